This is an optimization exercise on Yosys and OpenROAD, whose aim is small area and a short achievable clock period, not a production implementation.
Where RTL was checked, it was by simulation tests only, not by an equivalence proof against the original.
Order is by start time. A run may have started before the one above it ended, and the first run may already hold edits.
Not every run is shown, and edits may drop behaviour that the tests do not exercise.
Function not checked in runs 2 to 8, 15, 17, 18, 22, 23, 25, 27 and 31 to 33: the RTL went through the layout flow alone.
Power and IR drop assume default switching activity.

`flow/run.sh`:
```
#!/bin/bash
# synth_recipe.tcl (not shown) runs the flow's synth.tcl, then flattens the netlist and writes it again
# the make line also repeats each setting of config.mk as NAME=value (left out here)
make -C /OpenROAD-flow-scripts/flow DESIGN_CONFIG=/design/flow/config.mk WORK_HOME=/design/flow/orfs CLKGATE_MAP_FILE= SYNTH_SCRIPT=/design/flow/synth_recipe.tcl finish
```
`flow/design.v`:
```
`timescale 1ns/1ps
module line_buffer #(
    parameter IMG_WIDTH = 8
)(
    input  wire        clk,
    input  wire        rst,
    input  wire        pixel_valid,
    input  wire [7:0]  pixel_in,
    output reg         window_valid,
    output reg [71:0]  window_out    
);
    reg [7:0] line0[0:IMG_WIDTH-1];
    reg [7:0] line1[0:IMG_WIDTH-1];
    reg [7:0] prev_pixel1;  
    reg [7:0] prev_pixel2;  
    reg [7:0] top_pixel1, top_pixel2;
    reg [7:0] mid_pixel1, mid_pixel2;
    integer col;
    integer row;
    always @(posedge clk or posedge rst) begin
        if (rst) begin
            col <= 0;
            row <= 0;
            window_valid <= 0;
            prev_pixel1 <= 0;
            prev_pixel2 <= 0;
            top_pixel1 <= 0;
            top_pixel2 <= 0;
            mid_pixel1 <= 0;
            mid_pixel2 <= 0;
            window_out <= 72'd0;
        end else if (pixel_valid) begin
            prev_pixel2 <= prev_pixel1;
            prev_pixel1 <= pixel_in;
            top_pixel2  <= top_pixel1;
            top_pixel1  <= line0[col];
            mid_pixel2  <= mid_pixel1;
            mid_pixel1  <= line1[col];
            line0[col] <= line1[col];
            line1[col] <= pixel_in;
            if (col == IMG_WIDTH - 1) begin
                col <= 0;
                row <= row + 1;
            end else begin
                col <= col + 1;
            end
            if (row >= 2 && col >= 2) begin
                window_valid <= 1;
                window_out <= {
                    top_pixel2,   top_pixel1,   line0[col],
                    mid_pixel2,   mid_pixel1,   line1[col],
                    prev_pixel2,  prev_pixel1,  pixel_in
                };
            end else begin
                window_valid <= 0;
            end
        end else begin
            window_valid <= 0;
        end
    end
endmodule
`timescale 1ns/1ps
module conv_core(
    input  wire        clk,
    input  wire        rst,
    input  wire        window_valid,
    input  wire [71:0] window_in,    
    input  wire [71:0] kernel_in,    
    output reg signed [15:0] conv_out,    
    output reg         conv_valid
);
    integer i;
    reg signed [15:0] sum;
    reg signed [7:0]  pix;
    reg signed [7:0]  wgt;
    always @(posedge clk or posedge rst) begin
        if (rst) begin
            conv_out   <= 0;
            conv_valid <= 0;
        end else if (window_valid) begin
            sum = 0;
            for (i = 0; i < 9; i = i + 1) begin
                pix = $signed(window_in[(71-8*i) -: 8]);
                wgt = $signed(kernel_in[(71-8*i) -: 8]);
                sum = sum + $signed(pix) * $signed(wgt);
            end
            conv_out   <= sum;
            conv_valid <= 1;
        end else begin
            conv_valid <= 0;
        end
    end
endmodule
`timescale 1ns/1ps
module conv_top (
    input  wire        clk,
    input  wire        rst,
    input  wire        pixel_valid,
    input  wire [7:0]  pixel_in,
    input  wire [71:0] kernel_in,      
    output wire signed [15:0] conv_out,
    output wire        conv_valid
);
    wire [71:0] window_out;
    wire        window_valid;
    line_buffer u_line_buffer (
        .clk(clk),
        .rst(rst),
        .pixel_valid(pixel_valid),
        .pixel_in(pixel_in),
        .window_out(window_out),
        .window_valid(window_valid)
    );
    conv_core u_core (
        .clk(clk),
        .rst(rst),
        .window_valid(window_valid),
        .window_in(window_out),    
        .kernel_in(kernel_in),     
        .conv_out(conv_out),
        .conv_valid(conv_valid)
    );
endmodule
```
`flow/config.mk`:
```
export PLATFORM = sky130hd
export DESIGN_NAME = conv_top
export DESIGN_NICKNAME = conv_top
export VERILOG_FILES = /design/flow/design.v
export SDC_FILE = /design/flow/constraint.sdc
export NUM_CORES = 4
export LEC_CHECK = 0
export CAP_MARGIN = 20
export CORE_MARGIN = 2
export CORE_UTILIZATION = 40
export SLEW_MARGIN = 20
```
`flow/constraint.sdc`:
```
create_clock -name core_clock -period 11.0 [get_ports {clk}]
set_input_delay 2.2000 -clock core_clock [delete_from_list [all_inputs] [get_ports {clk}]]
set_output_delay 2.2000 -clock core_clock [all_outputs]
set_load 0.01 [all_outputs]
```
==> flow_summary.json, run 1 <==
{
  "status": "complete, no violations",
  "crit_required_ns": 11.39,
  "drtIter0Drc": 1431,
  "grt_usage_pct": 20.54,
  "drc": 0,
  "rows": 109,
  "routedWlPerCell_um": 20.33,
  "min_to": "u_line_buffer.window_out[13]",
  "first_pass_iters": 6,
  "min_period_ns": 9.929,
  "final_cell_mix": "inv_1, fa_1, and2_1",
  "dp.final_hpwl_um": 76110,
  "io-pin-count": 100,
  "grt_max_degree": 79,
  "rsz0062_at_grt": "no",
  "portBuffers": 99,
  "hold_class": "register to register",
  "ff2ff_path_depth": 23,
  "timing_hold_violations_final": 0,
  "die_area_um2": 92290,
  "initial_core_util_pct": 40.49,
  "postCtsSetupRepairBufs": 0,
  "seq_area_um2": 8899,
  "dpl-instance-area_um2": 38280,
  "min_period_over_period_pct": 90.27,
  "synth_warnings": 4,
  "core_area_um2": 88780,
  "tightest_slew_ns": 1.091,
  "fin_cells": 4492,
  "overflow": 0,
  "h-tree-depth": 2,
  "multi_input_area_um2": 23980,
  "finalClockSkew_ns": 0.06341,
  "ys.flop_type": "dfrtp_1",
  "antennaDiodeCount": 0,
  "cts_tree": "yes",
  "vias_per_cell": 4.856,
  "clk_pin_slew_ns": 0.08,
  "clock_tree.buffer_depth": 3,
  "finalSetupViolations": 0,
  "async_flop_share_pct": 61.21,
  "reg2reg_slack_ns": 2.77,
  "wl_um": 91310,
  "seq_area_frac_synth_pct": 24.75,
  "slew_violations": 0,
  "wl_met3_um": 4966,
  "cts_buffers": 38,
  "cts_resized": 0,
  "area_growth_pct": 9.978,
  "whs_path_depth": 1,
  "top_layer": "met5",
  "end_kind": "register",
  "cp.arrival_ns": 10.32,
  "fmax_mhz": 100.7,
  "wl_met1_um": 39100,
  "place.gp.congestion": 0.8909,
  "timing.rr.start": "u_line_buffer.window_out[55]",
  "cts-root-buf": "clkbuf_16",
  "worstSetupStartpointType": "input pin",
  "hold_buffers": 0,
  "yosysUniqueCellTypes": 53,
  "crit_fanout": 8,
  "syn-cell-area_um2": 35950,
  "clock-sinks": 330,
  "die_h_um": 303.8,
  "synth_nets": 4160,
  "grt_pass1_wl_um": 143700,
  "synth-edff-count": 128,
  "syn_inst": 3196,
  "met2WireLength_um": 44800,
  "num-fill-cells": 8303,
  "hold-worst-slack_ns": 0.4637,
  "nets": 4262,
  "finalInstanceArea_um2": 39540,
  "antenna_found_initial": 11,
  "syn_area_per_cell_um2": 11.25,
  "worst-setup-path-type": "input pin to register",
  "maxCapViolations": 0,
  "placedCellCount": 4423,
  "clk_latency_ns": 0.60,
  "drive_gt1_share_pct": 5.621,
  "dieWidth_um": 303.8,
  "slew_headroom_pct": 26.30,
  "hp-start": "u_line_buffer.prev_pixel1[5]",
  "r2r-end": "u_core.conv_out[15]",
  "grt_pass1_vias": 24000,
  "tns_ns": 0,
  "vias": 21810,
  "final_common_cell": "inv_1",
  "ant_nets": 0,
  "ys_ff_latch": 330
}
[area by class of cell]
class	count	area share, %
Clock inverter	17	0.5158
Clock buffer	52	2.614
Sequential cell	330	22.51
Inverter	776	7.386
Timing Repair Buffer	107	2.646
Multi-Input combinational cell	2045	60.65
Tap cell	1165	3.687
[flip-flops by register name, summed over array words and instances (netlist names)]
register / cells
u_line_buffer.window_out: 72
u_line_buffer.line0: 64
u_line_buffer.line1: 64
u_line_buffer.col: 32
u_line_buffer.row: 32
u_core.conv_out: 16
u_line_buffer.mid_pixel1: 8
u_line_buffer.mid_pixel2: 8
u_line_buffer.prev_pixel1: 8
u_line_buffer.prev_pixel2: 8
u_line_buffer.top_pixel1: 8
u_line_buffer.top_pixel2: 8
u_core.conv_valid: 1
u_line_buffer.window_valid: 1
[worst max-delay path, cell delays in order]
cell and delay (ns):
clkdlybuf4s50_1 0.67, nand2_1 0.22, fa_1 0.77, inv_1 0.15, fa_1 0.62, inv_1 0.07, fa_1 0.46, fa_1 0.55
inv_1 0.05, fa_1 0.50, inv_1 0.06, fa_1 0.52, fa_1 0.45, fa_1 0.51, fa_1 0.42, fa_1 0.39
xor2_1 0.17, xnor2_1 0.19, xnor2_1 0.16, xnor2_1 0.11, xnor2_1 0.23, xnor3_1 0.47, xnor2_1 0.24, a21oi_1 0.09
[per-stage QoR]
step	worst slack [ns]	util [%]
finish	1.071	44.53
global placement	0.6177	43.12
floorplan	1.788	-
detailed placement	0.5634	43.12
CTS	1.105	44.51
global route	0.7651	44.53
[worst max-delay path by stage]
stage | start | endpoint | slack, ns | depth (start not counted)
floorplan | kernel_in[10] | u_core.conv_out[15] | 1.79 | 25
global placement | kernel_in[49] | u_core.conv_out[15] | 0.62 | 24
detailed placement | kernel_in[49] | u_core.conv_out[15] | 0.56 | 24
CTS | kernel_in[49] | u_core.conv_out[15] | 1.11 | 24
global route | kernel_in[49] | u_core.conv_out[15] | 0.77 | 24
finish | kernel_in[49] | u_core.conv_out[15] | 1.07 | 24
[synthesized netlist by cell type (9+ instances only)]
master    count  area [um^2]
a21oi_1      13        65.06
a222oi_1     16        160.2
a41oi_1      11        96.34
and2_1      303         1896
and3_1       15        93.84
buf_2         9        45.04
clkbuf_1     31        116.4
dfrtp_1     202         5055
edfxtp_1    128         3844
fa_1        689        13790
ha_1        192         2402
inv_1       776         2913
mux2_1       48        540.5
mux2_2      104         1171
nand2_1     264        991.0
nand2b_1     40        250.2
nand3_1      21        105.1
nand4_1      15        93.84
nor2_1       59        221.5
nor2b_1      27        168.9
nor4_1       12        75.07
o21ai_0      15        75.07
xnor2_1     119         1042
xor2_1       24        210.2
[per-layer routing]
layer	up-vias	global-route usage, %
met3	120	4.060
met5	-	0
met1	11410	27.30
met2	452	34.67
li1	9822	-
met4	14	4.964
[cells by family after synthesis]
kind of cell	share of synthesized area, %
adder cells (fa/ha/maj)	45.05
buffers and inverters	8.624
AND/OR/NAND/NOR	11.44
flip-flops	24.75
multiplexers	4.817
XOR/XNOR	3.546
AO/OA/AOI/OAI	1.775
Power of run 1 is left out: the tool's default activity adds up to more than one toggle a clock period on the data nets, which glitch-free logic cannot reach.
==> run 2: too many edits to list; what changed since run 1 <==
flow/design.v: 123 -> 3064 lines; modules unchanged: 0
  line_buffer: edited, 60 -> 30 lines, not shown
  conv_core: edited, 31 -> 2990 lines, shown in part
  csa_fa: new, 4 lines
  conv_top: edited, 29 -> 37 lines, not shown
==> module conv_core, changes in run 2, first 61 of 3005 lines <==
@@ -4,26 +4,2985 @@
     input  wire        window_valid,
-    input  wire [71:0] window_in,    
-    input  wire [71:0] kernel_in,    
-    output reg signed [15:0] conv_out,    
+    input  wire [71:0] px,
+    input  wire [71:0] wt,
+    output reg  [15:0] conv_out,
     output reg         conv_valid
 );
-    integer i;
-    reg signed [15:0] sum;
-    reg signed [7:0]  pix;
-    reg signed [7:0]  wgt;
+    wire pp1;
+    wire pp2;
+    wire pp3;
+    wire pp4;
+    wire pp5;
+    wire pp6;
+    wire pp7;
+    wire pp8;
+    wire pp9;
+    wire pp10;
+    wire pp11;
+    wire pp12;
+    wire pp13;
+    wire pp14;
+    wire pp15;
+    wire pp16;
+    wire pp17;
+    wire pp18;
+    wire pp19;
+    wire pp20;
+    wire pp21;
+    wire pp22;
+    wire pp23;
+    wire pp24;
+    wire pp25;
+    wire pp26;
+    wire pp27;
+    wire pp28;
+    wire pp29;
+    wire pp30;
+    wire pp31;
+    wire pp32;
+    wire pp33;
+    wire pp34;
+    wire pp35;
+    wire pp36;
+    wire pp37;
+    wire pp38;
+    wire pp39;
+    wire pp40;
+    wire pp41;
+    wire pp42;
+    wire pp43;
+    wire pp44;
+    wire pp45;
+    wire pp46;
+    wire pp47;
==> module csa_fa as of run 2 <==
module csa_fa(input wire a, input wire b, input wire c, output wire s, output wire co);
    assign s  = a ^ b ^ c;
    assign co = (a & b) | (a & c) | (b & c);
endmodule
--- a/flow/config.mk
+++ b/flow/config.mk
@@ -11 +11,2 @@
 export SLEW_MARGIN = 20
+export SYNTH_HIERARCHICAL = 1
==> run 2 against run 1 <==
Effect of this change: critical path type is now register to register; setup slack gained 6.2 ns; die area shrank 34%; via count decreased by 44%; global-route usage increased by 1.4 points; largest cell class unchanged; sequential share of layout area rose by 8.1 points; utilization increased by 0.92 points; fmax rose to 2.7 times the previous value; critical path depth fell by 17.
==> flow_summary.json, run 2 <==
{
  "seq_area_frac_synth_pct": 34.34,
  "cts_tree": "yes",
  "timing.rr.start": "u_line_buffer.sr[123]",
  "grt_usage_pct": 21.94,
  "place.gp.congestion": 0.8776,
  "syn_inst": 1613,
  "vias": 12200,
  "top_register": "u_line_buffer.sr",
  "wl_um": 62030,
  "core_area_um2": 57920,
  "crit_fanout": 9,
  "rsz0062_at_grt": "no",
  "nets": 2309,
  "yosysUniqueCellTypes": 40,
  "min_period_over_period_pct": 33.92,
  "overflow": 0,
  "slew_headroom_pct": 31.67,
  "drc": 0,
  "met2WireLength_um": 31790,
  "worstSetupStartpointType": "register",
  "portBuffers": 99,
  "hold_buffers": 0,
  "clk_pin_slew_ns": 0.06,
  "status": "complete, no violations",
  "vias_per_cell": 4.928,
  "routedWlPerCell_um": 25.06,
  "num-fill-cells": 5239,
  "first_pass_iters": 5,
  "fmax_mhz": 268.0,
  "dieWidth_um": 246.3,
  "postCtsSetupRepairBufs": 0,
  "reg_top3": "u_line_buffer.sr x144, kq x72, u_core.conv_out x16",
  "timing_hold_violations_final": 0,
  "yosysTopAreaCell": "fa_1",
  "clk_latency_ns": 0.59,
  "die_area_um2": 60650,
  "hp-start": "u_core.r1562",
  "ys.flop_type": "dfxtp_1",
  "drive_gt1_share_pct": 5.088,
  "min_period_ns": 3.731,
  "initial_core_util_pct": 40.54,
  "synth-edff-count": 144,
  "wl_met1_um": 25920,
  "cts_resized": 0,
  "largest_register_ffs": 144,
  "top_layer": "met4",
  "drtIter0Drc": 920,
  "end_kind": "register",
  "final_cell_mix": "fa_1, and2_1, dfxtp_1",
  "rows": 88,
  "yosysMostFrequentCell": "fa_1",
  "grt_pass1_vias": 14360,
  "synth_warnings": 9,
  "grt_max_degree": 71,
  "synth_area_leaders": "fa_1, edfxtp_1, dfxtp_1, and2_1, buf_4",
  "hold_class": "register to register",
  "clock-sinks": 329,
  "slew_violations": 0,
  "area_growth_pct": 12.11,
  "wl_met3_um": 2382,
  "synth_nets": 2246,
  "async_flop_share_pct": 2.128,
  "synth_top_area_share_pct": 45.79,
  "cp.arrival_ns": 4.19,
  "antenna_found_initial": 0,
  "worst-setup-path-type": "register to register",
  "synth_commonest_cells": "fa_1, and2_1, dfxtp_1",
  "tightest_slew_ns": 1.025,
  "tns_ns": 0,
  "ys_ff_latch": 329,
  "grt_pass1_wl_um": 95050,
  "startpoint": "u_line_buffer.sr[123]",
  "clock_tree.buffer_depth": 3,
  "die_h_um": 246.3,
  "antennaDiodeCount": 0,
  "finalClockSkew_ns": 0.02315,
  "h-tree-depth": 2,
  "finalSetupViolations": 0,
  "final_common_cell": "fa_1",
  "ant_nets": 0,
  "syn-cell-area_um2": 23480,
  "io-pin-count": 100,
  "cts-root-buf": "clkbuf_16",
  "crit_required_ns": 11.45,
  "dp.final_hpwl_um": 52030,
  "syn_area_per_cell_um2": 14.56,
  "maxCapViolations": 0,
  "cts_buffers": 42
}
-- run 2: cell type report --
type	instances	area (um^2)	share of cell area, %
Timing Repair Buffer	101	1006	3.822
Clock buffer	58	1266	4.811
Sequential cell	329	8066	30.65
Multi-Input combinational cell	1195	14800	56.23
Tap cell	765	957.2	3.636
Inverter	7	26.28	0.09982
Clock inverter	20	197.7	0.7511
-- run 2: worst paths after layout --
kind	end	slack, ns	depth (start not counted)
hold / removal	u_core.conv_out[0]	0.33	0
max in group asynchronous	u_line_buffer.col[2]	8.98	2
setup / recovery	u_core.r1605	7.27	7
setup reg to reg	u_core.r1605	7.27	7
hold reg to reg	u_core.conv_out[0]	0.33	0
min in group asynchronous	u_core.vpipe	1.81	2
-- run 2: Yosys stat by module (local to each module, per instance) --
| module | cells inside | copies in the design | flops+latches |
|---|---|---|---|
| conv_core | 763 | 1 | 99 |
| line_buffer | 232 | 1 | 149 |
| conv_top | 81 | 1 | 81 |
| csa_fa | 1 | 537 | 0 |
-- run 2: metal layers --
metal,track usage [%],vias to the layer above
met4,7.034,0
met5,0,-
met2,37.88,311
li1,-,5152
met3,2.135,89
met1,29.24,6646
-- run 2: worst max-delay path, stage by stage, from the launching register on --
cell      delay (ns)
edfxtp_1        0.59
and2_1          0.28
fa_1            0.44
fa_1            0.41
fa_1            0.48
fa_1            0.45
fa_1            0.53
fa_1            0.42
-- run 2: metrics by stage --
stage | utilization, % | cell area [um^2] | std cells | hold WS, ns | setup WS, ns
detailed placement | 42.92 | 24860 | 2397 | 0.3211 | 7.269
finish | 45.45 | 26320 | 2475 | 0.3313 | 7.269
floorplan | - | 23480 | 1613 | 0.3096 | 6.768
CTS | 45.45 | 26320 | 2475 | 0.3339 | 7.272
global route | 45.45 | 26320 | 2475 | 0.3351 | 7.077
global placement | 42.92 | 24860 | 2397 | 0.3165 | 7.278
-- run 2: cell families after synthesis --
group	after synthesis	share of synthesized area, %
buf+inv	89	2.611
flops	329	34.34
fa+ha+maj	550	46.48
compound gates	17	0.7781
xor+xnor	28	1.045
simple gates	598	14.61
mux	2	0.1279
Power of run 2 is not shown: the default activity estimate is doubtful for this run.
--- run 3: outline of the changes from run 2 ---
flow/design.v: 3064 -> 3112 lines; modules unchanged: 3
  conv_core: edited, 2990 -> 3038 lines, shown in part
==> module conv_core, changes in run 3, first 48 of 3006 lines <==
@@ -4,4 +4,4 @@
     input  wire        window_valid,
-    input  wire [71:0] px,
-    input  wire [71:0] wt,
+    input  wire [71:0] px,           
+    input  wire [71:0] wt,           
     output reg  [15:0] conv_out,
@@ -1045,16 +1045,16 @@
     wire c1036;
-    wire s1037;
-    wire c1038;
-    wire s1039;
-    wire c1040;
-    wire s1041;
-    wire c1042;
-    wire s1043;
-    wire c1044;
-    wire s1045;
-    wire c1046;
-    wire s1047;
-    wire c1048;
-    wire s1049;
-    wire c1050;
+    wire i1037;
+    wire s1038;
+    wire c1039;
+    wire s1040;
+    wire c1041;
+    wire s1042;
+    wire c1043;
+    wire s1044;
+    wire c1045;
+    wire s1046;
+    wire c1047;
+    wire s1048;
+    wire c1049;
+    wire i1050;
     wire s1051;
@@ -1257,94 +1257,94 @@
     wire c1248;
-    wire s1249;
-    wire c1250;
-    wire s1251;
-    wire c1252;
-    wire s1253;
-    wire c1254;
-    wire s1255;
-    wire c1256;
removed: flow/run.sh
==> flow/flow/run.sh (new file) <==
#!/bin/bash
bash standard.sh BUFFER_PORTS_ARGS="-buffer_cell sky130_fd_sc_hd__buf_2" finish > standard.log 2>&1
==> flow/standard.sh (new file) <==
#!/bin/bash
# synth_recipe.tcl (not shown) runs the flow's synth.tcl, then flattens the netlist and writes it again
# the make line also repeats each setting of config.mk as NAME=value (left out here)
make -C /OpenROAD-flow-scripts/flow DESIGN_CONFIG=/design/flow/config.mk WORK_HOME=/design/flow/orfs CLKGATE_MAP_FILE= SYNTH_SCRIPT=/design/flow/synth_recipe.tcl "${@:-finish}"
--- a/flow/config.mk
+++ b/flow/config.mk
@@ -7,2 +7,3 @@
 export LEC_CHECK = 0
+export ABC_CLOCK_PERIOD_IN_PS = 3000
 export CAP_MARGIN = 20
==> run 3 against run 2 <==
Effect of this change: die area fell by 2.4%; first-iteration DRC count is 26% higher; wire length increased by 2.9%; highest routed layer unchanged.
==> flow_summary.json, run 3 <==
{
  "finalClockSkew_ns": 0.03925,
  "die_area_um2": 59200,
  "dieWidth_um": 243.3,
  "clk_latency_ns": 0.58,
  "grt_max_degree": 75,
  "drc": 0,
  "timing_hold_violations_final": 0,
  "syn_inst": 1782,
  "cts_buffers": 39,
  "clock_tree.buffer_depth": 3,
  "finalSetupViolations": 0,
  "wl_um": 63810,
  "vias": 12840,
  "worstSetupStartpointType": "register",
  "utilization_pct": 43.60,
  "slew_violations": 0,
  "worst-setup-path-type": "register to register",
  "place.gp.congestion": 1.036,
  "clock-sinks": 329,
  "drive_gt1_share_pct": 10.16,
  "end_kind": "register",
  "synth-edff-count": 144,
  "fmax_mhz": 236.4,
  "ys_ff_latch": 329,
  "grt_pass1_wl_um": 95890,
  "crit_required_ns": 11.50,
  "yosysTopAreaCell": "fa_1",
  "routedWlPerCell_um": 25.55,
  "cts_tree": "yes",
  "io-pin-count": 100,
  "antennaDiodeCount": 0,
  "rows": 87,
  "syn-cell-area_um2": 22910,
  "synth_commonest_cells": "nand2_1, fa_1, dfxtp_1",
  "hold_buffers": 0,
  "grt_pass1_vias": 14640,
  "synth_area_leaders": "fa_1, edfxtp_1, dfxtp_1, nand2_1, buf_4",
  "maxCapViolations": 0,
  "dp.final_hpwl_um": 53700,
  "cp.arrival_ns": 4.73,
  "first_pass_iters": 5,
  "initial_core_util_pct": 40.55,
  "status": "complete, no violations",
  "placedCellCount": 2426,
  "postCtsSetupRepairBufs": 0,
  "tightest_slew_ns": 1.070,
  "core_area_um2": 56500,
  "portBuffers": 99,
  "clk_pin_slew_ns": 0.06,
  "num-fill-cells": 5167,
  "die_h_um": 243.3,
  "antenna_found_initial": 0,
  "final_common_cell": "nand2_1",
  "path_cells": "fa_1, fa_1, fa_1, fa_1, inv_1, ha_1, or2b_2, nor4_1, o21ai_0, a21oi_1, xnor2_1",
  "cp_slowest_cell": "nor4_1",
  "async_flop_share_pct": 2.128,
  "ff2ff_path_depth": 11,
  "synth_nets": 2415,
  "slew_headroom_pct": 28.66,
  "grt_usage_pct": 22.56,
  "area_growth_pct": 7.532,
  "seq_area_frac_synth_pct": 35.20,
  "ys.flop_type": "dfxtp_1",
  "min_period_over_period_pct": 38.45,
  "synth_top_area_share_pct": 46.93,
  "crit_fanout": 4,
  "reg_top3": "u_line_buffer.sr x144, kq x72, u_core.conv_out x16",
  "whs_path_depth": 0,
  "drtIter0Drc": 1162,
  "yosysUniqueCellTypes": 32,
  "synth_warnings": 9,
  "min_period_ns": 4.230,
  "largest_register_ffs": 144,
  "ant_nets": 0,
  "final_cell_mix": "nand2_1, fa_1, dfxtp_1",
  "cts_resized": 0,
  "crit_path_frequent_cell": "fa_1",
  "max_stage_delay_ns": 0.72,
  "tns_ns": 0,
  "yosysMostFrequentCell": "nand2_1",
  "syn_area_per_cell_um2": 12.85,
  "overflow": 0,
  "top_register": "u_line_buffer.sr",
  "rsz0062_at_grt": "no",
  "nets": 2344,
  "vias_per_cell": 5.141,
  "fin_cells": 2498,
  "cts-root-buf": "clkbuf_16",
  "h-tree-depth": 2,
  "hold_class": "register to register"
}
run 3: final cells by class:
cell class	instances	area, um^2	share of cell area (%)
multi-input combinational	1190	13580	55.13
sequential	329	8066	32.75
clock buffer	52	1180	4.790
tap	756	945.9	3.840
timing repair buffer	101	510.5	2.072
inverter	50	187.7	0.7619
clock inverter	20	162.7	0.6603
run 3: final timing paths:
path                              startpoint  slack (ns)                    to
max in group asynchronous                rst        9.31  u_line_buffer.col[1]
worst max register to register  u_core.r1586        6.77   u_core.conv_out[15]
worst min register to register  u_core.vpipe        0.35     u_core.conv_valid
worst max-delay path            u_core.r1586        6.77   u_core.conv_out[15]
min in group asynchronous                rst        1.48     u_core.conv_valid
worst min-delay path            u_core.vpipe        0.35     u_core.conv_valid
run 3: metrics by stage:
stage / worst slack (ns) / cell area, um^2 / hold WS [ns]
3_3_place_gp: 6.639 / 23290 / 0.3336
6_report: 6.770 / 24630 / 0.3489
3_5_place_dp: 6.628 / 23290 / 0.3418
5_1_grt: 6.466 / 24630 / 0.3731
4_1_cts: 6.625 / 24630 / 0.3558
2_1_floorplan: 6.768 / 22910 / 0.3312
run 3: critical path: cells and delay by family, from the launching register on:
family | cells | cell delay (ns)
compound gates | 2 | 0.51
xor+xnor | 1 | 0.14
fa+ha+maj | 5 | 2.11
buf+inv | 1 | 0.04
flops | 1 | 0.32
simple gates | 2 | 1.06
run 3: kinds of logic after synthesis:
family	after synthesis	share of synthesized area [%]
XOR/XNOR	30	1.147
flip-flops	329	35.20
buffers and inverters	263	5.522
multiplexers	2	0.1311
adder cells (fa/ha/maj)	550	47.64
AO/OA/AOI/OAI	15	0.4370
AND/OR/NAND/NOR	593	9.925
run 3: Yosys stat by module (local to each module, per instance):
module	cell area [um^2]	flops+latches
conv_core	5431	99
line_buffer	5104	149
conv_top	1622	81
csa_fa	20.02	0
run 3: per-layer routing:
| layer | global-route usage, % | vias to the layer above | share of wire (%) |
|---|---|---|---|
| met1 | 29.59 | 6901 | 39 |
| met2 | 37.04 | 620 | 49 |
| li1 | - | 5178 | - |
| met4 | 11.28 | 0 | 5.6 |
| met3 | 3.040 | 143 | 6.6 |
| met5 | 0 | - | 0 |
Power of run 3 is not shown: the default activity estimate is doubtful for this run.
==> inputs of run 4 (changes only) <==
==> flow/run.sh (new file) <==
#!/bin/bash
# synth_recipe.tcl (not shown) runs the flow's synth.tcl, then flattens the netlist and writes it again
# the make line also repeats each setting of config.mk as NAME=value (left out here)
make -C /OpenROAD-flow-scripts/flow DESIGN_CONFIG=/design/flow/config.mk WORK_HOME=/design/flow/orfs CLKGATE_MAP_FILE= SYNTH_SCRIPT=/design/flow/synth_recipe.tcl finish
removed: flow/flow/run.sh
removed: flow/standard.sh
==> run 4 against run 3 <==
Effect of this change: clock-buffer cell count fell by 4; sequential share of layout area fell by 0.74 points; via count rose by 1.5%; hold slack got worse by 0.0075 ns; final cell count barely moved; synthesized cell count did not move; global-route usage rose by 0.29 points; area after synthesis did not move; non-clock buffer count did not move; fmax fell by 2.3%; utilization rose by 1.0 points; die area did not move; largest cell class unchanged; highest routed layer is now met5.
==> flow_summary.json, run 4 <==
{
  "cts_tree": "yes",
  "crit_required_ns": 11.49,
  "synth_nets": 2415,
  "synth_warnings": 9,
  "cts-root-buf": "clkbuf_16",
  "timing_hold_violations_final": 0,
  "ys_ff_latch": 329,
  "clk_latency_ns": 0.57,
  "synth_top_area_share_pct": 46.93,
  "synth_commonest_cells": "nand2_1, fa_1, dfxtp_1",
  "seq_area_um2": 8066,
  "antenna_found_initial": 1,
  "final_cell_mix": "nand2_1, fa_1, dfxtp_1",
  "finalClockSkew_ns": 0.02659,
  "ant_nets": 0,
  "worstSetupStartpointType": "register",
  "fmax_mhz": 231.1,
  "top_register": "u_line_buffer.sr",
  "core_area_um2": 56500,
  "io-pin-count": 100,
  "clock_tree.buffer_depth": 3,
  "synth-edff-count": 144,
  "h-tree-depth": 2,
  "die_h_um": 243.3,
  "vias": 13040,
  "num-fill-cells": 5117,
  "final_common_cell": "nand2_1",
  "cp.arrival_ns": 4.82,
  "wl_um": 64180,
  "initial_core_util_pct": 40.55,
  "end_kind": "register",
  "cts_buffers": 40,
  "reg_top3": "u_line_buffer.sr x144, kq x72, u_core.conv_out x16",
  "maxCapViolations": 0,
  "nets": 2345,
  "hold_buffers": 0,
  "dp.final_hpwl_um": 52850,
  "hold_class": "register to register",
  "cts_resized": 0,
  "dieWidth_um": 243.3,
  "tightest_slew_ns": 1.005,
  "async_flop_share_pct": 2.128,
  "ys.flop_type": "dfxtp_1",
  "clk_pin_slew_ns": 0.06,
  "yosysTopAreaCell": "fa_1",
  "largest_register_ffs": 144,
  "grt_pass1_vias": 15100,
  "grt_max_degree": 72,
  "grt_pass1_wl_um": 97170,
  "drive_gt1_share_pct": 4.590,
  "slew_headroom_pct": 32.97,
  "status": "complete, no violations",
  "synth_area_leaders": "fa_1, edfxtp_1, dfxtp_1, nand2_1, buf_4",
  "grt_usage_pct": 22.86,
  "routedWlPerCell_um": 25.68,
  "antennaDiodeCount": 0,
  "rsz0062_at_grt": "no",
  "finalSetupViolations": 0,
  "syn_area_per_cell_um2": 12.85,
  "clock-sinks": 329,
  "tns_ns": 0,
  "syn_inst": 1782,
  "worst-setup-path-type": "register to register",
  "place.gp.congestion": 0.9834,
  "vias_per_cell": 5.216,
  "crit_fanout": 4,
  "yosysMostFrequentCell": "nand2_1",
  "multi_input_area_um2": 13580,
  "portBuffers": 99,
  "overflow": 0,
  "seq_area_frac_synth_pct": 35.20,
  "first_pass_iters": 5,
  "postCtsSetupRepairBufs": 0,
  "syn-cell-area_um2": 22910,
  "slew_violations": 0,
  "die_area_um2": 59200,
  "yosysUniqueCellTypes": 32,
  "rows": 87,
  "area_growth_pct": 10.01,
  "drtIter0Drc": 1220,
  "min_period_ns": 4.328,
  "min_period_over_period_pct": 39.34,
  "drc": 0
}
[run 4: cell counts after synthesis]
No cell type changed its count.
[run 4: per-stage QoR]
step	utilization, %	hold slack [ns]	setup slack [ns]	area, um^2	cells
floorplan	-	0.3312	6.768	22910	1782
global placement	42.10	0.3336	6.715	23790	2426
detailed placement	42.10	0.3379	6.669	23790	2426
CTS	44.61	0.3432	6.656	25200	2499
global route	44.61	0.3436	6.379	25200	2499
finish	44.61	0.3415	6.672	25200	2499
[run 4: final timing paths]
| path | start | to | slack [ns] | depth (start not counted) |
|---|---|---|---|---|
| min in group asynchronous | rst | u_core.conv_valid | 1.83 | 2 |
| hold / removal | u_core.vpipe | u_core.conv_valid | 0.34 | 0 |
| setup reg to reg | u_core.r1586 | u_core.conv_out[15] | 6.67 | 11 |
| hold reg to reg | u_core.vpipe | u_core.conv_valid | 0.34 | 0 |
| max in group asynchronous | rst | u_line_buffer.col[2] | 8.94 | 2 |
| setup / recovery | u_core.r1586 | u_core.conv_out[15] | 6.67 | 11 |
[run 4: cells by family (layout without fill, tap and decap cells)]
group | after synthesis | in the layout | synth area share, %
buf+inv | 263 | 224 | 5.522
fa+ha+maj | 550 | 550 | 47.64
flops | 329 | 329 | 35.20
mux | 2 | 2 | 0.1311
simple gates | 593 | 593 | 9.925
compound gates | 15 | 15 | 0.4370
xor+xnor | 30 | 30 | 1.147
[run 4: final cells by class]
type	count	share of cell area [%]
Sequential cell	329	32.01
Clock buffer	48	4.508
Inverter	50	0.7448
Tap cell	756	3.754
Timing Repair Buffer	101	3.992
Multi-Input combinational cell	1190	53.89
Clock inverter	25	1.107
[run 4: routing by layer]
metal / routed length (um) / track usage, % / part of all wire, % / vias to the layer above
li1: - / - / - / 5181
met1: 24370 / 29.47 / 38 / 7063
met2: 31670 / 37.98 / 49 / 644
met3: 4258 / 2.831 / 6.6 / 145
met4: 3861 / 12.07 / 6.0 / 2
met5: 13 / 0 / 0.020 / -
[run 4: modules after synthesis, one instance, submodules excluded]
module	times used	flip-flops and latches	area, um^2	cells inside
conv_top	1	81	1622	81
conv_core	1	99	5431	932
line_buffer	1	149	5104	232
csa_fa	537	0	20.02	1
[run 4: worst max-delay path, cell delays in order, from the launching register on]
cell and delay, ns:
dfxtp_1 0.32, fa_1 0.44, fa_1 0.42, fa_1 0.48, fa_1 0.49, inv_1 0.04
ha_1 0.29, or2b_2 0.34, nor4_1 0.77, o21ai_0 0.27, a21oi_1 0.26, xnor2_1 0.15
Power of run 4 is not shown: the default activity estimate is doubtful for this run.
==> inputs of run 5 (changes only) <==
==> flow/flow/run.sh (new file) <==
#!/bin/bash
bash standard.sh BUFFER_PORTS_ARGS="-buffer_cell sky130_fd_sc_hd__buf_2" SETUP_SLACK_MARGIN=8.0 finish > standard.log 2>&1
==> flow/standard.sh (new file) <==
#!/bin/bash
# synth_recipe.tcl (not shown) runs the flow's synth.tcl, then flattens the netlist and writes it again
# the make line also repeats each setting of config.mk as NAME=value (left out here)
make -C /OpenROAD-flow-scripts/flow DESIGN_CONFIG=/design/flow/config.mk WORK_HOME=/design/flow/orfs CLKGATE_MAP_FILE= SYNTH_SCRIPT=/design/flow/synth_recipe.tcl "${@:-finish}"
--- a/flow/config.mk
+++ b/flow/config.mk
@@ -7,3 +7,2 @@
 export LEC_CHECK = 0
-export ABC_CLOCK_PERIOD_IN_PS = 3000
 export CAP_MARGIN = 20
removed: flow/run.sh
==> run 5 against run 4 <==
Effect of this change: first-iteration DRC count rose by 8.5%; die area did not move; largest cell class unchanged; setup slack improved by 0.72 ns; wire length rose by 4.0%; fmax rose by 20%; final cell count rose by 7.0%; synthesized cell count did not move; critical endpoint is now u_core.conv_out[12]; global-route usage rose by 0.30 points.
==> flow_summary.json, run 5 <==
{
  "status": "complete, no violations",
  "rows": 87,
  "synth-edff-count": 144,
  "synth_commonest_cells": "nand2_1, fa_1, dfxtp_1",
  "synth_top_area_share_pct": 46.93,
  "h-tree-depth": 2,
  "yosysMostFrequentCell": "nand2_1",
  "syn_inst": 1782,
  "synth_nets": 2415,
  "dpl-instance-area_um2": 24120,
  "nets": 2523,
  "utilization_pct": 49.65,
  "slew_violations": 0,
  "tns_ns": 0,
  "multi_input_area_um2": 15020,
  "end_kind": "register",
  "worstSetupStartpointType": "register",
  "critPathTopFamily": "adder cells",
  "initial_core_util_pct": 40.55,
  "rsz0062_at_grt": "yes",
  "cts_buffers": 39,
  "clock_tree.buffer_depth": 3,
  "cp.depth": 10,
  "synth_warnings": 9,
  "top_layer": "met4",
  "antenna_found_initial": 0,
  "crit_path_frequent_cell": "fa_2",
  "hold_class": "register to register",
  "overflow": 0,
  "path_buf_inv": 1,
  "vias": 13650,
  "drc": 0,
  "area_growth_pct": 22.46,
  "tightest_slew_ns": 0.8278,
  "io-pin-count": 100,
  "ant_nets": 0,
  "grt_max_degree": 75,
  "min_period_over_period_pct": 32.84,
  "drtIter0Drc": 1324,
  "final_common_cell": "nand2_1",
  "path_cells": "fa_2, fa_2, fa_2, fa_1, inv_2, ha_4, nand2_4, or4_4, a21oi_2, xor2_1",
  "finalInstanceArea_um2": 28050,
  "crit_required_ns": 11.48,
  "die_area_um2": 59200,
  "ff2ff_path_depth": 10,
  "clk_pin_slew_ns": 0.06,
  "core_area_um2": 56500,
  "top_register": "u_line_buffer.sr",
  "seq_area_um2": 8272,
  "ys_ff_latch": 329,
  "yosysUniqueCellTypes": 32,
  "dieWidth_um": 243.3,
  "final_cell_mix": "nand2_1, fa_2, fa_1",
  "num-fill-cells": 4816,
  "drive_gt1_share_pct": 47.68,
  "wl_met1_um": 25290,
  "ys.flop_type": "dfxtp_1",
  "dp.final_hpwl_um": 53190,
  "portBuffers": 99,
  "async_flop_share_pct": 2.128,
  "grt_pass1_wl_um": 98410,
  "fmax_mhz": 276.9,
  "syn-cell-area_um2": 22910,
  "whs_path_depth": 0,
  "synth_area_leaders": "fa_1, edfxtp_1, dfxtp_1, nand2_1, buf_4",
  "timing_hold_violations_final": 0,
  "crit_fanout": 3,
  "routedWlPerCell_um": 24.94,
  "place.gp.congestion": 0.9800,
  "finalClockSkew_ns": 0.03181,
  "grt_usage_pct": 23.16,
  "min_period_ns": 3.612,
  "clk_latency_ns": 0.57,
  "wl_um": 66720,
  "yosysTopAreaCell": "fa_1",
  "max_stage_delay_ns": 0.55,
  "hold-worst-slack_ns": 0.3511,
  "seq_area_frac_synth_pct": 35.20,
  "finalSetupViolations": 0,
  "slew_headroom_pct": 44.55,
  "worst-setup-path-type": "register to register",
  "met2WireLength_um": 33250,
  "cts_tree": "yes",
  "antennaDiodeCount": 0,
  "cp_slowest_cell": "or4_4",
  "first_pass_iters": 5,
  "reg_top3": "u_line_buffer.sr x144, kq x72, u_core.conv_out x16",
  "largest_register_ffs": 144,
  "wl_met3_um": 4631,
  "syn_area_per_cell_um2": 12.85,
  "die_h_um": 243.3,
  "cp.arrival_ns": 4.09,
  "grt_pass1_vias": 15430,
  "cts-root-buf": "clkbuf_16",
  "clock-sinks": 329,
  "vias_per_cell": 5.101,
  "maxCapViolations": 0
}
[run 5: per-layer routing]
| layer | vias to the layer above | GRT usage, % |
|---|---|---|
| met3 | 141 | 3.327 |
| met2 | 674 | 38.61 |
| met4 | 0 | 11.53 |
| met1 | 7285 | 29.72 |
| met5 | - | 0 |
| li1 | 5546 | - |
[run 5: final cells by class]
| class | count | area share, % |
|---|---|---|
| inverter | 50 | 0.6690 |
| clock inverter | 12 | 0.2810 |
| sequential | 329 | 29.49 |
| tap | 756 | 3.372 |
| timing repair buffer | 280 | 8.617 |
| clock buffer | 58 | 4.023 |
| multi-input combinational | 1190 | 53.55 |
[run 5: what timing repair did]
item                                   CTS  global route
setup endpoints to repair               94            92
hold buffers                             0             0
buffers inserted                       148            31
gates resized for setup                293           105
pin swaps                              157           122
endpoints found under the hold margin    0             0
[run 5: worst paths after layout]
| kind | from | to | slack, ns |
|---|---|---|---|
| setup / recovery | u_core.r1608 | u_core.conv_out[12] | 7.39 |
| hold / removal | u_core.vpipe | u_core.conv_valid | 0.35 |
| setup reg to reg | u_core.r1608 | u_core.conv_out[12] | 7.39 |
| hold reg to reg | u_core.vpipe | u_core.conv_valid | 0.35 |
| max in group asynchronous | rst | u_line_buffer.row[0] | 9.30 |
| min in group asynchronous | rst | u_core.conv_valid | 1.49 |
[run 5: worst register-to-register path: stages, from the launching register on]
cell and delay (ns):
dfxtp_2 0.32, fa_2 0.46, fa_2 0.54, fa_2 0.45
fa_1 0.51, inv_2 0.05, ha_4 0.27, nand2_4 0.06
or4_4 0.55, a21oi_2 0.16, xor2_1 0.15
[run 5: stage by stage]
| step | worst slack, ns | cells |
|---|---|---|
| floorplan | 7.542 | 1782 |
| global route | 7.294 | 2675 |
| finish | 7.388 | 2675 |
| global placement | 7.086 | 2426 |
| detailed placement | 7.064 | 2426 |
| CTS | 7.380 | 2644 |
[run 5: cells by family after synthesis]
| logic type | share of synthesized area [%] |
|---|---|
| AO/OA/AOI/OAI | 0.4370 |
| XOR/XNOR | 1.147 |
| adder cells (fa/ha/maj) | 47.64 |
| buffers and inverters | 5.522 |
| flip-flops | 35.20 |
| multiplexers | 0.1311 |
| AND/OR/NAND/NOR | 9.925 |
[run 5: modules after synthesis (local to each module, per instance)]
module,cell area [um^2],flops+latches,copies in the design
line_buffer,5104,149,1
conv_core,5431,99,1
conv_top,1622,81,1
csa_fa,20.02,0,537
Power of run 5 is not shown: the default activity estimate is doubtful for this run.
==> inputs of run 6 (changes only) <==
==> flow/flow/run.sh (replaced) <==
#!/bin/bash
bash standard.sh BUFFER_PORTS_ARGS="-buffer_cell sky130_fd_sc_hd__buf_2" SETUP_SLACK_MARGIN=7.5 finish > standard.log 2>&1
==> run 6 against run 5 <==
Effect of this change: sequential share of layout area increased by 0.92 points; utilization down 1.8 points; register-to-register slack got worse by 0.02 ns; area after synthesis stayed put; non-clock buffer count grew 12; global-route usage is 0.089 points higher.
==> flow_summary.json, run 6 <==
{
  "core_area_um2": 56500,
  "synth_commonest_cells": "nand2_1, fa_1, dfxtp_1",
  "crit_required_ns": 11.49,
  "synth_warnings": 9,
  "routedWlPerCell_um": 24.66,
  "startpoint": "u_core.r1608",
  "cts_tree": "yes",
  "reg2reg_slack_ns": 7.37,
  "crit_fanout": 3,
  "grt_max_degree": 64,
  "worstSetupStartpointType": "register",
  "slew_violations": 0,
  "yosysUniqueCellTypes": 32,
  "status": "complete, no violations",
  "synth_area_leaders": "fa_1, edfxtp_1, dfxtp_1, nand2_1, buf_4",
  "drc": 0,
  "clock-sinks": 329,
  "rows": 87,
  "utilization_pct": 47.88,
  "maxCapViolations": 0,
  "finalSetupViolations": 0,
  "antenna_found_initial": 1,
  "cp.arrival_ns": 4.12,
  "synth_xor_area_share_pct": 1.147,
  "path_cells": "fa_2, fa_2, fa_2, fa_1, inv_2, ha_4, nand2_4, or4_4, a21oi_2, xor2_1",
  "drtIter0Drc": 1279,
  "drive_gt1_share_pct": 32.82,
  "clock_tree.buffer_depth": 3,
  "io-pin-count": 100,
  "yosysMostFrequentCell": "nand2_1",
  "syn-cell-area_um2": 22910,
  "min_period_ns": 3.635,
  "max_stage_delay_ns": 0.55,
  "async_flop_share_pct": 2.128,
  "timing.rr.start": "u_core.r1608",
  "synth_top_family_by_area": "adder cells",
  "slew_headroom_pct": 38.07,
  "end_kind": "register",
  "synth-simple-area-share_pct": 9.925,
  "grt_pass1_vias": 15680,
  "worst-setup-path-type": "register to register",
  "min_period_over_period_pct": 33.04,
  "seq_area_frac_synth_pct": 35.20,
  "grt_usage_pct": 23.25,
  "clk_pin_slew_ns": 0.06,
  "ys.flop_type": "dfxtp_1",
  "cp.depth": 10,
  "yosysTopAreaCell": "fa_1",
  "dp.final_hpwl_um": 52400,
  "syn_inst": 1782,
  "vias": 13730,
  "timing_hold_violations_final": 0,
  "syn_area_per_cell_um2": 12.85,
  "path_buf_inv": 1,
  "die_area_um2": 59200,
  "cp_slowest_cell": "or4_4",
  "first_pass_iters": 5,
  "grt_pass1_wl_um": 98990,
  "reg_top3": "u_line_buffer.sr x144, kq x72, u_core.conv_out x16",
  "synth-edff-count": 144,
  "ys_ff_latch": 329,
  "rsz0062_at_grt": "yes",
  "dieWidth_um": 243.3,
  "ff2ff_path_depth": 10,
  "ant_nets": 0,
  "synth_nets": 2415,
  "hold_buffers": 0,
  "crit_end": "u_core.conv_out[14]",
  "cts_buffers": 40,
  "antennaDiodeCount": 0,
  "overflow": 0,
  "tns_ns": 0,
  "hold_class": "register to register",
  "portBuffers": 99,
  "final_cell_mix": "nand2_1, fa_1, fa_2",
  "clk_latency_ns": 0.57,
  "finalClockSkew_ns": 0.02223,
  "yosys.area_share.adder_pct": 47.64,
  "fmax_mhz": 275.1,
  "nets": 2536,
  "largest_register_ffs": 144,
  "synth_compound_area_share_pct": 0.4370,
  "vias_per_cell": 5.101,
  "area_growth_pct": 18.10,
  "wl_um": 66360,
  "tightest_slew_ns": 0.9289,
  "critPathTopFamily": "adder cells",
  "cts-root-buf": "clkbuf_16",
  "hold-worst-slack_ns": 0.3491,
  "top_register": "u_line_buffer.sr",
  "synth_top_area_share_pct": 46.93,
  "crit_path_frequent_cell": "fa_2",
  "final_common_cell": "nand2_1",
  "h-tree-depth": 2,
  "place.gp.congestion": 1.012,
  "r2r-end": "u_core.conv_out[14]",
  "die_h_um": 243.3,
  "initial_core_util_pct": 40.55,
  "muxShareOfSynthArea_pct": 0.1311
}
==> run 6: layer usage <==
metal	track usage, %	vias up	part of all wire [%]
met5	0	-	0
met4	14.07	0	7.3
met3	3.525	169	6.9
met2	37.42	693	47
met1	29.86	7302	38
li1	-	5562	-
==> run 6: kinds of logic (layout without fill, tap and decap cells) <==
kind of cell,after synthesis,in the layout
simple gates,593,593
mux,2,2
compound gates,15,15
xor+xnor,30,30
buf+inv,263,416
flops,329,329
fa+ha+maj,550,550
==> run 6: worst min path at each step <==
stage	start	end	slack (ns)	cells after the start
CTS	u_core.vpipe	u_core.conv_valid	0.35	0
finish	u_core.vpipe	u_core.conv_valid	0.35	0
detailed placement	u_core.r1571	u_core.conv_out[0]	0.34	1
global route	u_core.vpipe	u_core.conv_valid	0.36	0
floorplan	u_core.vpipe	u_core.conv_valid	0.33	0
global placement	u_core.vpipe	u_core.conv_valid	0.34	0
==> run 6: final cells by class <==
class	count	area [um^2]
clock buffers	49	1130
clock inverters	25	294.0
fillers	4932	29440
inverters	50	187.7
multi-input cells	1190	14110
flip-flops and latches	329	8227
well taps	756	945.9
repair buffers	292	2162
==> run 6: through the flow <==
step                      instance area [um^2]  instances  setup slack [ns]
after floorplan                          23020       1782             7.502
after CTS                                26500       2667             7.351
after detailed placement                 23330       2426             6.727
after global routing                     27050       2691             7.268
final                                    27050       2691             7.365
after global placement                   23330       2426             6.712
==> run 6: what timing repair did <==
action                                  4_1_cts  5_1_grt
setup buffers                               167       24
pin swaps                                    42       88
gates resized for setup                     185      128
endpoints found under the setup margin       23       30
==> run 6: per-module statistics from Yosys (local to each module, per instance) <==
module	copies in the design	cells
conv_top	1	81
conv_core	1	932
csa_fa	537	1
line_buffer	1	232
Power of run 6 is not shown: the default activity estimate is doubtful for this run.
## Run 7: large edit since run 6, in outline
flow/design.v: 3112 -> 3166 lines; modules unchanged: 3
  conv_core: edited, 3038 -> 3092 lines, shown in part
==> module conv_core, changes in run 7, first 80 of 1537 lines <==
@@ -1043,5 +1043,5 @@
     wire c1034;
-    wire s1035;
-    wire c1036;
-    wire i1037;
+    wire i1035;
+    wire s1036;
+    wire c1037;
     wire s1038;
@@ -1056,5 +1056,5 @@
     wire c1047;
-    wire s1048;
-    wire c1049;
-    wire i1050;
+    wire i1048;
+    wire s1049;
+    wire c1050;
     wire s1051;
@@ -1255,5 +1255,5 @@
     wire c1246;
-    wire s1247;
-    wire c1248;
-    wire i1249;
+    wire i1247;
+    wire s1248;
+    wire c1249;
     wire s1250;
@@ -1344,7 +1344,7 @@
     wire c1335;
-    wire s1336;
-    wire c1337;
-    wire s1338;
-    wire c1339;
-    wire i1340;
+    wire i1336;
+    wire s1337;
+    wire c1338;
+    wire s1339;
+    wire c1340;
     wire s1341;
@@ -1363,7 +1363,7 @@
     wire c1354;
-    wire s1355;
-    wire c1356;
-    wire s1357;
-    wire c1358;
-    wire i1359;
+    wire i1355;
+    wire s1356;
+    wire c1357;
+    wire s1358;
+    wire c1359;
     wire s1360;
@@ -1440,41 +1440,41 @@
     wire c1431;
-    wire i1432;
-    wire s1433;
-    wire c1434;
-    wire s1435;
-    wire c1436;
-    wire s1437;
-    wire c1438;
-    wire s1439;
-    wire c1440;
-    wire s1441;
-    wire c1442;
-    wire s1443;
-    wire c1444;
-    wire s1445;
-    wire c1446;
-    wire s1447;
-    wire c1448;
-    wire s1449;
-    wire c1450;
-    wire s1451;
-    wire c1452;
-    wire s1453;
-    wire c1454;
-    wire s1455;
-    wire c1456;
==> flow/flow/run.sh (replaced) <==
#!/bin/bash
bash standard.sh BUFFER_PORTS_ARGS="-buffer_cell sky130_fd_sc_hd__buf_2" finish > standard.log 2>&1
==> run 7 against run 6 <==
Effect of this change: still clean; global-route usage shrank 0.46 points; fmax shrank 2.2%; final area shrank 5.7%; synthesized cell count grew 3.0%; sequential cell count grew 29; die area grew 3.2%; final cell count shrank 4.5%; wire length shrank 1.7%; sequential share of layout area grew 3.5 points; critical path depth shrank 4; clock skew grew 0.0059 ns; clock-buffer cell count grew 8; largest cell class unchanged; highest routed layer unchanged.
==> flow_summary.json, run 7 <==
{
  "async_flop_share_pct": 2.235,
  "synth_warnings": 9,
  "synth_area_leaders": "fa_1, edfxtp_1, dfxtp_1, nand2_1, buf_4",
  "rows": 89,
  "grt_usage_pct": 22.79,
  "critPathTopFamily": "adder cells",
  "nets": 2398,
  "clock_tree.buffer_depth": 3,
  "path_buf_inv": 0,
  "grt_pass1_wl_um": 99640,
  "post-place-ws_ns": 7.284,
  "whs_path_depth": 0,
  "worst-setup-path-type": "register to register",
  "final_cell_mix": "nand2_1, fa_1, dfxtp_1",
  "final.setup.worst_slack_ns": 7.284,
  "cellPowerDensity_nw_per_um2": 281.8,
  "cp.depth": 6,
  "finalSetupViolations": 0,
  "ff2ff_path_depth": 6,
  "finalClockSkew_ns": 0.02815,
  "syn_area_per_cell_um2": 12.89,
  "final_common_cell": "nand2_1",
  "seq_area_frac_synth_pct": 36.55,
  "synth_top_area_share_pct": 45.44,
  "reg2reg_slack_ns": 7.28,
  "syn_inst": 1836,
  "vias": 13380,
  "dieWidth_um": 247.2,
  "reg_top3": "u_line_buffer.sr x144, kq x72, u_core.conv_out x16",
  "hold_class": "register to register",
  "peakVddDrop_mv": 0.2464,
  "drive_gt1_share_pct": 9.622,
  "r2r-end": "u_core.r1599",
  "max_stage_delay_ns": 0.73,
  "clk_latency_ns": 0.58,
  "hold-worst-slack_ns": 0.3257,
  "antenna_found_initial": 0,
  "die_h_um": 247.2,
  "h-tree-depth": 2,
  "crit_fanout": 9,
  "portBuffers": 99,
  "dp.final_hpwl_um": 53210,
  "top_register": "u_line_buffer.sr",
  "end_kind": "register",
  "yosysUniqueCellTypes": 42,
  "timing.rr.start": "pin_q[1]",
  "drtIter0Drc": 1236,
  "clk_pin_slew_ns": 0.06,
  "cp_slowest_cell": "dfxtp_1",
  "ys.flop_type": "dfxtp_1",
  "tns_ns": 0,
  "ant_nets": 0,
  "grt_pass1_vias": 15370,
  "core_area_um2": 58800,
  "ys_ff_latch": 358,
  "initial_core_util_pct": 40.24,
  "cts_tree": "yes",
  "grt_max_degree": 70,
  "startpoint": "pin_q[1]",
  "syn-cell-area_um2": 23660,
  "p_leak_nw": 9.186,
  "worstSetupStartpointType": "register",
  "antennaDiodeCount": 0,
  "synth_commonest_cells": "nand2_1, fa_1, dfxtp_1",
  "crit_path_frequent_cell": "fa_1",
  "maxCapViolations": 0,
  "vias_per_cell": 5.202,
  "slew_headroom_pct": 32.45,
  "dpl-instance-area_um2": 24050,
  "cts_buffers": 42,
  "place.gp.congestion": 1.009,
  "synth_nets": 2469,
  "tightest_slew_ns": 1.013,
  "crit_end": "u_core.r1599",
  "yosysMostFrequentCell": "nand2_1",
  "synth-edff-count": 144,
  "overflow": 0,
  "finalInstanceArea_um2": 25500,
  "io-pin-count": 100,
  "largest_register_ffs": 144,
  "crit_required_ns": 11.44,
  "routedWlPerCell_um": 25.37,
  "cp.arrival_ns": 4.16,
  "clock-sinks": 358,
  "slew_violations": 0,
  "cts_resized": 0,
  "min_period_over_period_pct": 33.78,
  "hold_buffers": 0,
  "wl_um": 65230,
  "path_cells": "nand2_1, fa_1, fa_1, fa_1, fa_1, fa_1",
  "yosysTopAreaCell": "fa_1",
  "timing_hold_violations_final": 0,
  "first_pass_iters": 5,
  "drc": 0,
  "min_period_ns": 3.716,
  "die_area_um2": 61110,
  "cts-root-buf": "clkbuf_16",
  "postCtsSetupRepairBufs": 0,
  "area_growth_pct": 7.801,
  "fmax_mhz": 269.1,
  "status": "complete, no violations",
  "rsz0062_at_grt": "no"
}
==> run 7: cell types whose count changed after synthesis, moves of 3 or more <==
cell	before	now
a21o_1	0	3
clkbuf_1	137	140
dfxtp_1	178	206
inv_1	50	45
nand2_1	574	582
nand3_1	0	3
nor2_1	4	9
nor3_1	3	0
o31ai_1	3	0
xor2_1	9	5
==> run 7: cells by family after synthesis <==
| family | after synthesis | synth area share, % |
|---|---|---|
| simple gates | 615 | 10.12 |
| compound gates | 22 | 0.6981 |
| fa+ha+maj | 550 | 46.13 |
| mux | 4 | 0.2115 |
| buf+inv | 261 | 5.325 |
| xor+xnor | 26 | 0.9625 |
| flops | 358 | 36.55 |
==> run 7: worst min-delay path by stage <==
stage            startpoint      endpoint  slack (ns)
4_1_cts        u_core.r1567  u_core.r1783        0.33
3_3_place_gp   u_core.r1563  u_core.r1779        0.31
2_1_floorplan  u_core.r1563  u_core.r1779        0.31
3_5_place_dp   u_core.r1567  u_core.r1783        0.31
6_report       u_core.r1567  u_core.r1783        0.33
5_1_grt        u_core.r1567  u_core.r1783        0.34
==> run 7: per-module statistics from Yosys, one instance, submodules excluded <==
module,copies in the design,cells,flip-flops and latches
conv_core,1,986,128
line_buffer,1,232,149
conv_top,1,81,81
csa_fa,537,1,0
==> run 7: layer usage <==
layer | vias up | wire length [um] | share of wire [%] | global-route usage (%)
met4 | 0 | 3236 | 5.0 | 9.863
met1 | 7178 | 25490 | 39 | 30.44
met3 | 145 | 4893 | 7.5 | 3.375
met2 | 680 | 31610 | 48 | 37.18
li1 | 5372 | - | - | -
met5 | - | 0 | 0 | 0
==> run 7: final cells by class <==
class / instances / area, um^2
timing repair buffer: 101 / 510.5
fill: 5420 / 33290
clock buffer: 57 / 1190
multi-input combinational: 1217 / 13750
inverter: 45 / 168.9
tap: 773 / 967.2
sequential: 358 / 8652
clock inverter: 20 / 265.3
==> run 7: power breakdown <==
part	switching (mW)	internal [mW]	leakage, nW
logic	2.02	1.63	5.24
registers	0.250	1.80	3.24
clock network	0.583	0.902	0.705
total	2.86	4.33	9.19
==> run 7: metrics by stage <==
stage	cells	power, mW	util (%)
final	2571	7.188	43.38
after detailed placement	2494	5.813	40.90
after global routing	2571	7.808	43.38
after floorplan	1836	4.249	-
after global placement	2494	5.733	40.90
after CTS	2571	7.315	43.38
==> inputs of run 8 (changes only) <==
==> flow/flow/run.sh (replaced) <==
#!/bin/bash
bash standard.sh BUFFER_PORTS_ARGS="-buffer_cell sky130_fd_sc_hd__buf_2" SETUP_SLACK_MARGIN=7.6 finish > standard.log 2>&1
==> run 8 against run 7 <==
Effect of this change: combinational power up 5%; sequential cell count unchanged; fmax up 11%; wire length up 5.1%; critical path type unchanged.
==> flow_summary.json, run 8 <==
{
  "ant_nets": 0,
  "cp.arrival_ns": 3.80,
  "grt_pass1_wl_um": 101900,
  "core_area_um2": 58800,
  "clk_latency_ns": 0.57,
  "slew_headroom_pct": 36.36,
  "portBuffers": 99,
  "seq_area_frac_synth_pct": 36.55,
  "antenna_found_initial": 0,
  "reg2reg_slack_ns": 7.65,
  "status": "complete, no violations",
  "area_growth_pct": 13.13,
  "nets": 2529,
  "crit_end": "u_core.r1568",
  "cts_tree": "yes",
  "place.gp.congestion": 0.9437,
  "utilization_pct": 45.52,
  "vias_per_cell": 5.180,
  "seqPwrFrac_pct": 27.8,
  "timing_hold_violations_final": 0,
  "antennaDiodeCount": 0,
  "ys_ff_latch": 358,
  "drc": 0,
  "fmax_mhz": 298.6,
  "post-place-ws_ns": 7.313,
  "combinationalPowerShare_pct": 53.1,
  "synth_warnings": 9,
  "clock_tree.buffer_depth": 3,
  "min_period_over_period_pct": 30.45,
  "rows": 89,
  "reg_top3": "u_line_buffer.sr x144, kq x72, u_core.conv_out x16",
  "met2WireLength_um": 33020,
  "ys.flop_type": "dfxtp_1",
  "overflow": 0,
  "dieWidth_um": 247.2,
  "peakVddDrop_mv": 0.2681,
  "final_cell_mix": "nand2_1, fa_1, edfxtp_1",
  "finalInstanceArea_um2": 26760,
  "p_int_mw": 4.311,
  "routedWlPerCell_um": 25.37,
  "h-tree-depth": 2,
  "switching_share_pct": 40.33,
  "final.setup.worst_slack_ns": 7.651,
  "ff2ff_path_depth": 6,
  "clock-sinks": 358,
  "hold_class": "register to register",
  "die_h_um": 247.2,
  "tightest_slew_ns": 0.9546,
  "dpl-instance-area_um2": 24050,
  "io-pin-count": 100,
  "synth-edff-count": 144,
  "initial_core_util_pct": 40.24,
  "crit_fanout": 8,
  "hold_buffers": 0,
  "switchingPower_mw": 2.914,
  "yosysTopAreaCell": "fa_1",
  "dp.final_hpwl_um": 54330,
  "synth_commonest_cells": "nand2_1, fa_1, dfxtp_1",
  "startpoint": "u_line_buffer.sr[10]",
  "tns_ns": 0,
  "cts_buffers": 43,
  "syn_inst": 1836,
  "grt_max_degree": 68,
  "syn_area_per_cell_um2": 12.89,
  "timing.rr.start": "u_line_buffer.sr[10]",
  "clk_pin_slew_ns": 0.07,
  "finalClockSkew_ns": 0.01738,
  "largest_register_ffs": 144,
  "wl_met3_um": 4881,
  "min_period_ns": 3.349,
  "crit_required_ns": 11.45,
  "grt_pass1_vias": 16000,
  "worst-setup-path-type": "register to register",
  "maxCapViolations": 0,
  "syn-cell-area_um2": 23660,
  "vias": 14000,
  "final_common_cell": "nand2_1",
  "die_area_um2": 61110,
  "synth_top_area_share_pct": 45.44,
  "hold-worst-slack_ns": 0.3176,
  "top_layer": "met4",
  "synth_area_leaders": "fa_1, edfxtp_1, dfxtp_1, nand2_1, buf_4",
  "slew_violations": 0,
  "cts-root-buf": "clkbuf_16",
  "end_kind": "register",
  "rsz0062_at_grt": "yes",
  "wl_um": 68540,
  "yosysMostFrequentCell": "nand2_1",
  "first_pass_iters": 5,
  "synth_nets": 2469,
  "r2r-end": "u_core.r1568",
  "top_register": "u_line_buffer.sr",
  "drtIter0Drc": 1289,
  "p_leak_nw": 9.838,
  "drive_gt1_share_pct": 21.05,
  "yosysUniqueCellTypes": 42,
  "p_clk_share_pct": 19.1,
  "cellPowerDensity_nw_per_um2": 270.0,
  "grt_usage_pct": 23.37,
  "worstSetupStartpointType": "register",
  "finalSetupViolations": 0,
  "wl_met1_um": 27050,
  "async_flop_share_pct": 2.235
}
-- run 8: cell types whose count changed in the layout (fill, tap and decap cells not counted), sizes merged --
cell,previous run,this run
buf,101,229
clkinv,8,14
bufinv,6,2
clkinvlp,3,4
-- run 8: cells by family (layout without fill, tap and decap cells) --
kind of cell / Yosys count / after routing / share of synthesized area, %
buffers and inverters: 261 / 354 / 5.325
xor gates and xnor gates: 26 / 26 / 0.9625
adders and majority gates: 550 / 550 / 46.13
and+or+nand+nor: 615 / 615 / 10.12
muxes: 4 / 4 / 0.2115
AOI/OAI and AO/OA: 22 / 22 / 0.6981
DFF: 358 / 358 / 36.55
-- run 8: cell type report --
cell class | count | area (um^2)
clock inverters | 23 | 195.2
clock buffers | 55 | 1161
fillers | 5319 | 32030
flip-flops and latches | 358 | 8757
repair buffers | 231 | 1702
multi-input cells | 1217 | 13810
inverters | 45 | 168.9
well taps | 773 | 967.2
-- run 8: through the flow --
step	instances	total power [mW]
floorplan	1836	4.247
global placement	2494	5.814
detailed placement	2494	5.913
CTS	2650	7.341
global route	2702	7.838
finish	2702	7.225
-- run 8: worst min-delay path by stage --
stage,slack [ns],startpoint,cells after the start,endpoint
after global placement,0.31,u_core.r1564,0,u_core.r1780
after global routing,0.32,u_core.r1564,0,u_core.r1780
after floorplan,0.31,u_core.r1563,0,u_core.r1779
final,0.32,u_core.r1564,0,u_core.r1780
after CTS,0.32,u_core.r1564,0,u_core.r1780
after detailed placement,0.32,u_core.r1564,0,u_core.r1780
-- run 8: routing by layer --
layer	global-route usage (%)	up-vias
met1	30.40	7471
li1	-	5641
met5	0	-
met4	10.48	0
met2	38.80	720
met3	3.582	165
-- run 8: Yosys stat by module (local to each module, per instance) --
| module | flip-flops and latches | copies in the design |
|---|---|---|
| conv_core | 128 | 1 |
| csa_fa | 0 | 537 |
| line_buffer | 149 | 1 |
| conv_top | 81 | 1 |
-- run 8: power groups by stage --
stage	logic [mW]	clock network, mW	registers, mW
global placement	3.75	0	2.06
floorplan	2.29	0	1.96
finish	3.84	1.38	2.01
global route	4.32	1.48	2.04
detailed placement	3.84	0	2.07
CTS	3.90	1.42	2.02
-- run 8: repair_timing --
action | CTS | global route
pin swaps | 0 | 11
gates resized for setup | 47 | 61
setup buffers | 78 | 52
setup endpoints to repair | 43 | 43
cloned | 0 | 0
-- run 8: worst max-delay path: stages, from the launching register on --
cell and delay [ns]:
edfxtp_1 0.57, nand2_1 0.16, fa_1 0.56, fa_1 0.46
fa_1 0.51, fa_1 0.55, fa_1 0.41
--- run 9: outline of the changes from run 8 ---
flow/design.v: 3166 -> 3246 lines; modules unchanged: 3
  conv_core: edited, 3092 -> 3172 lines, shown in part
==> module conv_core, changes in run 9, first 80 of 2226 lines <==
@@ -1025,16 +1025,16 @@
     wire c1016;
-    wire s1017;
-    wire c1018;
-    wire s1019;
-    wire c1020;
-    wire s1021;
-    wire c1022;
-    wire s1023;
-    wire c1024;
-    wire s1025;
-    wire c1026;
-    wire s1027;
-    wire c1028;
-    wire s1029;
-    wire c1030;
+    wire i1017;
+    wire s1018;
+    wire c1019;
+    wire s1020;
+    wire c1021;
+    wire s1022;
+    wire c1023;
+    wire s1024;
+    wire c1025;
+    wire s1026;
+    wire c1027;
+    wire s1028;
+    wire c1029;
+    wire i1030;
     wire s1031;
@@ -1043,16 +1043,16 @@
     wire c1034;
-    wire i1035;
-    wire s1036;
-    wire c1037;
-    wire s1038;
-    wire c1039;
-    wire s1040;
-    wire c1041;
-    wire s1042;
-    wire c1043;
-    wire s1044;
-    wire c1045;
-    wire s1046;
-    wire c1047;
-    wire i1048;
+    wire s1035;
+    wire c1036;
+    wire s1037;
+    wire c1038;
+    wire s1039;
+    wire c1040;
+    wire s1041;
+    wire c1042;
+    wire s1043;
+    wire c1044;
+    wire s1045;
+    wire c1046;
+    wire s1047;
+    wire c1048;
     wire s1049;
@@ -1223,35 +1223,35 @@
     wire c1214;
-    wire s1215;
-    wire c1216;
-    wire s1217;
-    wire c1218;
-    wire s1219;
-    wire c1220;
-    wire s1221;
-    wire c1222;
-    wire s1223;
-    wire c1224;
-    wire s1225;
-    wire c1226;
-    wire s1227;
-    wire c1228;
-    wire s1229;
-    wire c1230;
==> flow/flow/run.sh (replaced) <==
#!/bin/bash
bash standard.sh BUFFER_PORTS_ARGS="-buffer_cell sky130_fd_sc_hd__buf_2" finish > standard.log 2>&1
==> run 9 against run 8 <==
Effect of this change: still clean on timing, DRC and antenna; clock-buffer cell count increased by 12; clock skew increased by 0.0032 ns; critical path depth increased by 3; die area increased by 3.1%; sequential cell count increased by 39; sequential share of layout area increased by 3.1 points; clock power increased by 13%; total power increased by 9.1%; critical path type unchanged.
==> flow_summary.json, run 9 <==
{
  "area_growth_pct": 8.063,
  "dp.final_hpwl_um": 57550,
  "clk_pin_slew_ns": 0.06,
  "peakVddDrop_mv": 0.2781,
  "ant_nets": 0,
  "portBuffers": 99,
  "reg_top3": "u_line_buffer.sr x144, kq x72, u_core.conv_out x16",
  "cts_resized": 0,
  "final_common_cell": "nand2_1",
  "drtIter0Drc": 1208,
  "hold_buffers": 0,
  "hp-start": "u_core.r1492",
  "async_flop_share_pct": 2.015,
  "yosysMostFrequentCell": "nand2_1",
  "routedWlPerCell_um": 26.71,
  "core_area_um2": 60360,
  "synth_warnings": 9,
  "synth_commonest_cells": "nand2_1, fa_1, dfxtp_1",
  "cts-root-buf": "clkbuf_16",
  "finalSetupViolations": 0,
  "die_area_um2": 62980,
  "yosysTopAreaCell": "fa_1",
  "final_cell_mix": "nand2_1, fa_1, dfxtp_1",
  "finalClockSkew_ns": 0.02058,
  "die_h_um": 251.0,
  "crit_fanout": 9,
  "cellPowerDensity_nw_per_um2": 298.9,
  "grt_pass1_wl_um": 104200,
  "maxCapViolations": 0,
  "largest_register_ffs": 144,
  "worst-setup-path-type": "register to register",
  "ys_ff_latch": 397,
  "whs_path_depth": 0,
  "overflow": 0,
  "ys.flop_type": "dfxtp_1",
  "h-tree-depth": 2,
  "cts_buffers": 46,
  "tns_ns": 0,
  "cts_tree": "yes",
  "synth-edff-count": 144,
  "path_buf_inv": 0,
  "initial_core_util_pct": 40.42,
  "utilization_pct": 43.68,
  "synth_top_area_share_pct": 44.07,
  "p_leak_nw": 9.533,
  "min_to": "u_core.r1805",
  "multi_input_area_um2": 13720,
  "cp.arrival_ns": 3.82,
  "cp_slowest_cell": "edfxtp_1",
  "grt_max_degree": 72,
  "tightest_slew_ns": 1.058,
  "syn_inst": 1860,
  "path_cells": "nand2_1, fa_1, fa_1, fa_1, fa_1, xnor2_1, xnor2_1, xnor2_1, xnor2_1",
  "rows": 90,
  "postCtsSetupRepairBufs": 0,
  "grt_pass1_vias": 15530,
  "crit_required_ns": 11.51,
  "num-fill-cells": 5475,
  "end_kind": "register",
  "slew_violations": 0,
  "place.gp.congestion": 0.9128,
  "yosysUniqueCellTypes": 46,
  "nets": 2429,
  "min_period_over_period_pct": 30.09,
  "vias_per_cell": 5.181,
  "worstSetupStartpointType": "register",
  "status": "complete, no violations",
  "first_pass_iters": 5,
  "wl_um": 69870,
  "reg2reg_slack_ns": 7.69,
  "drive_gt1_share_pct": 10.09,
  "critPathTopFamily": "adder cells",
  "r2r-end": "u_core.r1611",
  "clk_latency_ns": 0.60,
  "antenna_found_initial": 4,
  "synth_area_leaders": "fa_1, dfxtp_1, edfxtp_1, nand2_1, buf_4",
  "syn_area_per_cell_um2": 13.12,
  "seq_area_frac_synth_pct": 38.65,
  "timing.rr.start": "u_line_buffer.sr[77]",
  "antennaDiodeCount": 0,
  "seq_area_um2": 9433,
  "vias": 13550,
  "clock_tree.buffer_depth": 3,
  "fmax_mhz": 302.1,
  "drc": 0,
  "syn-cell-area_um2": 24390,
  "slew_headroom_pct": 29.49,
  "clock-sinks": 397,
  "timing_hold_violations_final": 0,
  "synth_nets": 2493,
  "hold_class": "register to register",
  "ff2ff_path_depth": 9,
  "grt_usage_pct": 23.21,
  "top_register": "u_line_buffer.sr",
  "io-pin-count": 100,
  "rsz0062_at_grt": "no",
  "dieWidth_um": 251.0,
  "max_stage_delay_ns": 0.65,
  "min_period_ns": 3.310
}
-- run 9: layout make-up --
type / count / area share [%]
Clock buffer: 67 / 5.178
Tap cell: 782 / 3.712
Timing Repair Buffer: 101 / 1.936
Clock inverter: 19 / 0.7072
Sequential cell: 397 / 35.78
Inverter: 46 / 0.6550
Multi-Input combinational cell: 1204 / 52.03
-- run 9: worst max-delay path by stage --
stage | slack [ns] | end | depth (start not counted) | from
finish | 7.69 | u_core.r1611 | 9 | u_line_buffer.sr[77]
global route | 7.56 | u_core.r1611 | 9 | kq[70]
CTS | 7.66 | conv_out[1] | 1 | u_core.conv_out[1]
detailed placement | 7.72 | u_core.r1611 | 9 | u_line_buffer.sr[13]
global placement | 7.78 | u_core.r1611 | 9 | kq[70]
floorplan | 6.77 | u_line_buffer.col[1] | 2 | pv_q
-- run 9: metrics by stage --
stage | hold slack (ns) | area, um^2 | setup WS [ns] | cells | power [mW]
2_1_floorplan | 0.3096 | 24390 | 6.768 | 1860 | 4.742
3_3_place_gp | 0.3146 | 24810 | 7.777 | 2530 | 6.250
3_5_place_dp | 0.3157 | 24810 | 7.720 | 2530 | 6.370
4_1_cts | 0.3292 | 26360 | 7.659 | 2616 | 7.964
5_1_grt | 0.3404 | 26360 | 7.564 | 2616 | 8.534
6_report | 0.3265 | 26360 | 7.690 | 2616 | 7.881
-- run 9: where the power goes --
| group | leakage [nW] | internal [mW] | switching, mW |
|---|---|---|---|
| sequential | 3.57 | 2.01 | 0.285 |
| clock | 0.769 | 0.916 | 0.643 |
| combinational | 5.20 | 1.81 | 2.22 |
-- run 9: logic make-up (layout without fill, tap and decap cells) --
logic type,count (synthesis),count (layout),synth area share [%]
and+or+nand+nor,603,603,9.648
adders and majority gates,550,550,44.74
DFF,397,397,38.65
buffers and inverters,259,233,5.124
xor gates and xnor gates,28,28,1.005
AOI/OAI and AO/OA,21,21,0.7129
muxes,2,2,0.1231
-- run 9: per-layer routing --
layer | global-route usage (%) | wire [um] | part of all wire, % | vias to the layer above
met3 | 3.096 | 4018 | 5.8 | 155
met4 | 12.69 | 4294 | 6.1 | 0
li1 | - | - | - | 5477
met1 | 29.97 | 27560 | 39 | 7312
met2 | 38.23 | 33990 | 49 | 610
met5 | 0 | 0 | 0 | -
-- run 9: worst reg2reg max path: cells and delay by family (launching register included) --
family / cells / cell delay (ns)
xor gates and xnor gates: 4 / 0.65
DFF: 1 / 0.65
adders and majority gates: 4 / 1.78
and+or+nand+nor: 1 / 0.15
-- run 9: per-module statistics from Yosys (local to each module, per instance) --
module       flip-flops and latches  cells  area, um^2
conv_top                         81     81        1622
line_buffer                     149    232        5104
conv_core                       167   1010        6919
csa_fa                            0      1       20.02
==> inputs of run 10 (changes only) <==
==> flow/flow/run.sh (replaced) <==
#!/bin/bash
bash standard.sh BUFFER_PORTS_ARGS="-buffer_cell sky130_fd_sc_hd__buf_2" SETUP_SLACK_MARGIN=7.75 finish > standard.log 2>&1
==> run 10 against run 9 <==
Effect of this change: still clean on timing, DRC and antenna; area after synthesis unchanged; utilization grew 0.45 points; hold slack got worse by 0.0016 ns; final area grew 1.0%; die area unchanged; register-to-register slack improved by 0.18 ns; largest cell class unchanged.
==> flow_summary.json, run 10 <==
{
  "cp.arrival_ns": 1.06,
  "io-pin-count": 100,
  "wl_um": 70220,
  "hold_class": "register to register",
  "vias": 13550,
  "rsz0062_at_grt": "yes",
  "drtIter0Drc": 1058,
  "grt_pass1_wl_um": 103500,
  "combinationalPowerShare_pct": 51.1,
  "yosysTopAreaCell": "fa_1",
  "worstSetupStartpointType": "register",
  "final_common_cell": "nand2_1",
  "clk_latency_ns": 0.58,
  "dp.final_hpwl_um": 57460,
  "cts_tree": "yes",
  "switching_share_pct": 39.68,
  "synth_top_area_share_pct": 44.07,
  "maxCapViolations": 0,
  "synth_area_leaders": "fa_1, dfxtp_1, edfxtp_1, nand2_1, buf_4",
  "crit_fanout": 1,
  "ant_nets": 0,
  "grt_max_degree": 69,
  "muxShareOfSynthArea_pct": 0.1231,
  "reg_top3": "u_line_buffer.sr x144, kq x72, u_core.conv_out x16",
  "seqPwrFrac_pct": 29.4,
  "critPathTopFamily": "flip-flops",
  "rows": 90,
  "portBuffers": 99,
  "slew_headroom_pct": 28.90,
  "cp.depth": 1,
  "ff2ff_path_depth": 9,
  "path_cells": "buf_2",
  "p_clk_share_pct": 19.5,
  "overflow": 0,
  "cellPowerDensity_nw_per_um2": 292.6,
  "syn_inst": 1860,
  "syn_area_per_cell_um2": 13.12,
  "final_cell_mix": "nand2_1, fa_1, dfxtp_1",
  "power.total_mw": 7.794,
  "synth_commonest_cells": "nand2_1, fa_1, dfxtp_1",
  "dpl-instance-area_um2": 24810,
  "syn-cell-area_um2": 24390,
  "die_area_um2": 62980,
  "yosys.area_share.adder_pct": 44.74,
  "clock-sinks": 397,
  "grt_pass1_vias": 15200,
  "synth_compound_area_share_pct": 0.7129,
  "switchingPower_mw": 3.093,
  "h-tree-depth": 2,
  "end_kind": "output port",
  "antennaDiodeCount": 0,
  "initial_core_util_pct": 40.42,
  "async_flop_share_pct": 2.015,
  "cts-root-buf": "clkbuf_16",
  "finalClockSkew_ns": 0.01633,
  "finalSetupViolations": 0,
  "drive_gt1_share_pct": 12.77,
  "reg2reg_slack_ns": 7.87,
  "cp_slowest_cell": "dfrtp_1",
  "ys_ff_latch": 397,
  "slew_violations": 0,
  "synth_warnings": 9,
  "antenna_found_initial": 0,
  "seq_area_um2": 9463,
  "core_area_um2": 60360,
  "ys.flop_type": "dfxtp_1",
  "nets": 2460,
  "whs_path_depth": 0,
  "min_period_over_period_pct": 29.62,
  "clk_pin_slew_ns": 0.06,
  "path_buf_inv": 1,
  "yosysMostFrequentCell": "nand2_1",
  "vias_per_cell": 5.121,
  "synth-simple-area-share_pct": 9.648,
  "num-fill-cells": 5457,
  "finalInstanceArea_um2": 26640,
  "hold-worst-slack_ns": 0.3249,
  "p_int_mw": 4.701,
  "synth_xor_area_share_pct": 1.005,
  "synth_nets": 2493,
  "dieWidth_um": 251.0,
  "seq_area_frac_synth_pct": 38.65,
  "largest_register_ffs": 144,
  "synth_top_family_by_area": "adder cells",
  "max_stage_delay_ns": 0.36,
  "min_period_ns": 3.258,
  "routedWlPerCell_um": 26.54,
  "tightest_slew_ns": 1.066,
  "crit_required_ns": 8.80,
  "multi_input_area_um2": 13720,
  "clock_tree.buffer_depth": 3,
  "tns_ns": 0,
  "drc": 0,
  "grt_usage_pct": 23.22,
  "area_growth_pct": 9.186,
  "timing_hold_violations_final": 0,
  "status": "complete, no violations",
  "yosysUniqueCellTypes": 46,
  "synth-edff-count": 144,
  "cts_buffers": 45,
  "top_register": "u_line_buffer.sr",
  "fmax_mhz": 306.9,
  "peakVddDrop_mv": 0.2884,
  "worst-setup-path-type": "register to output port",
  "p_leak_nw": 9.689,
  "die_h_um": 251.0,
  "place.gp.congestion": 0.9072,
  "first_pass_iters": 5
}
-- run 10: cell counts after synthesis --
No cell type changed its count.
-- run 10: repair_timing --
item / in CTS / in global routing
hold buffers: 0 / 0
setup endpoints to repair: 8 / 7
pin swaps: 0 / 0
resized for setup: 9 / 24
buffers inserted: 1 / 31
hold endpoints to repair: 0 / 0
-- run 10: power groups by stage --
stage	Combinational (mW)	Sequential, mW	Clock (mW)
2_1_floorplan	2.54	2.20	0
3_3_place_gp	3.87	2.31	0
3_5_place_dp	3.95	2.32	0
4_1_cts	3.97	2.30	1.56
5_1_grt	4.50	2.33	1.61
6_report	3.98	2.29	1.52
-- run 10: logic make-up (layout without fill, tap and decap cells) --
kind of cell	after synthesis	count (layout)
adder cells (fa/ha/maj)	550	550
XOR/XNOR	28	28
flip-flops	397	397
AND/OR/NAND/NOR	603	603
buffers and inverters	259	263
AO/OA/AOI/OAI	21	21
multiplexers	2	2
-- run 10: metrics by stage --
stage / utilization (%) / worst slack, ns / cells
2_1_floorplan: - / 7.906 / 1860
3_3_place_gp: 41.10 / 7.756 / 2530
3_5_place_dp: 41.10 / 7.742 / 2530
4_1_cts: 43.67 / 7.708 / 2615
5_1_grt: 44.13 / 7.701 / 2646
6_report: 44.13 / 7.742 / 2646
-- run 10: Yosys stat by module, one instance, submodules excluded --
module       copies in the design  flip-flops and latches  cells inside
conv_core                       1                     167          1010
line_buffer                     1                     149           232
csa_fa                        537                       0             1
conv_top                        1                      81            81
-- run 10: cell type report --
class | instances | share of cell area (%)
repair buffers | 133 | 2.978
inverters | 46 | 0.6483
well taps | 782 | 3.673
multi-input cells | 1204 | 51.49
clock buffers | 69 | 5.308
clock inverters | 15 | 0.3711
flip-flops and latches | 397 | 35.53
-- run 10: worst reg2reg max path: stages, from the launching register on --
cell	delay, ns
dfxtp_1	0.56
nand2_1	0.14
fa_1	0.46
fa_1	0.44
fa_1	0.43
fa_1	0.39
xnor2_1	0.14
xnor2_1	0.20
xnor2_1	0.16
xnor2_1	0.09
-- run 10: metal layers --
metal,global-route usage (%),up-vias,part of all wire [%],wire length [um]
li1,-,5530,-,-
met1,30.23,7280,40,27970
met2,38.09,608,48,33940
met3,3.148,132,5.9,4108
met4,12.36,0,6.0,4197
met5,0,-,0,0
-- run 10: worst paths after layout --
check	from	endpoint
worst max-delay path	u_core.conv_valid	conv_valid
worst min-delay path	u_core.r1492	u_core.r1805
worst max register to register	kq[5]	u_core.r1611
worst min register to register	u_core.r1492	u_core.r1805
max in group asynchronous	rst	u_line_buffer.row[0]
min in group asynchronous	rst	u_core.vpipe[1]
==> inputs of run 11 (changes only) <==
--- a/flow/config.mk
+++ b/flow/config.mk
@@ -9,3 +9,4 @@
 export CORE_MARGIN = 2
-export CORE_UTILIZATION = 40
+export CORE_UTILIZATION = 65
+export PLACE_DENSITY = 0.72
 export SLEW_MARGIN = 20
==> run 11 against run 10 <==
Effect of this change: global-route usage up 13 points; clock power is 8% lower; still clean on timing, DRC and antenna; clock skew decreased by 0.0036 ns; fmax barely moved; sequential cell count unchanged.
==> flow_summary.json, run 11 <==
{
  "synth_area_leaders": "fa_1, dfxtp_1, edfxtp_1, nand2_1, buf_4",
  "finalSetupViolations": 0,
  "power.total_mw": 7.529,
  "switchingPower_mw": 2.962,
  "clock_tree.buffer_depth": 3,
  "fmax_mhz": 306.6,
  "status": "complete, no violations",
  "drive_gt1_share_pct": 11.73,
  "min_period_ns": 3.261,
  "synth_xor_area_share_pct": 1.005,
  "ys.flop_type": "dfxtp_1",
  "grt_pass1_wl_um": 96980,
  "cp_slowest_cell": "dfrtp_1",
  "muxShareOfSynthArea_pct": 0.1231,
  "rows": 70,
  "h-tree-depth": 2,
  "portBuffers": 99,
  "yosysTopAreaCell": "fa_1",
  "synth_warnings": 9,
  "cts_tree": "yes",
  "routedWlPerCell_um": 28.02,
  "die_h_um": 197.7,
  "grt_usage_pct": 36.19,
  "cts-root-buf": "clkbuf_16",
  "initial_core_util_pct": 66.32,
  "seqPwrFrac_pct": 30.4,
  "wl_um": 65180,
  "crit_fanout": 1,
  "io-pin-count": 100,
  "syn_inst": 1860,
  "max_stage_delay_ns": 0.36,
  "place.gp.congestion": 1.007,
  "min_period_over_period_pct": 29.65,
  "yosysUniqueCellTypes": 46,
  "drc": 0,
  "cellPowerDensity_nw_per_um2": 289.1,
  "synth-simple-area-share_pct": 9.648,
  "worst-setup-path-type": "register to output port",
  "antennaDiodeCount": 0,
  "synth_commonest_cells": "nand2_1, fa_1, dfxtp_1",
  "finalClockSkew_ns": 0.01278,
  "synth_top_area_share_pct": 44.07,
  "crit_required_ns": 8.80,
  "syn_area_per_cell_um2": 13.12,
  "wl_met1_um": 23030,
  "synth_compound_area_share_pct": 0.7129,
  "synth_top_family_by_area": "adder cells",
  "yosys.area_share.adder_pct": 44.74,
  "largest_register_ffs": 144,
  "dieWidth_um": 197.7,
  "reg_top3": "u_line_buffer.sr x144, kq x72, u_core.conv_out x16",
  "clk_pin_slew_ns": 0.06,
  "antenna_found_initial": 0,
  "grt_pass1_vias": 15460,
  "final_cell_mix": "nand2_1, fa_1, dfxtp_1",
  "top_layer": "met4",
  "clock-sinks": 397,
  "critPathTopFamily": "flip-flops",
  "end_kind": "output port",
  "vias_per_cell": 5.944,
  "maxCapViolations": 0,
  "combinationalPowerShare_pct": 51.1,
  "yosysMostFrequentCell": "nand2_1",
  "peakVddDrop_mv": 0.2034,
  "timing_hold_violations_final": 0,
  "p_int_mw": 4.567,
  "die_area_um2": 39100,
  "clk_latency_ns": 0.57,
  "ant_nets": 0,
  "num-fill-cells": 2539,
  "worstSetupStartpointType": "register",
  "hold_class": "register to register",
  "cts_buffers": 42,
  "ys_ff_latch": 397,
  "p_clk_share_pct": 18.6,
  "vias": 13830,
  "tightest_slew_ns": 0.8973,
  "cp.arrival_ns": 1.06,
  "core_area_um2": 36790,
  "async_flop_share_pct": 2.015,
  "slew_headroom_pct": 40.18,
  "drtIter0Drc": 1315,
  "nets": 2457,
  "met2WireLength_um": 31070,
  "slew_violations": 0,
  "path_cells": "buf_2",
  "synth-edff-count": 144,
  "utilization_pct": 70.80,
  "final_common_cell": "nand2_1",
  "switching_share_pct": 39.34,
  "area_growth_pct": 6.755,
  "first_pass_iters": 5,
  "p_leak_nw": 9.583,
  "wl_met3_um": 5274,
  "overflow": 0,
  "tns_ns": 0,
  "syn-cell-area_um2": 24390,
  "seq_area_frac_synth_pct": 38.65,
  "top_register": "u_line_buffer.sr",
  "dp.final_hpwl_um": 52870,
  "grt_max_degree": 60,
  "rsz0062_at_grt": "yes",
  "synth_nets": 2493,
  "path_buf_inv": 1
}
## run 11: cell counts after synthesis
No cell type changed its count.
## run 11: final cells by class
cell class / instances / area (um^2) / share of cell area [%]
Clock buffer: 65 / 1285 / 4.934
Clock inverter: 13 / 76.32 / 0.2931
Inverter: 46 / 172.7 / 0.6630
Multi-Input combinational cell: 1204 / 13720 / 52.67
Sequential cell: 397 / 9457 / 36.31
Tap cell: 468 / 585.6 / 2.248
Timing Repair Buffer: 133 / 750.7 / 2.883
## run 11: repair_timing
| action | in CTS | in global routing |
|---|---|---|
| setup buffers | 0 | 32 |
| gates resized for setup | 1 | 17 |
| endpoints found under the hold margin | 0 | 0 |
| hold buffers | 0 | 0 |
| setup endpoints to repair | 2 | 3 |
## run 11: cell families (layout without fill, tap and decap cells)
family | after synthesis | in the layout
mux | 2 | 2
xor+xnor | 28 | 28
compound gates | 21 | 21
buf+inv | 259 | 257
simple gates | 603 | 603
fa+ha+maj | 550 | 550
flops | 397 | 397
## run 11: Yosys stat by module, one instance, submodules excluded
module | area [um^2] | cells | flops+latches | times used
line_buffer | 5104 | 232 | 149 | 1
csa_fa | 20.02 | 1 | 0 | 537
conv_top | 1622 | 81 | 81 | 1
conv_core | 6919 | 1010 | 167 | 1
## run 11: through the flow
stage | worst slack (ns) | hold slack [ns] | instances | cell area (um^2)
2_1_floorplan | 7.906 | 0.3096 | 1860 | 24400
3_3_place_gp | 7.778 | 0.3117 | 2216 | 24420
3_5_place_dp | 7.725 | 0.3135 | 2216 | 24420
4_1_cts | 7.709 | 0.3282 | 2294 | 25780
5_1_grt | 7.709 | 0.3392 | 2326 | 26040
6_report | 7.739 | 0.3287 | 2326 | 26040
## run 11: power groups by stage
stage	combinational, mW	clock (mW)	sequential [mW]
finish	3.84	1.40	2.29
CTS	3.88	1.42	2.29
floorplan	2.54	0	2.20
global route	4.39	1.48	2.32
detailed placement	3.86	0	2.32
global placement	3.70	0	2.31
## run 11: worst paths after layout
check	slack [ns]	from	to	cells past startpoint
setup / recovery	7.74	u_core.conv_valid	conv_valid	1
hold / removal	0.33	u_core.r1493	u_core.r1806	0
setup reg to reg	7.80	u_line_buffer.sr[14]	u_core.r1611	9
hold reg to reg	0.33	u_core.r1493	u_core.r1806	0
max in group asynchronous	9.30	rst	u_line_buffer.col[2]	2
min in group asynchronous	1.50	rst	u_core.conv_valid	2
## run 11: metal layers
| layer | GRT usage (%) | vias to the layer above |
|---|---|---|
| met4 | 27.12 | 0 |
| met3 | 4.837 | 213 |
| li1 | - | 5521 |
| met1 | 46.26 | 7238 |
| met5 | 0 | - |
| met2 | 57.52 | 854 |
==> inputs of run 12 (changes only) <==
--- a/flow/config.mk
+++ b/flow/config.mk
@@ -10,2 +10,5 @@
 export CORE_UTILIZATION = 65
+export CTS_BUF_LIST = sky130_fd_sc_hd__clkbuf_8
+export CTS_CLUSTER_DIAMETER = 60
+export CTS_CLUSTER_SIZE = 20
 export PLACE_DENSITY = 0.72
==> run 12 against run 11 <==
Effect of this change: setup slack got worse by 0.12 ns; global-route usage down 0.84 points; fmax decreased by 3.6%; sequential cell count did not move; die area unchanged; wire length shrank 1.9%; sequential share of layout area up 0.95 points; synthesized cell count stayed put; clock skew is 0.024 ns higher; non-clock buffer count fell by 2; final cell count shrank 0.99%; largest power group unchanged.
==> flow_summary.json, run 12 <==
{
  "ant_nets": 0,
  "yosysUniqueCellTypes": 46,
  "rsz0062_at_grt": "yes",
  "first_pass_iters": 7,
  "antennaDiodeCount": 0,
  "synth_nets": 2493,
  "hold_buffers": 0,
  "overflow": 0,
  "yosysTopAreaCell": "fa_1",
  "timing.rr.start": "u_line_buffer.sr[6]",
  "dieWidth_um": 197.7,
  "grt_max_degree": 60,
  "crit_fanout": 1,
  "status": "complete, no violations",
  "peakVddDrop_mv": 0.2119,
  "final.setup.worst_slack_ns": 7.619,
  "wl_um": 63910,
  "cts_tree": "yes",
  "worst-setup-path-type": "register to output port",
  "ys.flop_type": "dfxtp_1",
  "seq_area_frac_synth_pct": 38.65,
  "clk_pin_slew_ns": 0.11,
  "top_layer": "met4",
  "wl_met1_um": 22360,
  "grt_usage_pct": 35.35,
  "p_clk_share_pct": 12.8,
  "cts-root-buf": "clkbuf_8",
  "final_common_cell": "nand2_1",
  "synth-edff-count": 144,
  "wl_met3_um": 5247,
  "dp.final_hpwl_um": 52870,
  "utilization_pct": 69.13,
  "hold_class": "register to register",
  "cp_slowest_cell": "dfrtp_1",
  "synth_top_area_share_pct": 44.07,
  "initial_core_util_pct": 66.32,
  "tns_ns": 0,
  "final_cell_mix": "nand2_1, fa_1, dfxtp_1",
  "p_int_mw": 4.114,
  "crit_required_ns": 8.80,
  "drive_gt1_share_pct": 11.66,
  "routedWlPerCell_um": 27.75,
  "drc": 0,
  "die_h_um": 197.7,
  "reg2reg_slack_ns": 7.85,
  "cts_buffers": 31,
  "reg_top3": "u_line_buffer.sr x144, kq x72, u_core.conv_out x16",
  "cellPowerDensity_nw_per_um2": 276.1,
  "h-tree-depth": 1,
  "multi_input_area_um2": 13720,
  "synth_commonest_cells": "nand2_1, fa_1, dfxtp_1",
  "grt_pass1_wl_um": 95280,
  "combinationalPowerShare_pct": 54.7,
  "whs_path_depth": 0,
  "grt_pass1_vias": 15100,
  "tightest_slew_ns": 0.9152,
  "fmax_mhz": 295.7,
  "seq_area_um2": 9477,
  "nets": 2444,
  "path_cells": "buf_2",
  "seqPwrFrac_pct": 32.5,
  "top_register": "u_line_buffer.sr",
  "core_area_um2": 36790,
  "vias_per_cell": 5.937,
  "vias": 13670,
  "worstSetupStartpointType": "register",
  "rows": 70,
  "portBuffers": 99,
  "area_growth_pct": 4.247,
  "synth_area_leaders": "fa_1, dfxtp_1, edfxtp_1, nand2_1, buf_4",
  "critPathTopFamily": "flip-flops",
  "min_period_over_period_pct": 30.74,
  "end_kind": "output port",
  "p_leak_nw": 9.310,
  "num-fill-cells": 2630,
  "switchingPower_mw": 2.908,
  "cp.depth": 1,
  "timing_hold_violations_final": 0,
  "met2WireLength_um": 30900,
  "clock-sinks": 397,
  "place.gp.congestion": 1.007,
  "slew_headroom_pct": 38.98,
  "post-place-ws_ns": 7.725,
  "syn_area_per_cell_um2": 13.12,
  "syn-cell-area_um2": 24390,
  "die_area_um2": 39100,
  "ff2ff_path_depth": 9,
  "finalSetupViolations": 0,
  "slew_violations": 0,
  "synth_warnings": 9,
  "max_stage_delay_ns": 0.38,
  "switching_share_pct": 41.41,
  "syn_inst": 1860,
  "crit_end": "conv_valid",
  "startpoint": "u_core.conv_valid",
  "drtIter0Drc": 1239,
  "finalClockSkew_ns": 0.03689,
  "r2r-end": "u_core.r1611",
  "maxCapViolations": 0,
  "path_buf_inv": 1,
  "antenna_found_initial": 0,
  "min_period_ns": 3.381,
  "io-pin-count": 100,
  "async_flop_share_pct": 2.015,
  "clock_tree.buffer_depth": 3,
  "ys_ff_latch": 397,
  "clk_latency_ns": 0.67,
  "largest_register_ffs": 144,
  "cp.arrival_ns": 1.18,
  "yosysMostFrequentCell": "nand2_1"
}
run 12: cell counts after synthesis:
No cell type changed its count.
run 12: worst min-delay path by stage:
stage                     slack (ns)      endpoint         start
final                           0.34  u_core.r1806  u_core.r1493
after global routing            0.35  u_core.r1807  u_core.r1494
after CTS                       0.34  u_core.r1806  u_core.r1493
after detailed placement        0.31  u_core.r1806  u_core.r1493
after global placement          0.31  u_core.r1806  u_core.r1493
after floorplan                 0.31  u_core.r1805  u_core.r1492
run 12: per-stage QoR:
stage | power, mW | instance area (um^2) | instances | hold slack, ns
2_1_floorplan | 4.740 | 24400 | 1860 | 0.3096
3_3_place_gp | 6.007 | 24420 | 2216 | 0.3117
3_5_place_dp | 6.182 | 24420 | 2216 | 0.3135
4_1_cts | 7.074 | 25180 | 2277 | 0.3416
5_1_grt | 7.671 | 25430 | 2303 | 0.3519
6_report | 7.023 | 25430 | 2303 | 0.3406
run 12: cells by family after synthesis:
| group | share of synthesized area (%) |
|---|---|
| muxes | 0.1231 |
| buffers and inverters | 5.124 |
| AOI/OAI and AO/OA | 0.7129 |
| and+or+nand+nor | 9.648 |
| DFF | 38.65 |
| adders and majority gates | 44.74 |
| xor gates and xnor gates | 1.005 |
run 12: power groups by stage:
stage,Combinational [mW],Clock [mW],Sequential (mW)
after floorplan,2.54,0,2.20
after global placement,3.70,0,2.31
after detailed placement,3.86,0,2.32
after CTS,3.87,0.916,2.28
after global routing,4.38,0.971,2.32
final,3.84,0.896,2.28
run 12: routing by layer:
layer | vias up | track usage (%)
li1 | 5484 | -
met1 | 7142 | 46.10
met2 | 841 | 57.54
met3 | 207 | 3.986
met4 | 0 | 22.75
met5 | - | 0
run 12: repair_timing:
item | CTS | global route
cloned | 0 | 0
resized for setup | 9 | 26
setup endpoints to repair | 18 | 18
setup buffers | 4 | 26
run 12: Yosys stat by module (local to each module, per instance):
module       copies in the design  cell area, um^2
csa_fa                        537            20.02
line_buffer                     1             5104
conv_core                       1             6919
conv_top                        1             1622
run 12: area by class of cell:
| type | count | area share (%) |
|---|---|---|
| clock buffers | 32 | 1.732 |
| clock inverters | 25 | 1.073 |
| inverters | 46 | 0.6790 |
| multi-input cells | 1204 | 53.93 |
| flip-flops and latches | 397 | 37.26 |
| well taps | 468 | 2.303 |
| repair buffers | 131 | 3.016 |
==> inputs of run 13 (changes only) <==
==> flow/flow/run.sh (replaced) <==
#!/bin/bash
bash standard.sh BUFFER_PORTS_ARGS="-buffer_cell sky130_fd_sc_hd__buf_2" SETUP_SLACK_MARGIN=7.85 finish > standard.log 2>&1
--- a/flow/config.mk
+++ b/flow/config.mk
@@ -10,5 +10,4 @@
 export CORE_UTILIZATION = 65
-export CTS_BUF_LIST = sky130_fd_sc_hd__clkbuf_8
-export CTS_CLUSTER_DIAMETER = 60
-export CTS_CLUSTER_SIZE = 20
+export CTS_CLUSTER_DIAMETER = 80
+export CTS_CLUSTER_SIZE = 24
 export PLACE_DENSITY = 0.72
==> run 13 against run 12 <==
Effect of this change: fmax rose by 3.1%; wire length rose by 0.47%; critical path type unchanged; final area rose by 0.48%; largest power group unchanged; area after synthesis did not move; utilization rose by 0.33 points; die area did not move; critical endpoint unchanged; still clean on timing, DRC and antenna; first-iteration DRC count fell by 2.7%; clock-buffer cell count rose by 3; via count fell by 0.76%; global-route usage rose by 0.23 points; clock skew fell by 0.015 ns; sequential share of layout area fell by 0.12 points.
==> flow_summary.json, run 13 <==
{
  "vias": 13570,
  "crit_required_ns": 8.80,
  "wl_um": 64210,
  "whs_path_depth": 0,
  "num-fill-cells": 2617,
  "overflow": 0,
  "seq_area_frac_synth_pct": 38.65,
  "syn_inst": 1860,
  "first_pass_iters": 5,
  "finalSetupViolations": 0,
  "tightest_slew_ns": 0.9087,
  "dp.final_hpwl_um": 52870,
  "min_period_ns": 3.278,
  "dpl-instance-area_um2": 24420,
  "reg2reg_slack_ns": 7.90,
  "grt_max_degree": 60,
  "drc": 0,
  "critPathTopFamily": "flip-flops",
  "drtIter0Drc": 1205,
  "rsz0062_at_grt": "yes",
  "dieWidth_um": 197.7,
  "ys.flop_type": "dfxtp_1",
  "synth-edff-count": 144,
  "grtUsageMet2_pct": 56.82,
  "path_cells": "buf_2",
  "cts-root-buf": "clkbuf_16",
  "routedWlPerCell_um": 28.03,
  "yosysMostFrequentCell": "nand2_1",
  "place.gp.congestion": 1.007,
  "p_leak_nw": 9.315,
  "cts_tree": "yes",
  "met1_usage_pct": 46.21,
  "finalClockSkew_ns": 0.02204,
  "combinationalPowerShare_pct": 54.2,
  "rows": 70,
  "worstSetupStartpointType": "register",
  "top_register": "u_line_buffer.sr",
  "synth_nets": 2493,
  "grt_busiest_layer": "met2",
  "seq_area_um2": 9492,
  "cp_slowest_cell": "dfrtp_1",
  "io-pin-count": 100,
  "grt_usage_pct": 35.58,
  "peakVddDrop_mv": 0.2186,
  "fmax_mhz": 305.0,
  "area_growth_pct": 4.750,
  "maxCapViolations": 0,
  "hold_buffers": 0,
  "die_h_um": 197.7,
  "p_int_mw": 4.214,
  "end_kind": "output port",
  "grt_pass1_vias": 15230,
  "switchingPower_mw": 2.903,
  "clock_tree.buffer_depth": 3,
  "tns_ns": 0,
  "synth_top_area_share_pct": 44.07,
  "synth_warnings": 9,
  "ant_nets": 0,
  "timing_hold_violations_final": 0,
  "synth_area_leaders": "fa_1, dfxtp_1, edfxtp_1, nand2_1, buf_4",
  "syn_area_per_cell_um2": 13.12,
  "ff2ff_path_depth": 5,
  "clock-sinks": 397,
  "portBuffers": 99,
  "worst-setup-path-type": "register to output port",
  "reg_top3": "u_line_buffer.sr x144, kq x72, u_core.conv_out x16",
  "slew_headroom_pct": 39.42,
  "nets": 2438,
  "p_clk_share_pct": 13.8,
  "max_stage_delay_ns": 0.37,
  "crit_fanout": 1,
  "largest_register_ffs": 144,
  "seqPwrFrac_pct": 32.0,
  "async_flop_share_pct": 2.015,
  "clk_pin_slew_ns": 0.09,
  "path_buf_inv": 1,
  "ys_ff_latch": 397,
  "yosysTopAreaCell": "fa_1",
  "cp.depth": 1,
  "status": "complete, no violations",
  "drive_gt1_share_pct": 11.19,
  "initial_core_util_pct": 66.32,
  "die_area_um2": 39100,
  "finalInstanceArea_um2": 25550,
  "h-tree-depth": 1,
  "hold_class": "register to register",
  "met3_usage_pct": 3.526,
  "multi_input_area_um2": 13730,
  "core_area_um2": 36790,
  "min_period_over_period_pct": 29.80,
  "yosysUniqueCellTypes": 46,
  "switching_share_pct": 40.79,
  "vias_per_cell": 5.923,
  "clk_latency_ns": 0.59,
  "final_cell_mix": "nand2_1, fa_1, dfxtp_1",
  "antennaDiodeCount": 0,
  "cp.arrival_ns": 1.08,
  "syn-cell-area_um2": 24390,
  "antenna_found_initial": 0,
  "grt_pass1_wl_um": 95830,
  "slew_violations": 0,
  "cts_buffers": 24,
  "synth_commonest_cells": "nand2_1, fa_1, dfxtp_1",
  "cellPowerDensity_nw_per_um2": 278.5,
  "final_common_cell": "nand2_1"
}
run 13: cell counts after synthesis:
No cell type changed its count.
run 13: repair_timing:
action                                  4_1_cts  5_1_grt
endpoints found under the hold margin         0        0
cloned                                        0        0
gates resized for setup                      20       26
setup buffers                                24        7
endpoints found under the setup margin       18       20
pin swaps                                     0        1
run 13: cell families (layout without fill, tap and decap cells):
| family | after synthesis | count (layout) | share of synthesized area (%) |
|---|---|---|---|
| and+or+nand+nor | 603 | 603 | 9.648 |
| adders and majority gates | 550 | 550 | 44.74 |
| DFF | 397 | 397 | 38.65 |
| buffers and inverters | 259 | 222 | 5.124 |
| xor gates and xnor gates | 28 | 28 | 1.005 |
| AOI/OAI and AO/OA | 21 | 21 | 0.7129 |
| muxes | 2 | 2 | 0.1231 |
run 13: metrics by stage:
stage	setup slack [ns]	power (mW)	util [%]	instances	hold slack [ns]
final	7.722	7.116	69.47	2291	0.3357
after global routing	7.690	7.765	69.47	2291	0.3488
after CTS	7.695	7.175	69.13	2284	0.3356
after detailed placement	7.725	6.182	66.38	2216	0.3135
after global placement	7.778	6.007	66.38	2216	0.3117
after floorplan	7.906	4.740	-	1860	0.3096
run 13: modules after synthesis, one instance, submodules excluded:
module / area [um^2] / flip-flops and latches / times used / cells inside
conv_core: 6919 / 167 / 1 / 1010
line_buffer: 5104 / 149 / 1 / 232
conv_top: 1622 / 81 / 1 / 81
csa_fa: 20.02 / 0 / 537 / 1
run 13: layout make-up:
class	count	share of cell area (%)
multi-input combinational	1204	53.74
sequential	397	37.14
clock buffer	35	2.595
tap	468	2.292
timing repair buffer	132	3.031
clock inverter	9	0.5190
inverter	46	0.6757
run 13: metal layers:
layer,up-vias,part of all wire (%),wire length [um]
met4,0,9.1,5823
li1,5472,-,-
met5,-,0,0
met2,796,48,30630
met1,7112,36,22890
met3,190,7.6,4861
run 13: worst paths after layout:
check	startpoint	end
min in group asynchronous	rst	u_core.conv_valid
worst max register to register	kq[66]	u_core.r1534
worst min register to register	u_core.r1493	u_core.r1806
max in group asynchronous	rst	u_line_buffer.row[1]
worst min-delay path	u_core.r1493	u_core.r1806
worst max-delay path	u_core.conv_valid	conv_valid
run 13: power groups by stage:
stage	logic [mW]	registers (mW)	clock network (mW)
after floorplan	2.54	2.20	0
after global placement	3.70	2.31	0
after detailed placement	3.86	2.32	0
after CTS	3.89	2.28	1.01
after global routing	4.39	2.32	1.06
final	3.85	2.28	0.982
==> inputs of run 14 (changes only) <==
==> flow/flow/run.sh (replaced) <==
#!/bin/bash
bash standard.sh BUFFER_PORTS_ARGS="-buffer_cell sky130_fd_sc_hd__buf_2" SETUP_SLACK_MARGIN=7.75 finish > standard.log 2>&1
==> run 14 against run 13 <==
Effect of this change: highest routed layer unchanged; largest power group unchanged; fmax about the same; still clean on timing, DRC and antenna; non-clock buffer count shrank 1; clock skew increased by 0.0025 ns; sequential power about the same.
==> flow_summary.json, run 14 <==
{
  "clk_pin_slew_ns": 0.09,
  "grt_pass1_wl_um": 95400,
  "cp_slowest_cell": "dfrtp_1",
  "multi_input_area_um2": 13720,
  "synth_area_leaders": "fa_1, dfxtp_1, edfxtp_1, nand2_1, buf_4",
  "cts_tree": "yes",
  "tns_ns": 0,
  "h-tree-depth": 1,
  "first_pass_iters": 8,
  "cp.arrival_ns": 1.08,
  "grt_usage_pct": 35.42,
  "vias": 13600,
  "worst-setup-path-type": "register to output port",
  "grt_pass1_vias": 15130,
  "slew_violations": 0,
  "clock_tree.buffer_depth": 3,
  "cts-root-buf": "clkbuf_16",
  "path_cells": "buf_2",
  "seq_area_frac_synth_pct": 38.65,
  "hold_class": "register to register",
  "final_cell_mix": "nand2_1, fa_1, dfxtp_1",
  "cts_buffers": 24,
  "wl_um": 64070,
  "slew_headroom_pct": 38.52,
  "area_growth_pct": 4.493,
  "synth_warnings": 9,
  "async_flop_share_pct": 2.015,
  "io-pin-count": 100,
  "syn_area_per_cell_um2": 13.12,
  "placedCellCount": 2216,
  "tightest_slew_ns": 0.9222,
  "nets": 2437,
  "antennaDiodeCount": 0,
  "synth_top_area_share_pct": 44.07,
  "fin_cells": 2290,
  "num-fill-cells": 2631,
  "critPathTopFamily": "flip-flops",
  "die_h_um": 197.7,
  "end_kind": "output port",
  "ant_nets": 0,
  "synth-edff-count": 144,
  "p_leak_nw": 9.301,
  "yosysTopAreaCell": "fa_1",
  "max_stage_delay_ns": 0.37,
  "portBuffers": 99,
  "antenna_found_initial": 0,
  "crit_required_ns": 8.80,
  "largest_register_ffs": 144,
  "cellPowerDensity_nw_per_um2": 279.1,
  "core_area_um2": 36790,
  "overflow": 0,
  "initial_core_util_pct": 66.32,
  "syn_inst": 1860,
  "path_buf_inv": 1,
  "finalSetupViolations": 0,
  "dp.final_hpwl_um": 52870,
  "min_period_ns": 3.280,
  "hold_buffers": 0,
  "drive_gt1_share_pct": 10.43,
  "ys.flop_type": "dfxtp_1",
  "status": "complete, no violations",
  "finalClockSkew_ns": 0.02459,
  "drc": 0,
  "rows": 70,
  "reg_top3": "u_line_buffer.sr x144, kq x72, u_core.conv_out x16",
  "fmax_mhz": 304.8,
  "timing_hold_violations_final": 0,
  "worstSetupStartpointType": "register",
  "vias_per_cell": 5.939,
  "drtIter0Drc": 1226,
  "routedWlPerCell_um": 27.98,
  "seq_area_um2": 9454,
  "final_common_cell": "nand2_1",
  "clk_latency_ns": 0.59,
  "maxCapViolations": 0,
  "place.gp.congestion": 1.007,
  "yosysMostFrequentCell": "nand2_1",
  "ys_ff_latch": 397,
  "min_period_over_period_pct": 29.82,
  "grt_max_degree": 60,
  "yosysUniqueCellTypes": 46,
  "rsz0062_at_grt": "yes",
  "dieWidth_um": 197.7,
  "synth_nets": 2493,
  "crit_fanout": 1,
  "peakVddDrop_mv": 0.2213,
  "die_area_um2": 39100,
  "syn-cell-area_um2": 24390,
  "synth_commonest_cells": "nand2_1, fa_1, dfxtp_1",
  "top_register": "u_line_buffer.sr",
  "clock-sinks": 397
}
-- run 14: cell counts after synthesis --
No cell type changed its count.
-- run 14: logic make-up after synthesis --
logic type	after synthesis	share of synthesized area (%)
adder cells (fa/ha/maj)	550	44.74
flip-flops	397	38.65
XOR/XNOR	28	1.005
AO/OA/AOI/OAI	21	0.7129
AND/OR/NAND/NOR	603	9.648
buffers and inverters	259	5.124
multiplexers	2	0.1231
-- run 14: area by class of cell --
class | instances | area share (%)
inverters | 46 | 0.6774
well taps | 468 | 2.297
multi-input cells | 1204 | 53.81
repair buffers | 131 | 3.009
clock inverters | 9 | 0.5203
flip-flops and latches | 397 | 37.09
clock buffers | 35 | 2.601
-- run 14: Yosys stat by module, one instance, submodules excluded --
module | cells inside | area (um^2) | times used | flip-flops and latches
conv_core | 1010 | 6919 | 1 | 167
line_buffer | 232 | 5104 | 1 | 149
conv_top | 81 | 1622 | 1 | 81
csa_fa | 1 | 20.02 | 537 | 0
-- run 14: report_power, final --
part           switching (mW)  internal, mW
sequential              0.280          2.01
clock                   0.537         0.447
combinational            2.09          1.76
total                    2.90          4.21
-- run 14: final timing paths --
| kind | from | cells past startpoint | end | slack [ns] |
|---|---|---|---|---|
| worst max register to register | kq[13] | 9 | u_core.r1611 | 7.77 |
| worst min-delay path | u_core.r1493 | 0 | u_core.r1806 | 0.34 |
| worst max-delay path | u_core.conv_valid | 1 | conv_valid | 7.72 |
| max in group asynchronous | rst | 2 | u_line_buffer.col[1] | 9.31 |
| min in group asynchronous | rst | 2 | u_core.vpipe[1] | 1.48 |
| worst min register to register | u_core.r1493 | 0 | u_core.r1806 | 0.34 |
-- run 14: per-layer routing --
metal	wire length, um	track usage, %	vias to the layer above
met5	0	0	-
met1	22950	46.24	7130
li1	-	-	5466
met4	5513	25.65	0
met2	30700	56.90	821
met3	4909	3.185	184
-- run 14: timing repair --
item / in CTS / in global routing
resized for setup: 6 / 16
gates cloned: 0 / 0
setup endpoints to repair: 4 / 10
setup buffers: 1 / 29
-- run 14: stage by stage --
step	instance area, um^2	power, mW	setup WS [ns]	hold slack [ns]	utilization [%]
floorplan	24400	4.740	7.906	0.3096	-
global placement	24420	6.007	7.778	0.3117	66.38
detailed placement	24420	6.182	7.725	0.3135	66.38
CTS	25230	7.164	7.695	0.3356	68.60
global route	25490	7.761	7.690	0.3488	69.30
finish	25490	7.116	7.720	0.3356	69.30
==> inputs of run 15 (changes only) <==
--- a/flow/design.v
+++ b/flow/design.v
@@ -2,15 +2,14 @@
 module line_buffer (
-    input  wire        clk,
-    input  wire        rst,
-    input  wire        pixel_valid,
-    input  wire [7:0]  pixel_in,
-    output wire        window_valid,
-    output wire [71:0] window_out    
+    input  wire         clk,
+    input  wire         rst,
+    input  wire         pixel_valid,
+    input  wire [7:0]   pixel_in,
+    output wire         window_valid,
+    output reg  [143:0] taps
 );
-    reg [143:0] sr;         
-    reg [2:0]   col;        
-    reg [1:0]   row;        
+    reg [2:0] col;        
+    reg [1:0] row;        
     always @(posedge clk) begin
         if (pixel_valid)
-            sr <= {sr[135:0], pixel_in};
+            taps <= {taps[135:0], pixel_in};
     end
@@ -27,5 +26,2 @@
     assign window_valid = pixel_valid & row[1] & (col[2] | col[1]);
-    assign window_out = {sr[143:136], sr[135:128], sr[127:120],
-                         sr[79:72],   sr[71:64],   sr[63:56],
-                         sr[15:8],    sr[7:0],     pixel_in};
 endmodule
@@ -3226,4 +3222,4 @@
     end
-    wire [71:0] window;
-    wire        window_valid;
+    wire [143:0] taps;
+    wire         window_valid;
     line_buffer u_line_buffer (
@@ -3233,5 +3229,8 @@
         .pixel_in(pin_q),
-        .window_out(window),
-        .window_valid(window_valid)
+        .window_valid(window_valid),
+        .taps(taps)
     );
+    wire [71:0] window = {taps[143:136], taps[135:128], taps[127:120],
+                          taps[79:72],   taps[71:64],   taps[63:56],
+                          taps[15:8],    taps[7:0],     pin_q};
     conv_core u_core (
==> run 15 against run 14 <==
Effect of this change: critical path depth did not move; sequential power barely moved; still clean; register-to-register slack improved by 0.05 ns; synthesized cell count fell by 3.9%; wire length rose by 1.2%; final area rose by 0.18%; via count rose by 1.0%; total power rose by 1.5%; area after synthesis fell by 2.2%; sequential share of layout area fell by 0.057 points; critical endpoint unchanged.
==> flow_summary.json, run 15 <==
{
  "status": "complete, no violations",
  "peakVddDrop_mv": 0.3044,
  "routedWlPerCell_um": 28.26,
  "clk_pin_slew_ns": 0.09,
  "timing_hold_violations_final": 0,
  "max_stage_delay_ns": 0.37,
  "hp-start": "u_core.r1493",
  "hold_class": "register to register",
  "final.setup.worst_slack_ns": 7.705,
  "antennaDiodeCount": 0,
  "place.gp.congestion": 0.9446,
  "yosysUniqueCellTypes": 45,
  "switching_share_pct": 40.85,
  "yosysMostFrequentCell": "nand2_1",
  "switchingPower_mw": 2.950,
  "synth-edff-count": 144,
  "rsz0062_at_grt": "yes",
  "syn-cell-area_um2": 23850,
  "tightest_slew_ns": 0.9302,
  "clock_tree.buffer_depth": 3,
  "num-fill-cells": 2525,
  "worst-setup-path-type": "register to output port",
  "cts_buffers": 24,
  "drtIter0Drc": 1324,
  "maxCapViolations": 0,
  "fmax_mhz": 303.5,
  "clock-sinks": 397,
  "top_register": "u_line_buffer.taps",
  "async_flop_share_pct": 2.015,
  "utilization_pct": 70.26,
  "synth_commonest_cells": "nand2_1, fa_1, dfxtp_1",
  "dpl-instance-area_um2": 24420,
  "overflow": 0,
  "antenna_found_initial": 0,
  "die_area_um2": 38250,
  "rows": 70,
  "h-tree-depth": 1,
  "critPathTopFamily": "flip-flops",
  "clk_latency_ns": 0.60,
  "seqPwrFrac_pct": 31.7,
  "synth_top_area_share_pct": 45.07,
  "grt_max_degree": 65,
  "syn_inst": 1788,
  "dp.final_hpwl_um": 52780,
  "die_h_um": 195.6,
  "hold_buffers": 0,
  "synth_warnings": 9,
  "min_period_over_period_pct": 29.96,
  "p_clk_share_pct": 13.8,
  "ys.flop_type": "dfxtp_1",
  "first_pass_iters": 5,
  "cts_tree": "yes",
  "area_growth_pct": 7.055,
  "dieWidth_um": 195.6,
  "cp_slowest_cell": "dfrtp_1",
  "final_common_cell": "nand2_1",
  "vias": 13740,
  "crit_fanout": 1,
  "post-place-ws_ns": 7.754,
  "cts-root-buf": "clkbuf_16",
  "p_leak_nw": 9.329,
  "grt_pass1_vias": 15230,
  "ant_nets": 0,
  "slew_headroom_pct": 37.99,
  "io-pin-count": 100,
  "path_buf_inv": 1,
  "path_cells": "buf_2",
  "timing.rr.start": "pin_q[5]",
  "portBuffers": 99,
  "seq_area_frac_synth_pct": 39.53,
  "synth_area_leaders": "fa_1, dfxtp_1, edfxtp_1, nand2_1, clkbuf_1",
  "syn_area_per_cell_um2": 13.34,
  "slew_violations": 0,
  "largest_register_ffs": 144,
  "drc": 0,
  "wl_um": 64870,
  "synth_nets": 2421,
  "finalInstanceArea_um2": 25540,
  "combinationalPowerShare_pct": 54.5,
  "cellPowerDensity_nw_per_um2": 282.7,
  "nets": 2442,
  "p_int_mw": 4.270,
  "ys_ff_latch": 397,
  "finalSetupViolations": 0,
  "cp.arrival_ns": 1.10,
  "yosysTopAreaCell": "fa_1",
  "final_cell_mix": "nand2_1, fa_1, dfxtp_1",
  "reg_top3": "u_line_buffer.taps x144, kq x72, u_core.conv_out x16",
  "min_period_ns": 3.295,
  "grt_pass1_wl_um": 96720,
  "core_area_um2": 36350,
  "worstSetupStartpointType": "register",
  "crit_required_ns": 8.80,
  "end_kind": "output port",
  "startpoint": "u_core.conv_valid",
  "finalClockSkew_ns": 0.03667,
  "initial_core_util_pct": 65.63,
  "vias_per_cell": 5.988,
  "drive_gt1_share_pct": 10.89,
  "tns_ns": 0,
  "grt_usage_pct": 36.10
}
run 15: cell families (layout without fill, tap and decap cells):
family	count (synthesis)	count (layout)	share of synthesized area [%]
xor+xnor	28	28	1.028
simple gates	603	603	9.866
flops	397	397	39.53
mux	2	2	0.1259
fa+ha+maj	550	550	45.75
buf+inv	187	226	2.974
compound gates	21	21	0.7291
run 15: per-module statistics from Yosys (local to each module, per instance):
module	cell area, um^2	copies in the design	flip-flops and latches	cells inside
csa_fa	20.02	537	0	1
conv_top	1622	1	81	81
line_buffer	4563	1	149	160
conv_core	6919	1	167	1010
run 15: power by group through the flow:
stage          clock network, mW  registers [mW]  logic [mW]
6_report                   0.993            2.29        3.94
3_5_place_dp                   0            2.32        3.89
3_3_place_gp                   0            2.31        3.76
5_1_grt                     1.06            2.32        4.38
4_1_cts                     1.02            2.29        3.91
2_1_floorplan                  0            2.20        2.52
run 15: stage by stage:
step                power [mW]  hold WS, ns  cells
finish                   7.220       0.3353   2295
global route             7.765       0.3540   2295
CTS                      7.216       0.3336   2261
detailed placement       6.209       0.3121   2216
global placement         6.072       0.3132   2216
floorplan                4.720       0.3096   1788
run 15: what timing repair did:
action,in CTS,in global routing
gates cloned,0,0
setup endpoints to repair,8,15
setup buffers,1,34
gates resized for setup,2,21
run 15: metal layers:
| metal | track usage, % | wire length [um] | up-vias |
|---|---|---|---|
| met3 | 4.698 | 4775 | 188 |
| met4 | 18.77 | 4335 | 0 |
| li1 | - | - | 5476 |
| met1 | 47.05 | 23510 | 7272 |
| met2 | 60.52 | 32240 | 806 |
| met5 | 0 | 0 | - |
run 15: cell type report:
| class | count | area [um^2] | share of cell area [%] |
|---|---|---|---|
| clock inverters | 14 | 185.2 | 0.7251 |
| inverters | 46 | 172.7 | 0.6761 |
| repair buffers | 136 | 798.3 | 3.126 |
| well taps | 468 | 585.6 | 2.293 |
| clock buffers | 30 | 623.1 | 2.440 |
| multi-input cells | 1204 | 13720 | 53.71 |
| flip-flops and latches | 397 | 9457 | 37.03 |
run 15: worst paths after layout:
path | end | slack (ns) | cells after the start
setup reg to reg | u_core.r1611 | 7.82 | 9
min in group asynchronous | u_core.conv_valid | 1.47 | 2
max in group asynchronous | u_line_buffer.row[0] | 9.33 | 2
setup / recovery | conv_valid | 7.70 | 1
hold / removal | u_core.r1806 | 0.34 | 0
hold reg to reg | u_core.r1806 | 0.34 | 0
## Run 16: large edit since run 15, in outline
flow/design.v: 3245 -> 2007 lines; modules unchanged: 2
  conv_core: edited, 3172 -> 1936 lines, shown in part
  conv_top: edited, 40 -> 38 lines
==> module conv_core as of run 16, first 73 of 1936 lines <==
module conv_core(
    input  wire        clk,
    input  wire        rst,
    input  wire        window_valid,
    input  wire [71:0] px,           
    input  wire [71:0] kernel,       
    output reg  [15:0] conv_out,
    output reg         conv_valid
);
    wire pp1;
    wire pp2;
    wire pp3;
    wire pp4;
    wire pp5;
    wire pp6;
    wire pp7;
    wire pp8;
    wire pp9;
    wire pp10;
    wire pp11;
    wire pp12;
    wire pp13;
    wire pp14;
    wire pp15;
    wire pp16;
    wire pp17;
    wire pp18;
    wire pp19;
    wire pp20;
    wire pp21;
    wire pp22;
    wire pp23;
    wire pp24;
    wire pp25;
    wire pp26;
    wire pp27;
    wire pp28;
    wire pp29;
    wire pp30;
    wire pp31;
    wire pp32;
    wire pp33;
    wire pp34;
    wire pp35;
    wire pp36;
    wire pp37;
    wire pp38;
    wire pp39;
    wire pp40;
    wire pp41;
    wire pp42;
    wire pp43;
    wire pp44;
    wire pp45;
    wire pp46;
    wire pp47;
    wire pp48;
    wire pp49;
    wire pp50;
    wire pp51;
    wire pp52;
    wire pp53;
    wire pp54;
    wire pp55;
    wire pp56;
    wire pp57;
    wire pp58;
    wire pp59;
    wire pp60;
    wire pp61;
    wire pp62;
    wire pp63;
    wire pp64;
==> module conv_top, changes in run 16 <==
@@ -11,3 +11,2 @@
     reg [7:0]  pin_q;
-    reg [71:0] kq;
     always @(posedge clk) begin
@@ -15,3 +14,2 @@
         pin_q <= pixel_in;
-        kq    <= kernel_in;
     end
@@ -35,3 +33,3 @@
         .px(window),
-        .wt(kq),
+        .kernel(kernel_in),
         .conv_out(conv_out),
==> run 16 against run 15 <==
Effect of this change: clock-buffer cell count rose by 2; highest routed layer unchanged; non-clock buffer count fell by 23; largest power group unchanged; global-route usage down 4.5 points; clock skew is 0.013 ns lower; wire length shrank 11%; setup slack better by 0.021 ns; hold slack worse by 0.00093 ns; critical path depth unchanged; sequential share of layout area up 1.9 points; first-iteration DRC count up 9.6%.
==> flow_summary.json, run 16 <==
{
  "clk_pin_slew_ns": 0.09,
  "clock_tree.buffer_depth": 3,
  "rsz0062_at_grt": "yes",
  "syn_area_per_cell_um2": 13.29,
  "area_growth_pct": 5.893,
  "hold_class": "register to register",
  "synth_top_area_share_pct": 28.09,
  "ant_nets": 0,
  "grt_max_degree": 81,
  "h-tree-depth": 1,
  "final.setup.worst_slack_ns": 7.726,
  "drtIter0Drc": 1451,
  "core_area_um2": 35480,
  "cts_tree": "yes",
  "die_h_um": 193.6,
  "synth-edff-count": 144,
  "clock-sinks": 405,
  "min_to": "u_core.r1082",
  "critPathTopFamily": "flip-flops",
  "seq_area_frac_synth_pct": 41.02,
  "timing_hold_violations_final": 0,
  "antennaDiodeCount": 0,
  "min_period_over_period_pct": 29.76,
  "io-pin-count": 100,
  "min_period_ns": 3.274,
  "utilization_pct": 69.76,
  "rows": 69,
  "grt_pass1_vias": 13990,
  "routedWlPerCell_um": 26.10,
  "synth_warnings": 9,
  "synth_area_leaders": "fa_1, dfxtp_1, edfxtp_1, xnor2_1, a22oi_1",
  "die_area_um2": 37490,
  "cts_buffers": 24,
  "post-place-ws_ns": 7.641,
  "max_stage_delay_ns": 0.36,
  "ff2ff_path_depth": 5,
  "finalInstanceArea_um2": 24750,
  "syn_inst": 1759,
  "yosysUniqueCellTypes": 38,
  "drc": 0,
  "seq_area_um2": 9635,
  "largest_register_ffs": 144,
  "yosysMostFrequentCell": "fa_1",
  "cts-root-buf": "clkbuf_16",
  "grt_usage_pct": 31.64,
  "timing.rr.start": "u_core.ke[87]",
  "nets": 2149,
  "final_cell_mix": "fa_1, xnor2_1, a22oi_1",
  "dp.final_hpwl_um": 45690,
  "place.gp.congestion": 0.9564,
  "multi_input_area_um2": 13120,
  "vias": 13610,
  "first_pass_iters": 6,
  "ys.flop_type": "dfxtp_1",
  "portBuffers": 99,
  "hp-start": "u_core.r856",
  "synth_nets": 2182,
  "clk_latency_ns": 0.58,
  "finalSetupViolations": 0,
  "final_common_cell": "fa_1",
  "slew_violations": 0,
  "p_leak_nw": 8.992,
  "drive_gt1_share_pct": 11.02,
  "async_flop_share_pct": 1.975,
  "worstSetupStartpointType": "register",
  "cp_slowest_cell": "dfrtp_1",
  "finalClockSkew_ns": 0.02354,
  "fmax_mhz": 305.5,
  "num-fill-cells": 2553,
  "worst-setup-path-type": "register to output port",
  "initial_core_util_pct": 65.88,
  "dieWidth_um": 193.6,
  "maxCapViolations": 0,
  "slew_headroom_pct": 31.36,
  "reg2reg_slack_ns": 7.79,
  "r2r-end": "u_core.r881",
  "antenna_found_initial": 0,
  "end_kind": "output port",
  "syn-cell-area_um2": 23370,
  "crit_required_ns": 8.80,
  "path_cells": "buf_2",
  "cellPowerDensity_nw_per_um2": 301.1,
  "yosysTopAreaCell": "fa_1",
  "dpl-instance-area_um2": 23810,
  "wl_um": 57530,
  "cp.arrival_ns": 1.07,
  "top_register": "u_line_buffer.taps",
  "overflow": 0,
  "tns_ns": 0,
  "status": "complete, no violations",
  "reg_top3": "u_line_buffer.taps x144, u_core.ke x108, u_core.conv_out x16",
  "hold-worst-slack_ns": 0.3344,
  "ys_ff_latch": 405,
  "synth_commonest_cells": "fa_1, xnor2_1, a22oi_1, dfxtp_1, clkbuf_1",
  "crit_fanout": 1,
  "path_buf_inv": 1,
  "peakVddDrop_mv": 0.3331,
  "grt_pass1_wl_um": 87570,
  "whs_path_depth": 0,
  "tightest_slew_ns": 1.030,
  "vias_per_cell": 6.176
}
-- run 16: changes by cell type in the layout (fill, tap and decap cells not counted), moves of 7 or more --
cell / previous run / this run
o21ai_0: 2 / 63
xor2_1: 9 / 73
nand3b_1: 2 / 28
xnor2_1: 19 / 302
fa_1: 537 / 328
dfxtp_2: 19 / 34
nor2b_1: 2 / 10
nand2_1: 573 / 41
nand2b_1: 1 / 29
inv_1: 47 / 6
dfxtp_1: 225 / 218
a22oi_1: 0 / 252
buf_4: 37 / 14
-- run 16: logic make-up after synthesis --
group | count (synthesis) | synth area share [%]
simple gates | 126 | 3.078
fa+ha+maj | 340 | 28.73
mux | 4 | 0.2141
buf+inv | 178 | 2.890
compound gates | 331 | 10.01
xor+xnor | 375 | 14.05
flops | 405 | 41.02
-- run 16: repair_timing --
action	in CTS	in global routing
buffers inserted	0	13
gates resized for setup	22	13
setup endpoints to repair	9	16
hold buffers	0	0
-- run 16: through the flow --
step / instances / power [mW]
5_1_grt: 2204 / 7.944
3_5_place_dp: 2148 / 6.457
3_3_place_gp: 2148 / 6.275
6_report: 2204 / 7.454
4_1_cts: 2191 / 7.483
2_1_floorplan: 1759 / 4.692
-- run 16: layout make-up --
type	count	area share (%)
multi-input combinational	1176	52.98
inverter	6	0.09099
clock buffer	32	2.634
sequential	405	38.93
timing repair buffer	113	2.426
clock inverter	11	0.6066
tap	461	2.330
-- run 16: worst max path at each step --
stage,cells past startpoint,endpoint,start
final,1,conv_valid,u_core.conv_valid
after global routing,6,u_core.r938,u_line_buffer.taps[142]
after CTS,1,conv_valid,u_core.conv_valid
after detailed placement,5,u_core.r907,u_core.ke[57]
after global placement,5,u_core.r907,u_core.ke[33]
after floorplan,6,u_core.r907,u_core.ke[9]
-- run 16: layer usage --
metal | global-route usage, % | share of wire [%]
met4 | 12.41 | 4.7
met2 | 48.76 | 46
met1 | 45.43 | 41
met5 | 0 | 0
met3 | 5.584 | 7.9
-- run 16: where the power goes --
part           internal (mW)  switching, mW
combinational           1.86           2.28
sequential              2.03          0.302
clock                  0.463          0.525
total                   4.35           3.11
-- run 16: per-module statistics from Yosys, one instance, submodules excluded --
module	times used	area [um^2]	cells	flops+latches
line_buffer	1	4563	160	149
csa_fa	328	20.02	1	0
conv_top	1	180.2	9	9
conv_core	1	12070	1262	247
==> inputs of run 17 (changes only) <==
--- a/flow/design.v
+++ b/flow/design.v
@@ -1152,15 +1152,86 @@
     wire [15:0] rb = {1'b0, r1106, r1104, r1102, r1100, c1113, 1'b0, c1111, 1'b0, 1'b0, 1'b0, 1'b0, 1'b0, 1'b0, 1'b0, r1083};
-    reg [107:0] ke;
-    integer i, k;
-    reg [8:0] wb;
-    always @(posedge clk) begin
-        for (i = 0; i < 9; i = i + 1) begin
-            wb = {kernel[71-8*i -: 8], 1'b0};
-            for (k = 0; k < 4; k = k + 1) begin
-                ke[(4*i+k)*3]   <= wb[2*k+2];
-                ke[(4*i+k)*3+1] <= wb[2*k+1] ^ wb[2*k];
-                ke[(4*i+k)*3+2] <= (wb[2*k+2] & ~wb[2*k+1] & ~wb[2*k]) | (~wb[2*k+2] & wb[2*k+1] & wb[2*k]);
-            end
-        end
-    end
+    reg [71:0] kq;
+    always @(posedge clk) kq <= kernel;
+    wire [107:0] ke;
+    assign ke[0] = kq[65];
+    assign ke[1] = kq[64];
+    assign ke[2] = kq[65] & ~kq[64];
+    assign ke[3] = kq[67];
+    booth_enc u_enc0_1 (.b2(kq[67]), .b1(kq[66]), .b0(kq[65]), .one(ke[4]), .two(ke[5]));
+    assign ke[6] = kq[69];
+    booth_enc u_enc0_2 (.b2(kq[69]), .b1(kq[68]), .b0(kq[67]), .one(ke[7]), .two(ke[8]));
+    assign ke[9] = kq[71];
+    booth_enc u_enc0_3 (.b2(kq[71]), .b1(kq[70]), .b0(kq[69]), .one(ke[10]), .two(ke[11]));
+    assign ke[12] = kq[57];
+    assign ke[13] = kq[56];
+    assign ke[14] = kq[57] & ~kq[56];
+    assign ke[15] = kq[59];
+    booth_enc u_enc1_1 (.b2(kq[59]), .b1(kq[58]), .b0(kq[57]), .one(ke[16]), .two(ke[17]));
+    assign ke[18] = kq[61];
+    booth_enc u_enc1_2 (.b2(kq[61]), .b1(kq[60]), .b0(kq[59]), .one(ke[19]), .two(ke[20]));
+    assign ke[21] = kq[63];
+    booth_enc u_enc1_3 (.b2(kq[63]), .b1(kq[62]), .b0(kq[61]), .one(ke[22]), .two(ke[23]));
+    assign ke[24] = kq[49];
+    assign ke[25] = kq[48];
+    assign ke[26] = kq[49] & ~kq[48];
+    assign ke[27] = kq[51];
+    booth_enc u_enc2_1 (.b2(kq[51]), .b1(kq[50]), .b0(kq[49]), .one(ke[28]), .two(ke[29]));
+    assign ke[30] = kq[53];
+    booth_enc u_enc2_2 (.b2(kq[53]), .b1(kq[52]), .b0(kq[51]), .one(ke[31]), .two(ke[32]));
+    assign ke[33] = kq[55];
+    booth_enc u_enc2_3 (.b2(kq[55]), .b1(kq[54]), .b0(kq[53]), .one(ke[34]), .two(ke[35]));
+    assign ke[36] = kq[41];
+    assign ke[37] = kq[40];
+    assign ke[38] = kq[41] & ~kq[40];
+    assign ke[39] = kq[43];
+    booth_enc u_enc3_1 (.b2(kq[43]), .b1(kq[42]), .b0(kq[41]), .one(ke[40]), .two(ke[41]));
+    assign ke[42] = kq[45];
+    booth_enc u_enc3_2 (.b2(kq[45]), .b1(kq[44]), .b0(kq[43]), .one(ke[43]), .two(ke[44]));
+    assign ke[45] = kq[47];
+    booth_enc u_enc3_3 (.b2(kq[47]), .b1(kq[46]), .b0(kq[45]), .one(ke[46]), .two(ke[47]));
+    assign ke[48] = kq[33];
+    assign ke[49] = kq[32];
+    assign ke[50] = kq[33] & ~kq[32];
+    assign ke[51] = kq[35];
+    booth_enc u_enc4_1 (.b2(kq[35]), .b1(kq[34]), .b0(kq[33]), .one(ke[52]), .two(ke[53]));
+    assign ke[54] = kq[37];
+    booth_enc u_enc4_2 (.b2(kq[37]), .b1(kq[36]), .b0(kq[35]), .one(ke[55]), .two(ke[56]));
+    assign ke[57] = kq[39];
+    booth_enc u_enc4_3 (.b2(kq[39]), .b1(kq[38]), .b0(kq[37]), .one(ke[58]), .two(ke[59]));
+    assign ke[60] = kq[25];
+    assign ke[61] = kq[24];
+    assign ke[62] = kq[25] & ~kq[24];
+    assign ke[63] = kq[27];
+    booth_enc u_enc5_1 (.b2(kq[27]), .b1(kq[26]), .b0(kq[25]), .one(ke[64]), .two(ke[65]));
+    assign ke[66] = kq[29];
+    booth_enc u_enc5_2 (.b2(kq[29]), .b1(kq[28]), .b0(kq[27]), .one(ke[67]), .two(ke[68]));
+    assign ke[69] = kq[31];
+    booth_enc u_enc5_3 (.b2(kq[31]), .b1(kq[30]), .b0(kq[29]), .one(ke[70]), .two(ke[71]));
+    assign ke[72] = kq[17];
+    assign ke[73] = kq[16];
+    assign ke[74] = kq[17] & ~kq[16];
+    assign ke[75] = kq[19];
+    booth_enc u_enc6_1 (.b2(kq[19]), .b1(kq[18]), .b0(kq[17]), .one(ke[76]), .two(ke[77]));
+    assign ke[78] = kq[21];
+    booth_enc u_enc6_2 (.b2(kq[21]), .b1(kq[20]), .b0(kq[19]), .one(ke[79]), .two(ke[80]));
+    assign ke[81] = kq[23];
+    booth_enc u_enc6_3 (.b2(kq[23]), .b1(kq[22]), .b0(kq[21]), .one(ke[82]), .two(ke[83]));
+    assign ke[84] = kq[9];
+    assign ke[85] = kq[8];
+    assign ke[86] = kq[9] & ~kq[8];
+    assign ke[87] = kq[11];
+    booth_enc u_enc7_1 (.b2(kq[11]), .b1(kq[10]), .b0(kq[9]), .one(ke[88]), .two(ke[89]));
+    assign ke[90] = kq[13];
+    booth_enc u_enc7_2 (.b2(kq[13]), .b1(kq[12]), .b0(kq[11]), .one(ke[91]), .two(ke[92]));
+    assign ke[93] = kq[15];
+    booth_enc u_enc7_3 (.b2(kq[15]), .b1(kq[14]), .b0(kq[13]), .one(ke[94]), .two(ke[95]));
+    assign ke[96] = kq[1];
+    assign ke[97] = kq[0];
+    assign ke[98] = kq[1] & ~kq[0];
+    assign ke[99] = kq[3];
+    booth_enc u_enc8_1 (.b2(kq[3]), .b1(kq[2]), .b0(kq[1]), .one(ke[100]), .two(ke[101]));
+    assign ke[102] = kq[5];
+    booth_enc u_enc8_2 (.b2(kq[5]), .b1(kq[4]), .b0(kq[3]), .one(ke[103]), .two(ke[104]));
+    assign ke[105] = kq[7];
+    booth_enc u_enc8_3 (.b2(kq[7]), .b1(kq[6]), .b0(kq[5]), .one(ke[106]), .two(ke[107]));
     assign pp1 = ((ke[1] & px[64]) ^ ke[0]);
@@ -1953,2 +2024,3 @@
         conv_out <= ra + rb;
+        conv_valid <= vpipe[1];
     end
@@ -1957,6 +2029,4 @@
             vpipe <= 2'd0;
-            conv_valid <= 1'b0;
         end else begin
             vpipe <= {vpipe[0:0], window_valid};
-            conv_valid <= vpipe[1];
         end
@@ -1968,2 +2038,6 @@
 endmodule
+module booth_enc(input wire b2, input wire b1, input wire b0, output wire one, output wire two);
+    assign one = b1 ^ b0;
+    assign two = (b2 ^ b1) & ~(b1 ^ b0);
+endmodule
 `timescale 1ns/1ps
==> run 17 against run 16 <==
Effect of this change: final cell count up 8.1%; clock skew up 0.012 ns; hold slack better by 0.0034 ns; largest cell class unchanged; fmax up 0.94%; highest routed layer is now met5; critical path type is now register to register.
==> flow_summary.json, run 17 <==
{
  "status": "complete, no violations",
  "switching_share_pct": 41.91,
  "core_area_um2": 34630,
  "largest_register_ffs": 144,
  "clock-sinks": 369,
  "p_int_mw": 4.228,
  "grt_usage_pct": 32.96,
  "place.gp.congestion": 1.040,
  "routedWlPerCell_um": 25.19,
  "wl_met3_um": 5391,
  "antenna_found_initial": 2,
  "finalSetupViolations": 0,
  "hold_buffers": 0,
  "placedCellCount": 2213,
  "combinationalPowerShare_pct": 57.7,
  "timing_hold_violations_final": 0,
  "initial_core_util_pct": 66.17,
  "yosysMostFrequentCell": "fa_1",
  "p_leak_nw": 9.701,
  "seq_area_frac_synth_pct": 38.68,
  "die_area_um2": 36770,
  "reg_top3": "u_line_buffer.taps x144, u_core.kq x72, u_core.conv_out x16",
  "io-pin-count": 100,
  "grt_pass1_wl_um": 87590,
  "fin_cells": 2382,
  "syn_area_per_cell_um2": 12.51,
  "grt_max_degree": 77,
  "yosysTopAreaCell": "fa_1",
  "finalClockSkew_ns": 0.03577,
  "path_cells": "nand2b_1, o21ai_4, a22oi_1, xnor2_1, fa_1, fa_2, fa_2, fa_1",
  "final_common_cell": "fa_1",
  "clk_latency_ns": 0.58,
  "wl_met1_um": 23680,
  "power.total_mw": 7.279,
  "ant_nets": 0,
  "end_kind": "register",
  "drive_gt1_share_pct": 26.83,
  "slew_headroom_pct": 33.98,
  "synth_area_leaders": "fa_1, dfxtp_1, edfxtp_1, xnor2_1, a22oi_1",
  "cp_slowest_cell": "fa_1",
  "wl_um": 60010,
  "dp.final_hpwl_um": 44200,
  "vias_per_cell": 6.206,
  "grt_pass1_vias": 14340,
  "drc": 0,
  "path_buf_inv": 0,
  "synth_top_area_share_pct": 28.66,
  "syn-cell-area_um2": 22910,
  "syn_inst": 1832,
  "ys_ff_latch": 369,
  "nets": 2335,
  "drtIter0Drc": 1488,
  "synth-edff-count": 144,
  "synth_commonest_cells": "fa_1, xnor2_1, dfxtp_1",
  "tightest_slew_ns": 0.9904,
  "rows": 68,
  "maxCapViolations": 0,
  "seqPwrFrac_pct": 29.3,
  "synth_nets": 2255,
  "p_clk_share_pct": 12.9,
  "rsz0062_at_grt": "yes",
  "area_growth_pct": 15.59,
  "yosysUniqueCellTypes": 41,
  "switchingPower_mw": 3.051,
  "hold_class": "register to register",
  "peakVddDrop_mv": 0.2601,
  "vias": 14780,
  "synth_warnings": 9,
  "dieWidth_um": 191.8,
  "max_stage_delay_ns": 0.48,
  "min_period_over_period_pct": 29.48,
  "crit_fanout": 8,
  "h-tree-depth": 1,
  "worstSetupStartpointType": "register",
  "cellPowerDensity_nw_per_um2": 274.8,
  "die_h_um": 191.8,
  "cts_buffers": 23,
  "antennaDiodeCount": 0,
  "min_period_ns": 3.243,
  "crit_required_ns": 11.42,
  "cp.arrival_ns": 3.67,
  "final_cell_mix": "fa_1, xnor2_1, a22oi_1",
  "portBuffers": 99,
  "critPathTopFamily": "adder cells",
  "top_layer": "met5",
  "overflow": 0,
  "num-fill-cells": 2123,
  "clock_tree.buffer_depth": 3,
  "cts_tree": "yes",
  "tns_ns": 0,
  "top_register": "u_line_buffer.taps",
  "slew_violations": 0,
  "async_flop_share_pct": 1.897,
  "met2WireLength_um": 28330,
  "clk_pin_slew_ns": 0.09,
  "first_pass_iters": 8,
  "fmax_mhz": 308.3,
  "worst-setup-path-type": "register to register",
  "cts-root-buf": "clkbuf_16",
  "ys.flop_type": "dfxtp_1"
}
-- run 17: per-module statistics from Yosys (local to each module, per instance) --
module,times used,area [um^2],flops+latches
csa_fa,328,20.02,0
conv_top,1,180.2,9
booth_enc,27,31.28,0
line_buffer,1,4563,149
conv_core,1,10760,211
-- run 17: logic make-up (layout without fill, tap and decap cells) --
group	after synthesis	in the layout	synth area share (%)
AO/OA/AOI/OAI	322	322	9.741
multiplexers	13	13	0.6607
flip-flops	369	369	38.68
buffers and inverters	180	274	3.047
AND/OR/NAND/NOR	306	306	7.016
adder cells (fa/ha/maj)	340	340	29.31
XOR/XNOR	302	303	11.54
-- run 17: worst reg2reg max path: stages (launching register included) --
cell,delay [ns]
dfxtp_4,0.40
nand2b_1,0.19
o21ai_4,0.27
a22oi_1,0.17
xnor2_1,0.25
fa_1,0.48
fa_2,0.44
fa_2,0.41
fa_1,0.46
-- run 17: power by group through the flow --
stage | sequential, mW | clock, mW | combinational (mW)
3_5_place_dp | 2.18 | 0 | 3.94
5_1_grt | 2.17 | 0.999 | 4.59
6_report | 2.14 | 0.939 | 4.20
3_3_place_gp | 2.16 | 0 | 3.79
2_1_floorplan | 2.07 | 0 | 2.41
4_1_cts | 2.13 | 0.958 | 4.06
-- run 17: final timing paths --
check | cells past startpoint | startpoint | slack, ns | endpoint
setup reg to reg | 8 | u_core.kq[13] | 7.76 | u_core.r938
hold / removal | 0 | u_core.r856 | 0.34 | u_core.r1082
setup / recovery | 8 | u_core.kq[13] | 7.76 | u_core.r938
hold reg to reg | 0 | u_core.r856 | 0.34 | u_core.r1082
min in group asynchronous | 2 | rst | 1.46 | u_core.vpipe[1]
max in group asynchronous | 2 | rst | 9.30 | u_line_buffer.row[0]
-- run 17: stage by stage --
step / hold WS [ns] / cell area, um^2 / setup WS, ns / utilization (%)
6_report: 0.3378 / 26490 / 7.757 / 76.49
5_1_grt: 0.3438 / 26490 / 7.692 / 76.49
4_1_cts: 0.3377 / 25220 / 7.735 / 72.84
3_5_place_dp: 0.3158 / 23310 / 7.017 / 67.33
3_3_place_gp: 0.3159 / 23310 / 7.022 / 67.33
2_1_floorplan: 0.3096 / 22920 / 7.874 / -
-- run 17: layout make-up --
class,instances,area (um^2),area share [%]
multi-input combinational,1284,14500,54.75
sequential,369,9039,34.12
timing repair buffer,228,1587,5.990
clock buffer,30,611.8,2.310
tap,455,569.3,2.149
clock inverter,10,156.4,0.5905
inverter,6,22.52,0.08503
-- run 17: layer usage --
layer  global-route usage (%)  up-vias
li1                         -     6316
met5                        0        -
met1                    46.75     7556
met3                    5.609      136
met2                    52.36      772
met4                    10.95        2
-- run 17: repair_timing --
item,4_1_cts,5_1_grt
gates resized for setup,168,142
setup endpoints to repair,83,32
pin swaps,35,149
endpoints found under the hold margin,0,0
gates cloned,0,1
setup buffers,54,74
==> inputs of run 18 (changes only) <==
==> flow/flow/run.sh (replaced) <==
#!/bin/bash
# The standard layout (standard.sh), with these changes:
#  - port buffers are plain buffers: buf_2 on the outputs, and buf_1 on the
#    inputs (swapped in after global placement by flow/small_inbuf.tcl);
#  - the timing repair steps aim for 7.75 ns of setup slack.
# Each tool's output goes to the ORFS logs; make's own output to standard.log.
bash standard.sh \
  BUFFER_PORTS_ARGS="-buffer_cell sky130_fd_sc_hd__buf_2" \
  POST_GLOBAL_PLACE_TCL="$PWD/flow/small_inbuf.tcl" \
  SETUP_SLACK_MARGIN=7.75 \
  finish > standard.log 2>&1
==> flow/flow/small_inbuf.tcl (new file) <==
# Input port buffers only drive a register or two: use buf_1 for them.
set db [ord::get_db]
set block [ord::get_db_block]
set m [$db findMaster sky130_fd_sc_hd__buf_1]
set n 0
foreach bt [$block getBTerms] {
  if {[$bt getIoType] ne "INPUT" || [$bt getName] eq "clk"} { continue }
  set net [$bt getNet]
  foreach it [$net getITerms] {
    set inst [$it getInst]
    if {[[$inst getMaster] getName] eq "sky130_fd_sc_hd__buf_2"} {
      $inst swapMaster $m
      incr n
    }
  }
}
puts "small_inbuf: $n input buffers set to buf_1"
==> run 18 against run 17 <==
Effect of this change: still clean; global-route usage down 0.075 points; hold slack worse by 0.0014 ns; clock skew down 0.017 ns; final area down 0.46%; non-clock buffer count up 4; via count about the same; utilization down 0.35 points; sequential share of layout area up 0.15 points; area after synthesis unchanged; largest cell class unchanged; highest routed layer unchanged.
==> flow_summary.json, run 18 <==
{
  "first_pass_iters": 5,
  "crit_required_ns": 11.43,
  "dieWidth_um": 191.8,
  "drc": 0,
  "min_period_over_period_pct": 29.63,
  "timing_hold_violations_final": 0,
  "overflow": 0,
  "yosysTopAreaCell": "fa_1",
  "end_kind": "register",
  "status": "complete, no violations",
  "cts_buffers": 23,
  "final_cell_mix": "fa_1, xnor2_1, a22oi_1",
  "finalClockSkew_ns": 0.01860,
  "power.total_mw": 7.266,
  "cts_tree": "yes",
  "slew_headroom_pct": 33.77,
  "maxCapViolations": 0,
  "syn_inst": 1832,
  "drtIter0Drc": 1611,
  "largest_register_ffs": 144,
  "initial_core_util_pct": 66.17,
  "critPathTopFamily": "adder cells",
  "ys.flop_type": "dfxtp_1",
  "grt_max_degree": 77,
  "grt_pass1_vias": 14380,
  "rsz0062_at_grt": "yes",
  "ant_nets": 0,
  "clock-sinks": 369,
  "yosysUniqueCellTypes": 41,
  "synth_area_leaders": "fa_1, dfxtp_1, edfxtp_1, xnor2_1, a22oi_1",
  "ys_ff_latch": 369,
  "peakVddDrop_mv": 0.2951,
  "cp_slowest_cell": "fa_1",
  "synth_nets": 2255,
  "met2WireLength_um": 27980,
  "slew_violations": 0,
  "wl_um": 60100,
  "syn-cell-area_um2": 22910,
  "dp.final_hpwl_um": 44100,
  "clock_tree.buffer_depth": 3,
  "cellPowerDensity_nw_per_um2": 275.6,
  "hold_class": "register to register",
  "portBuffers": 99,
  "cts-root-buf": "clkbuf_16",
  "min_period_ns": 3.259,
  "max_stage_delay_ns": 0.55,
  "synth-edff-count": 144,
  "async_flop_share_pct": 1.897,
  "die_area_um2": 36770,
  "finalSetupViolations": 0,
  "top_register": "u_line_buffer.taps",
  "fmax_mhz": 306.8,
  "worst-setup-path-type": "register to register",
  "tns_ns": 0,
  "area_growth_pct": 15.06,
  "io-pin-count": 100,
  "hold_buffers": 0,
  "nets": 2339,
  "clk_pin_slew_ns": 0.09,
  "final_common_cell": "fa_1",
  "synth_top_area_share_pct": 28.66,
  "antenna_found_initial": 1,
  "vias_per_cell": 6.192,
  "crit_fanout": 10,
  "seq_area_frac_synth_pct": 38.68,
  "synth_commonest_cells": "fa_1, xnor2_1, dfxtp_1",
  "routedWlPerCell_um": 25.17,
  "wl_met1_um": 23810,
  "vias": 14790,
  "die_h_um": 191.8,
  "num-fill-cells": 2191,
  "reg_top3": "u_line_buffer.taps x144, u_core.kq x72, u_core.conv_out x16",
  "grt_usage_pct": 32.89,
  "core_area_um2": 34630,
  "wl_met3_um": 5417,
  "p_leak_nw": 9.460,
  "reg2reg_slack_ns": 7.74,
  "rows": 68,
  "drive_gt1_share_pct": 22.52,
  "top_layer": "met5",
  "synth_warnings": 9,
  "grt_pass1_wl_um": 87420,
  "syn_area_per_cell_um2": 12.51,
  "cp.arrival_ns": 3.69,
  "yosysMostFrequentCell": "fa_1",
  "tightest_slew_ns": 0.9934,
  "path_cells": "nand2b_1, o21ai_4, a22oi_1, xnor2_1, fa_1, fa_2, fa_1, fa_1",
  "worstSetupStartpointType": "register",
  "crit_path_frequent_cell": "fa_1",
  "path_buf_inv": 0,
  "clk_latency_ns": 0.56,
  "h-tree-depth": 1
}
[run 18: per-layer routing]
metal | global-route usage (%) | up-vias
met5 | 0 | -
met4 | 12.28 | 2
met3 | 6.505 | 148
met2 | 51.33 | 736
met1 | 46.29 | 7572
li1 | - | 6329
[run 18: through the flow]
step	area (um^2)	worst slack, ns	cells	hold WS [ns]	utilization [%]
floorplan	22920	7.874	1832	0.3096	-
CTS	25130	7.737	2304	0.3372	72.56
global placement	23310	7.022	2213	0.3159	67.33
finish	26370	7.741	2388	0.3364	76.14
global route	26360	7.616	2387	0.3439	76.13
detailed placement	23210	6.998	2213	0.3158	67.03
[run 18: logic make-up after synthesis]
kind of cell	count (synthesis)	share of synthesized area, %
DFF	369	38.68
adders and majority gates	340	29.31
AOI/OAI and AO/OA	322	9.741
and+or+nand+nor	306	7.016
xor gates and xnor gates	302	11.54
buffers and inverters	180	3.047
muxes	13	0.6607
[run 18: layout make-up]
| type | count | area, um^2 | area share [%] |
|---|---|---|---|
| clock buffer | 30 | 601.8 | 2.283 |
| sequential | 369 | 9036 | 34.27 |
| tap | 455 | 569.3 | 2.159 |
| inverter | 6 | 22.52 | 0.08542 |
| clock inverter | 11 | 183.9 | 0.6976 |
| antenna | 1 | 2.502 | 0.009491 |
| multi-input combinational | 1284 | 14500 | 54.98 |
| timing repair buffer | 232 | 1453 | 5.510 |
[run 18: power by group]
part           total [mW]  leakage [nW]  switching, mW  internal (mW)
Combinational        4.19          5.74           2.28           1.91
Sequential           2.13          3.35          0.257           1.87
Clock               0.948         0.377          0.490          0.458
[run 18: path summary, 6_finish.rpt]
| path | start | endpoint | cells after the start |
|---|---|---|---|
| setup / recovery | u_core.kq[3] | u_core.r943 | 8 |
| hold / removal | u_core.r856 | u_core.r1082 | 0 |
| setup reg to reg | u_core.kq[3] | u_core.r943 | 8 |
| hold reg to reg | u_core.r856 | u_core.r1082 | 0 |
| max in group asynchronous | rst | u_line_buffer.row[0] | 2 |
| min in group asynchronous | rst | u_core.vpipe[0] | 2 |
[run 18: Yosys stat by module (local to each module, per instance)]
| module | area (um^2) | cells | flip-flops and latches |
|---|---|---|---|
| booth_enc | 31.28 | 4 | 0 |
| conv_top | 180.2 | 9 | 9 |
| csa_fa | 20.02 | 1 | 0 |
| line_buffer | 4563 | 160 | 149 |
| conv_core | 10760 | 1227 | 211 |
[run 18: what timing repair did]
action / CTS / global route
setup buffers: 50 / 82
endpoints found under the setup margin: 82 / 31
pin swaps: 34 / 145
gates resized for setup: 172 / 130
gates cloned: 0 / 1
==> inputs of run 19 (changes only) <==
--- a/flow/design.v
+++ b/flow/design.v
@@ -1152,86 +1152,15 @@
     wire [15:0] rb = {1'b0, r1106, r1104, r1102, r1100, c1113, 1'b0, c1111, 1'b0, 1'b0, 1'b0, 1'b0, 1'b0, 1'b0, 1'b0, r1083};
-    reg [71:0] kq;
-    always @(posedge clk) kq <= kernel;
-    wire [107:0] ke;
-    assign ke[0] = kq[65];
-    assign ke[1] = kq[64];
-    assign ke[2] = kq[65] & ~kq[64];
-    assign ke[3] = kq[67];
-    booth_enc u_enc0_1 (.b2(kq[67]), .b1(kq[66]), .b0(kq[65]), .one(ke[4]), .two(ke[5]));
-    assign ke[6] = kq[69];
-    booth_enc u_enc0_2 (.b2(kq[69]), .b1(kq[68]), .b0(kq[67]), .one(ke[7]), .two(ke[8]));
-    assign ke[9] = kq[71];
-    booth_enc u_enc0_3 (.b2(kq[71]), .b1(kq[70]), .b0(kq[69]), .one(ke[10]), .two(ke[11]));
-    assign ke[12] = kq[57];
-    assign ke[13] = kq[56];
-    assign ke[14] = kq[57] & ~kq[56];
-    assign ke[15] = kq[59];
-    booth_enc u_enc1_1 (.b2(kq[59]), .b1(kq[58]), .b0(kq[57]), .one(ke[16]), .two(ke[17]));
-    assign ke[18] = kq[61];
-    booth_enc u_enc1_2 (.b2(kq[61]), .b1(kq[60]), .b0(kq[59]), .one(ke[19]), .two(ke[20]));
-    assign ke[21] = kq[63];
-    booth_enc u_enc1_3 (.b2(kq[63]), .b1(kq[62]), .b0(kq[61]), .one(ke[22]), .two(ke[23]));
-    assign ke[24] = kq[49];
-    assign ke[25] = kq[48];
-    assign ke[26] = kq[49] & ~kq[48];
-    assign ke[27] = kq[51];
-    booth_enc u_enc2_1 (.b2(kq[51]), .b1(kq[50]), .b0(kq[49]), .one(ke[28]), .two(ke[29]));
-    assign ke[30] = kq[53];
-    booth_enc u_enc2_2 (.b2(kq[53]), .b1(kq[52]), .b0(kq[51]), .one(ke[31]), .two(ke[32]));
-    assign ke[33] = kq[55];
-    booth_enc u_enc2_3 (.b2(kq[55]), .b1(kq[54]), .b0(kq[53]), .one(ke[34]), .two(ke[35]));
-    assign ke[36] = kq[41];
-    assign ke[37] = kq[40];
-    assign ke[38] = kq[41] & ~kq[40];
-    assign ke[39] = kq[43];
-    booth_enc u_enc3_1 (.b2(kq[43]), .b1(kq[42]), .b0(kq[41]), .one(ke[40]), .two(ke[41]));
-    assign ke[42] = kq[45];
-    booth_enc u_enc3_2 (.b2(kq[45]), .b1(kq[44]), .b0(kq[43]), .one(ke[43]), .two(ke[44]));
-    assign ke[45] = kq[47];
-    booth_enc u_enc3_3 (.b2(kq[47]), .b1(kq[46]), .b0(kq[45]), .one(ke[46]), .two(ke[47]));
-    assign ke[48] = kq[33];
-    assign ke[49] = kq[32];
-    assign ke[50] = kq[33] & ~kq[32];
-    assign ke[51] = kq[35];
-    booth_enc u_enc4_1 (.b2(kq[35]), .b1(kq[34]), .b0(kq[33]), .one(ke[52]), .two(ke[53]));
-    assign ke[54] = kq[37];
-    booth_enc u_enc4_2 (.b2(kq[37]), .b1(kq[36]), .b0(kq[35]), .one(ke[55]), .two(ke[56]));
-    assign ke[57] = kq[39];
-    booth_enc u_enc4_3 (.b2(kq[39]), .b1(kq[38]), .b0(kq[37]), .one(ke[58]), .two(ke[59]));
-    assign ke[60] = kq[25];
-    assign ke[61] = kq[24];
-    assign ke[62] = kq[25] & ~kq[24];
-    assign ke[63] = kq[27];
-    booth_enc u_enc5_1 (.b2(kq[27]), .b1(kq[26]), .b0(kq[25]), .one(ke[64]), .two(ke[65]));
-    assign ke[66] = kq[29];
-    booth_enc u_enc5_2 (.b2(kq[29]), .b1(kq[28]), .b0(kq[27]), .one(ke[67]), .two(ke[68]));
-    assign ke[69] = kq[31];
-    booth_enc u_enc5_3 (.b2(kq[31]), .b1(kq[30]), .b0(kq[29]), .one(ke[70]), .two(ke[71]));
-    assign ke[72] = kq[17];
-    assign ke[73] = kq[16];
-    assign ke[74] = kq[17] & ~kq[16];
-    assign ke[75] = kq[19];
-    booth_enc u_enc6_1 (.b2(kq[19]), .b1(kq[18]), .b0(kq[17]), .one(ke[76]), .two(ke[77]));
-    assign ke[78] = kq[21];
-    booth_enc u_enc6_2 (.b2(kq[21]), .b1(kq[20]), .b0(kq[19]), .one(ke[79]), .two(ke[80]));
-    assign ke[81] = kq[23];
-    booth_enc u_enc6_3 (.b2(kq[23]), .b1(kq[22]), .b0(kq[21]), .one(ke[82]), .two(ke[83]));
-    assign ke[84] = kq[9];
-    assign ke[85] = kq[8];
-    assign ke[86] = kq[9] & ~kq[8];
-    assign ke[87] = kq[11];
-    booth_enc u_enc7_1 (.b2(kq[11]), .b1(kq[10]), .b0(kq[9]), .one(ke[88]), .two(ke[89]));
-    assign ke[90] = kq[13];
-    booth_enc u_enc7_2 (.b2(kq[13]), .b1(kq[12]), .b0(kq[11]), .one(ke[91]), .two(ke[92]));
-    assign ke[93] = kq[15];
-    booth_enc u_enc7_3 (.b2(kq[15]), .b1(kq[14]), .b0(kq[13]), .one(ke[94]), .two(ke[95]));
-    assign ke[96] = kq[1];
-    assign ke[97] = kq[0];
-    assign ke[98] = kq[1] & ~kq[0];
-    assign ke[99] = kq[3];
-    booth_enc u_enc8_1 (.b2(kq[3]), .b1(kq[2]), .b0(kq[1]), .one(ke[100]), .two(ke[101]));
-    assign ke[102] = kq[5];
-    booth_enc u_enc8_2 (.b2(kq[5]), .b1(kq[4]), .b0(kq[3]), .one(ke[103]), .two(ke[104]));
-    assign ke[105] = kq[7];
-    booth_enc u_enc8_3 (.b2(kq[7]), .b1(kq[6]), .b0(kq[5]), .one(ke[106]), .two(ke[107]));
+    reg [107:0] ke;
+    integer i, k;
+    reg [8:0] wb;
+    always @(posedge clk) begin
+        for (i = 0; i < 9; i = i + 1) begin
+            wb = {kernel[71-8*i -: 8], 1'b0};
+            for (k = 0; k < 4; k = k + 1) begin
+                ke[(4*i+k)*3]   <= wb[2*k+2];
+                ke[(4*i+k)*3+1] <= wb[2*k+1] ^ wb[2*k];
+                ke[(4*i+k)*3+2] <= (wb[2*k+2] & ~wb[2*k+1] & ~wb[2*k]) | (~wb[2*k+2] & wb[2*k+1] & wb[2*k]);
+            end
+        end
+    end
     assign pp1 = ((ke[1] & px[64]) ^ ke[0]);
@@ -2038,6 +1967,2 @@
 endmodule
-module booth_enc(input wire b2, input wire b1, input wire b0, output wire one, output wire two);
-    assign one = b1 ^ b0;
-    assign two = (b2 ^ b1) & ~(b1 ^ b0);
-endmodule
 `timescale 1ns/1ps
--- a/flow/flow/run.sh
+++ b/flow/flow/run.sh
@@ -4,3 +4,4 @@
 #    inputs (swapped in after global placement by flow/small_inbuf.tcl);
-#  - the timing repair steps aim for 7.75 ns of setup slack.
+#  - clock tree: sink clusters of up to 27 sinks within 90 um, no dummy loads;
+#  - the timing repair steps aim for 7.82 ns of setup slack.
 # Each tool's output goes to the ORFS logs; make's own output to standard.log.
@@ -9,3 +10,4 @@
   POST_GLOBAL_PLACE_TCL="$PWD/flow/small_inbuf.tcl" \
-  SETUP_SLACK_MARGIN=7.75 \
+  CTS_ARGS="-sink_clustering_enable -repair_clock_nets -sink_clustering_size 27 -sink_clustering_max_diameter 90 -dont_use_dummy_load" \
+  SETUP_SLACK_MARGIN=7.82 \
   finish > standard.log 2>&1
==> run 19 against run 18 <==
Effect of this change: clock power down 18%; final cell count down 7.1%; still clean on timing, DRC and antenna; sequential share of layout area up 4.8 points; utilization down 6.6 points; synthesized cell count down 4.0%; highest routed layer unchanged; final area down 6.5%.
==> flow_summary.json, run 19 <==
{
  "portBuffers": 99,
  "rsz0062_at_grt": "yes",
  "yosysTopAreaCell": "fa_1",
  "cp.depth": 1,
  "timing.rr.start": "u_line_buffer.taps[11]",
  "vias": 13670,
  "end_kind": "output port",
  "drtIter0Drc": 1553,
  "ff2ff_path_depth": 6,
  "synth_top_area_share_pct": 28.10,
  "clk_pin_slew_ns": 0.09,
  "syn-cell-area_um2": 23370,
  "fin_cells": 2219,
  "first_pass_iters": 6,
  "overflow": 0,
  "antennaDiodeCount": 0,
  "final_cell_mix": "fa_1, xnor2_1, a22oi_1",
  "largest_register_ffs": 144,
  "cellPowerDensity_nw_per_um2": 294.7,
  "cts_buffers": 20,
  "min_to": "u_core.r1083",
  "max_stage_delay_ns": 0.33,
  "critPathTopFamily": "flip-flops",
  "syn_inst": 1759,
  "seq_area_frac_synth_pct": 41.01,
  "tns_ns": 0,
  "hp-start": "u_core.r857",
  "finalSetupViolations": 0,
  "die_h_um": 193.6,
  "grt_max_degree": 78,
  "synth_nets": 2182,
  "clk_latency_ns": 0.56,
  "path_cells": "buf_6",
  "path_buf_inv": 1,
  "core_area_um2": 35480,
  "min_period_over_period_pct": 29.02,
  "tightest_slew_ns": 0.9869,
  "num-fill-cells": 2534,
  "ys_ff_latch": 405,
  "synth_area_leaders": "fa_1, dfxtp_1, edfxtp_1, xnor2_1, a22oi_1",
  "min_period_ns": 3.193,
  "grt_pass1_wl_um": 86290,
  "h-tree-depth": 1,
  "grt_usage_pct": 31.22,
  "status": "complete, no violations",
  "slew_violations": 0,
  "wl_um": 58110,
  "clock_tree.buffer_depth": 3,
  "finalClockSkew_ns": 0.05534,
  "timing_hold_violations_final": 0,
  "whs_path_depth": 0,
  "rows": 69,
  "placedCellCount": 2148,
  "syn_area_per_cell_um2": 13.29,
  "peakVddDrop_mv": 0.4150,
  "yosysMostFrequentCell": "fa_1",
  "antenna_found_initial": 2,
  "ys.flop_type": "dfxtp_1",
  "dieWidth_um": 193.6,
  "clock-sinks": 405,
  "hold_class": "register to register",
  "worst-setup-path-type": "register to output port",
  "nets": 2183,
  "cp_slowest_cell": "dfxtp_2",
  "dp.final_hpwl_um": 46020,
  "crit_fanout": 1,
  "reg_top3": "u_line_buffer.taps x144, u_core.ke x108, u_core.conv_out x16",
  "synth-edff-count": 144,
  "initial_core_util_pct": 65.86,
  "post-place-ws_ns": 7.684,
  "routedWlPerCell_um": 26.19,
  "synth_commonest_cells": "fa_1, xnor2_1, dfxtp_1",
  "hold-worst-slack_ns": 0.3397,
  "cts-root-buf": "clkbuf_16",
  "p_leak_nw": 8.818,
  "vias_per_cell": 6.158,
  "io-pin-count": 100,
  "drc": 0,
  "drive_gt1_share_pct": 8.191,
  "area_growth_pct": 5.536,
  "reg2reg_slack_ns": 7.87,
  "r2r-end": "u_core.r917",
  "power.total_mw": 7.268,
  "cts_tree": "yes",
  "ant_nets": 0,
  "maxCapViolations": 0,
  "cp.arrival_ns": 0.99,
  "yosysUniqueCellTypes": 38,
  "final_common_cell": "fa_1",
  "top_register": "u_line_buffer.taps",
  "synth_warnings": 9,
  "worstSetupStartpointType": "register",
  "grt_pass1_vias": 13690,
  "fmax_mhz": 313.2,
  "die_area_um2": 37490,
  "async_flop_share_pct": 1.728,
  "final.setup.worst_slack_ns": 7.807,
  "crit_required_ns": 8.80,
  "slew_headroom_pct": 34.21
}
## run 19: area by class of cell
type,instances,area (um^2),area share [%]
Multi-Input combinational cell,1176,13140,53.27
Sequential cell,405,9638,39.08
Clock buffer,20,500.5,2.029
Timing Repair Buffer,151,788.3,3.196
Inverter,6,22.52,0.09131
Tap cell,461,576.8,2.339
## run 19: repair_timing
| action | 4_1_cts | 5_1_grt |
|---|---|---|
| setup endpoints to repair | 33 | 34 |
| pin swaps | 0 | 1 |
| resized for setup | 35 | 14 |
| hold endpoints to repair | 0 | 0 |
| hold buffers | 0 | 0 |
| setup buffers | 0 | 51 |
## run 19: stage by stage
stage,cell area (um^2),utilization (%)
floorplan,23370,-
global placement,23800,67.08
detailed placement,23700,66.79
CTS,24250,68.33
global route,24660,69.51
finish,24660,69.51
## run 19: logic make-up (layout without fill, tap and decap cells)
logic type	after synthesis	in the layout	share of synthesized area (%)
flip-flops	405	405	41.01
AO/OA/AOI/OAI	331	331	10.01
adder cells (fa/ha/maj)	340	340	28.74
multiplexers	4	4	0.2142
buffers and inverters	178	177	2.891
AND/OR/NAND/NOR	126	126	3.078
XOR/XNOR	375	375	14.05
## run 19: how the worst max path moves through the flow
stage | from | end | slack [ns]
6_report | u_core.conv_out[0] | conv_out[0] | 7.81
5_1_grt | u_core.conv_out[12] | conv_out[12] | 7.76
4_1_cts | u_core.conv_out[9] | conv_out[9] | 7.78
3_5_place_dp | u_core.ke[51] | u_core.r881 | 7.68
3_3_place_gp | u_core.ke[93] | u_core.r907 | 7.74
2_1_floorplan | u_core.ke[9] | u_core.r907 | 8.07
## run 19: per-module statistics from Yosys (local to each module, per instance)
module	times used	flip-flops and latches
conv_top	1	9
conv_core	1	247
csa_fa	328	0
line_buffer	1	149
## run 19: where the power goes
group	leakage [nW]	internal, mW	total, mW	switching, mW
Sequential	3.63	2.03	2.32	0.297
Combinational	4.94	1.87	4.17	2.30
Clock	0.246	0.326	0.775	0.448
## run 19: layer usage
layer  up-vias  part of all wire [%]  track usage, %
met2       589                    46           48.97
met4         4                   3.7           10.21
met1      7046                    43           45.38
met3       102                   7.3           4.836
li1       5924                     -               -
met5         -                 0.041               0
==> inputs of run 20 (changes only) <==
--- a/flow/flow/run.sh
+++ b/flow/flow/run.sh
@@ -5,3 +5,3 @@
 #  - clock tree: sink clusters of up to 27 sinks within 90 um, no dummy loads;
-#  - the timing repair steps aim for 7.82 ns of setup slack.
+#  - the timing repair steps aim for 7.75 ns of setup slack.
 # Each tool's output goes to the ORFS logs; make's own output to standard.log.
@@ -11,3 +11,3 @@
   CTS_ARGS="-sink_clustering_enable -repair_clock_nets -sink_clustering_size 27 -sink_clustering_max_diameter 90 -dont_use_dummy_load" \
-  SETUP_SLACK_MARGIN=7.82 \
+  SETUP_SLACK_MARGIN=7.75 \
   finish > standard.log 2>&1
==> run 20 against run 19 <==
Effect of this change: utilization shrank 1.1 points; wire length decreased by 1.1%; synthesized cell count unchanged; fmax shrank 0.23%; global-route usage barely moved; critical endpoint unchanged.
==> flow_summary.json, run 20 <==
{
  "status": "complete, no violations",
  "cts_tree": "yes",
  "worst-setup-path-type": "register to output port",
  "slew_violations": 0,
  "async_flop_share_pct": 1.728,
  "initial_core_util_pct": 65.86,
  "cts-root-buf": "clkbuf_16",
  "finalSetupViolations": 0,
  "cellPowerDensity_nw_per_um2": 296.8,
  "wl_met1_um": 24260,
  "path_cells": "buf_2",
  "p_leak_nw": 8.590,
  "h-tree-depth": 1,
  "routedWlPerCell_um": 26.43,
  "path_buf_inv": 1,
  "synth_top_area_share_pct": 28.10,
  "cp.depth": 1,
  "rsz0062_at_grt": "yes",
  "min_period_ns": 3.200,
  "first_pass_iters": 6,
  "max_stage_delay_ns": 0.33,
  "synth_area_leaders": "fa_1, dfxtp_1, edfxtp_1, xnor2_1, a22oi_1",
  "post-place-ws_ns": 7.684,
  "clock_tree.buffer_depth": 3,
  "rows": 69,
  "vias_per_cell": 6.207,
  "fmax_mhz": 312.5,
  "tns_ns": 0,
  "hold-worst-slack_ns": 0.3393,
  "drc": 0,
  "grt_max_degree": 78,
  "core_area_um2": 35480,
  "yosysUniqueCellTypes": 38,
  "worstSetupStartpointType": "register",
  "met2WireLength_um": 26780,
  "portBuffers": 99,
  "end_kind": "output port",
  "synth_commonest_cells": "fa_1, xnor2_1, dfxtp_1",
  "antenna_found_initial": 2,
  "syn_inst": 1759,
  "cts_buffers": 20,
  "overflow": 0,
  "die_h_um": 193.6,
  "seq_area_frac_synth_pct": 41.01,
  "syn-cell-area_um2": 23370,
  "clk_pin_slew_ns": 0.09,
  "die_area_um2": 37490,
  "top_register": "u_line_buffer.taps",
  "crit_required_ns": 8.80,
  "whs_path_depth": 0,
  "grt_usage_pct": 31.21,
  "syn_area_per_cell_um2": 13.29,
  "maxCapViolations": 0,
  "area_growth_pct": 3.914,
  "top_layer": "met5",
  "antennaDiodeCount": 0,
  "dp.final_hpwl_um": 46020,
  "reg_top3": "u_line_buffer.taps x144, u_core.ke x108, u_core.conv_out x16",
  "wl_um": 57450,
  "drtIter0Drc": 1370,
  "min_period_over_period_pct": 29.09,
  "synth_warnings": 9,
  "ys_ff_latch": 405,
  "synth_nets": 2182,
  "tightest_slew_ns": 0.9857,
  "timing_hold_violations_final": 0,
  "yosysMostFrequentCell": "fa_1",
  "grt_pass1_wl_um": 86260,
  "slew_headroom_pct": 34.29,
  "clock-sinks": 405,
  "io-pin-count": 100,
  "final.setup.worst_slack_ns": 7.800,
  "nets": 2138,
  "synth-edff-count": 144,
  "clk_latency_ns": 0.55,
  "crit_fanout": 1,
  "drive_gt1_share_pct": 5.020,
  "dieWidth_um": 193.6,
  "peakVddDrop_mv": 0.4094,
  "wl_met3_um": 4360,
  "grt_pass1_vias": 13680,
  "largest_register_ffs": 144,
  "ant_nets": 0,
  "ff2ff_path_depth": 5,
  "critPathTopFamily": "flip-flops",
  "vias": 13490,
  "hold_class": "register to register",
  "finalClockSkew_ns": 0.05236,
  "final_cell_mix": "fa_1, xnor2_1, a22oi_1",
  "final_common_cell": "fa_1",
  "cp_slowest_cell": "dfxtp_1",
  "cp.arrival_ns": 1.00,
  "ys.flop_type": "dfxtp_1",
  "yosysTopAreaCell": "fa_1"
}
==> run 20: cell counts after synthesis <==
Identical to the previous run, type by type.
==> run 20: final cells by class <==
cell class,count,area [um^2]
multi-input combinational,1176,13110
fill,2563,11200
sequential,405,9629
tap,461,576.8
clock buffer,20,500.5
timing repair buffer,106,445.4
inverter,6,22.52
==> run 20: cell families (layout without fill, tap and decap cells) <==
family                     Yosys count  count (layout)  synth area share, %
buffers and inverters              178             132                2.891
and+or+nand+nor                    126             126                3.078
AOI/OAI and AO/OA                  331             331                10.01
adders and majority gates          340             340                28.74
muxes                                4               4               0.2142
DFF                                405             405                41.01
xor gates and xnor gates           375             375                14.05
==> run 20: path summary, 6_finish.rpt <==
kind                                     from                    to  slack, ns
max                        u_core.conv_out[0]           conv_out[0]       7.80
min                               u_core.r857          u_core.r1083       0.34
max reg2reg                     u_core.ke[96]           u_core.r862       7.81
min reg2reg                       u_core.r857          u_core.r1083       0.34
max in group asynchronous                 rst  u_line_buffer.col[0]       9.30
min in group asynchronous                 rst       u_core.vpipe[1]       1.47
==> run 20: power breakdown <==
group	internal (mW)	switching [mW]	total, mW
combinational	1.84	2.28	4.11
clock	0.326	0.447	0.773
sequential	2.03	0.300	2.33
total	4.19	3.02	7.21
==> run 20: timing repair <==
action | CTS | global route
buffers inserted | 0 | 6
resized for setup | 13 | 20
hold endpoints to repair | 0 | 0
hold buffers | 0 | 0
gates cloned | 0 | 0
endpoints found under the setup margin | 7 | 13
==> run 20: routing by layer <==
| metal | up-vias | GRT usage [%] |
|---|---|---|
| li1 | 5835 | - |
| met1 | 6936 | 45.38 |
| met2 | 622 | 48.94 |
| met3 | 96 | 4.836 |
| met4 | 4 | 10.21 |
| met5 | - | 0 |
==> run 20: modules after synthesis (local to each module, per instance) <==
module	flip-flops and latches	area [um^2]	cells
line_buffer	149	4563	160
csa_fa	0	20.02	1
conv_top	9	180.2	9
conv_core	247	12060	1262
==> run 20: through the flow <==
stage | total power, mW | area, um^2 | std cells | utilization, %
2_1_floorplan | 4.692 | 23370 | 1759 | -
3_3_place_gp | 6.312 | 23800 | 2148 | 67.08
3_5_place_dp | 6.466 | 23700 | 2148 | 66.79
4_1_cts | 7.239 | 24210 | 2168 | 68.24
5_1_grt | 7.720 | 24280 | 2174 | 68.44
6_report | 7.209 | 24280 | 2174 | 68.44
==> inputs of run 21 (changes only) <==
--- a/flow/config.mk
+++ b/flow/config.mk
@@ -9,6 +9,4 @@
 export CORE_MARGIN = 2
-export CORE_UTILIZATION = 65
-export CTS_CLUSTER_DIAMETER = 80
-export CTS_CLUSTER_SIZE = 24
-export PLACE_DENSITY = 0.72
+export CORE_UTILIZATION = 75
+export PLACE_DENSITY = 0.8
 export SLEW_MARGIN = 20
==> run 21 against run 20 <==
Effect of this change: setup slack lost 0.027 ns; still clean; critical path depth up 4; clock-buffer cell count shrank 1; sequential power about the same; wire length grew 3.5%; final cell count fell by 2.9%; global-route usage is 6.3 points higher; critical path type is now register to register.
==> flow_summary.json, run 21 <==
{
  "status": "complete, no violations",
  "combinationalPowerShare_pct": 57.1,
  "io-pin-count": 100,
  "largest_register_ffs": 144,
  "vias": 13960,
  "drc": 0,
  "seq_area_um2": 9633,
  "min_period_over_period_pct": 29.34,
  "crit_path_frequent_cell": "fa_1",
  "peakVddDrop_mv": 0.1750,
  "switching_share_pct": 42.04,
  "crit_required_ns": 11.42,
  "num-fill-cells": 1844,
  "tns_ns": 0,
  "grt_pass1_wl_um": 89580,
  "syn_area_per_cell_um2": 13.29,
  "seq_area_frac_synth_pct": 41.01,
  "end_kind": "register",
  "clock-sinks": 405,
  "antenna_found_initial": 3,
  "synth_warnings": 9,
  "clock_tree.buffer_depth": 3,
  "cts_buffers": 19,
  "min_period_ns": 3.227,
  "synth_top_area_share_pct": 28.10,
  "cts-root-buf": "clkbuf_16",
  "die_area_um2": 32590,
  "area_growth_pct": 3.528,
  "cellPowerDensity_nw_per_um2": 297.9,
  "timing_hold_violations_final": 0,
  "utilization_pct": 78.89,
  "ys_ff_latch": 405,
  "dieWidth_um": 180.5,
  "max_stage_delay_ns": 0.59,
  "drive_gt1_share_pct": 5.251,
  "fmax_mhz": 309.9,
  "p_int_mw": 4.177,
  "drtIter0Drc": 1746,
  "cts_tree": "yes",
  "syn_inst": 1759,
  "ant_nets": 0,
  "p_leak_nw": 8.586,
  "critPathTopFamily": "adder cells",
  "yosysTopAreaCell": "fa_1",
  "wl_um": 59470,
  "finalSetupViolations": 0,
  "synth_commonest_cells": "fa_1, xnor2_1, dfxtp_1",
  "portBuffers": 99,
  "grt_usage_pct": 37.50,
  "switchingPower_mw": 3.030,
  "grt_pass1_vias": 14430,
  "cp_slowest_cell": "fa_1",
  "die_h_um": 180.5,
  "nets": 2139,
  "initial_core_util_pct": 76.20,
  "vias_per_cell": 6.617,
  "routedWlPerCell_um": 28.19,
  "clk_latency_ns": 0.57,
  "dp.final_hpwl_um": 47090,
  "finalClockSkew_ns": 0.05630,
  "top_register": "u_line_buffer.taps",
  "yosysUniqueCellTypes": 38,
  "post-place-ws_ns": 7.686,
  "first_pass_iters": 6,
  "multi_input_area_um2": 13110,
  "slew_violations": 0,
  "reg_top3": "u_line_buffer.taps x144, u_core.ke x108, u_core.conv_out x16",
  "clk_pin_slew_ns": 0.11,
  "tightest_slew_ns": 1.006,
  "seqPwrFrac_pct": 32.4,
  "core_area_um2": 30670,
  "antennaDiodeCount": 0,
  "path_buf_inv": 0,
  "syn-cell-area_um2": 23370,
  "crit_fanout": 10,
  "yosysMostFrequentCell": "fa_1",
  "async_flop_share_pct": 1.728,
  "slew_headroom_pct": 32.93,
  "synth_area_leaders": "fa_1, dfxtp_1, edfxtp_1, xnor2_1, a22oi_1",
  "worstSetupStartpointType": "register",
  "synth-edff-count": 144,
  "ys.flop_type": "dfxtp_1",
  "maxCapViolations": 0,
  "p_clk_share_pct": 10.5,
  "cp.arrival_ns": 3.64,
  "path_cells": "fa_1, fa_1, fa_1, fa_1, fa_1",
  "h-tree-depth": 1,
  "final.setup.worst_slack_ns": 7.773,
  "final_cell_mix": "fa_1, xnor2_1, a22oi_1",
  "overflow": 0,
  "synth_nets": 2182,
  "rsz0062_at_grt": "yes",
  "rows": 64,
  "grt_max_degree": 82,
  "worst-setup-path-type": "register to register",
  "final_common_cell": "fa_1",
  "hold_class": "register to register"
}
run 21: area by class of cell:
cell class	count	share of cell area (%)
inverters	6	0.09309
repair buffers	108	1.893
multi-input cells	1176	54.19
well taps	396	2.048
flip-flops and latches	405	39.81
clock buffers	19	1.965
run 21: timing repair:
action | CTS | global route
hold endpoints to repair | 0 | 0
hold buffers | 0 | 0
pin swaps | 0 | 0
buffers inserted | 0 | 8
resized for setup | 25 | 11
endpoints found under the setup margin | 9 | 10
run 21: worst paths after layout:
path | start | endpoint | slack [ns] | depth (start not counted)
min in group asynchronous | rst | u_core.vpipe[1] | 1.49 | 2
hold / removal | u_core.r857 | u_core.r1083 | 0.34 | 0
setup / recovery | u_core.ke[105] | u_core.r907 | 7.77 | 5
hold reg to reg | u_core.r857 | u_core.r1083 | 0.34 | 0
setup reg to reg | u_core.ke[105] | u_core.r907 | 7.77 | 5
max in group asynchronous | rst | u_line_buffer.col[0] | 9.30 | 2
run 21: cell families after synthesis:
group / Yosys count / synth area share (%)
compound gates: 331 / 10.01
simple gates: 126 / 3.078
flops: 405 / 41.01
buf+inv: 178 / 2.891
mux: 4 / 0.2142
fa+ha+maj: 340 / 28.74
xor+xnor: 375 / 14.05
run 21: power groups by stage:
stage / Sequential (mW) / Combinational, mW / Clock, mW
after detailed placement: 2.36 / 4.05 / 0
after global placement: 2.34 / 3.83 / 0
final: 2.33 / 4.12 / 0.758
after floorplan: 2.22 / 2.48 / 0
after CTS: 2.33 / 4.08 / 0.766
after global routing: 2.37 / 4.45 / 0.810
run 21: per-module statistics from Yosys (local to each module, per instance):
| module | flops+latches | cells inside |
|---|---|---|
| conv_core | 247 | 1262 |
| conv_top | 9 | 9 |
| csa_fa | 0 | 1 |
| line_buffer | 149 | 160 |
run 21: metal layers:
layer	vias to the layer above	track usage (%)	part of all wire, %
met2	867	59.07	47
met1	7097	52.76	38
met4	6	15.81	5.5
met5	-	0	0.074
li1	5833	-	-
met3	159	6.346	9.8
run 21: stage by stage:
stage / hold WS [ns] / power [mW] / cells / area [um^2]
after floorplan: 0.3096 / 4.692 / 1759 / 23370
after global placement: 0.3121 / 6.171 / 2083 / 23720
after detailed placement: 0.3150 / 6.409 / 2083 / 23620
after CTS: 0.3378 / 7.178 / 2102 / 24120
after global routing: 0.3432 / 7.630 / 2110 / 24190
final: 0.3368 / 7.207 / 2110 / 24190
==> run 22: too many edits to list; what changed since run 21 <==
flow/design.v: 2006 -> 1972 lines; modules unchanged: 3
  conv_core: edited, 1935 -> 1901 lines, shown in part
==> module conv_core as of run 22, first 75 of 1901 lines <==
module conv_core(
    input  wire        clk,
    input  wire        rst,
    input  wire        window_valid,
    input  wire [71:0] px,           
    input  wire [71:0] kernel,       
    output reg  [15:0] conv_out,
    output reg         conv_valid
);
    wire pp1;
    wire pp2;
    wire pp3;
    wire pp4;
    wire pp5;
    wire pp6;
    wire pp7;
    wire pp8;
    wire pp9;
    wire pp10;
    wire pp11;
    wire pp12;
    wire pp13;
    wire pp14;
    wire pp15;
    wire pp16;
    wire pp17;
    wire pp18;
    wire pp19;
    wire pp20;
    wire pp21;
    wire pp22;
    wire pp23;
    wire pp24;
    wire pp25;
    wire pp26;
    wire pp27;
    wire pp28;
    wire pp29;
    wire pp30;
    wire pp31;
    wire pp32;
    wire pp33;
    wire pp34;
    wire pp35;
    wire pp36;
    wire pp37;
    wire pp38;
    wire pp39;
    wire pp40;
    wire pp41;
    wire pp42;
    wire pp43;
    wire pp44;
    wire pp45;
    wire pp46;
    wire pp47;
    wire pp48;
    wire pp49;
    wire pp50;
    wire pp51;
    wire pp52;
    wire pp53;
    wire pp54;
    wire pp55;
    wire pp56;
    wire pp57;
    wire pp58;
    wire pp59;
    wire pp60;
    wire pp61;
    wire pp62;
    wire pp63;
    wire pp64;
    wire pp65;
    wire pp66;
--- a/flow/config.mk
+++ b/flow/config.mk
@@ -9,4 +9,6 @@
 export CORE_MARGIN = 2
-export CORE_UTILIZATION = 75
-export PLACE_DENSITY = 0.8
+export CORE_UTILIZATION = 65
+export CTS_CLUSTER_DIAMETER = 80
+export CTS_CLUSTER_SIZE = 24
+export PLACE_DENSITY = 0.72
 export SLEW_MARGIN = 20
==> run 22 against run 21 <==
Effect of this change: sequential cell count is 17 lower; clock skew is 0.010 ns lower; first-iteration DRC count is 25% lower; non-clock buffer count is 33 higher; final area is 0.44% higher; clock power is 3.0% higher; largest power group unchanged; highest routed layer is now met4.
==> flow_summary.json, run 22 <==
{
  "status": "complete, no violations",
  "syn-cell-area_um2": 23030,
  "finalInstanceArea_um2": 24300,
  "cellPowerDensity_nw_per_um2": 279.2,
  "routedWlPerCell_um": 26.30,
  "drtIter0Drc": 1315,
  "die_h_um": 192.2,
  "grt_max_degree": 77,
  "dp.final_hpwl_um": 45570,
  "top_register": "u_line_buffer.taps",
  "synth-edff-count": 144,
  "final_cell_mix": "fa_1, xnor2_1, a22oi_1",
  "overflow": 0,
  "max_stage_delay_ns": 0.57,
  "hold-worst-slack_ns": 0.3530,
  "combinationalPowerShare_pct": 56.0,
  "slew_violations": 0,
  "finalClockSkew_ns": 0.04591,
  "min_period_over_period_pct": 29.42,
  "synth_warnings": 9,
  "finalSetupViolations": 0,
  "yosysMostFrequentCell": "fa_1",
  "fmax_mhz": 309.0,
  "yosysTopAreaCell": "fa_1",
  "met3_usage_pct": 4.988,
  "grt_pass1_wl_um": 85290,
  "ys.flop_type": "dfxtp_1",
  "seqPwrFrac_pct": 32.5,
  "vias": 13570,
  "p_clk_share_pct": 11.5,
  "rows": 68,
  "hold_class": "register to register",
  "worst-setup-path-type": "register to register",
  "syn_inst": 1742,
  "io-pin-count": 100,
  "clock_tree.buffer_depth": 3,
  "final_common_cell": "fa_1",
  "initial_core_util_pct": 66.34,
  "met1_usage_pct": 45.34,
  "vias_per_cell": 6.203,
  "clk_pin_slew_ns": 0.10,
  "cts_tree": "yes",
  "yosysUniqueCellTypes": 38,
  "switchingPower_mw": 2.762,
  "worstSetupStartpointType": "register",
  "rsz0062_at_grt": "yes",
  "grtUsageMet2_pct": 51.45,
  "cts_buffers": 21,
  "final.setup.worst_slack_ns": 7.764,
  "timing_hold_violations_final": 0,
  "core_area_um2": 34710,
  "synth_commonest_cells": "fa_1, xnor2_1, a22oi_1",
  "crit_required_ns": 11.43,
  "nets": 2157,
  "clk_latency_ns": 0.56,
  "min_period_ns": 3.236,
  "peakVddDrop_mv": 0.2245,
  "ant_nets": 0,
  "path_buf_inv": 1,
  "crit_path_frequent_cell": "fa_1",
  "first_pass_iters": 6,
  "wl_um": 57520,
  "grt_pass1_vias": 13780,
  "reg_top3": "u_line_buffer.taps x144, u_core.ke x108, u_core.conv_out x16",
  "antenna_found_initial": 0,
  "end_kind": "register",
  "tns_ns": 0,
  "antennaDiodeCount": 0,
  "switching_share_pct": 40.70,
  "tightest_slew_ns": 0.9789,
  "grt_usage_pct": 32.23,
  "cp.arrival_ns": 3.66,
  "async_flop_share_pct": 1.804,
  "ys_ff_latch": 388,
  "dieWidth_um": 192.2,
  "clock-sinks": 388,
  "die_area_um2": 36950,
  "seq_area_frac_synth_pct": 40.14,
  "crit_fanout": 7,
  "cp_slowest_cell": "fa_1",
  "syn_area_per_cell_um2": 13.22,
  "p_int_mw": 4.024,
  "dpl-instance-area_um2": 23350,
  "path_cells": "buf_4, a22oi_1, xnor2_1, fa_1, fa_1, fa_1, fa_1",
  "area_growth_pct": 5.520,
  "drc": 0,
  "synth_top_area_share_pct": 28.51,
  "synth_nets": 2165,
  "maxCapViolations": 0,
  "critPathTopFamily": "adder cells",
  "grt_busiest_layer": "met2",
  "h-tree-depth": 1,
  "drive_gt1_share_pct": 8.372,
  "largest_register_ffs": 144,
  "post-place-ws_ns": 7.616,
  "cts-root-buf": "clkbuf_16",
  "p_leak_nw": 8.640,
  "slew_headroom_pct": 34.74,
  "portBuffers": 99,
  "synth_area_leaders": "fa_1, dfxtp_1, edfxtp_1, xnor2_1, a22oi_1"
}
[run 22: changes by cell type after synthesis]
cell / before / now
dfxtp_1: 254 / 237
[run 22: logic make-up (layout without fill, tap and decap cells)]
| logic type | after synthesis | in the layout | share of synthesized area (%) |
|---|---|---|---|
| AND/OR/NAND/NOR | 126 | 126 | 3.124 |
| flip-flops | 388 | 388 | 40.14 |
| XOR/XNOR | 375 | 375 | 14.26 |
| buffers and inverters | 178 | 168 | 2.934 |
| adder cells (fa/ha/maj) | 340 | 340 | 29.16 |
| multiplexers | 4 | 4 | 0.2173 |
| AO/OA/AOI/OAI | 331 | 331 | 10.16 |
[run 22: layout make-up]
class | count | area, um^2
clock buffers | 21 | 525.5
fillers | 2480 | 10410
multi-input cells | 1176 | 13190
flip-flops and latches | 388 | 9310
inverters | 6 | 22.52
well taps | 455 | 569.3
repair buffers | 141 | 688.2
[run 22: per-layer routing]
layer	wire [um]	vias to the layer above
met3	4739	92
met1	23170	6989
met2	27420	639
met5	0	-
met4	2194	0
li1	-	5846
[run 22: Yosys stat by module, one instance, submodules excluded]
| module | flops+latches | times used |
|---|---|---|
| line_buffer | 149 | 1 |
| conv_top | 9 | 1 |
| conv_core | 230 | 1 |
| csa_fa | 0 | 328 |
[run 22: metrics by stage]
step           power, mW  cells  utilization [%]
5_1_grt            7.291   2187            70.00
2_1_floorplan      4.576   1742                -
3_3_place_gp       5.879   2125            67.56
4_1_cts            6.799   2148            68.94
3_5_place_dp       6.015   2125            67.27
6_report           6.786   2187            70.00
[run 22: power groups by stage]
stage	clock network [mW]	logic, mW	registers [mW]
finish	0.781	3.80	2.21
global route	0.841	4.21	2.24
CTS	0.800	3.79	2.21
detailed placement	0	3.77	2.24
global placement	0	3.64	2.23
floorplan	0	2.47	2.11
[run 22: worst register-to-register path, delay by kind of cell, from the launching register on]
| kind | cells | cell delay [ns] |
|---|---|---|
| XOR/XNOR | 1 | 0.21 |
| adder cells (fa/ha/maj) | 4 | 1.99 |
| buffers and inverters | 1 | 0.19 |
| flip-flops | 1 | 0.52 |
| AO/OA/AOI/OAI | 1 | 0.20 |
[run 22: what timing repair did]
| item | in CTS | in global routing |
|---|---|---|
| gates resized for setup | 34 | 29 |
| buffers inserted | 2 | 39 |
| pin swaps | 0 | 4 |
| hold endpoints to repair | 0 | 0 |
| hold buffers | 0 | 0 |
| setup endpoints to repair | 28 | 31 |
[run 22: path summary, 6_finish.rpt]
| kind | from | to | depth (start not counted) | slack (ns) |
|---|---|---|---|---|
| setup / recovery | u_line_buffer.taps[58] | u_core.r900 | 7 | 7.76 |
| hold / removal | u_core.vpipe[1] | u_core.conv_valid | 0 | 0.35 |
| setup reg to reg | u_line_buffer.taps[58] | u_core.r900 | 7 | 7.76 |
| hold reg to reg | u_core.vpipe[1] | u_core.conv_valid | 0 | 0.35 |
| max in group asynchronous | rst | u_line_buffer.col[2] | 2 | 9.31 |
| min in group asynchronous | rst | u_core.vpipe[1] | 2 | 1.48 |
## Run 23: large edit since run 22, in outline
flow/design.v: 1972 -> 2581 lines; modules unchanged: 3
  conv_core: edited, 1901 -> 2507 lines, shown in part
  bx_xnor: new, 3 lines
==> module conv_core, changes in run 23, first 88 of 3330 lines <==
@@ -9,10 +9,10 @@
 );
-    wire pp1;
-    wire pp2;
-    wire pp3;
-    wire pp4;
-    wire pp5;
-    wire pp6;
-    wire pp7;
-    wire pp8;
+    wire bx1;
+    wire bx2;
+    wire bx3;
+    wire bx4;
+    wire bx5;
+    wire bx6;
+    wire bx7;
+    wire bx8;
     wire pp9;
@@ -26,10 +26,10 @@
     wire pp17;
-    wire pp18;
-    wire pp19;
-    wire pp20;
-    wire pp21;
-    wire pp22;
-    wire pp23;
-    wire pp24;
-    wire pp25;
+    wire bx18;
+    wire bx19;
+    wire bx20;
+    wire bx21;
+    wire bx22;
+    wire bx23;
+    wire bx24;
+    wire bx25;
     wire pp26;
@@ -43,10 +43,10 @@
     wire pp34;
-    wire pp35;
-    wire pp36;
-    wire pp37;
-    wire pp38;
-    wire pp39;
-    wire pp40;
-    wire pp41;
-    wire pp42;
+    wire bx35;
+    wire bx36;
+    wire bx37;
+    wire bx38;
+    wire bx39;
+    wire bx40;
+    wire bx41;
+    wire bx42;
     wire pp43;
@@ -60,10 +60,10 @@
     wire pp51;
-    wire pp52;
-    wire pp53;
-    wire pp54;
-    wire pp55;
-    wire pp56;
-    wire pp57;
-    wire pp58;
-    wire pp59;
+    wire bx52;
+    wire bx53;
+    wire bx54;
+    wire bx55;
+    wire bx56;
+    wire bx57;
+    wire bx58;
+    wire bx59;
     wire pp60;
@@ -77,10 +77,10 @@
     wire pp68;
-    wire pp69;
-    wire pp70;
-    wire pp71;
-    wire pp72;
-    wire pp73;
-    wire pp74;
-    wire pp75;
-    wire pp76;
+    wire bx69;
+    wire bx70;
==> module bx_xnor as of run 23 <==
module bx_xnor(input wire a, input wire b, output wire y);
    assign y = ~(a ^ b);
endmodule
==> run 23 against run 22 <==
Effect of this change: final area up 2.3%; highest routed layer unchanged; largest cell class unchanged; combinational power is 3% lower; critical endpoint is now conv_valid; clock power up 2%; critical path type is now register to output port.
==> flow_summary.json, run 23 <==
{
  "cts_tree": "yes",
  "ys_ff_latch": 403,
  "cp.arrival_ns": 1.01,
  "clock-sinks": 403,
  "yosys.area_share.adder_pct": 30.16,
  "dp.final_hpwl_um": 47870,
  "ff2ff_path_depth": 6,
  "syn_area_per_cell_um2": 13.65,
  "synth-simple-area-share_pct": 3.290,
  "hold-worst-slack_ns": 0.3370,
  "tightest_slew_ns": 1.027,
  "min_period_ns": 3.209,
  "hold_buffers": 0,
  "seqPwrFrac_pct": 33.8,
  "path_cells": "buf_2",
  "routedWlPerCell_um": 25.81,
  "worstSetupStartpointType": "register",
  "clock_tree.buffer_depth": 3,
  "synth_warnings": 9,
  "rows": 69,
  "slew_violations": 0,
  "yosysMostFrequentCell": "fa_1",
  "final_cell_mix": "fa_1, xnor2_1, a22oi_1",
  "grt_max_degree": 81,
  "syn_inst": 1714,
  "initial_core_util_pct": 65.92,
  "critPathTopFamily": "flip-flops",
  "status": "complete, no violations",
  "p_int_mw": 4.052,
  "vias_per_cell": 6.176,
  "antenna_found_initial": 1,
  "cts_buffers": 21,
  "synth_top_area_share_pct": 28.07,
  "reg2reg_slack_ns": 7.82,
  "max_stage_delay_ns": 0.32,
  "min_period_over_period_pct": 29.17,
  "switchingPower_mw": 2.722,
  "crit_required_ns": 8.80,
  "end_kind": "output port",
  "synth_nets": 2164,
  "timing_hold_violations_final": 0,
  "timing.rr.start": "u_line_buffer.taps[64]",
  "crit_fanout": 1,
  "nets": 2236,
  "cts-root-buf": "clkbuf_16",
  "wl_um": 57930,
  "largest_register_ffs": 144,
  "ys.flop_type": "dfxtp_1",
  "p_leak_nw": 8.819,
  "grt_pass1_wl_um": 86020,
  "area_growth_pct": 6.291,
  "io-pin-count": 100,
  "clk_pin_slew_ns": 0.10,
  "syn-cell-area_um2": 23390,
  "drtIter0Drc": 1160,
  "synth_commonest_cells": "fa_1, xnor2_1, a22oi_1",
  "maxCapViolations": 0,
  "core_area_um2": 35480,
  "r2r-end": "u_core.r1177",
  "slew_headroom_pct": 31.51,
  "utilization_pct": 70.06,
  "startpoint": "u_core.conv_valid",
  "fmax_mhz": 311.6,
  "yosysTopAreaCell": "fa_1",
  "cp.depth": 1,
  "clk_latency_ns": 0.56,
  "num-fill-cells": 2537,
  "h-tree-depth": 1,
  "synth_xor_area_share_pct": 11.57,
  "combinationalPowerShare_pct": 54.5,
  "power.total_mw": 6.774,
  "antennaDiodeCount": 0,
  "yosysUniqueCellTypes": 47,
  "muxShareOfSynthArea_pct": 0.1765,
  "synth_area_leaders": "fa_1, dfxtp_1, edfxtp_1, xnor2_1, a22oi_1",
  "final_common_cell": "fa_1",
  "cp_slowest_cell": "dfxtp_1",
  "drive_gt1_share_pct": 6.334,
  "switching_share_pct": 40.18,
  "synth_compound_area_share_pct": 11.68,
  "synth_top_family_by_area": "adder cells",
  "ant_nets": 0,
  "synth-edff-count": 144,
  "first_pass_iters": 6,
  "die_h_um": 193.7,
  "crit_end": "conv_valid",
  "drc": 0,
  "overflow": 0,
  "hold_class": "register to register",
  "async_flop_share_pct": 1.737,
  "finalSetupViolations": 0,
  "seq_area_frac_synth_pct": 40.81,
  "tns_ns": 0,
  "vias": 13860,
  "rsz0062_at_grt": "no",
  "die_area_um2": 37520,
  "grt_pass1_vias": 14060,
  "grt_usage_pct": 31.33,
  "reg_top3": "u_line_buffer.taps x144, u_core.ke x108, u_core.conv_out x16",
  "top_register": "u_line_buffer.taps",
  "worst-setup-path-type": "register to output port",
  "portBuffers": 99,
  "cellPowerDensity_nw_per_um2": 272.5,
  "path_buf_inv": 1,
  "peakVddDrop_mv": 0.2823,
  "dieWidth_um": 193.7,
  "p_clk_share_pct": 11.7,
  "finalClockSkew_ns": 0.06060
}
## run 23: how the worst min path moves through the flow
stage | slack (ns) | start | depth (start not counted) | endpoint
after floorplan | 0.31 | u_core.r1144 | 0 | u_core.r1369
after global placement | 0.31 | u_core.r1144 | 0 | u_core.r1369
final | 0.34 | u_core.r1144 | 0 | u_core.r1369
after global routing | 0.35 | u_core.r1144 | 0 | u_core.r1369
after detailed placement | 0.32 | u_core.r1144 | 0 | u_core.r1369
after CTS | 0.34 | u_core.r1144 | 0 | u_core.r1369
## run 23: layer usage
layer  wire length, um  global-route usage (%)  share of wire [%]  up-vias
met5                 0                       0                  0        -
met4              2446                   12.13                4.2        0
met3              4664                   6.105                8.1       97
met2             26860                   48.84                 46      580
met1             23960                   44.14                 41     7092
li1                  -                       -                  -     6095
## run 23: stage by stage
| step | cells | instance area (um^2) | setup slack [ns] |
|---|---|---|---|
| 2_1_floorplan | 1714 | 23390 | 7.934 |
| 3_3_place_gp | 2200 | 24170 | 7.747 |
| 3_5_place_dp | 2200 | 24070 | 7.672 |
| 4_1_cts | 2226 | 24650 | 7.755 |
| 5_1_grt | 2245 | 24860 | 7.751 |
| 6_report | 2245 | 24860 | 7.791 |
## run 23: kinds of logic (layout without fill, tap and decap cells)
family	after synthesis	count (layout)
AO/OA/AOI/OAI	371	371
AND/OR/NAND/NOR	122	122
flip-flops	403	403
adder cells (fa/ha/maj)	367	367
multiplexers	3	3
buffers and inverters	139	209
XOR/XNOR	309	309
## run 23: area by class of cell
class / count / area [um^2] / area share [%]
multi-input cells: 1172 / 13330 / 53.64
flip-flops and latches: 403 / 9590 / 38.58
repair buffers: 124 / 593.1 / 2.386
well taps: 461 / 576.8 / 2.320
clock buffers: 21 / 525.5 / 2.114
inverters: 64 / 240.2 / 0.9663
## run 23: modules after synthesis (local to each module, per instance)
module / flip-flops and latches / cells / copies in the design / cell area (um^2)
bx_xnor: 0 / 1 / 288 / 8.758
csa_fa: 0 / 1 / 328 / 20.02
line_buffer: 149 / 160 / 1 / 4563
conv_top: 9 / 9 / 1 / 180.2
conv_core: 245 / 929 / 1 / 9557
## run 23: power groups by stage
stage          sequential [mW]  combinational [mW]  clock (mW)
5_1_grt                   2.33                4.11       0.856
6_report                  2.29                3.69       0.793
3_3_place_gp              2.31                3.51           0
4_1_cts                   2.29                3.66       0.813
3_5_place_dp              2.33                3.64           0
2_1_floorplan             2.23                2.40           0
## run 23: repair_timing
item | CTS | global route
pin swaps | 0 | 1
setup endpoints to repair | 12 | 24
setup buffers | 5 | 19
resized for setup | 18 | 21
==> inputs of run 24 (changes only) <==
==> flow/design.v: back to that of run 19 <==
--- a/flow/config.mk
+++ b/flow/config.mk
@@ -7,2 +7,3 @@
 export LEC_CHECK = 0
+export ABC_AREA = 1
 export CAP_MARGIN = 20
@@ -10,4 +11,2 @@
 export CORE_UTILIZATION = 65
-export CTS_CLUSTER_DIAMETER = 80
-export CTS_CLUSTER_SIZE = 24
 export PLACE_DENSITY = 0.72
==> run 24 against run 23 <==
Effect of this change: final area fell by 0.29%; register-to-register slack got worse by 0.05 ns; clock power about the same; final cell count grew 9.0%; fmax shrank 0.74%; hold slack lost 0.0011 ns; first-iteration DRC count rose by 28%; utilization is 0.20 points lower.
==> flow_summary.json, run 24 <==
{
  "status": "complete, no violations",
  "worstSetupStartpointType": "register",
  "syn_area_per_cell_um2": 12.34,
  "yosysTopAreaCell": "fa_1",
  "top_register": "u_line_buffer.taps",
  "slew_violations": 0,
  "io-pin-count": 100,
  "synth_commonest_cells": "fa_1, xor2_1, dfxtp_1",
  "path_buf_inv": 1,
  "initial_core_util_pct": 65.70,
  "cp.arrival_ns": 3.67,
  "routedWlPerCell_um": 24.39,
  "async_flop_share_pct": 1.728,
  "max_stage_delay_ns": 0.54,
  "synth_top_area_share_pct": 28.17,
  "finalSetupViolations": 0,
  "grt_usage_pct": 32.58,
  "rows": 69,
  "fmax_mhz": 309.3,
  "dieWidth_um": 193.4,
  "tns_ns": 0,
  "clock-sinks": 405,
  "cp_slowest_cell": "fa_1",
  "vias_per_cell": 5.969,
  "p_leak_nw": 10.23,
  "finalClockSkew_ns": 0.04347,
  "synth_area_leaders": "fa_1, dfxtp_1, edfxtp_1, xor2_1, o22ai_1",
  "die_area_um2": 37400,
  "reg2reg_slack_ns": 7.77,
  "seq_area_frac_synth_pct": 41.11,
  "end_kind": "register",
  "ys.flop_type": "dfxtp_1",
  "portBuffers": 99,
  "drive_gt1_share_pct": 7.154,
  "drtIter0Drc": 1488,
  "rsz0062_at_grt": "no",
  "die_h_um": 193.4,
  "area_growth_pct": 6.333,
  "largest_register_ffs": 144,
  "timing_hold_violations_final": 0,
  "post-place-ws_ns": 7.682,
  "yosysUniqueCellTypes": 29,
  "worst-setup-path-type": "register to register",
  "syn-cell-area_um2": 23310,
  "antennaDiodeCount": 0,
  "nets": 2410,
  "final_cell_mix": "fa_1, xor2_1, o22ai_1",
  "synth-edff-count": 144,
  "grt_max_degree": 78,
  "clk_latency_ns": 0.57,
  "overflow": 0,
  "cts_buffers": 21,
  "synth_warnings": 9,
  "yosysMostFrequentCell": "fa_1",
  "final.setup.worst_slack_ns": 7.767,
  "min_period_ns": 3.233,
  "peakVddDrop_mv": 0.4890,
  "reg_top3": "u_line_buffer.taps x144, u_core.ke x108, u_core.conv_out x16",
  "num-fill-cells": 2565,
  "cts_tree": "yes",
  "synth_nets": 2312,
  "cellPowerDensity_nw_per_um2": 291.1,
  "ant_nets": 0,
  "crit_fanout": 6,
  "clock_tree.buffer_depth": 3,
  "hold_buffers": 0,
  "core_area_um2": 35480,
  "syn_inst": 1889,
  "tightest_slew_ns": 0.9751,
  "min_period_over_period_pct": 29.39,
  "cts-root-buf": "clkbuf_16",
  "utilization_pct": 69.86,
  "clk_pin_slew_ns": 0.10,
  "grt_pass1_vias": 14860,
  "h-tree-depth": 1,
  "dp.final_hpwl_um": 48700,
  "maxCapViolations": 0,
  "critPathTopFamily": "adder cells",
  "final_common_cell": "fa_1",
  "drc": 0,
  "hold_class": "register to register",
  "crit_path_frequent_cell": "fa_1",
  "vias": 14600,
  "ys_ff_latch": 405,
  "first_pass_iters": 5,
  "slew_headroom_pct": 35.00,
  "antenna_found_initial": 1,
  "wl_um": 59660,
  "grt_pass1_wl_um": 90320,
  "path_cells": "inv_1, o22ai_1, xor2_1, fa_1, fa_1, fa_1, fa_1",
  "crit_required_ns": 11.44
}
run 24: cell types whose count changed in the layout (fill, tap and decap cells not counted), sizes merged, moves of 13 or more:
cell,before,now
nand2,6,128
nand2b,56,0
xnor2,301,36
buf,124,111
a22oi,288,0
ha,39,12
xor2,8,302
nand3b,28,1
mux2,3,27
inv,64,219
nand3,2,15
o22ai,0,252
nor2,15,78
o21a,36,0
run 24: timing repair:
action                                  CTS  global route
setup buffers                             0            11
endpoints found under the setup margin   12            16
pin swaps                                 0             0
gates cloned                              0             0
resized for setup                        24            25
run 24: worst paths after layout:
check,start,to,depth (start not counted)
min in group asynchronous,rst,u_core.vpipe[1],2
worst min-delay path,u_core.r857,u_core.r1083,0
worst max register to register,u_line_buffer.taps[56],u_core.r917,7
max in group asynchronous,rst,u_line_buffer.col[1],2
worst max-delay path,u_line_buffer.taps[56],u_core.r917,7
worst min register to register,u_core.r857,u_core.r1083,0
run 24: kinds of logic after synthesis:
kind of cell,count (synthesis),share of synthesized area (%)
DFF,405,41.11
and+or+nand+nor,230,4.106
buffers and inverters,255,4.299
muxes,27,1.304
adders and majority gates,340,28.81
AOI/OAI and AO/OA,294,7.670
xor gates and xnor gates,338,12.70
run 24: final cells by class:
| class | count | area [um^2] | share of cell area (%) |
|---|---|---|---|
| clock buffer | 21 | 525.5 | 2.120 |
| inverter | 219 | 822.0 | 3.316 |
| multi-input combinational | 1229 | 12750 | 51.43 |
| sequential | 405 | 9632 | 38.86 |
| tap | 461 | 576.8 | 2.327 |
| timing repair buffer | 111 | 483.0 | 1.948 |
run 24: per-layer routing:
| layer | wire, um | global-route usage (%) | up-vias |
|---|---|---|---|
| li1 | - | - | 6402 |
| met1 | 24760 | 46.13 | 7414 |
| met2 | 28210 | 52.71 | 665 |
| met3 | 4494 | 5.248 | 118 |
| met4 | 2192 | 9.697 | 0 |
| met5 | 0 | 0 | - |
run 24: Yosys stat by module (local to each module, per instance):
| module | area (um^2) | cells inside | flops+latches | times used |
|---|---|---|---|---|
| conv_core | 12000 | 1381 | 247 | 1 |
| conv_top | 180.2 | 9 | 9 | 1 |
| line_buffer | 4566 | 171 | 149 | 1 |
| csa_fa | 20.02 | 1 | 0 | 328 |
run 24: stage by stage:
stage | hold slack [ns] | std cells | cell area [um^2] | total power, mW
global route | 0.3419 | 2446 | 24790 | 7.679
finish | 0.3359 | 2446 | 24790 | 7.215
floorplan | 0.3096 | 1889 | 23310 | 4.620
detailed placement | 0.3121 | 2414 | 24110 | 6.346
global placement | 0.3118 | 2414 | 24220 | 6.190
CTS | 0.3349 | 2435 | 24670 | 7.181
run 24: report_power, final:
group          internal [mW]  switching (mW)
sequential              2.02           0.228
clock                  0.341           0.453
combinational           1.78            2.40
total                   4.14            3.08
==> inputs of run 25 (changes only) <==
--- a/flow/design.v
+++ b/flow/design.v
@@ -1161,3 +1161,2 @@
                 ke[(4*i+k)*3+1] <= wb[2*k+1] ^ wb[2*k];
-                ke[(4*i+k)*3+2] <= (wb[2*k+2] & ~wb[2*k+1] & ~wb[2*k]) | (~wb[2*k+2] & wb[2*k+1] & wb[2*k]);
             end
@@ -1165,326 +1164,398 @@
     end
+    wire two_0_0;
+    assign two_0_0 = ke[0] & ~ke[1];
+    wire two_0_1;
+    booth_two u_two0_1 (.n(ke[3]), .nb(ke[0]), .one(ke[4]), .two(two_0_1));
+    wire two_0_2;
+    booth_two u_two0_2 (.n(ke[6]), .nb(ke[3]), .one(ke[7]), .two(two_0_2));
+    wire two_0_3;
+    booth_two u_two0_3 (.n(ke[9]), .nb(ke[6]), .one(ke[10]), .two(two_0_3));
+    wire two_1_0;
+    assign two_1_0 = ke[12] & ~ke[13];
+    wire two_1_1;
+    booth_two u_two1_1 (.n(ke[15]), .nb(ke[12]), .one(ke[16]), .two(two_1_1));
+    wire two_1_2;
+    booth_two u_two1_2 (.n(ke[18]), .nb(ke[15]), .one(ke[19]), .two(two_1_2));
+    wire two_1_3;
+    booth_two u_two1_3 (.n(ke[21]), .nb(ke[18]), .one(ke[22]), .two(two_1_3));
+    wire two_2_0;
+    assign two_2_0 = ke[24] & ~ke[25];
+    wire two_2_1;
+    booth_two u_two2_1 (.n(ke[27]), .nb(ke[24]), .one(ke[28]), .two(two_2_1));
+    wire two_2_2;
+    booth_two u_two2_2 (.n(ke[30]), .nb(ke[27]), .one(ke[31]), .two(two_2_2));
+    wire two_2_3;
+    booth_two u_two2_3 (.n(ke[33]), .nb(ke[30]), .one(ke[34]), .two(two_2_3));
+    wire two_3_0;
+    assign two_3_0 = ke[36] & ~ke[37];
+    wire two_3_1;
+    booth_two u_two3_1 (.n(ke[39]), .nb(ke[36]), .one(ke[40]), .two(two_3_1));
+    wire two_3_2;
+    booth_two u_two3_2 (.n(ke[42]), .nb(ke[39]), .one(ke[43]), .two(two_3_2));
+    wire two_3_3;
+    booth_two u_two3_3 (.n(ke[45]), .nb(ke[42]), .one(ke[46]), .two(two_3_3));
+    wire two_4_0;
+    assign two_4_0 = ke[48] & ~ke[49];
+    wire two_4_1;
+    booth_two u_two4_1 (.n(ke[51]), .nb(ke[48]), .one(ke[52]), .two(two_4_1));
+    wire two_4_2;
+    booth_two u_two4_2 (.n(ke[54]), .nb(ke[51]), .one(ke[55]), .two(two_4_2));
+    wire two_4_3;
+    booth_two u_two4_3 (.n(ke[57]), .nb(ke[54]), .one(ke[58]), .two(two_4_3));
+    wire two_5_0;
+    assign two_5_0 = ke[60] & ~ke[61];
+    wire two_5_1;
+    booth_two u_two5_1 (.n(ke[63]), .nb(ke[60]), .one(ke[64]), .two(two_5_1));
+    wire two_5_2;
+    booth_two u_two5_2 (.n(ke[66]), .nb(ke[63]), .one(ke[67]), .two(two_5_2));
+    wire two_5_3;
+    booth_two u_two5_3 (.n(ke[69]), .nb(ke[66]), .one(ke[70]), .two(two_5_3));
+    wire two_6_0;
+    assign two_6_0 = ke[72] & ~ke[73];
+    wire two_6_1;
+    booth_two u_two6_1 (.n(ke[75]), .nb(ke[72]), .one(ke[76]), .two(two_6_1));
+    wire two_6_2;
+    booth_two u_two6_2 (.n(ke[78]), .nb(ke[75]), .one(ke[79]), .two(two_6_2));
+    wire two_6_3;
+    booth_two u_two6_3 (.n(ke[81]), .nb(ke[78]), .one(ke[82]), .two(two_6_3));
+    wire two_7_0;
+    assign two_7_0 = ke[84] & ~ke[85];
+    wire two_7_1;
+    booth_two u_two7_1 (.n(ke[87]), .nb(ke[84]), .one(ke[88]), .two(two_7_1));
+    wire two_7_2;
+    booth_two u_two7_2 (.n(ke[90]), .nb(ke[87]), .one(ke[91]), .two(two_7_2));
+    wire two_7_3;
+    booth_two u_two7_3 (.n(ke[93]), .nb(ke[90]), .one(ke[94]), .two(two_7_3));
+    wire two_8_0;
+    assign two_8_0 = ke[96] & ~ke[97];
+    wire two_8_1;
+    booth_two u_two8_1 (.n(ke[99]), .nb(ke[96]), .one(ke[100]), .two(two_8_1));
+    wire two_8_2;
+    booth_two u_two8_2 (.n(ke[102]), .nb(ke[99]), .one(ke[103]), .two(two_8_2));
+    wire two_8_3;
+    booth_two u_two8_3 (.n(ke[105]), .nb(ke[102]), .one(ke[106]), .two(two_8_3));
     assign pp1 = ((ke[1] & px[64]) ^ ke[0]);
-    assign pp2 = (((ke[1] & px[65]) | (ke[2] & px[64])) ^ ke[0]);
-    assign pp3 = (((ke[1] & px[66]) | (ke[2] & px[65])) ^ ke[0]);
-    assign pp4 = (((ke[1] & px[67]) | (ke[2] & px[66])) ^ ke[0]);
-    assign pp5 = (((ke[1] & px[68]) | (ke[2] & px[67])) ^ ke[0]);
-    assign pp6 = (((ke[1] & px[69]) | (ke[2] & px[68])) ^ ke[0]);
-    assign pp7 = (((ke[1] & px[70]) | (ke[2] & px[69])) ^ ke[0]);
-    assign pp8 = (((ke[1] & px[71]) | (ke[2] & px[70])) ^ ke[0]);
-    assign pp9 = ~(((ke[1] | ke[2]) & px[71]) ^ ke[0]);
+    assign pp2 = (((ke[1] & px[65]) | (two_0_0 & px[64])) ^ ke[0]);
+    assign pp3 = (((ke[1] & px[66]) | (two_0_0 & px[65])) ^ ke[0]);
+    assign pp4 = (((ke[1] & px[67]) | (two_0_0 & px[66])) ^ ke[0]);
+    assign pp5 = (((ke[1] & px[68]) | (two_0_0 & px[67])) ^ ke[0]);
+    assign pp6 = (((ke[1] & px[69]) | (two_0_0 & px[68])) ^ ke[0]);
+    assign pp7 = (((ke[1] & px[70]) | (two_0_0 & px[69])) ^ ke[0]);
+    assign pp8 = (((ke[1] & px[71]) | (two_0_0 & px[70])) ^ ke[0]);
+    assign pp9 = ~(((ke[1] | two_0_0) & px[71]) ^ ke[0]);
     assign pp10 = ((ke[4] & px[64]) ^ ke[3]);
-    assign pp11 = (((ke[4] & px[65]) | (ke[5] & px[64])) ^ ke[3]);
-    assign pp12 = (((ke[4] & px[66]) | (ke[5] & px[65])) ^ ke[3]);
-    assign pp13 = (((ke[4] & px[67]) | (ke[5] & px[66])) ^ ke[3]);
-    assign pp14 = (((ke[4] & px[68]) | (ke[5] & px[67])) ^ ke[3]);
-    assign pp15 = (((ke[4] & px[69]) | (ke[5] & px[68])) ^ ke[3]);
-    assign pp16 = (((ke[4] & px[70]) | (ke[5] & px[69])) ^ ke[3]);
-    assign pp17 = (((ke[4] & px[71]) | (ke[5] & px[70])) ^ ke[3]);
-    assign pp18 = ~(((ke[4] | ke[5]) & px[71]) ^ ke[3]);
+    assign pp11 = (((ke[4] & px[65]) | (two_0_1 & px[64])) ^ ke[3]);
+    assign pp12 = (((ke[4] & px[66]) | (two_0_1 & px[65])) ^ ke[3]);
+    assign pp13 = (((ke[4] & px[67]) | (two_0_1 & px[66])) ^ ke[3]);
+    assign pp14 = (((ke[4] & px[68]) | (two_0_1 & px[67])) ^ ke[3]);
+    assign pp15 = (((ke[4] & px[69]) | (two_0_1 & px[68])) ^ ke[3]);
+    assign pp16 = (((ke[4] & px[70]) | (two_0_1 & px[69])) ^ ke[3]);
+    assign pp17 = (((ke[4] & px[71]) | (two_0_1 & px[70])) ^ ke[3]);
+    assign pp18 = ~(((ke[4] | two_0_1) & px[71]) ^ ke[3]);
     assign pp19 = ((ke[7] & px[64]) ^ ke[6]);
-    assign pp20 = (((ke[7] & px[65]) | (ke[8] & px[64])) ^ ke[6]);
-    assign pp21 = (((ke[7] & px[66]) | (ke[8] & px[65])) ^ ke[6]);
-    assign pp22 = (((ke[7] & px[67]) | (ke[8] & px[66])) ^ ke[6]);
-    assign pp23 = (((ke[7] & px[68]) | (ke[8] & px[67])) ^ ke[6]);
-    assign pp24 = (((ke[7] & px[69]) | (ke[8] & px[68])) ^ ke[6]);
-    assign pp25 = (((ke[7] & px[70]) | (ke[8] & px[69])) ^ ke[6]);
-    assign pp26 = (((ke[7] & px[71]) | (ke[8] & px[70])) ^ ke[6]);
-    assign pp27 = ~(((ke[7] | ke[8]) & px[71]) ^ ke[6]);
+    assign pp20 = (((ke[7] & px[65]) | (two_0_2 & px[64])) ^ ke[6]);
+    assign pp21 = (((ke[7] & px[66]) | (two_0_2 & px[65])) ^ ke[6]);
+    assign pp22 = (((ke[7] & px[67]) | (two_0_2 & px[66])) ^ ke[6]);
+    assign pp23 = (((ke[7] & px[68]) | (two_0_2 & px[67])) ^ ke[6]);
+    assign pp24 = (((ke[7] & px[69]) | (two_0_2 & px[68])) ^ ke[6]);
+    assign pp25 = (((ke[7] & px[70]) | (two_0_2 & px[69])) ^ ke[6]);
+    assign pp26 = (((ke[7] & px[71]) | (two_0_2 & px[70])) ^ ke[6]);
+    assign pp27 = ~(((ke[7] | two_0_2) & px[71]) ^ ke[6]);
     assign pp28 = ((ke[10] & px[64]) ^ ke[9]);
-    assign pp29 = (((ke[10] & px[65]) | (ke[11] & px[64])) ^ ke[9]);
-    assign pp30 = (((ke[10] & px[66]) | (ke[11] & px[65])) ^ ke[9]);
-    assign pp31 = (((ke[10] & px[67]) | (ke[11] & px[66])) ^ ke[9]);
-    assign pp32 = (((ke[10] & px[68]) | (ke[11] & px[67])) ^ ke[9]);
-    assign pp33 = (((ke[10] & px[69]) | (ke[11] & px[68])) ^ ke[9]);
-    assign pp34 = (((ke[10] & px[70]) | (ke[11] & px[69])) ^ ke[9]);
-    assign pp35 = (((ke[10] & px[71]) | (ke[11] & px[70])) ^ ke[9]);
-    assign pp36 = ~(((ke[10] | ke[11]) & px[71]) ^ ke[9]);
+    assign pp29 = (((ke[10] & px[65]) | (two_0_3 & px[64])) ^ ke[9]);
+    assign pp30 = (((ke[10] & px[66]) | (two_0_3 & px[65])) ^ ke[9]);
+    assign pp31 = (((ke[10] & px[67]) | (two_0_3 & px[66])) ^ ke[9]);
+    assign pp32 = (((ke[10] & px[68]) | (two_0_3 & px[67])) ^ ke[9]);
+    assign pp33 = (((ke[10] & px[69]) | (two_0_3 & px[68])) ^ ke[9]);
+    assign pp34 = (((ke[10] & px[70]) | (two_0_3 & px[69])) ^ ke[9]);
+    assign pp35 = (((ke[10] & px[71]) | (two_0_3 & px[70])) ^ ke[9]);
+    assign pp36 = ~(((ke[10] | two_0_3) & px[71]) ^ ke[9]);
     assign pp37 = ((ke[13] & px[56]) ^ ke[12]);
-    assign pp38 = (((ke[13] & px[57]) | (ke[14] & px[56])) ^ ke[12]);
-    assign pp39 = (((ke[13] & px[58]) | (ke[14] & px[57])) ^ ke[12]);
-    assign pp40 = (((ke[13] & px[59]) | (ke[14] & px[58])) ^ ke[12]);
-    assign pp41 = (((ke[13] & px[60]) | (ke[14] & px[59])) ^ ke[12]);
-    assign pp42 = (((ke[13] & px[61]) | (ke[14] & px[60])) ^ ke[12]);
-    assign pp43 = (((ke[13] & px[62]) | (ke[14] & px[61])) ^ ke[12]);
-    assign pp44 = (((ke[13] & px[63]) | (ke[14] & px[62])) ^ ke[12]);
-    assign pp45 = ~(((ke[13] | ke[14]) & px[63]) ^ ke[12]);
+    assign pp38 = (((ke[13] & px[57]) | (two_1_0 & px[56])) ^ ke[12]);
+    assign pp39 = (((ke[13] & px[58]) | (two_1_0 & px[57])) ^ ke[12]);
+    assign pp40 = (((ke[13] & px[59]) | (two_1_0 & px[58])) ^ ke[12]);
+    assign pp41 = (((ke[13] & px[60]) | (two_1_0 & px[59])) ^ ke[12]);
+    assign pp42 = (((ke[13] & px[61]) | (two_1_0 & px[60])) ^ ke[12]);
+    assign pp43 = (((ke[13] & px[62]) | (two_1_0 & px[61])) ^ ke[12]);
+    assign pp44 = (((ke[13] & px[63]) | (two_1_0 & px[62])) ^ ke[12]);
+    assign pp45 = ~(((ke[13] | two_1_0) & px[63]) ^ ke[12]);
     assign pp46 = ((ke[16] & px[56]) ^ ke[15]);
-    assign pp47 = (((ke[16] & px[57]) | (ke[17] & px[56])) ^ ke[15]);
-    assign pp48 = (((ke[16] & px[58]) | (ke[17] & px[57])) ^ ke[15]);
-    assign pp49 = (((ke[16] & px[59]) | (ke[17] & px[58])) ^ ke[15]);
-    assign pp50 = (((ke[16] & px[60]) | (ke[17] & px[59])) ^ ke[15]);
-    assign pp51 = (((ke[16] & px[61]) | (ke[17] & px[60])) ^ ke[15]);
-    assign pp52 = (((ke[16] & px[62]) | (ke[17] & px[61])) ^ ke[15]);
-    assign pp53 = (((ke[16] & px[63]) | (ke[17] & px[62])) ^ ke[15]);
-    assign pp54 = ~(((ke[16] | ke[17]) & px[63]) ^ ke[15]);
+    assign pp47 = (((ke[16] & px[57]) | (two_1_1 & px[56])) ^ ke[15]);
+    assign pp48 = (((ke[16] & px[58]) | (two_1_1 & px[57])) ^ ke[15]);
+    assign pp49 = (((ke[16] & px[59]) | (two_1_1 & px[58])) ^ ke[15]);
+    assign pp50 = (((ke[16] & px[60]) | (two_1_1 & px[59])) ^ ke[15]);
+    assign pp51 = (((ke[16] & px[61]) | (two_1_1 & px[60])) ^ ke[15]);
+    assign pp52 = (((ke[16] & px[62]) | (two_1_1 & px[61])) ^ ke[15]);
+    assign pp53 = (((ke[16] & px[63]) | (two_1_1 & px[62])) ^ ke[15]);
+    assign pp54 = ~(((ke[16] | two_1_1) & px[63]) ^ ke[15]);
     assign pp55 = ((ke[19] & px[56]) ^ ke[18]);
-    assign pp56 = (((ke[19] & px[57]) | (ke[20] & px[56])) ^ ke[18]);
-    assign pp57 = (((ke[19] & px[58]) | (ke[20] & px[57])) ^ ke[18]);
-    assign pp58 = (((ke[19] & px[59]) | (ke[20] & px[58])) ^ ke[18]);
-    assign pp59 = (((ke[19] & px[60]) | (ke[20] & px[59])) ^ ke[18]);
-    assign pp60 = (((ke[19] & px[61]) | (ke[20] & px[60])) ^ ke[18]);
-    assign pp61 = (((ke[19] & px[62]) | (ke[20] & px[61])) ^ ke[18]);
-    assign pp62 = (((ke[19] & px[63]) | (ke[20] & px[62])) ^ ke[18]);
-    assign pp63 = ~(((ke[19] | ke[20]) & px[63]) ^ ke[18]);
+    assign pp56 = (((ke[19] & px[57]) | (two_1_2 & px[56])) ^ ke[18]);
+    assign pp57 = (((ke[19] & px[58]) | (two_1_2 & px[57])) ^ ke[18]);
+    assign pp58 = (((ke[19] & px[59]) | (two_1_2 & px[58])) ^ ke[18]);
+    assign pp59 = (((ke[19] & px[60]) | (two_1_2 & px[59])) ^ ke[18]);
+    assign pp60 = (((ke[19] & px[61]) | (two_1_2 & px[60])) ^ ke[18]);
+    assign pp61 = (((ke[19] & px[62]) | (two_1_2 & px[61])) ^ ke[18]);
+    assign pp62 = (((ke[19] & px[63]) | (two_1_2 & px[62])) ^ ke[18]);
+    assign pp63 = ~(((ke[19] | two_1_2) & px[63]) ^ ke[18]);
     assign pp64 = ((ke[22] & px[56]) ^ ke[21]);
-    assign pp65 = (((ke[22] & px[57]) | (ke[23] & px[56])) ^ ke[21]);
-    assign pp66 = (((ke[22] & px[58]) | (ke[23] & px[57])) ^ ke[21]);
-    assign pp67 = (((ke[22] & px[59]) | (ke[23] & px[58])) ^ ke[21]);
-    assign pp68 = (((ke[22] & px[60]) | (ke[23] & px[59])) ^ ke[21]);
-    assign pp69 = (((ke[22] & px[61]) | (ke[23] & px[60])) ^ ke[21]);
-    assign pp70 = (((ke[22] & px[62]) | (ke[23] & px[61])) ^ ke[21]);
-    assign pp71 = (((ke[22] & px[63]) | (ke[23] & px[62])) ^ ke[21]);
-    assign pp72 = ~(((ke[22] | ke[23]) & px[63]) ^ ke[21]);
+    assign pp65 = (((ke[22] & px[57]) | (two_1_3 & px[56])) ^ ke[21]);
+    assign pp66 = (((ke[22] & px[58]) | (two_1_3 & px[57])) ^ ke[21]);
+    assign pp67 = (((ke[22] & px[59]) | (two_1_3 & px[58])) ^ ke[21]);
+    assign pp68 = (((ke[22] & px[60]) | (two_1_3 & px[59])) ^ ke[21]);
+    assign pp69 = (((ke[22] & px[61]) | (two_1_3 & px[60])) ^ ke[21]);
+    assign pp70 = (((ke[22] & px[62]) | (two_1_3 & px[61])) ^ ke[21]);
+    assign pp71 = (((ke[22] & px[63]) | (two_1_3 & px[62])) ^ ke[21]);
+    assign pp72 = ~(((ke[22] | two_1_3) & px[63]) ^ ke[21]);
     assign pp73 = ((ke[25] & px[48]) ^ ke[24]);
-    assign pp74 = (((ke[25] & px[49]) | (ke[26] & px[48])) ^ ke[24]);
-    assign pp75 = (((ke[25] & px[50]) | (ke[26] & px[49])) ^ ke[24]);
-    assign pp76 = (((ke[25] & px[51]) | (ke[26] & px[50])) ^ ke[24]);
-    assign pp77 = (((ke[25] & px[52]) | (ke[26] & px[51])) ^ ke[24]);
-    assign pp78 = (((ke[25] & px[53]) | (ke[26] & px[52])) ^ ke[24]);
-    assign pp79 = (((ke[25] & px[54]) | (ke[26] & px[53])) ^ ke[24]);
-    assign pp80 = (((ke[25] & px[55]) | (ke[26] & px[54])) ^ ke[24]);
-    assign pp81 = ~(((ke[25] | ke[26]) & px[55]) ^ ke[24]);
+    assign pp74 = (((ke[25] & px[49]) | (two_2_0 & px[48])) ^ ke[24]);
+    assign pp75 = (((ke[25] & px[50]) | (two_2_0 & px[49])) ^ ke[24]);
+    assign pp76 = (((ke[25] & px[51]) | (two_2_0 & px[50])) ^ ke[24]);
+    assign pp77 = (((ke[25] & px[52]) | (two_2_0 & px[51])) ^ ke[24]);
+    assign pp78 = (((ke[25] & px[53]) | (two_2_0 & px[52])) ^ ke[24]);
+    assign pp79 = (((ke[25] & px[54]) | (two_2_0 & px[53])) ^ ke[24]);
+    assign pp80 = (((ke[25] & px[55]) | (two_2_0 & px[54])) ^ ke[24]);
+    assign pp81 = ~(((ke[25] | two_2_0) & px[55]) ^ ke[24]);
     assign pp82 = ((ke[28] & px[48]) ^ ke[27]);
-    assign pp83 = (((ke[28] & px[49]) | (ke[29] & px[48])) ^ ke[27]);
-    assign pp84 = (((ke[28] & px[50]) | (ke[29] & px[49])) ^ ke[27]);
-    assign pp85 = (((ke[28] & px[51]) | (ke[29] & px[50])) ^ ke[27]);
-    assign pp86 = (((ke[28] & px[52]) | (ke[29] & px[51])) ^ ke[27]);
-    assign pp87 = (((ke[28] & px[53]) | (ke[29] & px[52])) ^ ke[27]);
-    assign pp88 = (((ke[28] & px[54]) | (ke[29] & px[53])) ^ ke[27]);
-    assign pp89 = (((ke[28] & px[55]) | (ke[29] & px[54])) ^ ke[27]);
-    assign pp90 = ~(((ke[28] | ke[29]) & px[55]) ^ ke[27]);
+    assign pp83 = (((ke[28] & px[49]) | (two_2_1 & px[48])) ^ ke[27]);
+    assign pp84 = (((ke[28] & px[50]) | (two_2_1 & px[49])) ^ ke[27]);
+    assign pp85 = (((ke[28] & px[51]) | (two_2_1 & px[50])) ^ ke[27]);
+    assign pp86 = (((ke[28] & px[52]) | (two_2_1 & px[51])) ^ ke[27]);
+    assign pp87 = (((ke[28] & px[53]) | (two_2_1 & px[52])) ^ ke[27]);
+    assign pp88 = (((ke[28] & px[54]) | (two_2_1 & px[53])) ^ ke[27]);
+    assign pp89 = (((ke[28] & px[55]) | (two_2_1 & px[54])) ^ ke[27]);
+    assign pp90 = ~(((ke[28] | two_2_1) & px[55]) ^ ke[27]);
     assign pp91 = ((ke[31] & px[48]) ^ ke[30]);
-    assign pp92 = (((ke[31] & px[49]) | (ke[32] & px[48])) ^ ke[30]);
-    assign pp93 = (((ke[31] & px[50]) | (ke[32] & px[49])) ^ ke[30]);
-    assign pp94 = (((ke[31] & px[51]) | (ke[32] & px[50])) ^ ke[30]);
-    assign pp95 = (((ke[31] & px[52]) | (ke[32] & px[51])) ^ ke[30]);
-    assign pp96 = (((ke[31] & px[53]) | (ke[32] & px[52])) ^ ke[30]);
-    assign pp97 = (((ke[31] & px[54]) | (ke[32] & px[53])) ^ ke[30]);
-    assign pp98 = (((ke[31] & px[55]) | (ke[32] & px[54])) ^ ke[30]);
-    assign pp99 = ~(((ke[31] | ke[32]) & px[55]) ^ ke[30]);
+    assign pp92 = (((ke[31] & px[49]) | (two_2_2 & px[48])) ^ ke[30]);
+    assign pp93 = (((ke[31] & px[50]) | (two_2_2 & px[49])) ^ ke[30]);
+    assign pp94 = (((ke[31] & px[51]) | (two_2_2 & px[50])) ^ ke[30]);
+    assign pp95 = (((ke[31] & px[52]) | (two_2_2 & px[51])) ^ ke[30]);
+    assign pp96 = (((ke[31] & px[53]) | (two_2_2 & px[52])) ^ ke[30]);
+    assign pp97 = (((ke[31] & px[54]) | (two_2_2 & px[53])) ^ ke[30]);
+    assign pp98 = (((ke[31] & px[55]) | (two_2_2 & px[54])) ^ ke[30]);
+    assign pp99 = ~(((ke[31] | two_2_2) & px[55]) ^ ke[30]);
     assign pp100 = ((ke[34] & px[48]) ^ ke[33]);
-    assign pp101 = (((ke[34] & px[49]) | (ke[35] & px[48])) ^ ke[33]);
-    assign pp102 = (((ke[34] & px[50]) | (ke[35] & px[49])) ^ ke[33]);
-    assign pp103 = (((ke[34] & px[51]) | (ke[35] & px[50])) ^ ke[33]);
-    assign pp104 = (((ke[34] & px[52]) | (ke[35] & px[51])) ^ ke[33]);
-    assign pp105 = (((ke[34] & px[53]) | (ke[35] & px[52])) ^ ke[33]);
-    assign pp106 = (((ke[34] & px[54]) | (ke[35] & px[53])) ^ ke[33]);
-    assign pp107 = (((ke[34] & px[55]) | (ke[35] & px[54])) ^ ke[33]);
-    assign pp108 = ~(((ke[34] | ke[35]) & px[55]) ^ ke[33]);
+    assign pp101 = (((ke[34] & px[49]) | (two_2_3 & px[48])) ^ ke[33]);
+    assign pp102 = (((ke[34] & px[50]) | (two_2_3 & px[49])) ^ ke[33]);
+    assign pp103 = (((ke[34] & px[51]) | (two_2_3 & px[50])) ^ ke[33]);
+    assign pp104 = (((ke[34] & px[52]) | (two_2_3 & px[51])) ^ ke[33]);
+    assign pp105 = (((ke[34] & px[53]) | (two_2_3 & px[52])) ^ ke[33]);
+    assign pp106 = (((ke[34] & px[54]) | (two_2_3 & px[53])) ^ ke[33]);
+    assign pp107 = (((ke[34] & px[55]) | (two_2_3 & px[54])) ^ ke[33]);
+    assign pp108 = ~(((ke[34] | two_2_3) & px[55]) ^ ke[33]);
     assign pp109 = ((ke[37] & px[40]) ^ ke[36]);
-    assign pp110 = (((ke[37] & px[41]) | (ke[38] & px[40])) ^ ke[36]);
-    assign pp111 = (((ke[37] & px[42]) | (ke[38] & px[41])) ^ ke[36]);
-    assign pp112 = (((ke[37] & px[43]) | (ke[38] & px[42])) ^ ke[36]);
-    assign pp113 = (((ke[37] & px[44]) | (ke[38] & px[43])) ^ ke[36]);
-    assign pp114 = (((ke[37] & px[45]) | (ke[38] & px[44])) ^ ke[36]);
-    assign pp115 = (((ke[37] & px[46]) | (ke[38] & px[45])) ^ ke[36]);
-    assign pp116 = (((ke[37] & px[47]) | (ke[38] & px[46])) ^ ke[36]);
-    assign pp117 = ~(((ke[37] | ke[38]) & px[47]) ^ ke[36]);
+    assign pp110 = (((ke[37] & px[41]) | (two_3_0 & px[40])) ^ ke[36]);
+    assign pp111 = (((ke[37] & px[42]) | (two_3_0 & px[41])) ^ ke[36]);
+    assign pp112 = (((ke[37] & px[43]) | (two_3_0 & px[42])) ^ ke[36]);
+    assign pp113 = (((ke[37] & px[44]) | (two_3_0 & px[43])) ^ ke[36]);
+    assign pp114 = (((ke[37] & px[45]) | (two_3_0 & px[44])) ^ ke[36]);
+    assign pp115 = (((ke[37] & px[46]) | (two_3_0 & px[45])) ^ ke[36]);
+    assign pp116 = (((ke[37] & px[47]) | (two_3_0 & px[46])) ^ ke[36]);
+    assign pp117 = ~(((ke[37] | two_3_0) & px[47]) ^ ke[36]);
     assign pp118 = ((ke[40] & px[40]) ^ ke[39]);
-    assign pp119 = (((ke[40] & px[41]) | (ke[41] & px[40])) ^ ke[39]);
-    assign pp120 = (((ke[40] & px[42]) | (ke[41] & px[41])) ^ ke[39]);
-    assign pp121 = (((ke[40] & px[43]) | (ke[41] & px[42])) ^ ke[39]);
-    assign pp122 = (((ke[40] & px[44]) | (ke[41] & px[43])) ^ ke[39]);
-    assign pp123 = (((ke[40] & px[45]) | (ke[41] & px[44])) ^ ke[39]);
-    assign pp124 = (((ke[40] & px[46]) | (ke[41] & px[45])) ^ ke[39]);
-    assign pp125 = (((ke[40] & px[47]) | (ke[41] & px[46])) ^ ke[39]);
-    assign pp126 = ~(((ke[40] | ke[41]) & px[47]) ^ ke[39]);
+    assign pp119 = (((ke[40] & px[41]) | (two_3_1 & px[40])) ^ ke[39]);
+    assign pp120 = (((ke[40] & px[42]) | (two_3_1 & px[41])) ^ ke[39]);
+    assign pp121 = (((ke[40] & px[43]) | (two_3_1 & px[42])) ^ ke[39]);
+    assign pp122 = (((ke[40] & px[44]) | (two_3_1 & px[43])) ^ ke[39]);
+    assign pp123 = (((ke[40] & px[45]) | (two_3_1 & px[44])) ^ ke[39]);
+    assign pp124 = (((ke[40] & px[46]) | (two_3_1 & px[45])) ^ ke[39]);
+    assign pp125 = (((ke[40] & px[47]) | (two_3_1 & px[46])) ^ ke[39]);
+    assign pp126 = ~(((ke[40] | two_3_1) & px[47]) ^ ke[39]);
     assign pp127 = ((ke[43] & px[40]) ^ ke[42]);
-    assign pp128 = (((ke[43] & px[41]) | (ke[44] & px[40])) ^ ke[42]);
-    assign pp129 = (((ke[43] & px[42]) | (ke[44] & px[41])) ^ ke[42]);
-    assign pp130 = (((ke[43] & px[43]) | (ke[44] & px[42])) ^ ke[42]);
-    assign pp131 = (((ke[43] & px[44]) | (ke[44] & px[43])) ^ ke[42]);
-    assign pp132 = (((ke[43] & px[45]) | (ke[44] & px[44])) ^ ke[42]);
-    assign pp133 = (((ke[43] & px[46]) | (ke[44] & px[45])) ^ ke[42]);
-    assign pp134 = (((ke[43] & px[47]) | (ke[44] & px[46])) ^ ke[42]);
-    assign pp135 = ~(((ke[43] | ke[44]) & px[47]) ^ ke[42]);
+    assign pp128 = (((ke[43] & px[41]) | (two_3_2 & px[40])) ^ ke[42]);
+    assign pp129 = (((ke[43] & px[42]) | (two_3_2 & px[41])) ^ ke[42]);
+    assign pp130 = (((ke[43] & px[43]) | (two_3_2 & px[42])) ^ ke[42]);
+    assign pp131 = (((ke[43] & px[44]) | (two_3_2 & px[43])) ^ ke[42]);
+    assign pp132 = (((ke[43] & px[45]) | (two_3_2 & px[44])) ^ ke[42]);
+    assign pp133 = (((ke[43] & px[46]) | (two_3_2 & px[45])) ^ ke[42]);
+    assign pp134 = (((ke[43] & px[47]) | (two_3_2 & px[46])) ^ ke[42]);
+    assign pp135 = ~(((ke[43] | two_3_2) & px[47]) ^ ke[42]);
     assign pp136 = ((ke[46] & px[40]) ^ ke[45]);
-    assign pp137 = (((ke[46] & px[41]) | (ke[47] & px[40])) ^ ke[45]);
-    assign pp138 = (((ke[46] & px[42]) | (ke[47] & px[41])) ^ ke[45]);
-    assign pp139 = (((ke[46] & px[43]) | (ke[47] & px[42])) ^ ke[45]);
-    assign pp140 = (((ke[46] & px[44]) | (ke[47] & px[43])) ^ ke[45]);
-    assign pp141 = (((ke[46] & px[45]) | (ke[47] & px[44])) ^ ke[45]);
-    assign pp142 = (((ke[46] & px[46]) | (ke[47] & px[45])) ^ ke[45]);
-    assign pp143 = (((ke[46] & px[47]) | (ke[47] & px[46])) ^ ke[45]);
-    assign pp144 = ~(((ke[46] | ke[47]) & px[47]) ^ ke[45]);
+    assign pp137 = (((ke[46] & px[41]) | (two_3_3 & px[40])) ^ ke[45]);
+    assign pp138 = (((ke[46] & px[42]) | (two_3_3 & px[41])) ^ ke[45]);
+    assign pp139 = (((ke[46] & px[43]) | (two_3_3 & px[42])) ^ ke[45]);
+    assign pp140 = (((ke[46] & px[44]) | (two_3_3 & px[43])) ^ ke[45]);
+    assign pp141 = (((ke[46] & px[45]) | (two_3_3 & px[44])) ^ ke[45]);
+    assign pp142 = (((ke[46] & px[46]) | (two_3_3 & px[45])) ^ ke[45]);
+    assign pp143 = (((ke[46] & px[47]) | (two_3_3 & px[46])) ^ ke[45]);
+    assign pp144 = ~(((ke[46] | two_3_3) & px[47]) ^ ke[45]);
     assign pp145 = ((ke[49] & px[32]) ^ ke[48]);
-    assign pp146 = (((ke[49] & px[33]) | (ke[50] & px[32])) ^ ke[48]);
-    assign pp147 = (((ke[49] & px[34]) | (ke[50] & px[33])) ^ ke[48]);
-    assign pp148 = (((ke[49] & px[35]) | (ke[50] & px[34])) ^ ke[48]);
-    assign pp149 = (((ke[49] & px[36]) | (ke[50] & px[35])) ^ ke[48]);
-    assign pp150 = (((ke[49] & px[37]) | (ke[50] & px[36])) ^ ke[48]);
-    assign pp151 = (((ke[49] & px[38]) | (ke[50] & px[37])) ^ ke[48]);
-    assign pp152 = (((ke[49] & px[39]) | (ke[50] & px[38])) ^ ke[48]);
-    assign pp153 = ~(((ke[49] | ke[50]) & px[39]) ^ ke[48]);
+    assign pp146 = (((ke[49] & px[33]) | (two_4_0 & px[32])) ^ ke[48]);
+    assign pp147 = (((ke[49] & px[34]) | (two_4_0 & px[33])) ^ ke[48]);
+    assign pp148 = (((ke[49] & px[35]) | (two_4_0 & px[34])) ^ ke[48]);
+    assign pp149 = (((ke[49] & px[36]) | (two_4_0 & px[35])) ^ ke[48]);
+    assign pp150 = (((ke[49] & px[37]) | (two_4_0 & px[36])) ^ ke[48]);
+    assign pp151 = (((ke[49] & px[38]) | (two_4_0 & px[37])) ^ ke[48]);
+    assign pp152 = (((ke[49] & px[39]) | (two_4_0 & px[38])) ^ ke[48]);
+    assign pp153 = ~(((ke[49] | two_4_0) & px[39]) ^ ke[48]);
     assign pp154 = ((ke[52] & px[32]) ^ ke[51]);
-    assign pp155 = (((ke[52] & px[33]) | (ke[53] & px[32])) ^ ke[51]);
-    assign pp156 = (((ke[52] & px[34]) | (ke[53] & px[33])) ^ ke[51]);
-    assign pp157 = (((ke[52] & px[35]) | (ke[53] & px[34])) ^ ke[51]);
-    assign pp158 = (((ke[52] & px[36]) | (ke[53] & px[35])) ^ ke[51]);
-    assign pp159 = (((ke[52] & px[37]) | (ke[53] & px[36])) ^ ke[51]);
-    assign pp160 = (((ke[52] & px[38]) | (ke[53] & px[37])) ^ ke[51]);
-    assign pp161 = (((ke[52] & px[39]) | (ke[53] & px[38])) ^ ke[51]);
-    assign pp162 = ~(((ke[52] | ke[53]) & px[39]) ^ ke[51]);
+    assign pp155 = (((ke[52] & px[33]) | (two_4_1 & px[32])) ^ ke[51]);
+    assign pp156 = (((ke[52] & px[34]) | (two_4_1 & px[33])) ^ ke[51]);
+    assign pp157 = (((ke[52] & px[35]) | (two_4_1 & px[34])) ^ ke[51]);
+    assign pp158 = (((ke[52] & px[36]) | (two_4_1 & px[35])) ^ ke[51]);
+    assign pp159 = (((ke[52] & px[37]) | (two_4_1 & px[36])) ^ ke[51]);
+    assign pp160 = (((ke[52] & px[38]) | (two_4_1 & px[37])) ^ ke[51]);
+    assign pp161 = (((ke[52] & px[39]) | (two_4_1 & px[38])) ^ ke[51]);
+    assign pp162 = ~(((ke[52] | two_4_1) & px[39]) ^ ke[51]);
     assign pp163 = ((ke[55] & px[32]) ^ ke[54]);
-    assign pp164 = (((ke[55] & px[33]) | (ke[56] & px[32])) ^ ke[54]);
-    assign pp165 = (((ke[55] & px[34]) | (ke[56] & px[33])) ^ ke[54]);
-    assign pp166 = (((ke[55] & px[35]) | (ke[56] & px[34])) ^ ke[54]);
-    assign pp167 = (((ke[55] & px[36]) | (ke[56] & px[35])) ^ ke[54]);
-    assign pp168 = (((ke[55] & px[37]) | (ke[56] & px[36])) ^ ke[54]);
-    assign pp169 = (((ke[55] & px[38]) | (ke[56] & px[37])) ^ ke[54]);
-    assign pp170 = (((ke[55] & px[39]) | (ke[56] & px[38])) ^ ke[54]);
-    assign pp171 = ~(((ke[55] | ke[56]) & px[39]) ^ ke[54]);
+    assign pp164 = (((ke[55] & px[33]) | (two_4_2 & px[32])) ^ ke[54]);
+    assign pp165 = (((ke[55] & px[34]) | (two_4_2 & px[33])) ^ ke[54]);
+    assign pp166 = (((ke[55] & px[35]) | (two_4_2 & px[34])) ^ ke[54]);
+    assign pp167 = (((ke[55] & px[36]) | (two_4_2 & px[35])) ^ ke[54]);
+    assign pp168 = (((ke[55] & px[37]) | (two_4_2 & px[36])) ^ ke[54]);
+    assign pp169 = (((ke[55] & px[38]) | (two_4_2 & px[37])) ^ ke[54]);
+    assign pp170 = (((ke[55] & px[39]) | (two_4_2 & px[38])) ^ ke[54]);
+    assign pp171 = ~(((ke[55] | two_4_2) & px[39]) ^ ke[54]);
     assign pp172 = ((ke[58] & px[32]) ^ ke[57]);
-    assign pp173 = (((ke[58] & px[33]) | (ke[59] & px[32])) ^ ke[57]);
-    assign pp174 = (((ke[58] & px[34]) | (ke[59] & px[33])) ^ ke[57]);
-    assign pp175 = (((ke[58] & px[35]) | (ke[59] & px[34])) ^ ke[57]);
-    assign pp176 = (((ke[58] & px[36]) | (ke[59] & px[35])) ^ ke[57]);
-    assign pp177 = (((ke[58] & px[37]) | (ke[59] & px[36])) ^ ke[57]);
-    assign pp178 = (((ke[58] & px[38]) | (ke[59] & px[37])) ^ ke[57]);
-    assign pp179 = (((ke[58] & px[39]) | (ke[59] & px[38])) ^ ke[57]);
-    assign pp180 = ~(((ke[58] | ke[59]) & px[39]) ^ ke[57]);
+    assign pp173 = (((ke[58] & px[33]) | (two_4_3 & px[32])) ^ ke[57]);
+    assign pp174 = (((ke[58] & px[34]) | (two_4_3 & px[33])) ^ ke[57]);
+    assign pp175 = (((ke[58] & px[35]) | (two_4_3 & px[34])) ^ ke[57]);
+    assign pp176 = (((ke[58] & px[36]) | (two_4_3 & px[35])) ^ ke[57]);
+    assign pp177 = (((ke[58] & px[37]) | (two_4_3 & px[36])) ^ ke[57]);
+    assign pp178 = (((ke[58] & px[38]) | (two_4_3 & px[37])) ^ ke[57]);
+    assign pp179 = (((ke[58] & px[39]) | (two_4_3 & px[38])) ^ ke[57]);
+    assign pp180 = ~(((ke[58] | two_4_3) & px[39]) ^ ke[57]);
     assign pp181 = ((ke[61] & px[24]) ^ ke[60]);
-    assign pp182 = (((ke[61] & px[25]) | (ke[62] & px[24])) ^ ke[60]);
-    assign pp183 = (((ke[61] & px[26]) | (ke[62] & px[25])) ^ ke[60]);
-    assign pp184 = (((ke[61] & px[27]) | (ke[62] & px[26])) ^ ke[60]);
-    assign pp185 = (((ke[61] & px[28]) | (ke[62] & px[27])) ^ ke[60]);
-    assign pp186 = (((ke[61] & px[29]) | (ke[62] & px[28])) ^ ke[60]);
-    assign pp187 = (((ke[61] & px[30]) | (ke[62] & px[29])) ^ ke[60]);
-    assign pp188 = (((ke[61] & px[31]) | (ke[62] & px[30])) ^ ke[60]);
-    assign pp189 = ~(((ke[61] | ke[62]) & px[31]) ^ ke[60]);
+    assign pp182 = (((ke[61] & px[25]) | (two_5_0 & px[24])) ^ ke[60]);
+    assign pp183 = (((ke[61] & px[26]) | (two_5_0 & px[25])) ^ ke[60]);
+    assign pp184 = (((ke[61] & px[27]) | (two_5_0 & px[26])) ^ ke[60]);
+    assign pp185 = (((ke[61] & px[28]) | (two_5_0 & px[27])) ^ ke[60]);
+    assign pp186 = (((ke[61] & px[29]) | (two_5_0 & px[28])) ^ ke[60]);
+    assign pp187 = (((ke[61] & px[30]) | (two_5_0 & px[29])) ^ ke[60]);
+    assign pp188 = (((ke[61] & px[31]) | (two_5_0 & px[30])) ^ ke[60]);
+    assign pp189 = ~(((ke[61] | two_5_0) & px[31]) ^ ke[60]);
     assign pp190 = ((ke[64] & px[24]) ^ ke[63]);
-    assign pp191 = (((ke[64] & px[25]) | (ke[65] & px[24])) ^ ke[63]);
-    assign pp192 = (((ke[64] & px[26]) | (ke[65] & px[25])) ^ ke[63]);
-    assign pp193 = (((ke[64] & px[27]) | (ke[65] & px[26])) ^ ke[63]);
-    assign pp194 = (((ke[64] & px[28]) | (ke[65] & px[27])) ^ ke[63]);
-    assign pp195 = (((ke[64] & px[29]) | (ke[65] & px[28])) ^ ke[63]);
-    assign pp196 = (((ke[64] & px[30]) | (ke[65] & px[29])) ^ ke[63]);
-    assign pp197 = (((ke[64] & px[31]) | (ke[65] & px[30])) ^ ke[63]);
-    assign pp198 = ~(((ke[64] | ke[65]) & px[31]) ^ ke[63]);
+    assign pp191 = (((ke[64] & px[25]) | (two_5_1 & px[24])) ^ ke[63]);
+    assign pp192 = (((ke[64] & px[26]) | (two_5_1 & px[25])) ^ ke[63]);
+    assign pp193 = (((ke[64] & px[27]) | (two_5_1 & px[26])) ^ ke[63]);
+    assign pp194 = (((ke[64] & px[28]) | (two_5_1 & px[27])) ^ ke[63]);
+    assign pp195 = (((ke[64] & px[29]) | (two_5_1 & px[28])) ^ ke[63]);
+    assign pp196 = (((ke[64] & px[30]) | (two_5_1 & px[29])) ^ ke[63]);
+    assign pp197 = (((ke[64] & px[31]) | (two_5_1 & px[30])) ^ ke[63]);
+    assign pp198 = ~(((ke[64] | two_5_1) & px[31]) ^ ke[63]);
     assign pp199 = ((ke[67] & px[24]) ^ ke[66]);
-    assign pp200 = (((ke[67] & px[25]) | (ke[68] & px[24])) ^ ke[66]);
-    assign pp201 = (((ke[67] & px[26]) | (ke[68] & px[25])) ^ ke[66]);
-    assign pp202 = (((ke[67] & px[27]) | (ke[68] & px[26])) ^ ke[66]);
-    assign pp203 = (((ke[67] & px[28]) | (ke[68] & px[27])) ^ ke[66]);
-    assign pp204 = (((ke[67] & px[29]) | (ke[68] & px[28])) ^ ke[66]);
-    assign pp205 = (((ke[67] & px[30]) | (ke[68] & px[29])) ^ ke[66]);
-    assign pp206 = (((ke[67] & px[31]) | (ke[68] & px[30])) ^ ke[66]);
-    assign pp207 = ~(((ke[67] | ke[68]) & px[31]) ^ ke[66]);
+    assign pp200 = (((ke[67] & px[25]) | (two_5_2 & px[24])) ^ ke[66]);
+    assign pp201 = (((ke[67] & px[26]) | (two_5_2 & px[25])) ^ ke[66]);
+    assign pp202 = (((ke[67] & px[27]) | (two_5_2 & px[26])) ^ ke[66]);
+    assign pp203 = (((ke[67] & px[28]) | (two_5_2 & px[27])) ^ ke[66]);
+    assign pp204 = (((ke[67] & px[29]) | (two_5_2 & px[28])) ^ ke[66]);
+    assign pp205 = (((ke[67] & px[30]) | (two_5_2 & px[29])) ^ ke[66]);
+    assign pp206 = (((ke[67] & px[31]) | (two_5_2 & px[30])) ^ ke[66]);
+    assign pp207 = ~(((ke[67] | two_5_2) & px[31]) ^ ke[66]);
     assign pp208 = ((ke[70] & px[24]) ^ ke[69]);
-    assign pp209 = (((ke[70] & px[25]) | (ke[71] & px[24])) ^ ke[69]);
-    assign pp210 = (((ke[70] & px[26]) | (ke[71] & px[25])) ^ ke[69]);
-    assign pp211 = (((ke[70] & px[27]) | (ke[71] & px[26])) ^ ke[69]);
-    assign pp212 = (((ke[70] & px[28]) | (ke[71] & px[27])) ^ ke[69]);
-    assign pp213 = (((ke[70] & px[29]) | (ke[71] & px[28])) ^ ke[69]);
-    assign pp214 = (((ke[70] & px[30]) | (ke[71] & px[29])) ^ ke[69]);
-    assign pp215 = (((ke[70] & px[31]) | (ke[71] & px[30])) ^ ke[69]);
-    assign pp216 = ~(((ke[70] | ke[71]) & px[31]) ^ ke[69]);
+    assign pp209 = (((ke[70] & px[25]) | (two_5_3 & px[24])) ^ ke[69]);
+    assign pp210 = (((ke[70] & px[26]) | (two_5_3 & px[25])) ^ ke[69]);
+    assign pp211 = (((ke[70] & px[27]) | (two_5_3 & px[26])) ^ ke[69]);
+    assign pp212 = (((ke[70] & px[28]) | (two_5_3 & px[27])) ^ ke[69]);
+    assign pp213 = (((ke[70] & px[29]) | (two_5_3 & px[28])) ^ ke[69]);
+    assign pp214 = (((ke[70] & px[30]) | (two_5_3 & px[29])) ^ ke[69]);
+    assign pp215 = (((ke[70] & px[31]) | (two_5_3 & px[30])) ^ ke[69]);
+    assign pp216 = ~(((ke[70] | two_5_3) & px[31]) ^ ke[69]);
     assign pp217 = ((ke[73] & px[16]) ^ ke[72]);
-    assign pp218 = (((ke[73] & px[17]) | (ke[74] & px[16])) ^ ke[72]);
-    assign pp219 = (((ke[73] & px[18]) | (ke[74] & px[17])) ^ ke[72]);
-    assign pp220 = (((ke[73] & px[19]) | (ke[74] & px[18])) ^ ke[72]);
-    assign pp221 = (((ke[73] & px[20]) | (ke[74] & px[19])) ^ ke[72]);
-    assign pp222 = (((ke[73] & px[21]) | (ke[74] & px[20])) ^ ke[72]);
-    assign pp223 = (((ke[73] & px[22]) | (ke[74] & px[21])) ^ ke[72]);
-    assign pp224 = (((ke[73] & px[23]) | (ke[74] & px[22])) ^ ke[72]);
-    assign pp225 = ~(((ke[73] | ke[74]) & px[23]) ^ ke[72]);
+    assign pp218 = (((ke[73] & px[17]) | (two_6_0 & px[16])) ^ ke[72]);
+    assign pp219 = (((ke[73] & px[18]) | (two_6_0 & px[17])) ^ ke[72]);
+    assign pp220 = (((ke[73] & px[19]) | (two_6_0 & px[18])) ^ ke[72]);
+    assign pp221 = (((ke[73] & px[20]) | (two_6_0 & px[19])) ^ ke[72]);
+    assign pp222 = (((ke[73] & px[21]) | (two_6_0 & px[20])) ^ ke[72]);
+    assign pp223 = (((ke[73] & px[22]) | (two_6_0 & px[21])) ^ ke[72]);
+    assign pp224 = (((ke[73] & px[23]) | (two_6_0 & px[22])) ^ ke[72]);
+    assign pp225 = ~(((ke[73] | two_6_0) & px[23]) ^ ke[72]);
     assign pp226 = ((ke[76] & px[16]) ^ ke[75]);
-    assign pp227 = (((ke[76] & px[17]) | (ke[77] & px[16])) ^ ke[75]);
-    assign pp228 = (((ke[76] & px[18]) | (ke[77] & px[17])) ^ ke[75]);
-    assign pp229 = (((ke[76] & px[19]) | (ke[77] & px[18])) ^ ke[75]);
-    assign pp230 = (((ke[76] & px[20]) | (ke[77] & px[19])) ^ ke[75]);
-    assign pp231 = (((ke[76] & px[21]) | (ke[77] & px[20])) ^ ke[75]);
-    assign pp232 = (((ke[76] & px[22]) | (ke[77] & px[21])) ^ ke[75]);
-    assign pp233 = (((ke[76] & px[23]) | (ke[77] & px[22])) ^ ke[75]);
-    assign pp234 = ~(((ke[76] | ke[77]) & px[23]) ^ ke[75]);
+    assign pp227 = (((ke[76] & px[17]) | (two_6_1 & px[16])) ^ ke[75]);
+    assign pp228 = (((ke[76] & px[18]) | (two_6_1 & px[17])) ^ ke[75]);
+    assign pp229 = (((ke[76] & px[19]) | (two_6_1 & px[18])) ^ ke[75]);
+    assign pp230 = (((ke[76] & px[20]) | (two_6_1 & px[19])) ^ ke[75]);
+    assign pp231 = (((ke[76] & px[21]) | (two_6_1 & px[20])) ^ ke[75]);
+    assign pp232 = (((ke[76] & px[22]) | (two_6_1 & px[21])) ^ ke[75]);
+    assign pp233 = (((ke[76] & px[23]) | (two_6_1 & px[22])) ^ ke[75]);
+    assign pp234 = ~(((ke[76] | two_6_1) & px[23]) ^ ke[75]);
     assign pp235 = ((ke[79] & px[16]) ^ ke[78]);
-    assign pp236 = (((ke[79] & px[17]) | (ke[80] & px[16])) ^ ke[78]);
-    assign pp237 = (((ke[79] & px[18]) | (ke[80] & px[17])) ^ ke[78]);
-    assign pp238 = (((ke[79] & px[19]) | (ke[80] & px[18])) ^ ke[78]);
-    assign pp239 = (((ke[79] & px[20]) | (ke[80] & px[19])) ^ ke[78]);
-    assign pp240 = (((ke[79] & px[21]) | (ke[80] & px[20])) ^ ke[78]);
-    assign pp241 = (((ke[79] & px[22]) | (ke[80] & px[21])) ^ ke[78]);
-    assign pp242 = (((ke[79] & px[23]) | (ke[80] & px[22])) ^ ke[78]);
-    assign pp243 = ~(((ke[79] | ke[80]) & px[23]) ^ ke[78]);
+    assign pp236 = (((ke[79] & px[17]) | (two_6_2 & px[16])) ^ ke[78]);
+    assign pp237 = (((ke[79] & px[18]) | (two_6_2 & px[17])) ^ ke[78]);
+    assign pp238 = (((ke[79] & px[19]) | (two_6_2 & px[18])) ^ ke[78]);
+    assign pp239 = (((ke[79] & px[20]) | (two_6_2 & px[19])) ^ ke[78]);
+    assign pp240 = (((ke[79] & px[21]) | (two_6_2 & px[20])) ^ ke[78]);
+    assign pp241 = (((ke[79] & px[22]) | (two_6_2 & px[21])) ^ ke[78]);
+    assign pp242 = (((ke[79] & px[23]) | (two_6_2 & px[22])) ^ ke[78]);
+    assign pp243 = ~(((ke[79] | two_6_2) & px[23]) ^ ke[78]);
     assign pp244 = ((ke[82] & px[16]) ^ ke[81]);
-    assign pp245 = (((ke[82] & px[17]) | (ke[83] & px[16])) ^ ke[81]);
-    assign pp246 = (((ke[82] & px[18]) | (ke[83] & px[17])) ^ ke[81]);
-    assign pp247 = (((ke[82] & px[19]) | (ke[83] & px[18])) ^ ke[81]);
-    assign pp248 = (((ke[82] & px[20]) | (ke[83] & px[19])) ^ ke[81]);
-    assign pp249 = (((ke[82] & px[21]) | (ke[83] & px[20])) ^ ke[81]);
-    assign pp250 = (((ke[82] & px[22]) | (ke[83] & px[21])) ^ ke[81]);
-    assign pp251 = (((ke[82] & px[23]) | (ke[83] & px[22])) ^ ke[81]);
-    assign pp252 = ~(((ke[82] | ke[83]) & px[23]) ^ ke[81]);
+    assign pp245 = (((ke[82] & px[17]) | (two_6_3 & px[16])) ^ ke[81]);
+    assign pp246 = (((ke[82] & px[18]) | (two_6_3 & px[17])) ^ ke[81]);
+    assign pp247 = (((ke[82] & px[19]) | (two_6_3 & px[18])) ^ ke[81]);
+    assign pp248 = (((ke[82] & px[20]) | (two_6_3 & px[19])) ^ ke[81]);
+    assign pp249 = (((ke[82] & px[21]) | (two_6_3 & px[20])) ^ ke[81]);
+    assign pp250 = (((ke[82] & px[22]) | (two_6_3 & px[21])) ^ ke[81]);
+    assign pp251 = (((ke[82] & px[23]) | (two_6_3 & px[22])) ^ ke[81]);
+    assign pp252 = ~(((ke[82] | two_6_3) & px[23]) ^ ke[81]);
     assign pp253 = ((ke[85] & px[8]) ^ ke[84]);
-    assign pp254 = (((ke[85] & px[9]) | (ke[86] & px[8])) ^ ke[84]);
-    assign pp255 = (((ke[85] & px[10]) | (ke[86] & px[9])) ^ ke[84]);
-    assign pp256 = (((ke[85] & px[11]) | (ke[86] & px[10])) ^ ke[84]);
-    assign pp257 = (((ke[85] & px[12]) | (ke[86] & px[11])) ^ ke[84]);
-    assign pp258 = (((ke[85] & px[13]) | (ke[86] & px[12])) ^ ke[84]);
-    assign pp259 = (((ke[85] & px[14]) | (ke[86] & px[13])) ^ ke[84]);
-    assign pp260 = (((ke[85] & px[15]) | (ke[86] & px[14])) ^ ke[84]);
-    assign pp261 = ~(((ke[85] | ke[86]) & px[15]) ^ ke[84]);
+    assign pp254 = (((ke[85] & px[9]) | (two_7_0 & px[8])) ^ ke[84]);
+    assign pp255 = (((ke[85] & px[10]) | (two_7_0 & px[9])) ^ ke[84]);
+    assign pp256 = (((ke[85] & px[11]) | (two_7_0 & px[10])) ^ ke[84]);
+    assign pp257 = (((ke[85] & px[12]) | (two_7_0 & px[11])) ^ ke[84]);
+    assign pp258 = (((ke[85] & px[13]) | (two_7_0 & px[12])) ^ ke[84]);
+    assign pp259 = (((ke[85] & px[14]) | (two_7_0 & px[13])) ^ ke[84]);
+    assign pp260 = (((ke[85] & px[15]) | (two_7_0 & px[14])) ^ ke[84]);
+    assign pp261 = ~(((ke[85] | two_7_0) & px[15]) ^ ke[84]);
     assign pp262 = ((ke[88] & px[8]) ^ ke[87]);
-    assign pp263 = (((ke[88] & px[9]) | (ke[89] & px[8])) ^ ke[87]);
-    assign pp264 = (((ke[88] & px[10]) | (ke[89] & px[9])) ^ ke[87]);
-    assign pp265 = (((ke[88] & px[11]) | (ke[89] & px[10])) ^ ke[87]);
-    assign pp266 = (((ke[88] & px[12]) | (ke[89] & px[11])) ^ ke[87]);
-    assign pp267 = (((ke[88] & px[13]) | (ke[89] & px[12])) ^ ke[87]);
-    assign pp268 = (((ke[88] & px[14]) | (ke[89] & px[13])) ^ ke[87]);
-    assign pp269 = (((ke[88] & px[15]) | (ke[89] & px[14])) ^ ke[87]);
-    assign pp270 = ~(((ke[88] | ke[89]) & px[15]) ^ ke[87]);
+    assign pp263 = (((ke[88] & px[9]) | (two_7_1 & px[8])) ^ ke[87]);
+    assign pp264 = (((ke[88] & px[10]) | (two_7_1 & px[9])) ^ ke[87]);
+    assign pp265 = (((ke[88] & px[11]) | (two_7_1 & px[10])) ^ ke[87]);
+    assign pp266 = (((ke[88] & px[12]) | (two_7_1 & px[11])) ^ ke[87]);
+    assign pp267 = (((ke[88] & px[13]) | (two_7_1 & px[12])) ^ ke[87]);
+    assign pp268 = (((ke[88] & px[14]) | (two_7_1 & px[13])) ^ ke[87]);
+    assign pp269 = (((ke[88] & px[15]) | (two_7_1 & px[14])) ^ ke[87]);
+    assign pp270 = ~(((ke[88] | two_7_1) & px[15]) ^ ke[87]);
     assign pp271 = ((ke[91] & px[8]) ^ ke[90]);
-    assign pp272 = (((ke[91] & px[9]) | (ke[92] & px[8])) ^ ke[90]);
-    assign pp273 = (((ke[91] & px[10]) | (ke[92] & px[9])) ^ ke[90]);
-    assign pp274 = (((ke[91] & px[11]) | (ke[92] & px[10])) ^ ke[90]);
-    assign pp275 = (((ke[91] & px[12]) | (ke[92] & px[11])) ^ ke[90]);
-    assign pp276 = (((ke[91] & px[13]) | (ke[92] & px[12])) ^ ke[90]);
-    assign pp277 = (((ke[91] & px[14]) | (ke[92] & px[13])) ^ ke[90]);
-    assign pp278 = (((ke[91] & px[15]) | (ke[92] & px[14])) ^ ke[90]);
-    assign pp279 = ~(((ke[91] | ke[92]) & px[15]) ^ ke[90]);
+    assign pp272 = (((ke[91] & px[9]) | (two_7_2 & px[8])) ^ ke[90]);
+    assign pp273 = (((ke[91] & px[10]) | (two_7_2 & px[9])) ^ ke[90]);
+    assign pp274 = (((ke[91] & px[11]) | (two_7_2 & px[10])) ^ ke[90]);
+    assign pp275 = (((ke[91] & px[12]) | (two_7_2 & px[11])) ^ ke[90]);
+    assign pp276 = (((ke[91] & px[13]) | (two_7_2 & px[12])) ^ ke[90]);
+    assign pp277 = (((ke[91] & px[14]) | (two_7_2 & px[13])) ^ ke[90]);
+    assign pp278 = (((ke[91] & px[15]) | (two_7_2 & px[14])) ^ ke[90]);
+    assign pp279 = ~(((ke[91] | two_7_2) & px[15]) ^ ke[90]);
     assign pp280 = ((ke[94] & px[8]) ^ ke[93]);
-    assign pp281 = (((ke[94] & px[9]) | (ke[95] & px[8])) ^ ke[93]);
-    assign pp282 = (((ke[94] & px[10]) | (ke[95] & px[9])) ^ ke[93]);
-    assign pp283 = (((ke[94] & px[11]) | (ke[95] & px[10])) ^ ke[93]);
-    assign pp284 = (((ke[94] & px[12]) | (ke[95] & px[11])) ^ ke[93]);
-    assign pp285 = (((ke[94] & px[13]) | (ke[95] & px[12])) ^ ke[93]);
-    assign pp286 = (((ke[94] & px[14]) | (ke[95] & px[13])) ^ ke[93]);
-    assign pp287 = (((ke[94] & px[15]) | (ke[95] & px[14])) ^ ke[93]);
-    assign pp288 = ~(((ke[94] | ke[95]) & px[15]) ^ ke[93]);
+    assign pp281 = (((ke[94] & px[9]) | (two_7_3 & px[8])) ^ ke[93]);
+    assign pp282 = (((ke[94] & px[10]) | (two_7_3 & px[9])) ^ ke[93]);
+    assign pp283 = (((ke[94] & px[11]) | (two_7_3 & px[10])) ^ ke[93]);
+    assign pp284 = (((ke[94] & px[12]) | (two_7_3 & px[11])) ^ ke[93]);
+    assign pp285 = (((ke[94] & px[13]) | (two_7_3 & px[12])) ^ ke[93]);
+    assign pp286 = (((ke[94] & px[14]) | (two_7_3 & px[13])) ^ ke[93]);
+    assign pp287 = (((ke[94] & px[15]) | (two_7_3 & px[14])) ^ ke[93]);
+    assign pp288 = ~(((ke[94] | two_7_3) & px[15]) ^ ke[93]);
     assign pp289 = ((ke[97] & px[0]) ^ ke[96]);
-    assign pp290 = (((ke[97] & px[1]) | (ke[98] & px[0])) ^ ke[96]);
-    assign pp291 = (((ke[97] & px[2]) | (ke[98] & px[1])) ^ ke[96]);
-    assign pp292 = (((ke[97] & px[3]) | (ke[98] & px[2])) ^ ke[96]);
-    assign pp293 = (((ke[97] & px[4]) | (ke[98] & px[3])) ^ ke[96]);
-    assign pp294 = (((ke[97] & px[5]) | (ke[98] & px[4])) ^ ke[96]);
-    assign pp295 = (((ke[97] & px[6]) | (ke[98] & px[5])) ^ ke[96]);
-    assign pp296 = (((ke[97] & px[7]) | (ke[98] & px[6])) ^ ke[96]);
-    assign pp297 = ~(((ke[97] | ke[98]) & px[7]) ^ ke[96]);
+    assign pp290 = (((ke[97] & px[1]) | (two_8_0 & px[0])) ^ ke[96]);
+    assign pp291 = (((ke[97] & px[2]) | (two_8_0 & px[1])) ^ ke[96]);
+    assign pp292 = (((ke[97] & px[3]) | (two_8_0 & px[2])) ^ ke[96]);
+    assign pp293 = (((ke[97] & px[4]) | (two_8_0 & px[3])) ^ ke[96]);
+    assign pp294 = (((ke[97] & px[5]) | (two_8_0 & px[4])) ^ ke[96]);
+    assign pp295 = (((ke[97] & px[6]) | (two_8_0 & px[5])) ^ ke[96]);
+    assign pp296 = (((ke[97] & px[7]) | (two_8_0 & px[6])) ^ ke[96]);
+    assign pp297 = ~(((ke[97] | two_8_0) & px[7]) ^ ke[96]);
     assign pp298 = ((ke[100] & px[0]) ^ ke[99]);
-    assign pp299 = (((ke[100] & px[1]) | (ke[101] & px[0])) ^ ke[99]);
-    assign pp300 = (((ke[100] & px[2]) | (ke[101] & px[1])) ^ ke[99]);
-    assign pp301 = (((ke[100] & px[3]) | (ke[101] & px[2])) ^ ke[99]);
-    assign pp302 = (((ke[100] & px[4]) | (ke[101] & px[3])) ^ ke[99]);
-    assign pp303 = (((ke[100] & px[5]) | (ke[101] & px[4])) ^ ke[99]);
-    assign pp304 = (((ke[100] & px[6]) | (ke[101] & px[5])) ^ ke[99]);
-    assign pp305 = (((ke[100] & px[7]) | (ke[101] & px[6])) ^ ke[99]);
-    assign pp306 = ~(((ke[100] | ke[101]) & px[7]) ^ ke[99]);
+    assign pp299 = (((ke[100] & px[1]) | (two_8_1 & px[0])) ^ ke[99]);
+    assign pp300 = (((ke[100] & px[2]) | (two_8_1 & px[1])) ^ ke[99]);
+    assign pp301 = (((ke[100] & px[3]) | (two_8_1 & px[2])) ^ ke[99]);
+    assign pp302 = (((ke[100] & px[4]) | (two_8_1 & px[3])) ^ ke[99]);
+    assign pp303 = (((ke[100] & px[5]) | (two_8_1 & px[4])) ^ ke[99]);
+    assign pp304 = (((ke[100] & px[6]) | (two_8_1 & px[5])) ^ ke[99]);
+    assign pp305 = (((ke[100] & px[7]) | (two_8_1 & px[6])) ^ ke[99]);
+    assign pp306 = ~(((ke[100] | two_8_1) & px[7]) ^ ke[99]);
     assign pp307 = ((ke[103] & px[0]) ^ ke[102]);
-    assign pp308 = (((ke[103] & px[1]) | (ke[104] & px[0])) ^ ke[102]);
-    assign pp309 = (((ke[103] & px[2]) | (ke[104] & px[1])) ^ ke[102]);
-    assign pp310 = (((ke[103] & px[3]) | (ke[104] & px[2])) ^ ke[102]);
-    assign pp311 = (((ke[103] & px[4]) | (ke[104] & px[3])) ^ ke[102]);
-    assign pp312 = (((ke[103] & px[5]) | (ke[104] & px[4])) ^ ke[102]);
-    assign pp313 = (((ke[103] & px[6]) | (ke[104] & px[5])) ^ ke[102]);
-    assign pp314 = (((ke[103] & px[7]) | (ke[104] & px[6])) ^ ke[102]);
-    assign pp315 = ~(((ke[103] | ke[104]) & px[7]) ^ ke[102]);
+    assign pp308 = (((ke[103] & px[1]) | (two_8_2 & px[0])) ^ ke[102]);
+    assign pp309 = (((ke[103] & px[2]) | (two_8_2 & px[1])) ^ ke[102]);
+    assign pp310 = (((ke[103] & px[3]) | (two_8_2 & px[2])) ^ ke[102]);
+    assign pp311 = (((ke[103] & px[4]) | (two_8_2 & px[3])) ^ ke[102]);
+    assign pp312 = (((ke[103] & px[5]) | (two_8_2 & px[4])) ^ ke[102]);
+    assign pp313 = (((ke[103] & px[6]) | (two_8_2 & px[5])) ^ ke[102]);
+    assign pp314 = (((ke[103] & px[7]) | (two_8_2 & px[6])) ^ ke[102]);
+    assign pp315 = ~(((ke[103] | two_8_2) & px[7]) ^ ke[102]);
     assign pp316 = ((ke[106] & px[0]) ^ ke[105]);
-    assign pp317 = (((ke[106] & px[1]) | (ke[107] & px[0])) ^ ke[105]);
-    assign pp318 = (((ke[106] & px[2]) | (ke[107] & px[1])) ^ ke[105]);
-    assign pp319 = (((ke[106] & px[3]) | (ke[107] & px[2])) ^ ke[105]);
-    assign pp320 = (((ke[106] & px[4]) | (ke[107] & px[3])) ^ ke[105]);
-    assign pp321 = (((ke[106] & px[5]) | (ke[107] & px[4])) ^ ke[105]);
-    assign pp322 = (((ke[106] & px[6]) | (ke[107] & px[5])) ^ ke[105]);
-    assign pp323 = (((ke[106] & px[7]) | (ke[107] & px[6])) ^ ke[105]);
-    assign pp324 = ~(((ke[106] | ke[107]) & px[7]) ^ ke[105]);
+    assign pp317 = (((ke[106] & px[1]) | (two_8_3 & px[0])) ^ ke[105]);
+    assign pp318 = (((ke[106] & px[2]) | (two_8_3 & px[1])) ^ ke[105]);
+    assign pp319 = (((ke[106] & px[3]) | (two_8_3 & px[2])) ^ ke[105]);
+    assign pp320 = (((ke[106] & px[4]) | (two_8_3 & px[3])) ^ ke[105]);
+    assign pp321 = (((ke[106] & px[5]) | (two_8_3 & px[4])) ^ ke[105]);
+    assign pp322 = (((ke[106] & px[6]) | (two_8_3 & px[5])) ^ ke[105]);
+    assign pp323 = (((ke[106] & px[7]) | (two_8_3 & px[6])) ^ ke[105]);
+    assign pp324 = ~(((ke[106] | two_8_3) & px[7]) ^ ke[105]);
     csa_fa u_s325 (.a(ke[0]), .b(ke[12]), .c(ke[24]), .s(s325), .co(c326));
@@ -1967,2 +2038,5 @@
 endmodule
+module booth_two(input wire n, input wire nb, input wire one, output wire two);
+    assign two = (n ^ nb) & ~one;
+endmodule
 `timescale 1ns/1ps
--- a/flow/config.mk
+++ b/flow/config.mk
@@ -7,3 +7,2 @@
 export LEC_CHECK = 0
-export ABC_AREA = 1
 export CAP_MARGIN = 20
@@ -11,2 +10,4 @@
 export CORE_UTILIZATION = 65
+export CTS_CLUSTER_DIAMETER = 80
+export CTS_CLUSTER_SIZE = 24
 export PLACE_DENSITY = 0.72
==> run 25 against run 24 <==
Effect of this change: via count down 3.1%; largest power group unchanged; highest routed layer unchanged; non-clock buffer count rose by 109; critical endpoint is now u_core.r898; synthesized cell count is 4.4% lower; final cell count decreased by 4.9%.
==> flow_summary.json, run 25 <==
{
  "status": "complete, no violations",
  "tns_ns": 0,
  "cp.arrival_ns": 3.66,
  "synth-edff-count": 144,
  "crit_path_frequent_cell": "fa_1",
  "io-pin-count": 100,
  "rows": 68,
  "path_cells": "buf_4, fa_1, fa_1, fa_1, fa_1, fa_1",
  "ant_nets": 0,
  "yosysUniqueCellTypes": 40,
  "nets": 2295,
  "cp_slowest_cell": "fa_1",
  "seq_area_frac_synth_pct": 39.14,
  "crit_required_ns": 11.43,
  "hold_class": "register to register",
  "crit_fanout": 6,
  "tightest_slew_ns": 1.003,
  "clock-sinks": 369,
  "final_common_cell": "fa_1",
  "hold_buffers": 0,
  "synth_commonest_cells": "fa_1, xnor2_1, dfxtp_1",
  "fmax_mhz": 309.7,
  "drc": 0,
  "grt_pass1_wl_um": 88310,
  "syn_area_per_cell_um2": 12.55,
  "worstSetupStartpointType": "register",
  "antenna_found_initial": 0,
  "clock_tree.buffer_depth": 3,
  "syn_inst": 1805,
  "vias": 14150,
  "drive_gt1_share_pct": 18.29,
  "h-tree-depth": 1,
  "core_area_um2": 34460,
  "critPathTopFamily": "adder cells",
  "portBuffers": 99,
  "ys.flop_type": "dfxtp_1",
  "worst-setup-path-type": "register to register",
  "seq_area_um2": 9027,
  "maxCapViolations": 0,
  "vias_per_cell": 6.084,
  "yosysTopAreaCell": "fa_1",
  "reg_top3": "u_line_buffer.taps x144, u_core.ke x72, u_core.conv_out x16",
  "post-place-ws_ns": 6.998,
  "overflow": 0,
  "cts_buffers": 19,
  "end_kind": "register",
  "grt_usage_pct": 33.80,
  "slew_headroom_pct": 33.13,
  "top_register": "u_line_buffer.taps",
  "timing_hold_violations_final": 0,
  "area_growth_pct": 10.12,
  "finalClockSkew_ns": 0.04832,
  "dieWidth_um": 190.6,
  "cts_tree": "yes",
  "grt_max_degree": 80,
  "drtIter0Drc": 1452,
  "min_period_over_period_pct": 29.35,
  "routedWlPerCell_um": 25.68,
  "final_cell_mix": "fa_1, xnor2_1, a22oi_1",
  "slew_violations": 0,
  "initial_core_util_pct": 65.72,
  "utilization_pct": 72.37,
  "clk_pin_slew_ns": 0.10,
  "finalSetupViolations": 0,
  "fin_cells": 2325,
  "synth_area_leaders": "fa_1, dfxtp_1, edfxtp_1, xnor2_1, a22oi_1",
  "wl_um": 59700,
  "path_buf_inv": 1,
  "cellPowerDensity_nw_per_um2": 272.7,
  "num-fill-cells": 2364,
  "antennaDiodeCount": 0,
  "die_area_um2": 36350,
  "largest_register_ffs": 144,
  "final.setup.worst_slack_ns": 7.771,
  "hold-worst-slack_ns": 0.3379,
  "yosysMostFrequentCell": "fa_1",
  "first_pass_iters": 6,
  "synth_nets": 2228,
  "ys_ff_latch": 369,
  "dp.final_hpwl_um": 45410,
  "die_h_um": 190.6,
  "max_stage_delay_ns": 0.67,
  "p_leak_nw": 9.088,
  "synth_warnings": 9,
  "peakVddDrop_mv": 0.2466,
  "clk_latency_ns": 0.55,
  "syn-cell-area_um2": 22640,
  "placedCellCount": 2186,
  "async_flop_share_pct": 1.897,
  "cts-root-buf": "clkbuf_16",
  "grt_pass1_vias": 14130,
  "synth_top_area_share_pct": 29.00,
  "min_period_ns": 3.229,
  "multi_input_area_um2": 13500,
  "rsz0062_at_grt": "yes"
}
[run 25: changes by cell type in the layout (fill, tap and decap cells not counted), moves of 48 or more]
cell      change
dfxtp_1      -57
a22oi_1     +177
inv_1       -199
buf_4       +106
xor2_1      -234
nor2_1       -73
nand3_1      +54
nand2b_1     +66
o22ai_1     -251
xnor2_1     +211
fa_1         -56
fa_2         +56
o21ai_0      +48
[run 25: cell families (layout without fill, tap and decap cells)]
group,Yosys count,count (layout),synth area share [%]
flops,369,369,39.14
fa+ha+maj,340,340,29.66
xor+xnor,329,329,12.73
compound gates,295,295,8.813
simple gates,279,279,5.907
buf+inv,180,245,3.083
mux,13,13,0.6686
[run 25: what timing repair did]
action / 4_1_cts / 5_1_grt
endpoints found under the setup margin: 80 / 27
endpoints found under the hold margin: 0 / 0
resized for setup: 111 / 105
setup buffers: 82 / 38
pin swaps: 20 / 70
[run 25: metal layers]
| layer | up-vias | global-route usage (%) | routed length, um |
|---|---|---|---|
| met2 | 668 | 54.32 | 28260 |
| met1 | 7194 | 46.98 | 23800 |
| met3 | 131 | 5.889 | 4904 |
| li1 | 6153 | - | - |
| met5 | - | 0 | 0 |
| met4 | 0 | 11.96 | 2741 |
[run 25: area by class of cell]
| cell class | instances | area share, % |
|---|---|---|
| multi-input cells | 1256 | 54.15 |
| inverters | 6 | 0.09032 |
| flip-flops and latches | 369 | 36.20 |
| repair buffers | 220 | 5.369 |
| clock buffers | 19 | 1.907 |
| well taps | 455 | 2.283 |
[run 25: stage by stage]
| stage | cell area (um^2) | total power, mW |
|---|---|---|
| final | 24940 | 6.800 |
| after global routing | 24940 | 7.320 |
| after CTS | 24310 | 6.773 |
| after detailed placement | 22940 | 6.002 |
| after global placement | 23040 | 5.907 |
| after floorplan | 22650 | 4.560 |
[run 25: worst register-to-register path: cells and delay by family (launching register included)]
kind                       cells  cell delay [ns]
DFF                            1             0.36
adders and majority gates      5             2.59
buffers and inverters          1             0.16
[run 25: path summary, 6_finish.rpt]
kind	slack (ns)	to	start	cells after the start
max	7.77	u_core.r898	u_core.ke[81]	6
min	0.34	u_core.r1083	u_core.r857	0
max reg2reg	7.77	u_core.r898	u_core.ke[81]	6
min reg2reg	0.34	u_core.r1083	u_core.r857	0
max in group asynchronous	9.28	u_line_buffer.row[1]	rst	2
min in group asynchronous	1.49	u_core.vpipe[1]	rst	2
[run 25: modules after synthesis (local to each module, per instance)]
module	flip-flops and latches	cells inside
booth_two	0	2
csa_fa	0	1
line_buffer	149	160
conv_top	9	9
conv_core	211	1254
[run 25: power by group]
group	internal (mW)	switching (mW)
logic	1.83	2.08
registers	1.88	0.268
clock network	0.310	0.425
==> inputs of run 26 (changes only) <==
==> flow/design.v: back to that of run 19 <==
--- a/flow/flow/run.sh
+++ b/flow/flow/run.sh
@@ -5,3 +5,3 @@
 #  - clock tree: sink clusters of up to 27 sinks within 90 um, no dummy loads;
-#  - the timing repair steps aim for 7.75 ns of setup slack.
+#  - the timing repair steps aim for 7.68 ns of setup slack.
 # Each tool's output goes to the ORFS logs; make's own output to standard.log.
@@ -11,3 +11,3 @@
   CTS_ARGS="-sink_clustering_enable -repair_clock_nets -sink_clustering_size 27 -sink_clustering_max_diameter 90 -dont_use_dummy_load" \
-  SETUP_SLACK_MARGIN=7.75 \
+  SETUP_SLACK_MARGIN=7.68 \
   finish > standard.log 2>&1
==> run 26 against run 25 <==
Effect of this change: still clean on timing, DRC and antenna; first-iteration DRC count is 9.1% higher; total power is 6.1% higher; global-route usage down 2.6 points; largest cell class unchanged.
==> flow_summary.json, run 26 <==
{
  "status": "complete, no violations",
  "finalSetupViolations": 0,
  "switchingPower_mw": 3.030,
  "placedCellCount": 2148,
  "cp.arrival_ns": 3.68,
  "synth_commonest_cells": "fa_1, xnor2_1, dfxtp_1",
  "p_leak_nw": 8.561,
  "reg_top3": "u_line_buffer.taps x144, u_core.ke x108, u_core.conv_out x16",
  "hold_buffers": 0,
  "hold_class": "register to register",
  "rsz0062_at_grt": "no",
  "grt_max_degree": 78,
  "ant_nets": 0,
  "die_area_um2": 37490,
  "synth_warnings": 9,
  "peakVddDrop_mv": 0.4097,
  "p_clk_share_pct": 10.7,
  "first_pass_iters": 7,
  "p_int_mw": 4.186,
  "antennaDiodeCount": 0,
  "io-pin-count": 100,
  "largest_register_ffs": 144,
  "cellPowerDensity_nw_per_um2": 297.9,
  "post-place-ws_ns": 7.684,
  "cts-root-buf": "clkbuf_16",
  "syn-cell-area_um2": 23370,
  "timing_hold_violations_final": 0,
  "nets": 2132,
  "cts_tree": "yes",
  "max_stage_delay_ns": 0.77,
  "synth_top_area_share_pct": 28.10,
  "wl_um": 57470,
  "drc": 0,
  "postCtsSetupRepairBufs": 0,
  "grt_usage_pct": 31.20,
  "seqPwrFrac_pct": 32.3,
  "end_kind": "register",
  "dpl-instance-area_um2": 23700,
  "worstSetupStartpointType": "register",
  "grt_pass1_vias": 13690,
  "yosysUniqueCellTypes": 38,
  "num-fill-cells": 2572,
  "crit_path_frequent_cell": "fa_1",
  "reg2reg_slack_ns": 7.76,
  "synth-edff-count": 144,
  "ys.flop_type": "dfxtp_1",
  "min_period_ns": 3.238,
  "finalClockSkew_ns": 0.05275,
  "switching_share_pct": 41.99,
  "vias_per_cell": 6.231,
  "vias": 13510,
  "final_cell_mix": "fa_1, xnor2_1, a22oi_1",
  "startpoint": "u_core.ke[75]",
  "yosysTopAreaCell": "fa_1",
  "cts_buffers": 20,
  "maxCapViolations": 0,
  "slew_violations": 0,
  "dp.final_hpwl_um": 46020,
  "cp_slowest_cell": "dfxtp_1",
  "yosysMostFrequentCell": "fa_1",
  "async_flop_share_pct": 1.728,
  "initial_core_util_pct": 65.86,
  "syn_inst": 1759,
  "hold-worst-slack_ns": 0.3385,
  "finalInstanceArea_um2": 24230,
  "core_area_um2": 35480,
  "crit_required_ns": 11.44,
  "fin_cells": 2168,
  "h-tree-depth": 1,
  "clk_latency_ns": 0.56,
  "synth_nets": 2182,
  "whs_path_depth": 0,
  "synth_area_leaders": "fa_1, dfxtp_1, edfxtp_1, xnor2_1, a22oi_1",
  "slew_headroom_pct": 34.41,
  "combinationalPowerShare_pct": 57.0,
  "antenna_found_initial": 2,
  "routedWlPerCell_um": 26.51,
  "rows": 69,
  "area_growth_pct": 3.662,
  "timing.rr.start": "u_core.ke[75]",
  "syn_area_per_cell_um2": 13.29,
  "cts_resized": 0,
  "tns_ns": 0,
  "tightest_slew_ns": 0.9838,
  "clock-sinks": 405,
  "seq_area_frac_synth_pct": 41.01,
  "hp-start": "u_core.r857",
  "drtIter0Drc": 1584,
  "ff2ff_path_depth": 5,
  "min_period_over_period_pct": 29.44,
  "portBuffers": 99,
  "grt_pass1_wl_um": 86220,
  "dieWidth_um": 193.6,
  "fmax_mhz": 308.8,
  "clk_pin_slew_ns": 0.10,
  "ys_ff_latch": 405,
  "crit_fanout": 10,
  "overflow": 0,
  "die_h_um": 193.6,
  "top_register": "u_line_buffer.taps",
  "drive_gt1_share_pct": 4.042,
  "path_cells": "fa_1, fa_1, fa_1, fa_1, fa_1",
  "final_common_cell": "fa_1",
  "worst-setup-path-type": "register to register",
  "clock_tree.buffer_depth": 3,
  "final.setup.worst_slack_ns": 7.762
}
run 26: changes by cell type after synthesis, sizes merged, moves of 7 or more:
cell,previous run,this run
xor2,66,73
nand2,103,41
dfxtp,218,254
nand3b,1,28
nor2b,1,10
o21ai,91,63
a22oi,189,253
mux2,11,2
nand2b,66,29
xnor2,263,302
nor2,30,4
nand3,67,3
run 26: final timing paths:
path | to
max | u_core.r881
min | u_core.r1083
max reg2reg | u_core.r881
min reg2reg | u_core.r1083
max in group asynchronous | u_line_buffer.col[0]
min in group asynchronous | u_core.vpipe[1]
run 26: critical path: cells and delay by family (launching register included):
kind | cells | cell delay (ns)
adders and majority gates | 5 | 2.34
DFF | 1 | 0.77
run 26: power by group through the flow:
stage               registers (mW)  logic [mW]  clock network (mW)
finish                        2.33        4.11               0.774
global route                  2.37        4.51               0.841
CTS                           2.33        4.12               0.793
detailed placement            2.36        4.11                   0
global placement              2.35        3.96                   0
floorplan                     2.22        2.48                   0
run 26: final cells by class:
cell class                 count  area (um^2)  share of cell area (%)
clock buffer                  20        500.5                   2.066
inverter                       6        22.52                 0.09297
multi-input combinational   1176        13110                   54.12
tap                          461        576.8                   2.381
sequential                   405         9615                   39.69
timing repair buffer         100        400.4                   1.653
run 26: Yosys stat by module, one instance, submodules excluded:
module       cell area (um^2)  copies in the design  flip-flops and latches  cells inside
line_buffer              4563                     1                     149           160
conv_top                180.2                     1                       9             9
conv_core               12060                     1                     247          1262
csa_fa                  20.02                   328                       0             1
run 26: through the flow:
stage                     utilization, %  power [mW]
after floorplan                        -       4.692
after global placement             67.08       6.312
after detailed placement           66.79       6.466
after CTS                          68.20       7.238
after global routing               68.27       7.717
final                              68.27       7.216
run 26: logic make-up after synthesis:
group           count (synthesis)  share of synthesized area, %
mux                             4                        0.2142
xor+xnor                      375                         14.05
fa+ha+maj                     340                         28.74
compound gates                331                         10.01
simple gates                  126                         3.078
flops                         405                         41.01
buf+inv                       178                         2.891
run 26: metal layers:
metal / GRT usage [%] / share of wire [%] / up-vias
li1: - / - / 5822
met1: 45.32 / 42 / 6992
met2: 48.96 / 47 / 596
met3: 4.836 / 8.0 / 94
met4: 10.21 / 3.6 / 4
met5: 0 / 0.042 / -
==> run 27: too many edits to list; what changed since run 26 <==
flow/design.v: 2006 -> 2114 lines; modules unchanged: 3
  conv_core: edited, 1935 -> 2040 lines, shown in part
  booth_two: new, 3 lines
==> module conv_core as of run 27, first 53 of 2040 lines <==
module conv_core(
    input  wire        clk,
    input  wire        rst,
    input  wire        window_valid,
    input  wire [71:0] px,           
    input  wire [71:0] kernel,       
    output reg  [15:0] conv_out,
    output reg         conv_valid
);
    wire pp1;
    wire pp2;
    wire pp3;
    wire pp4;
    wire pp5;
    wire pp6;
    wire pp7;
    wire pp8;
    wire pp9;
    wire pp10;
    wire pp11;
    wire pp12;
    wire pp13;
    wire pp14;
    wire pp15;
    wire pp16;
    wire pp17;
    wire pp18;
    wire pp19;
    wire pp20;
    wire pp21;
    wire pp22;
    wire pp23;
    wire pp24;
    wire pp25;
    wire pp26;
    wire pp27;
    wire pp28;
    wire pp29;
    wire pp30;
    wire pp31;
    wire pp32;
    wire pp33;
    wire pp34;
    wire pp35;
    wire pp36;
    wire pp37;
    wire pp38;
    wire pp39;
    wire pp40;
    wire pp41;
    wire pp42;
    wire pp43;
    wire pp44;
==> module booth_two as of run 27 <==
module booth_two(input wire n, input wire nb, input wire one, output wire two);
    assign two = (n ^ nb) & ~one;
endmodule
--- a/flow/flow/run.sh
+++ b/flow/flow/run.sh
@@ -5,3 +5,3 @@
 #  - clock tree: sink clusters of up to 27 sinks within 90 um, no dummy loads;
-#  - the timing repair steps aim for 7.68 ns of setup slack.
+#  - the timing repair steps aim for 7.75 ns of setup slack.
 # Each tool's output goes to the ORFS logs; make's own output to standard.log.
@@ -11,3 +11,3 @@
   CTS_ARGS="-sink_clustering_enable -repair_clock_nets -sink_clustering_size 27 -sink_clustering_max_diameter 90 -dont_use_dummy_load" \
-  SETUP_SLACK_MARGIN=7.68 \
+  SETUP_SLACK_MARGIN=7.75 \
   finish > standard.log 2>&1
==> run 27 against run 26 <==
Effect of this change: still clean on timing, DRC and antenna; highest routed layer is now met4; sequential share of layout area fell by 0.92 points; first-iteration DRC count fell by 3.5%; combinational power up 9.2%; utilization grew 0.94 points; register-to-register slack gained 0.02 ns; critical path type unchanged; area after synthesis down 1.6%; non-clock buffer count rose by 11; sequential power is essentially flat; fmax up 0.70%; clock power shrank 3.9%.
==> flow_summary.json, run 27 <==
{
  "cts_tree": "yes",
  "crit_required_ns": 11.46,
  "routedWlPerCell_um": 25.90,
  "end_kind": "register",
  "die_h_um": 192.0,
  "whs_path_depth": 0,
  "clk_pin_slew_ns": 0.10,
  "dieWidth_um": 192.0,
  "max_stage_delay_ns": 0.53,
  "min_period_ns": 3.216,
  "timing.rr.start": "u_core.ke[3]",
  "drc": 0,
  "min_period_over_period_pct": 29.24,
  "yosys.area_share.adder_pct": 29.22,
  "crit_fanout": 12,
  "reg2reg_slack_ns": 7.78,
  "maxCapViolations": 0,
  "synth_top_area_share_pct": 28.57,
  "finalSetupViolations": 0,
  "rows": 68,
  "ys.flop_type": "dfxtp_1",
  "drtIter0Drc": 1528,
  "status": "complete, no violations",
  "nets": 2203,
  "reg_top3": "u_line_buffer.taps x144, u_core.ke x72, u_core.conv_out x16",
  "grt_pass1_wl_um": 84590,
  "wl_um": 57860,
  "slew_headroom_pct": 31.96,
  "first_pass_iters": 5,
  "portBuffers": 99,
  "finalClockSkew_ns": 0.03397,
  "yosysUniqueCellTypes": 40,
  "ff2ff_path_depth": 10,
  "synth-edff-count": 144,
  "syn_area_per_cell_um2": 12.62,
  "tns_ns": 0,
  "grt_usage_pct": 32.13,
  "vias_per_cell": 6.164,
  "yosysTopAreaCell": "fa_1",
  "ys_ff_latch": 386,
  "cp.arrival_ns": 3.68,
  "muxShareOfSynthArea_pct": 0.6587,
  "hold_buffers": 0,
  "syn_inst": 1822,
  "dp.final_hpwl_um": 46050,
  "p_leak_nw": 8.630,
  "min_to": "u_core.r1100",
  "final.setup.worst_slack_ns": 7.784,
  "clock_tree.buffer_depth": 3,
  "synth_area_leaders": "fa_1, dfxtp_1, edfxtp_1, xnor2_1, a22oi_1",
  "grt_pass1_vias": 13410,
  "synth_warnings": 9,
  "clk_latency_ns": 0.54,
  "worstSetupStartpointType": "register",
  "slew_violations": 0,
  "syn-cell-area_um2": 22980,
  "h-tree-depth": 1,
  "cts-root-buf": "clkbuf_16",
  "area_growth_pct": 4.535,
  "synth_nets": 2245,
  "io-pin-count": 100,
  "synth-simple-area-share_pct": 5.819,
  "async_flop_share_pct": 1.813,
  "seq_area_frac_synth_pct": 40.04,
  "tightest_slew_ns": 1.021,
  "grt_max_degree": 81,
  "timing_hold_violations_final": 0,
  "cts_buffers": 19,
  "fmax_mhz": 311.0,
  "initial_core_util_pct": 66.21,
  "synth_top_family_by_area": "adder cells",
  "critPathTopFamily": "adder cells",
  "power.total_mw": 7.546,
  "path_cells": "xnor2_1, nor2_2, o21ai_0, xor2_1, fa_1, fa_1, fa_1, xnor2_1, xnor2_1, xnor2_1",
  "rsz0062_at_grt": "yes",
  "drive_gt1_share_pct": 7.087,
  "overflow": 0,
  "final_common_cell": "fa_1",
  "vias": 13770,
  "largest_register_ffs": 144,
  "yosysMostFrequentCell": "fa_1",
  "final_cell_mix": "fa_1, xnor2_1, dfxtp_1",
  "die_area_um2": 36880,
  "post-place-ws_ns": 7.336,
  "synth_xor_area_share_pct": 12.54,
  "cellPowerDensity_nw_per_um2": 314.1,
  "synth_commonest_cells": "fa_1, xnor2_1, dfxtp_1",
  "hp-start": "u_core.r823",
  "top_register": "u_line_buffer.taps",
  "num-fill-cells": 2497,
  "clock-sinks": 386,
  "core_area_um2": 34710,
  "antenna_found_initial": 1,
  "peakVddDrop_mv": 0.4860,
  "cp_slowest_cell": "fa_1",
  "worst-setup-path-type": "register to register",
  "hold_class": "register to register",
  "crit_path_frequent_cell": "xnor2_1",
  "path_buf_inv": 0,
  "synth_compound_area_share_pct": 8.683,
  "r2r-end": "u_core.r932",
  "ant_nets": 0
}
[run 27: cell count changes after synthesis, sizes merged, moves of 7 or more]
cell	before	now
nor2b	10	1
dfxtp	254	235
xnor2	302	263
nand3	3	67
nand3b	28	1
xor2	73	66
nor2	4	30
o21ai	63	91
mux2	2	11
a22oi	253	189
nand2b	29	66
nand2	41	103
[run 27: layer usage]
layer | share of wire (%) | up-vias | track usage, %
met5 | 0 | - | 0
met4 | 3.2 | 0 | 9.336
met2 | 48 | 591 | 51.39
li1 | - | 5981 | -
met1 | 42 | 7116 | 46.98
met3 | 6.8 | 82 | 3.800
[run 27: kinds of logic after synthesis]
group | count (synthesis)
compound gates | 295
xor+xnor | 329
fa+ha+maj | 340
buf+inv | 180
flops | 386
mux | 13
simple gates | 279
[run 27: what timing repair did]
action                                 in CTS  in global routing
resized for setup                          37                 52
buffers inserted                            0                 10
endpoints found under the hold margin       0                  0
pin swaps                                   0                  3
setup endpoints to repair                  66                 50
cloned                                      0                  0
[run 27: worst max-delay path by stage]
stage | startpoint | endpoint | slack (ns) | depth (start not counted)
CTS | u_core.ke[15] | u_core.r932 | 7.59 | 10
detailed placement | u_core.ke[6] | u_core.r932 | 7.34 | 10
floorplan | u_core.ke[3] | u_core.r932 | 8.05 | 11
global placement | u_core.ke[6] | u_core.r932 | 7.40 | 10
global route | u_core.ke[3] | u_core.r932 | 7.65 | 10
finish | u_core.ke[3] | u_core.r932 | 7.78 | 10
[run 27: final cells by class]
class                           count  area [um^2]  area share [%]
Sequential cell                   386         9316           38.78
Timing Repair Buffer              111        483.0           2.010
Inverter                            6        22.52         0.09374
Multi-Input combinational cell   1256        13160           54.76
Clock buffer                       19        475.5           1.979
Tap cell                          455        569.3           2.369
Antenna cell                        1        2.502         0.01042
[run 27: through the flow]
step           area [um^2]  cells  utilization (%)  hold WS (ns)
2_1_floorplan        22990   1822                -        0.3096
3_3_place_gp         23390   2204            67.39        0.3124
3_5_place_dp         23290   2204            67.09        0.3150
4_1_cts              23820   2223            68.61        0.3367
5_1_grt              24020   2233            69.21        0.3444
6_report             24030   2234            69.22        0.3387
[run 27: where the power goes]
group | switching, mW | internal (mW) | total, mW
registers | 0.319 | 1.99 | 2.31
logic | 2.46 | 2.03 | 4.49
clock network | 0.433 | 0.311 | 0.744
total | 3.21 | 4.33 | 7.55
[run 27: modules after synthesis, one instance, submodules excluded]
| module | area, um^2 | cells inside |
|---|---|---|
| conv_core | 11340 | 1271 |
| csa_fa | 20.02 | 1 |
| booth_two | 12.51 | 2 |
| conv_top | 180.2 | 9 |
| line_buffer | 4563 | 160 |
==> inputs of run 28 (changes only) <==
--- a/flow/design.v
+++ b/flow/design.v
@@ -853,4 +853,4 @@
     wire c816;
-    wire x817;
-    wire x818;
+    wire s817;
+    wire c818;
     wire x819;
@@ -858,164 +858,165 @@
     wire x821;
-    wire s933;
-    wire c934;
-    wire s935;
-    wire c936;
-    wire s937;
-    wire c938;
-    wire s939;
-    wire c940;
-    wire s941;
-    wire c942;
-    wire s943;
-    wire c944;
-    wire s945;
-    wire c946;
-    wire s947;
-    wire c948;
-    wire s949;
-    wire c950;
-    wire s951;
-    wire c952;
-    wire s953;
-    wire c954;
-    wire s955;
-    wire c956;
-    wire s957;
-    wire c958;
-    wire s959;
-    wire c960;
-    wire s961;
-    wire c962;
-    wire s963;
-    wire c964;
-    wire s965;
-    wire c966;
-    wire s967;
-    wire c968;
-    wire s969;
-    wire c970;
-    wire s971;
-    wire c972;
-    wire s973;
-    wire c974;
-    wire s975;
-    wire c976;
-    wire s977;
-    wire c978;
-    wire s979;
-    wire c980;
-    wire s981;
-    wire c982;
-    wire s983;
-    wire c984;
-    wire s985;
-    wire c986;
-    wire s987;
-    wire c988;
-    wire s989;
-    wire c990;
-    wire s991;
-    wire c992;
-    wire s993;
-    wire c994;
-    wire s995;
-    wire c996;
-    wire s997;
-    wire c998;
-    wire s999;
-    wire c1000;
-    wire s1001;
-    wire c1002;
-    wire s1003;
-    wire c1004;
-    wire s1005;
-    wire c1006;
-    wire s1007;
-    wire c1008;
-    wire s1009;
-    wire c1010;
-    wire s1011;
-    wire c1012;
-    wire s1013;
-    wire c1014;
-    wire s1015;
-    wire c1016;
-    wire s1017;
-    wire c1018;
-    wire s1019;
-    wire c1020;
-    wire s1021;
-    wire c1022;
-    wire s1023;
-    wire c1024;
-    wire s1025;
-    wire c1026;
-    wire s1027;
-    wire c1028;
-    wire s1029;
-    wire c1030;
-    wire s1031;
-    wire c1032;
-    wire s1033;
-    wire c1034;
-    wire s1035;
-    wire c1036;
-    wire s1037;
-    wire c1038;
-    wire s1039;
-    wire c1040;
-    wire s1041;
-    wire c1042;
-    wire s1043;
-    wire c1044;
-    wire s1045;
-    wire c1046;
-    wire s1047;
-    wire c1048;
-    wire s1049;
-    wire c1050;
-    wire s1051;
-    wire c1052;
-    wire s1053;
-    wire c1054;
-    wire s1055;
-    wire c1056;
-    wire s1057;
-    wire c1058;
-    wire s1059;
-    wire c1060;
-    wire s1061;
-    wire c1062;
-    wire s1063;
-    wire c1064;
-    wire s1065;
-    wire c1066;
-    wire s1067;
-    wire c1068;
-    wire s1069;
-    wire c1070;
-    wire s1071;
-    wire c1072;
-    wire s1073;
-    wire c1074;
-    wire s1075;
-    wire c1076;
-    wire s1077;
-    wire c1078;
-    wire s1079;
-    wire c1080;
-    wire s1081;
-    wire c1082;
-    wire s1083;
-    wire c1084;
-    wire s1085;
-    wire c1086;
-    wire s1087;
-    wire c1088;
-    wire s1089;
-    wire c1090;
-    wire s1091;
-    wire c1092;
-    wire s1093;
-    wire c1094;
+    wire x822;
+    wire x823;
+    wire s934;
+    wire c935;
+    wire s936;
+    wire c937;
+    wire s938;
+    wire c939;
+    wire s940;
+    wire c941;
+    wire s942;
+    wire c943;
+    wire s944;
+    wire c945;
+    wire s946;
+    wire c947;
+    wire s948;
+    wire c949;
+    wire s950;
+    wire c951;
+    wire s952;
+    wire c953;
+    wire s954;
+    wire c955;
+    wire s956;
+    wire c957;
+    wire s958;
+    wire c959;
+    wire s960;
+    wire c961;
+    wire s962;
+    wire c963;
+    wire s964;
+    wire c965;
+    wire s966;
+    wire c967;
+    wire s968;
+    wire c969;
+    wire s970;
+    wire c971;
+    wire s972;
+    wire c973;
+    wire s974;
+    wire c975;
+    wire s976;
+    wire c977;
+    wire s978;
+    wire c979;
+    wire s980;
+    wire c981;
+    wire s982;
+    wire c983;
+    wire s984;
+    wire c985;
+    wire s986;
+    wire c987;
+    wire s988;
+    wire c989;
+    wire s990;
+    wire c991;
+    wire s992;
+    wire c993;
+    wire s994;
+    wire c995;
+    wire s996;
+    wire c997;
+    wire s998;
+    wire c999;
+    wire s1000;
+    wire c1001;
+    wire s1002;
+    wire c1003;
+    wire s1004;
+    wire c1005;
+    wire s1006;
+    wire c1007;
+    wire s1008;
+    wire c1009;
+    wire s1010;
+    wire c1011;
+    wire s1012;
+    wire c1013;
+    wire s1014;
+    wire c1015;
+    wire s1016;
+    wire c1017;
+    wire s1018;
+    wire c1019;
+    wire s1020;
+    wire c1021;
+    wire s1022;
+    wire c1023;
+    wire s1024;
+    wire c1025;
+    wire s1026;
+    wire c1027;
+    wire s1028;
+    wire c1029;
+    wire s1030;
+    wire c1031;
+    wire s1032;
+    wire c1033;
+    wire s1034;
+    wire c1035;
+    wire s1036;
+    wire c1037;
+    wire s1038;
+    wire c1039;
+    wire s1040;
+    wire c1041;
+    wire s1042;
+    wire c1043;
+    wire s1044;
+    wire c1045;
+    wire s1046;
+    wire c1047;
+    wire s1048;
+    wire c1049;
+    wire s1050;
+    wire c1051;
+    wire s1052;
+    wire c1053;
+    wire s1054;
+    wire c1055;
+    wire s1056;
+    wire c1057;
+    wire s1058;
+    wire c1059;
+    wire s1060;
+    wire c1061;
+    wire s1062;
+    wire c1063;
+    wire s1064;
+    wire c1065;
+    wire s1066;
+    wire c1067;
+    wire s1068;
+    wire c1069;
+    wire s1070;
+    wire c1071;
+    wire s1072;
+    wire c1073;
+    wire s1074;
+    wire c1075;
+    wire s1076;
+    wire c1077;
+    wire s1078;
+    wire c1079;
+    wire s1080;
+    wire c1081;
+    wire s1082;
+    wire c1083;
+    wire s1084;
+    wire c1085;
+    wire s1086;
+    wire c1087;
+    wire s1088;
+    wire c1089;
+    wire s1090;
+    wire c1091;
+    wire s1092;
+    wire c1093;
+    wire x1094;
     wire x1095;
@@ -1023,11 +1024,8 @@
     wire x1097;
-    wire x1098;
-    wire s1125;
-    wire c1126;
-    wire s1127;
-    wire c1128;
-    wire s1129;
-    wire c1130;
-    reg r822;
-    reg r823;
+    wire s1124;
+    wire c1125;
+    wire s1126;
+    wire c1127;
+    wire s1128;
+    wire c1129;
     reg r824;
@@ -1141,2 +1139,4 @@
     reg r932;
+    reg r933;
+    reg r1098;
     reg r1099;
@@ -1166,5 +1166,4 @@
     reg r1123;
-    reg r1124;
-    wire [15:0] ra = {r1124, r1122, r1120, r1118, r1116, r1115, s1129, r1111, s1127, s1125, r1105, r1104, r1103, r1102, r1101, r1099};
-    wire [15:0] rb = {1'b0, r1123, r1121, r1119, r1117, c1130, 1'b0, c1128, 1'b0, 1'b0, 1'b0, 1'b0, 1'b0, 1'b0, 1'b0, r1100};
+    wire [15:0] ra = {r1123, r1121, r1119, r1117, r1115, r1114, s1128, r1110, s1126, s1124, r1104, r1103, r1102, r1101, r1100, r1098};
+    wire [15:0] rb = {1'b0, r1122, r1120, r1118, r1116, c1129, 1'b0, c1127, 1'b0, 1'b0, 1'b0, 1'b0, 1'b0, 1'b0, 1'b0, r1099};
     reg [107:0] ke;
@@ -1765,232 +1764,230 @@
     csa_fa u_s695 (.a(s679), .b(s681), .c(s683), .s(s695), .co(c696));
-    csa_fa u_s697 (.a(pp18), .b(pp25), .c(pp32), .s(s697), .co(c698));
-    csa_fa u_s699 (.a(pp54), .b(pp61), .c(pp68), .s(s699), .co(c700));
-    csa_fa u_s701 (.a(pp90), .b(pp97), .c(pp104), .s(s701), .co(c702));
-    csa_fa u_s703 (.a(pp126), .b(pp133), .c(pp140), .s(s703), .co(c704));
-    csa_fa u_s705 (.a(pp162), .b(pp169), .c(pp176), .s(s705), .co(c706));
-    csa_fa u_s707 (.a(pp198), .b(pp205), .c(pp212), .s(s707), .co(c708));
-    csa_fa u_s709 (.a(pp234), .b(pp241), .c(pp248), .s(s709), .co(c710));
-    csa_fa u_s711 (.a(pp270), .b(pp277), .c(pp284), .s(s711), .co(c712));
-    csa_fa u_s713 (.a(pp306), .b(pp313), .c(pp320), .s(s713), .co(c714));
-    csa_fa u_s715 (.a(c656), .b(c658), .c(c660), .s(s715), .co(c716));
-    csa_fa u_s717 (.a(c662), .b(c664), .c(c666), .s(s717), .co(c718));
-    csa_fa u_s719 (.a(c668), .b(c670), .c(c672), .s(s719), .co(c720));
-    csa_fa u_s721 (.a(s697), .b(s699), .c(s701), .s(s721), .co(c722));
-    csa_fa u_s723 (.a(s703), .b(s705), .c(s707), .s(s723), .co(c724));
-    csa_fa u_s725 (.a(s709), .b(s711), .c(s713), .s(s725), .co(c726));
-    csa_fa u_s727 (.a(c674), .b(c676), .c(c678), .s(s727), .co(c728));
-    csa_fa u_s729 (.a(c680), .b(c682), .c(c684), .s(s729), .co(c730));
-    csa_fa u_s731 (.a(c686), .b(s715), .c(s717), .s(s731), .co(c732));
-    csa_fa u_s733 (.a(s719), .b(s721), .c(s723), .s(s733), .co(c734));
-    csa_fa u_s735 (.a(pp26), .b(pp33), .c(pp62), .s(s735), .co(c736));
-    csa_fa u_s737 (.a(pp69), .b(pp98), .c(pp105), .s(s737), .co(c738));
-    csa_fa u_s739 (.a(pp134), .b(pp141), .c(pp170), .s(s739), .co(c740));
-    csa_fa u_s741 (.a(pp177), .b(pp206), .c(pp213), .s(s741), .co(c742));
-    csa_fa u_s743 (.a(pp242), .b(pp249), .c(pp278), .s(s743), .co(c744));
-    csa_fa u_s745 (.a(pp285), .b(pp314), .c(pp321), .s(s745), .co(c746));
-    csa_fa u_s747 (.a(c698), .b(c700), .c(c702), .s(s747), .co(c748));
-    csa_fa u_s749 (.a(c704), .b(c706), .c(c708), .s(s749), .co(c750));
-    csa_fa u_s751 (.a(c710), .b(c712), .c(c714), .s(s751), .co(c752));
-    csa_fa u_s753 (.a(s735), .b(s737), .c(s739), .s(s753), .co(c754));
-    csa_fa u_s755 (.a(s741), .b(s743), .c(s745), .s(s755), .co(c756));
-    csa_fa u_s757 (.a(c716), .b(c718), .c(c720), .s(s757), .co(c758));
-    csa_fa u_s759 (.a(c722), .b(c724), .c(c726), .s(s759), .co(c760));
-    csa_fa u_s761 (.a(s747), .b(s749), .c(s751), .s(s761), .co(c762));
-    csa_fa u_s763 (.a(pp27), .b(pp34), .c(pp63), .s(s763), .co(c764));
-    csa_fa u_s765 (.a(pp70), .b(pp99), .c(pp106), .s(s765), .co(c766));
-    csa_fa u_s767 (.a(pp135), .b(pp142), .c(pp171), .s(s767), .co(c768));
-    csa_fa u_s769 (.a(pp178), .b(pp207), .c(pp214), .s(s769), .co(c770));
-    csa_fa u_s771 (.a(pp243), .b(pp250), .c(pp279), .s(s771), .co(c772));
-    csa_fa u_s773 (.a(pp286), .b(pp315), .c(pp322), .s(s773), .co(c774));
-    csa_fa u_s775 (.a(c736), .b(c738), .c(c740), .s(s775), .co(c776));
-    csa_fa u_s777 (.a(c742), .b(c744), .c(c746), .s(s777), .co(c778));
-    csa_fa u_s779 (.a(s763), .b(s765), .c(s767), .s(s779), .co(c780));
-    csa_fa u_s781 (.a(s769), .b(s771), .c(s773), .s(s781), .co(c782));
-    csa_fa u_s783 (.a(c748), .b(c750), .c(c752), .s(s783), .co(c784));
-    csa_fa u_s785 (.a(c754), .b(c756), .c(s775), .s(s785), .co(c786));
-    csa_fa u_s787 (.a(s777), .b(s779), .c(s781), .s(s787), .co(c788));
-    csa_fa u_s789 (.a(pp35), .b(pp71), .c(pp107), .s(s789), .co(c790));
-    csa_fa u_s791 (.a(pp143), .b(pp179), .c(pp215), .s(s791), .co(c792));
-    csa_fa u_s793 (.a(pp251), .b(pp287), .c(pp323), .s(s793), .co(c794));
-    csa_fa u_s795 (.a(c764), .b(c766), .c(c768), .s(s795), .co(c796));
-    csa_fa u_s797 (.a(c770), .b(c772), .c(c774), .s(s797), .co(c798));
-    csa_fa u_s799 (.a(s789), .b(s791), .c(s793), .s(s799), .co(c800));
-    csa_fa u_s801 (.a(c776), .b(c778), .c(c780), .s(s801), .co(c802));
-    csa_fa u_s803 (.a(c782), .b(s795), .c(s797), .s(s803), .co(c804));
-    csa_fa u_s805 (.a(pp36), .b(pp72), .c(pp108), .s(s805), .co(c806));
-    csa_fa u_s807 (.a(pp144), .b(pp180), .c(pp216), .s(s807), .co(c808));
-    csa_fa u_s809 (.a(pp252), .b(pp288), .c(pp324), .s(s809), .co(c810));
-    csa_fa u_s811 (.a(c790), .b(c792), .c(c794), .s(s811), .co(c812));
-    csa_fa u_s813 (.a(s805), .b(s807), .c(s809), .s(s813), .co(c814));
-    csa_fa u_s815 (.a(c796), .b(c798), .c(c800), .s(s815), .co(c816));
-    assign x817 = c806 ^ c808;
-    assign x818 = c810 ^ x817;
-    assign x819 = x818 ^ c812;
-    assign x820 = c814 ^ x819;
-    assign x821 = x820 ^ c816;
-    csa_fa u_s933 (.a(r824), .b(r825), .c(r826), .s(s933), .co(c934));
-    csa_fa u_s935 (.a(r827), .b(r828), .c(r829), .s(s935), .co(c936));
-    csa_fa u_s937 (.a(r830), .b(c934), .c(s935), .s(s937), .co(c938));
-    csa_fa u_s939 (.a(r831), .b(r832), .c(r833), .s(s939), .co(c940));
-    csa_fa u_s941 (.a(r834), .b(r835), .c(c936), .s(s941), .co(c942));
-    csa_fa u_s943 (.a(s939), .b(c938), .c(s941), .s(s943), .co(c944));
-    csa_fa u_s945 (.a(r836), .b(r837), .c(r838), .s(s945), .co(c946));
-    csa_fa u_s947 (.a(r839), .b(r840), .c(r841), .s(s947), .co(c948));
-    csa_fa u_s949 (.a(r842), .b(r843), .c(c940), .s(s949), .co(c950));
-    csa_fa u_s951 (.a(s945), .b(s947), .c(c942), .s(s951), .co(c952));
-    csa_fa u_s953 (.a(s949), .b(c944), .c(s951), .s(s953), .co(c954));
-    csa_fa u_s955 (.a(r844), .b(r845), .c(r846), .s(s955), .co(c956));
-    csa_fa u_s957 (.a(r847), .b(r848), .c(r849), .s(s957), .co(c958));
-    csa_fa u_s959 (.a(r850), .b(r851), .c(c946), .s(s959), .co(c960));
-    csa_fa u_s961 (.a(c948), .b(s955), .c(s957), .s(s961), .co(c962));
-    csa_fa u_s963 (.a(c950), .b(s959), .c(s961), .s(s963), .co(c964));
-    csa_fa u_s965 (.a(c952), .b(s963), .c(c954), .s(s965), .co(c966));
-    csa_fa u_s967 (.a(r852), .b(r853), .c(r854), .s(s967), .co(c968));
-    csa_fa u_s969 (.a(r855), .b(r856), .c(r857), .s(s969), .co(c970));
-    csa_fa u_s971 (.a(r858), .b(r859), .c(r860), .s(s971), .co(c972));
-    csa_fa u_s973 (.a(c956), .b(c958), .c(s967), .s(s973), .co(c974));
-    csa_fa u_s975 (.a(s969), .b(s971), .c(c960), .s(s975), .co(c976));
-    csa_fa u_s977 (.a(c962), .b(s973), .c(s975), .s(s977), .co(c978));
-    csa_fa u_s979 (.a(r861), .b(r862), .c(r863), .s(s979), .co(c980));
-    csa_fa u_s981 (.a(r864), .b(r865), .c(r866), .s(s981), .co(c982));
-    csa_fa u_s983 (.a(r867), .b(r868), .c(r869), .s(s983), .co(c984));
-    csa_fa u_s985 (.a(r870), .b(r871), .c(r872), .s(s985), .co(c986));
-    csa_fa u_s987 (.a(c968), .b(c970), .c(c972), .s(s987), .co(c988));
-    csa_fa u_s989 (.a(s979), .b(s981), .c(s983), .s(s989), .co(c990));
-    csa_fa u_s991 (.a(s985), .b(c974), .c(s987), .s(s991), .co(c992));
-    csa_fa u_s993 (.a(s989), .b(c976), .c(s991), .s(s993), .co(c994));
-    csa_fa u_s995 (.a(r873), .b(r874), .c(r875), .s(s995), .co(c996));
-    csa_fa u_s997 (.a(r876), .b(r877), .c(r878), .s(s997), .co(c998));
-    csa_fa u_s999 (.a(r879), .b(r880), .c(r881), .s(s999), .co(c1000));
-    csa_fa u_s1001 (.a(r882), .b(r883), .c(c980), .s(s1001), .co(c1002));
-    csa_fa u_s1003 (.a(c982), .b(c984), .c(c986), .s(s1003), .co(c1004));
-    csa_fa u_s1005 (.a(s995), .b(s997), .c(s999), .s(s1005), .co(c1006));
-    csa_fa u_s1007 (.a(c988), .b(c990), .c(s1001), .s(s1007), .co(c1008));
-    csa_fa u_s1009 (.a(s1003), .b(s1005), .c(c992), .s(s1009), .co(c1010));
-    csa_fa u_s1011 (.a(s1007), .b(c994), .c(s1009), .s(s1011), .co(c1012));
-    csa_fa u_s1013 (.a(r884), .b(r885), .c(r886), .s(s1013), .co(c1014));
-    csa_fa u_s1015 (.a(r887), .b(r888), .c(r889), .s(s1015), .co(c1016));
-    csa_fa u_s1017 (.a(r890), .b(r891), .c(r892), .s(s1017), .co(c1018));
-    csa_fa u_s1019 (.a(r893), .b(r894), .c(r895), .s(s1019), .co(c1020));
-    csa_fa u_s1021 (.a(c996), .b(c998), .c(c1000), .s(s1021), .co(c1022));
-    csa_fa u_s1023 (.a(s1013), .b(s1015), .c(s1017), .s(s1023), .co(c1024));
-    csa_fa u_s1025 (.a(s1019), .b(c1002), .c(c1004), .s(s1025), .co(c1026));
-    csa_fa u_s1027 (.a(c1006), .b(s1021), .c(s1023), .s(s1027), .co(c1028));
-    csa_fa u_s1029 (.a(c1008), .b(s1025), .c(s1027), .s(s1029), .co(c1030));
-    csa_fa u_s1031 (.a(r896), .b(r897), .c(r898), .s(s1031), .co(c1032));
-    csa_fa u_s1033 (.a(r899), .b(r900), .c(r901), .s(s1033), .co(c1034));
-    csa_fa u_s1035 (.a(r902), .b(r903), .c(r904), .s(s1035), .co(c1036));
-    csa_fa u_s1037 (.a(r905), .b(c1014), .c(c1016), .s(s1037), .co(c1038));
-    csa_fa u_s1039 (.a(c1018), .b(c1020), .c(s1031), .s(s1039), .co(c1040));
-    csa_fa u_s1041 (.a(s1033), .b(s1035), .c(c1022), .s(s1041), .co(c1042));
-    csa_fa u_s1043 (.a(c1024), .b(s1037), .c(s1039), .s(s1043), .co(c1044));
-    csa_fa u_s1045 (.a(c1026), .b(s1041), .c(c1028), .s(s1045), .co(c1046));
-    csa_fa u_s1047 (.a(s1043), .b(c1030), .c(s1045), .s(s1047), .co(c1048));
-    csa_fa u_s1049 (.a(r906), .b(r907), .c(r908), .s(s1049), .co(c1050));
-    csa_fa u_s1051 (.a(r909), .b(r910), .c(r911), .s(s1051), .co(c1052));
-    csa_fa u_s1053 (.a(r912), .b(r913), .c(r914), .s(s1053), .co(c1054));
-    csa_fa u_s1055 (.a(c1032), .b(c1034), .c(c1036), .s(s1055), .co(c1056));
-    csa_fa u_s1057 (.a(s1049), .b(s1051), .c(s1053), .s(s1057), .co(c1058));
-    csa_fa u_s1059 (.a(c1038), .b(c1040), .c(s1055), .s(s1059), .co(c1060));
-    csa_fa u_s1061 (.a(s1057), .b(c1042), .c(c1044), .s(s1061), .co(c1062));
-    csa_fa u_s1063 (.a(s1059), .b(c1046), .c(s1061), .s(s1063), .co(c1064));
-    csa_fa u_s1065 (.a(r915), .b(r916), .c(r917), .s(s1065), .co(c1066));
-    csa_fa u_s1067 (.a(r918), .b(r919), .c(r920), .s(s1067), .co(c1068));
-    csa_fa u_s1069 (.a(c1050), .b(c1052), .c(c1054), .s(s1069), .co(c1070));
-    csa_fa u_s1071 (.a(s1065), .b(s1067), .c(c1056), .s(s1071), .co(c1072));
-    csa_fa u_s1073 (.a(c1058), .b(s1069), .c(c1060), .s(s1073), .co(c1074));
-    csa_fa u_s1075 (.a(s1071), .b(c1062), .c(s1073), .s(s1075), .co(c1076));
-    csa_fa u_s1077 (.a(r921), .b(r922), .c(r923), .s(s1077), .co(c1078));
-    csa_fa u_s1079 (.a(r924), .b(r925), .c(r926), .s(s1079), .co(c1080));
-    csa_fa u_s1081 (.a(c1066), .b(c1068), .c(s1077), .s(s1081), .co(c1082));
-    csa_fa u_s1083 (.a(s1079), .b(c1070), .c(s1081), .s(s1083), .co(c1084));
-    csa_fa u_s1085 (.a(c1072), .b(s1083), .c(c1074), .s(s1085), .co(c1086));
-    csa_fa u_s1087 (.a(r927), .b(r928), .c(r929), .s(s1087), .co(c1088));
-    csa_fa u_s1089 (.a(r930), .b(r931), .c(c1078), .s(s1089), .co(c1090));
-    csa_fa u_s1091 (.a(c1080), .b(s1087), .c(c1082), .s(s1091), .co(c1092));
-    csa_fa u_s1093 (.a(s1089), .b(c1084), .c(s1091), .s(s1093), .co(c1094));
-    assign x1095 = r932 ^ c1088;
-    assign x1096 = x1095 ^ c1090;
-    assign x1097 = x1096 ^ c1092;
-    assign x1098 = x1097 ^ c1094;
-    csa_fa u_s1125 (.a(r1106), .b(r1107), .c(r1108), .s(s1125), .co(c1126));
-    csa_fa u_s1127 (.a(r1109), .b(r1110), .c(c1126), .s(s1127), .co(c1128));
-    csa_fa u_s1129 (.a(r1112), .b(r1113), .c(r1114), .s(s1129), .co(c1130));
+    csa_fa u_s697 (.a(s685), .b(c644), .c(s687), .s(s697), .co(c698));
+    csa_fa u_s699 (.a(pp18), .b(pp25), .c(pp32), .s(s699), .co(c700));
+    csa_fa u_s701 (.a(pp54), .b(pp61), .c(pp68), .s(s701), .co(c702));
+    csa_fa u_s703 (.a(pp90), .b(pp97), .c(pp104), .s(s703), .co(c704));
+    csa_fa u_s705 (.a(pp126), .b(pp133), .c(pp140), .s(s705), .co(c706));
+    csa_fa u_s707 (.a(pp162), .b(pp169), .c(pp176), .s(s707), .co(c708));
+    csa_fa u_s709 (.a(pp198), .b(pp205), .c(pp212), .s(s709), .co(c710));
+    csa_fa u_s711 (.a(pp234), .b(pp241), .c(pp248), .s(s711), .co(c712));
+    csa_fa u_s713 (.a(pp270), .b(pp277), .c(pp284), .s(s713), .co(c714));
+    csa_fa u_s715 (.a(pp306), .b(pp313), .c(pp320), .s(s715), .co(c716));
+    csa_fa u_s717 (.a(c656), .b(c658), .c(c660), .s(s717), .co(c718));
+    csa_fa u_s719 (.a(c662), .b(c664), .c(c666), .s(s719), .co(c720));
+    csa_fa u_s721 (.a(c668), .b(c670), .c(c672), .s(s721), .co(c722));
+    csa_fa u_s723 (.a(s699), .b(s701), .c(s703), .s(s723), .co(c724));
+    csa_fa u_s725 (.a(s705), .b(s707), .c(s709), .s(s725), .co(c726));
+    csa_fa u_s727 (.a(s711), .b(s713), .c(s715), .s(s727), .co(c728));
+    csa_fa u_s729 (.a(c674), .b(c676), .c(c678), .s(s729), .co(c730));
+    csa_fa u_s731 (.a(c680), .b(c682), .c(c684), .s(s731), .co(c732));
+    csa_fa u_s733 (.a(c686), .b(s717), .c(s719), .s(s733), .co(c734));
+    csa_fa u_s735 (.a(s721), .b(s723), .c(s725), .s(s735), .co(c736));
+    csa_fa u_s737 (.a(pp26), .b(pp33), .c(pp62), .s(s737), .co(c738));
+    csa_fa u_s739 (.a(pp69), .b(pp98), .c(pp105), .s(s739), .co(c740));
+    csa_fa u_s741 (.a(pp134), .b(pp141), .c(pp170), .s(s741), .co(c742));
+    csa_fa u_s743 (.a(pp177), .b(pp206), .c(pp213), .s(s743), .co(c744));
+    csa_fa u_s745 (.a(pp242), .b(pp249), .c(pp278), .s(s745), .co(c746));
+    csa_fa u_s747 (.a(pp285), .b(pp314), .c(pp321), .s(s747), .co(c748));
+    csa_fa u_s749 (.a(c700), .b(c702), .c(c704), .s(s749), .co(c750));
+    csa_fa u_s751 (.a(c706), .b(c708), .c(c710), .s(s751), .co(c752));
+    csa_fa u_s753 (.a(c712), .b(c714), .c(c716), .s(s753), .co(c754));
+    csa_fa u_s755 (.a(s737), .b(s739), .c(s741), .s(s755), .co(c756));
+    csa_fa u_s757 (.a(s743), .b(s745), .c(s747), .s(s757), .co(c758));
+    csa_fa u_s759 (.a(c718), .b(c720), .c(c722), .s(s759), .co(c760));
+    csa_fa u_s761 (.a(c724), .b(c726), .c(c728), .s(s761), .co(c762));
+    csa_fa u_s763 (.a(s749), .b(s751), .c(s753), .s(s763), .co(c764));
+    csa_fa u_s765 (.a(pp27), .b(pp34), .c(pp63), .s(s765), .co(c766));
+    csa_fa u_s767 (.a(pp70), .b(pp99), .c(pp106), .s(s767), .co(c768));
+    csa_fa u_s769 (.a(pp135), .b(pp142), .c(pp171), .s(s769), .co(c770));
+    csa_fa u_s771 (.a(pp178), .b(pp207), .c(pp214), .s(s771), .co(c772));
+    csa_fa u_s773 (.a(pp243), .b(pp250), .c(pp279), .s(s773), .co(c774));
+    csa_fa u_s775 (.a(pp286), .b(pp315), .c(pp322), .s(s775), .co(c776));
+    csa_fa u_s777 (.a(c738), .b(c740), .c(c742), .s(s777), .co(c778));
+    csa_fa u_s779 (.a(c744), .b(c746), .c(c748), .s(s779), .co(c780));
+    csa_fa u_s781 (.a(s765), .b(s767), .c(s769), .s(s781), .co(c782));
+    csa_fa u_s783 (.a(s771), .b(s773), .c(s775), .s(s783), .co(c784));
+    csa_fa u_s785 (.a(c750), .b(c752), .c(c754), .s(s785), .co(c786));
+    csa_fa u_s787 (.a(c756), .b(c758), .c(s777), .s(s787), .co(c788));
+    csa_fa u_s789 (.a(s779), .b(s781), .c(s783), .s(s789), .co(c790));
+    csa_fa u_s791 (.a(pp35), .b(pp71), .c(pp107), .s(s791), .co(c792));
+    csa_fa u_s793 (.a(pp143), .b(pp179), .c(pp215), .s(s793), .co(c794));
+    csa_fa u_s795 (.a(pp251), .b(pp287), .c(pp323), .s(s795), .co(c796));
+    csa_fa u_s797 (.a(c766), .b(c768), .c(c770), .s(s797), .co(c798));
+    csa_fa u_s799 (.a(c772), .b(c774), .c(c776), .s(s799), .co(c800));
+    csa_fa u_s801 (.a(s791), .b(s793), .c(s795), .s(s801), .co(c802));
+    csa_fa u_s803 (.a(c778), .b(c780), .c(c782), .s(s803), .co(c804));
+    csa_fa u_s805 (.a(c784), .b(s797), .c(s799), .s(s805), .co(c806));
+    csa_fa u_s807 (.a(pp36), .b(pp72), .c(pp108), .s(s807), .co(c808));
+    csa_fa u_s809 (.a(pp144), .b(pp180), .c(pp216), .s(s809), .co(c810));
+    csa_fa u_s811 (.a(pp252), .b(pp288), .c(pp324), .s(s811), .co(c812));
+    csa_fa u_s813 (.a(c792), .b(c794), .c(c796), .s(s813), .co(c814));
+    csa_fa u_s815 (.a(s807), .b(s809), .c(s811), .s(s815), .co(c816));
+    csa_fa u_s817 (.a(c798), .b(c800), .c(c802), .s(s817), .co(c818));
+    assign x819 = c808 ^ c810;
+    assign x820 = c812 ^ x819;
+    assign x821 = x820 ^ c814;
+    assign x822 = c816 ^ x821;
+    assign x823 = x822 ^ c818;
+    csa_fa u_s934 (.a(r826), .b(r827), .c(r828), .s(s934), .co(c935));
+    csa_fa u_s936 (.a(r829), .b(r830), .c(r831), .s(s936), .co(c937));
+    csa_fa u_s938 (.a(r832), .b(c935), .c(s936), .s(s938), .co(c939));
+    csa_fa u_s940 (.a(r833), .b(r834), .c(r835), .s(s940), .co(c941));
+    csa_fa u_s942 (.a(r836), .b(r837), .c(c937), .s(s942), .co(c943));
+    csa_fa u_s944 (.a(s940), .b(c939), .c(s942), .s(s944), .co(c945));
+    csa_fa u_s946 (.a(r838), .b(r839), .c(r840), .s(s946), .co(c947));
+    csa_fa u_s948 (.a(r841), .b(r842), .c(r843), .s(s948), .co(c949));
+    csa_fa u_s950 (.a(r844), .b(r845), .c(c941), .s(s950), .co(c951));
+    csa_fa u_s952 (.a(s946), .b(s948), .c(c943), .s(s952), .co(c953));
+    csa_fa u_s954 (.a(s950), .b(c945), .c(s952), .s(s954), .co(c955));
+    csa_fa u_s956 (.a(r846), .b(r847), .c(r848), .s(s956), .co(c957));
+    csa_fa u_s958 (.a(r849), .b(r850), .c(r851), .s(s958), .co(c959));
+    csa_fa u_s960 (.a(r852), .b(r853), .c(c947), .s(s960), .co(c961));
+    csa_fa u_s962 (.a(c949), .b(s956), .c(s958), .s(s962), .co(c963));
+    csa_fa u_s964 (.a(c951), .b(s960), .c(s962), .s(s964), .co(c965));
+    csa_fa u_s966 (.a(c953), .b(s964), .c(c955), .s(s966), .co(c967));
+    csa_fa u_s968 (.a(r854), .b(r855), .c(r856), .s(s968), .co(c969));
+    csa_fa u_s970 (.a(r857), .b(r858), .c(r859), .s(s970), .co(c971));
+    csa_fa u_s972 (.a(r860), .b(r861), .c(r862), .s(s972), .co(c973));
+    csa_fa u_s974 (.a(c957), .b(c959), .c(s968), .s(s974), .co(c975));
+    csa_fa u_s976 (.a(s970), .b(s972), .c(c961), .s(s976), .co(c977));
+    csa_fa u_s978 (.a(c963), .b(s974), .c(s976), .s(s978), .co(c979));
+    csa_fa u_s980 (.a(r863), .b(r864), .c(r865), .s(s980), .co(c981));
+    csa_fa u_s982 (.a(r866), .b(r867), .c(r868), .s(s982), .co(c983));
+    csa_fa u_s984 (.a(r869), .b(r870), .c(r871), .s(s984), .co(c985));
+    csa_fa u_s986 (.a(r872), .b(r873), .c(r874), .s(s986), .co(c987));
+    csa_fa u_s988 (.a(c969), .b(c971), .c(c973), .s(s988), .co(c989));
+    csa_fa u_s990 (.a(s980), .b(s982), .c(s984), .s(s990), .co(c991));
+    csa_fa u_s992 (.a(s986), .b(c975), .c(s988), .s(s992), .co(c993));
+    csa_fa u_s994 (.a(s990), .b(c977), .c(s992), .s(s994), .co(c995));
+    csa_fa u_s996 (.a(r875), .b(r876), .c(r877), .s(s996), .co(c997));
+    csa_fa u_s998 (.a(r878), .b(r879), .c(r880), .s(s998), .co(c999));
+    csa_fa u_s1000 (.a(r881), .b(r882), .c(r883), .s(s1000), .co(c1001));
+    csa_fa u_s1002 (.a(r884), .b(r885), .c(c981), .s(s1002), .co(c1003));
+    csa_fa u_s1004 (.a(c983), .b(c985), .c(c987), .s(s1004), .co(c1005));
+    csa_fa u_s1006 (.a(s996), .b(s998), .c(s1000), .s(s1006), .co(c1007));
+    csa_fa u_s1008 (.a(c989), .b(c991), .c(s1002), .s(s1008), .co(c1009));
+    csa_fa u_s1010 (.a(s1004), .b(s1006), .c(c993), .s(s1010), .co(c1011));
+    csa_fa u_s1012 (.a(s1008), .b(c995), .c(s1010), .s(s1012), .co(c1013));
+    csa_fa u_s1014 (.a(r886), .b(r887), .c(r888), .s(s1014), .co(c1015));
+    csa_fa u_s1016 (.a(r889), .b(r890), .c(r891), .s(s1016), .co(c1017));
+    csa_fa u_s1018 (.a(r892), .b(r893), .c(r894), .s(s1018), .co(c1019));
+    csa_fa u_s1020 (.a(r895), .b(c997), .c(c999), .s(s1020), .co(c1021));
+    csa_fa u_s1022 (.a(c1001), .b(s1014), .c(s1016), .s(s1022), .co(c1023));
+    csa_fa u_s1024 (.a(s1018), .b(c1003), .c(c1005), .s(s1024), .co(c1025));
+    csa_fa u_s1026 (.a(c1007), .b(s1020), .c(s1022), .s(s1026), .co(c1027));
+    csa_fa u_s1028 (.a(c1009), .b(s1024), .c(s1026), .s(s1028), .co(c1029));
+    csa_fa u_s1030 (.a(r896), .b(r897), .c(r898), .s(s1030), .co(c1031));
+    csa_fa u_s1032 (.a(r899), .b(r900), .c(r901), .s(s1032), .co(c1033));
+    csa_fa u_s1034 (.a(r902), .b(r903), .c(r904), .s(s1034), .co(c1035));
+    csa_fa u_s1036 (.a(r905), .b(r906), .c(c1015), .s(s1036), .co(c1037));
+    csa_fa u_s1038 (.a(c1017), .b(c1019), .c(s1030), .s(s1038), .co(c1039));
+    csa_fa u_s1040 (.a(s1032), .b(s1034), .c(c1021), .s(s1040), .co(c1041));
+    csa_fa u_s1042 (.a(c1023), .b(s1036), .c(s1038), .s(s1042), .co(c1043));
+    csa_fa u_s1044 (.a(c1025), .b(s1040), .c(c1027), .s(s1044), .co(c1045));
+    csa_fa u_s1046 (.a(s1042), .b(c1029), .c(s1044), .s(s1046), .co(c1047));
+    csa_fa u_s1048 (.a(r907), .b(r908), .c(r909), .s(s1048), .co(c1049));
+    csa_fa u_s1050 (.a(r910), .b(r911), .c(r912), .s(s1050), .co(c1051));
+    csa_fa u_s1052 (.a(r913), .b(r914), .c(r915), .s(s1052), .co(c1053));
+    csa_fa u_s1054 (.a(c1031), .b(c1033), .c(c1035), .s(s1054), .co(c1055));
+    csa_fa u_s1056 (.a(s1048), .b(s1050), .c(s1052), .s(s1056), .co(c1057));
+    csa_fa u_s1058 (.a(c1037), .b(c1039), .c(s1054), .s(s1058), .co(c1059));
+    csa_fa u_s1060 (.a(s1056), .b(c1041), .c(c1043), .s(s1060), .co(c1061));
+    csa_fa u_s1062 (.a(s1058), .b(c1045), .c(s1060), .s(s1062), .co(c1063));
+    csa_fa u_s1064 (.a(r916), .b(r917), .c(r918), .s(s1064), .co(c1065));
+    csa_fa u_s1066 (.a(r919), .b(r920), .c(r921), .s(s1066), .co(c1067));
+    csa_fa u_s1068 (.a(c1049), .b(c1051), .c(c1053), .s(s1068), .co(c1069));
+    csa_fa u_s1070 (.a(s1064), .b(s1066), .c(c1055), .s(s1070), .co(c1071));
+    csa_fa u_s1072 (.a(c1057), .b(s1068), .c(c1059), .s(s1072), .co(c1073));
+    csa_fa u_s1074 (.a(s1070), .b(c1061), .c(s1072), .s(s1074), .co(c1075));
+    csa_fa u_s1076 (.a(r922), .b(r923), .c(r924), .s(s1076), .co(c1077));
+    csa_fa u_s1078 (.a(r925), .b(r926), .c(r927), .s(s1078), .co(c1079));
+    csa_fa u_s1080 (.a(c1065), .b(c1067), .c(s1076), .s(s1080), .co(c1081));
+    csa_fa u_s1082 (.a(s1078), .b(c1069), .c(s1080), .s(s1082), .co(c1083));
+    csa_fa u_s1084 (.a(c1071), .b(s1082), .c(c1073), .s(s1084), .co(c1085));
+    csa_fa u_s1086 (.a(r928), .b(r929), .c(r930), .s(s1086), .co(c1087));
+    csa_fa u_s1088 (.a(r931), .b(r932), .c(c1077), .s(s1088), .co(c1089));
+    csa_fa u_s1090 (.a(c1079), .b(s1086), .c(c1081), .s(s1090), .co(c1091));
+    csa_fa u_s1092 (.a(s1088), .b(c1083), .c(s1090), .s(s1092), .co(c1093));
+    assign x1094 = r933 ^ c1087;
+    assign x1095 = x1094 ^ c1089;
+    assign x1096 = x1095 ^ c1091;
+    assign x1097 = x1096 ^ c1093;
+    csa_fa u_s1124 (.a(r1105), .b(r1106), .c(r1107), .s(s1124), .co(c1125));
+    csa_fa u_s1126 (.a(r1108), .b(r1109), .c(c1125), .s(s1126), .co(c1127));
+    csa_fa u_s1128 (.a(r1111), .b(r1112), .c(r1113), .s(s1128), .co(c1129));
     reg [1:0] vpipe;
     always @(posedge clk) begin
-        r822 <= s337;
-        r823 <= s339;
-        r824 <= s349;
-        r825 <= s351;
-        r826 <= s353;
-        r827 <= s379;
-        r828 <= c354;
-        r829 <= s381;
-        r830 <= s383;
-        r831 <= c382;
-        r832 <= s407;
-        r833 <= c384;
-        r834 <= s409;
-        r835 <= s411;
-        r836 <= s445;
-        r837 <= s447;
-        r838 <= c408;
-        r839 <= c410;
-        r840 <= s449;
-        r841 <= c412;
-        r842 <= s451;
-        r843 <= s453;
-        r844 <= s485;
-        r845 <= c450;
-        r846 <= c452;
-        r847 <= s487;
-        r848 <= c454;
-        r849 <= s489;
-        r850 <= s491;
-        r851 <= s493;
-        r852 <= c488;
-        r853 <= c490;
-        r854 <= c492;
-        r855 <= s541;
-        r856 <= c494;
-        r857 <= s543;
-        r858 <= s545;
-        r859 <= s547;
-        r860 <= s549;
-        r861 <= s589;
-        r862 <= s591;
-        r863 <= c542;
-        r864 <= c544;
-        r865 <= c546;
-        r866 <= s593;
-        r867 <= c548;
-        r868 <= c550;
-        r869 <= s595;
-        r870 <= s597;
-        r871 <= s599;
-        r872 <= s601;
-        r873 <= s643;
-        r874 <= c594;
-        r875 <= c596;
-        r876 <= c598;
-        r877 <= c600;
-        r878 <= s645;
-        r879 <= c602;
-        r880 <= s647;
-        r881 <= s649;
-        r882 <= s651;
-        r883 <= s653;
-        r884 <= s685;
-        r885 <= c644;
-        r886 <= s687;
-        r887 <= c646;
-        r888 <= c648;
-        r889 <= c650;
-        r890 <= c652;
-        r891 <= s689;
-        r892 <= c654;
-        r893 <= s691;
-        r894 <= s693;
-        r895 <= s695;
-        r896 <= s725;
+        r824 <= s337;
+        r825 <= s339;
+        r826 <= s349;
+        r827 <= s351;
+        r828 <= s353;
+        r829 <= s379;
+        r830 <= c354;
+        r831 <= s381;
+        r832 <= s383;
+        r833 <= c382;
+        r834 <= s407;
+        r835 <= c384;
+        r836 <= s409;
+        r837 <= s411;
+        r838 <= s445;
+        r839 <= s447;
+        r840 <= c408;
+        r841 <= c410;
+        r842 <= s449;
+        r843 <= c412;
+        r844 <= s451;
+        r845 <= s453;
+        r846 <= s485;
+        r847 <= c450;
+        r848 <= c452;
+        r849 <= s487;
+        r850 <= c454;
+        r851 <= s489;
+        r852 <= s491;
+        r853 <= s493;
+        r854 <= c488;
+        r855 <= c490;
+        r856 <= c492;
+        r857 <= s541;
+        r858 <= c494;
+        r859 <= s543;
+        r860 <= s545;
+        r861 <= s547;
+        r862 <= s549;
+        r863 <= s589;
+        r864 <= s591;
+        r865 <= c542;
+        r866 <= c544;
+        r867 <= c546;
+        r868 <= s593;
+        r869 <= c548;
+        r870 <= c550;
+        r871 <= s595;
+        r872 <= s597;
+        r873 <= s599;
+        r874 <= s601;
+        r875 <= s643;
+        r876 <= c594;
+        r877 <= c596;
+        r878 <= c598;
+        r879 <= c600;
+        r880 <= s645;
+        r881 <= c602;
+        r882 <= s647;
+        r883 <= s649;
+        r884 <= s651;
+        r885 <= s653;
+        r886 <= c646;
+        r887 <= c648;
+        r888 <= c650;
+        r889 <= c652;
+        r890 <= s689;
+        r891 <= c654;
+        r892 <= s691;
+        r893 <= s693;
+        r894 <= s695;
+        r895 <= s697;
+        r896 <= s727;
         r897 <= c688;
@@ -1999,60 +1996,61 @@
         r900 <= c694;
-        r901 <= s727;
+        r901 <= s729;
         r902 <= c696;
-        r903 <= s729;
-        r904 <= s731;
-        r905 <= s733;
-        r906 <= s753;
+        r903 <= s731;
+        r904 <= s733;
+        r905 <= s735;
+        r906 <= c698;
         r907 <= s755;
-        r908 <= c728;
+        r908 <= s757;
         r909 <= c730;
         r910 <= c732;
-        r911 <= s757;
-        r912 <= c734;
-        r913 <= s759;
+        r911 <= c734;
+        r912 <= s759;
+        r913 <= c736;
         r914 <= s761;
-        r915 <= c758;
+        r915 <= s763;
         r916 <= c760;
         r917 <= c762;
-        r918 <= s783;
+        r918 <= c764;
         r919 <= s785;
         r920 <= s787;
-        r921 <= s799;
-        r922 <= c784;
+        r921 <= s789;
+        r922 <= s801;
         r923 <= c786;
         r924 <= c788;
-        r925 <= s801;
+        r925 <= c790;
         r926 <= s803;
-        r927 <= s811;
+        r927 <= s805;
         r928 <= s813;
-        r929 <= c802;
+        r929 <= s815;
         r930 <= c804;
-        r931 <= s815;
-        r932 <= x821;
-        r1099 <= r822;
-        r1100 <= r823;
-        r1101 <= s933;
-        r1102 <= s937;
-        r1103 <= s943;
-        r1104 <= s953;
-        r1105 <= s965;
-        r1106 <= c964;
-        r1107 <= s977;
-        r1108 <= c966;
-        r1109 <= c978;
-        r1110 <= s993;
-        r1111 <= s1011;
-        r1112 <= c1010;
-        r1113 <= s1029;
-        r1114 <= c1012;
-        r1115 <= s1047;
-        r1116 <= c1048;
-        r1117 <= s1063;
-        r1118 <= c1064;
-        r1119 <= s1075;
-        r1120 <= c1076;
-        r1121 <= s1085;
-        r1122 <= s1093;
-        r1123 <= c1086;
-        r1124 <= x1098;
+        r931 <= c806;
+        r932 <= s817;
+        r933 <= x823;
+        r1098 <= r824;
+        r1099 <= r825;
+        r1100 <= s934;
+        r1101 <= s938;
+        r1102 <= s944;
+        r1103 <= s954;
+        r1104 <= s966;
+        r1105 <= c965;
+        r1106 <= s978;
+        r1107 <= c967;
+        r1108 <= c979;
+        r1109 <= s994;
+        r1110 <= s1012;
+        r1111 <= c1011;
+        r1112 <= s1028;
+        r1113 <= c1013;
+        r1114 <= s1046;
+        r1115 <= c1047;
+        r1116 <= s1062;
+        r1117 <= c1063;
+        r1118 <= s1074;
+        r1119 <= c1075;
+        r1120 <= s1084;
+        r1121 <= s1092;
+        r1122 <= c1085;
+        r1123 <= x1097;
         conv_out <= ra + rb;
--- a/flow/flow/run.sh
+++ b/flow/flow/run.sh
@@ -5,3 +5,3 @@
 #  - clock tree: sink clusters of up to 27 sinks within 90 um, no dummy loads;
-#  - the timing repair steps aim for 7.75 ns of setup slack.
+#  - the timing repair steps aim for 7.8 ns of setup slack.
 # Each tool's output goes to the ORFS logs; make's own output to standard.log.
@@ -11,3 +11,3 @@
   CTS_ARGS="-sink_clustering_enable -repair_clock_nets -sink_clustering_size 27 -sink_clustering_max_diameter 90 -dont_use_dummy_load" \
-  SETUP_SLACK_MARGIN=7.75 \
+  SETUP_SLACK_MARGIN=7.8 \
   finish > standard.log 2>&1
==> run 28 against run 27 <==
Effect of this change: sequential power barely moved; final cell count rose by 1.1%; final area rose by 1.1%; clock-buffer cell count did not move; register-to-register slack improved by 0.02 ns; non-clock buffer count rose by 26; critical path depth fell by 1; largest cell class unchanged; still clean; synthesized cell count barely moved; first-iteration DRC count fell by 11%; setup slack improved by 0.023 ns; area after synthesis barely moved.
==> flow_summary.json, run 28 <==
{
  "worstSetupStartpointType": "register",
  "wl_um": 57070,
  "yosysMostFrequentCell": "fa_1",
  "synth_area_leaders": "fa_1, dfxtp_1, edfxtp_1, xnor2_1, a22oi_1",
  "drive_gt1_share_pct": 9.040,
  "area_growth_pct": 5.759,
  "syn_inst": 1821,
  "end_kind": "register",
  "synth_warnings": 9,
  "switching_share_pct": 42.85,
  "syn_area_per_cell_um2": 12.61,
  "hold_class": "register to register",
  "finalClockSkew_ns": 0.04560,
  "critPathTopFamily": "adder cells",
  "min_period_ns": 3.193,
  "yosysTopAreaCell": "fa_1",
  "tns_ns": 0,
  "io-pin-count": 100,
  "top_register": "u_line_buffer.taps",
  "p_clk_share_pct": 9.7,
  "slew_violations": 0,
  "cellPowerDensity_nw_per_um2": 315.9,
  "vias_per_cell": 5.970,
  "ys_ff_latch": 385,
  "core_area_um2": 34630,
  "cts_tree": "yes",
  "nets": 2228,
  "dieWidth_um": 192.0,
  "antenna_found_initial": 1,
  "path_buf_inv": 1,
  "peakVddDrop_mv": 0.5235,
  "portBuffers": 99,
  "die_h_um": 192.0,
  "drtIter0Drc": 1360,
  "rows": 68,
  "syn-cell-area_um2": 22960,
  "timing_hold_violations_final": 0,
  "worst-setup-path-type": "register to register",
  "grt_usage_pct": 32.01,
  "combinationalPowerShare_pct": 60.3,
  "clock-sinks": 385,
  "switchingPower_mw": 3.287,
  "reg_top3": "u_line_buffer.taps x144, u_core.ke x72, u_core.conv_out x16",
  "grt_max_degree": 77,
  "routedWlPerCell_um": 25.26,
  "grt_pass1_vias": 13620,
  "clk_pin_slew_ns": 0.10,
  "drc": 0,
  "cp_slowest_cell": "fa_1",
  "ant_nets": 0,
  "crit_required_ns": 11.42,
  "clk_latency_ns": 0.55,
  "ys.flop_type": "dfxtp_1",
  "max_stage_delay_ns": 0.57,
  "synth_top_area_share_pct": 28.59,
  "async_flop_share_pct": 1.818,
  "cts-root-buf": "clkbuf_16",
  "p_leak_nw": 8.776,
  "path_cells": "xnor2_1, nor2_4, a22oi_1, xor2_1, ha_1, inv_1, fa_1, fa_1, fa_1",
  "min_period_over_period_pct": 29.03,
  "final.setup.worst_slack_ns": 7.807,
  "finalSetupViolations": 0,
  "p_int_mw": 4.385,
  "seqPwrFrac_pct": 30.0,
  "synth_nets": 2244,
  "overflow": 0,
  "synth-edff-count": 144,
  "cp.arrival_ns": 3.62,
  "first_pass_iters": 5,
  "dp.final_hpwl_um": 45130,
  "die_area_um2": 36850,
  "fmax_mhz": 313.2,
  "post-place-ws_ns": 7.382,
  "crit_fanout": 18,
  "h-tree-depth": 1,
  "cts_buffers": 19,
  "status": "complete, no violations",
  "maxCapViolations": 0,
  "seq_area_frac_synth_pct": 39.99,
  "initial_core_util_pct": 66.32,
  "final_cell_mix": "fa_1, xnor2_1, dfxtp_1",
  "slew_headroom_pct": 35.41,
  "vias": 13490,
  "yosysUniqueCellTypes": 40,
  "rsz0062_at_grt": "yes",
  "crit_path_frequent_cell": "fa_1",
  "tightest_slew_ns": 0.9688,
  "clock_tree.buffer_depth": 3,
  "grt_pass1_wl_um": 83900,
  "largest_register_ffs": 144,
  "synth_commonest_cells": "fa_1, xnor2_1, dfxtp_1",
  "final_common_cell": "fa_1"
}
## run 28: cell types whose count changed after synthesis
cell,delta
dfxtp_1,-1
## run 28: Yosys stat by module (local to each module, per instance)
| module | cells | times used | flops+latches | cell area (um^2) |
|---|---|---|---|---|
| conv_core | 1270 | 1 | 227 | 11320 |
| booth_two | 2 | 27 | 0 | 12.51 |
| line_buffer | 160 | 1 | 149 | 4563 |
| csa_fa | 1 | 328 | 0 | 20.02 |
| conv_top | 9 | 1 | 9 | 180.2 |
## run 28: cells by family after synthesis
family	after synthesis	synth area share (%)
adder cells (fa/ha/maj)	340	29.25
flip-flops	385	39.99
AND/OR/NAND/NOR	279	5.824
buffers and inverters	180	3.040
XOR/XNOR	329	12.55
multiplexers	13	0.6593
AO/OA/AOI/OAI	295	8.690
## run 28: worst reg2reg max path, delay by kind of cell (launching register included)
kind                     cells  cell delay, ns
adder cells (fa/ha/maj)      4            1.70
XOR/XNOR                     2            0.57
flip-flops                   1            0.43
AO/OA/AOI/OAI                1            0.21
AND/OR/NAND/NOR              1            0.11
buffers and inverters        1            0.07
## run 28: what timing repair did
item                       in CTS  in global routing
pin swaps                       0                  9
setup endpoints to repair      74                 64
gates cloned                    0                  0
hold buffers                    0                  0
resized for setup              50                 63
setup buffers                   0                 37
## run 28: final timing paths
kind | depth (start not counted) | slack, ns | startpoint | to
worst max-delay path | 9 | 7.81 | u_core.ke[0] | u_core.r895
worst min-delay path | 0 | 0.33 | u_core.r824 | u_core.r1098
worst max register to register | 9 | 7.81 | u_core.ke[0] | u_core.r895
worst min register to register | 0 | 0.33 | u_core.r824 | u_core.r1098
max in group asynchronous | 2 | 9.28 | rst | u_line_buffer.col[2]
min in group asynchronous | 2 | 1.49 | rst | u_core.vpipe[0]
## run 28: through the flow
step | hold slack, ns | instance area, um^2 | util (%) | std cells | power [mW]
2_1_floorplan | 0.3096 | 22970 | - | 1821 | 4.948
3_3_place_gp | 0.3117 | 23360 | 67.47 | 2202 | 6.673
3_5_place_dp | 0.3147 | 23260 | 67.18 | 2202 | 6.811
4_1_cts | 0.3368 | 23820 | 68.79 | 2221 | 7.607
5_1_grt | 0.3400 | 24280 | 70.13 | 2258 | 8.252
6_report | 0.3346 | 24290 | 70.14 | 2259 | 7.672
## run 28: cell type report
cell class                      instances  area, um^2
Clock buffer                           19       475.5
Antenna cell                            1       2.502
Multi-Input combinational cell       1256       13180
Inverter                                6       22.52
Timing Repair Buffer                  137       715.7
Fill cell                            2489       10340
Sequential cell                       385        9321
Tap cell                              455       569.3
## run 28: power groups by stage
stage | Combinational (mW) | Clock (mW) | Sequential [mW]
floorplan | 2.75 | 0 | 2.20
global placement | 4.35 | 0 | 2.32
detailed placement | 4.48 | 0 | 2.34
CTS | 4.54 | 0.762 | 2.31
global route | 5.10 | 0.803 | 2.35
finish | 4.63 | 0.743 | 2.30
## run 28: routing by layer
| layer | track usage, % | vias up | routed length, um | part of all wire, % |
|---|---|---|---|---|
| met1 | 43.22 | 6786 | 22300 | 39 |
| met5 | 0 | - | 0 | 0 |
| met2 | 49.57 | 561 | 26500 | 46 |
| met4 | 12.78 | 0 | 2590 | 4.5 |
| met3 | 8.862 | 110 | 5687 | 10 |
| li1 | - | 6030 | - | - |
==> inputs of run 29 (changes only) <==
--- a/flow/flow/run.sh
+++ b/flow/flow/run.sh
@@ -5,3 +5,3 @@
 #  - clock tree: sink clusters of up to 27 sinks within 90 um, no dummy loads;
-#  - the timing repair steps aim for 7.8 ns of setup slack.
+#  - the timing repair steps aim for 7.75 ns of setup slack.
 # Each tool's output goes to the ORFS logs; make's own output to standard.log.
@@ -11,3 +11,3 @@
   CTS_ARGS="-sink_clustering_enable -repair_clock_nets -sink_clustering_size 27 -sink_clustering_max_diameter 90 -dont_use_dummy_load" \
-  SETUP_SLACK_MARGIN=7.8 \
+  SETUP_SLACK_MARGIN=7.75 \
   finish > standard.log 2>&1
==> run 29 against run 28 <==
Effect of this change: sequential share of layout area is 0.45 points higher; largest power group unchanged; still clean on timing, DRC and antenna; sequential cell count stayed put; critical path type unchanged; fmax is 0.38% lower; largest cell class unchanged; first-iteration DRC count is 3.8% higher; combinational power is 2% lower.
==> flow_summary.json, run 29 <==
{
  "synth_commonest_cells": "fa_1, xnor2_1, dfxtp_1",
  "met2WireLength_um": 26130,
  "ys_ff_latch": 385,
  "die_h_um": 192.0,
  "grt_pass1_wl_um": 83820,
  "routedWlPerCell_um": 25.47,
  "grt_max_degree": 77,
  "finalClockSkew_ns": 0.04845,
  "postCtsSetupRepairBufs": 0,
  "yosysTopAreaCell": "fa_1",
  "reg_top3": "u_line_buffer.taps x144, u_core.ke x72, u_core.conv_out x16",
  "worstSetupStartpointType": "register",
  "hold_buffers": 0,
  "vias_per_cell": 6.020,
  "top_register": "u_line_buffer.taps",
  "die_area_um2": 36850,
  "antenna_found_initial": 1,
  "slew_headroom_pct": 35.44,
  "peakVddDrop_mv": 0.5215,
  "crit_required_ns": 11.48,
  "ant_nets": 0,
  "maxCapViolations": 0,
  "synth_nets": 2244,
  "top_layer": "met4",
  "seqPwrFrac_pct": 30.3,
  "min_period_ns": 3.205,
  "clock_tree.buffer_depth": 3,
  "switchingPower_mw": 3.263,
  "tns_ns": 0,
  "cts_buffers": 19,
  "p_int_mw": 4.336,
  "cellPowerDensity_nw_per_um2": 318.0,
  "syn_area_per_cell_um2": 12.61,
  "syn_inst": 1821,
  "p_leak_nw": 8.563,
  "area_growth_pct": 4.064,
  "hold-worst-slack_ns": 0.3350,
  "timing_hold_violations_final": 0,
  "cts_resized": 40,
  "rsz0062_at_grt": "yes",
  "synth_area_leaders": "fa_1, dfxtp_1, edfxtp_1, xnor2_1, a22oi_1",
  "worst-setup-path-type": "register to register",
  "io-pin-count": 100,
  "overflow": 0,
  "core_area_um2": 34630,
  "end_kind": "register",
  "yosysMostFrequentCell": "fa_1",
  "wl_met1_um": 22560,
  "syn-cell-area_um2": 22960,
  "vias": 13380,
  "largest_register_ffs": 144,
  "p_clk_share_pct": 9.8,
  "async_flop_share_pct": 1.818,
  "clock-sinks": 385,
  "initial_core_util_pct": 66.32,
  "seq_area_frac_synth_pct": 39.99,
  "dp.final_hpwl_um": 45130,
  "crit_fanout": 11,
  "nets": 2191,
  "final_common_cell": "fa_1",
  "synth-edff-count": 144,
  "clk_pin_slew_ns": 0.11,
  "synth_top_area_share_pct": 28.59,
  "hold_class": "register to register",
  "portBuffers": 99,
  "switching_share_pct": 42.94,
  "drive_gt1_share_pct": 6.569,
  "ys.flop_type": "dfxtp_1",
  "cp.arrival_ns": 3.68,
  "final_cell_mix": "fa_1, xnor2_1, dfxtp_1",
  "synth_warnings": 9,
  "rows": 68,
  "grt_pass1_vias": 13600,
  "tightest_slew_ns": 0.9684,
  "drtIter0Drc": 1412,
  "finalSetupViolations": 0,
  "h-tree-depth": 1,
  "num-fill-cells": 2517,
  "clk_latency_ns": 0.55,
  "slew_violations": 0,
  "first_pass_iters": 5,
  "min_period_over_period_pct": 29.14,
  "status": "complete, no violations",
  "grt_usage_pct": 31.99,
  "wl_um": 56600,
  "fmax_mhz": 312.0,
  "cts-root-buf": "clkbuf_16",
  "cts_tree": "yes",
  "dieWidth_um": 192.0,
  "combinationalPowerShare_pct": 59.9,
  "yosysUniqueCellTypes": 40,
  "wl_met3_um": 5441,
  "drc": 0
}
run 29: cell counts after synthesis:
Identical to the previous run, type by type.
run 29: kinds of logic after synthesis:
logic type	share of synthesized area, %
compound gates	8.690
flops	39.99
xor+xnor	12.55
fa+ha+maj	29.25
buf+inv	3.040
simple gates	5.824
mux	0.6593
run 29: final cells by class:
cell class / count / area, um^2 / share of cell area [%]
inverter: 6 / 22.52 / 0.09424
multi-input combinational: 1256 / 13150 / 55.02
timing repair buffer: 100 / 400.4 / 1.675
sequential: 385 / 9280 / 38.83
tap: 455 / 569.3 / 2.382
clock buffer: 19 / 475.5 / 1.990
antenna: 1 / 2.502 / 0.01047
run 29: final timing paths:
path                           startpoint                    to  slack, ns  cells after the start
hold / removal                u_core.r824          u_core.r1098       0.34                      0
hold reg to reg               u_core.r824          u_core.r1098       0.34                      0
setup reg to reg           u_core.ke[105]           u_core.r933       7.79                     10
max in group asynchronous             rst  u_line_buffer.col[2]       9.28                      2
min in group asynchronous             rst       u_core.vpipe[0]       1.49                      2
setup / recovery           u_core.ke[105]           u_core.r933       7.79                     10
run 29: worst max-delay path, stage by stage (launching register included):
cell and delay (ns):
dfxtp_2 0.57, xnor2_1 0.13, nor2_2 0.30, a22oi_1 0.14, xnor2_1 0.21, fa_1 0.51, fa_1 0.41, fa_1 0.38
xnor2_1 0.18, xnor2_1 0.16, xnor2_1 0.13
run 29: power by group through the flow:
stage	combinational [mW]	sequential, mW	clock (mW)
CTS	4.54	2.30	0.762
global route	5.03	2.35	0.802
global placement	4.35	2.32	0
detailed placement	4.48	2.34	0
floorplan	2.75	2.20	0
finish	4.55	2.30	0.744
run 29: stage by stage:
stage	util, %	std cells	area (um^2)	setup slack (ns)	power, mW
floorplan	-	1821	22970	8.052	4.948
global placement	67.47	2202	23360	7.401	6.673
detailed placement	67.18	2202	23260	7.382	6.811
CTS	68.71	2221	23790	7.615	7.602
global route	69.01	2221	23900	7.642	8.177
finish	69.01	2222	23900	7.795	7.599
run 29: modules after synthesis (local to each module, per instance):
module / flip-flops and latches / times used / area [um^2]
line_buffer: 149 / 1 / 4563
conv_core: 227 / 1 / 11320
csa_fa: 0 / 328 / 20.02
booth_two: 0 / 27 / 12.51
conv_top: 9 / 1 / 180.2
run 29: metal layers:
layer / up-vias / global-route usage, %
met1: 6796 / 43.17
met2: 520 / 49.54
met4: 0 / 12.78
li1: 5962 / -
met3: 99 / 8.862
met5: - / 0
==> inputs of run 30 (changes only) <==
==> flow/flow/run.sh (replaced) <==
#!/bin/bash
# The standard layout (standard.sh), with these changes:
#  - port buffers are plain buffers: buf_4 on the outputs, and buf_1 on the
#    inputs (swapped in after global placement by flow/small_inbuf.tcl);
#  - clock tree: sink clusters of up to 27 sinks within 90 um, no dummy loads;
#  - the timing repair steps aim for 7.8 ns of setup slack.
# Each tool's output goes to the ORFS logs; make's own output to standard.log.
bash standard.sh \
  BUFFER_PORTS_ARGS="-buffer_cell sky130_fd_sc_hd__buf_4" \
  POST_GLOBAL_PLACE_TCL="$PWD/flow/small_inbuf.tcl" \
  CTS_ARGS="-sink_clustering_enable -repair_clock_nets -sink_clustering_size 27 -sink_clustering_max_diameter 90 -dont_use_dummy_load" \
  SETUP_SLACK_MARGIN=7.8 \
  finish > standard.log 2>&1
--- a/flow/flow/small_inbuf.tcl
+++ b/flow/flow/small_inbuf.tcl
@@ -10,3 +10,3 @@
     set inst [$it getInst]
-    if {[[$inst getMaster] getName] eq "sky130_fd_sc_hd__buf_2"} {
+    if {[[$inst getMaster] getName] eq "sky130_fd_sc_hd__buf_4"} {
       $inst swapMaster $m
==> run 30 against run 29 <==
Effect of this change: non-clock buffer count increased by 46; register-to-register slack got worse by 0.04 ns; hold slack better by 0.0033 ns; still clean; utilization grew 1.7 points; final cell count rose by 2.0%; highest routed layer unchanged; total power up 1.6%; sequential share of layout area decreased by 0.70 points.
==> flow_summary.json, run 30 <==
{
  "ys.flop_type": "dfxtp_1",
  "ys_ff_latch": 385,
  "p_leak_nw": 8.869,
  "hold_class": "register to register",
  "syn-cell-area_um2": 22960,
  "synth-simple-area-share_pct": 5.824,
  "num-fill-cells": 2458,
  "clock-sinks": 385,
  "clk_pin_slew_ns": 0.10,
  "die_h_um": 192.0,
  "synth_top_family_by_area": "adder cells",
  "ant_nets": 0,
  "synth_nets": 2244,
  "synth_compound_area_share_pct": 8.690,
  "grt_usage_pct": 32.39,
  "clk_latency_ns": 0.54,
  "worstSetupStartpointType": "register",
  "synth-edff-count": 144,
  "clock_tree.buffer_depth": 3,
  "synth_xor_area_share_pct": 12.55,
  "cp_slowest_cell": "dfxtp_1",
  "synth_area_leaders": "fa_1, dfxtp_1, edfxtp_1, xnor2_1, a22oi_1",
  "min_period_over_period_pct": 29.47,
  "finalClockSkew_ns": 0.04280,
  "yosysTopAreaCell": "fa_1",
  "drtIter0Drc": 1449,
  "syn_area_per_cell_um2": 12.61,
  "cts_buffers": 19,
  "slew_violations": 0,
  "final_cell_mix": "fa_1, xnor2_1, a22oi_1",
  "final_common_cell": "fa_1",
  "cts_tree": "yes",
  "vias_per_cell": 6.030,
  "yosys.area_share.adder_pct": 29.25,
  "post-place-ws_ns": 7.356,
  "cts-root-buf": "clkbuf_16",
  "grt_pass1_vias": 13480,
  "crit_required_ns": 11.43,
  "core_area_um2": 34630,
  "async_flop_share_pct": 1.818,
  "crit_fanout": 10,
  "path_buf_inv": 2,
  "antenna_found_initial": 0,
  "power.total_mw": 7.724,
  "cp.arrival_ns": 3.67,
  "die_area_um2": 36850,
  "vias": 13670,
  "fmax_mhz": 308.5,
  "finalSetupViolations": 0,
  "seq_area_um2": 9335,
  "final.setup.worst_slack_ns": 7.758,
  "antennaDiodeCount": 0,
  "utilization_pct": 70.70,
  "critPathTopFamily": "adder cells",
  "max_stage_delay_ns": 0.60,
  "path_cells": "nor2_2, buf_4, a22oi_1, xor2_1, ha_1, inv_1, fa_1, fa_1, fa_1",
  "h-tree-depth": 1,
  "nets": 2237,
  "yosysMostFrequentCell": "fa_1",
  "rsz0062_at_grt": "yes",
  "grt_pass1_wl_um": 84430,
  "area_growth_pct": 6.609,
  "tightest_slew_ns": 1.020,
  "io-pin-count": 100,
  "end_kind": "register",
  "maxCapViolations": 0,
  "yosysUniqueCellTypes": 40,
  "muxShareOfSynthArea_pct": 0.6593,
  "hold_buffers": 0,
  "worst-setup-path-type": "register to register",
  "timing_hold_violations_final": 0,
  "seq_area_frac_synth_pct": 39.99,
  "initial_core_util_pct": 66.32,
  "min_period_ns": 3.242,
  "overflow": 0,
  "drc": 0,
  "first_pass_iters": 6,
  "routedWlPerCell_um": 25.65,
  "status": "complete, no violations",
  "synth_commonest_cells": "fa_1, xnor2_1, dfxtp_1",
  "portBuffers": 99,
  "tns_ns": 0,
  "syn_inst": 1821,
  "cellPowerDensity_nw_per_um2": 315.5,
  "drive_gt1_share_pct": 10.21,
  "multi_input_area_um2": 13240,
  "synth_top_area_share_pct": 28.59,
  "dp.final_hpwl_um": 45700,
  "synth_warnings": 9,
  "rows": 68,
  "peakVddDrop_mv": 0.7712,
  "crit_path_frequent_cell": "fa_1",
  "top_register": "u_line_buffer.taps",
  "slew_headroom_pct": 32.01,
  "wl_um": 58150,
  "grt_max_degree": 80,
  "dieWidth_um": 192.0,
  "largest_register_ffs": 144,
  "reg_top3": "u_line_buffer.taps x144, u_core.ke x72, u_core.conv_out x16"
}
-- run 30: cell counts after synthesis --
Identical to the previous run, type by type.
-- run 30: metal layers --
metal	part of all wire [%]	vias to the layer above	GRT usage (%)	routed length [um]
met5	0	-	0	0
met4	4.6	0	12.37	2699
met3	9.9	117	8.843	5733
met2	46	603	50.00	26640
met1	40	6904	44.20	23080
li1	-	6047	-	-
-- run 30: final timing paths --
path | start | slack, ns | endpoint | cells after the start
worst max register to register | u_core.ke[7] | 7.76 | u_core.r895 | 9
min in group asynchronous | rst | 1.49 | u_core.vpipe[1] | 2
worst min register to register | u_core.r824 | 0.34 | u_core.r1098 | 0
max in group asynchronous | rst | 9.28 | u_line_buffer.row[1] | 2
worst max-delay path | u_core.ke[7] | 7.76 | u_core.r895 | 9
worst min-delay path | u_core.r824 | 0.34 | u_core.r1098 | 0
-- run 30: logic make-up after synthesis --
| kind of cell | after synthesis |
|---|---|
| flops | 385 |
| fa+ha+maj | 340 |
| xor+xnor | 329 |
| compound gates | 295 |
| simple gates | 279 |
| buf+inv | 180 |
| mux | 13 |
-- run 30: where the power goes --
part	switching (mW)	leakage (nW)	internal (mW)
logic	2.55	5.15	2.12
registers	0.322	3.48	1.99
clock network	0.435	0.234	0.311
total	3.30	8.87	4.42
-- run 30: per-stage QoR --
| stage | hold slack (ns) | instances | instance area [um^2] |
|---|---|---|---|
| floorplan | 0.3096 | 1821 | 22970 |
| global placement | 0.3122 | 2202 | 23610 |
| detailed placement | 0.3154 | 2202 | 23300 |
| CTS | 0.3391 | 2221 | 23870 |
| global route | 0.3633 | 2267 | 24480 |
| finish | 0.3383 | 2267 | 24480 |
-- run 30: repair_timing --
item,in CTS,in global routing
setup buffers,0,46
endpoints found under the setup margin,75,68
pin swaps,0,13
gates resized for setup,52,89
-- run 30: layout make-up --
class	count	share of cell area [%]
clock buffers	19	1.942
inverters	6	0.09199
multi-input cells	1256	54.06
flip-flops and latches	385	38.13
well taps	455	2.325
repair buffers	146	3.450
-- run 30: worst register-to-register path, stage by stage, from the launching register on --
cell and delay (ns):
dfxtp_1 0.60, nor2_2 0.13, buf_4 0.17, a22oi_1 0.25, xor2_1 0.23, ha_1 0.27
inv_1 0.10, fa_1 0.45, fa_1 0.54, fa_1 0.41
-- run 30: per-module statistics from Yosys, one instance, submodules excluded --
| module | times used | cells inside | flip-flops and latches | cell area, um^2 |
|---|---|---|---|---|
| line_buffer | 1 | 160 | 149 | 4563 |
| csa_fa | 328 | 1 | 0 | 20.02 |
| booth_two | 27 | 2 | 0 | 12.51 |
| conv_top | 1 | 9 | 9 | 180.2 |
| conv_core | 1 | 1270 | 227 | 11320 |
--- run 31: outline of the changes from run 30 ---
flow/design.v: 2112 -> 2046 lines; modules unchanged: 4
  conv_core: edited, 2038 -> 1972 lines, shown in part
==> module conv_core, changes in run 31, first 41 of 1465 lines <==
@@ -827,23 +827,39 @@
     wire c818;
-    wire x819;
-    wire x820;
-    wire x821;
-    wire x822;
-    wire x823;
-    wire s934;
-    wire c935;
-    wire s936;
-    wire c937;
-    wire s938;
-    wire c939;
-    wire s940;
-    wire c941;
-    wire s942;
-    wire c943;
-    wire s944;
-    wire c945;
-    wire s946;
-    wire c947;
-    wire s948;
-    wire c949;
+    wire s819;
+    wire c820;
+    wire s821;
+    wire c822;
+    wire s823;
+    wire c824;
+    wire s825;
+    wire c826;
+    wire s827;
+    wire c828;
+    wire s829;
+    wire c830;
+    wire s831;
+    wire c832;
+    wire s833;
+    wire c834;
+    wire s835;
+    wire c836;
==> flow/flow/run.sh (replaced) <==
#!/bin/bash
# The standard layout (standard.sh), with these changes:
#  - port buffers are plain buffers: buf_2 on the outputs, and buf_1 on the
#    inputs (swapped in after global placement by flow/small_inbuf.tcl);
#  - clock tree: sink clusters of up to 27 sinks within 90 um, no dummy loads;
#  - the timing repair steps aim for 7.75 ns of setup slack.
# Each tool's output goes to the ORFS logs; make's own output to standard.log.
bash standard.sh \
  BUFFER_PORTS_ARGS="-buffer_cell sky130_fd_sc_hd__buf_2" \
  POST_GLOBAL_PLACE_TCL="$PWD/flow/small_inbuf.tcl" \
  CTS_ARGS="-sink_clustering_enable -repair_clock_nets -sink_clustering_size 27 -sink_clustering_max_diameter 90 -dont_use_dummy_load" \
  SETUP_SLACK_MARGIN=7.75 \
  finish > standard.log 2>&1
--- a/flow/flow/small_inbuf.tcl
+++ b/flow/flow/small_inbuf.tcl
@@ -10,3 +10,3 @@
     set inst [$it getInst]
-    if {[[$inst getMaster] getName] eq "sky130_fd_sc_hd__buf_4"} {
+    if {[[$inst getMaster] getName] eq "sky130_fd_sc_hd__buf_2"} {
       $inst swapMaster $m
==> run 31 against run 30 <==
Effect of this change: utilization is 0.67 points lower; hold slack better by 0.0026 ns; global-route usage up 0.45 points; critical endpoint is now u_core.r907; largest cell class unchanged; synthesized cell count increased by 1.6%; clock-buffer cell count increased by 1; non-clock buffer count increased by 22; still clean; highest routed layer unchanged; critical path depth down 3; clock power is 2.8% higher; via count rose by 4.1%; die area grew 0.56%; area after synthesis up 0.57%.
==> flow_summary.json, run 31 <==
{
  "status": "complete, no violations",
  "first_pass_iters": 6,
  "clock_tree.buffer_depth": 3,
  "dieWidth_um": 192.5,
  "slew_violations": 0,
  "timing_hold_violations_final": 0,
  "min_period_ns": 3.293,
  "syn-cell-area_um2": 23090,
  "clk_latency_ns": 0.57,
  "drc": 0,
  "synth_nets": 2273,
  "h-tree-depth": 1,
  "antenna_found_initial": 0,
  "ant_nets": 0,
  "grt_pass1_wl_um": 86480,
  "grt_pass1_vias": 14020,
  "die_area_um2": 37050,
  "synth_commonest_cells": "fa_1, xnor2_1, dfxtp_1",
  "largest_register_ffs": 144,
  "tns_ns": 0,
  "vias": 14230,
  "antennaDiodeCount": 0,
  "cts_buffers": 20,
  "reg_top3": "u_line_buffer.taps x144, u_core.ke x90, u_core.conv_out x16",
  "peakVddDrop_mv": 0.3566,
  "finalClockSkew_ns": 0.06214,
  "portBuffers": 99,
  "routedWlPerCell_um": 25.46,
  "yosysUniqueCellTypes": 40,
  "grt_usage_pct": 32.84,
  "p_leak_nw": 8.990,
  "core_area_um2": 35310,
  "end_kind": "register",
  "cp.arrival_ns": 3.68,
  "nets": 2289,
  "cts_tree": "yes",
  "vias_per_cell": 6.122,
  "synth-edff-count": 144,
  "syn_inst": 1850,
  "top_register": "u_line_buffer.taps",
  "synth_area_leaders": "fa_1, dfxtp_1, edfxtp_1, xnor2_1, a22oi_1",
  "crit_fanout": 9,
  "async_flop_share_pct": 1.809,
  "syn_area_per_cell_um2": 12.48,
  "final_cell_mix": "fa_1, xnor2_1, a22oi_1",
  "synth_top_area_share_pct": 28.43,
  "tightest_slew_ns": 1.056,
  "final_common_cell": "fa_1",
  "dp.final_hpwl_um": 45900,
  "clk_pin_slew_ns": 0.09,
  "cellPowerDensity_nw_per_um2": 290.8,
  "fin_cells": 2325,
  "min_period_over_period_pct": 29.94,
  "cts-root-buf": "clkbuf_16",
  "ys.flop_type": "dfxtp_1",
  "rows": 69,
  "synth_warnings": 9,
  "drtIter0Drc": 1468,
  "maxCapViolations": 0,
  "placedCellCount": 2237,
  "initial_core_util_pct": 65.41,
  "wl_um": 59180,
  "die_h_um": 192.5,
  "seq_area_frac_synth_pct": 39.94,
  "slew_headroom_pct": 29.57,
  "worst-setup-path-type": "register to register",
  "power.total_mw": 7.192,
  "rsz0062_at_grt": "yes",
  "drive_gt1_share_pct": 11.70,
  "grt_max_degree": 83,
  "area_growth_pct": 7.075,
  "clock-sinks": 387,
  "fmax_mhz": 303.7,
  "worstSetupStartpointType": "register",
  "yosysTopAreaCell": "fa_1",
  "overflow": 0,
  "yosysMostFrequentCell": "fa_1",
  "hold_class": "register to register",
  "ys_ff_latch": 387,
  "io-pin-count": 100,
  "finalSetupViolations": 0,
  "num-fill-cells": 2540,
  "crit_required_ns": 11.39
}
[run 31: cell types whose count changed after synthesis, sizes merged]
cell / delta
nand2: +18
o21ai: +18
xnor2: -18
nand2b: +9
nand3b: +9
nor2: -9
dfxtp: +2
[run 31: worst paths after layout]
| check | endpoint | depth (start not counted) | startpoint | slack (ns) |
|---|---|---|---|---|
| setup / recovery | u_core.r907 | 6 | u_line_buffer.taps[134] | 7.71 |
| hold / removal | u_core.r1083 | 0 | u_core.r857 | 0.34 |
| setup reg to reg | u_core.r907 | 6 | u_line_buffer.taps[134] | 7.71 |
| hold reg to reg | u_core.r1083 | 0 | u_core.r857 | 0.34 |
| max in group asynchronous | u_line_buffer.row[0] | 2 | rst | 9.30 |
| min in group asynchronous | u_core.vpipe[1] | 2 | rst | 1.50 |
[run 31: critical path, cell delays in order (launching register included)]
cell and delay, ns:
edfxtp_1 0.62, nand2_1 0.15, o21ai_0 0.45, fa_1 0.54, fa_1 0.46, fa_1 0.47
fa_1 0.49
[run 31: cells by family (layout without fill, tap and decap cells)]
kind of cell               count (synthesis)  in the layout  synth area share (%)
muxes                                     13             13                0.6556
buffers and inverters                    180            194                 3.023
AOI/OAI and AO/OA                        313            313                 9.031
and+or+nand+nor                          306            306                 6.474
DFF                                      387            387                 39.94
adders and majority gates                340            340                 29.08
xor gates and xnor gates                 311            311                 11.79
[run 31: final cells by class]
cell class / instances / area, um^2 / area share (%)
repair buffers: 168 / 948.4 / 3.835
multi-input cells: 1283 / 13340 / 53.94
well taps: 461 / 576.8 / 2.333
clock buffers: 20 / 500.5 / 2.024
inverters: 6 / 22.52 / 0.09107
flip-flops and latches: 387 / 9341 / 37.78
[run 31: timing repair]
action / CTS / global route
setup buffers: 21 / 47
endpoints found under the setup margin: 70 / 32
gates resized for setup: 68 / 58
hold buffers: 0 / 0
pin swaps: 7 / 35
[run 31: Yosys stat by module, one instance, submodules excluded]
module	cell area (um^2)	flip-flops and latches
conv_top	180.2	9
line_buffer	4563	149
booth_two	12.51	0
conv_core	11670	229
csa_fa	20.02	0
[run 31: power breakdown]
part	total [mW]	switching, mW	internal [mW]
clock	0.766	0.441	0.325
sequential	2.25	0.294	1.96
combinational	4.18	2.30	1.88
[run 31: layer usage]
layer  part of all wire [%]  vias to the layer above  global-route usage (%)
li1                       -                     6203                       -
met1                     38                     7184                   44.07
met2                     47                      721                   51.27
met3                     10                      125                   8.529
met4                    4.9                        0                   13.86
met5                      0                        -                       0
[run 31: stage by stage]
stage / hold WS (ns) / util [%] / cell area (um^2) / setup WS, ns
global placement: 0.3159 / 66.56 / 23500 / 7.041
CTS: 0.3446 / 68.50 / 24190 / 7.750
floorplan: 0.3096 / - / 23100 / 7.958
global route: 0.3507 / 70.03 / 24730 / 7.688
finish: 0.3409 / 70.03 / 24730 / 7.707
detailed placement: 0.3161 / 66.27 / 23400 / 6.975
==> inputs of run 32 (changes only) <==
--- a/flow/design.v
+++ b/flow/design.v
@@ -855,39 +855,23 @@
     wire c818;
-    wire s819;
-    wire c820;
-    wire s821;
-    wire c822;
-    wire s823;
-    wire c824;
-    wire s825;
-    wire c826;
-    wire s827;
-    wire c828;
-    wire s829;
-    wire c830;
-    wire s831;
-    wire c832;
-    wire s833;
-    wire c834;
-    wire s835;
-    wire c836;
-    wire s837;
-    wire c838;
-    wire s839;
-    wire c840;
-    wire s841;
-    wire c842;
-    wire s843;
-    wire c844;
-    wire s845;
-    wire c846;
-    wire s847;
-    wire c848;
-    wire s849;
-    wire c850;
-    wire x851;
-    wire x852;
-    wire x853;
-    wire x854;
-    wire x855;
+    wire x819;
+    wire x820;
+    wire x821;
+    wire x822;
+    wire x823;
+    wire s934;
+    wire c935;
+    wire s936;
+    wire c937;
+    wire s938;
+    wire c939;
+    wire s940;
+    wire c941;
+    wire s942;
+    wire c943;
+    wire s944;
+    wire c945;
+    wire s946;
+    wire c947;
+    wire s948;
+    wire c949;
     wire s950;
@@ -1020,12 +1004,60 @@
     wire c1077;
-    wire x1078;
-    wire x1079;
-    wire x1080;
-    wire x1081;
-    wire s1108;
-    wire c1109;
-    wire s1110;
-    wire c1111;
-    wire s1112;
-    wire c1113;
+    wire s1078;
+    wire c1079;
+    wire s1080;
+    wire c1081;
+    wire s1082;
+    wire c1083;
+    wire s1084;
+    wire c1085;
+    wire s1086;
+    wire c1087;
+    wire s1088;
+    wire c1089;
+    wire s1090;
+    wire c1091;
+    wire s1092;
+    wire c1093;
+    wire x1094;
+    wire x1095;
+    wire x1096;
+    wire x1097;
+    wire s1124;
+    wire c1125;
+    wire s1126;
+    wire c1127;
+    wire s1128;
+    wire c1129;
+    reg r824;
+    reg r825;
+    reg r826;
+    reg r827;
+    reg r828;
+    reg r829;
+    reg r830;
+    reg r831;
+    reg r832;
+    reg r833;
+    reg r834;
+    reg r835;
+    reg r836;
+    reg r837;
+    reg r838;
+    reg r839;
+    reg r840;
+    reg r841;
+    reg r842;
+    reg r843;
+    reg r844;
+    reg r845;
+    reg r846;
+    reg r847;
+    reg r848;
+    reg r849;
+    reg r850;
+    reg r851;
+    reg r852;
+    reg r853;
+    reg r854;
+    reg r855;
     reg r856;
@@ -1108,34 +1140,2 @@
     reg r933;
-    reg r934;
-    reg r935;
-    reg r936;
-    reg r937;
-    reg r938;
-    reg r939;
-    reg r940;
-    reg r941;
-    reg r942;
-    reg r943;
-    reg r944;
-    reg r945;
-    reg r946;
-    reg r947;
-    reg r948;
-    reg r949;
-    reg r1082;
-    reg r1083;
-    reg r1084;
-    reg r1085;
-    reg r1086;
-    reg r1087;
-    reg r1088;
-    reg r1089;
-    reg r1090;
-    reg r1091;
-    reg r1092;
-    reg r1093;
-    reg r1094;
-    reg r1095;
-    reg r1096;
-    reg r1097;
     reg r1098;
@@ -1150,4 +1150,20 @@
     reg r1107;
-    wire [15:0] ra = {r1107, r1105, r1103, r1101, r1099, r1098, s1112, r1094, s1110, s1108, r1088, r1087, r1086, r1085, r1084, r1082};
-    wire [15:0] rb = {1'b0, r1106, r1104, r1102, r1100, c1113, 1'b0, c1111, 1'b0, 1'b0, 1'b0, 1'b0, 1'b0, 1'b0, 1'b0, r1083};
+    reg r1108;
+    reg r1109;
+    reg r1110;
+    reg r1111;
+    reg r1112;
+    reg r1113;
+    reg r1114;
+    reg r1115;
+    reg r1116;
+    reg r1117;
+    reg r1118;
+    reg r1119;
+    reg r1120;
+    reg r1121;
+    reg r1122;
+    reg r1123;
+    wire [15:0] ra = {r1123, r1121, r1119, r1117, r1115, r1114, s1128, r1110, s1126, s1124, r1104, r1103, r1102, r1101, r1100, r1098};
+    wire [15:0] rb = {1'b0, r1122, r1120, r1118, r1116, c1129, 1'b0, c1127, 1'b0, 1'b0, 1'b0, 1'b0, 1'b0, 1'b0, 1'b0, r1099};
     reg [107:0] ke;
@@ -1556,435 +1572,451 @@
     csa_fa u_s383 (.a(c352), .b(s375), .c(s377), .s(s383), .co(c384));
-    csa_fa u_s385 (.a(s379), .b(c354), .c(s381), .s(s385), .co(c386));
-    csa_fa u_s387 (.a(c356), .b(c358), .c(c360), .s(s387), .co(c388));
-    csa_fa u_s389 (.a(pp4), .b(pp11), .c(pp40), .s(s389), .co(c390));
-    csa_fa u_s391 (.a(pp47), .b(pp76), .c(pp83), .s(s391), .co(c392));
-    csa_fa u_s393 (.a(pp112), .b(pp119), .c(pp148), .s(s393), .co(c394));
-    csa_fa u_s395 (.a(pp155), .b(pp184), .c(pp191), .s(s395), .co(c396));
-    csa_fa u_s397 (.a(pp220), .b(pp227), .c(pp256), .s(s397), .co(c398));
-    csa_fa u_s399 (.a(pp263), .b(pp292), .c(pp299), .s(s399), .co(c400));
-    csa_fa u_s401 (.a(c362), .b(s387), .c(c364), .s(s401), .co(c402));
-    csa_fa u_s403 (.a(c366), .b(c368), .c(c370), .s(s403), .co(c404));
-    csa_fa u_s405 (.a(c372), .b(c374), .c(s389), .s(s405), .co(c406));
-    csa_fa u_s407 (.a(s391), .b(s393), .c(s395), .s(s407), .co(c408));
-    csa_fa u_s409 (.a(s397), .b(s399), .c(c376), .s(s409), .co(c410));
-    csa_fa u_s411 (.a(c378), .b(c380), .c(s401), .s(s411), .co(c412));
-    csa_fa u_s413 (.a(s403), .b(s405), .c(s407), .s(s413), .co(c414));
-    csa_fa u_s415 (.a(ke[6]), .b(ke[18]), .c(ke[30]), .s(s415), .co(c416));
-    csa_fa u_s417 (.a(ke[42]), .b(ke[54]), .c(ke[66]), .s(s417), .co(c418));
-    csa_fa u_s419 (.a(ke[78]), .b(ke[90]), .c(ke[102]), .s(s419), .co(c420));
-    csa_fa u_s421 (.a(s415), .b(s417), .c(s419), .s(s421), .co(c422));
-    csa_fa u_s423 (.a(pp5), .b(pp12), .c(pp19), .s(s423), .co(c424));
-    csa_fa u_s425 (.a(pp41), .b(pp48), .c(pp55), .s(s425), .co(c426));
-    csa_fa u_s427 (.a(pp77), .b(pp84), .c(pp91), .s(s427), .co(c428));
-    csa_fa u_s429 (.a(pp113), .b(pp120), .c(pp127), .s(s429), .co(c430));
-    csa_fa u_s431 (.a(pp149), .b(pp156), .c(pp163), .s(s431), .co(c432));
-    csa_fa u_s433 (.a(pp185), .b(pp192), .c(pp199), .s(s433), .co(c434));
-    csa_fa u_s435 (.a(pp221), .b(pp228), .c(pp235), .s(s435), .co(c436));
-    csa_fa u_s437 (.a(pp257), .b(pp264), .c(pp271), .s(s437), .co(c438));
-    csa_fa u_s439 (.a(pp293), .b(pp300), .c(pp307), .s(s439), .co(c440));
-    csa_fa u_s441 (.a(c388), .b(s421), .c(c390), .s(s441), .co(c442));
-    csa_fa u_s443 (.a(c392), .b(c394), .c(c396), .s(s443), .co(c444));
-    csa_fa u_s445 (.a(c398), .b(c400), .c(s423), .s(s445), .co(c446));
-    csa_fa u_s447 (.a(s425), .b(s427), .c(s429), .s(s447), .co(c448));
-    csa_fa u_s449 (.a(s431), .b(s433), .c(s435), .s(s449), .co(c450));
-    csa_fa u_s451 (.a(s437), .b(s439), .c(c402), .s(s451), .co(c452));
-    csa_fa u_s453 (.a(c404), .b(c406), .c(c408), .s(s453), .co(c454));
-    csa_fa u_s455 (.a(s441), .b(s443), .c(s445), .s(s455), .co(c456));
-    csa_fa u_s457 (.a(s447), .b(s449), .c(c410), .s(s457), .co(c458));
-    csa_fa u_s459 (.a(c416), .b(c418), .c(c420), .s(s459), .co(c460));
-    csa_fa u_s461 (.a(pp6), .b(pp13), .c(pp20), .s(s461), .co(c462));
-    csa_fa u_s463 (.a(pp42), .b(pp49), .c(pp56), .s(s463), .co(c464));
-    csa_fa u_s465 (.a(pp78), .b(pp85), .c(pp92), .s(s465), .co(c466));
-    csa_fa u_s467 (.a(pp114), .b(pp121), .c(pp128), .s(s467), .co(c468));
-    csa_fa u_s469 (.a(pp150), .b(pp157), .c(pp164), .s(s469), .co(c470));
-    csa_fa u_s471 (.a(pp186), .b(pp193), .c(pp200), .s(s471), .co(c472));
-    csa_fa u_s473 (.a(pp222), .b(pp229), .c(pp236), .s(s473), .co(c474));
-    csa_fa u_s475 (.a(pp258), .b(pp265), .c(pp272), .s(s475), .co(c476));
-    csa_fa u_s477 (.a(pp294), .b(pp301), .c(pp308), .s(s477), .co(c478));
-    csa_fa u_s479 (.a(c422), .b(s459), .c(c424), .s(s479), .co(c480));
-    csa_fa u_s481 (.a(c426), .b(c428), .c(c430), .s(s481), .co(c482));
-    csa_fa u_s483 (.a(c432), .b(c434), .c(c436), .s(s483), .co(c484));
-    csa_fa u_s485 (.a(c438), .b(c440), .c(s461), .s(s485), .co(c486));
-    csa_fa u_s487 (.a(s463), .b(s465), .c(s467), .s(s487), .co(c488));
-    csa_fa u_s489 (.a(s469), .b(s471), .c(s473), .s(s489), .co(c490));
-    csa_fa u_s491 (.a(s475), .b(s477), .c(c442), .s(s491), .co(c492));
-    csa_fa u_s493 (.a(c444), .b(c446), .c(c448), .s(s493), .co(c494));
-    csa_fa u_s495 (.a(c450), .b(s479), .c(s481), .s(s495), .co(c496));
-    csa_fa u_s497 (.a(s483), .b(s485), .c(s487), .s(s497), .co(c498));
-    csa_fa u_s499 (.a(s489), .b(c452), .c(c454), .s(s499), .co(c500));
-    csa_fa u_s501 (.a(ke[9]), .b(ke[21]), .c(ke[33]), .s(s501), .co(c502));
-    csa_fa u_s503 (.a(ke[45]), .b(ke[57]), .c(ke[69]), .s(s503), .co(c504));
-    csa_fa u_s505 (.a(ke[81]), .b(ke[93]), .c(ke[105]), .s(s505), .co(c506));
-    csa_fa u_s507 (.a(s501), .b(s503), .c(s505), .s(s507), .co(c508));
-    csa_fa u_s509 (.a(pp7), .b(pp14), .c(pp21), .s(s509), .co(c510));
-    csa_fa u_s511 (.a(pp28), .b(pp43), .c(pp50), .s(s511), .co(c512));
-    csa_fa u_s513 (.a(pp57), .b(pp64), .c(pp79), .s(s513), .co(c514));
-    csa_fa u_s515 (.a(pp86), .b(pp93), .c(pp100), .s(s515), .co(c516));
-    csa_fa u_s517 (.a(pp115), .b(pp122), .c(pp129), .s(s517), .co(c518));
-    csa_fa u_s519 (.a(pp136), .b(pp151), .c(pp158), .s(s519), .co(c520));
-    csa_fa u_s521 (.a(pp165), .b(pp172), .c(pp187), .s(s521), .co(c522));
-    csa_fa u_s523 (.a(pp194), .b(pp201), .c(pp208), .s(s523), .co(c524));
-    csa_fa u_s525 (.a(pp223), .b(pp230), .c(pp237), .s(s525), .co(c526));
-    csa_fa u_s527 (.a(pp244), .b(pp259), .c(pp266), .s(s527), .co(c528));
-    csa_fa u_s529 (.a(pp273), .b(pp280), .c(pp295), .s(s529), .co(c530));
-    csa_fa u_s531 (.a(pp302), .b(pp309), .c(pp316), .s(s531), .co(c532));
-    csa_fa u_s533 (.a(c460), .b(s507), .c(c462), .s(s533), .co(c534));
-    csa_fa u_s535 (.a(c464), .b(c466), .c(c468), .s(s535), .co(c536));
-    csa_fa u_s537 (.a(c470), .b(c472), .c(c474), .s(s537), .co(c538));
-    csa_fa u_s539 (.a(c476), .b(c478), .c(s509), .s(s539), .co(c540));
-    csa_fa u_s541 (.a(s511), .b(s513), .c(s515), .s(s541), .co(c542));
-    csa_fa u_s543 (.a(s517), .b(s519), .c(s521), .s(s543), .co(c544));
-    csa_fa u_s545 (.a(s523), .b(s525), .c(s527), .s(s545), .co(c546));
-    csa_fa u_s547 (.a(s529), .b(s531), .c(c480), .s(s547), .co(c548));
-    csa_fa u_s549 (.a(c482), .b(c484), .c(c486), .s(s549), .co(c550));
-    csa_fa u_s551 (.a(c488), .b(c490), .c(s533), .s(s551), .co(c552));
-    csa_fa u_s553 (.a(s535), .b(s537), .c(s539), .s(s553), .co(c554));
-    csa_fa u_s555 (.a(s541), .b(s543), .c(s545), .s(s555), .co(c556));
-    csa_fa u_s557 (.a(c492), .b(c494), .c(c496), .s(s557), .co(c558));
-    csa_fa u_s559 (.a(c502), .b(c504), .c(c506), .s(s559), .co(c560));
-    csa_fa u_s561 (.a(pp8), .b(pp15), .c(pp22), .s(s561), .co(c562));
-    csa_fa u_s563 (.a(pp29), .b(pp44), .c(pp51), .s(s563), .co(c564));
-    csa_fa u_s565 (.a(pp58), .b(pp65), .c(pp80), .s(s565), .co(c566));
-    csa_fa u_s567 (.a(pp87), .b(pp94), .c(pp101), .s(s567), .co(c568));
-    csa_fa u_s569 (.a(pp116), .b(pp123), .c(pp130), .s(s569), .co(c570));
-    csa_fa u_s571 (.a(pp137), .b(pp152), .c(pp159), .s(s571), .co(c572));
-    csa_fa u_s573 (.a(pp166), .b(pp173), .c(pp188), .s(s573), .co(c574));
-    csa_fa u_s575 (.a(pp195), .b(pp202), .c(pp209), .s(s575), .co(c576));
-    csa_fa u_s577 (.a(pp224), .b(pp231), .c(pp238), .s(s577), .co(c578));
-    csa_fa u_s579 (.a(pp245), .b(pp260), .c(pp267), .s(s579), .co(c580));
-    csa_fa u_s581 (.a(pp274), .b(pp281), .c(pp296), .s(s581), .co(c582));
-    csa_fa u_s583 (.a(pp303), .b(pp310), .c(pp317), .s(s583), .co(c584));
-    csa_fa u_s585 (.a(c508), .b(s559), .c(c510), .s(s585), .co(c586));
-    csa_fa u_s587 (.a(c512), .b(c514), .c(c516), .s(s587), .co(c588));
-    csa_fa u_s589 (.a(c518), .b(c520), .c(c522), .s(s589), .co(c590));
-    csa_fa u_s591 (.a(c524), .b(c526), .c(c528), .s(s591), .co(c592));
-    csa_fa u_s593 (.a(c530), .b(c532), .c(s561), .s(s593), .co(c594));
-    csa_fa u_s595 (.a(s563), .b(s565), .c(s567), .s(s595), .co(c596));
-    csa_fa u_s597 (.a(s569), .b(s571), .c(s573), .s(s597), .co(c598));
-    csa_fa u_s599 (.a(s575), .b(s577), .c(s579), .s(s599), .co(c600));
-    csa_fa u_s601 (.a(s581), .b(s583), .c(c534), .s(s601), .co(c602));
-    csa_fa u_s603 (.a(c536), .b(c538), .c(c540), .s(s603), .co(c604));
-    csa_fa u_s605 (.a(c542), .b(c544), .c(c546), .s(s605), .co(c606));
-    csa_fa u_s607 (.a(s585), .b(s587), .c(s589), .s(s607), .co(c608));
-    csa_fa u_s609 (.a(s591), .b(s593), .c(s595), .s(s609), .co(c610));
-    csa_fa u_s611 (.a(s597), .b(s599), .c(c548), .s(s611), .co(c612));
-    csa_fa u_s613 (.a(c550), .b(c552), .c(s601), .s(s613), .co(c614));
-    assign s615 = ~(pp9 ^ pp16);
-    assign c616 = pp9 | pp16;
-    csa_fa u_s617 (.a(pp23), .b(pp30), .c(pp45), .s(s617), .co(c618));
-    csa_fa u_s619 (.a(pp52), .b(pp59), .c(pp66), .s(s619), .co(c620));
-    csa_fa u_s621 (.a(pp81), .b(pp88), .c(pp95), .s(s621), .co(c622));
-    csa_fa u_s623 (.a(pp102), .b(pp117), .c(pp124), .s(s623), .co(c624));
-    csa_fa u_s625 (.a(pp131), .b(pp138), .c(pp153), .s(s625), .co(c626));
-    csa_fa u_s627 (.a(pp160), .b(pp167), .c(pp174), .s(s627), .co(c628));
-    csa_fa u_s629 (.a(pp189), .b(pp196), .c(pp203), .s(s629), .co(c630));
-    csa_fa u_s631 (.a(pp210), .b(pp225), .c(pp232), .s(s631), .co(c632));
-    csa_fa u_s633 (.a(pp239), .b(pp246), .c(pp261), .s(s633), .co(c634));
-    csa_fa u_s635 (.a(pp268), .b(pp275), .c(pp282), .s(s635), .co(c636));
-    csa_fa u_s637 (.a(pp297), .b(pp304), .c(pp311), .s(s637), .co(c638));
-    csa_fa u_s639 (.a(pp318), .b(s615), .c(c560), .s(s639), .co(c640));
-    csa_fa u_s641 (.a(c562), .b(c564), .c(c566), .s(s641), .co(c642));
-    csa_fa u_s643 (.a(c568), .b(c570), .c(c572), .s(s643), .co(c644));
-    csa_fa u_s645 (.a(c574), .b(c576), .c(c578), .s(s645), .co(c646));
-    csa_fa u_s647 (.a(c580), .b(c582), .c(c584), .s(s647), .co(c648));
-    csa_fa u_s649 (.a(s617), .b(s619), .c(s621), .s(s649), .co(c650));
-    csa_fa u_s651 (.a(s623), .b(s625), .c(s627), .s(s651), .co(c652));
-    csa_fa u_s653 (.a(s629), .b(s631), .c(s633), .s(s653), .co(c654));
-    csa_fa u_s655 (.a(s635), .b(s637), .c(s639), .s(s655), .co(c656));
-    csa_fa u_s657 (.a(c586), .b(c588), .c(c590), .s(s657), .co(c658));
-    csa_fa u_s659 (.a(c592), .b(c594), .c(c596), .s(s659), .co(c660));
-    csa_fa u_s661 (.a(c598), .b(c600), .c(s641), .s(s661), .co(c662));
-    csa_fa u_s663 (.a(s643), .b(s645), .c(s647), .s(s663), .co(c664));
-    csa_fa u_s665 (.a(s649), .b(s651), .c(s653), .s(s665), .co(c666));
-    csa_fa u_s667 (.a(s655), .b(c602), .c(c604), .s(s667), .co(c668));
-    csa_fa u_s669 (.a(c606), .b(c608), .c(s657), .s(s669), .co(c670));
-    assign s671 = ~(pp17 ^ pp24);
-    assign c672 = pp17 | pp24;
-    csa_fa u_s673 (.a(pp31), .b(pp53), .c(pp60), .s(s673), .co(c674));
-    csa_fa u_s675 (.a(pp67), .b(pp89), .c(pp96), .s(s675), .co(c676));
-    csa_fa u_s677 (.a(pp103), .b(pp125), .c(pp132), .s(s677), .co(c678));
-    csa_fa u_s679 (.a(pp139), .b(pp161), .c(pp168), .s(s679), .co(c680));
-    csa_fa u_s681 (.a(pp175), .b(pp197), .c(pp204), .s(s681), .co(c682));
-    csa_fa u_s683 (.a(pp211), .b(pp233), .c(pp240), .s(s683), .co(c684));
-    csa_fa u_s685 (.a(pp247), .b(pp269), .c(pp276), .s(s685), .co(c686));
-    csa_fa u_s687 (.a(pp283), .b(pp305), .c(pp312), .s(s687), .co(c688));
-    csa_fa u_s689 (.a(pp319), .b(c616), .c(s671), .s(s689), .co(c690));
-    csa_fa u_s691 (.a(c618), .b(c620), .c(c622), .s(s691), .co(c692));
-    csa_fa u_s693 (.a(c624), .b(c626), .c(c628), .s(s693), .co(c694));
-    csa_fa u_s695 (.a(c630), .b(c632), .c(c634), .s(s695), .co(c696));
-    csa_fa u_s697 (.a(c636), .b(c638), .c(s673), .s(s697), .co(c698));
-    csa_fa u_s699 (.a(s675), .b(s677), .c(s679), .s(s699), .co(c700));
-    csa_fa u_s701 (.a(s681), .b(s683), .c(s685), .s(s701), .co(c702));
-    csa_fa u_s703 (.a(s687), .b(s689), .c(c640), .s(s703), .co(c704));
-    csa_fa u_s705 (.a(c642), .b(c644), .c(c646), .s(s705), .co(c706));
-    csa_fa u_s707 (.a(c648), .b(c650), .c(c652), .s(s707), .co(c708));
-    csa_fa u_s709 (.a(c654), .b(s691), .c(s693), .s(s709), .co(c710));
-    csa_fa u_s711 (.a(s695), .b(s697), .c(s699), .s(s711), .co(c712));
-    csa_fa u_s713 (.a(s701), .b(c656), .c(s703), .s(s713), .co(c714));
-    csa_fa u_s715 (.a(c658), .b(c660), .c(c662), .s(s715), .co(c716));
-    csa_fa u_s717 (.a(pp18), .b(pp25), .c(pp32), .s(s717), .co(c718));
-    csa_fa u_s719 (.a(pp54), .b(pp61), .c(pp68), .s(s719), .co(c720));
-    csa_fa u_s721 (.a(pp90), .b(pp97), .c(pp104), .s(s721), .co(c722));
-    csa_fa u_s723 (.a(pp126), .b(pp133), .c(pp140), .s(s723), .co(c724));
-    csa_fa u_s725 (.a(pp162), .b(pp169), .c(pp176), .s(s725), .co(c726));
-    csa_fa u_s727 (.a(pp198), .b(pp205), .c(pp212), .s(s727), .co(c728));
-    csa_fa u_s729 (.a(pp234), .b(pp241), .c(pp248), .s(s729), .co(c730));
-    csa_fa u_s731 (.a(pp270), .b(pp277), .c(pp284), .s(s731), .co(c732));
-    csa_fa u_s733 (.a(pp306), .b(pp313), .c(pp320), .s(s733), .co(c734));
-    csa_fa u_s735 (.a(c672), .b(c674), .c(c676), .s(s735), .co(c736));
-    csa_fa u_s737 (.a(c678), .b(c680), .c(c682), .s(s737), .co(c738));
-    csa_fa u_s739 (.a(c684), .b(c686), .c(c688), .s(s739), .co(c740));
-    csa_fa u_s741 (.a(s717), .b(s719), .c(s721), .s(s741), .co(c742));
-    csa_fa u_s743 (.a(s723), .b(s725), .c(s727), .s(s743), .co(c744));
-    csa_fa u_s745 (.a(s729), .b(s731), .c(s733), .s(s745), .co(c746));
-    csa_fa u_s747 (.a(c690), .b(c692), .c(c694), .s(s747), .co(c748));
-    csa_fa u_s749 (.a(c696), .b(c698), .c(c700), .s(s749), .co(c750));
-    csa_fa u_s751 (.a(c702), .b(s735), .c(s737), .s(s751), .co(c752));
-    csa_fa u_s753 (.a(s739), .b(s741), .c(s743), .s(s753), .co(c754));
-    csa_fa u_s755 (.a(s745), .b(c704), .c(c706), .s(s755), .co(c756));
-    csa_fa u_s757 (.a(c708), .b(c710), .c(s747), .s(s757), .co(c758));
-    csa_fa u_s759 (.a(pp26), .b(pp33), .c(pp62), .s(s759), .co(c760));
-    csa_fa u_s761 (.a(pp69), .b(pp98), .c(pp105), .s(s761), .co(c762));
-    csa_fa u_s763 (.a(pp134), .b(pp141), .c(pp170), .s(s763), .co(c764));
-    csa_fa u_s765 (.a(pp177), .b(pp206), .c(pp213), .s(s765), .co(c766));
-    csa_fa u_s767 (.a(pp242), .b(pp249), .c(pp278), .s(s767), .co(c768));
-    csa_fa u_s769 (.a(pp285), .b(pp314), .c(pp321), .s(s769), .co(c770));
-    csa_fa u_s771 (.a(c718), .b(c720), .c(c722), .s(s771), .co(c772));
-    csa_fa u_s773 (.a(c724), .b(c726), .c(c728), .s(s773), .co(c774));
-    csa_fa u_s775 (.a(c730), .b(c732), .c(c734), .s(s775), .co(c776));
-    csa_fa u_s777 (.a(s759), .b(s761), .c(s763), .s(s777), .co(c778));
-    csa_fa u_s779 (.a(s765), .b(s767), .c(s769), .s(s779), .co(c780));
-    csa_fa u_s781 (.a(c736), .b(c738), .c(c740), .s(s781), .co(c782));
-    csa_fa u_s783 (.a(c742), .b(c744), .c(c746), .s(s783), .co(c784));
-    csa_fa u_s785 (.a(s771), .b(s773), .c(s775), .s(s785), .co(c786));
-    csa_fa u_s787 (.a(s777), .b(s779), .c(c748), .s(s787), .co(c788));
-    csa_fa u_s789 (.a(c750), .b(c752), .c(s781), .s(s789), .co(c790));
-    csa_fa u_s791 (.a(pp27), .b(pp34), .c(pp63), .s(s791), .co(c792));
-    csa_fa u_s793 (.a(pp70), .b(pp99), .c(pp106), .s(s793), .co(c794));
-    csa_fa u_s795 (.a(pp135), .b(pp142), .c(pp171), .s(s795), .co(c796));
-    csa_fa u_s797 (.a(pp178), .b(pp207), .c(pp214), .s(s797), .co(c798));
-    csa_fa u_s799 (.a(pp243), .b(pp250), .c(pp279), .s(s799), .co(c800));
-    csa_fa u_s801 (.a(pp286), .b(pp315), .c(pp322), .s(s801), .co(c802));
-    csa_fa u_s803 (.a(c760), .b(c762), .c(c764), .s(s803), .co(c804));
-    csa_fa u_s805 (.a(c766), .b(c768), .c(c770), .s(s805), .co(c806));
-    csa_fa u_s807 (.a(s791), .b(s793), .c(s795), .s(s807), .co(c808));
-    csa_fa u_s809 (.a(s797), .b(s799), .c(s801), .s(s809), .co(c810));
-    csa_fa u_s811 (.a(c772), .b(c774), .c(c776), .s(s811), .co(c812));
-    csa_fa u_s813 (.a(c778), .b(c780), .c(s803), .s(s813), .co(c814));
-    csa_fa u_s815 (.a(s805), .b(s807), .c(s809), .s(s815), .co(c816));
-    csa_fa u_s817 (.a(c782), .b(c784), .c(c786), .s(s817), .co(c818));
-    csa_fa u_s819 (.a(pp35), .b(pp71), .c(pp107), .s(s819), .co(c820));
-    csa_fa u_s821 (.a(pp143), .b(pp179), .c(pp215), .s(s821), .co(c822));
-    csa_fa u_s823 (.a(pp251), .b(pp287), .c(pp323), .s(s823), .co(c824));
-    csa_fa u_s825 (.a(c792), .b(c794), .c(c796), .s(s825), .co(c826));
-    csa_fa u_s827 (.a(c798), .b(c800), .c(c802), .s(s827), .co(c828));
-    csa_fa u_s829 (.a(s819), .b(s821), .c(s823), .s(s829), .co(c830));
-    csa_fa u_s831 (.a(c804), .b(c806), .c(c808), .s(s831), .co(c832));
-    csa_fa u_s833 (.a(c810), .b(s825), .c(s827), .s(s833), .co(c834));
-    csa_fa u_s835 (.a(s829), .b(c812), .c(c814), .s(s835), .co(c836));
-    csa_fa u_s837 (.a(pp36), .b(pp72), .c(pp108), .s(s837), .co(c838));
-    csa_fa u_s839 (.a(pp144), .b(pp180), .c(pp216), .s(s839), .co(c840));
-    csa_fa u_s841 (.a(pp252), .b(pp288), .c(pp324), .s(s841), .co(c842));
-    csa_fa u_s843 (.a(c820), .b(c822), .c(c824), .s(s843), .co(c844));
-    csa_fa u_s845 (.a(s837), .b(s839), .c(s841), .s(s845), .co(c846));
-    csa_fa u_s847 (.a(c826), .b(c828), .c(c830), .s(s847), .co(c848));
-    csa_fa u_s849 (.a(s843), .b(s845), .c(c832), .s(s849), .co(c850));
-    assign x851 = c838 ^ c840;
-    assign x852 = c842 ^ x851;
-    assign x853 = x852 ^ c844;
-    assign x854 = c846 ^ x853;
-    assign x855 = x854 ^ c848;
-    csa_fa u_s950 (.a(r858), .b(r859), .c(r860), .s(s950), .co(c951));
-    csa_fa u_s952 (.a(r861), .b(r862), .c(c951), .s(s952), .co(c953));
-    csa_fa u_s954 (.a(r863), .b(r864), .c(r865), .s(s954), .co(c955));
-    csa_fa u_s956 (.a(r866), .b(r867), .c(r868), .s(s956), .co(c957));
-    csa_fa u_s958 (.a(s954), .b(s956), .c(c953), .s(s958), .co(c959));
-    csa_fa u_s960 (.a(r869), .b(r870), .c(r871), .s(s960), .co(c961));
-    csa_fa u_s962 (.a(r872), .b(r873), .c(r874), .s(s962), .co(c963));
-    csa_fa u_s964 (.a(c955), .b(c957), .c(s960), .s(s964), .co(c965));
-    csa_fa u_s966 (.a(s962), .b(s964), .c(c959), .s(s966), .co(c967));
-    csa_fa u_s968 (.a(r875), .b(r876), .c(r877), .s(s968), .co(c969));
-    csa_fa u_s970 (.a(r878), .b(r879), .c(r880), .s(s970), .co(c971));
-    csa_fa u_s972 (.a(r881), .b(c961), .c(c963), .s(s972), .co(c973));
-    csa_fa u_s974 (.a(s968), .b(s970), .c(c965), .s(s974), .co(c975));
-    csa_fa u_s976 (.a(s972), .b(s974), .c(c967), .s(s976), .co(c977));
-    csa_fa u_s978 (.a(r882), .b(r883), .c(r884), .s(s978), .co(c979));
-    csa_fa u_s980 (.a(r885), .b(r886), .c(r887), .s(s980), .co(c981));
-    csa_fa u_s982 (.a(r888), .b(r889), .c(c969), .s(s982), .co(c983));
-    csa_fa u_s984 (.a(c971), .b(s978), .c(s980), .s(s984), .co(c985));
-    csa_fa u_s986 (.a(c973), .b(s982), .c(s984), .s(s986), .co(c987));
-    csa_fa u_s988 (.a(r890), .b(r891), .c(r892), .s(s988), .co(c989));
-    csa_fa u_s990 (.a(r893), .b(r894), .c(r895), .s(s990), .co(c991));
-    csa_fa u_s992 (.a(r896), .b(r897), .c(r898), .s(s992), .co(c993));
-    csa_fa u_s994 (.a(c979), .b(c981), .c(s988), .s(s994), .co(c995));
-    csa_fa u_s996 (.a(s990), .b(s992), .c(c983), .s(s996), .co(c997));
-    csa_fa u_s998 (.a(c985), .b(s994), .c(s996), .s(s998), .co(c999));
-    csa_fa u_s1000 (.a(r899), .b(r900), .c(r901), .s(s1000), .co(c1001));
-    csa_fa u_s1002 (.a(r902), .b(r903), .c(r904), .s(s1002), .co(c1003));
-    csa_fa u_s1004 (.a(r905), .b(r906), .c(r907), .s(s1004), .co(c1005));
-    csa_fa u_s1006 (.a(c989), .b(c991), .c(c993), .s(s1006), .co(c1007));
-    csa_fa u_s1008 (.a(s1000), .b(s1002), .c(s1004), .s(s1008), .co(c1009));
-    csa_fa u_s1010 (.a(c995), .b(s1006), .c(s1008), .s(s1010), .co(c1011));
-    csa_fa u_s1012 (.a(c997), .b(s1010), .c(c999), .s(s1012), .co(c1013));
-    csa_fa u_s1014 (.a(r908), .b(r909), .c(r910), .s(s1014), .co(c1015));
-    csa_fa u_s1016 (.a(r911), .b(r912), .c(r913), .s(s1016), .co(c1017));
-    csa_fa u_s1018 (.a(r914), .b(r915), .c(r916), .s(s1018), .co(c1019));
-    csa_fa u_s1020 (.a(r917), .b(c1001), .c(c1003), .s(s1020), .co(c1021));
-    csa_fa u_s1022 (.a(c1005), .b(s1014), .c(s1016), .s(s1022), .co(c1023));
-    csa_fa u_s1024 (.a(s1018), .b(c1007), .c(c1009), .s(s1024), .co(c1025));
-    csa_fa u_s1026 (.a(s1020), .b(s1022), .c(c1011), .s(s1026), .co(c1027));
-    csa_fa u_s1028 (.a(r918), .b(r919), .c(r920), .s(s1028), .co(c1029));
-    csa_fa u_s1030 (.a(r921), .b(r922), .c(r923), .s(s1030), .co(c1031));
-    csa_fa u_s1032 (.a(r924), .b(r925), .c(c1015), .s(s1032), .co(c1033));
-    csa_fa u_s1034 (.a(c1017), .b(c1019), .c(s1028), .s(s1034), .co(c1035));
-    csa_fa u_s1036 (.a(s1030), .b(c1021), .c(c1023), .s(s1036), .co(c1037));
-    csa_fa u_s1038 (.a(s1032), .b(s1034), .c(c1025), .s(s1038), .co(c1039));
-    csa_fa u_s1040 (.a(s1036), .b(c1027), .c(s1038), .s(s1040), .co(c1041));
-    csa_fa u_s1042 (.a(r926), .b(r927), .c(r928), .s(s1042), .co(c1043));
-    csa_fa u_s1044 (.a(r929), .b(r930), .c(r931), .s(s1044), .co(c1045));
-    csa_fa u_s1046 (.a(r932), .b(c1029), .c(c1031), .s(s1046), .co(c1047));
-    csa_fa u_s1048 (.a(s1042), .b(s1044), .c(c1033), .s(s1048), .co(c1049));
-    csa_fa u_s1050 (.a(c1035), .b(s1046), .c(c1037), .s(s1050), .co(c1051));
-    csa_fa u_s1052 (.a(s1048), .b(c1039), .c(s1050), .s(s1052), .co(c1053));
-    csa_fa u_s1054 (.a(r933), .b(r934), .c(r935), .s(s1054), .co(c1055));
-    csa_fa u_s1056 (.a(r936), .b(r937), .c(r938), .s(s1056), .co(c1057));
-    csa_fa u_s1058 (.a(c1043), .b(c1045), .c(s1054), .s(s1058), .co(c1059));
-    csa_fa u_s1060 (.a(s1056), .b(c1047), .c(s1058), .s(s1060), .co(c1061));
-    csa_fa u_s1062 (.a(c1049), .b(s1060), .c(c1051), .s(s1062), .co(c1063));
-    csa_fa u_s1064 (.a(r939), .b(r940), .c(r941), .s(s1064), .co(c1065));
-    csa_fa u_s1066 (.a(r942), .b(r943), .c(c1055), .s(s1066), .co(c1067));
-    csa_fa u_s1068 (.a(c1057), .b(s1064), .c(c1059), .s(s1068), .co(c1069));
-    csa_fa u_s1070 (.a(s1066), .b(c1061), .c(s1068), .s(s1070), .co(c1071));
-    csa_fa u_s1072 (.a(r944), .b(r945), .c(r946), .s(s1072), .co(c1073));
-    csa_fa u_s1074 (.a(r947), .b(c1065), .c(s1072), .s(s1074), .co(c1075));
-    csa_fa u_s1076 (.a(c1067), .b(s1074), .c(c1069), .s(s1076), .co(c1077));
-    assign x1078 = r948 ^ r949;
-    assign x1079 = x1078 ^ c1073;
-    assign x1080 = x1079 ^ c1075;
-    assign x1081 = x1080 ^ c1077;
-    csa_fa u_s1108 (.a(r1089), .b(r1090), .c(r1091), .s(s1108), .co(c1109));
-    csa_fa u_s1110 (.a(r1092), .b(r1093), .c(c1109), .s(s1110), .co(c1111));
-    csa_fa u_s1112 (.a(r1095), .b(r1096), .c(r1097), .s(s1112), .co(c1113));
+    csa_fa u_s385 (.a(c356), .b(c358), .c(c360), .s(s385), .co(c386));
+    csa_fa u_s387 (.a(pp4), .b(pp11), .c(pp40), .s(s387), .co(c388));
+    csa_fa u_s389 (.a(pp47), .b(pp76), .c(pp83), .s(s389), .co(c390));
+    csa_fa u_s391 (.a(pp112), .b(pp119), .c(pp148), .s(s391), .co(c392));
+    csa_fa u_s393 (.a(pp155), .b(pp184), .c(pp191), .s(s393), .co(c394));
+    csa_fa u_s395 (.a(pp220), .b(pp227), .c(pp256), .s(s395), .co(c396));
+    csa_fa u_s397 (.a(pp263), .b(pp292), .c(pp299), .s(s397), .co(c398));
+    csa_fa u_s399 (.a(c362), .b(s385), .c(c364), .s(s399), .co(c400));
+    csa_fa u_s401 (.a(c366), .b(c368), .c(c370), .s(s401), .co(c402));
+    csa_fa u_s403 (.a(c372), .b(c374), .c(s387), .s(s403), .co(c404));
+    csa_fa u_s405 (.a(s389), .b(s391), .c(s393), .s(s405), .co(c406));
+    csa_fa u_s407 (.a(s395), .b(s397), .c(c376), .s(s407), .co(c408));
+    csa_fa u_s409 (.a(c378), .b(c380), .c(s399), .s(s409), .co(c410));
+    csa_fa u_s411 (.a(s401), .b(s403), .c(s405), .s(s411), .co(c412));
+    csa_fa u_s413 (.a(ke[6]), .b(ke[18]), .c(ke[30]), .s(s413), .co(c414));
+    csa_fa u_s415 (.a(ke[42]), .b(ke[54]), .c(ke[66]), .s(s415), .co(c416));
+    csa_fa u_s417 (.a(ke[78]), .b(ke[90]), .c(ke[102]), .s(s417), .co(c418));
+    csa_fa u_s419 (.a(s413), .b(s415), .c(s417), .s(s419), .co(c420));
+    csa_fa u_s421 (.a(pp5), .b(pp12), .c(pp19), .s(s421), .co(c422));
+    csa_fa u_s423 (.a(pp41), .b(pp48), .c(pp55), .s(s423), .co(c424));
+    csa_fa u_s425 (.a(pp77), .b(pp84), .c(pp91), .s(s425), .co(c426));
+    csa_fa u_s427 (.a(pp113), .b(pp120), .c(pp127), .s(s427), .co(c428));
+    csa_fa u_s429 (.a(pp149), .b(pp156), .c(pp163), .s(s429), .co(c430));
+    csa_fa u_s431 (.a(pp185), .b(pp192), .c(pp199), .s(s431), .co(c432));
+    csa_fa u_s433 (.a(pp221), .b(pp228), .c(pp235), .s(s433), .co(c434));
+    csa_fa u_s435 (.a(pp257), .b(pp264), .c(pp271), .s(s435), .co(c436));
+    csa_fa u_s437 (.a(pp293), .b(pp300), .c(pp307), .s(s437), .co(c438));
+    csa_fa u_s439 (.a(c386), .b(s419), .c(c388), .s(s439), .co(c440));
+    csa_fa u_s441 (.a(c390), .b(c392), .c(c394), .s(s441), .co(c442));
+    csa_fa u_s443 (.a(c396), .b(c398), .c(s421), .s(s443), .co(c444));
+    csa_fa u_s445 (.a(s423), .b(s425), .c(s427), .s(s445), .co(c446));
+    csa_fa u_s447 (.a(s429), .b(s431), .c(s433), .s(s447), .co(c448));
+    csa_fa u_s449 (.a(s435), .b(s437), .c(c400), .s(s449), .co(c450));
+    csa_fa u_s451 (.a(c402), .b(c404), .c(c406), .s(s451), .co(c452));
+    csa_fa u_s453 (.a(s439), .b(s441), .c(s443), .s(s453), .co(c454));
+    csa_fa u_s455 (.a(c414), .b(c416), .c(c418), .s(s455), .co(c456));
+    csa_fa u_s457 (.a(pp6), .b(pp13), .c(pp20), .s(s457), .co(c458));
+    csa_fa u_s459 (.a(pp42), .b(pp49), .c(pp56), .s(s459), .co(c460));
+    csa_fa u_s461 (.a(pp78), .b(pp85), .c(pp92), .s(s461), .co(c462));
+    csa_fa u_s463 (.a(pp114), .b(pp121), .c(pp128), .s(s463), .co(c464));
+    csa_fa u_s465 (.a(pp150), .b(pp157), .c(pp164), .s(s465), .co(c466));
+    csa_fa u_s467 (.a(pp186), .b(pp193), .c(pp200), .s(s467), .co(c468));
+    csa_fa u_s469 (.a(pp222), .b(pp229), .c(pp236), .s(s469), .co(c470));
+    csa_fa u_s471 (.a(pp258), .b(pp265), .c(pp272), .s(s471), .co(c472));
+    csa_fa u_s473 (.a(pp294), .b(pp301), .c(pp308), .s(s473), .co(c474));
+    csa_fa u_s475 (.a(c420), .b(s455), .c(c422), .s(s475), .co(c476));
+    csa_fa u_s477 (.a(c424), .b(c426), .c(c428), .s(s477), .co(c478));
+    csa_fa u_s479 (.a(c430), .b(c432), .c(c434), .s(s479), .co(c480));
+    csa_fa u_s481 (.a(c436), .b(c438), .c(s457), .s(s481), .co(c482));
+    csa_fa u_s483 (.a(s459), .b(s461), .c(s463), .s(s483), .co(c484));
+    csa_fa u_s485 (.a(s465), .b(s467), .c(s469), .s(s485), .co(c486));
+    csa_fa u_s487 (.a(s471), .b(s473), .c(c440), .s(s487), .co(c488));
+    csa_fa u_s489 (.a(c442), .b(c444), .c(c446), .s(s489), .co(c490));
+    csa_fa u_s491 (.a(c448), .b(s475), .c(s477), .s(s491), .co(c492));
+    csa_fa u_s493 (.a(s479), .b(s481), .c(s483), .s(s493), .co(c494));
+    csa_fa u_s495 (.a(ke[9]), .b(ke[21]), .c(ke[33]), .s(s495), .co(c496));
+    csa_fa u_s497 (.a(ke[45]), .b(ke[57]), .c(ke[69]), .s(s497), .co(c498));
+    csa_fa u_s499 (.a(ke[81]), .b(ke[93]), .c(ke[105]), .s(s499), .co(c500));
+    csa_fa u_s501 (.a(s495), .b(s497), .c(s499), .s(s501), .co(c502));
+    csa_fa u_s503 (.a(pp7), .b(pp14), .c(pp21), .s(s503), .co(c504));
+    csa_fa u_s505 (.a(pp28), .b(pp43), .c(pp50), .s(s505), .co(c506));
+    csa_fa u_s507 (.a(pp57), .b(pp64), .c(pp79), .s(s507), .co(c508));
+    csa_fa u_s509 (.a(pp86), .b(pp93), .c(pp100), .s(s509), .co(c510));
+    csa_fa u_s511 (.a(pp115), .b(pp122), .c(pp129), .s(s511), .co(c512));
+    csa_fa u_s513 (.a(pp136), .b(pp151), .c(pp158), .s(s513), .co(c514));
+    csa_fa u_s515 (.a(pp165), .b(pp172), .c(pp187), .s(s515), .co(c516));
+    csa_fa u_s517 (.a(pp194), .b(pp201), .c(pp208), .s(s517), .co(c518));
+    csa_fa u_s519 (.a(pp223), .b(pp230), .c(pp237), .s(s519), .co(c520));
+    csa_fa u_s521 (.a(pp244), .b(pp259), .c(pp266), .s(s521), .co(c522));
+    csa_fa u_s523 (.a(pp273), .b(pp280), .c(pp295), .s(s523), .co(c524));
+    csa_fa u_s525 (.a(pp302), .b(pp309), .c(pp316), .s(s525), .co(c526));
+    csa_fa u_s527 (.a(c456), .b(s501), .c(c458), .s(s527), .co(c528));
+    csa_fa u_s529 (.a(c460), .b(c462), .c(c464), .s(s529), .co(c530));
+    csa_fa u_s531 (.a(c466), .b(c468), .c(c470), .s(s531), .co(c532));
+    csa_fa u_s533 (.a(c472), .b(c474), .c(s503), .s(s533), .co(c534));
+    csa_fa u_s535 (.a(s505), .b(s507), .c(s509), .s(s535), .co(c536));
+    csa_fa u_s537 (.a(s511), .b(s513), .c(s515), .s(s537), .co(c538));
+    csa_fa u_s539 (.a(s517), .b(s519), .c(s521), .s(s539), .co(c540));
+    csa_fa u_s541 (.a(s523), .b(s525), .c(c476), .s(s541), .co(c542));
+    csa_fa u_s543 (.a(c478), .b(c480), .c(c482), .s(s543), .co(c544));
+    csa_fa u_s545 (.a(c484), .b(c486), .c(s527), .s(s545), .co(c546));
+    csa_fa u_s547 (.a(s529), .b(s531), .c(s533), .s(s547), .co(c548));
+    csa_fa u_s549 (.a(s535), .b(s537), .c(s539), .s(s549), .co(c550));
+    csa_fa u_s551 (.a(c496), .b(c498), .c(c500), .s(s551), .co(c552));
+    csa_fa u_s553 (.a(pp8), .b(pp15), .c(pp22), .s(s553), .co(c554));
+    csa_fa u_s555 (.a(pp29), .b(pp44), .c(pp51), .s(s555), .co(c556));
+    csa_fa u_s557 (.a(pp58), .b(pp65), .c(pp80), .s(s557), .co(c558));
+    csa_fa u_s559 (.a(pp87), .b(pp94), .c(pp101), .s(s559), .co(c560));
+    csa_fa u_s561 (.a(pp116), .b(pp123), .c(pp130), .s(s561), .co(c562));
+    csa_fa u_s563 (.a(pp137), .b(pp152), .c(pp159), .s(s563), .co(c564));
+    csa_fa u_s565 (.a(pp166), .b(pp173), .c(pp188), .s(s565), .co(c566));
+    csa_fa u_s567 (.a(pp195), .b(pp202), .c(pp209), .s(s567), .co(c568));
+    csa_fa u_s569 (.a(pp224), .b(pp231), .c(pp238), .s(s569), .co(c570));
+    csa_fa u_s571 (.a(pp245), .b(pp260), .c(pp267), .s(s571), .co(c572));
+    csa_fa u_s573 (.a(pp274), .b(pp281), .c(pp296), .s(s573), .co(c574));
+    csa_fa u_s575 (.a(pp303), .b(pp310), .c(pp317), .s(s575), .co(c576));
+    csa_fa u_s577 (.a(c502), .b(s551), .c(c504), .s(s577), .co(c578));
+    csa_fa u_s579 (.a(c506), .b(c508), .c(c510), .s(s579), .co(c580));
+    csa_fa u_s581 (.a(c512), .b(c514), .c(c516), .s(s581), .co(c582));
+    csa_fa u_s583 (.a(c518), .b(c520), .c(c522), .s(s583), .co(c584));
+    csa_fa u_s585 (.a(c524), .b(c526), .c(s553), .s(s585), .co(c586));
+    csa_fa u_s587 (.a(s555), .b(s557), .c(s559), .s(s587), .co(c588));
+    csa_fa u_s589 (.a(s561), .b(s563), .c(s565), .s(s589), .co(c590));
+    csa_fa u_s591 (.a(s567), .b(s569), .c(s571), .s(s591), .co(c592));
+    csa_fa u_s593 (.a(s573), .b(s575), .c(c528), .s(s593), .co(c594));
+    csa_fa u_s595 (.a(c530), .b(c532), .c(c534), .s(s595), .co(c596));
+    csa_fa u_s597 (.a(c536), .b(c538), .c(c540), .s(s597), .co(c598));
+    csa_fa u_s599 (.a(s577), .b(s579), .c(s581), .s(s599), .co(c600));
+    csa_fa u_s601 (.a(s583), .b(s585), .c(s587), .s(s601), .co(c602));
+    assign s603 = ~(pp9 ^ pp16);
+    assign c604 = pp9 | pp16;
+    csa_fa u_s605 (.a(pp23), .b(pp30), .c(pp45), .s(s605), .co(c606));
+    csa_fa u_s607 (.a(pp52), .b(pp59), .c(pp66), .s(s607), .co(c608));
+    csa_fa u_s609 (.a(pp81), .b(pp88), .c(pp95), .s(s609), .co(c610));
+    csa_fa u_s611 (.a(pp102), .b(pp117), .c(pp124), .s(s611), .co(c612));
+    csa_fa u_s613 (.a(pp131), .b(pp138), .c(pp153), .s(s613), .co(c614));
+    csa_fa u_s615 (.a(pp160), .b(pp167), .c(pp174), .s(s615), .co(c616));
+    csa_fa u_s617 (.a(pp189), .b(pp196), .c(pp203), .s(s617), .co(c618));
+    csa_fa u_s619 (.a(pp210), .b(pp225), .c(pp232), .s(s619), .co(c620));
+    csa_fa u_s621 (.a(pp239), .b(pp246), .c(pp261), .s(s621), .co(c622));
+    csa_fa u_s623 (.a(pp268), .b(pp275), .c(pp282), .s(s623), .co(c624));
+    csa_fa u_s625 (.a(pp297), .b(pp304), .c(pp311), .s(s625), .co(c626));
+    csa_fa u_s627 (.a(pp318), .b(s603), .c(c552), .s(s627), .co(c628));
+    csa_fa u_s629 (.a(c554), .b(c556), .c(c558), .s(s629), .co(c630));
+    csa_fa u_s631 (.a(c560), .b(c562), .c(c564), .s(s631), .co(c632));
+    csa_fa u_s633 (.a(c566), .b(c568), .c(c570), .s(s633), .co(c634));
+    csa_fa u_s635 (.a(c572), .b(c574), .c(c576), .s(s635), .co(c636));
+    csa_fa u_s637 (.a(s605), .b(s607), .c(s609), .s(s637), .co(c638));
+    csa_fa u_s639 (.a(s611), .b(s613), .c(s615), .s(s639), .co(c640));
+    csa_fa u_s641 (.a(s617), .b(s619), .c(s621), .s(s641), .co(c642));
+    csa_fa u_s643 (.a(s623), .b(s625), .c(s627), .s(s643), .co(c644));
+    csa_fa u_s645 (.a(c578), .b(c580), .c(c582), .s(s645), .co(c646));
+    csa_fa u_s647 (.a(c584), .b(c586), .c(c588), .s(s647), .co(c648));
+    csa_fa u_s649 (.a(c590), .b(c592), .c(s629), .s(s649), .co(c650));
+    csa_fa u_s651 (.a(s631), .b(s633), .c(s635), .s(s651), .co(c652));
+    csa_fa u_s653 (.a(s637), .b(s639), .c(s641), .s(s653), .co(c654));
+    assign s655 = ~(pp17 ^ pp24);
+    assign c656 = pp17 | pp24;
+    csa_fa u_s657 (.a(pp31), .b(pp53), .c(pp60), .s(s657), .co(c658));
+    csa_fa u_s659 (.a(pp67), .b(pp89), .c(pp96), .s(s659), .co(c660));
+    csa_fa u_s661 (.a(pp103), .b(pp125), .c(pp132), .s(s661), .co(c662));
+    csa_fa u_s663 (.a(pp139), .b(pp161), .c(pp168), .s(s663), .co(c664));
+    csa_fa u_s665 (.a(pp175), .b(pp197), .c(pp204), .s(s665), .co(c666));
+    csa_fa u_s667 (.a(pp211), .b(pp233), .c(pp240), .s(s667), .co(c668));
+    csa_fa u_s669 (.a(pp247), .b(pp269), .c(pp276), .s(s669), .co(c670));
+    csa_fa u_s671 (.a(pp283), .b(pp305), .c(pp312), .s(s671), .co(c672));
+    csa_fa u_s673 (.a(pp319), .b(c604), .c(s655), .s(s673), .co(c674));
+    csa_fa u_s675 (.a(c606), .b(c608), .c(c610), .s(s675), .co(c676));
+    csa_fa u_s677 (.a(c612), .b(c614), .c(c616), .s(s677), .co(c678));
+    csa_fa u_s679 (.a(c618), .b(c620), .c(c622), .s(s679), .co(c680));
+    csa_fa u_s681 (.a(c624), .b(c626), .c(s657), .s(s681), .co(c682));
+    csa_fa u_s683 (.a(s659), .b(s661), .c(s663), .s(s683), .co(c684));
+    csa_fa u_s685 (.a(s665), .b(s667), .c(s669), .s(s685), .co(c686));
+    csa_fa u_s687 (.a(s671), .b(s673), .c(c628), .s(s687), .co(c688));
+    csa_fa u_s689 (.a(c630), .b(c632), .c(c634), .s(s689), .co(c690));
+    csa_fa u_s691 (.a(c636), .b(c638), .c(c640), .s(s691), .co(c692));
+    csa_fa u_s693 (.a(c642), .b(s675), .c(s677), .s(s693), .co(c694));
+    csa_fa u_s695 (.a(s679), .b(s681), .c(s683), .s(s695), .co(c696));
+    csa_fa u_s697 (.a(s685), .b(c644), .c(s687), .s(s697), .co(c698));
+    csa_fa u_s699 (.a(pp18), .b(pp25), .c(pp32), .s(s699), .co(c700));
+    csa_fa u_s701 (.a(pp54), .b(pp61), .c(pp68), .s(s701), .co(c702));
+    csa_fa u_s703 (.a(pp90), .b(pp97), .c(pp104), .s(s703), .co(c704));
+    csa_fa u_s705 (.a(pp126), .b(pp133), .c(pp140), .s(s705), .co(c706));
+    csa_fa u_s707 (.a(pp162), .b(pp169), .c(pp176), .s(s707), .co(c708));
+    csa_fa u_s709 (.a(pp198), .b(pp205), .c(pp212), .s(s709), .co(c710));
+    csa_fa u_s711 (.a(pp234), .b(pp241), .c(pp248), .s(s711), .co(c712));
+    csa_fa u_s713 (.a(pp270), .b(pp277), .c(pp284), .s(s713), .co(c714));
+    csa_fa u_s715 (.a(pp306), .b(pp313), .c(pp320), .s(s715), .co(c716));
+    csa_fa u_s717 (.a(c656), .b(c658), .c(c660), .s(s717), .co(c718));
+    csa_fa u_s719 (.a(c662), .b(c664), .c(c666), .s(s719), .co(c720));
+    csa_fa u_s721 (.a(c668), .b(c670), .c(c672), .s(s721), .co(c722));
+    csa_fa u_s723 (.a(s699), .b(s701), .c(s703), .s(s723), .co(c724));
+    csa_fa u_s725 (.a(s705), .b(s707), .c(s709), .s(s725), .co(c726));
+    csa_fa u_s727 (.a(s711), .b(s713), .c(s715), .s(s727), .co(c728));
+    csa_fa u_s729 (.a(c674), .b(c676), .c(c678), .s(s729), .co(c730));
+    csa_fa u_s731 (.a(c680), .b(c682), .c(c684), .s(s731), .co(c732));
+    csa_fa u_s733 (.a(c686), .b(s717), .c(s719), .s(s733), .co(c734));
+    csa_fa u_s735 (.a(s721), .b(s723), .c(s725), .s(s735), .co(c736));
+    csa_fa u_s737 (.a(pp26), .b(pp33), .c(pp62), .s(s737), .co(c738));
+    csa_fa u_s739 (.a(pp69), .b(pp98), .c(pp105), .s(s739), .co(c740));
+    csa_fa u_s741 (.a(pp134), .b(pp141), .c(pp170), .s(s741), .co(c742));
+    csa_fa u_s743 (.a(pp177), .b(pp206), .c(pp213), .s(s743), .co(c744));
+    csa_fa u_s745 (.a(pp242), .b(pp249), .c(pp278), .s(s745), .co(c746));
+    csa_fa u_s747 (.a(pp285), .b(pp314), .c(pp321), .s(s747), .co(c748));
+    csa_fa u_s749 (.a(c700), .b(c702), .c(c704), .s(s749), .co(c750));
+    csa_fa u_s751 (.a(c706), .b(c708), .c(c710), .s(s751), .co(c752));
+    csa_fa u_s753 (.a(c712), .b(c714), .c(c716), .s(s753), .co(c754));
+    csa_fa u_s755 (.a(s737), .b(s739), .c(s741), .s(s755), .co(c756));
+    csa_fa u_s757 (.a(s743), .b(s745), .c(s747), .s(s757), .co(c758));
+    csa_fa u_s759 (.a(c718), .b(c720), .c(c722), .s(s759), .co(c760));
+    csa_fa u_s761 (.a(c724), .b(c726), .c(c728), .s(s761), .co(c762));
+    csa_fa u_s763 (.a(s749), .b(s751), .c(s753), .s(s763), .co(c764));
+    csa_fa u_s765 (.a(pp27), .b(pp34), .c(pp63), .s(s765), .co(c766));
+    csa_fa u_s767 (.a(pp70), .b(pp99), .c(pp106), .s(s767), .co(c768));
+    csa_fa u_s769 (.a(pp135), .b(pp142), .c(pp171), .s(s769), .co(c770));
+    csa_fa u_s771 (.a(pp178), .b(pp207), .c(pp214), .s(s771), .co(c772));
+    csa_fa u_s773 (.a(pp243), .b(pp250), .c(pp279), .s(s773), .co(c774));
+    csa_fa u_s775 (.a(pp286), .b(pp315), .c(pp322), .s(s775), .co(c776));
+    csa_fa u_s777 (.a(c738), .b(c740), .c(c742), .s(s777), .co(c778));
+    csa_fa u_s779 (.a(c744), .b(c746), .c(c748), .s(s779), .co(c780));
+    csa_fa u_s781 (.a(s765), .b(s767), .c(s769), .s(s781), .co(c782));
+    csa_fa u_s783 (.a(s771), .b(s773), .c(s775), .s(s783), .co(c784));
+    csa_fa u_s785 (.a(c750), .b(c752), .c(c754), .s(s785), .co(c786));
+    csa_fa u_s787 (.a(c756), .b(c758), .c(s777), .s(s787), .co(c788));
+    csa_fa u_s789 (.a(s779), .b(s781), .c(s783), .s(s789), .co(c790));
+    csa_fa u_s791 (.a(pp35), .b(pp71), .c(pp107), .s(s791), .co(c792));
+    csa_fa u_s793 (.a(pp143), .b(pp179), .c(pp215), .s(s793), .co(c794));
+    csa_fa u_s795 (.a(pp251), .b(pp287), .c(pp323), .s(s795), .co(c796));
+    csa_fa u_s797 (.a(c766), .b(c768), .c(c770), .s(s797), .co(c798));
+    csa_fa u_s799 (.a(c772), .b(c774), .c(c776), .s(s799), .co(c800));
+    csa_fa u_s801 (.a(s791), .b(s793), .c(s795), .s(s801), .co(c802));
+    csa_fa u_s803 (.a(c778), .b(c780), .c(c782), .s(s803), .co(c804));
+    csa_fa u_s805 (.a(c784), .b(s797), .c(s799), .s(s805), .co(c806));
+    csa_fa u_s807 (.a(pp36), .b(pp72), .c(pp108), .s(s807), .co(c808));
+    csa_fa u_s809 (.a(pp144), .b(pp180), .c(pp216), .s(s809), .co(c810));
+    csa_fa u_s811 (.a(pp252), .b(pp288), .c(pp324), .s(s811), .co(c812));
+    csa_fa u_s813 (.a(c792), .b(c794), .c(c796), .s(s813), .co(c814));
+    csa_fa u_s815 (.a(s807), .b(s809), .c(s811), .s(s815), .co(c816));
+    csa_fa u_s817 (.a(c798), .b(c800), .c(c802), .s(s817), .co(c818));
+    assign x819 = c808 ^ c810;
+    assign x820 = c812 ^ x819;
+    assign x821 = x820 ^ c814;
+    assign x822 = c816 ^ x821;
+    assign x823 = x822 ^ c818;
+    csa_fa u_s934 (.a(r826), .b(r827), .c(r828), .s(s934), .co(c935));
+    csa_fa u_s936 (.a(r829), .b(r830), .c(r831), .s(s936), .co(c937));
+    csa_fa u_s938 (.a(r832), .b(c935), .c(s936), .s(s938), .co(c939));
+    csa_fa u_s940 (.a(r833), .b(r834), .c(r835), .s(s940), .co(c941));
+    csa_fa u_s942 (.a(r836), .b(r837), .c(c937), .s(s942), .co(c943));
+    csa_fa u_s944 (.a(s940), .b(c939), .c(s942), .s(s944), .co(c945));
+    csa_fa u_s946 (.a(r838), .b(r839), .c(r840), .s(s946), .co(c947));
+    csa_fa u_s948 (.a(r841), .b(r842), .c(r843), .s(s948), .co(c949));
+    csa_fa u_s950 (.a(r844), .b(r845), .c(c941), .s(s950), .co(c951));
+    csa_fa u_s952 (.a(s946), .b(s948), .c(c943), .s(s952), .co(c953));
+    csa_fa u_s954 (.a(s950), .b(c945), .c(s952), .s(s954), .co(c955));
+    csa_fa u_s956 (.a(r846), .b(r847), .c(r848), .s(s956), .co(c957));
+    csa_fa u_s958 (.a(r849), .b(r850), .c(r851), .s(s958), .co(c959));
+    csa_fa u_s960 (.a(r852), .b(r853), .c(c947), .s(s960), .co(c961));
+    csa_fa u_s962 (.a(c949), .b(s956), .c(s958), .s(s962), .co(c963));
+    csa_fa u_s964 (.a(c951), .b(s960), .c(s962), .s(s964), .co(c965));
+    csa_fa u_s966 (.a(c953), .b(s964), .c(c955), .s(s966), .co(c967));
+    csa_fa u_s968 (.a(r854), .b(r855), .c(r856), .s(s968), .co(c969));
+    csa_fa u_s970 (.a(r857), .b(r858), .c(r859), .s(s970), .co(c971));
+    csa_fa u_s972 (.a(r860), .b(r861), .c(r862), .s(s972), .co(c973));
+    csa_fa u_s974 (.a(c957), .b(c959), .c(s968), .s(s974), .co(c975));
+    csa_fa u_s976 (.a(s970), .b(s972), .c(c961), .s(s976), .co(c977));
+    csa_fa u_s978 (.a(c963), .b(s974), .c(s976), .s(s978), .co(c979));
+    csa_fa u_s980 (.a(r863), .b(r864), .c(r865), .s(s980), .co(c981));
+    csa_fa u_s982 (.a(r866), .b(r867), .c(r868), .s(s982), .co(c983));
+    csa_fa u_s984 (.a(r869), .b(r870), .c(r871), .s(s984), .co(c985));
+    csa_fa u_s986 (.a(r872), .b(r873), .c(r874), .s(s986), .co(c987));
+    csa_fa u_s988 (.a(c969), .b(c971), .c(c973), .s(s988), .co(c989));
+    csa_fa u_s990 (.a(s980), .b(s982), .c(s984), .s(s990), .co(c991));
+    csa_fa u_s992 (.a(s986), .b(c975), .c(s988), .s(s992), .co(c993));
+    csa_fa u_s994 (.a(s990), .b(c977), .c(s992), .s(s994), .co(c995));
+    csa_fa u_s996 (.a(r875), .b(r876), .c(r877), .s(s996), .co(c997));
+    csa_fa u_s998 (.a(r878), .b(r879), .c(r880), .s(s998), .co(c999));
+    csa_fa u_s1000 (.a(r881), .b(r882), .c(r883), .s(s1000), .co(c1001));
+    csa_fa u_s1002 (.a(r884), .b(r885), .c(c981), .s(s1002), .co(c1003));
+    csa_fa u_s1004 (.a(c983), .b(c985), .c(c987), .s(s1004), .co(c1005));
+    csa_fa u_s1006 (.a(s996), .b(s998), .c(s1000), .s(s1006), .co(c1007));
+    csa_fa u_s1008 (.a(c989), .b(c991), .c(s1002), .s(s1008), .co(c1009));
+    csa_fa u_s1010 (.a(s1004), .b(s1006), .c(c993), .s(s1010), .co(c1011));
+    csa_fa u_s1012 (.a(s1008), .b(c995), .c(s1010), .s(s1012), .co(c1013));
+    csa_fa u_s1014 (.a(r886), .b(r887), .c(r888), .s(s1014), .co(c1015));
+    csa_fa u_s1016 (.a(r889), .b(r890), .c(r891), .s(s1016), .co(c1017));
+    csa_fa u_s1018 (.a(r892), .b(r893), .c(r894), .s(s1018), .co(c1019));
+    csa_fa u_s1020 (.a(r895), .b(c997), .c(c999), .s(s1020), .co(c1021));
+    csa_fa u_s1022 (.a(c1001), .b(s1014), .c(s1016), .s(s1022), .co(c1023));
+    csa_fa u_s1024 (.a(s1018), .b(c1003), .c(c1005), .s(s1024), .co(c1025));
+    csa_fa u_s1026 (.a(c1007), .b(s1020), .c(s1022), .s(s1026), .co(c1027));
+    csa_fa u_s1028 (.a(c1009), .b(s1024), .c(s1026), .s(s1028), .co(c1029));
+    csa_fa u_s1030 (.a(r896), .b(r897), .c(r898), .s(s1030), .co(c1031));
+    csa_fa u_s1032 (.a(r899), .b(r900), .c(r901), .s(s1032), .co(c1033));
+    csa_fa u_s1034 (.a(r902), .b(r903), .c(r904), .s(s1034), .co(c1035));
+    csa_fa u_s1036 (.a(r905), .b(r906), .c(c1015), .s(s1036), .co(c1037));
+    csa_fa u_s1038 (.a(c1017), .b(c1019), .c(s1030), .s(s1038), .co(c1039));
+    csa_fa u_s1040 (.a(s1032), .b(s1034), .c(c1021), .s(s1040), .co(c1041));
+    csa_fa u_s1042 (.a(c1023), .b(s1036), .c(s1038), .s(s1042), .co(c1043));
+    csa_fa u_s1044 (.a(c1025), .b(s1040), .c(c1027), .s(s1044), .co(c1045));
+    csa_fa u_s1046 (.a(s1042), .b(c1029), .c(s1044), .s(s1046), .co(c1047));
+    csa_fa u_s1048 (.a(r907), .b(r908), .c(r909), .s(s1048), .co(c1049));
+    csa_fa u_s1050 (.a(r910), .b(r911), .c(r912), .s(s1050), .co(c1051));
+    csa_fa u_s1052 (.a(r913), .b(r914), .c(r915), .s(s1052), .co(c1053));
+    csa_fa u_s1054 (.a(c1031), .b(c1033), .c(c1035), .s(s1054), .co(c1055));
+    csa_fa u_s1056 (.a(s1048), .b(s1050), .c(s1052), .s(s1056), .co(c1057));
+    csa_fa u_s1058 (.a(c1037), .b(c1039), .c(s1054), .s(s1058), .co(c1059));
+    csa_fa u_s1060 (.a(s1056), .b(c1041), .c(c1043), .s(s1060), .co(c1061));
+    csa_fa u_s1062 (.a(s1058), .b(c1045), .c(s1060), .s(s1062), .co(c1063));
+    csa_fa u_s1064 (.a(r916), .b(r917), .c(r918), .s(s1064), .co(c1065));
+    csa_fa u_s1066 (.a(r919), .b(r920), .c(r921), .s(s1066), .co(c1067));
+    csa_fa u_s1068 (.a(c1049), .b(c1051), .c(c1053), .s(s1068), .co(c1069));
+    csa_fa u_s1070 (.a(s1064), .b(s1066), .c(c1055), .s(s1070), .co(c1071));
+    csa_fa u_s1072 (.a(c1057), .b(s1068), .c(c1059), .s(s1072), .co(c1073));
+    csa_fa u_s1074 (.a(s1070), .b(c1061), .c(s1072), .s(s1074), .co(c1075));
+    csa_fa u_s1076 (.a(r922), .b(r923), .c(r924), .s(s1076), .co(c1077));
+    csa_fa u_s1078 (.a(r925), .b(r926), .c(r927), .s(s1078), .co(c1079));
+    csa_fa u_s1080 (.a(c1065), .b(c1067), .c(s1076), .s(s1080), .co(c1081));
+    csa_fa u_s1082 (.a(s1078), .b(c1069), .c(s1080), .s(s1082), .co(c1083));
+    csa_fa u_s1084 (.a(c1071), .b(s1082), .c(c1073), .s(s1084), .co(c1085));
+    csa_fa u_s1086 (.a(r928), .b(r929), .c(r930), .s(s1086), .co(c1087));
+    csa_fa u_s1088 (.a(r931), .b(r932), .c(c1077), .s(s1088), .co(c1089));
+    csa_fa u_s1090 (.a(c1079), .b(s1086), .c(c1081), .s(s1090), .co(c1091));
+    csa_fa u_s1092 (.a(s1088), .b(c1083), .c(s1090), .s(s1092), .co(c1093));
+    assign x1094 = r933 ^ c1087;
+    assign x1095 = x1094 ^ c1089;
+    assign x1096 = x1095 ^ c1091;
+    assign x1097 = x1096 ^ c1093;
+    csa_fa u_s1124 (.a(r1105), .b(r1106), .c(r1107), .s(s1124), .co(c1125));
+    csa_fa u_s1126 (.a(r1108), .b(r1109), .c(c1125), .s(s1126), .co(c1127));
+    csa_fa u_s1128 (.a(r1111), .b(r1112), .c(r1113), .s(s1128), .co(c1129));
     reg [1:0] vpipe;
     always @(posedge clk) begin
-        r856 <= s337;
-        r857 <= s339;
-        r858 <= s349;
-        r859 <= s351;
-        r860 <= s353;
-        r861 <= s383;
-        r862 <= s385;
-        r863 <= c382;
-        r864 <= s409;
-        r865 <= c384;
-        r866 <= s411;
-        r867 <= s413;
-        r868 <= c386;
-        r869 <= c412;
-        r870 <= s451;
-        r871 <= c414;
-        r872 <= s453;
-        r873 <= s455;
-        r874 <= s457;
-        r875 <= s491;
-        r876 <= c456;
-        r877 <= s493;
-        r878 <= s495;
-        r879 <= s497;
-        r880 <= c458;
-        r881 <= s499;
-        r882 <= s547;
-        r883 <= c498;
-        r884 <= s549;
-        r885 <= s551;
-        r886 <= s553;
-        r887 <= s555;
-        r888 <= c500;
-        r889 <= s557;
-        r890 <= c554;
-        r891 <= c556;
-        r892 <= s603;
-        r893 <= s605;
-        r894 <= s607;
-        r895 <= s609;
-        r896 <= c558;
-        r897 <= s611;
-        r898 <= s613;
-        r899 <= c610;
-        r900 <= s659;
-        r901 <= s661;
-        r902 <= s663;
-        r903 <= s665;
-        r904 <= c612;
-        r905 <= c614;
-        r906 <= s667;
-        r907 <= s669;
-        r908 <= c664;
-        r909 <= s705;
-        r910 <= c666;
-        r911 <= s707;
-        r912 <= s709;
-        r913 <= s711;
-        r914 <= s713;
-        r915 <= c668;
-        r916 <= c670;
-        r917 <= s715;
-        r918 <= c712;
-        r919 <= s749;
-        r920 <= s751;
-        r921 <= s753;
-        r922 <= c714;
-        r923 <= c716;
-        r924 <= s755;
-        r925 <= s757;
-        r926 <= c754;
-        r927 <= s783;
-        r928 <= s785;
-        r929 <= c756;
-        r930 <= c758;
-        r931 <= s787;
-        r932 <= s789;
-        r933 <= s811;
-        r934 <= s813;
-        r935 <= s815;
-        r936 <= c788;
-        r937 <= c790;
-        r938 <= s817;
-        r939 <= c816;
-        r940 <= s831;
-        r941 <= s833;
-        r942 <= c818;
-        r943 <= s835;
-        r944 <= c834;
-        r945 <= s847;
-        r946 <= c836;
-        r947 <= s849;
-        r948 <= x855;
-        r949 <= c850;
-        r1082 <= r856;
-        r1083 <= r857;
-        r1084 <= s950;
-        r1085 <= s952;
-        r1086 <= s958;
-        r1087 <= s966;
-        r1088 <= s976;
-        r1089 <= c975;
-        r1090 <= s986;
-        r1091 <= c977;
-        r1092 <= c987;
-        r1093 <= s998;
-        r1094 <= s1012;
-        r1095 <= s1024;
-        r1096 <= s1026;
-        r1097 <= c1013;
-        r1098 <= s1040;
-        r1099 <= c1041;
-        r1100 <= s1052;
-        r1101 <= c1053;
-        r1102 <= s1062;
-        r1103 <= s1070;
-        r1104 <= c1063;
-        r1105 <= c1071;
-        r1106 <= s1076;
-        r1107 <= x1081;
+        r824 <= s337;
+        r825 <= s339;
+        r826 <= s349;
+        r827 <= s351;
+        r828 <= s353;
+        r829 <= s379;
+        r830 <= c354;
+        r831 <= s381;
+        r832 <= s383;
+        r833 <= c382;
+        r834 <= s407;
+        r835 <= c384;
+        r836 <= s409;
+        r837 <= s411;
+        r838 <= s445;
+        r839 <= s447;
+        r840 <= c408;
+        r841 <= c410;
+        r842 <= s449;
+        r843 <= c412;
+        r844 <= s451;
+        r845 <= s453;
+        r846 <= s485;
+        r847 <= c450;
+        r848 <= c452;
+        r849 <= s487;
+        r850 <= c454;
+        r851 <= s489;
+        r852 <= s491;
+        r853 <= s493;
+        r854 <= c488;
+        r855 <= c490;
+        r856 <= c492;
+        r857 <= s541;
+        r858 <= c494;
+        r859 <= s543;
+        r860 <= s545;
+        r861 <= s547;
+        r862 <= s549;
+        r863 <= s589;
+        r864 <= s591;
+        r865 <= c542;
+        r866 <= c544;
+        r867 <= c546;
+        r868 <= s593;
+        r869 <= c548;
+        r870 <= c550;
+        r871 <= s595;
+        r872 <= s597;
+        r873 <= s599;
+        r874 <= s601;
+        r875 <= s643;
+        r876 <= c594;
+        r877 <= c596;
+        r878 <= c598;
+        r879 <= c600;
+        r880 <= s645;
+        r881 <= c602;
+        r882 <= s647;
+        r883 <= s649;
+        r884 <= s651;
+        r885 <= s653;
+        r886 <= c646;
+        r887 <= c648;
+        r888 <= c650;
+        r889 <= c652;
+        r890 <= s689;
+        r891 <= c654;
+        r892 <= s691;
+        r893 <= s693;
+        r894 <= s695;
+        r895 <= s697;
+        r896 <= s727;
+        r897 <= c688;
+        r898 <= c690;
+        r899 <= c692;
+        r900 <= c694;
+        r901 <= s729;
+        r902 <= c696;
+        r903 <= s731;
+        r904 <= s733;
+        r905 <= s735;
+        r906 <= c698;
+        r907 <= s755;
+        r908 <= s757;
+        r909 <= c730;
+        r910 <= c732;
+        r911 <= c734;
+        r912 <= s759;
+        r913 <= c736;
+        r914 <= s761;
+        r915 <= s763;
+        r916 <= c760;
+        r917 <= c762;
+        r918 <= c764;
+        r919 <= s785;
+        r920 <= s787;
+        r921 <= s789;
+        r922 <= s801;
+        r923 <= c786;
+        r924 <= c788;
+        r925 <= c790;
+        r926 <= s803;
+        r927 <= s805;
+        r928 <= s813;
+        r929 <= s815;
+        r930 <= c804;
+        r931 <= c806;
+        r932 <= s817;
+        r933 <= x823;
+        r1098 <= r824;
+        r1099 <= r825;
+        r1100 <= s934;
+        r1101 <= s938;
+        r1102 <= s944;
+        r1103 <= s954;
+        r1104 <= s966;
+        r1105 <= c965;
+        r1106 <= s978;
+        r1107 <= c967;
+        r1108 <= c979;
+        r1109 <= s994;
+        r1110 <= s1012;
+        r1111 <= c1011;
+        r1112 <= s1028;
+        r1113 <= c1013;
+        r1114 <= s1046;
+        r1115 <= c1047;
+        r1116 <= s1062;
+        r1117 <= c1063;
+        r1118 <= s1074;
+        r1119 <= c1075;
+        r1120 <= s1084;
+        r1121 <= s1092;
+        r1122 <= c1085;
+        r1123 <= x1097;
         conv_out <= ra + rb;
==> run 32 against run 31 <==
Effect of this change: total power rose by 5.0%; wire length fell by 3.5%; sequential cell count rose by 16; global-route usage fell by 1.6 points; clock-buffer cell count did not move; fmax rose by 3.4%; clock power rose by 0.9%; area after synthesis rose by 1.4%; sequential share of layout area rose by 1.6 points.
==> flow_summary.json, run 32 <==
{
  "top_register": "u_line_buffer.taps",
  "hold_class": "register to register",
  "synth-edff-count": 144,
  "drtIter0Drc": 1376,
  "yosysUniqueCellTypes": 40,
  "dpl-instance-area_um2": 23720,
  "cellPowerDensity_nw_per_um2": 310.3,
  "largest_register_ffs": 144,
  "slew_headroom_pct": 32.49,
  "first_pass_iters": 5,
  "synth_commonest_cells": "fa_1, dfxtp_1, xnor2_1",
  "fmax_mhz": 314.0,
  "clk_latency_ns": 0.56,
  "ys_ff_latch": 403,
  "combinationalPowerShare_pct": 58.3,
  "die_h_um": 193.8,
  "synth_area_leaders": "fa_1, dfxtp_1, edfxtp_1, xnor2_1, a22oi_1",
  "reg2reg_slack_ns": 7.84,
  "power.total_mw": 7.554,
  "cp_slowest_cell": "dfxtp_1",
  "finalSetupViolations": 0,
  "grt_pass1_vias": 14060,
  "vias_per_cell": 6.109,
  "portBuffers": 99,
  "clk_pin_slew_ns": 0.10,
  "crit_required_ns": 8.80,
  "path_cells": "buf_2",
  "path_buf_inv": 1,
  "finalClockSkew_ns": 0.03092,
  "switchingPower_mw": 3.169,
  "wl_um": 57100,
  "worst-setup-path-type": "register to output port",
  "area_growth_pct": 3.960,
  "grt_usage_pct": 31.24,
  "finalInstanceArea_um2": 24340,
  "hold_buffers": 0,
  "syn-cell-area_um2": 23410,
  "grt_max_degree": 80,
  "drive_gt1_share_pct": 5.000,
  "max_stage_delay_ns": 0.32,
  "dp.final_hpwl_um": 45440,
  "rows": 69,
  "p_int_mw": 4.384,
  "final_cell_mix": "fa_1, xnor2_1, dfxtp_1",
  "slew_violations": 0,
  "hp-start": "u_core.r825",
  "cts_tree": "yes",
  "seqPwrFrac_pct": 31.5,
  "whs_path_depth": 0,
  "clock-sinks": 403,
  "cts_buffers": 20,
  "crit_fanout": 1,
  "rsz0062_at_grt": "no",
  "nets": 2245,
  "syn_area_per_cell_um2": 12.55,
  "clock_tree.buffer_depth": 3,
  "worstSetupStartpointType": "register",
  "reg_top3": "u_line_buffer.taps x144, u_core.ke x90, u_core.conv_out x16",
  "h-tree-depth": 1,
  "vias": 13940,
  "synth_warnings": 9,
  "io-pin-count": 100,
  "r2r-end": "u_core.r895",
  "post-place-ws_ns": 7.408,
  "hold-worst-slack_ns": 0.3317,
  "syn_inst": 1866,
  "fin_cells": 2281,
  "dieWidth_um": 193.8,
  "seq_area_frac_synth_pct": 40.76,
  "min_period_over_period_pct": 28.95,
  "cp.arrival_ns": 0.99,
  "async_flop_share_pct": 1.737,
  "ff2ff_path_depth": 9,
  "synth_nets": 2289,
  "critPathTopFamily": "flip-flops",
  "initial_core_util_pct": 65.99,
  "final.setup.worst_slack_ns": 7.815,
  "cts-root-buf": "clkbuf_16",
  "tns_ns": 0,
  "antenna_found_initial": 0,
  "grt_pass1_wl_um": 86680,
  "antennaDiodeCount": 0,
  "yosysMostFrequentCell": "fa_1",
  "ant_nets": 0,
  "overflow": 0,
  "yosysTopAreaCell": "fa_1",
  "min_to": "u_core.r1099",
  "end_kind": "output port",
  "tightest_slew_ns": 1.013,
  "min_period_ns": 3.185,
  "timing_hold_violations_final": 0,
  "p_leak_nw": 8.802,
  "switching_share_pct": 41.96,
  "drc": 0,
  "synth_top_area_share_pct": 28.04,
  "die_area_um2": 37560,
  "routedWlPerCell_um": 25.03,
  "maxCapViolations": 0,
  "ys.flop_type": "dfxtp_1",
  "timing.rr.start": "u_core.ke[0]",
  "final_common_cell": "fa_1",
  "placedCellCount": 2253,
  "utilization_pct": 68.60,
  "peakVddDrop_mv": 0.6305,
  "p_clk_share_pct": 10.2,
  "core_area_um2": 35480,
  "status": "complete, no violations"
}
## run 32: cell types whose count changed after synthesis, sizes merged
cell	previous run	this run
dfxtp	236	252
## run 32: worst max path at each step
stage / from / end / slack, ns / depth (start not counted)
after global routing: u_core.ke[9] / u_core.r933 / 7.74 / 7
after floorplan: u_core.ke[0] / u_core.r895 / 8.17 / 10
after CTS: u_core.ke[87] / u_core.r853 / 7.75 / 7
after global placement: u_core.ke[3] / u_core.r895 / 7.45 / 9
final: u_core.conv_valid / conv_valid / 7.81 / 1
after detailed placement: u_core.ke[3] / u_core.r895 / 7.41 / 9
## run 32: repair_timing
| action | CTS | global route |
|---|---|---|
| endpoints found under the setup margin | 53 | 48 |
| pin swaps | 0 | 1 |
| setup buffers | 0 | 8 |
| gates resized for setup | 19 | 13 |
## run 32: worst register-to-register path, cell delays in order, from the launching register on
cell and delay, ns:
dfxtp_4 0.47, xnor2_1 0.12, nor2_2 0.27, a22oi_1 0.14
xor2_1 0.25, ha_1 0.27, inv_1 0.07, fa_1 0.48
fa_1 0.56, fa_1 0.42
## run 32: Yosys stat by module, one instance, submodules excluded
module,area (um^2),flip-flops and latches,copies in the design,cells inside
conv_top,180.2,9,1,9
conv_core,11990,245,1,1351
line_buffer,4563,149,1,160
csa_fa,20.02,0,328,1
booth_two,12.51,0,9,2
## run 32: power groups by stage
stage          clock, mW  combinational [mW]  sequential, mW
3_3_place_gp           0                4.14            2.40
6_report           0.773                4.40            2.38
3_5_place_dp           0                4.34            2.41
5_1_grt            0.839                4.85            2.42
4_1_cts            0.793                4.36            2.38
2_1_floorplan          0                2.70            2.26
## run 32: area by class of cell
| class | count | area [um^2] |
|---|---|---|
| multi-input cells | 1283 | 13200 |
| fillers | 2588 | 11140 |
| flip-flops and latches | 403 | 9582 |
| well taps | 461 | 576.8 |
| clock buffers | 20 | 500.5 |
| repair buffers | 108 | 460.4 |
| inverters | 6 | 22.52 |
## run 32: kinds of logic after synthesis
family | Yosys count | share of synthesized area [%]
fa+ha+maj | 340 | 28.68
compound gates | 313 | 8.908
xor+xnor | 311 | 11.63
buf+inv | 180 | 2.982
mux | 13 | 0.6466
simple gates | 306 | 6.386
flops | 403 | 40.76
## run 32: routing by layer
metal	track usage (%)	share of wire [%]	up-vias
met2	50.01	47	614
met4	10.38	3.8	0
met5	0	0	-
met1	43.80	41	7096
li1	-	-	6131
met3	5.688	8.2	94
==> run 33: too many edits to list; what changed since run 32 <==
flow/design.v: 2078 -> 2100 lines; modules unchanged: 4
  conv_core: edited, 2004 -> 2026 lines, shown in part
==> module conv_core as of run 33, first 94 of 2026 lines <==
module conv_core(
    input  wire        clk,
    input  wire        rst,
    input  wire        window_valid,
    input  wire [71:0] px,           
    input  wire [71:0] kernel,       
    output reg  [15:0] conv_out,
    output reg         conv_valid
);
    wire pp1;
    wire pp2;
    wire pp3;
    wire pp4;
    wire pp5;
    wire pp6;
    wire pp7;
    wire pp8;
    wire pp9;
    wire pp10;
    wire pp11;
    wire pp12;
    wire pp13;
    wire pp14;
    wire pp15;
    wire pp16;
    wire pp17;
    wire pp18;
    wire pp19;
    wire pp20;
    wire pp21;
    wire pp22;
    wire pp23;
    wire pp24;
    wire pp25;
    wire pp26;
    wire pp27;
    wire pp28;
    wire pp29;
    wire pp30;
    wire pp31;
    wire pp32;
    wire pp33;
    wire pp34;
    wire pp35;
    wire pp36;
    wire pp37;
    wire pp38;
    wire pp39;
    wire pp40;
    wire pp41;
    wire pp42;
    wire pp43;
    wire pp44;
    wire pp45;
    wire pp46;
    wire pp47;
    wire pp48;
    wire pp49;
    wire pp50;
    wire pp51;
    wire pp52;
    wire pp53;
    wire pp54;
    wire pp55;
    wire pp56;
    wire pp57;
    wire pp58;
    wire pp59;
    wire pp60;
    wire pp61;
    wire pp62;
    wire pp63;
    wire pp64;
    wire pp65;
    wire pp66;
    wire pp67;
    wire pp68;
    wire pp69;
    wire pp70;
    wire pp71;
    wire pp72;
    wire pp73;
    wire pp74;
    wire pp75;
    wire pp76;
    wire pp77;
    wire pp78;
    wire pp79;
    wire pp80;
    wire pp81;
    wire pp82;
    wire pp83;
    wire pp84;
    wire pp85;
==> run 33 against run 32 <==
Effect of this change: still clean; via count is 2.3% lower; final cell count is 2.1% lower; clock power shrank 4.0%; hold slack better by 0.013 ns; total power decreased by 3.0%; critical path type is now register to register; critical endpoint is now u_core.r938.
==> flow_summary.json, run 33 <==
{
  "status": "complete, no violations",
  "num-fill-cells": 2508,
  "async_flop_share_pct": 1.847,
  "yosysUniqueCellTypes": 40,
  "min_period_ns": 3.241,
  "maxCapViolations": 0,
  "peakVddDrop_mv": 0.4103,
  "syn-cell-area_um2": 22840,
  "vias_per_cell": 6.099,
  "yosysTopAreaCell": "fa_1",
  "area_growth_pct": 4.957,
  "max_stage_delay_ns": 0.66,
  "clock-sinks": 379,
  "p_leak_nw": 8.614,
  "cts_tree": "yes",
  "worst-setup-path-type": "register to register",
  "overflow": 0,
  "first_pass_iters": 6,
  "timing.rr.start": "u_core.ke[10]",
  "reg_top3": "u_line_buffer.taps x144, u_core.ke x72, u_core.conv_out x16",
  "finalSetupViolations": 0,
  "vias": 13620,
  "slew_headroom_pct": 32.57,
  "nets": 2203,
  "final_cell_mix": "fa_1, xnor2_1, dfxtp_1",
  "clk_pin_slew_ns": 0.11,
  "cts-root-buf": "clkbuf_16",
  "crit_required_ns": 11.47,
  "seq_area_um2": 9185,
  "grt_pass1_vias": 13530,
  "dieWidth_um": 191.5,
  "clk_latency_ns": 0.56,
  "clock_tree.buffer_depth": 3,
  "min_period_over_period_pct": 29.46,
  "rsz0062_at_grt": "yes",
  "synth_warnings": 9,
  "tns_ns": 0,
  "drtIter0Drc": 1601,
  "end_kind": "register",
  "syn_area_per_cell_um2": 12.59,
  "drc": 0,
  "syn_inst": 1815,
  "synth_nets": 2238,
  "finalClockSkew_ns": 0.03673,
  "cp.arrival_ns": 3.71,
  "utilization_pct": 69.41,
  "startpoint": "u_core.ke[10]",
  "grt_pass1_wl_um": 85880,
  "ant_nets": 0,
  "ys_ff_latch": 379,
  "yosysMostFrequentCell": "fa_1",
  "top_register": "u_line_buffer.taps",
  "hp-start": "u_core.vpipe[1]",
  "grt_usage_pct": 33.02,
  "final_common_cell": "fa_1",
  "initial_core_util_pct": 66.13,
  "h-tree-depth": 1,
  "cp_slowest_cell": "dfxtp_1",
  "multi_input_area_um2": 13180,
  "ys.flop_type": "dfxtp_1",
  "core_area_um2": 34540,
  "seq_area_frac_synth_pct": 39.68,
  "antenna_found_initial": 2,
  "timing_hold_violations_final": 0,
  "die_h_um": 191.5,
  "path_cells": "nor2_2, a22oi_1, xnor2_1, fa_1, fa_1, fa_1, xnor2_2, xnor2_1, xnor2_1",
  "cellPowerDensity_nw_per_um2": 305.7,
  "synth_area_leaders": "fa_1, dfxtp_1, edfxtp_1, xnor2_1, a22oi_1",
  "fmax_mhz": 308.6,
  "dp.final_hpwl_um": 46900,
  "grt_max_degree": 82,
  "crit_fanout": 10,
  "wl_um": 58480,
  "portBuffers": 99,
  "tightest_slew_ns": 1.011,
  "largest_register_ffs": 144,
  "die_area_um2": 36660,
  "antennaDiodeCount": 0,
  "synth-edff-count": 144,
  "hold_class": "register to register",
  "cts_buffers": 19,
  "slew_violations": 0,
  "drive_gt1_share_pct": 7.705,
  "synth_top_area_share_pct": 28.74,
  "synth_commonest_cells": "fa_1, xnor2_1, dfxtp_1",
  "worstSetupStartpointType": "register",
  "hold_buffers": 0,
  "io-pin-count": 100,
  "rows": 68,
  "routedWlPerCell_um": 26.19
}
[run 33: cell families after synthesis]
logic type | Yosys count | share of synthesized area, %
flops | 379 | 39.68
buf+inv | 180 | 3.056
mux | 13 | 0.6627
simple gates | 279 | 5.855
compound gates | 295 | 8.736
fa+ha+maj | 340 | 29.40
xor+xnor | 329 | 12.61
[run 33: where the power goes]
group          switching [mW]  internal, mW  total, mW
registers               0.304          1.95       2.25
clock network           0.432         0.310      0.742
logic                    2.36          1.97       4.33
[run 33: cell type report]
type | instances | share of cell area, %
clock buffer | 19 | 1.983
inverter | 6 | 0.09393
multi-input combinational | 1256 | 54.96
sequential | 379 | 38.31
tap | 455 | 2.374
timing repair buffer | 118 | 2.280
[run 33: critical path, delay by kind of cell (launching register included)]
| kind | cells | cell delay (ns) |
|---|---|---|
| adders and majority gates | 3 | 1.46 |
| AOI/OAI and AO/OA | 1 | 0.22 |
| and+or+nand+nor | 1 | 0.19 |
| DFF | 1 | 0.66 |
| xor gates and xnor gates | 4 | 0.63 |
[run 33: metrics by stage]
stage | setup WS [ns] | cell area (um^2) | instances | hold slack (ns) | power (mW)
6_report | 7.759 | 23980 | 2233 | 0.3449 | 7.331
5_1_grt | 7.668 | 23980 | 2233 | 0.3526 | 7.911
4_1_cts | 7.643 | 23710 | 2217 | 0.3448 | 7.323
3_5_place_dp | 7.354 | 23160 | 2198 | 0.3226 | 6.568
3_3_place_gp | 7.418 | 23260 | 2198 | 0.3123 | 6.397
2_1_floorplan | 8.052 | 22850 | 1815 | 0.3096 | 4.886
[run 33: per-module statistics from Yosys (local to each module, per instance)]
module       copies in the design  flops+latches  area (um^2)  cells
booth_two                      27              0        12.51      2
line_buffer                     1            149         4563    160
csa_fa                        328              0        20.02      1
conv_top                        1              9        180.2      9
conv_core                       1            221        11200   1264
[run 33: repair_timing]
action	4_1_cts	5_1_grt
pin swaps	0	5
endpoints found under the setup margin	72	43
resized for setup	49	52
setup buffers	0	16
endpoints found under the hold margin	0	0
[run 33: path summary, 6_finish.rpt]
path | to | slack [ns] | depth (start not counted)
min in group asynchronous | u_core.vpipe[1] | 1.48 | 2
min | u_core.conv_valid | 0.34 | 0
max | u_core.r938 | 7.76 | 9
min reg2reg | u_core.conv_valid | 0.34 | 0
max reg2reg | u_core.r938 | 7.76 | 9
max in group asynchronous | u_line_buffer.col[1] | 9.31 | 2
[run 33: layer usage]
metal,up-vias,global-route usage (%),wire length (um)
met5,-,0,23
met4,4,11.66,2439
met3,117,5.397,4687
met2,547,52.03,27500
met1,6981,46.97,23830
li1,5970,-,-

## static timing again, ports no longer ideal
In the flow no input, the clock included, has a driving cell. The finished layouts below were timed again as built, in two steps.
Step 1, drivers: a clkbuf_16 drives clk and a buf_2 each remaining input, both assumed.
Step 2 adds t to the input delays and takes it off the output delays; t is the mean of the earliest and latest rising clock arrival at the registers after step 1. Input paths then give back, and output paths get back, about the clock's delay inside the block.
a / b / c = no drivers / after step 1 / after step 2; a / b = the first two.
run | t, ns | setup slack, ns | worst setup path after step 2 | latest minus earliest clock arrival (ns)
run 1 | 0.633 | 1.071 / 1.059 / 0.426 | input to register | 0.064 / 0.064
run 2 | 0.636 | 7.269 / 7.269 / 7.269 | register to register | 0.027 / 0.026
run 3 | 0.615 | 6.770 / 6.770 / 6.770 | register to register | 0.039 / 0.039
run 4 | 0.612 | 6.672 / 6.672 / 6.672 | register to register | 0.027 / 0.026
run 5 | 0.614 | 7.388 / 7.388 / 7.388 | register to register | 0.032 / 0.032
run 6 | 0.621 | 7.365 / 7.365 / 7.365 | register to register | 0.022 / 0.023
run 7 | 0.628 | 7.284 / 7.284 / 7.284 | register to register | 0.028 / 0.028
run 8 | 0.623 | 7.651 / 7.651 / 7.651 | register to register | 0.017 / 0.017
run 9 | 0.643 | 7.690 / 7.670 / 7.690 | register to register | 0.024 / 0.024
run 10 | 0.629 | 7.742 / 7.683 / 7.869 | register to register | 0.017 / 0.017
run 11 | 0.625 | 7.739 / 7.679 / 7.796 | register to register | 0.012 / 0.013
run 12 | 0.708 | 7.619 / 7.565 / 7.852 | register to register | 0.039 / 0.039
run 13 | 0.633 | 7.722 / 7.663 / 7.896 | register to register | 0.022 / 0.023
run 14 | 0.633 | 7.720 / 7.662 / 7.770 | register to register | 0.025 / 0.025
run 15 | 0.635 | 7.705 / 7.650 / 7.816 | register to register | 0.040 / 0.040
run 16 | 0.624 | 7.726 / 7.673 / 7.785 | register to register | 0.024 / 0.024
run 17 | 0.615 | 7.757 / 7.736 / 7.757 | register to register | 0.038 / 0.037
run 18 | 0.607 | 7.741 / 7.741 / 7.741 | register to register | 0.019 / 0.019
run 19 | 0.593 | 7.807 / 7.749 / 7.865 | register to register | 0.067 / 0.067
run 20 | 0.593 | 7.800 / 7.741 / 7.808 | register to register | 0.063 / 0.063
run 21 | 0.595 | 7.773 / 7.754 / 7.773 | register to register | 0.057 / 0.056
run 22 | 0.592 | 7.764 / 7.753 / 7.764 | register to register | 0.049 / 0.050
run 23 | 0.587 | 7.791 / 7.738 / 7.817 | register to register | 0.061 / 0.061
run 24 | 0.599 | 7.767 / 7.744 / 7.767 | register to register | 0.044 / 0.043
run 25 | 0.582 | 7.771 / 7.747 / 7.771 | register to register | 0.049 / 0.049
run 26 | 0.594 | 7.762 / 7.741 / 7.762 | register to register | 0.063 / 0.063
run 27 | 0.581 | 7.784 / 7.765 / 7.784 | register to register | 0.035 / 0.035
run 28 | 0.579 | 7.807 / 7.753 / 7.807 | register to register | 0.046 / 0.046
run 29 | 0.581 | 7.795 / 7.754 / 7.795 | register to register | 0.049 / 0.048
run 30 | 0.577 | 7.758 / 7.758 / 7.758 | register to register | 0.044 / 0.044
run 31 | 0.596 | 7.707 / 7.707 / 7.707 | register to register | 0.063 / 0.062
run 32 | 0.597 | 7.815 / 7.759 / 7.843 | register to register | 0.031 / 0.031
run 33 | 0.599 | 7.759 / 7.739 / 7.759 | register to register | 0.037 / 0.037
After both steps setup and hold are still met in every run listed. The setup slack of run 1, which loses most, moves by -0.012 ns with the drivers and by -0.645 ns with both steps.
